What follows belongs to an exercise in optimizing a design on an open flow for small area, a short achievable clock period and few clock cycles; a production flow would make more cautious choices. RTL that was checked went through simulation tests only; none was proved equivalent to the original. Runs are listed by start time; runs that overlapped did not see each other's results, and the first one shown may already differ from the original design. Some runs may be left out. An edit can pass the tests and still lose a function that they never use. No functional check of the RTL was part of runs 2 to 12, 14 to 16 and 30 to 33. Power is estimated from default activity; no workload was simulated.

## flow/config.mk

```make
export PLATFORM = sky130hd
export DESIGN_NAME = ALU
export DESIGN_NICKNAME = ALU
export VERILOG_FILES = /design/flow/design.v
export SDC_FILE = /design/flow/constraint.sdc
export NUM_CORES = 4
export LEC_CHECK = 0
export CAP_MARGIN = 20
export CORE_MARGIN = 2
export CORE_UTILIZATION = 40
export SLEW_MARGIN = 20
```

## flow/constraint.sdc

```tcl
create_clock -name core_clock -period 7.0 [get_ports {i_clk}]
set_input_delay 1.4000 -clock core_clock [delete_from_list [all_inputs] [get_ports {i_clk}]]
set_output_delay 1.4000 -clock core_clock [all_outputs]
set_load 0.01 [all_outputs]
```

## flow/design.v

```verilog
module ALU #(
    parameter DATA_W = 32
)
(
    input                       i_clk,    
    input                       i_rst_n,  
    input                       i_valid,  
    input [DATA_W - 1 : 0]      i_A,      
    input [DATA_W - 1 : 0]      i_B,      
    input [         2 : 0]      i_inst,   
    output [2*DATA_W - 1 : 0]   o_data,   
    output                      o_done    
);
    parameter S_IDLE           = 2'd0;
    parameter S_ONE_CYCLE_OP   = 2'd1;
    parameter S_MULTI_CYCLE_OP = 2'd2;
    reg  [         1: 0] state, state_nxt;  
    reg  [  DATA_W-1: 0] operand_a, operand_a_nxt;
    reg  [  DATA_W-1: 0] operand_b, operand_b_nxt;
    reg  [         2: 0] inst, inst_nxt;
    wire [  DATA_W-1: 0] add_buf, sub_buf;
    reg  [  2*DATA_W: 0] shift_reg, shift_reg_nxt;
    reg                  done, done_nxt;
    reg  [         4: 0] counter;
    assign add_buf = operand_a + operand_b;
    assign sub_buf = operand_a - operand_b;
    assign o_data = shift_reg[ 2*DATA_W-1: 0];
    assign o_done = done;
    always @(*) begin
        if (i_valid) begin
            operand_a_nxt = i_A;
            operand_b_nxt = i_B;
            inst_nxt      = i_inst;
        end
        else begin
            operand_a_nxt = operand_a;
            operand_b_nxt = operand_b;
            inst_nxt      = inst;
        end
    end
    always @(*) begin
        case(state)
            S_IDLE           :  begin
                if (i_valid) state_nxt = (i_inst >= 6 ) ? S_MULTI_CYCLE_OP : S_ONE_CYCLE_OP;
                else state_nxt = state;
            end
            S_ONE_CYCLE_OP   :  state_nxt = S_IDLE;
            S_MULTI_CYCLE_OP :  state_nxt = (counter == 31) ? S_IDLE : state;           
            default : state_nxt = state;
        endcase
    end
    always @(posedge i_clk) begin 
        counter <= (state == S_MULTI_CYCLE_OP) ? counter + 5'd1 : 5'd0;
    end
    always @(*) begin
        shift_reg_nxt = shift_reg;
        case (state)
            S_IDLE          : begin
                shift_reg_nxt = 65'b0;
                done_nxt = 1'b0;
            end
            S_ONE_CYCLE_OP  : begin
                case (inst)
                    3'd0    : begin
                        if ((operand_a[DATA_W-1] == 1) && (operand_b[DATA_W-1] == 1) && (add_buf[DATA_W-1] == 0))
                            shift_reg_nxt[31:0] = {1'b1, 31'b0};
                        else if ((operand_a[DATA_W-1] == 0) && (operand_b[DATA_W-1] == 0) && (add_buf[DATA_W-1] == 1))
                            shift_reg_nxt[31:0] = {1'b0, {31{1'b1}}};
                        else
                            shift_reg_nxt[31:0] = add_buf;
                    end
                    3'd1    : begin
                        if ((operand_a[DATA_W-1] == 1) && (operand_b[DATA_W-1] == 0) && (sub_buf[DATA_W-1] == 0))
                            shift_reg_nxt[31:0] = {1'b1, 31'b0};
                        else if ((operand_a[DATA_W-1] == 0) && (operand_b[DATA_W-1] == 1) && (sub_buf[DATA_W-1] == 1))
                            shift_reg_nxt[31:0] = {1'b0, {31{1'b1}}};
                        else
                            shift_reg_nxt[31:0] = sub_buf;
                    end
                    3'd2    : shift_reg_nxt[31:0] = operand_a & operand_b;
                    3'd3    : shift_reg_nxt[31:0] = operand_a | operand_b;
                    3'd4    : shift_reg_nxt[31:0] = ($signed(operand_a) < $signed(operand_b)) ? 32'd1 : 32'd0;
                    3'd5    : shift_reg_nxt[31:0] = $signed(operand_a) >>> $signed(operand_b);
                    default : shift_reg_nxt[31:0] = shift_reg[31:0];
                endcase
                shift_reg_nxt[64:32] = 33'b0;
                done_nxt = 1'b1;
            end
            S_MULTI_CYCLE_OP: begin
                case (inst)
                    3'd6    : begin
                        if (counter == 0)
                            shift_reg_nxt[31:0] = operand_a;
                        else
                            shift_reg_nxt[31:0] = shift_reg[31:0];
                        if(shift_reg_nxt[0] == 1)
                            shift_reg_nxt[64:32] = shift_reg[63:32] + operand_b;
                        else
                            shift_reg_nxt[64:32] = shift_reg[63:32];
                        shift_reg_nxt = shift_reg_nxt >> 1;
                        if (counter == 31) 
                            done_nxt = 1'b1;
                        else 
                            done_nxt = 1'b0;
                    end
                    3'd7    :begin
                        if (counter == 0) begin
                            if ((operand_b == 1) && (operand_a[31] == 1)) begin
                                shift_reg_nxt[31:1] = operand_a[30:0];
                                shift_reg_nxt[32] = 0;
                                shift_reg_nxt[0] = 1;
                            end
                            else begin
                                shift_reg_nxt[32:1] = operand_a;
                                shift_reg_nxt[0] = 0;
                            end
                            shift_reg_nxt[63:33] = shift_reg[63:33];
                        end
                        else begin
                            if (shift_reg[63:32] >= operand_b) begin
                                shift_reg_nxt[63:32] = shift_reg[63:32] - operand_b;
                                shift_reg_nxt[0] = 1;
                            end
                            else begin
                                shift_reg_nxt[63:32] = shift_reg[63:32];
                                shift_reg_nxt[0] = 0;
                            end
                            shift_reg_nxt[31:1] = shift_reg[31:1];
                        end
                        if (counter == 31) 
                            done_nxt = 1'b1;
                        else begin
                            shift_reg_nxt = shift_reg_nxt << 1;
                            done_nxt = 1'b0;
                        end
                    end
                    default :begin
                        shift_reg_nxt = shift_reg;
                        done_nxt = done;
                    end
                endcase
            end
            default : begin
                shift_reg_nxt = shift_reg;
                done_nxt = 1'b0;
            end
        endcase
    end
    always @(posedge i_clk or negedge i_rst_n) begin
        if(!i_rst_n) begin 
            done <= 0;
        end
        else begin
            done <= done_nxt;
        end
    end
    always @(posedge i_clk or negedge i_rst_n) begin
        if (!i_rst_n) begin
            state       <= S_IDLE;
            operand_a   <= 0;
            operand_b   <= 0;
            inst        <= 0;
            shift_reg   <= 0;
        end
        else begin
            state       <= state_nxt;
            operand_a   <= operand_a_nxt;
            operand_b   <= operand_b_nxt;
            inst        <= inst_nxt;
            shift_reg   <= shift_reg_nxt;
        end
    end
endmodule
```

## flow/run.sh

```bash
#!/bin/bash
# synth_recipe.tcl (not shown) runs the flow's synth.tcl, then flattens the netlist and writes it again
# the make line also repeats each setting of config.mk as NAME=value (left out here)
make -C /OpenROAD-flow-scripts/flow DESIGN_CONFIG=/design/flow/config.mk WORK_HOME=/design/flow/orfs CLKGATE_MAP_FILE= SYNTH_SCRIPT=/design/flow/synth_recipe.tcl finish
```

==> results.cfg, run 1 <==
[setup_path]
crit-reg2reg-launch = operand_b[2]
crit_path_top_delay_cell = sky130_fd_sc_hd__a21oi_2
timing.critical_path.from = operand_b[2]
slowest_delay_ns = 0.91
cp_max_fo = 46
timing.critical_path.cells = buf_4, inv_2, ha_1, o21ai_0, o21a_1, o311a_1, o2bb2ai_2, a21oi_2, mux2i_1, nor2_4, a21oi_2, a21oi_1, a221o_1
r2r-end = shift_reg[1]
setup.worst_path.class = reg -> reg
worst-endpoint-arrival_ns = 5.49
worst-r2r-cell-count = 13
worst_ep_required_time_ns = 7.38
startpoint_types = flop
endpoint_kind = flop
regToRegSetupSlack_ns = 1.89
critPathMostFrequentCell = sky130_fd_sc_hd__a21oi_2

[floorplanning]
design.die.area_mm2 = 0.04623
rows = 77
top_level_ports = 135
chipHeight_um = 215.0
starting_density_of_the_core_pct = 40.36
die_width_um = 215.0
core-area_mm2 = 0.04412

[power]
peak_supply_drop_mv = 0.1691
power.leakage_nw = 8.336
cellPowerDensity_mw_per_mm2 = 243.1

[yosys]
syn_area_mm2 = 0.01781
seq_area_frac_synth_pct = 19.39
synth_top_cell_area_share_pct = 18.83
proportion_of_register_bits_with_asynchronous_set_or_reset_after_synthesis_pct = 96.40
synth_top_area_cell = sky130_fd_sc_hd__dfrtp_1
yosys_warnings = 1
synthesis.nets = 2670
synth_area_per_cell_um2 = 7.341
yosys_most_used_dff = sky130_fd_sc_hd__dfrtp_1
synthesis.instances = 2426
count_of_flip_flops_with_a_built_in_enable_after_synthesis = 0
synth_cell_types = 93
post_synth_main_area_contributors = sky130_fd_sc_hd__dfrtp_1 19%, sky130_fd_sc_hd__ha_1 12%, sky130_fd_sc_hd__a21oi_1 7.8%
synth.ff_latch_count = 139

[drt]
wl_met2_um = 36920
postRouteWirelength_um = 84490
met3_length_um = 7082
dr.max_layer_used = met4
first_pass_iters = 6
wirelength_met1_um = 36120
post-route-drc-count = 0
drt.antenna.violating_nets = 0
vias = 19670
drt_first_iter_violations = 2412
wire_per_inst_um = 27.79
route.detailed.vias_per_inst = 6.469

[clock_tree]
cts_root_buf = sky130_fd_sc_hd__clkbuf_16
worst_skew_pair.late_latency_ns = 0.51
post_cts_resize_count = 0
clock_sink_count = 139
ctsHoldBuffers = 0
cts-htree-levels = 4
cts_tree = built
bufs_on_longest_clock_path = 2
clkTransAtPathRegs_ns = 0.07
setup_fix_bufs_post_cts = 0
cts-buffers-inserted = 17

[layout]
layout-area-overhead-vs-synth_pct = 12.36
multiInputGateArea_mm2 = 0.01319
final_layout_size_suffix_gt1_share_pct = 5.721
final_common_cell = sky130_fd_sc_hd__nand2_1
final_nets = 2679
finish.utilization_pct = 45.35
final_layout_fill_cell_count = 4636
area.sequential_mm2 = 0.003456
final_cell_mix = 305 x sky130_fd_sc_hd__nand2_1, 277 x sky130_fd_sc_hd__a21oi_1, 206 x sky130_fd_sc_hd__o21ai_0
fin_cells = 3040
largest_register_ff_count = 64

[timing]
fin_setup_tns_ns = 0
worst_tran_pin_value_ns = 1.290
final.setup_skew_ns = 0.01230
fmax_ghz = 0.1959
maxSlewHeadroom_pct = 14.01
finalMaxSlewViolations = 0
hold_violation_total_from_the_final_report = 0
hold_ws_ns = 0.4642
rsz0062_at_grt = no
setup_violations = 0
min_cycle_time_layout_ns = 5.105
final_min_period_over_clock_period_pct = 72.93

[global_route]
antenna_violations_before_repair = 1
overflow = 0
grt_max_degree = 73
grt_pass1_vias = 18490
first_pass_grt_wire_length_um = 124100
grtUsageTotal_pct = 35.84

[hold_path]
hold_path_class = reg -> reg
beginning_of_the_worst_hold_path = counter[0]
worst_hold_path.endpoint = counter[0]
hold-path-cell-count = 1

[placed_design]
place_inst = 3008
port_buffers = 134
routabilityCongestion = 1.020
dpl.hpwl_um = 63840

[run]
max_cap_violations = 0

[outcome]
status = finished clean
## cells by family (layout without fill, tap and decap cells)
kind of cell | Yosys count | in the layout | share of synthesized area, %
and+or+nand+nor | 731 | 731 | 18.32
buffers and inverters | 301 | 322 | 6.801
adders and majority gates | 174 | 174 | 12.39
muxes | 67 | 67 | 5.501
AOI/OAI and AO/OA | 904 | 904 | 32.19
xor gates and xnor gates | 110 | 110 | 5.410
other | 0 | 1 | 0
DFF | 139 | 139 | 19.39
## metrics by stage
stage | setup slack [ns] | power (mW) | instance area [µm²]
after floorplan | 3.216 | 2.779 | 17810
after global placement | 2.200 | 3.809 | 19430
after detailed placement | 2.061 | 3.804 | 19430
after CTS | 2.035 | 4.803 | 20010
after global routing | 1.779 | 5.105 | 20010
final | 1.895 | 4.865 | 20010
## worst max path at each step
stage               slack (ns)  cells after the start       endpoint
floorplan                 3.22                     15  shift_reg[30]
global placement          2.20                     13  shift_reg[30]
detailed placement        2.06                     13   shift_reg[1]
CTS                       2.04                     13   shift_reg[1]
global route              1.78                     13   shift_reg[1]
finish                    1.89                     13   shift_reg[1]
## power breakdown
group / switching [mW] / leakage (nW) / internal (mW)
clock: 0.436 / 0.273 / 0.542
sequential: 0.256 / 1.77 / 0.937
combinational: 1.72 / 6.29 / 0.971
## synthesized netlist by cell type (18+ instances only)
cell / n
sky130_fd_sc_hd__a31oi_1: 30
sky130_fd_sc_hd__o211ai_1: 27
sky130_fd_sc_hd__buf_2: 29
sky130_fd_sc_hd__nor2_1: 186
sky130_fd_sc_hd__o21bai_1: 21
sky130_fd_sc_hd__o21ai_0: 206
sky130_fd_sc_hd__and2_1: 18
sky130_fd_sc_hd__a21oi_1: 278
sky130_fd_sc_hd__buf_1: 20
sky130_fd_sc_hd__mux2i_1: 36
sky130_fd_sc_hd__clkbuf_1: 116
sky130_fd_sc_hd__o31ai_1: 22
sky130_fd_sc_hd__a21o_1: 24
sky130_fd_sc_hd__a221oi_1: 18
sky130_fd_sc_hd__nor3_1: 35
sky130_fd_sc_hd__nand3_1: 67
sky130_fd_sc_hd__ha_1: 170
sky130_fd_sc_hd__a221o_1: 22
sky130_fd_sc_hd__inv_1: 118
sky130_fd_sc_hd__mux4_2: 24
sky130_fd_sc_hd__nor2b_1: 24
sky130_fd_sc_hd__o21ai_1: 47
sky130_fd_sc_hd__a211oi_1: 44
sky130_fd_sc_hd__a311oi_1: 24
sky130_fd_sc_hd__dfrtp_1: 134
sky130_fd_sc_hd__xnor2_1: 94
sky130_fd_sc_hd__nand2_1: 306
## worst max-delay path: cells and delay by family, from the launching register on
| kind | cells | cell delay, ns |
|---|---|---|
| AO/OA/AOI/OAI | 8 | 2.73 |
| adder cells (fa/ha/maj) | 1 | 0.57 |
| buffers and inverters | 2 | 0.83 |
| flip-flops | 1 | 0.33 |
| multiplexers | 1 | 0.44 |
| AND/OR/NAND/NOR | 1 | 0.08 |
## routing by layer
layer | global-route usage (%) | vias to the layer above
li1 | - | 8816
met1 | 48.45 | 9604
met2 | 54.34 | 1064
met3 | 6.808 | 183
met4 | 18.53 | 0
met5 | 0 | -
## area by class of cell
cell class              instances  share of cell area, %
repair buffers                164                  7.822
clock inverters                 9                 0.5690
flip-flops and latches        139                  17.27
clock buffers                  22                  2.320
multi-input cells            1986                  65.92
diodes                          1                0.01251
well taps                     592                  3.702
inverters                     127                  2.382
Testbench counts, summed over its fixed seeds: cycles 30,518.
==> inputs of run 2 (changes only) <==
==> flow/design.v (replaced) <==
module ALU #(
    parameter DATA_W = 32
)
(
    input                       i_clk,    
    input                       i_rst_n,  
    input                       i_valid,  
    input [DATA_W - 1 : 0]      i_A,      
    input [DATA_W - 1 : 0]      i_B,      
    input [         2 : 0]      i_inst,   
    output [2*DATA_W - 1 : 0]   o_data,   
    output                      o_done    
);
    reg         busy;       
    reg         done;
    reg         is_div;     
    reg  [4:0]  cnt;        
    reg  [63:0] acc;        
    reg  [31:0] opb;        
    assign o_data = acc;
    assign o_done = done;
    wire [31:0] H = acc[63:32];
    wire [31:0] L = acc[31:0];
    wire [35:0] p0 = {4'd0, opb & {32{L[0]}}};
    wire [35:0] p1 = {3'd0, opb & {32{L[1]}}, 1'b0};
    wire [35:0] p2 = {2'd0, opb & {32{L[2]}}, 2'b0};
    wire [35:0] p3 = {1'd0, opb & {32{L[3]}}, 3'b0};
    wire [35:0] p4 = {4'd0, H};
    wire [35:0] s1 = p0 ^ p1 ^ p2;
    wire [35:0] c1 = {((p0 & p1) | (p0 & p2) | (p1 & p2)), 1'b0};
    wire [35:0] s2 = p3 ^ p4 ^ s1;
    wire [35:0] c2 = {((p3 & p4) | (p3 & s1) | (p4 & s1)), 1'b0};
    wire [35:0] s3 = c1 ^ s2 ^ c2;
    wire [35:0] c3 = {((c1 & s2) | (c1 & c2) | (s2 & c2)), 1'b0};
    wire        sub  = (i_inst == 3'd1) | (i_inst == 3'd4);
    wire [31:0] bx   = i_B ^ {32{sub}};
    reg  [35:0] ax, ay;
    reg         ac;
    always @(*) begin
        if (busy) begin
            if (is_div) begin
                ax = {4'd0, H};
                ay = {4'hf, ~opb};
                ac = 1'b1;
            end else begin
                ax = s3;
                ay = c3;
                ac = 1'b0;
            end
        end else begin
            ax = {{4{i_A[31]}}, i_A};
            ay = {{4{bx[31]}}, bx};
            ac = sub;
        end
    end
    wire [35:0] sum = ax + ay + {35'd0, ac};
    wire        ovf  = sum[32] ^ sum[31];
    wire [31:0] sat  = ovf ? {sum[32], {31{~sum[32]}}} : sum[31:0];
    wire        lt   = sum[32];
    reg  [4:0]  clz;
    integer k;
    always @(*) begin
        clz = 5'd31;
        for (k = 0; k < 32; k = k + 1)
            if (i_B[k]) clz = 5'd31 - k[4:0];
    end
    wire        bzero = ~|i_B;
    wire        dv    = i_inst[1];    
    reg  [31:0] brev;
    always @(*) for (k = 0; k < 32; k = k + 1) brev[k] = i_B[31-k];
    wire [31:0] shin  = dv ? brev : i_A;
    wire [4:0]  shamt = dv ? clz : i_B[4:0];
    wire        fill  = ~dv & i_A[31];
    wire [63:0] shx   = {{32{fill}}, shin} >> shamt;
    wire [31:0] shr   = shx[31:0];
    reg  [31:0] bnorm;
    always @(*) for (k = 0; k < 32; k = k + 1) bnorm[k] = shr[31-k];
    wire        bbig  = |i_B[31:5];
    wire [31:0] sra   = bbig ? {32{i_A[31]}} : shr;
    reg  [31:0] lo_init;
    always @(*) begin
        case (i_inst)
            3'd0, 3'd1: lo_init = sat;
            3'd2:       lo_init = i_A & i_B;
            3'd3:       lo_init = i_A | i_B;
            3'd4:       lo_init = {31'd0, lt};
            3'd5:       lo_init = sra;
            3'd6:       lo_init = i_A;
            default:    lo_init = bzero ? 32'h7fffffff : 32'd0;
        endcase
    end
    wire [31:0] hi_init = (i_inst == 3'd7) ? i_A : 32'd0;
    wire        q     = ~sum[35];
    wire [31:0] rnext = q ? sum[31:0] : H;
    wire        last  = (cnt == 5'd0);
    wire        muldv = i_inst[2] & i_inst[1];
    always @(posedge i_clk or negedge i_rst_n) begin
        if (!i_rst_n) begin
            busy <= 1'b0;
            done <= 1'b0;
        end else if (busy) begin
            busy <= ~last;
            done <= last;
        end else begin
            busy <= i_valid & muldv & ~(i_inst[0] & bzero);
            done <= i_valid & ~(muldv & ~(i_inst[0] & bzero));
        end
    end
    always @(posedge i_clk) begin
        if (busy) begin
            cnt <= cnt - 5'd1;
            if (is_div) begin
                acc <= {rnext, L[30:0], q};
                opb <= {1'b0, opb[31:1]};
            end else begin
                acc <= {sum, L[31:4]};
            end
        end else begin
            is_div <= i_inst[0];
            cnt    <= i_inst[0] ? clz : 5'd7;
            acc    <= {hi_init, lo_init};
            opb    <= i_inst[0] ? bnorm : i_B;
        end
    end
endmodule
--- a/flow/config.mk
+++ b/flow/config.mk
@@ -5,6 +5,7 @@
 export SDC_FILE = /design/flow/constraint.sdc
 export NUM_CORES = 4
 export LEC_CHECK = 0
+export ABC_AREA = 1
 export CAP_MARGIN = 20
 export CORE_MARGIN = 2
 export CORE_UTILIZATION = 40
==> results.cfg, run 2 <==
[yosys]
seq_area_frac_synth_pct = 17.83
post_synth_main_area_contributors = sky130_fd_sc_hd__nand2_1 17%, sky130_fd_sc_hd__edfxtp_1 13%, sky130_fd_sc_hd__fa_1 12%
synth.ff_latch_count = 104
ys_top_cells_by_count = 679 x sky130_fd_sc_hd__nand2_1, 406 x sky130_fd_sc_hd__inv_1, 296 x sky130_fd_sc_hd__nand3_1
yosysMostFrequentCell = sky130_fd_sc_hd__nand2_1
synth_top_cell_area_share_pct = 16.57
count_of_flip_flops_with_a_built_in_enable_after_synthesis = 65
synth_cell_types = 55
syn_area_mm2 = 0.01538
yosys_most_used_dff = sky130_fd_sc_hd__edfxtp_1
synthesis.instances = 2443
synthesis.nets = 2652
synth_area_per_cell_um2 = 6.295
yosys_warnings = 1
synth_top_area_cell = sky130_fd_sc_hd__nand2_1
proportion_of_register_bits_with_asynchronous_set_or_reset_after_synthesis_pct = 1.923

[drt]
drt_first_iter_violations = 2193
postRouteWirelength_um = 74100
first_pass_iters = 6
vias = 17710
route.detailed.vias_per_inst = 5.804
post-route-drc-count = 0
wire_per_inst_um = 24.28
drt.antenna.violating_nets = 0

[floorplanning]
core-area_mm2 = 0.03776
design.die.area_mm2 = 0.04003
die_width_um = 200.1
chipHeight_um = 200.1
starting_density_of_the_core_pct = 40.74
top_level_ports = 135
rows = 71

[setup_path]
top_cell_family_by_delay_on_the_critical_path = simple AND/OR/NAND/NOR gates
regToRegSetupSlack_ns = 0.37
path_buf_inv = 6
r2r-end = acc[25]
timing.critical_path.from = i_inst[2]
worstSetupPathDepth = 39
setup.worst_path.class = in -> reg
endpoint_kind = flop
critPathMostFrequentCell = sky130_fd_sc_hd__nand2_1
crit_path_top_delay_cell = sky130_fd_sc_hd__clkdlybuf4s50_1
slowest_delay_ns = 0.50
worst-r2r-cell-count = 42
worstSetupEndpoint = acc[25]
crit-reg2reg-launch = opb[2]
worst_ep_required_time_ns = 7.29
startpoint_types = input pin
cp_max_fo = 8
worst-endpoint-arrival_ns = 6.97

[timing]
hold_ws_ns = 0.4411
maxSlewHeadroom_pct = 27.31
setup_violations = 0
final_min_period_over_clock_period_pct = 95.42
min_cycle_time_layout_ns = 6.679
fmax_ghz = 0.1497
final.setup_skew_ns = 0.01651
worst_tran_pin_value_ns = 1.079
hold_violation_total_from_the_final_report = 0
finalMaxSlewViolations = 0

[placed_design]
place_inst = 3030
dpl.hpwl_um = 59120
port_buffers = 134
post_place_instance_area_mm2 = 0.01743
routabilityCongestion = 1.053

[layout]
final_layout_size_suffix_gt1_share_pct = 7.323
final_design_area_no_fill_mm2 = 0.01783
fin_cells = 3052
final_nets = 2744
area.sequential_mm2 = 0.002749
largest_register_ff_count = 64
final_cell_mix = 678 x sky130_fd_sc_hd__nand2_1, 402 x sky130_fd_sc_hd__inv_1, 296 x sky130_fd_sc_hd__nand3_1
layout-area-overhead-vs-synth_pct = 15.92
final_layout_fill_cell_count = 3983
final_common_cell = sky130_fd_sc_hd__nand2_1
multiInputGateArea_mm2 = 0.01052

[clock_tree]
worst_skew_pair.late_latency_ns = 0.39
ctsHoldBuffers = 0
bufs_on_longest_clock_path = 2
clkTransAtPathRegs_ns = 0.08
cts-htree-levels = 3
clock_sink_count = 104
cts_root_buf = sky130_fd_sc_hd__clkbuf_16
cts-buffers-inserted = 9
cts_tree = built

[global_route]
grt_pass1_vias = 16860
antenna_violations_before_repair = 3
grtUsageTotal_pct = 37.40
overflow = 0
first_pass_grt_wire_length_um = 109600
grt_max_degree = 72

[hold_path]
hold_path_class = reg -> reg
beginning_of_the_worst_hold_path = cnt[0]

[outcome]
status = finished clean

[run]
max_cap_violations = 0
[run 2: cell count changes after synthesis, moves of 124 or more]
cell	delta
sky130_fd_sc_hd__nand3_1	+229
sky130_fd_sc_hd__inv_1	+288
sky130_fd_sc_hd__a21oi_1	-200
sky130_fd_sc_hd__dfrtp_1	-132
sky130_fd_sc_hd__ha_1	-124
sky130_fd_sc_hd__nand2_1	+373
[run 2: cell type report]
cell class	count	area share [%]
clock inverters	6	0.2807
clock buffers	10	1.284
flip-flops and latches	104	15.42
multi-input cells	1778	59.02
diodes	1	0.01404
well taps	511	3.586
repair buffers	227	11.64
inverters	415	8.752
[run 2: metrics by stage]
step | TNS, ns | worst slack (ns) | utilization, %
2_1_floorplan | 0 | 0.4833 | -
4_1_cts | 0 | 0.1392 | 46.91
3_5_place_dp | -0.2637 | -0.07538 | 46.17
3_3_place_gp | 0 | 0.08122 | 46.17
6_report | 0 | 0.3206 | 47.22
5_1_grt | -0.02277 | -0.005656 | 47.21
[run 2: per-layer routing]
metal  wire, µm  GRT usage, %  vias up
li1           -             -     8109
met1      31670         52.64     8430
met2      31560         55.65     1021
met3       7347         7.241      150
met4       3485         16.27        4
met5         26             0        -
[run 2: logic make-up after synthesis]
family / share of synthesized area, %
XOR/XNOR: 1.822
adder cells (fa/ha/maj): 15.85
buffers and inverters: 14.25
AND/OR/NAND/NOR: 30.63
flip-flops: 17.83
AO/OA/AOI/OAI: 19.61
[run 2: worst min-delay path by stage]
stage / endpoint / slack (ns) / cells after the start
after floorplan: cnt[0] / 0.41 / 1
after global placement: cnt[0] / 0.42 / 1
after detailed placement: cnt[0] / 0.43 / 1
after CTS: cnt[0] / 0.45 / 1
after global routing: cnt[0] / 0.47 / 1
final: cnt[0] / 0.44 / 1
[run 2: repair_timing]
item	in CTS	in global routing
setup endpoints to repair	0	53
buffers inserted	0	4
gates resized for setup	0	15
[run 2: worst register-to-register path: cells and delay by family (launching register included)]
kind / cells / cell delay [ns]
adder cells (fa/ha/maj): 5 / 2.23
XOR/XNOR: 1 / 0.23
flip-flops: 1 / 0.54
AND/OR/NAND/NOR: 18 / 1.26
AO/OA/AOI/OAI: 11 / 1.67
buffers and inverters: 7 / 0.64
Power of run 2 is left out: the tool's default activity adds up to more than one toggle a clock period on the data nets, which glitch-free logic cannot reach.
==> inputs of run 3 (changes only) <==
--- a/flow/config.mk
+++ b/flow/config.mk
@@ -5,7 +5,6 @@
 export SDC_FILE = /design/flow/constraint.sdc
 export NUM_CORES = 4
 export LEC_CHECK = 0
-export ABC_AREA = 1
 export CAP_MARGIN = 20
 export CORE_MARGIN = 2
 export CORE_UTILIZATION = 40
==> results.cfg, run 3 <==
[global_route]
overflow = 0
first_pass_grt_wire_length_um = 117500
antenna_violations_before_repair = 2
grt_pass1_vias = 16980
grtUsageTotal_pct = 38.56
grt_max_degree = 70

[setup_path]
setup.worst_path.class = reg -> reg
crit_path_top_delay_cell = sky130_fd_sc_hd__fa_1
worst_ep_required_time_ns = 7.24
r2r-end = acc[15]
top_cell_family_by_delay_on_the_critical_path = adder cells
worst-endpoint-arrival_ns = 6.89
regToRegSetupSlack_ns = 0.34
endpoint_kind = flop
startpoint_types = flop
critPathMostFrequentCell = sky130_fd_sc_hd__fa_1
worst-r2r-cell-count = 26
slowest_delay_ns = 0.53
cp_max_fo = 24
path_buf_inv = 4
crit-reg2reg-launch = acc[2]

[timing]
maxSlewHeadroom_pct = 31.77
fin_setup_tns_ns = 0
finalMaxSlewViolations = 0
worst_tran_pin_value_ns = 1.022
final_min_period_over_clock_period_pct = 95.11
hold_violation_total_from_the_final_report = 0
setup_violations = 0
fmax_ghz = 0.1502
rsz0062_at_grt = no
min_cycle_time_layout_ns = 6.658
final.setup_skew_ns = 0.01787

[hold_path]
hold_path_class = reg -> reg
hold-path-cell-count = 1
worst_hold_path.endpoint = cnt[0]
beginning_of_the_worst_hold_path = cnt[0]

[floorplanning]
die_width_um = 204.9
chipHeight_um = 204.9
core-area_mm2 = 0.03982
design.die.area_mm2 = 0.04198
starting_density_of_the_core_pct = 40.54
rows = 73
top_level_ports = 135

[yosys]
seq_area_frac_synth_pct = 16.99
post_synth_main_area_contributors = sky130_fd_sc_hd__edfxtp_1 12%, sky130_fd_sc_hd__fa_1 12%, sky130_fd_sc_hd__mux2i_1 6.9%
ys_top_cells_by_count = 239 x sky130_fd_sc_hd__nand2_1, 208 x sky130_fd_sc_hd__o21ai_0, 169 x sky130_fd_sc_hd__a21oi_1
synthesis.nets = 2312
synth_top_cell_area_share_pct = 12.09
synth_area_per_cell_um2 = 7.676
yosys_warnings = 1
synth_cell_types = 95
proportion_of_register_bits_with_asynchronous_set_or_reset_after_synthesis_pct = 1.923
synthesis.instances = 2103
yosys_most_used_dff = sky130_fd_sc_hd__edfxtp_1
synth_top_area_cell = sky130_fd_sc_hd__edfxtp_1
yosysMostFrequentCell = sky130_fd_sc_hd__nand2_1
syn_area_mm2 = 0.01614
synth.ff_latch_count = 104
count_of_flip_flops_with_a_built_in_enable_after_synthesis = 65

[clock_tree]
clkTransAtPathRegs_ns = 0.09
cts-htree-levels = 3
bufs_on_longest_clock_path = 2
setup_fix_bufs_post_cts = 0
worst_skew_pair.late_latency_ns = 0.38
clock_sink_count = 104
cts_tree = built
cts_root_buf = sky130_fd_sc_hd__clkbuf_16
cts-buffers-inserted = 9

[drt]
post-route-drc-count = 0
first_pass_iters = 6
drt_first_iter_violations = 2089
route.detailed.vias_per_inst = 6.429
wire_per_inst_um = 29.72
vias = 17550
drt.antenna.violating_nets = 0
postRouteWirelength_um = 81140

[layout]
largest_register_ff_count = 64
final_nets = 2408
area.sequential_mm2 = 0.002746
final_common_cell = sky130_fd_sc_hd__nand2_1
final_layout_fill_cell_count = 4039
final_layout_size_suffix_gt1_share_pct = 10.21
finish.utilization_pct = 46.91
final_cell_mix = 239 x sky130_fd_sc_hd__nand2_1, 207 x sky130_fd_sc_hd__o21ai_0, 168 x sky130_fd_sc_hd__a21oi_1
multiInputGateArea_mm2 = 0.01229
layout-area-overhead-vs-synth_pct = 15.72

[placed_design]
port_buffers = 134
dpl.hpwl_um = 63710
routabilityCongestion = 1.041

[outcome]
status = finished clean

[run]
max_cap_violations = 0
## run 3: changes by cell type in the layout (fill, tap and decap cells not counted), sizes merged, moves of 28 or more
| cell | previous run | this run |
|---|---|---|
| nand3 | 304 | 28 |
| nor3 | 5 | 39 |
| and2 | 1 | 102 |
| a21o | 1 | 29 |
| xnor2 | 16 | 50 |
| mux2i | 0 | 113 |
| o21ai | 249 | 219 |
| inv | 416 | 123 |
| a21oi | 80 | 171 |
| o211ai | 12 | 41 |
| mux2 | 0 | 49 |
| nand2 | 696 | 242 |
| a22oi | 66 | 15 |
| nor2 | 100 | 151 |
## run 3: timing repair
action	CTS	global route
hold buffers	0	0
resized for setup	0	4
endpoints found under the setup margin	0	16
## run 3: metrics by stage
step / hold WS [ns] / cell area (µm²) / setup WS (ns) / std cells
2_1_floorplan: 0.4329 / 16170 / 0.02175 / 2103
3_3_place_gp: 0.4558 / 18380 / 0.09934 / 2713
3_5_place_dp: 0.4628 / 18380 / 0.03840 / 2713
4_1_cts: 0.4754 / 18660 / 0.2066 / 2729
5_1_grt: 0.5130 / 18680 / 0.04652 / 2729
6_report: 0.4731 / 18680 / 0.3424 / 2730
## run 3: cell type report
cell class	instances	share of cell area (%)
timing repair buffer	251	12.03
clock inverter	7	0.3014
tap	525	3.516
antenna	1	0.01340
clock buffer	9	1.206
inverter	122	2.451
multi-input combinational	1711	65.78
sequential	104	14.70
## run 3: cells by family after synthesis
group | count (synthesis) | share of synthesized area (%)
AOI/OAI and AO/OA | 693 | 27.47
and+or+nand+nor | 653 | 19.11
buffers and inverters | 288 | 7.138
muxes | 165 | 10.89
adders and majority gates | 139 | 15.10
DFF | 104 | 16.99
xor gates and xnor gates | 61 | 3.310
## run 3: worst max-delay path by stage
stage          slack [ns]       to  cells after the start       from
2_1_floorplan        0.02  acc[30]                     26  i_inst[1]
3_3_place_gp          0.1  acc[19]                     23  i_inst[0]
3_5_place_dp         0.04  acc[19]                     23  i_inst[0]
4_1_cts              0.21  acc[19]                     24     acc[2]
5_1_grt              0.05   acc[3]                     25     acc[2]
6_report             0.34  acc[15]                     26     acc[2]
## run 3: metal layers
| layer | track usage [%] | routed length (µm) |
|---|---|---|
| met5 | 0 | 18 |
| met4 | 21.76 | 5216 |
| met3 | 8.097 | 8954 |
| met2 | 57.96 | 34640 |
| met1 | 51.29 | 32310 |
## run 3: worst reg2reg max path, stage by stage (launching register included)
cell	delay (ns)
sky130_fd_sc_hd__dfxtp_1	0.40
sky130_fd_sc_hd__buf_6	0.21
sky130_fd_sc_hd__and2_1	0.20
sky130_fd_sc_hd__fa_1	0.53
sky130_fd_sc_hd__inv_1	0.05
sky130_fd_sc_hd__fa_1	0.48
sky130_fd_sc_hd__fa_1	0.51
sky130_fd_sc_hd__o21ai_0	0.08
sky130_fd_sc_hd__mux2_2	0.30
sky130_fd_sc_hd__ha_1	0.34
sky130_fd_sc_hd__nor3_1	0.26
sky130_fd_sc_hd__nor3_1	0.12
sky130_fd_sc_hd__a2111oi_1	0.48
sky130_fd_sc_hd__buf_4	0.22
sky130_fd_sc_hd__nor4_2	0.06
sky130_fd_sc_hd__o21a_1	0.25
sky130_fd_sc_hd__o21a_1	0.21
sky130_fd_sc_hd__and2_1	0.16
sky130_fd_sc_hd__o21ai_0	0.18
sky130_fd_sc_hd__a21oi_1	0.15
sky130_fd_sc_hd__ha_1	0.37
sky130_fd_sc_hd__buf_4	0.21
sky130_fd_sc_hd__a21oi_1	0.15
sky130_fd_sc_hd__o211ai_1	0.09
sky130_fd_sc_hd__a211oi_1	0.29
sky130_fd_sc_hd__a22o_1	0.17
sky130_fd_sc_hd__a31oi_1	0.04
Power of run 3 is not shown: the default activity estimate is doubtful for this run.
==> inputs of run 4 (changes only) <==
==> flow/design.v (replaced) <==
module ALU #(
    parameter DATA_W = 32
)
(
    input                       i_clk,    
    input                       i_rst_n,  
    input                       i_valid,  
    input [DATA_W - 1 : 0]      i_A,      
    input [DATA_W - 1 : 0]      i_B,      
    input [         2 : 0]      i_inst,   
    output [2*DATA_W - 1 : 0]   o_data,   
    output                      o_done    
);
    localparam S_IDLE = 3'd0, S_EXEC = 3'd1, S_MUL = 3'd2, S_MULF = 3'd3,
               S_DIV  = 3'd4, S_DIVC = 3'd5;
    reg  [2:0]  st;
    reg         done;
    reg  [2:0]  inst;
    reg  [4:0]  cnt;
    reg  [31:0] hi, lo;     
    reg  [31:0] opb;        
    reg  [31:0] hc;         
    reg         cy;         
    reg         rs;         
    reg         satf, sats; 
    assign o_data = {hi, satf ? {sats, {31{~sats}}} : lo};
    assign o_done = done;
    wire [35:0] p0 = {4'd0, opb & {32{lo[0]}}};
    wire [35:0] p1 = {3'd0, opb & {32{lo[1]}}, 1'b0};
    wire [35:0] p2 = {2'd0, opb & {32{lo[2]}}, 2'b0};
    wire [35:0] p3 = {1'd0, opb & {32{lo[3]}}, 3'b0};
    wire [35:0] p4 = {4'd0, hi};
    wire [35:0] p5 = {4'd0, hc};
    wire [35:0] s1a = p0 ^ p1 ^ p2;
    wire [35:0] c1a = {((p0 & p1) | (p0 & p2) | (p1 & p2)), 1'b0};
    wire [35:0] s1b = p3 ^ p4 ^ p5;
    wire [35:0] c1b = {((p3 & p4) | (p3 & p5) | (p4 & p5)), 1'b0};
    wire [35:0] s2  = s1a ^ c1a ^ s1b;
    wire [35:0] c2  = {((s1a & c1a) | (s1a & s1b) | (c1a & s1b)), 1'b0};
    wire [35:0] s3  = s2 ^ c2 ^ c1b;
    wire [35:0] c3  = {((s2 & c2) | (s2 & c1b) | (c2 & c1b)), 1'b0};
    wire [4:0]  nib = {1'b0, s3[3:0]} + {1'b0, c3[3:0]} + {4'd0, cy};
    wire        t_mul = (st == S_MULF);
    wire        t_div = st[2];
    wire        inv   = t_div & ~rs;            
    wire [35:0] ax    = t_div ? {{4{rs}}, hi} : t_mul ? {4'd0, hi} : {{4{lo[31]}}, lo};
    wire [35:0] yb    = t_mul ? {4'd0, hc} : {{4{opb[31] & ~t_div}}, opb};
    wire [35:0] ay    = yb ^ {36{inv}};
    wire        ac    = t_div ? inv : t_mul ? cy : inst[0] | inst[2];
    wire [35:0] sum;
    pfx_add #(36) u_add (.a(ax), .b(ay), .c(ac), .s(sum));
    integer k;
    wire        dv    = inst[1];
    reg  [31:0] brev;
    always @(*) for (k = 0; k < 32; k = k + 1) brev[k] = opb[31-k];
    wire [31:0] shin  = dv ? brev : lo;
    wire [4:0]  shamt = dv ? cnt : opb[4:0];
    wire        fill  = ~dv & lo[31];
    wire [63:0] shx   = {{32{fill}}, shin} >> shamt;
    reg  [31:0] bnorm;
    always @(*) for (k = 0; k < 32; k = k + 1) bnorm[k] = shx[31-k];
    wire        bbig  = |opb[31:5];
    wire [31:0] sra   = bbig ? {32{lo[31]}} : shx[31:0];
    reg  [4:0]  clz;
    always @(*) begin
        clz = 5'd31;
        for (k = 0; k < 32; k = k + 1)
            if (i_B[k]) clz = 5'd31 - k[4:0];
    end
    wire        bzero = ~|i_B;
    wire        i_sub = (i_inst == 3'd1) | (i_inst == 3'd4);
    reg  [31:0] lo_iss;
    always @(*) begin
        case (i_inst)
            3'd2:    lo_iss = i_A & i_B;
            3'd3:    lo_iss = i_A | i_B;
            3'd7:    lo_iss = bzero ? 32'h7fffffff : 32'd0;
            default: lo_iss = i_A;
        endcase
    end
    reg  [2:0]  st_iss;
    always @(*) begin
        case (i_inst)
            3'd2, 3'd3: st_iss = S_IDLE;
            3'd6:       st_iss = S_MUL;
            3'd7:       st_iss = bzero ? S_IDLE : S_EXEC;
            default:    st_iss = S_EXEC;
        endcase
    end
    wire        dn_iss = (i_inst == 3'd2) | (i_inst == 3'd3) | ((i_inst == 3'd7) & bzero);
    wire        ovf   = sum[32] ^ sum[31];
    reg  [31:0] lo_ex;
    always @(*) begin
        case (inst)
            3'd4:    lo_ex = {31'd0, sum[32]};
            3'd5:    lo_ex = sra;
            default: lo_ex = sum[31:0];
        endcase
    end
    wire        last  = (cnt == 5'd0);
    wire        rneg  = sum[32];
    always @(posedge i_clk or negedge i_rst_n) begin
        if (!i_rst_n) begin
            st   <= S_IDLE;
            done <= 1'b0;
        end else begin
            case (st)
                S_EXEC: begin
                    st   <= inst[2] & inst[1] ? S_DIV : S_IDLE;
                    done <= ~(inst[2] & inst[1]);
                end
                S_MUL: begin
                    st   <= last ? S_MULF : S_MUL;
                    done <= 1'b0;
                end
                S_DIV: begin
                    st   <= last ? (rneg ? S_DIVC : S_IDLE) : S_DIV;
                    done <= last & ~rneg;
                end
                S_MULF, S_DIVC: begin
                    st   <= S_IDLE;
                    done <= 1'b1;
                end
                default: begin
                    st   <= i_valid ? st_iss : S_IDLE;
                    done <= i_valid & dn_iss;
                end
            endcase
        end
    end
    always @(posedge i_clk) begin
        case (st)
            S_EXEC: begin
                opb  <= bnorm;
                lo   <= (inst[2] & inst[1]) ? 32'd0 : lo_ex;
                satf <= ~inst[2] & ~inst[1] & ovf;
                sats <= sum[32];
                rs   <= 1'b0;
            end
            S_MUL: begin
                hi  <= s3[35:4];
                hc  <= c3[35:4];
                lo  <= {nib[3:0], lo[31:4]};
                cy  <= nib[4];
                cnt <= cnt - 5'd1;
            end
            S_MULF: begin
                hi  <= sum[31:0];
            end
            S_DIV: begin
                hi  <= sum[31:0];
                rs  <= sum[32];
                lo  <= {lo[30:0], ~sum[32]};
                if (!last) opb <= {1'b0, opb[31:1]};
                cnt <= cnt - 5'd1;
            end
            S_DIVC: begin
                hi  <= sum[31:0];
            end
            default: begin
                inst <= i_inst;
                opb  <= i_B ^ {32{i_sub}};
                cnt  <= (i_inst[0]) ? clz : 5'd7;
                hi   <= (i_inst == 3'd7) ? i_A : 32'd0;
                lo   <= lo_iss;
                hc   <= 32'd0;
                cy   <= 1'b0;
                satf <= 1'b0;
            end
        endcase
    end
endmodule
module pfx_add #(parameter N = 36) (
    input  [N-1:0] a,
    input  [N-1:0] b,
    input          c,
    output [N-1:0] s
);
    localparam L = $clog2(N + 1);
    wire [N:0] g [0:L];
    wire [N:0] p [0:L];
    assign g[0] = {a & b, c};
    assign p[0] = {a ^ b, 1'b0};
    genvar i, j;
    generate
        for (i = 0; i < L; i = i + 1) begin : lv
            for (j = 0; j <= N; j = j + 1) begin : bt
                if ((j >> i) & 1) begin : m
                    assign g[i+1][j] = g[i][j] | (p[i][j] & g[i][((j >> i) << i) - 1]);
                    assign p[i+1][j] = p[i][j] & p[i][((j >> i) << i) - 1];
                end else begin : t
                    assign g[i+1][j] = g[i][j];
                    assign p[i+1][j] = p[i][j];
                end
            end
        end
    endgenerate
    assign s = p[0][N:1] ^ g[L][N-1:0];
endmodule
--- a/flow/config.mk
+++ b/flow/config.mk
@@ -8,4 +8,5 @@
 export CAP_MARGIN = 20
 export CORE_MARGIN = 2
 export CORE_UTILIZATION = 40
+export SETUP_SLACK_MARGIN = 2.5
 export SLEW_MARGIN = 20
==> results.cfg, run 4 <==
[outcome]
status = finished clean

[yosys]
syn_area_mm2 = 0.01732
synth_xor_xnor_area_share_pct = 4.653
fraction_of_the_mapped_netlist_area_in_adder_cells_pct = 18.09
seq_area_frac_synth_pct = 24.86
ys_top_cells_by_count = 170 x sky130_fd_sc_hd__and2_1, 140 x sky130_fd_sc_hd__edfxtp_1, 129 x sky130_fd_sc_hd__fa_1
synth.ff_latch_count = 144
count_of_flip_flops_with_a_built_in_enable_after_synthesis = 140
synth_cell_types = 77
post_synth_main_area_contributors = sky130_fd_sc_hd__edfxtp_1 24%, sky130_fd_sc_hd__fa_1 15%, sky130_fd_sc_hd__mux2i_1 6.4%
synthesis.nets = 2042
complex_gate_fraction_of_the_synthesized_area_pct = 18.79
fraction_of_synthesized_area_in_multiplexers_pct = 13.76
proportion_of_register_bits_with_asynchronous_set_or_reset_after_synthesis_pct = 2.778
synth_top_family_by_area = compound AO/OA/AOI/OAI gates
synth_simple_gate_area_share_pct = 14.96
yosys_warnings = 2
synth_top_cell_area_share_pct = 24.28
yosysMostFrequentCell = sky130_fd_sc_hd__and2_1
yosys_most_used_dff = sky130_fd_sc_hd__edfxtp_1
synth_area_per_cell_um2 = 9.626
synthesis.instances = 1799
synth_top_area_cell = sky130_fd_sc_hd__edfxtp_1

[layout]
final_layout_fill_cell_count = 4003
final_common_cell = sky130_fd_sc_hd__and2_1
layout-area-overhead-vs-synth_pct = 18.08
multiInputGateArea_mm2 = 0.01258
area.sequential_mm2 = 0.004310
final_nets = 2143
final_layout_size_suffix_gt1_share_pct = 14.11
final_cell_mix = 170 x sky130_fd_sc_hd__and2_1, 140 x sky130_fd_sc_hd__edfxtp_1, 132 x sky130_fd_sc_hd__clkdlybuf4s50_1
final_antenna_diode_count = 0

[setup_path]
setup.worst_path.class = reg -> reg
worst_ep_required_time_ns = 7.21
endpoint_kind = flop
worst-endpoint-arrival_ns = 4.78
cp_max_fo = 8
startpoint_types = flop
slowest_delay_ns = 0.44
timing.critical_path.cells = buf_6, a21oi_4, buf_12, buf_12, mux2_4, ha_4, nand4_1, or3_4, nor3b_4, o21ai_4, a21oi_4, a211o_1, a21oi_2, o21ba_4, fa_2, xnor2_4, o311ai_2, o21ai_1, a21oi_1
crit_path_top_delay_cell = sky130_fd_sc_hd__or3_4

[timing]
fmax_ghz = 0.2187
rsz0062_at_grt = yes
fin_setup_tns_ns = 0
final_min_period_over_clock_period_pct = 65.33
finalMaxSlewViolations = 0
min_cycle_time_layout_ns = 4.573
setup_violations = 0
worst_tran_pin_value_ns = 1.189
maxSlewHeadroom_pct = 20.72
final.setup_skew_ns = 0.01299
hold_violation_total_from_the_final_report = 0

[floorplanning]
chipHeight_um = 212.1
design.die.area_mm2 = 0.04497
core-area_mm2 = 0.04289
top_level_ports = 135
rows = 76
die_width_um = 212.1
starting_density_of_the_core_pct = 40.38

[drt]
drt.antenna.violating_nets = 0
postRouteWirelength_um = 75950
drt_first_iter_violations = 1911
vias = 16100
wire_per_inst_um = 30.40
post-route-drc-count = 0
first_pass_iters = 6
route.detailed.vias_per_inst = 6.446

[clock_tree]
clkTransAtPathRegs_ns = 0.08
cts-htree-levels = 4
cts-buffers-inserted = 17
bufs_on_longest_clock_path = 2
clock_sink_count = 144
ctsHoldBuffers = 0
cts_tree = built
worst_skew_pair.late_latency_ns = 0.47
cts_root_buf = sky130_fd_sc_hd__clkbuf_16

[global_route]
overflow = 0
grt_pass1_vias = 15740
first_pass_grt_wire_length_um = 110100
grt_max_degree = 65
antenna_violations_before_repair = 3
grtUsageTotal_pct = 33.92

[placed_design]
port_buffers = 134
routabilityCongestion = 1.004
dpl.hpwl_um = 55140

[run]
max_cap_violations = 0

[hold_path]
hold_path_class = reg -> reg
## run 4: changes by cell type in the layout (fill, tap and decap cells not counted), moves of 47 or more
cell                       delta
sky130_fd_sc_hd__o21ai_0    -142
sky130_fd_sc_hd__nand2_1    -114
sky130_fd_sc_hd__inv_1       -78
sky130_fd_sc_hd__edfxtp_1    +75
sky130_fd_sc_hd__and2_1      +70
sky130_fd_sc_hd__nor2_1      -64
sky130_fd_sc_hd__o21a_1      +57
sky130_fd_sc_hd__a21oi_1     -47
## run 4: final timing paths
| kind | startpoint | end | slack, ns | cells past startpoint |
|---|---|---|---|---|
| worst max register to register | st[1] | lo[0] | 2.43 | 19 |
| worst min-delay path | opb[3] | opb[2] | 0.79 | 3 |
| min in group asynchronous | i_rst_n | st[0] | 1.22 | 1 |
| max in group asynchronous | i_rst_n | st[0] | 5.47 | 1 |
| worst min register to register | opb[3] | opb[2] | 0.79 | 3 |
| worst max-delay path | st[1] | lo[0] | 2.43 | 19 |
## run 4: cells by family (layout without fill, tap and decap cells)
logic type | count (synthesis) | in the layout
AO/OA/AOI/OAI | 491 | 491
XOR/XNOR | 92 | 92
adder cells (fa/ha/maj) | 173 | 173
buffers and inverters | 188 | 299
flip-flops | 144 | 144
multiplexers | 200 | 200
AND/OR/NAND/NOR | 511 | 514
## run 4: repair_timing
| action | in CTS | in global routing |
|---|---|---|
| setup endpoints to repair | 33 | 8 |
| gates resized for setup | 25 | 27 |
| cloned | 2 | 1 |
| pin swaps | 12 | 29 |
| setup buffers | 17 | 30 |
## run 4: metrics by stage
stage | cells | setup slack (ns) | instance area [µm²] | util (%) | hold slack, ns
final | 2498 | 2.427 | 20450 | 47.68 | 0.7895
after global routing | 2498 | 2.322 | 20450 | 47.68 | 0.8259
after CTS | 2467 | 2.510 | 20000 | 46.63 | 0.7930
after detailed placement | 2416 | 1.233 | 19160 | 44.67 | 0.7771
after global placement | 2414 | 1.510 | 19100 | 44.54 | 0.7721
after floorplan | 1799 | 2.513 | 17390 | - | 0.6060
## run 4: critical path: cells and delay by family, from the launching register on
family	cells	cell delay (ns)
adders and majority gates	2	0.70
and+or+nand+nor	3	0.85
muxes	1	0.32
AOI/OAI and AO/OA	9	1.27
DFF	1	0.43
buffers and inverters	3	0.44
xor gates and xnor gates	1	0.27
## run 4: routing by layer
layer / wire length, µm / GRT usage (%)
met1: 30070 / 44.31
met2: 34320 / 53.14
met3: 7224 / 7.474
met4: 4306 / 16.88
met5: 25 / 0
## run 4: final cells by class
cell class	count	area share [%]
flip-flops and latches	144	21.08
clock buffers	18	2.099
repair buffers	224	10.37
multi-input cells	1470	61.50
well taps	585	3.580
clock inverters	14	0.5752
inverters	43	0.7894
Power of run 4 is not shown: default switching activity piles up to over one toggle a cycle in this logic, so the estimate is an artifact.
==> inputs of run 5 (changes only) <==
--- a/flow/config.mk
+++ b/flow/config.mk
@@ -8,5 +8,5 @@
 export CAP_MARGIN = 20
 export CORE_MARGIN = 2
 export CORE_UTILIZATION = 40
-export SETUP_SLACK_MARGIN = 2.5
+export SETUP_SLACK_MARGIN = 3.5
 export SLEW_MARGIN = 20
==> results.cfg, run 5 <==
[drt]
drt_first_iter_violations = 2247
first_pass_iters = 6
post-route-drc-count = 0
postRouteWirelength_um = 78570
drt.antenna.violating_nets = 0
vias = 16660
route.detailed.vias_per_inst = 6.559
wire_per_inst_um = 30.93

[placed_design]
dpl.hpwl_um = 55620
post_place_instance_area_mm2 = 0.01926
port_buffers = 134
routabilityCongestion = 1.071

[clock_tree]
cts-htree-levels = 4
ctsHoldBuffers = 0
clkTransAtPathRegs_ns = 0.07
worst_skew_pair.late_latency_ns = 0.46
bufs_on_longest_clock_path = 2
clock_sink_count = 144
cts_tree = built
cts_root_buf = sky130_fd_sc_hd__clkbuf_16
cts-buffers-inserted = 17

[timing]
rsz0062_at_grt = yes
setup_violations = 0
final_min_period_over_clock_period_pct = 65.65
worst_tran_pin_value_ns = 1.034
fin_setup_tns_ns = 0
fmax_ghz = 0.2176
hold_violation_total_from_the_final_report = 0
maxSlewHeadroom_pct = 30.88
hold_ws_ns = 0.5654
finalMaxSlewViolations = 0
final.setup_skew_ns = 0.01269
min_cycle_time_layout_ns = 4.596

[layout]
final_layout_fill_cell_count = 3894
final_common_cell = sky130_fd_sc_hd__and2_1
final_design_area_no_fill_mm2 = 0.02164
final_layout_size_suffix_gt1_share_pct = 20.56
finish.utilization_pct = 50.47
final_antenna_diode_count = 0
layout-area-overhead-vs-synth_pct = 24.99
final_nets = 2185
final_cell_mix = 169 x sky130_fd_sc_hd__and2_1, 140 x sky130_fd_sc_hd__edfxtp_1, 124 x sky130_fd_sc_hd__fa_1

[yosys]
synth_cell_types = 77
yosysMostFrequentCell = sky130_fd_sc_hd__and2_1
synth_area_per_cell_um2 = 9.626
synth.ff_latch_count = 144
ys_top_cells_by_count = 170 x sky130_fd_sc_hd__and2_1, 140 x sky130_fd_sc_hd__edfxtp_1, 129 x sky130_fd_sc_hd__fa_1
synthesis.instances = 1799
yosys_most_used_dff = sky130_fd_sc_hd__edfxtp_1
syn_area_mm2 = 0.01732
synthesis.nets = 2042
post_synth_main_area_contributors = sky130_fd_sc_hd__edfxtp_1 24%, sky130_fd_sc_hd__fa_1 15%, sky130_fd_sc_hd__mux2i_1 6.4%
yosys_warnings = 2
synth_top_area_cell = sky130_fd_sc_hd__edfxtp_1
proportion_of_register_bits_with_asynchronous_set_or_reset_after_synthesis_pct = 2.778
count_of_flip_flops_with_a_built_in_enable_after_synthesis = 140
seq_area_frac_synth_pct = 24.86
synth_top_cell_area_share_pct = 24.28

[setup_path]
worst-endpoint-arrival_ns = 4.78
startpoint_types = flop
cp_max_fo = 5
worst_ep_required_time_ns = 7.18
endpoint_kind = flop
setup.worst_path.class = reg -> reg

[floorplanning]
design.die.area_mm2 = 0.04497
die_width_um = 212.1
chipHeight_um = 212.1
top_level_ports = 135
core-area_mm2 = 0.04289
rows = 76
starting_density_of_the_core_pct = 40.38

[hold_path]
hold_path_class = reg -> reg

[run]
max_cap_violations = 0

[global_route]
overflow = 0
grt_max_degree = 62
antenna_violations_before_repair = 1
first_pass_grt_wire_length_um = 112700
grt_pass1_vias = 16280
grtUsageTotal_pct = 34.98

[outcome]
status = finished clean
[run 5: cell counts after synthesis]
No cell type changed its count.
[run 5: logic make-up (layout without fill, tap and decap cells)]
kind of cell | after synthesis | in the layout | synth area share [%]
flops | 144 | 144 | 24.86
simple gates | 511 | 515 | 14.96
compound gates | 491 | 491 | 18.79
xor+xnor | 92 | 92 | 4.653
mux | 200 | 200 | 13.76
buf+inv | 188 | 340 | 4.892
fa+ha+maj | 173 | 173 | 18.09
[run 5: final timing paths]
check | from | to | slack (ns) | cells past startpoint
worst max-delay path | st[2] | satf | 2.40 | 19
worst max register to register | st[2] | satf | 2.40 | 19
max in group asynchronous | i_rst_n | st[2] | 5.56 | 1
worst min-delay path | opb[3] | opb[2] | 0.57 | 2
worst min register to register | opb[3] | opb[2] | 0.57 | 2
min in group asynchronous | i_rst_n | done | 1.18 | 1
[run 5: area by class of cell]
type                            instances  area, µm²  area share (%)
Sequential cell                       144       4313           19.93
Tap cell                              585      732.0           3.382
Multi-Input combinational cell       1471      13270           61.32
Inverter                               43      161.4          0.7457
Clock inverter                          5      75.07          0.3468
Clock buffer                           27      513.0           2.370
Timing Repair Buffer                  265       2579           11.91
[run 5: metal layers]
metal  vias to the layer above  share of wire [%]  wire [µm]  GRT usage [%]
met5                         -              0.013         10              0
met2                      1295                 44      34190          52.46
met1                      8233                 38      29670          46.07
li1                       6853                  -          -              -
met4                         2                6.6       5172          19.55
met3                       278                 12       9518          8.892
[run 5: metrics by stage]
| stage | worst slack, ns | instances |
|---|---|---|
| floorplan | 2.836 | 1799 |
| global placement | 1.712 | 2413 |
| detailed placement | 1.689 | 2413 |
| CTS | 2.518 | 2515 |
| global route | 2.324 | 2540 |
| finish | 2.404 | 2540 |
[run 5: what timing repair did]
item,in CTS,in global routing
cloned,7,1
resized for setup,160,87
setup buffers,63,24
pin swaps,52,46
endpoints found under the setup margin,113,67
[run 5: worst max-delay path: stages, from the launching register on]
cell and delay [ns]:
sky130_fd_sc_hd__dfrtp_4 0.52, sky130_fd_sc_hd__nor2b_4 0.33, sky130_fd_sc_hd__buf_12 0.16, sky130_fd_sc_hd__nand2_8 0.09, sky130_fd_sc_hd__mux2i_4 0.21, sky130_fd_sc_hd__xnor2_2 0.18
sky130_fd_sc_hd__ha_4 0.32, sky130_fd_sc_hd__nand4_1 0.13, sky130_fd_sc_hd__or3_4 0.38, sky130_fd_sc_hd__nor3b_4 0.28, sky130_fd_sc_hd__o21ai_4 0.12, sky130_fd_sc_hd__a21oi_4 0.20
sky130_fd_sc_hd__a211o_1 0.19, sky130_fd_sc_hd__a21oi_2 0.08, sky130_fd_sc_hd__o21ba_4 0.21, sky130_fd_sc_hd__fa_2 0.39, sky130_fd_sc_hd__xnor2_4 0.23, sky130_fd_sc_hd__buf_4 0.14
sky130_fd_sc_hd__xnor2_1 0.11, sky130_fd_sc_hd__nor4_1 0.06
Power of run 5 is left out for the same reason.
==> inputs of run 6 (changes only) <==
==> flow/design.v (replaced) <==
module ALU #(
    parameter DATA_W = 32
)
(
    input                       i_clk,    
    input                       i_rst_n,  
    input                       i_valid,  
    input [DATA_W - 1 : 0]      i_A,      
    input [DATA_W - 1 : 0]      i_B,      
    input [         2 : 0]      i_inst,   
    output [2*DATA_W - 1 : 0]   o_data,   
    output                      o_done    
);
    reg         s_ex, s_mul, s_mulf, s_div, s_divc;
    reg         done;
    reg         x_hi;       
    reg         x_rs;       
    reg         x_lo;       
    reg         y_hc;       
    reg         y_sx;       
    reg         inv;        
    reg         e_sum, e_slt, e_sra, e_div;  
    reg         e_sub;      
    reg  [4:0]  cnt;
    reg  [31:0] hi, lo;     
    reg  [31:0] opb;        
    reg  [31:0] hc;         
    reg         cy;         
    reg         rs;         
    reg         satf, sats; 
    wire        idle = ~(s_ex | s_mul | s_mulf | s_div | s_divc);
    assign o_data = {hi, satf ? {sats, {31{~sats}}} : lo};
    assign o_done = done;
    wire [35:0] p0 = {4'd0, opb & {32{lo[0]}}};
    wire [35:0] p1 = {3'd0, opb & {32{lo[1]}}, 1'b0};
    wire [35:0] p2 = {2'd0, opb & {32{lo[2]}}, 2'b0};
    wire [35:0] p3 = {1'd0, opb & {32{lo[3]}}, 3'b0};
    wire [35:0] p4 = {4'd0, hi};
    wire [35:0] p5 = {4'd0, hc};
    wire [35:0] s1a = p0 ^ p1 ^ p2;
    wire [35:0] c1a = {((p0 & p1) | (p0 & p2) | (p1 & p2)), 1'b0};
    wire [35:0] s1b = p3 ^ p4 ^ p5;
    wire [35:0] c1b = {((p3 & p4) | (p3 & p5) | (p4 & p5)), 1'b0};
    wire [35:0] s2  = s1a ^ c1a ^ s1b;
    wire [35:0] c2  = {((s1a & c1a) | (s1a & s1b) | (c1a & s1b)), 1'b0};
    wire [35:0] s3  = s2 ^ c2 ^ c1b;
    wire [35:0] c3  = {((s2 & c2) | (s2 & c1b) | (c2 & c1b)), 1'b0};
    wire [4:0]  nib = {1'b0, s3[3:0]} + {1'b0, c3[3:0]} + {4'd0, cy};
    wire [31:0] xa    = x_hi ? hi : lo;
    wire        xs    = (x_rs & rs) | (x_lo & lo[31]);
    wire [31:0] ya    = (y_hc ? hc : opb) ^ {32{inv}};
    wire        ys    = (y_sx & opb[31]) ^ inv;
    wire        ac    = inv | e_sub | (y_hc & cy);
    wire [35:0] sum;
    pfx_add #(36) u_add (.a({{4{xs}}, xa}), .b({{4{ys}}, ya}), .c(ac), .s(sum));
    integer k;
    reg  [31:0] brev;
    always @(*) for (k = 0; k < 32; k = k + 1) brev[k] = opb[31-k];
    wire [31:0] shin  = e_div ? brev : lo;
    wire [4:0]  shamt = e_div ? cnt : opb[4:0];
    wire        fill  = ~e_div & lo[31];
    wire [63:0] shx   = {{32{fill}}, shin} >> shamt;
    reg  [31:0] bnorm;
    always @(*) for (k = 0; k < 32; k = k + 1) bnorm[k] = shx[31-k];
    wire        bbig  = |opb[31:5];
    wire [31:0] sra   = bbig ? {32{lo[31]}} : shx[31:0];
    reg  [4:0]  clz;
    always @(*) begin
        clz = 5'd31;
        for (k = 0; k < 32; k = k + 1)
            if (i_B[k]) clz = 5'd31 - k[4:0];
    end
    wire        bzero = ~|i_B;
    wire        op_as  = (i_inst == 3'd0) | (i_inst == 3'd1);
    wire        op_sub = (i_inst == 3'd1) | (i_inst == 3'd4);
    wire        op_lo  = (i_inst == 3'd2) | (i_inst == 3'd3);
    wire        op_mul = (i_inst == 3'd6);
    wire        op_div = (i_inst == 3'd7);
    reg  [31:0] lo_iss;
    always @(*) begin
        case (i_inst)
            3'd2:    lo_iss = i_A & i_B;
            3'd3:    lo_iss = i_A | i_B;
            3'd7:    lo_iss = bzero ? 32'h7fffffff : i_A;
            default: lo_iss = i_A;
        endcase
    end
    wire        last  = (cnt == 5'd0);
    wire        rneg  = sum[32];
    wire        ovf   = sum[32] ^ sum[31];
    wire        go      = idle & i_valid;
    wire        n_ex    = go & ~op_lo & ~op_mul & ~(op_div & bzero);
    wire        n_mul   = (go & op_mul) | (s_mul & ~last);
    wire        n_mulf  = s_mul & last;
    wire        n_div   = (s_ex & e_div) | (s_div & ~last);
    wire        n_divc  = s_div & last & rneg;
    wire        n_done  = (go & (op_lo | (op_div & bzero))) | (s_ex & ~e_div) |
                          s_mulf | s_divc | (s_div & last & ~rneg);
    always @(posedge i_clk or negedge i_rst_n) begin
        if (!i_rst_n) begin
            s_ex   <= 1'b0;
            s_mul  <= 1'b0;
            s_mulf <= 1'b0;
            s_div  <= 1'b0;
            s_divc <= 1'b0;
            done   <= 1'b0;
        end else begin
            s_ex   <= n_ex;
            s_mul  <= n_mul;
            s_mulf <= n_mulf;
            s_div  <= n_div;
            s_divc <= n_divc;
            done   <= n_done;
        end
    end
    always @(posedge i_clk) begin
        x_hi  <= n_mulf | n_div | n_divc;
        x_rs  <= n_div | n_divc;
        x_lo  <= ~(n_mulf | n_div | n_divc);
        y_hc  <= n_mulf;
        y_sx  <= ~(n_mulf | n_div | n_divc);
        inv   <= (s_ex & e_div) | (s_div & ~last & ~rneg);
        cy    <= idle ? 1'b0 : nib[4];
        rs    <= s_ex ? 1'b0 : rneg;
        if (idle) begin
            e_sum <= op_as;
            e_slt <= (i_inst == 3'd4);
            e_sra <= (i_inst == 3'd5);
            e_div <= op_div;
            e_sub <= op_sub;
        end else begin
            e_sub <= 1'b0;
        end
        hc   <= idle ? 32'd0 : c3[35:4];
        cnt  <= idle ? (i_inst[0] ? clz : 5'd7) : s_ex ? cnt : cnt - 5'd1;
        satf <= s_ex & e_sum & ovf;
        sats <= rneg;
        if (idle)        hi <= (op_div & bzero) ? i_A : 32'd0;
        else if (s_ex)   hi <= e_div ? lo : 32'd0;
        else if (s_mul)  hi <= s3[35:4];
        else             hi <= sum[31:0];
        if (idle)        lo <= lo_iss;
        else if (s_ex)   lo <= ({32{e_sum}} & sum[31:0]) | {31'd0, e_slt & rneg} |
                               ({32{e_sra}} & sra);
        else if (s_mul)  lo <= {nib[3:0], lo[31:4]};
        else if (s_div)  lo <= {lo[30:0], ~rneg};
        if (idle)        opb <= i_B ^ {32{op_sub}};
        else if (s_ex)   opb <= bnorm;
        else if (s_div & ~last) opb <= {1'b0, opb[31:1]};
    end
endmodule
module pfx_add #(parameter N = 36) (
    input  [N-1:0] a,
    input  [N-1:0] b,
    input          c,
    output [N-1:0] s
);
    localparam L = $clog2(N + 1);
    wire [N:0] g [0:L];
    wire [N:0] p [0:L];
    assign g[0] = {a & b, c};
    assign p[0] = {a ^ b, 1'b0};
    genvar i, j;
    generate
        for (i = 0; i < L; i = i + 1) begin : lv
            for (j = 0; j <= N; j = j + 1) begin : bt
                if ((j >> i) & 1) begin : m
                    assign g[i+1][j] = g[i][j] | (p[i][j] & g[i][((j >> i) << i) - 1]);
                    assign p[i+1][j] = p[i][j] & p[i][((j >> i) << i) - 1];
                end else begin : t
                    assign g[i+1][j] = g[i][j];
                    assign p[i+1][j] = p[i][j];
                end
            end
        end
    endgenerate
    assign s = p[0][N:1] ^ g[L][N-1:0];
endmodule
--- a/flow/config.mk
+++ b/flow/config.mk
@@ -8,5 +8,5 @@
 export CAP_MARGIN = 20
 export CORE_MARGIN = 2
 export CORE_UTILIZATION = 40
-export SETUP_SLACK_MARGIN = 3.5
+export SETUP_SLACK_MARGIN = 2.5
 export SLEW_MARGIN = 20
==> results.cfg, run 6 <==
[outcome]
status = finished clean

[layout]
final_common_cell = sky130_fd_sc_hd__inv_1
final_layout_fill_cell_count = 4221
final_cell_mix = 171 x sky130_fd_sc_hd__inv_1, 147 x sky130_fd_sc_hd__mux2i_1, 136 x sky130_fd_sc_hd__o21ai_0
final_nets = 2292
layout-area-overhead-vs-synth_pct = 16.61
final_layout_size_suffix_gt1_share_pct = 11.60

[clock_tree]
clock_sink_count = 153
cts_tree = built
cts-htree-levels = 4
clkTransAtPathRegs_ns = 0.07
cts-buffers-inserted = 17
cts_root_buf = sky130_fd_sc_hd__clkbuf_16
bufs_on_longest_clock_path = 2
worst_skew_pair.late_latency_ns = 0.47

[drt]
drt_first_iter_violations = 2225
wire_per_inst_um = 30.27
postRouteWirelength_um = 80120
drt.antenna.violating_nets = 0
vias = 16710
route.detailed.vias_per_inst = 6.314
first_pass_iters = 8
post-route-drc-count = 0

[yosys]
yosys_warnings = 2
seq_area_frac_synth_pct = 21.77
synth_top_cell_area_share_pct = 14.70
synthesis.instances = 1974
yosys_most_used_dff = sky130_fd_sc_hd__dfxtp_1
count_of_flip_flops_with_a_built_in_enable_after_synthesis = 73
syn_area_mm2 = 0.01756
synth_cell_types = 75
proportion_of_register_bits_with_asynchronous_set_or_reset_after_synthesis_pct = 3.922
synth_top_area_cell = sky130_fd_sc_hd__fa_1
synthesis.nets = 2218
yosysMostFrequentCell = sky130_fd_sc_hd__inv_1
post_synth_main_area_contributors = sky130_fd_sc_hd__fa_1 15%, sky130_fd_sc_hd__edfxtp_1 12%, sky130_fd_sc_hd__mux2i_1 8.7%
synth_area_per_cell_um2 = 8.897
ys_top_cells_by_count = 172 x sky130_fd_sc_hd__inv_1, 152 x sky130_fd_sc_hd__mux2i_1, 138 x sky130_fd_sc_hd__o21ai_0
synth.ff_latch_count = 153

[setup_path]
worstSetupPathDepth = 18
timing.critical_path.cells = buf_12, mux2i_2, xnor2_2, ha_1, a211oi_2, o21a_2, o211ai_1, nand4_1, nand2_2, a31oi_4, nor2_2, a211oi_2, fa_2, xor2_4, xnor2_4, o21ai_0, a21oi_1, o211ai_1
top_cell_family_by_delay_on_the_critical_path = compound AO/OA/AOI/OAI gates
regToRegSetupSlack_ns = 2.57
crit_path_top_delay_cell = sky130_fd_sc_hd__o211ai_1
timing.critical_path.from = y_hc
worst_ep_required_time_ns = 7.19
cp_max_fo = 10
slowest_delay_ns = 0.48
setup.worst_path.class = reg -> reg
r2r-end = lo[0]
crit-reg2reg-launch = y_hc
path_buf_inv = 1
worst-r2r-cell-count = 18
worstSetupEndpoint = lo[0]
startpoint_types = flop
endpoint_kind = flop
worst-endpoint-arrival_ns = 4.61

[hold_path]
hold-path-cell-count = 2
hold_path_class = reg -> reg

[timing]
final_min_period_over_clock_period_pct = 63.23
setup_violations = 0
maxSlewHeadroom_pct = 18.05
fmax_ghz = 0.2259
worst_tran_pin_value_ns = 1.225
hold_violation_total_from_the_final_report = 0
final.setup_skew_ns = 0.01522
rsz0062_at_grt = yes
fin_setup_tns_ns = 0
finalMaxSlewViolations = 0
min_cycle_time_layout_ns = 4.426

[floorplanning]
die_width_um = 213.5
design.die.area_mm2 = 0.04560
chipHeight_um = 213.5
rows = 76
core-area_mm2 = 0.04317
top_level_ports = 135
starting_density_of_the_core_pct = 40.68

[global_route]
first_pass_grt_wire_length_um = 114100
overflow = 0
antenna_violations_before_repair = 1
grt_pass1_vias = 16280
grtUsageTotal_pct = 35.03
grt_max_degree = 68

[placed_design]
routabilityCongestion = 0.9778
port_buffers = 134
dpl.hpwl_um = 56620

[run]
max_cap_violations = 0
[run 6: cell count changes after synthesis, sizes merged, moves of 36 or more]
cell / before / now
mux2i: 113 / 154
inv: 43 / 172
edfxtp: 140 / 73
dfxtp: 0 / 74
and2: 170 / 134
o21ai: 86 / 142
[run 6: repair_timing]
action | 4_1_cts | 5_1_grt
hold buffers | 0 | 0
resized for setup | 23 | 14
cloned | 0 | 1
buffers inserted | 24 | 12
pin swaps | 10 | 9
setup endpoints to repair | 55 | 18
[run 6: cell type report]
class	count	area [µm²]	area share, %
diodes	1	2.502	0.01222
clock buffers	19	454.2	2.218
clock inverters	13	123.9	0.6048
inverters	173	649.4	3.171
multi-input cells	1494	12630	61.68
flip-flops and latches	153	3837	18.74
well taps	585	732.0	3.574
repair buffers	209	2048	10.00
[run 6: kinds of logic after synthesis]
| family | count (synthesis) | synth area share [%] |
|---|---|---|
| AO/OA/AOI/OAI | 482 | 18.31 |
| XOR/XNOR | 97 | 4.837 |
| adder cells (fa/ha/maj) | 174 | 17.91 |
| buffers and inverters | 327 | 7.395 |
| flip-flops | 153 | 21.77 |
| multiplexers | 240 | 15.40 |
| AND/OR/NAND/NOR | 501 | 14.38 |
[run 6: worst min-delay path by stage]
stage,from,endpoint,slack (ns)
floorplan,s_mulf,done,0.48
global placement,s_div,done,0.58
detailed placement,s_div,done,0.57
CTS,s_div,done,0.60
global route,s_div,done,0.63
finish,s_div,done,0.61
[run 6: metal layers]
metal / routed length, µm / share of wire (%) / vias to the layer above / global-route usage [%]
li1: - / - / 7079 / -
met1: 33820 / 42 / 8301 / 48.89
met2: 34450 / 43 / 1159 / 52.82
met3: 8041 / 10 / 175 / 7.264
met4: 3806 / 4.8 / 0 / 14.37
met5: 0 / 0 / - / 0
[run 6: stage by stage]
| stage | area [µm²] | setup WS [ns] | utilization [%] | hold WS [ns] | instances |
|---|---|---|---|---|---|
| after global routing | 20480 | 2.455 | 47.44 | 0.6342 | 2646 |
| after CTS | 20260 | 2.503 | 46.92 | 0.6043 | 2632 |
| after floorplan | 17580 | 2.549 | - | 0.4798 | 1974 |
| after global placement | 19330 | 1.513 | 44.77 | 0.5812 | 2576 |
| after detailed placement | 19330 | 1.432 | 44.79 | 0.5729 | 2576 |
| final | 20480 | 2.574 | 47.44 | 0.6143 | 2647 |
[run 6: worst min-delay path, cell delays in order (launching register included)]
cell and delay [ns]:
sky130_fd_sc_hd__dfrtp_1 0.39, sky130_fd_sc_hd__nand3b_1 0.09, sky130_fd_sc_hd__o2111ai_1 0.08
Power of run 6 is left out for the same reason.
==> inputs of run 7 (changes only) <==
==> flow/design.v (replaced) <==
module ALU #(
    parameter DATA_W = 32
)
(
    input                       i_clk,    
    input                       i_rst_n,  
    input                       i_valid,  
    input [DATA_W - 1 : 0]      i_A,      
    input [DATA_W - 1 : 0]      i_B,      
    input [         2 : 0]      i_inst,   
    output [2*DATA_W - 1 : 0]   o_data,   
    output                      o_done    
);
    reg         s_ex, s_mul, s_mulf, s_div, s_divc;
    reg         busy;       
    reg         done;
    reg         y_hc;       
    reg         inv;        
    reg         x_rs;       
    reg  [4:0]  cnt;
    reg  [31:0] hi, lo;     
    reg  [31:0] opb;        
    reg  [31:0] hc;         
    reg         cy;         
    reg         rs;         
    reg         satf, sats; 
    assign o_data = {hi, satf ? {sats, {31{~sats}}} : lo};
    assign o_done = done;
    wire [35:0] p0 = {4'd0, opb & {32{lo[0]}}};
    wire [35:0] p1 = {3'd0, opb & {32{lo[1]}}, 1'b0};
    wire [35:0] p2 = {2'd0, opb & {32{lo[2]}}, 2'b0};
    wire [35:0] p3 = {1'd0, opb & {32{lo[3]}}, 3'b0};
    wire [35:0] p4 = {4'd0, hi};
    wire [35:0] p5 = {4'd0, hc};
    wire [35:0] s1a = p0 ^ p1 ^ p2;
    wire [35:0] c1a = {((p0 & p1) | (p0 & p2) | (p1 & p2)), 1'b0};
    wire [35:0] s1b = p3 ^ p4 ^ p5;
    wire [35:0] c1b = {((p3 & p4) | (p3 & p5) | (p4 & p5)), 1'b0};
    wire [35:0] s2  = s1a ^ c1a ^ s1b;
    wire [35:0] c2  = {((s1a & c1a) | (s1a & s1b) | (c1a & s1b)), 1'b0};
    wire [35:0] s3  = s2 ^ c2 ^ c1b;
    wire [35:0] c3  = {((s2 & c2) | (s2 & c1b) | (c2 & c1b)), 1'b0};
    wire [4:0]  nib = {1'b0, s3[3:0]} + {1'b0, c3[3:0]} + {4'd0, cy};
    wire        op_as  = (i_inst == 3'd0) | (i_inst == 3'd1);
    wire        op_sub = (i_inst == 3'd1) | (i_inst == 3'd4);
    wire        op_lo  = (i_inst == 3'd2) | (i_inst == 3'd3);
    wire        op_mul = (i_inst == 3'd6);
    wire        op_div = (i_inst == 3'd7);
    wire [31:0] xa    = busy ? hi : i_A;
    wire        xs    = busy ? (x_rs & rs) : i_A[31];
    wire [31:0] yb    = busy ? (y_hc ? hc : opb) : i_B;
    wire        ysb   = ~busy & i_B[31];
    wire        yi    = busy ? inv : op_sub;
    wire [31:0] ya    = yb ^ {32{yi}};
    wire        ys    = ysb ^ yi;
    wire        ac    = yi | (y_hc & cy);
    wire [35:0] sum;
    pfx_add #(36) u_add (.a({{4{xs}}, xa}), .b({{4{ys}}, ya}), .c(ac), .s(sum));
    integer k;
    reg  [31:0] brev;
    always @(*) for (k = 0; k < 32; k = k + 1) brev[k] = opb[31-k];
    wire [31:0] shin  = busy ? brev : i_A;
    wire [4:0]  shamt = busy ? cnt : i_B[4:0];
    wire        fill  = ~busy & i_A[31];
    wire [63:0] shx   = {{32{fill}}, shin} >> shamt;
    reg  [31:0] bnorm;
    always @(*) for (k = 0; k < 32; k = k + 1) bnorm[k] = shx[31-k];
    wire        bbig  = |i_B[31:5];
    wire [31:0] sra   = bbig ? {32{i_A[31]}} : shx[31:0];
    reg  [4:0]  clzb, clza;
    always @(*) begin
        clzb = 5'd31;
        clza = 5'd31;
        for (k = 0; k < 32; k = k + 1) begin
            if (i_B[k]) clzb = 5'd31 - k[4:0];
            if (i_A[k]) clza = 5'd31 - k[4:0];
        end
    end
    wire        bzero = ~|i_B;
    wire [5:0]  dlz   = {1'b0, clzb} - {1'b0, clza};
    wire        aless = dlz[5];             
    wire        dp0   = (dlz == 6'd0);      
    wire        dnow  = bzero | aless;      
    wire        ovf   = sum[32] ^ sum[31];
    wire        rneg  = sum[32];
    reg  [31:0] lo_iss;
    always @(*) begin
        case (i_inst)
            3'd0, 3'd1: lo_iss = sum[31:0];
            3'd2:       lo_iss = i_A & i_B;
            3'd3:       lo_iss = i_A | i_B;
            3'd4:       lo_iss = {31'd0, rneg};
            3'd5:       lo_iss = sra;
            3'd6:       lo_iss = i_A;
            default:    lo_iss = bzero ? 32'h7fffffff : (aless | dp0) ? 32'd0 : i_A;
        endcase
    end
    wire        last  = (cnt == 5'd0);
    wire        go      = ~busy & i_valid;
    wire        n_ex    = go & op_div & ~dnow & ~dp0;
    wire        n_mul   = (go & op_mul) | (s_mul & ~last);
    wire        n_mulf  = s_mul & last;
    wire        n_div   = (go & op_div & ~dnow & dp0) | s_ex | (s_div & ~last);
    wire        n_divc  = s_div & last & rneg;
    wire        n_done  = (go & ~op_mul & ~(op_div & ~dnow)) |
                          s_mulf | s_divc | (s_div & last & ~rneg);
    always @(posedge i_clk or negedge i_rst_n) begin
        if (!i_rst_n) begin
            s_ex   <= 1'b0;
            s_mul  <= 1'b0;
            s_mulf <= 1'b0;
            s_div  <= 1'b0;
            s_divc <= 1'b0;
            busy   <= 1'b0;
            done   <= 1'b0;
        end else begin
            s_ex   <= n_ex;
            s_mul  <= n_mul;
            s_mulf <= n_mulf;
            s_div  <= n_div;
            s_divc <= n_divc;
            busy   <= n_ex | n_mul | n_mulf | n_div | n_divc;
            done   <= n_done;
        end
    end
    always @(posedge i_clk) begin
        x_rs  <= n_div | n_divc;
        y_hc  <= n_mulf;
        inv   <= (go & op_div) | s_ex | (s_div & ~last & ~rneg);
        cy    <= busy ? nib[4] : 1'b0;
        rs    <= (s_div | s_divc) ? rneg : 1'b0;
        hc    <= busy ? c3[35:4] : 32'd0;
        cnt   <= busy ? (s_ex ? cnt : cnt - 5'd1) : (i_inst[0] ? dlz[4:0] : 5'd7);
        satf  <= ~busy & op_as & ovf;
        sats  <= rneg;
        if (!busy)       hi <= (op_div & (dnow | dp0)) ? i_A : 32'd0;
        else if (s_ex)   hi <= lo;
        else if (s_mul)  hi <= s3[35:4];
        else             hi <= sum[31:0];
        if (!busy)       lo <= lo_iss;
        else if (s_ex)   lo <= 32'd0;
        else if (s_mul)  lo <= {nib[3:0], lo[31:4]};
        else if (s_div)  lo <= {lo[30:0], ~rneg};
        if (!busy)       opb <= i_B;
        else if (s_ex)   opb <= bnorm;
        else if (s_div & ~last) opb <= {1'b0, opb[31:1]};
    end
endmodule
module pfx_add #(parameter N = 36) (
    input  [N-1:0] a,
    input  [N-1:0] b,
    input          c,
    output [N-1:0] s
);
    localparam L = $clog2(N + 1);
    wire [N:0] g [0:L];
    wire [N:0] p [0:L];
    assign g[0] = {a & b, c};
    assign p[0] = {a ^ b, 1'b0};
    genvar i, j;
    generate
        for (i = 0; i < L; i = i + 1) begin : lv
            for (j = 0; j <= N; j = j + 1) begin : bt
                if ((j >> i) & 1) begin : m
                    assign g[i+1][j] = g[i][j] | (p[i][j] & g[i][((j >> i) << i) - 1]);
                    assign p[i+1][j] = p[i][j] & p[i][((j >> i) << i) - 1];
                end else begin : t
                    assign g[i+1][j] = g[i][j];
                    assign p[i+1][j] = p[i][j];
                end
            end
        end
    endgenerate
    assign s = p[0][N:1] ^ g[L][N-1:0];
endmodule
==> results.cfg, run 7 <==
[outcome]
status = finished clean

[yosys]
yosys_most_used_dff = sky130_fd_sc_hd__dfxtp_1
synth.ff_latch_count = 147
proportion_of_register_bits_with_asynchronous_set_or_reset_after_synthesis_pct = 4.762
synth_top_area_cell = sky130_fd_sc_hd__fa_1
yosys_warnings = 2
yosysMostFrequentCell = sky130_fd_sc_hd__inv_1
synth_area_per_cell_um2 = 8.523
ys_top_cells_by_count = 186 x sky130_fd_sc_hd__inv_1, 169 x sky130_fd_sc_hd__nand2_1, 168 x sky130_fd_sc_hd__a21oi_1
seq_area_frac_synth_pct = 20.63
synthesis.nets = 2336
synth_cell_types = 78
count_of_flip_flops_with_a_built_in_enable_after_synthesis = 69
synthesis.instances = 2086
syn_area_mm2 = 0.01778
post_synth_main_area_contributors = sky130_fd_sc_hd__fa_1 15%, sky130_fd_sc_hd__edfxtp_1 12%, sky130_fd_sc_hd__dfxtp_1 8.0%
synth_top_cell_area_share_pct = 14.64

[drt]
wire_per_inst_um = 30.17
first_pass_iters = 8
drt_first_iter_violations = 2180
post-route-drc-count = 0
route.detailed.vias_per_inst = 6.377
postRouteWirelength_um = 85710
drt.antenna.violating_nets = 0
vias = 18120

[timing]
fmax_ghz = 0.1890
final.setup_skew_ns = 0.01797
worst_tran_pin_value_ns = 1.211
min_cycle_time_layout_ns = 5.291
maxSlewHeadroom_pct = 19.17
setup_violations = 0
hold_violation_total_from_the_final_report = 0
finalMaxSlewViolations = 0
fin_setup_tns_ns = 0
final.setup.worst_slack_ns = 1.709
hold_ws_ns = 0.4870
final_min_period_over_clock_period_pct = 75.58
rsz0062_at_grt = yes

[run]
max_cap_violations = 0

[floorplanning]
starting_density_of_the_core_pct = 40.38
core-area_mm2 = 0.04403
die_width_um = 214.8
rows = 77
design.die.area_mm2 = 0.04615
chipHeight_um = 214.8
top_level_ports = 135

[clock_tree]
clock_sink_count = 147
worst_skew_pair.late_latency_ns = 0.49
ctsHoldBuffers = 0
clkTransAtPathRegs_ns = 0.07
cts-htree-levels = 4
cts_tree = built
cts_root_buf = sky130_fd_sc_hd__clkbuf_16
cts-buffers-inserted = 17
bufs_on_longest_clock_path = 2

[placed_design]
routabilityCongestion = 1.014
dp_worst_setup_slack_ns = 0.4375
place_inst = 2727
dpl.hpwl_um = 61980
port_buffers = 134

[setup_path]
setup.worst_path.class = in -> reg
cp_max_fo = 8
endpoint_kind = flop
crit-reg2reg-launch = busy
worst-r2r-cell-count = 18
worst_ep_required_time_ns = 7.35
r2r-end = busy
regToRegSetupSlack_ns = 1.98
worst-endpoint-arrival_ns = 5.64
startpoint_types = input pin

[layout]
layout-area-overhead-vs-synth_pct = 24.23
final_layout_fill_cell_count = 4209
fin_cells = 2841
final_cell_mix = 182 x sky130_fd_sc_hd__inv_1, 168 x sky130_fd_sc_hd__nand2_1, 163 x sky130_fd_sc_hd__and2_1
final_nets = 2484
final_common_cell = sky130_fd_sc_hd__inv_1
final_layout_size_suffix_gt1_share_pct = 19.27

[global_route]
grtUsageTotal_pct = 36.54
grt_pass1_vias = 18010
first_pass_grt_wire_length_um = 123700
grt_max_degree = 57
antenna_violations_before_repair = 3
overflow = 0

[hold_path]
worst_hold_path.endpoint = done
hold_path_class = reg -> reg
hold-path-cell-count = 2
beginning_of_the_worst_hold_path = s_mulf
## run 7: area by class of cell
type	instances	area, µm²	area share, %
multi-input cells	1598	13640	61.76
flip-flops and latches	147	3680	16.66
repair buffers	284	2776	12.57
well taps	592	740.7	3.354
inverters	186	698.2	3.161
clock buffers	21	471.7	2.136
clock inverters	11	73.82	0.3342
diodes	2	5.005	0.02266
## run 7: routing by layer
metal / vias to the layer above / wire length (µm) / track usage (%)
met3: 273 / 7630 / 7.615
li1: 7663 / - / -
met4: 2 / 4316 / 17.45
met5: - / 13 / 0
met2: 1137 / 39340 / 58.47
met1: 9041 / 34410 / 47.18
## run 7: critical path: stages
cell and delay [ns]:
sky130_fd_sc_hd__buf_6 0.10, sky130_fd_sc_hd__xor2_2 0.17, sky130_fd_sc_hd__a22o_4 0.32, sky130_fd_sc_hd__buf_6 0.17, sky130_fd_sc_hd__xor2_1 0.15, sky130_fd_sc_hd__ha_1 0.33
sky130_fd_sc_hd__o21a_1 0.20, sky130_fd_sc_hd__o21ai_4 0.09, sky130_fd_sc_hd__o31ai_4 0.39, sky130_fd_sc_hd__a31oi_4 0.19, sky130_fd_sc_hd__inv_2 0.12, sky130_fd_sc_hd__a41oi_4 0.16
sky130_fd_sc_hd__o21ai_2 0.23, sky130_fd_sc_hd__a21oi_2 0.09, sky130_fd_sc_hd__fa_2 0.37, sky130_fd_sc_hd__xor2_2 0.20, sky130_fd_sc_hd__xor2_2 0.26, sky130_fd_sc_hd__buf_4 0.16
sky130_fd_sc_hd__o21ai_2 0.06, sky130_fd_sc_hd__or4_1 0.47
## run 7: cell families after synthesis
kind of cell	synth area share (%)
compound gates	21.57
simple gates	15.50
buf+inv	7.502
mux	13.19
fa+ha+maj	18.16
flops	20.63
xor+xnor	3.448
## run 7: metrics by stage
stage          utilization, %  instance area (µm²)
4_1_cts                 48.70                21440
6_report                50.17                22090
2_1_floorplan               -                18100
3_3_place_gp            45.34                19960
3_5_place_dp            45.34                19960
5_1_grt                 50.15                22080
## run 7: how the worst max path moves through the flow
stage	startpoint	to	slack [ns]	cells after the start
2_1_floorplan	i_inst[2]	lo[0]	1.54	22
3_3_place_gp	i_A[3]	hi[13]	0.52	19
3_5_place_dp	i_inst[1]	lo[0]	0.44	20
4_1_cts	i_inst[2]	lo[0]	1.63	20
5_1_grt	i_inst[0]	lo[0]	1.61	21
6_report	i_inst[2]	busy	1.71	20
## run 7: repair_timing
action / in CTS / in global routing
cloned: 6 / 0
pin swaps: 81 / 72
setup buffers: 43 / 31
setup endpoints to repair: 92 / 86
resized for setup: 205 / 118
Power of run 7 is not shown: the default activity estimate is doubtful for this run.
==> inputs of run 8 (changes only) <==
--- a/flow/design.v
+++ b/flow/design.v
@@ -54,8 +54,8 @@
     wire [31:0] ya    = yb ^ {32{yi}};
     wire        ys    = ysb ^ yi;
     wire        ac    = yi | (y_hc & cy);
-    wire [35:0] sum;
-    pfx_add #(36) u_add (.a({{4{xs}}, xa}), .b({{4{ys}}, ya}), .c(ac), .s(sum));
+    wire [32:0] sum;
+    pfx_add #(33) u_add (.a({xs, xa}), .b({ys, ya}), .c(ac), .s(sum));
     integer k;
     reg  [31:0] brev;
     always @(*) for (k = 0; k < 32; k = k + 1) brev[k] = opb[31-k];
==> results.cfg, run 8 <==
[floorplanning]
rows = 77
die_width_um = 215.3
core-area_mm2 = 0.04412
starting_density_of_the_core_pct = 40.47
chipHeight_um = 215.3
top_level_ports = 135
design.die.area_mm2 = 0.04635

[drt]
route.detailed.vias_per_inst = 6.304
first_pass_iters = 5
drt.antenna.violating_nets = 0
drt_first_iter_violations = 2175
vias = 18250
post-route-drc-count = 0
postRouteWirelength_um = 86430
wire_per_inst_um = 29.86

[timing]
hold_violation_total_from_the_final_report = 0
rsz0062_at_grt = yes
worst_tran_pin_value_ns = 0.9884
fmax_ghz = 0.1820
min_cycle_time_layout_ns = 5.494
setup_violations = 0
final.setup.worst_slack_ns = 1.506
fin_setup_tns_ns = 0
final_min_period_over_clock_period_pct = 78.48
maxSlewHeadroom_pct = 33.18
final.setup_skew_ns = 0.02314
finalMaxSlewViolations = 0

[clock_tree]
cts_root_buf = sky130_fd_sc_hd__clkbuf_16
worst_skew_pair.late_latency_ns = 0.49
bufs_on_longest_clock_path = 2
clkTransAtPathRegs_ns = 0.07
cts-buffers-inserted = 17
cts-htree-levels = 4
ctsHoldBuffers = 0
cts_tree = built
clock_sink_count = 147

[placed_design]
post_place_instance_area_mm2 = 0.02006
port_buffers = 134
dp_worst_setup_slack_ns = 0.3216
dpl.hpwl_um = 62800
place_inst = 2769
routabilityCongestion = 0.9758

[layout]
layout-area-overhead-vs-synth_pct = 24.54
final_layout_size_suffix_gt1_share_pct = 17.85
final_common_cell = sky130_fd_sc_hd__inv_1
final_design_area_no_fill_mm2 = 0.02224
final_cell_mix = 180 x sky130_fd_sc_hd__inv_1, 170 x sky130_fd_sc_hd__nand2_1, 164 x sky130_fd_sc_hd__and2_1
fin_cells = 2895
final_nets = 2540
final_antenna_diode_count = 0

[outcome]
status = finished clean

[yosys]
yosys_most_used_dff = sky130_fd_sc_hd__dfxtp_1
yosys_warnings = 2
synth_top_area_cell = sky130_fd_sc_hd__fa_1
ys_top_cells_by_count = 182 x sky130_fd_sc_hd__inv_1, 175 x sky130_fd_sc_hd__a21oi_1, 174 x sky130_fd_sc_hd__nand2_1
seq_area_frac_synth_pct = 20.54
post_synth_main_area_contributors = sky130_fd_sc_hd__fa_1 15%, sky130_fd_sc_hd__edfxtp_1 12%, sky130_fd_sc_hd__dfxtp_1 8.0%
synth_cell_types = 83
synthesis.nets = 2377
yosysMostFrequentCell = sky130_fd_sc_hd__inv_1
synth_top_cell_area_share_pct = 14.57
synth_area_per_cell_um2 = 8.396
count_of_flip_flops_with_a_built_in_enable_after_synthesis = 69
syn_area_mm2 = 0.01786
synth.ff_latch_count = 147
proportion_of_register_bits_with_asynchronous_set_or_reset_after_synthesis_pct = 4.762
synthesis.instances = 2127

[global_route]
grtUsageTotal_pct = 36.42
antenna_violations_before_repair = 0
overflow = 0
grt_pass1_vias = 18090
grt_max_degree = 107
first_pass_grt_wire_length_um = 123700

[setup_path]
worst_ep_required_time_ns = 7.34
worst-endpoint-arrival_ns = 5.83
setup.worst_path.class = in -> reg
startpoint_types = input pin
cp_max_fo = 6
endpoint_kind = flop

[run]
max_cap_violations = 0

[hold_path]
hold_path_class = reg -> reg
## run 8: layer usage
layer / share of wire, % / GRT usage [%] / vias to the layer above
met1: 41 / 48.11 / 9115
met2: 45 / 57.63 / 1124
met5: 0 / 0 / -
li1: - / - / 7770
met3: 9.4 / 7.955 / 241
met4: 5.0 / 15.38 / 0
## run 8: cell type report
class,count,area [µm²]
Tap cell,592,740.7
Inverter,183,686.9
Sequential cell,147,3679
Multi-Input combinational cell,1648,13620
Timing Repair Buffer,293,2889
Fill cell,4275,21880
Clock inverter,7,55.05
Clock buffer,25,570.5
## run 8: cells by family (layout without fill, tap and decap cells)
logic type                 count (synthesis)  after routing  share of synthesized area (%)
buffers and inverters                    333            508                          7.581
muxes                                    188            188                          12.25
xor gates and xnor gates                  65             65                          3.188
and+or+nand+nor                          622            622                          17.29
adders and majority gates                180            180                          18.08
AOI/OAI and AO/OA                        592            593                          21.07
DFF                                      147            147                          20.54
## run 8: worst paths after layout
kind                            startpoint  endpoint  slack [ns]  cells past startpoint
worst max-delay path             i_inst[0]     lo[0]        1.51                     21
worst min-delay path                s_mulf      done        0.50                      2
worst max register to register        busy     lo[0]        1.70                     21
worst min register to register      s_mulf      done        0.50                      2
max in group asynchronous          i_rst_n      busy        5.53                      1
min in group asynchronous          i_rst_n    s_mulf        1.18                      1
## run 8: through the flow
stage	hold slack (ns)	utilization [%]
floorplan	0.4483	-
global placement	0.4693	45.45
detailed placement	0.4915	45.46
CTS	0.5017	48.64
global route	0.5325	50.41
finish	0.5020	50.41
## run 8: what timing repair did
| item | 4_1_cts | 5_1_grt |
|---|---|---|
| setup endpoints to repair | 82 | 79 |
| pin swaps | 72 | 63 |
| gates cloned | 2 | 4 |
| setup buffers | 54 | 33 |
| gates resized for setup | 177 | 79 |
## run 8: worst max-delay path, stage by stage
cell,delay [ns]
sky130_fd_sc_hd__buf_6,0.11
sky130_fd_sc_hd__xor2_4,0.19
sky130_fd_sc_hd__a22o_4,0.32
sky130_fd_sc_hd__buf_12,0.18
sky130_fd_sc_hd__xor2_2,0.17
sky130_fd_sc_hd__ha_1,0.36
sky130_fd_sc_hd__nand4_1,0.16
sky130_fd_sc_hd__nor3_4,0.44
sky130_fd_sc_hd__o2111ai_4,0.20
sky130_fd_sc_hd__a21oi_4,0.20
sky130_fd_sc_hd__nor2_2,0.06
sky130_fd_sc_hd__o21ai_2,0.19
sky130_fd_sc_hd__o21a_1,0.18
sky130_fd_sc_hd__nor2_2,0.04
sky130_fd_sc_hd__fa_2,0.38
sky130_fd_sc_hd__xor2_4,0.21
sky130_fd_sc_hd__xor2_4,0.25
sky130_fd_sc_hd__o31ai_2,0.26
sky130_fd_sc_hd__a21oi_1,0.11
sky130_fd_sc_hd__o32a_1,0.30
sky130_fd_sc_hd__o21ai_1,0.07
Power of run 8 is not shown: the default activity estimate is doubtful for this run.
==> inputs of run 9 (changes only) <==
--- a/flow/design.v
+++ b/flow/design.v
@@ -24,7 +24,8 @@
     reg         cy;         
     reg         rs;         
     reg         satf, sats; 
-    assign o_data = {hi, satf ? {sats, {31{~sats}}} : lo};
+    reg         sltf;       
+    assign o_data = {hi, satf ? {sats, {31{~sats}}} : {lo[31:1], lo[0] | sltf}};
     assign o_done = done;
     wire [35:0] p0 = {4'd0, opb & {32{lo[0]}}};
     wire [35:0] p1 = {3'd0, opb & {32{lo[1]}}, 1'b0};
@@ -89,7 +90,7 @@
             3'd0, 3'd1: lo_iss = sum[31:0];
             3'd2:       lo_iss = i_A & i_B;
             3'd3:       lo_iss = i_A | i_B;
-            3'd4:       lo_iss = {31'd0, rneg};
+            3'd4:       lo_iss = 32'd0;
             3'd5:       lo_iss = sra;
             3'd6:       lo_iss = i_A;
             default:    lo_iss = bzero ? 32'h7fffffff : (aless | dp0) ? 32'd0 : i_A;
@@ -133,6 +134,7 @@
         cnt   <= busy ? (s_ex ? cnt : cnt - 5'd1) : (i_inst[0] ? dlz[4:0] : 5'd7);
         satf  <= ~busy & op_as & ovf;
         sats  <= rneg;
+        sltf  <= ~busy & (i_inst == 3'd4) & rneg;
         if (!busy)       hi <= (op_div & (dnow | dp0)) ? i_A : 32'd0;
         else if (s_ex)   hi <= lo;
         else if (s_mul)  hi <= s3[35:4];
--- a/flow/config.mk
+++ b/flow/config.mk
@@ -8,5 +8,5 @@
 export CAP_MARGIN = 20
 export CORE_MARGIN = 2
 export CORE_UTILIZATION = 40
-export SETUP_SLACK_MARGIN = 2.5
+export SETUP_SLACK_MARGIN = 2.0
 export SLEW_MARGIN = 20
==> results.cfg, run 9 <==
[global_route]
antenna_violations_before_repair = 1
first_pass_grt_wire_length_um = 124000
grtUsageTotal_pct = 36.09
overflow = 0
grt_pass1_vias = 18060
grt_max_degree = 70

[floorplanning]
design.die.area_mm2 = 0.04701
starting_density_of_the_core_pct = 40.79
chipHeight_um = 216.8
top_level_ports = 135
core-area_mm2 = 0.04441
rows = 77
die_width_um = 216.8

[clock_tree]
cts-buffers-inserted = 17
cts_tree = built
cts-htree-levels = 4
clkTransAtPathRegs_ns = 0.07
clock_sink_count = 148
worst_skew_pair.late_latency_ns = 0.49
cts_root_buf = sky130_fd_sc_hd__clkbuf_16
bufs_on_longest_clock_path = 2

[outcome]
status = finished clean

[drt]
wirelength_met1_um = 33330
post-route-drc-count = 0
wl_met2_um = 37130
drt.antenna.violating_nets = 0
vias = 18580
met3_length_um = 9606
drt_first_iter_violations = 2255
route.detailed.vias_per_inst = 6.474
dr.max_layer_used = met4
postRouteWirelength_um = 85910
wire_per_inst_um = 29.93
first_pass_iters = 8

[setup_path]
startpoint_types = input pin
worst-r2r-cell-count = 17
worstSetupEndpoint = busy
r2r-end = busy
regToRegSetupSlack_ns = 1.93
endpoint_kind = flop
timing.critical_path.cells = buf_8, xnor2_4, o31ai_4, buf_12, buf_8, buf_16, buf_4, xor2_1, ha_1, and3_4, nand2_2, a2bb2oi_4, a32oi_2, nand2_2, o21ai_4, a21oi_2, fa_2, xor2_4, xnor2_4, nand3_2, o311ai_4, or4_1
crit_path_top_delay_cell = sky130_fd_sc_hd__or4_1
crit-reg2reg-launch = busy
worst_ep_required_time_ns = 7.34
setup.worst_path.class = in -> reg
cp_max_fo = 6
slowest_delay_ns = 0.41
worst-endpoint-arrival_ns = 5.53
timing.critical_path.from = i_inst[0]

[placed_design]
routabilityCongestion = 1.055
dpl.hpwl_um = 61650
port_buffers = 134

[layout]
final_cell_mix = 185 x sky130_fd_sc_hd__inv_1, 175 x sky130_fd_sc_hd__nand2_1, 164 x sky130_fd_sc_hd__and2_1
layout-area-overhead-vs-synth_pct = 23.50
final_layout_size_suffix_gt1_share_pct = 17.49
final_nets = 2513
final_layout_fill_cell_count = 4256
final_common_cell = sky130_fd_sc_hd__inv_1

[yosys]
synthesis.nets = 2392
synth_area_per_cell_um2 = 8.458
count_of_flip_flops_with_a_built_in_enable_after_synthesis = 69
synth_top_cell_area_share_pct = 14.37
yosys_most_used_dff = sky130_fd_sc_hd__dfxtp_1
syn_area_mm2 = 0.01812
yosys_warnings = 2
synth.ff_latch_count = 148
synthesis.instances = 2142
synth_top_area_cell = sky130_fd_sc_hd__fa_1
yosysMostFrequentCell = sky130_fd_sc_hd__inv_1
post_synth_main_area_contributors = sky130_fd_sc_hd__fa_1 14%, sky130_fd_sc_hd__edfxtp_1 11%, sky130_fd_sc_hd__dfxtp_1 8.0%
ys_top_cells_by_count = 188 x sky130_fd_sc_hd__inv_1, 182 x sky130_fd_sc_hd__nand2_1, 177 x sky130_fd_sc_hd__a21oi_1
synth_cell_types = 89
proportion_of_register_bits_with_asynchronous_set_or_reset_after_synthesis_pct = 4.730
seq_area_frac_synth_pct = 20.36

[timing]
final_min_period_over_clock_period_pct = 74.05
min_cycle_time_layout_ns = 5.184
finalMaxSlewViolations = 0
worst_tran_pin_value_ns = 1.080
fin_setup_tns_ns = 0
hold_violation_total_from_the_final_report = 0
rsz0062_at_grt = yes
maxSlewHeadroom_pct = 28.01
setup_violations = 0
fmax_ghz = 0.1929
final.setup_skew_ns = 0.03038

[hold_path]
hold_path_class = reg -> reg

[run]
max_cap_violations = 0
==> run 9: cell types whose count changed in the layout (fill, tap and decap cells not counted), sizes merged, moves of 12 or more <==
cell / before / now
mux2i: 139 / 112
buf: 171 / 138
o22ai: 15 / 28
dlygate4sd2: 10 / 30
clkdlybuf4s50: 99 / 79
o211ai: 21 / 33
o21ai: 151 / 87
a211oi: 14 / 27
==> run 9: layer usage <==
layer  vias up  GRT usage [%]
met1      9253          47.24
li1       7802              -
met3       297          9.294
met5         -              0
met4         0          20.25
met2      1228          54.25
==> run 9: logic make-up after synthesis <==
| group | after synthesis | share of synthesized area (%) |
|---|---|---|
| AOI/OAI and AO/OA | 593 | 21.82 |
| xor gates and xnor gates | 70 | 3.384 |
| adders and majority gates | 181 | 17.87 |
| muxes | 171 | 11.50 |
| and+or+nand+nor | 627 | 17.25 |
| DFF | 148 | 20.36 |
| buffers and inverters | 352 | 7.818 |
==> run 9: worst max-delay path, delay by kind of cell <==
family / cells / cell delay (ns)
buffers and inverters: 5 / 0.73
AOI/OAI and AO/OA: 6 / 1.09
and+or+nand+nor: 5 / 0.95
xor gates and xnor gates: 4 / 0.59
adders and majority gates: 2 / 0.74
==> run 9: stage by stage <==
stage	area (µm²)	hold WS, ns	setup slack (ns)	util (%)	std cells
2_1_floorplan	18240	0.4381	1.758	-	2142
3_3_place_gp	20150	0.4599	0.6812	45.37	2771
6_report	22370	0.4741	1.816	50.38	2870
4_1_cts	21760	0.4811	1.838	49.00	2848
3_5_place_dp	20160	0.4659	0.5948	45.40	2771
5_1_grt	22370	0.5046	1.729	50.37	2869
==> run 9: repair_timing <==
action	in CTS	in global routing
setup buffers	36	20
hold buffers	0	0
gates resized for setup	192	126
endpoints found under the setup margin	74	67
gates cloned	9	0
pin swaps	78	69
==> run 9: how the worst min path moves through the flow <==
stage                      start    to  slack [ns]  cells after the start
after floorplan           s_mulf  done        0.44                      2
after global placement    s_mulf  done        0.46                      2
after detailed placement  s_mulf  done        0.47                      2
after CTS                 s_mulf  done        0.48                      2
after global routing      s_mulf  done        0.50                      2
final                     s_mulf  done        0.47                      2
==> run 9: final cells by class <==
| class | count | area (µm²) | area share [%] |
|---|---|---|---|
| flip-flops and latches | 148 | 3695 | 16.51 |
| repair buffers | 266 | 2745 | 12.27 |
| well taps | 592 | 740.7 | 3.311 |
| clock inverters | 12 | 128.9 | 0.5760 |
| multi-input cells | 1642 | 13920 | 62.20 |
| diodes | 2 | 5.005 | 0.02237 |
| inverters | 188 | 705.7 | 3.154 |
| clock buffers | 20 | 436.7 | 1.952 |
Power of run 9 is not shown: the default activity estimate is doubtful for this run.
==> inputs of run 10 (changes only) <==
==> flow/design.v (replaced) <==
module ALU #(
    parameter DATA_W = 32
)
(
    input                       i_clk,    
    input                       i_rst_n,  
    input                       i_valid,  
    input [DATA_W - 1 : 0]      i_A,      
    input [DATA_W - 1 : 0]      i_B,      
    input [         2 : 0]      i_inst,   
    output [2*DATA_W - 1 : 0]   o_data,   
    output                      o_done    
);
    reg         s_ex, s_mul, s_mulf, s_div, s_divc;
    reg         done;
    reg         x_hi;       
    reg         x_rs;       
    reg         x_lo;       
    reg         y_hc;       
    reg         y_sx;       
    reg         inv;        
    reg         e_sum, e_slt, e_sra, e_div;  
    reg         e_sub;      
    reg  [4:0]  cnt;
    reg  [31:0] hi, lo;     
    reg  [31:0] opb;        
    reg  [31:0] hc;         
    reg         cy;         
    reg         rs;         
    reg         satf, sats; 
    wire        idle = ~(s_ex | s_mul | s_mulf | s_div | s_divc);
    assign o_data = {hi, satf ? {sats, {31{~sats}}} : lo};
    assign o_done = done;
    wire [35:0] p0 = {4'd0, opb & {32{lo[0]}}};
    wire [35:0] p1 = {3'd0, opb & {32{lo[1]}}, 1'b0};
    wire [35:0] p2 = {2'd0, opb & {32{lo[2]}}, 2'b0};
    wire [35:0] p3 = {1'd0, opb & {32{lo[3]}}, 3'b0};
    wire [35:0] p4 = {4'd0, hi};
    wire [35:0] p5 = {4'd0, hc};
    wire [35:0] s1a = p0 ^ p1 ^ p2;
    wire [35:0] c1a = {((p0 & p1) | (p0 & p2) | (p1 & p2)), 1'b0};
    wire [35:0] s1b = p3 ^ p4 ^ p5;
    wire [35:0] c1b = {((p3 & p4) | (p3 & p5) | (p4 & p5)), 1'b0};
    wire [35:0] s2  = s1a ^ c1a ^ s1b;
    wire [35:0] c2  = {((s1a & c1a) | (s1a & s1b) | (c1a & s1b)), 1'b0};
    wire [35:0] s3  = s2 ^ c2 ^ c1b;
    wire [35:0] c3  = {((s2 & c2) | (s2 & c1b) | (c2 & c1b)), 1'b0};
    wire [4:0]  nib = {1'b0, s3[3:0]} + {1'b0, c3[3:0]} + {4'd0, cy};
    wire [31:0] xa    = x_hi ? hi : lo;
    wire        xs    = (x_rs & rs) | (x_lo & lo[31]);
    wire [31:0] ya    = (y_hc ? hc : opb) ^ {32{inv}};
    wire        ys    = (y_sx & opb[31]) ^ inv;
    wire        ac    = inv | e_sub | (y_hc & cy);
    wire [35:0] sum;
    pfx_add #(36) u_add (.a({{4{xs}}, xa}), .b({{4{ys}}, ya}), .c(ac), .s(sum));
    integer k;
    reg  [31:0] brev;
    always @(*) for (k = 0; k < 32; k = k + 1) brev[k] = opb[31-k];
    wire [31:0] shin  = e_div ? brev : lo;
    wire [4:0]  shamt = e_div ? cnt : opb[4:0];
    wire        fill  = ~e_div & lo[31];
    wire [63:0] shx   = {{32{fill}}, shin} >> shamt;
    reg  [31:0] bnorm;
    always @(*) for (k = 0; k < 32; k = k + 1) bnorm[k] = shx[31-k];
    wire        bbig  = |opb[31:5];
    wire [31:0] sra   = bbig ? {32{lo[31]}} : shx[31:0];
    reg  [4:0]  clzb, clza;
    always @(*) begin
        clzb = 5'd31;
        clza = 5'd31;
        for (k = 0; k < 32; k = k + 1) begin
            if (i_B[k]) clzb = 5'd31 - k[4:0];
            if (i_A[k]) clza = 5'd31 - k[4:0];
        end
    end
    wire        bzero = ~|i_B;
    wire [5:0]  dlz   = {1'b0, clzb} - {1'b0, clza};
    wire        aless = dlz[5];             
    wire        dp0   = (dlz == 6'd0);      
    wire        dnow  = bzero | aless;      
    wire        op_as  = (i_inst == 3'd0) | (i_inst == 3'd1);
    wire        op_sub = (i_inst == 3'd1) | (i_inst == 3'd4);
    wire        op_lo  = (i_inst == 3'd2) | (i_inst == 3'd3);
    wire        op_mul = (i_inst == 3'd6);
    wire        op_div = (i_inst == 3'd7);
    reg  [31:0] lo_iss;
    always @(*) begin
        case (i_inst)
            3'd2:    lo_iss = i_A & i_B;
            3'd3:    lo_iss = i_A | i_B;
            3'd7:    lo_iss = bzero ? 32'h7fffffff : (aless | dp0) ? 32'd0 : i_A;
            default: lo_iss = i_A;
        endcase
    end
    wire        last  = (cnt == 5'd0);
    wire        rneg  = sum[32];
    wire        ovf   = sum[32] ^ sum[31];
    wire        go      = idle & i_valid;
    wire        n_ex    = go & ~op_lo & ~op_mul & ~(op_div & (dnow | dp0));
    wire        n_mul   = (go & op_mul) | (s_mul & ~last);
    wire        n_mulf  = s_mul & last;
    wire        n_div   = (go & op_div & ~dnow & dp0) | (s_ex & e_div) | (s_div & ~last);
    wire        n_divc  = s_div & last & rneg;
    wire        n_done  = (go & (op_lo | (op_div & dnow))) | (s_ex & ~e_div) |
                          s_mulf | s_divc | (s_div & last & ~rneg);
    always @(posedge i_clk or negedge i_rst_n) begin
        if (!i_rst_n) begin
            s_ex   <= 1'b0;
            s_mul  <= 1'b0;
            s_mulf <= 1'b0;
            s_div  <= 1'b0;
            s_divc <= 1'b0;
            done   <= 1'b0;
        end else begin
            s_ex   <= n_ex;
            s_mul  <= n_mul;
            s_mulf <= n_mulf;
            s_div  <= n_div;
            s_divc <= n_divc;
            done   <= n_done;
        end
    end
    always @(posedge i_clk) begin
        x_hi  <= n_mulf | n_div | n_divc;
        x_rs  <= n_div | n_divc;
        x_lo  <= ~(n_mulf | n_div | n_divc);
        y_hc  <= n_mulf;
        y_sx  <= ~(n_mulf | n_div | n_divc);
        inv   <= (go & op_div) | (s_ex & e_div) | (s_div & ~last & ~rneg);
        cy    <= idle ? 1'b0 : nib[4];
        rs    <= (idle | s_ex) ? 1'b0 : rneg;
        if (idle) begin
            e_sum <= op_as;
            e_slt <= (i_inst == 3'd4);
            e_sra <= (i_inst == 3'd5);
            e_div <= op_div;
            e_sub <= op_sub;
        end else begin
            e_sub <= 1'b0;
        end
        hc   <= idle ? 32'd0 : c3[35:4];
        cnt  <= idle ? (i_inst[0] ? dlz[4:0] : 5'd7) : s_ex ? cnt : cnt - 5'd1;
        satf <= s_ex & e_sum & ovf;
        sats <= rneg;
        if (idle)        hi <= (op_div & (dnow | dp0)) ? i_A : 32'd0;
        else if (s_ex)   hi <= e_div ? lo : 32'd0;
        else if (s_mul)  hi <= s3[35:4];
        else             hi <= sum[31:0];
        if (idle)        lo <= lo_iss;
        else if (s_ex)   lo <= ({32{e_sum}} & sum[31:0]) | {31'd0, e_slt & rneg} |
                               ({32{e_sra}} & sra);
        else if (s_mul)  lo <= {nib[3:0], lo[31:4]};
        else if (s_div)  lo <= {lo[30:0], ~rneg};
        if (idle)        opb <= i_B ^ {32{op_sub}};
        else if (s_ex)   opb <= bnorm;
        else if (s_div & ~last) opb <= {1'b0, opb[31:1]};
    end
endmodule
module pfx_add #(parameter N = 36) (
    input  [N-1:0] a,
    input  [N-1:0] b,
    input          c,
    output [N-1:0] s
);
    localparam L = $clog2(N + 1);
    wire [N:0] g [0:L];
    wire [N:0] p [0:L];
    assign g[0] = {a & b, c};
    assign p[0] = {a ^ b, 1'b0};
    genvar i, j;
    generate
        for (i = 0; i < L; i = i + 1) begin : lv
            for (j = 0; j <= N; j = j + 1) begin : bt
                if ((j >> i) & 1) begin : m
                    assign g[i+1][j] = g[i][j] | (p[i][j] & g[i][((j >> i) << i) - 1]);
                    assign p[i+1][j] = p[i][j] & p[i][((j >> i) << i) - 1];
                end else begin : t
                    assign g[i+1][j] = g[i][j];
                    assign p[i+1][j] = p[i][j];
                end
            end
        end
    endgenerate
    assign s = p[0][N:1] ^ g[L][N-1:0];
endmodule
--- a/flow/config.mk
+++ b/flow/config.mk
@@ -8,5 +8,5 @@
 export CAP_MARGIN = 20
 export CORE_MARGIN = 2
 export CORE_UTILIZATION = 40
-export SETUP_SLACK_MARGIN = 2.0
+export SETUP_SLACK_MARGIN = 2.5
 export SLEW_MARGIN = 20
==> results.cfg, run 10 <==
[layout]
final_cell_mix = 178 x sky130_fd_sc_hd__inv_1, 171 x sky130_fd_sc_hd__and2_1, 137 x sky130_fd_sc_hd__nand2_1
final_layout_size_suffix_gt1_share_pct = 18.69
layout-area-overhead-vs-synth_pct = 22.12
final_common_cell = sky130_fd_sc_hd__inv_1
finish.utilization_pct = 49.45
final_antenna_diode_count = 0
final_nets = 2399

[yosys]
synth_top_cell_area_share_pct = 14.54
yosys_most_used_dff = sky130_fd_sc_hd__dfxtp_1
count_of_flip_flops_with_a_built_in_enable_after_synthesis = 73
ys_top_cells_by_count = 179 x sky130_fd_sc_hd__inv_1, 171 x sky130_fd_sc_hd__and2_1, 148 x sky130_fd_sc_hd__nand2_1
synth_cell_types = 82
yosysMostFrequentCell = sky130_fd_sc_hd__inv_1
yosys_warnings = 2
synthesis.instances = 2025
post_synth_main_area_contributors = sky130_fd_sc_hd__fa_1 15%, sky130_fd_sc_hd__edfxtp_1 12%, sky130_fd_sc_hd__dfxtp_1 8.3%
synth.ff_latch_count = 153
seq_area_frac_synth_pct = 21.36
synth_top_area_cell = sky130_fd_sc_hd__fa_1
proportion_of_register_bits_with_asynchronous_set_or_reset_after_synthesis_pct = 3.922
synth_area_per_cell_um2 = 8.842
syn_area_mm2 = 0.01790
synthesis.nets = 2275

[drt]
post-route-drc-count = 0
vias = 17920
postRouteWirelength_um = 84660
drt.antenna.violating_nets = 0
wire_per_inst_um = 30.74
first_pass_iters = 9
drt_first_iter_violations = 3081
route.detailed.vias_per_inst = 6.507

[floorplanning]
die_width_um = 215.6
top_level_ports = 135
core-area_mm2 = 0.04422
starting_density_of_the_core_pct = 40.49
design.die.area_mm2 = 0.04647
rows = 77
chipHeight_um = 215.6

[clock_tree]
clkTransAtPathRegs_ns = 0.07
cts_tree = built
cts-htree-levels = 4
cts_root_buf = sky130_fd_sc_hd__clkbuf_16
bufs_on_longest_clock_path = 2
cts-buffers-inserted = 17
clock_sink_count = 153
worst_skew_pair.late_latency_ns = 0.47

[timing]
rsz0062_at_grt = yes
setup_violations = 0
final.setup_skew_ns = 0.02169
finalMaxSlewViolations = 0
fmax_ghz = 0.1994
hold_violation_total_from_the_final_report = 0
min_cycle_time_layout_ns = 5.016
worst_tran_pin_value_ns = 1.170
maxSlewHeadroom_pct = 21.52
final_min_period_over_clock_period_pct = 71.66
final.setup.worst_slack_ns = 1.984
fin_setup_tns_ns = 0

[placed_design]
dp_worst_setup_slack_ns = 0.9840
dpl.hpwl_um = 61080
routabilityCongestion = 1.045
port_buffers = 134

[outcome]
status = finished clean

[setup_path]
slowest_delay_ns = 0.89
setup.worst_path.class = in -> reg
crit_path_top_delay_cell = sky130_fd_sc_hd__clkdlybuf4s50_1
worst-endpoint-arrival_ns = 5.22
endpoint_kind = flop
worst_ep_required_time_ns = 7.20
critPathMostFrequentCell = sky130_fd_sc_hd__a21oi_2
startpoint_types = input pin
timing.critical_path.cells = clkdlybuf4s50_1, a221oi_1, a21oi_2, ha_2, inv_1, fa_2, a21o_1, a21oi_2, xnor2_2, nor4bb_4, a21oi_4, buf_4, buf_16, nor2b_4, a2111oi_2, o21ai_1
cp_max_fo = 7

[global_route]
grt_pass1_vias = 17260
grt_max_degree = 55
overflow = 0
antenna_violations_before_repair = 2
grtUsageTotal_pct = 35.96
first_pass_grt_wire_length_um = 122200

[run]
max_cap_violations = 0

[hold_path]
hold_path_class = reg -> reg
## run 10: final cells by class
| cell class | count | area (µm²) |
|---|---|---|
| clock inverters | 14 | 148.9 |
| fillers | 4176 | 22360 |
| clock buffers | 18 | 429.2 |
| inverters | 182 | 686.9 |
| flip-flops and latches | 153 | 3834 |
| multi-input cells | 1544 | 13530 |
| well taps | 592 | 740.7 |
| repair buffers | 251 | 2494 |
## run 10: per-layer routing
metal,GRT usage [%],wire length [µm]
met1,48.74,33150
met2,52.89,35730
met5,0,25
met3,8.612,10550
met4,19.47,5209
## run 10: worst max-delay path: cells and delay by family
kind / cells / cell delay [ns]
AOI/OAI and AO/OA: 7 / 1.35
buffers and inverters: 4 / 1.27
adders and majority gates: 2 / 0.55
and+or+nand+nor: 2 / 0.52
xor gates and xnor gates: 1 / 0.12
## run 10: cells by family (layout without fill, tap and decap cells)
kind of cell	Yosys count	in the layout	share of synthesized area, %
flip-flops	153	153	21.36
adder cells (fa/ha/maj)	180	180	18.03
AND/OR/NAND/NOR	568	568	16.13
buffers and inverters	328	465	7.365
XOR/XNOR	96	96	4.696
multiplexers	190	190	12.98
AO/OA/AOI/OAI	510	510	19.45
## run 10: final timing paths
check	depth (start not counted)	start	endpoint	slack (ns)
worst max-delay path	16	i_A[28]	lo[24]	1.98
worst min-delay path	1	s_div	s_divc	0.61
worst max register to register	11	s_ex	hi[24]	2.39
worst min register to register	1	s_div	s_divc	0.61
max in group asynchronous	1	i_rst_n	s_mul	5.50
min in group asynchronous	1	i_rst_n	s_mulf	1.22
## run 10: timing repair
item / in CTS / in global routing
gates cloned: 8 / 0
endpoints found under the setup margin: 77 / 104
pin swaps: 69 / 57
gates resized for setup: 278 / 87
hold buffers: 0 / 0
setup buffers: 35 / 18
## run 10: through the flow
step / cells / hold WS, ns / cell area [µm²]
2_1_floorplan: 2025 / 0.5578 / 18010
3_3_place_gp: 2659 / 0.6228 / 19910
3_5_place_dp: 2661 / 0.6270 / 19960
4_1_cts: 2736 / 0.6064 / 21490
5_1_grt: 2754 / 0.6324 / 21870
6_report: 2754 / 0.6128 / 21870
Power of run 10 is left out: the tool's default activity adds up to more than one toggle a clock period on the data nets, which glitch-free logic cannot reach.
==> inputs of run 11 (changes only) <==
--- a/flow/design.v
+++ b/flow/design.v
@@ -28,8 +28,9 @@
     reg         cy;         
     reg         rs;         
     reg         satf, sats; 
+    reg         sltf;       
     wire        idle = ~(s_ex | s_mul | s_mulf | s_div | s_divc);
-    assign o_data = {hi, satf ? {sats, {31{~sats}}} : lo};
+    assign o_data = {hi, satf ? {sats, {31{~sats}}} : {lo[31:1], lo[0] | sltf}};
     assign o_done = done;
     wire [35:0] p0 = {4'd0, opb & {32{lo[0]}}};
     wire [35:0] p1 = {3'd0, opb & {32{lo[1]}}, 1'b0};
@@ -51,8 +52,8 @@
     wire [31:0] ya    = (y_hc ? hc : opb) ^ {32{inv}};
     wire        ys    = (y_sx & opb[31]) ^ inv;
     wire        ac    = inv | e_sub | (y_hc & cy);
-    wire [35:0] sum;
-    pfx_add #(36) u_add (.a({{4{xs}}, xa}), .b({{4{ys}}, ya}), .c(ac), .s(sum));
+    wire [32:0] sum;
+    pfx_add #(33) u_add (.a({xs, xa}), .b({ys, ya}), .c(ac), .s(sum));
     integer k;
     reg  [31:0] brev;
     always @(*) for (k = 0; k < 32; k = k + 1) brev[k] = opb[31-k];
@@ -88,7 +89,7 @@
         case (i_inst)
             3'd2:    lo_iss = i_A & i_B;
             3'd3:    lo_iss = i_A | i_B;
-            3'd7:    lo_iss = bzero ? 32'h7fffffff : (aless | dp0) ? 32'd0 : i_A;
+            3'd7:    lo_iss = bzero ? 32'h7fffffff : 32'd0;
             default: lo_iss = i_A;
         endcase
     end
@@ -142,13 +143,13 @@
         cnt  <= idle ? (i_inst[0] ? dlz[4:0] : 5'd7) : s_ex ? cnt : cnt - 5'd1;
         satf <= s_ex & e_sum & ovf;
         sats <= rneg;
-        if (idle)        hi <= (op_div & (dnow | dp0)) ? i_A : 32'd0;
-        else if (s_ex)   hi <= e_div ? lo : 32'd0;
+        sltf <= s_ex & e_slt & rneg;
+        if (idle)        hi <= op_div ? i_A : 32'd0;
+        else if (s_ex)   hi <= e_div ? hi : 32'd0;
         else if (s_mul)  hi <= s3[35:4];
         else             hi <= sum[31:0];
         if (idle)        lo <= lo_iss;
-        else if (s_ex)   lo <= ({32{e_sum}} & sum[31:0]) | {31'd0, e_slt & rneg} |
-                               ({32{e_sra}} & sra);
+        else if (s_ex)   lo <= ({32{e_sum}} & sum[31:0]) | ({32{e_sra}} & sra);
         else if (s_mul)  lo <= {nib[3:0], lo[31:4]};
         else if (s_div)  lo <= {lo[30:0], ~rneg};
         if (idle)        opb <= i_B ^ {32{op_sub}};
@@ -171,9 +172,9 @@
     generate
         for (i = 0; i < L; i = i + 1) begin : lv
             for (j = 0; j <= N; j = j + 1) begin : bt
-                if ((j >> i) & 1) begin : m
-                    assign g[i+1][j] = g[i][j] | (p[i][j] & g[i][((j >> i) << i) - 1]);
-                    assign p[i+1][j] = p[i][j] & p[i][((j >> i) << i) - 1];
+                if (j >= (1 << i)) begin : m
+                    assign g[i+1][j] = g[i][j] | (p[i][j] & g[i][j - (1 << i)]);
+                    assign p[i+1][j] = p[i][j] & p[i][j - (1 << i)];
                 end else begin : t
                     assign g[i+1][j] = g[i][j];
                     assign p[i+1][j] = p[i][j];
==> results.cfg, run 11 <==
[setup_path]
worst-r2r-cell-count = 12
worstSetupEndpoint = x_hi
regToRegSetupSlack_ns = 2.62
top_cell_family_by_delay_on_the_critical_path = compound AO/OA/AOI/OAI gates
crit-reg2reg-launch = x_hi
worst_ep_required_time_ns = 7.38
crit_path_top_delay_cell = sky130_fd_sc_hd__a211oi_4
timing.critical_path.from = i_A[4]
worst-endpoint-arrival_ns = 4.78
setup.worst_path.class = in -> reg
timing.critical_path.cells = buf_4, nor2_4, o21ai_2, a211oi_4, o31ai_2, a211oi_2, nor3_2, o31ai_2, a21boi_1, o31ai_2, ha_1, a21o_1, a21o_1, a21o_1, a21oi_2, nor2_1, a41oi_2, o21ai_2, nand2b_1
cp_max_fo = 5
endpoint_kind = flop
path_buf_inv = 1
r2r-end = hi[31]
slowest_delay_ns = 0.33
startpoint_types = input pin
worstSetupPathDepth = 19

[clock_tree]
cts_root_buf = sky130_fd_sc_hd__clkbuf_16
cts-buffers-inserted = 17
cts-htree-levels = 4
ctsHoldBuffers = 0
clkTransAtPathRegs_ns = 0.06
bufs_on_longest_clock_path = 2
clock_sink_count = 154
cts_tree = built
worst_skew_pair.late_latency_ns = 0.49

[placed_design]
routabilityCongestion = 1.010
dpl.hpwl_um = 59030
port_buffers = 134

[yosys]
seq_area_frac_synth_pct = 23.23
ys_top_cells_by_count = 168 x sky130_fd_sc_hd__and2_1, 147 x sky130_fd_sc_hd__nor2_1, 143 x sky130_fd_sc_hd__a21oi_1
proportion_of_register_bits_with_asynchronous_set_or_reset_after_synthesis_pct = 3.896
syn_area_mm2 = 0.01793
synthesis.nets = 2214
synthesis.instances = 1967
yosys_most_used_dff = sky130_fd_sc_hd__edfxtp_1
count_of_flip_flops_with_a_built_in_enable_after_synthesis = 105
synth_top_area_cell = sky130_fd_sc_hd__edfxtp_1
synth_top_cell_area_share_pct = 17.59
synth.ff_latch_count = 154
synth_area_per_cell_um2 = 9.115
yosysMostFrequentCell = sky130_fd_sc_hd__and2_1
synth_cell_types = 79
yosys_warnings = 2
post_synth_main_area_contributors = sky130_fd_sc_hd__edfxtp_1 18%, sky130_fd_sc_hd__fa_1 14%, sky130_fd_sc_hd__mux2i_1 7.0%

[drt]
drt_first_iter_violations = 2255
route.detailed.vias_per_inst = 6.496
first_pass_iters = 7
drt.antenna.violating_nets = 0
post-route-drc-count = 0
wire_per_inst_um = 30.59
postRouteWirelength_um = 80500
vias = 17100

[timing]
worst_tran_pin_value_ns = 1.095
maxSlewHeadroom_pct = 26.99
final_min_period_over_clock_period_pct = 62.80
fmax_ghz = 0.2275
hold_violation_total_from_the_final_report = 0
final.setup_skew_ns = 0.01505
fin_setup_tns_ns = 0
finalMaxSlewViolations = 0
setup_violations = 0
rsz0062_at_grt = yes
min_cycle_time_layout_ns = 4.396

[floorplanning]
design.die.area_mm2 = 0.04653
top_level_ports = 135
starting_density_of_the_core_pct = 40.54
die_width_um = 215.7
rows = 77
core-area_mm2 = 0.04422
chipHeight_um = 215.7

[global_route]
grtUsageTotal_pct = 34.46
grt_max_degree = 67
grt_pass1_vias = 16980
first_pass_grt_wire_length_um = 116900
overflow = 0
antenna_violations_before_repair = 2

[layout]
layout-area-overhead-vs-synth_pct = 15.26
final_common_cell = sky130_fd_sc_hd__and2_1
final_layout_size_suffix_gt1_share_pct = 12.65
final_cell_mix = 168 x sky130_fd_sc_hd__and2_1, 140 x sky130_fd_sc_hd__nor2_1, 139 x sky130_fd_sc_hd__a21oi_1
final_nets = 2274
final_antenna_diode_count = 0

[hold_path]
hold_path_class = reg -> reg

[run]
max_cap_violations = 0

[outcome]
status = finished clean
-- run 11: layer usage --
layer,vias up,GRT usage [%],wire length [µm]
met2,1116,53.80,36040
met1,8486,44.53,32070
met4,2,17.17,4487
met3,263,8.443,7899
met5,-,0,12
li1,7231,-,-
-- run 11: stage by stage --
stage	instances	area (µm²)	setup slack, ns	util [%]	hold slack, ns
3_5_place_dp	2579	19730	1.065	44.61	0.5997
3_3_place_gp	2579	19730	1.019	44.61	0.5700
6_report	2632	20660	2.604	46.73	0.6134
5_1_grt	2632	20660	2.438	46.73	0.6395
2_1_floorplan	1967	17930	2.582	-	0.4509
4_1_cts	2623	20520	2.459	46.39	0.6112
-- run 11: cells by family (layout without fill, tap and decap cells) --
kind of cell	after synthesis	in the layout	share of synthesized area (%)
AOI/OAI and AO/OA	558	558	20.29
buffers and inverters	200	273	4.529
xor gates and xnor gates	100	100	4.885
DFF	154	154	23.23
adders and majority gates	177	177	17.59
and+or+nand+nor	559	559	15.52
muxes	219	219	13.96
-- run 11: worst register-to-register path: stages (launching register included) --
cell	delay [ns]
sky130_fd_sc_hd__dfxtp_4	0.55
sky130_fd_sc_hd__buf_4	0.34
sky130_fd_sc_hd__mux2_2	0.38
sky130_fd_sc_hd__ha_1	0.49
sky130_fd_sc_hd__o21ai_0	0.24
sky130_fd_sc_hd__a2111oi_1	0.62
sky130_fd_sc_hd__o21ai_0	0.17
sky130_fd_sc_hd__a21oi_1	0.17
sky130_fd_sc_hd__o21ai_1	0.16
sky130_fd_sc_hd__a21oi_2	0.23
sky130_fd_sc_hd__nor4_1	0.08
sky130_fd_sc_hd__a311oi_2	0.51
sky130_fd_sc_hd__o21ai_0	0.17
-- run 11: layout make-up --
| cell class | count | area, µm² |
|---|---|---|
| flip-flops and latches | 154 | 4177 |
| clock buffers | 23 | 553.0 |
| inverters | 49 | 183.9 |
| clock inverters | 9 | 71.32 |
| fillers | 4230 | 23560 |
| well taps | 592 | 740.7 |
| multi-input cells | 1613 | 13190 |
| repair buffers | 192 | 1753 |
-- run 11: how the worst min path moves through the flow --
stage          cells past startpoint  startpoint  slack [ns]     end
4_1_cts                            2       s_div        0.61  s_divc
3_3_place_gp                       1       s_div        0.57    done
2_1_floorplan                      1       e_slt        0.45    sltf
3_5_place_dp                       2       s_div        0.60  s_divc
6_report                           2       s_div        0.61  s_divc
5_1_grt                            2       s_div        0.64  s_divc
-- run 11: repair_timing --
action | in CTS | in global routing
setup endpoints to repair | 28 | 28
buffers inserted | 12 | 9
resized for setup | 48 | 65
pin swaps | 11 | 22
Power of run 11 is left out for the same reason.
==> inputs of run 12 (changes only) <==
==> flow/flow/run.sh (new file) <==
#!/bin/bash
# The standard layout (standard.sh: ORFS synthesis to final layout),
# with one ORFS setting changed: the port buffers are buf_2 cells instead of
# the resizer's default pick (a delay cell); every input and output port
# still gets a buffer.
set -euo pipefail
export BUFFER_PORTS_ARGS="-buffer_cell sky130_fd_sc_hd__buf_2"
bash standard.sh > standard.log 2>&1
==> flow/standard.sh (new file) <==
#!/bin/bash
# synth_recipe.tcl (not shown) runs the flow's synth.tcl, then flattens the netlist and writes it again
# the make line also repeats each setting of config.mk as NAME=value (left out here)
make -C /OpenROAD-flow-scripts/flow DESIGN_CONFIG=/design/flow/config.mk WORK_HOME=/design/flow/orfs CLKGATE_MAP_FILE= SYNTH_SCRIPT=/design/flow/synth_recipe.tcl "${@:-finish}"
removed: flow/run.sh
==> results.cfg, run 12 <==
[yosys]
synth_simple_gate_area_share_pct = 15.52
seq_area_frac_synth_pct = 23.23
synth_top_family_by_area = compound AO/OA/AOI/OAI gates
synthesis.nets = 2214
proportion_of_register_bits_with_asynchronous_set_or_reset_after_synthesis_pct = 3.896
synth.ff_latch_count = 154
fraction_of_the_mapped_netlist_area_in_adder_cells_pct = 17.59
synthesis.instances = 1967
ys_top_cells_by_count = 168 x sky130_fd_sc_hd__and2_1, 147 x sky130_fd_sc_hd__nor2_1, 143 x sky130_fd_sc_hd__a21oi_1
synth_top_area_cell = sky130_fd_sc_hd__edfxtp_1
syn_area_mm2 = 0.01793
count_of_flip_flops_with_a_built_in_enable_after_synthesis = 105
synth_cell_types = 79
complex_gate_fraction_of_the_synthesized_area_pct = 20.29
yosys_most_used_dff = sky130_fd_sc_hd__edfxtp_1
yosys_warnings = 2
synth_area_per_cell_um2 = 9.115
post_synth_main_area_contributors = sky130_fd_sc_hd__edfxtp_1 18%, sky130_fd_sc_hd__fa_1 14%, sky130_fd_sc_hd__mux2i_1 7.0%
yosysMostFrequentCell = sky130_fd_sc_hd__and2_1
synth_xor_xnor_area_share_pct = 4.885
fraction_of_synthesized_area_in_multiplexers_pct = 13.96
synth_top_cell_area_share_pct = 17.59

[global_route]
grt_max_degree = 62
overflow = 0
grt_pass1_vias = 16390
grtUsageTotal_pct = 33.17
antenna_violations_before_repair = 2
first_pass_grt_wire_length_um = 112600

[placed_design]
dpl.hpwl_um = 57450
routabilityCongestion = 0.9939
port_buffers = 134

[timing]
hold_ws_ns = 0.6015
final_min_period_over_clock_period_pct = 62.65
fin_setup_tns_ns = 0
maxSlewHeadroom_pct = 25.60
hold_violation_total_from_the_final_report = 0
finalMaxSlewViolations = 0
setup_violations = 0
min_cycle_time_layout_ns = 4.385
fmax_ghz = 0.2280
final.setup_skew_ns = 0.01347
rsz0062_at_grt = yes
worst_tran_pin_value_ns = 1.112

[drt]
post-route-drc-count = 0
drt.antenna.violating_nets = 0
vias = 16880
first_pass_iters = 6
route.detailed.vias_per_inst = 6.454
drt_first_iter_violations = 2156
postRouteWirelength_um = 78090
wire_per_inst_um = 29.86

[layout]
final_common_cell = sky130_fd_sc_hd__and2_1
final_layout_fill_cell_count = 4366
final_cell_mix = 168 x sky130_fd_sc_hd__and2_1, 143 x sky130_fd_sc_hd__nor2_1, 137 x sky130_fd_sc_hd__a21oi_1
final_layout_size_suffix_gt1_share_pct = 17.26
layout-area-overhead-vs-synth_pct = 10.31
final_nets = 2256

[setup_path]
cp_max_fo = 5
worst-endpoint-arrival_ns = 4.75
slowest_delay_ns = 0.34
crit_path_top_delay_cell = sky130_fd_sc_hd__a211oi_2
regToRegSetupSlack_ns = 2.69
setup.worst_path.class = in -> reg
crit-reg2reg-launch = x_hi
worst-r2r-cell-count = 12
critPathMostFrequentCell = sky130_fd_sc_hd__a21o_1
endpoint_kind = flop
worst_ep_required_time_ns = 7.37
r2r-end = hi[25]
startpoint_types = input pin
timing.critical_path.cells = buf_2, nor2_1, o21ai_1, a211oi_2, o31ai_2, a211oi_2, nor3_2, o31ai_1, a21boi_1, o31ai_2, buf_4, ha_1, a21o_1, a21o_1, a21o_1, a21oi_2, nor2_1, a41oi_2, o21ai_2, nand2b_1

[floorplanning]
top_level_ports = 135
rows = 77
die_width_um = 215.7
starting_density_of_the_core_pct = 40.54
core-area_mm2 = 0.04422
design.die.area_mm2 = 0.04653
chipHeight_um = 215.7

[clock_tree]
ctsHoldBuffers = 0
cts_tree = built
cts-buffers-inserted = 17
cts-htree-levels = 4
clock_sink_count = 154
bufs_on_longest_clock_path = 2
cts_root_buf = sky130_fd_sc_hd__clkbuf_16
clkTransAtPathRegs_ns = 0.06
worst_skew_pair.late_latency_ns = 0.48

[hold_path]
worst_hold_path.endpoint = done
hold_path_class = reg -> reg
beginning_of_the_worst_hold_path = s_div
hold-path-cell-count = 1

[outcome]
status = finished clean

[run]
max_cap_violations = 0
-- run 12: changes by cell type in the layout (fill, tap and decap cells not counted), moves of 3 or more --
| cell | delta |
|---|---|
| sky130_fd_sc_hd__clkdlybuf4s50_1 | -106 |
| sky130_fd_sc_hd__buf_4 | -18 |
| sky130_fd_sc_hd__o31ai_2 | -3 |
| sky130_fd_sc_hd__clkinvlp_4 | +3 |
| sky130_fd_sc_hd__nor2_1 | +3 |
| sky130_fd_sc_hd__o31ai_1 | +3 |
| sky130_fd_sc_hd__clkbuf_2 | -13 |
| sky130_fd_sc_hd__buf_2 | +134 |
| sky130_fd_sc_hd__clkbuf_16 | -4 |
| sky130_fd_sc_hd__dlygate4sd2_1 | -3 |
| sky130_fd_sc_hd__dlymetal6s2s_1 | -9 |
-- run 12: repair_timing --
item	4_1_cts	5_1_grt
cloned	0	0
setup endpoints to repair	16	16
gates resized for setup	4	21
pin swaps	1	9
buffers inserted	3	2
-- run 12: cell families after synthesis --
logic type	count (synthesis)
muxes	219
AOI/OAI and AO/OA	558
xor gates and xnor gates	100
and+or+nand+nor	559
buffers and inverters	200
adders and majority gates	177
DFF	154
-- run 12: metal layers --
layer,vias up,global-route usage (%),routed length (µm)
met2,1032,51.03,34970
met5,-,0,31
met3,211,6.455,7441
met4,4,18.21,4588
met1,8409,43.92,31060
li1,7222,-,-
-- run 12: area by class of cell --
type	count	area (µm²)	area share [%]
multi-input combinational	1613	13110	66.27
tap	592	740.7	3.745
sequential	154	4173	21.10
timing repair buffer	174	991.0	5.011
antenna	1	2.502	0.01265
clock buffer	18	429.2	2.170
clock inverter	14	150.1	0.7592
inverter	49	183.9	0.9300
-- run 12: worst max-delay path by stage --
stage | slack [ns] | cells after the start | end | startpoint
2_1_floorplan | 2.58 | 18 | x_hi | i_A[5]
3_3_place_gp | 1.52 | 19 | x_hi | i_A[5]
3_5_place_dp | 1.59 | 19 | x_hi | i_A[5]
4_1_cts | 2.43 | 19 | x_hi | i_A[5]
5_1_grt | 2.46 | 20 | x_hi | i_A[5]
6_report | 2.61 | 20 | x_hi | i_A[5]
-- run 12: per-stage QoR --
stage | area [µm²] | std cells | setup WS [ns] | util, %
6_report | 19780 | 2615 | 2.615 | 44.72
5_1_grt | 19770 | 2614 | 2.462 | 44.72
4_1_cts | 19680 | 2612 | 2.433 | 44.49
3_5_place_dp | 19050 | 2577 | 1.589 | 43.09
3_3_place_gp | 19050 | 2577 | 1.519 | 43.07
2_1_floorplan | 17930 | 1967 | 2.582 | -
-- run 12: critical path: cells and delay by family --
kind,cells,cell delay (ns)
fa+ha+maj,1,0.22
compound gates,13,2.41
buf+inv,2,0.30
simple gates,4,0.43
Power of run 12 is left out for the same reason.
==> inputs of run 13 (changes only) <==
--- a/flow/design.v
+++ b/flow/design.v
@@ -163,7 +163,7 @@
     input          c,
     output [N-1:0] s
 );
-    localparam L = $clog2(N + 1);
+    localparam L = (N < 16) ? 4 : (N < 32) ? 5 : (N < 64) ? 6 : 7;
     wire [N:0] g [0:L];
     wire [N:0] p [0:L];
     assign g[0] = {a & b, c};
==> flow/run.sh (new file) <==
#!/bin/bash
# synth_recipe.tcl (not shown) runs the flow's synth.tcl, then flattens the netlist and writes it again
# the make line also repeats each setting of config.mk as NAME=value (left out here)
make -C /OpenROAD-flow-scripts/flow DESIGN_CONFIG=/design/flow/config.mk WORK_HOME=/design/flow/orfs CLKGATE_MAP_FILE= SYNTH_SCRIPT=/design/flow/synth_recipe.tcl finish
removed: flow/flow/run.sh
removed: flow/standard.sh
==> results.cfg, run 13 <==
[placed_design]
routabilityCongestion = 1.010
dpl.hpwl_um = 59030
port_buffers = 134

[layout]
final_layout_size_suffix_gt1_share_pct = 12.65
final_cell_mix = 168 x sky130_fd_sc_hd__and2_1, 140 x sky130_fd_sc_hd__nor2_1, 139 x sky130_fd_sc_hd__a21oi_1
final_antenna_diode_count = 0
layout-area-overhead-vs-synth_pct = 15.26
final_nets = 2274
final_common_cell = sky130_fd_sc_hd__and2_1

[setup_path]
worst-endpoint-arrival_ns = 4.78
worst_ep_required_time_ns = 7.38
cp_max_fo = 5
setup.worst_path.class = in -> reg
startpoint_types = input pin
endpoint_kind = flop

[clock_tree]
bufs_on_longest_clock_path = 2
clkTransAtPathRegs_ns = 0.06
ctsHoldBuffers = 0
cts_root_buf = sky130_fd_sc_hd__clkbuf_16
cts_tree = built
worst_skew_pair.late_latency_ns = 0.49
cts-htree-levels = 4
clock_sink_count = 154
cts-buffers-inserted = 17

[drt]
post-route-drc-count = 0
first_pass_iters = 7
vias = 17100
route.detailed.vias_per_inst = 6.496
postRouteWirelength_um = 80500
wire_per_inst_um = 30.59
drt_first_iter_violations = 2255
drt.antenna.violating_nets = 0

[floorplanning]
starting_density_of_the_core_pct = 40.54
top_level_ports = 135
rows = 77
core-area_mm2 = 0.04422
chipHeight_um = 215.7
design.die.area_mm2 = 0.04653
die_width_um = 215.7

[timing]
min_cycle_time_layout_ns = 4.396
final_min_period_over_clock_period_pct = 62.80
final.setup_skew_ns = 0.01505
fin_setup_tns_ns = 0
hold_violation_total_from_the_final_report = 0
rsz0062_at_grt = yes
maxSlewHeadroom_pct = 26.99
setup_violations = 0
fmax_ghz = 0.2275
worst_tran_pin_value_ns = 1.095
finalMaxSlewViolations = 0

[global_route]
grt_max_degree = 67
grtUsageTotal_pct = 34.46
first_pass_grt_wire_length_um = 116900
antenna_violations_before_repair = 2
grt_pass1_vias = 16980
overflow = 0

[yosys]
ys_top_cells_by_count = 168 x sky130_fd_sc_hd__and2_1, 147 x sky130_fd_sc_hd__nor2_1, 143 x sky130_fd_sc_hd__a21oi_1
synth_cell_types = 79
synth_top_cell_area_share_pct = 17.59
yosys_warnings = 2
count_of_flip_flops_with_a_built_in_enable_after_synthesis = 105
proportion_of_register_bits_with_asynchronous_set_or_reset_after_synthesis_pct = 3.896
seq_area_frac_synth_pct = 23.23
post_synth_main_area_contributors = sky130_fd_sc_hd__edfxtp_1 18%, sky130_fd_sc_hd__fa_1 14%, sky130_fd_sc_hd__mux2i_1 7.0%
synth_top_area_cell = sky130_fd_sc_hd__edfxtp_1
synthesis.nets = 2214
synthesis.instances = 1967
yosys_most_used_dff = sky130_fd_sc_hd__edfxtp_1
synth.ff_latch_count = 154
yosysMostFrequentCell = sky130_fd_sc_hd__and2_1
syn_area_mm2 = 0.01793
synth_area_per_cell_um2 = 9.115

[outcome]
status = finished clean

[run]
max_cap_violations = 0

[hold_path]
hold_path_class = reg -> reg
-- run 13: area by class of cell --
| class | instances | area, µm² |
|---|---|---|
| clock inverter | 9 | 71.32 |
| fill | 4230 | 23560 |
| clock buffer | 23 | 553.0 |
| multi-input combinational | 1613 | 13190 |
| tap | 592 | 740.7 |
| inverter | 49 | 183.9 |
| timing repair buffer | 192 | 1753 |
| sequential | 154 | 4177 |
-- run 13: path summary, 6_finish.rpt --
check | from | endpoint | slack [ns] | cells after the start
max | i_A[4] | x_hi | 2.60 | 19
min in group asynchronous | i_rst_n | s_mulf | 1.15 | 1
min | s_div | s_divc | 0.61 | 2
min reg2reg | s_div | s_divc | 0.61 | 2
max reg2reg | x_hi | hi[31] | 2.62 | 12
max in group asynchronous | i_rst_n | s_mul | 5.61 | 1
-- run 13: kinds of logic (layout without fill, tap and decap cells) --
| kind of cell | Yosys count | in the layout | share of synthesized area [%] |
|---|---|---|---|
| multiplexers | 219 | 219 | 13.96 |
| flip-flops | 154 | 154 | 23.23 |
| XOR/XNOR | 100 | 100 | 4.885 |
| AO/OA/AOI/OAI | 558 | 558 | 20.29 |
| adder cells (fa/ha/maj) | 177 | 177 | 17.59 |
| buffers and inverters | 200 | 273 | 4.529 |
| AND/OR/NAND/NOR | 559 | 559 | 15.52 |
-- run 13: timing repair --
item / CTS / global route
pin swaps: 11 / 22
resized for setup: 48 / 65
buffers inserted: 12 / 9
endpoints found under the setup margin: 28 / 28
gates cloned: 0 / 0
-- run 13: worst max-delay path, cell delays in order --
cell                       delay, ns
sky130_fd_sc_hd__buf_4          0.14
sky130_fd_sc_hd__nor2_4         0.11
sky130_fd_sc_hd__o21ai_2        0.09
sky130_fd_sc_hd__a211oi_4       0.33
sky130_fd_sc_hd__o31ai_2        0.12
sky130_fd_sc_hd__a211oi_2       0.28
sky130_fd_sc_hd__nor3_2         0.08
sky130_fd_sc_hd__o31ai_2        0.24
sky130_fd_sc_hd__a21boi_1       0.12
sky130_fd_sc_hd__o31ai_2        0.32
sky130_fd_sc_hd__ha_1           0.30
sky130_fd_sc_hd__a21o_1         0.16
sky130_fd_sc_hd__a21o_1         0.16
sky130_fd_sc_hd__a21o_1         0.18
sky130_fd_sc_hd__a21oi_2        0.18
sky130_fd_sc_hd__nor2_1         0.07
sky130_fd_sc_hd__a41oi_2        0.25
sky130_fd_sc_hd__o21ai_2        0.10
sky130_fd_sc_hd__nand2b_1       0.14
-- run 13: per-stage QoR --
step	utilization, %	setup slack [ns]	instance area, µm²	hold WS [ns]	instances
final	46.73	2.604	20660	0.6134	2632
after global routing	46.73	2.438	20660	0.6395	2632
after CTS	46.39	2.459	20520	0.6112	2623
after detailed placement	44.61	1.065	19730	0.5997	2579
after global placement	44.61	1.019	19730	0.5700	2579
after floorplan	-	2.582	17930	0.4509	1967
-- run 13: metal layers --
layer / track usage (%) / share of wire (%)
met2: 53.80 / 45
met3: 8.443 / 9.8
met1: 44.53 / 40
met4: 17.17 / 5.6
met5: 0 / 0.015
Testbench counts for the RTL of run 13, summed over its fixed seeds: cycles 9,974.
Power of run 13 is left out for the same reason.
==> inputs of run 14 (changes only) <==
--- a/flow/design.v
+++ b/flow/design.v
@@ -21,6 +21,7 @@
     reg         inv;        
     reg         e_sum, e_slt, e_sra, e_div;  
     reg         e_sub;      
+    reg         hz;         
     reg  [4:0]  cnt;
     reg  [31:0] hi, lo;     
     reg  [31:0] opb;        
@@ -102,6 +103,7 @@
     wire        n_mulf  = s_mul & last;
     wire        n_div   = (go & op_div & ~dnow & dp0) | (s_ex & e_div) | (s_div & ~last);
     wire        n_divc  = s_div & last & rneg;
+    wire        n_exdiv = go & op_div & ~dnow & ~dp0;    
     wire        n_done  = (go & (op_lo | (op_div & dnow))) | (s_ex & ~e_div) |
                           s_mulf | s_divc | (s_div & last & ~rneg);
     always @(posedge i_clk or negedge i_rst_n) begin
@@ -122,32 +124,28 @@
         end
     end
     always @(posedge i_clk) begin
-        x_hi  <= n_mulf | n_div | n_divc;
+        x_hi  <= n_mulf | n_div | n_divc | n_exdiv;
         x_rs  <= n_div | n_divc;
-        x_lo  <= ~(n_mulf | n_div | n_divc);
-        y_hc  <= n_mulf;
-        y_sx  <= ~(n_mulf | n_div | n_divc);
-        inv   <= (go & op_div) | (s_ex & e_div) | (s_div & ~last & ~rneg);
+        x_lo  <= ~(n_mulf | n_div | n_divc | n_exdiv);
+        y_hc  <= n_mulf | n_exdiv;
+        y_sx  <= ~(n_mulf | n_div | n_divc | n_exdiv);
+        inv   <= (go & op_div & dp0) | (s_ex & e_div) | (s_div & ~last & ~rneg);
+        hz    <= n_ex & ~op_div;
         cy    <= idle ? 1'b0 : nib[4];
         rs    <= (idle | s_ex) ? 1'b0 : rneg;
-        if (idle) begin
-            e_sum <= op_as;
-            e_slt <= (i_inst == 3'd4);
-            e_sra <= (i_inst == 3'd5);
-            e_div <= op_div;
-            e_sub <= op_sub;
-        end else begin
-            e_sub <= 1'b0;
-        end
+        e_sum <= op_as;
+        e_slt <= (i_inst == 3'd4);
+        e_sra <= (i_inst == 3'd5);
+        e_div <= op_div;
+        e_sub <= idle & op_sub;
         hc   <= idle ? 32'd0 : c3[35:4];
         cnt  <= idle ? (i_inst[0] ? dlz[4:0] : 5'd7) : s_ex ? cnt : cnt - 5'd1;
         satf <= s_ex & e_sum & ovf;
         sats <= rneg;
         sltf <= s_ex & e_slt & rneg;
         if (idle)        hi <= op_div ? i_A : 32'd0;
-        else if (s_ex)   hi <= e_div ? hi : 32'd0;
         else if (s_mul)  hi <= s3[35:4];
-        else             hi <= sum[31:0];
+        else             hi <= sum[31:0] & {32{~hz}};   
         if (idle)        lo <= lo_iss;
         else if (s_ex)   lo <= ({32{e_sum}} & sum[31:0]) | ({32{e_sra}} & sra);
         else if (s_mul)  lo <= {nib[3:0], lo[31:4]};
==> flow/flow/run.sh (new file) <==
#!/bin/bash
# The standard layout (standard.sh: ORFS synthesis to final layout),
# with one ORFS setting changed: the port buffers are buf_2 cells instead of
# the resizer's default pick (a delay cell); every input and output port
# still gets a buffer.
set -euo pipefail
export BUFFER_PORTS_ARGS="-buffer_cell sky130_fd_sc_hd__buf_2"
bash standard.sh > standard.log 2>&1
==> flow/standard.sh (new file) <==
#!/bin/bash
# synth_recipe.tcl (not shown) runs the flow's synth.tcl, then flattens the netlist and writes it again
# the make line also repeats each setting of config.mk as NAME=value (left out here)
make -C /OpenROAD-flow-scripts/flow DESIGN_CONFIG=/design/flow/config.mk WORK_HOME=/design/flow/orfs CLKGATE_MAP_FILE= SYNTH_SCRIPT=/design/flow/synth_recipe.tcl "${@:-finish}"
removed: flow/run.sh
==> results.cfg, run 14 <==
[outcome]
status = finished clean

[floorplanning]
die_width_um = 216.5
starting_density_of_the_core_pct = 40.66
chipHeight_um = 216.5
rows = 77
top_level_ports = 135
core-area_mm2 = 0.04441
design.die.area_mm2 = 0.04686

[global_route]
overflow = 0
grt_pass1_vias = 16480
grtUsageTotal_pct = 32.24
antenna_violations_before_repair = 5
grt_max_degree = 53
first_pass_grt_wire_length_um = 110700

[drt]
post-route-drc-count = 0
route.detailed.vias_per_inst = 6.184
first_pass_iters = 6
drt.antenna.violating_nets = 0
drt_first_iter_violations = 2108
postRouteWirelength_um = 75980
vias = 16810
wire_per_inst_um = 27.94

[setup_path]
endpoint_kind = flop
crit-reg2reg-launch = x_hi
worst_ep_required_time_ns = 7.20
setup.worst_path.class = reg -> reg
worst-endpoint-arrival_ns = 4.64
startpoint_types = flop
cp_max_fo = 20
timing.critical_path.from = x_hi

[timing]
maxSlewHeadroom_pct = 24.73
worst_tran_pin_value_ns = 1.129
fmax_ghz = 0.2252
fin_setup_tns_ns = 0
finalMaxSlewViolations = 0
setup_violations = 0
final_min_period_over_clock_period_pct = 63.43
hold_violation_total_from_the_final_report = 0
min_cycle_time_layout_ns = 4.440
final.setup_skew_ns = 0.01626
rsz0062_at_grt = yes

[layout]
final_cell_mix = 183 x sky130_fd_sc_hd__inv_1, 169 x sky130_fd_sc_hd__and2_1, 134 x sky130_fd_sc_hd__nand2_1
layout-area-overhead-vs-synth_pct = 10.44
final_layout_size_suffix_gt1_share_pct = 16.51
final_nets = 2360
final_design_area_no_fill_mm2 = 0.01994
final_common_cell = sky130_fd_sc_hd__inv_1

[yosys]
proportion_of_register_bits_with_asynchronous_set_or_reset_after_synthesis_pct = 3.871
synthesis.nets = 2308
fraction_of_synthesized_area_in_multiplexers_pct = 14.38
synth_cell_types = 82
synth_top_cell_area_share_pct = 13.86
post_synth_main_area_contributors = sky130_fd_sc_hd__fa_1 14%, sky130_fd_sc_hd__edfxtp_1 11%, sky130_fd_sc_hd__dfxtp_1 8.9%
synth_top_family_by_area = compound AO/OA/AOI/OAI gates
complex_gate_fraction_of_the_synthesized_area_pct = 19.33
synthesis.instances = 2061
syn_area_mm2 = 0.01806
synth_simple_gate_area_share_pct = 15.13
synth_top_area_cell = sky130_fd_sc_hd__fa_1
synth_area_per_cell_um2 = 8.762
ys_top_cells_by_count = 184 x sky130_fd_sc_hd__inv_1, 169 x sky130_fd_sc_hd__and2_1, 135 x sky130_fd_sc_hd__nand2_1
seq_area_frac_synth_pct = 21.17
yosys_warnings = 2
yosysMostFrequentCell = sky130_fd_sc_hd__inv_1
count_of_flip_flops_with_a_built_in_enable_after_synthesis = 69
synth_xor_xnor_area_share_pct = 4.995
synth.ff_latch_count = 155
yosys_most_used_dff = sky130_fd_sc_hd__dfxtp_1
fraction_of_the_mapped_netlist_area_in_adder_cells_pct = 17.46

[hold_path]
beginning_of_the_worst_hold_path = e_slt
hold_path_class = reg -> reg

[placed_design]
post_place_instance_area_mm2 = 0.01916
routabilityCongestion = 0.9977
dpl.hpwl_um = 57520
port_buffers = 134

[clock_tree]
bufs_on_longest_clock_path = 2
cts_root_buf = sky130_fd_sc_hd__clkbuf_16
cts-htree-levels = 4
ctsHoldBuffers = 0
clock_sink_count = 155
cts-buffers-inserted = 17
worst_skew_pair.late_latency_ns = 0.46
clkTransAtPathRegs_ns = 0.07
cts_tree = built

[run]
max_cap_violations = 0
run 14: changes by cell type after synthesis, moves of 9 or more:
cell	previous run	this run
sky130_fd_sc_hd__o21ai_0	126	107
sky130_fd_sc_hd__a21oi_1	143	133
sky130_fd_sc_hd__a211oi_1	21	31
sky130_fd_sc_hd__inv_1	45	184
sky130_fd_sc_hd__nor2_1	147	119
sky130_fd_sc_hd__edfxtp_1	105	69
sky130_fd_sc_hd__clkbuf_1	108	99
sky130_fd_sc_hd__nand3_1	9	19
sky130_fd_sc_hd__dfxtp_1	43	80
run 14: stage by stage:
stage               std cells  util [%]  hold slack, ns  worst slack [ns]
floorplan                2061         -          0.4367             2.625
global placement         2682     43.13          0.4725             1.763
detailed placement       2682     43.13          0.4611             1.748
CTS                      2714     44.49          0.4857             2.489
global route             2718     44.90          0.5103             2.341
finish                   2719     44.91          0.4884             2.560
run 14: worst paths after layout:
check,to,slack (ns),cells after the start
setup reg to reg,lo[0],2.56,11
setup / recovery,lo[0],2.56,11
min in group asynchronous,s_mulf,0.76,1
hold reg to reg,sltf,0.49,1
max in group asynchronous,s_mul,6.08,1
hold / removal,sltf,0.49,1
run 14: repair_timing:
item	in CTS	in global routing
setup endpoints to repair	5	10
gates cloned	0	0
setup buffers	0	4
resized for setup	8	46
pin swaps	0	19
run 14: layout make-up:
class	count	area [µm²]
Multi-Input combinational cell	1579	13090
Sequential cell	155	3832
Clock inverter	12	123.9
Antenna cell	1	2.502
Tap cell	592	740.7
Timing Repair Buffer	175	1015
Inverter	185	694.4
Fill cell	4364	24470
Clock buffer	20	446.7
run 14: routing by layer:
| layer | vias up | GRT usage (%) | share of wire, % |
|---|---|---|---|
| met1 | 8291 | 43.28 | 41 |
| met5 | - | 0 | 0.059 |
| met2 | 996 | 49.93 | 44 |
| met3 | 186 | 6.765 | 9.8 |
| met4 | 8 | 14.54 | 4.9 |
| li1 | 7332 | - | - |
run 14: kinds of logic (layout without fill, tap and decap cells):
kind of cell               Yosys count  count (layout)
other                                0               1
buffers and inverters              327             392
AOI/OAI and AO/OA                  535             535
xor gates and xnor gates           103             103
adders and majority gates          177             177
and+or+nand+nor                    542             542
muxes                              222             222
DFF                                155             155
run 14: critical path, stage by stage, from the launching register on:
cell,delay [ns]
sky130_fd_sc_hd__dfxtp_2,0.78
sky130_fd_sc_hd__mux2_2,0.42
sky130_fd_sc_hd__ha_1,0.39
sky130_fd_sc_hd__nand4_1,0.12
sky130_fd_sc_hd__o22ai_1,0.48
sky130_fd_sc_hd__o21ai_1,0.35
sky130_fd_sc_hd__a211oi_2,0.50
sky130_fd_sc_hd__o31ai_2,0.15
sky130_fd_sc_hd__mux2i_1,0.21
sky130_fd_sc_hd__nor2_4,0.28
sky130_fd_sc_hd__nor3_1,0.07
sky130_fd_sc_hd__or4_1,0.41
Power of run 14 is left out for the same reason.
==> inputs of run 15 (changes only) <==
--- a/flow/design.v
+++ b/flow/design.v
@@ -13,15 +13,12 @@
 );
     reg         s_ex, s_mul, s_mulf, s_div, s_divc;
     reg         done;
-    reg         x_hi;       
     reg         x_rs;       
-    reg         x_lo;       
     reg         y_hc;       
     reg         y_sx;       
     reg         inv;        
-    reg         e_sum, e_slt, e_sra, e_div;  
+    reg         e_sum, e_slt, e_div;  
     reg         e_sub;      
-    reg         hz;         
     reg  [4:0]  cnt;
     reg  [31:0] hi, lo;     
     reg  [31:0] opb;        
@@ -48,9 +45,9 @@
     wire [35:0] s3  = s2 ^ c2 ^ c1b;
     wire [35:0] c3  = {((s2 & c2) | (s2 & c1b) | (c2 & c1b)), 1'b0};
     wire [4:0]  nib = {1'b0, s3[3:0]} + {1'b0, c3[3:0]} + {4'd0, cy};
-    wire [31:0] xa    = x_hi ? hi : lo;
-    wire        xs    = (x_rs & rs) | (x_lo & lo[31]);
-    wire [31:0] ya    = (y_hc ? hc : opb) ^ {32{inv}};
+    wire [31:0] xa    = hi;
+    wire        xs    = (x_rs & rs) | (y_sx & hi[31]);
+    wire [31:0] ya    = opb ^ {32{inv}};
     wire        ys    = (y_sx & opb[31]) ^ inv;
     wire        ac    = inv | e_sub | (y_hc & cy);
     wire [32:0] sum;
@@ -58,14 +55,14 @@
     integer k;
     reg  [31:0] brev;
     always @(*) for (k = 0; k < 32; k = k + 1) brev[k] = opb[31-k];
-    wire [31:0] shin  = e_div ? brev : lo;
-    wire [4:0]  shamt = e_div ? cnt : opb[4:0];
-    wire        fill  = ~e_div & lo[31];
+    wire [31:0] shin  = s_ex ? brev : i_A;
+    wire [4:0]  shamt = s_ex ? cnt : i_B[4:0];
+    wire        fill  = ~s_ex & i_A[31];
     wire [63:0] shx   = {{32{fill}}, shin} >> shamt;
     reg  [31:0] bnorm;
     always @(*) for (k = 0; k < 32; k = k + 1) bnorm[k] = shx[31-k];
-    wire        bbig  = |opb[31:5];
-    wire [31:0] sra   = bbig ? {32{lo[31]}} : shx[31:0];
+    wire        bbig  = |i_B[31:5];
+    wire [31:0] sra   = bbig ? {32{i_A[31]}} : shx[31:0];
     reg  [4:0]  clzb, clza;
     always @(*) begin
         clzb = 5'd31;
@@ -76,13 +73,13 @@
         end
     end
     wire        bzero = ~|i_B;
-    wire [5:0]  dlz   = {1'b0, clzb} - {1'b0, clza};
-    wire        aless = dlz[5];             
-    wire        dp0   = (dlz == 6'd0);      
+    wire [4:0]  dlz   = clzb - clza;
+    wire        aless = clza > clzb;        
+    wire        dp0   = clza == clzb;       
     wire        dnow  = bzero | aless;      
     wire        op_as  = (i_inst == 3'd0) | (i_inst == 3'd1);
     wire        op_sub = (i_inst == 3'd1) | (i_inst == 3'd4);
-    wire        op_lo  = (i_inst == 3'd2) | (i_inst == 3'd3);
+    wire        op_lo  = (i_inst == 3'd2) | (i_inst == 3'd3) | (i_inst == 3'd5);  
     wire        op_mul = (i_inst == 3'd6);
     wire        op_div = (i_inst == 3'd7);
     reg  [31:0] lo_iss;
@@ -90,6 +87,7 @@
         case (i_inst)
             3'd2:    lo_iss = i_A & i_B;
             3'd3:    lo_iss = i_A | i_B;
+            3'd5:    lo_iss = sra;
             3'd7:    lo_iss = bzero ? 32'h7fffffff : 32'd0;
             default: lo_iss = i_A;
         endcase
@@ -124,34 +122,32 @@
         end
     end
     always @(posedge i_clk) begin
-        x_hi  <= n_mulf | n_div | n_divc | n_exdiv;
         x_rs  <= n_div | n_divc;
-        x_lo  <= ~(n_mulf | n_div | n_divc | n_exdiv);
-        y_hc  <= n_mulf | n_exdiv;
-        y_sx  <= ~(n_mulf | n_div | n_divc | n_exdiv);
+        y_hc  <= n_mulf;
+        y_sx  <= n_ex & ~op_div;
         inv   <= (go & op_div & dp0) | (s_ex & e_div) | (s_div & ~last & ~rneg);
-        hz    <= n_ex & ~op_div;
         cy    <= idle ? 1'b0 : nib[4];
         rs    <= (idle | s_ex) ? 1'b0 : rneg;
         e_sum <= op_as;
         e_slt <= (i_inst == 3'd4);
-        e_sra <= (i_inst == 3'd5);
         e_div <= op_div;
         e_sub <= idle & op_sub;
         hc   <= idle ? 32'd0 : c3[35:4];
-        cnt  <= idle ? (i_inst[0] ? dlz[4:0] : 5'd7) : s_ex ? cnt : cnt - 5'd1;
+        cnt  <= idle ? (i_inst[0] ? dlz : 5'd7) : s_ex ? cnt : cnt - 5'd1;
         satf <= s_ex & e_sum & ovf;
         sats <= rneg;
         sltf <= s_ex & e_slt & rneg;
-        if (idle)        hi <= op_div ? i_A : 32'd0;
-        else if (s_mul)  hi <= s3[35:4];
-        else             hi <= sum[31:0] & {32{~hz}};   
+        hi <= ({32{idle & (op_as | op_sub | op_div)}} & i_A) |
+              ({32{s_mul}} & s3[35:4]) |
+              ({32{s_ex & e_div}} & hi) |
+              ({32{s_mulf | s_div | s_divc}} & sum[31:0]);
         if (idle)        lo <= lo_iss;
-        else if (s_ex)   lo <= ({32{e_sum}} & sum[31:0]) | ({32{e_sra}} & sra);
+        else if (s_ex)   lo <= {32{e_sum}} & sum[31:0];
         else if (s_mul)  lo <= {nib[3:0], lo[31:4]};
         else if (s_div)  lo <= {lo[30:0], ~rneg};
         if (idle)        opb <= i_B ^ {32{op_sub}};
         else if (s_ex)   opb <= bnorm;
+        else if (s_mul & last) opb <= c3[35:4];      
         else if (s_div & ~last) opb <= {1'b0, opb[31:1]};
     end
 endmodule
--- a/flow/config.mk
+++ b/flow/config.mk
@@ -8,5 +8,5 @@
 export CAP_MARGIN = 20
 export CORE_MARGIN = 2
 export CORE_UTILIZATION = 40
-export SETUP_SLACK_MARGIN = 2.5
+export SETUP_SLACK_MARGIN = 3.0
 export SLEW_MARGIN = 20
==> results.cfg, run 15 <==
[hold_path]
hold-path-cell-count = 1
beginning_of_the_worst_hold_path = e_slt
hold_path_class = reg -> reg
worst_hold_path.endpoint = sltf

[yosys]
proportion_of_register_bits_with_asynchronous_set_or_reset_after_synthesis_pct = 3.947
synth_top_area_cell = sky130_fd_sc_hd__fa_1
synthesis.instances = 1973
syn_area_mm2 = 0.01730
yosysMostFrequentCell = sky130_fd_sc_hd__inv_1
synthesis.nets = 2219
synth_area_per_cell_um2 = 8.770
seq_area_frac_synth_pct = 21.75
synth_top_cell_area_share_pct = 14.46
ys_top_cells_by_count = 151 x sky130_fd_sc_hd__inv_1, 139 x sky130_fd_sc_hd__and2_1, 139 x sky130_fd_sc_hd__nand2_1
yosys_most_used_dff = sky130_fd_sc_hd__dfxtp_1
synth_cell_types = 85
yosys_warnings = 2
post_synth_main_area_contributors = sky130_fd_sc_hd__fa_1 14%, sky130_fd_sc_hd__edfxtp_1 12%, sky130_fd_sc_hd__dfxtp_1 8.9%
count_of_flip_flops_with_a_built_in_enable_after_synthesis = 69
synth.ff_latch_count = 152

[timing]
final.setup_skew_ns = 0.01621
worst_tran_pin_value_ns = 0.9832
final.setup.worst_slack_ns = 2.746
min_cycle_time_layout_ns = 4.254
final_min_period_over_clock_period_pct = 60.77
fin_setup_tns_ns = 0
hold_violation_total_from_the_final_report = 0
maxSlewHeadroom_pct = 33.76
setup_violations = 0
fmax_ghz = 0.2351
finalMaxSlewViolations = 0
rsz0062_at_grt = yes

[setup_path]
regToRegSetupSlack_ns = 3.04
worst-r2r-cell-count = 8
timing.critical_path.cells = buf_12, nor2_4, o21ai_4, a211oi_4, o31ai_2, a211oi_2, nor3_1, o31ai_1, a21boi_1, o31ai_1, ha_1, nor2b_4, o21ai_2, nand2b_1, a21o_1, a21oi_2, a21oi_2, inv_1, o211ai_1, or2_1
slowest_delay_ns = 0.37
crit-reg2reg-launch = s_ex
worst-endpoint-arrival_ns = 4.62
endpoint_kind = flop
setup.worst_path.class = in -> reg
path_buf_inv = 2
r2r-end = opb[28]
top_cell_family_by_delay_on_the_critical_path = compound AO/OA/AOI/OAI gates
startpoint_types = input pin
crit_path_top_delay_cell = sky130_fd_sc_hd__a211oi_4
cp_max_fo = 3
worst_ep_required_time_ns = 7.37

[clock_tree]
cts-buffers-inserted = 17
clkTransAtPathRegs_ns = 0.07
cts_root_buf = sky130_fd_sc_hd__clkbuf_16
clock_sink_count = 152
bufs_on_longest_clock_path = 2
worst_skew_pair.late_latency_ns = 0.47
ctsHoldBuffers = 0
cts_tree = built
cts-htree-levels = 4

[outcome]
status = finished clean

[global_route]
overflow = 0
first_pass_grt_wire_length_um = 114800
grtUsageTotal_pct = 35.87
antenna_violations_before_repair = 2
grt_max_degree = 49
grt_pass1_vias = 16300

[layout]
final_layout_size_suffix_gt1_share_pct = 16.75
final_layout_fill_cell_count = 4193
layout-area-overhead-vs-synth_pct = 12.65
final_cell_mix = 151 x sky130_fd_sc_hd__inv_1, 139 x sky130_fd_sc_hd__and2_1, 138 x sky130_fd_sc_hd__nand2_1
final_design_area_no_fill_mm2 = 0.01949
final_common_cell = sky130_fd_sc_hd__inv_1
fin_cells = 2641
final_nets = 2287

[drt]
route.detailed.vias_per_inst = 6.331
postRouteWirelength_um = 80240
wire_per_inst_um = 30.38
drt.antenna.violating_nets = 0
vias = 16720
first_pass_iters = 6
post-route-drc-count = 0
drt_first_iter_violations = 2058

[placed_design]
dpl.hpwl_um = 60530
place_inst = 2578
dp_worst_setup_slack_ns = 1.831
routabilityCongestion = 1.002
post_place_instance_area_mm2 = 0.01838
port_buffers = 134

[floorplanning]
rows = 76
design.die.area_mm2 = 0.04494
core-area_mm2 = 0.04289
die_width_um = 212.0
starting_density_of_the_core_pct = 40.35
chipHeight_um = 212.0
top_level_ports = 135

[run]
max_cap_violations = 0
## run 15: cell types whose count changed after synthesis, sizes merged, moves of 19 or more
| cell | before | now |
|---|---|---|
| o21ai | 120 | 146 |
| o221ai | 3 | 36 |
| xnor2 | 82 | 45 |
| maj3 | 0 | 31 |
| xor2 | 21 | 53 |
| inv | 184 | 151 |
| mux2 | 78 | 40 |
| and2 | 169 | 139 |
| clkbuf | 100 | 119 |
## run 15: cell families after synthesis
| group | count (synthesis) | synth area share, % |
|---|---|---|
| flip-flops | 152 | 21.75 |
| XOR/XNOR | 98 | 4.961 |
| adder cells (fa/ha/maj) | 207 | 19.94 |
| buffers and inverters | 299 | 6.927 |
| AND/OR/NAND/NOR | 496 | 14.33 |
| AO/OA/AOI/OAI | 561 | 21.75 |
| multiplexers | 160 | 10.33 |
## run 15: layer usage
metal	share of wire, %	vias to the layer above	GRT usage [%]
li1	-	7138	-
met1	40	8338	47.51
met2	44	1045	54.82
met3	11	198	8.523
met4	5.3	0	17.73
met5	0	-	0
## run 15: worst max path at each step
stage	start	end	slack (ns)	cells past startpoint
finish	i_A[4]	x_rs	2.75	20
detailed placement	i_A[5]	x_rs	1.83	20
floorplan	i_B[3]	x_rs	2.74	21
global route	i_B[3]	x_rs	2.59	21
CTS	i_A[4]	x_rs	2.73	20
global placement	i_A[5]	x_rs	1.83	20
## run 15: cell type report
| type | count | area [µm²] | area share, % |
|---|---|---|---|
| well taps | 585 | 732.0 | 3.755 |
| repair buffers | 195 | 1225 | 6.284 |
| multi-input cells | 1523 | 12620 | 64.74 |
| diodes | 2 | 5.005 | 0.02568 |
| flip-flops and latches | 152 | 3774 | 19.36 |
| inverters | 152 | 570.5 | 2.927 |
| clock inverters | 11 | 95.09 | 0.4879 |
| clock buffers | 21 | 471.7 | 2.420 |
## run 15: timing repair
item | in CTS | in global routing
pin swaps | 19 | 18
setup endpoints to repair | 90 | 37
setup buffers | 9 | 18
gates cloned | 1 | 1
resized for setup | 33 | 37
hold endpoints to repair | 0 | 0
## run 15: per-stage QoR
| step | util (%) | hold WS, ns |
|---|---|---|
| after global routing | 45.44 | 0.5319 |
| after detailed placement | 42.87 | 0.5031 |
| final | 45.45 | 0.5316 |
| after CTS | 44.63 | 0.5215 |
| after global placement | 42.87 | 0.5036 |
| after floorplan | - | 0.4367 |
Power of run 15 is not shown: the default activity estimate is doubtful for this run.
==> inputs of run 16 (changes only) <==
--- a/flow/design.v
+++ b/flow/design.v
@@ -20,6 +20,7 @@
     reg         e_sum, e_slt, e_div;  
     reg         e_sub;      
     reg  [4:0]  cnt;
+    reg         dneg;       
     reg  [31:0] hi, lo;     
     reg  [31:0] opb;        
     reg  [31:0] hc;         
@@ -63,20 +64,11 @@
     always @(*) for (k = 0; k < 32; k = k + 1) bnorm[k] = shx[31-k];
     wire        bbig  = |i_B[31:5];
     wire [31:0] sra   = bbig ? {32{i_A[31]}} : shx[31:0];
-    reg  [4:0]  clzb, clza;
-    always @(*) begin
-        clzb = 5'd31;
-        clza = 5'd31;
-        for (k = 0; k < 32; k = k + 1) begin
-            if (i_B[k]) clzb = 5'd31 - k[4:0];
-            if (i_A[k]) clza = 5'd31 - k[4:0];
-        end
-    end
+    wire [4:0]  clzb, clza;
+    clz32 u_clzb (.x(i_B), .n(clzb));
+    clz32 u_clza (.x(i_A), .n(clza));
     wire        bzero = ~|i_B;
-    wire [4:0]  dlz   = clzb - clza;
-    wire        aless = clza > clzb;        
-    wire        dp0   = clza == clzb;       
-    wire        dnow  = bzero | aless;      
+    wire [5:0]  dlz   = {1'b0, clzb} - {1'b0, clza};
     wire        op_as  = (i_inst == 3'd0) | (i_inst == 3'd1);
     wire        op_sub = (i_inst == 3'd1) | (i_inst == 3'd4);
     wire        op_lo  = (i_inst == 3'd2) | (i_inst == 3'd3) | (i_inst == 3'd5);  
@@ -96,13 +88,12 @@
     wire        rneg  = sum[32];
     wire        ovf   = sum[32] ^ sum[31];
     wire        go      = idle & i_valid;
-    wire        n_ex    = go & ~op_lo & ~op_mul & ~(op_div & (dnow | dp0));
+    wire        n_ex    = go & ~op_lo & ~op_mul & ~(op_div & bzero);
     wire        n_mul   = (go & op_mul) | (s_mul & ~last);
     wire        n_mulf  = s_mul & last;
-    wire        n_div   = (go & op_div & ~dnow & dp0) | (s_ex & e_div) | (s_div & ~last);
+    wire        n_div   = (s_ex & e_div & ~dneg) | (s_div & ~last);
     wire        n_divc  = s_div & last & rneg;
-    wire        n_exdiv = go & op_div & ~dnow & ~dp0;    
-    wire        n_done  = (go & (op_lo | (op_div & dnow))) | (s_ex & ~e_div) |
+    wire        n_done  = (go & (op_lo | (op_div & bzero))) | (s_ex & ~(e_div & ~dneg)) |
                           s_mulf | s_divc | (s_div & last & ~rneg);
     always @(posedge i_clk or negedge i_rst_n) begin
         if (!i_rst_n) begin
@@ -125,7 +116,8 @@
         x_rs  <= n_div | n_divc;
         y_hc  <= n_mulf;
         y_sx  <= n_ex & ~op_div;
-        inv   <= (go & op_div & dp0) | (s_ex & e_div) | (s_div & ~last & ~rneg);
+        inv   <= (s_ex & e_div) | (s_div & ~last & ~rneg);
+        dneg  <= dlz[5];
         cy    <= idle ? 1'b0 : nib[4];
         rs    <= (idle | s_ex) ? 1'b0 : rneg;
         e_sum <= op_as;
@@ -133,7 +125,7 @@
         e_div <= op_div;
         e_sub <= idle & op_sub;
         hc   <= idle ? 32'd0 : c3[35:4];
-        cnt  <= idle ? (i_inst[0] ? dlz : 5'd7) : s_ex ? cnt : cnt - 5'd1;
+        cnt  <= idle ? (i_inst[0] ? dlz[4:0] : 5'd7) : s_ex ? cnt : cnt - 5'd1;
         satf <= s_ex & e_sum & ovf;
         sats <= rneg;
         sltf <= s_ex & e_slt & rneg;
@@ -178,3 +170,35 @@
     endgenerate
     assign s = p[0][N:1] ^ g[L][N-1:0];
 endmodule
+module clz32 (
+    input  [31:0] x,
+    output [4:0]  n
+);
+    wire [7:0]  z;           
+    wire [15:0] c;           
+    genvar i;
+    generate
+        for (i = 0; i < 8; i = i + 1) begin : nb
+            wire [3:0] v = x[4*i+3:4*i];
+            assign z[i] = ~|v;
+            assign c[2*i+1:2*i] = v[3] ? 2'd0 : v[2] ? 2'd1 : v[1] ? 2'd2 : 2'd3;
+        end
+    endgenerate
+    wire [3:0]  zb;
+    wire [11:0] cb;
+    generate
+        for (i = 0; i < 4; i = i + 1) begin : by
+            assign zb[i] = z[2*i+1] & z[2*i];
+            assign cb[3*i+2:3*i] = z[2*i+1] ? {1'b1, c[4*i+1:4*i]} : {1'b0, c[4*i+3:4*i+2]};
+        end
+    endgenerate
+    wire [1:0]  zh;
+    wire [7:0]  ch;
+    generate
+        for (i = 0; i < 2; i = i + 1) begin : hw
+            assign zh[i] = zb[2*i+1] & zb[2*i];
+            assign ch[4*i+3:4*i] = zb[2*i+1] ? {1'b1, cb[6*i+2:6*i]} : {1'b0, cb[6*i+5:6*i+3]};
+        end
+    endgenerate
+    assign n = zh[1] ? {1'b1, ch[3:0]} : {1'b0, ch[7:4]};
+endmodule
==> results.cfg, run 16 <==
[layout]
final_layout_size_suffix_gt1_share_pct = 16.57
final_nets = 2370
layout-area-overhead-vs-synth_pct = 12.39
final_common_cell = sky130_fd_sc_hd__nand2_1
multiInputGateArea_mm2 = 0.01288
final_layout_fill_cell_count = 4318
area.sequential_mm2 = 0.003790
final_cell_mix = 187 x sky130_fd_sc_hd__nand2_1, 156 x sky130_fd_sc_hd__inv_1, 154 x sky130_fd_sc_hd__o21ai_0
fin_cells = 2723
final_design_area_no_fill_mm2 = 0.01978

[global_route]
grt_pass1_vias = 17030
overflow = 0
antenna_violations_before_repair = 4
first_pass_grt_wire_length_um = 122800
grtUsageTotal_pct = 38.18
grt_max_degree = 46

[drt]
postRouteWirelength_um = 86860
route.detailed.vias_per_inst = 6.514
wire_per_inst_um = 31.90
drt.antenna.violating_nets = 0
first_pass_iters = 6
vias = 17740
drt_first_iter_violations = 2450
post-route-drc-count = 0

[clock_tree]
cts_tree = built
ctsHoldBuffers = 0
cts_root_buf = sky130_fd_sc_hd__clkbuf_16
clkTransAtPathRegs_ns = 0.09
worst_skew_pair.late_latency_ns = 0.49
clock_sink_count = 153
cts-buffers-inserted = 17
bufs_on_longest_clock_path = 2
cts-htree-levels = 4

[placed_design]
post_place_instance_area_mm2 = 0.01870
place_inst = 2657
port_buffers = 134
routabilityCongestion = 1.061
dpl.hpwl_um = 65650

[yosys]
synthesis.instances = 2056
ys_top_cells_by_count = 189 x sky130_fd_sc_hd__nand2_1, 160 x sky130_fd_sc_hd__o21ai_0, 157 x sky130_fd_sc_hd__inv_1
synth_top_area_cell = sky130_fd_sc_hd__fa_1
synth.ff_latch_count = 153
count_of_flip_flops_with_a_built_in_enable_after_synthesis = 69
post_synth_main_area_contributors = sky130_fd_sc_hd__fa_1 14%, sky130_fd_sc_hd__edfxtp_1 12%, sky130_fd_sc_hd__dfxtp_1 8.9%
synth_top_cell_area_share_pct = 14.22
syn_area_mm2 = 0.01760
proportion_of_register_bits_with_asynchronous_set_or_reset_after_synthesis_pct = 3.922
synth_cell_types = 87
yosys_most_used_dff = sky130_fd_sc_hd__dfxtp_1
yosys_warnings = 2
synth_area_per_cell_um2 = 8.561
seq_area_frac_synth_pct = 21.50
yosysMostFrequentCell = sky130_fd_sc_hd__nand2_1
synthesis.nets = 2302

[floorplanning]
starting_density_of_the_core_pct = 40.68
rows = 76
design.die.area_mm2 = 0.04570
top_level_ports = 135
chipHeight_um = 213.8
die_width_um = 213.8
core-area_mm2 = 0.04327

[setup_path]
startpoint_types = input pin
crit-reg2reg-launch = s_ex
worst-endpoint-arrival_ns = 4.33
r2r-end = lo[6]
worst-r2r-cell-count = 9
cp_max_fo = 12
endpoint_kind = flop
worst_ep_required_time_ns = 7.21
setup.worst_path.class = in -> reg
regToRegSetupSlack_ns = 2.93

[timing]
fmax_ghz = 0.2428
final.setup_skew_ns = 0.02452
final_min_period_over_clock_period_pct = 58.85
finalMaxSlewViolations = 0
min_cycle_time_layout_ns = 4.119
hold_ws_ns = 0.5081
setup_violations = 0
worst_tran_pin_value_ns = 0.9801
rsz0062_at_grt = yes
maxSlewHeadroom_pct = 33.37
hold_violation_total_from_the_final_report = 0
fin_setup_tns_ns = 0

[run]
max_cap_violations = 0

[outcome]
status = finished clean

[hold_path]
hold_path_class = reg -> reg
worst_hold_path.endpoint = inv
hold-path-cell-count = 2
beginning_of_the_worst_hold_path = e_div
-- run 16: changes by cell type after synthesis, moves of 10 or more --
cell,change
sky130_fd_sc_hd__xnor2_1,+10
sky130_fd_sc_hd__nor2_1,+16
sky130_fd_sc_hd__a211oi_1,-15
sky130_fd_sc_hd__o21ai_0,+29
sky130_fd_sc_hd__mux2i_1,-34
sky130_fd_sc_hd__mux4_2,+19
sky130_fd_sc_hd__nand2_1,+50
sky130_fd_sc_hd__mux2_2,-15
sky130_fd_sc_hd__maj3_1,-13
-- run 16: final cells by class --
type                            count  area share [%]
Clock inverter                     15          0.6957
Tap cell                          585           3.700
Antenna cell                        1         0.01265
Inverter                          160           3.042
Timing Repair Buffer              196           6.141
Multi-Input combinational cell   1596           65.10
Sequential cell                   153           19.16
Clock buffer                       17           2.150
-- run 16: critical path, stage by stage --
cell                       delay [ns]
sky130_fd_sc_hd__buf_2           0.35
sky130_fd_sc_hd__mux2i_4         0.13
sky130_fd_sc_hd__buf_12          0.17
sky130_fd_sc_hd__mux4_2          0.35
sky130_fd_sc_hd__mux2_2          0.31
sky130_fd_sc_hd__mux2i_1         0.24
sky130_fd_sc_hd__o21ai_0         0.18
sky130_fd_sc_hd__o22ai_1         0.33
sky130_fd_sc_hd__nand2_1         0.09
sky130_fd_sc_hd__a221oi_1        0.58
sky130_fd_sc_hd__o21ai_0         0.20
-- run 16: layer usage --
layer  GRT usage (%)  wire length (µm)
met5               0                48
met4           20.64              5147
met3           9.783             10230
met2           57.79             37430
met1           49.96             34000
-- run 16: worst max path at each step --
stage	start	endpoint	slack, ns	depth (start not counted)
after floorplan	i_B[27]	cnt[4]	3.00	13
after global placement	i_B[1]	lo[1]	1.82	10
after detailed placement	i_B[1]	lo[1]	1.86	10
after CTS	i_B[1]	lo[1]	2.94	11
after global routing	s_ex	lo[6]	2.92	9
final	i_B[0]	lo[6]	2.88	11
-- run 16: cell families (layout without fill, tap and decap cells) --
logic type | Yosys count | after routing | synth area share, %
simple gates | 590 | 590 | 16.65
compound gates | 581 | 581 | 21.58
buf+inv | 309 | 388 | 6.945
fa+ha+maj | 194 | 194 | 18.87
flops | 153 | 153 | 21.50
mux | 126 | 128 | 9.333
xor+xnor | 103 | 103 | 5.125
other cells | 0 | 1 | 0
-- run 16: per-stage QoR --
| step | utilization (%) | setup WS, ns |
|---|---|---|
| floorplan | - | 3.002 |
| global placement | 43.22 | 1.819 |
| detailed placement | 43.22 | 1.861 |
| CTS | 45.02 | 2.943 |
| global route | 45.72 | 2.924 |
| finish | 45.72 | 2.881 |
-- run 16: timing repair --
| action | CTS | global route |
|---|---|---|
| pin swaps | 7 | 13 |
| setup buffers | 11 | 20 |
| gates cloned | 2 | 0 |
| resized for setup | 20 | 35 |
| setup endpoints to repair | 75 | 29 |
Power of run 16 is not shown: the default activity estimate is doubtful for this run.
==> inputs of run 17 (changes only) <==
--- a/flow/design.v
+++ b/flow/design.v
@@ -17,10 +17,9 @@
     reg         y_hc;       
     reg         y_sx;       
     reg         inv;        
-    reg         e_sum, e_slt, e_div;  
+    reg         e_sum, e_slt, e_sra, e_div;  
     reg         e_sub;      
     reg  [4:0]  cnt;
-    reg         dneg;       
     reg  [31:0] hi, lo;     
     reg  [31:0] opb;        
     reg  [31:0] hc;         
@@ -56,22 +55,31 @@
     integer k;
     reg  [31:0] brev;
     always @(*) for (k = 0; k < 32; k = k + 1) brev[k] = opb[31-k];
-    wire [31:0] shin  = s_ex ? brev : i_A;
-    wire [4:0]  shamt = s_ex ? cnt : i_B[4:0];
-    wire        fill  = ~s_ex & i_A[31];
+    wire [31:0] shin  = e_div ? brev : lo;
+    wire [4:0]  shamt = e_div ? cnt : opb[4:0];
+    wire        fill  = ~e_div & lo[31];
     wire [63:0] shx   = {{32{fill}}, shin} >> shamt;
     reg  [31:0] bnorm;
     always @(*) for (k = 0; k < 32; k = k + 1) bnorm[k] = shx[31-k];
-    wire        bbig  = |i_B[31:5];
-    wire [31:0] sra   = bbig ? {32{i_A[31]}} : shx[31:0];
-    wire [4:0]  clzb, clza;
-    clz32 u_clzb (.x(i_B), .n(clzb));
-    clz32 u_clza (.x(i_A), .n(clza));
+    wire        bbig  = |opb[31:5];
+    wire [31:0] sra   = bbig ? {32{lo[31]}} : shx[31:0];
+    reg  [4:0]  clzb, clza;
+    always @(*) begin
+        clzb = 5'd31;
+        clza = 5'd31;
+        for (k = 0; k < 32; k = k + 1) begin
+            if (i_B[k]) clzb = 5'd31 - k[4:0];
+            if (i_A[k]) clza = 5'd31 - k[4:0];
+        end
+    end
     wire        bzero = ~|i_B;
-    wire [5:0]  dlz   = {1'b0, clzb} - {1'b0, clza};
+    wire [4:0]  dlz   = clzb - clza;
+    wire        aless = clza > clzb;        
+    wire        dp0   = clza == clzb;       
+    wire        dnow  = bzero | aless;      
     wire        op_as  = (i_inst == 3'd0) | (i_inst == 3'd1);
     wire        op_sub = (i_inst == 3'd1) | (i_inst == 3'd4);
-    wire        op_lo  = (i_inst == 3'd2) | (i_inst == 3'd3) | (i_inst == 3'd5);  
+    wire        op_lo  = (i_inst == 3'd2) | (i_inst == 3'd3);
     wire        op_mul = (i_inst == 3'd6);
     wire        op_div = (i_inst == 3'd7);
     reg  [31:0] lo_iss;
@@ -79,7 +87,6 @@
         case (i_inst)
             3'd2:    lo_iss = i_A & i_B;
             3'd3:    lo_iss = i_A | i_B;
-            3'd5:    lo_iss = sra;
             3'd7:    lo_iss = bzero ? 32'h7fffffff : 32'd0;
             default: lo_iss = i_A;
         endcase
@@ -88,12 +95,13 @@
     wire        rneg  = sum[32];
     wire        ovf   = sum[32] ^ sum[31];
     wire        go      = idle & i_valid;
-    wire        n_ex    = go & ~op_lo & ~op_mul & ~(op_div & bzero);
+    wire        n_ex    = go & ~op_lo & ~op_mul & ~(op_div & (dnow | dp0));
     wire        n_mul   = (go & op_mul) | (s_mul & ~last);
     wire        n_mulf  = s_mul & last;
-    wire        n_div   = (s_ex & e_div & ~dneg) | (s_div & ~last);
+    wire        n_div   = (go & op_div & ~dnow & dp0) | (s_ex & e_div) | (s_div & ~last);
     wire        n_divc  = s_div & last & rneg;
-    wire        n_done  = (go & (op_lo | (op_div & bzero))) | (s_ex & ~(e_div & ~dneg)) |
+    wire        n_exdiv = go & op_div & ~dnow & ~dp0;    
+    wire        n_done  = (go & (op_lo | (op_div & dnow))) | (s_ex & ~e_div) |
                           s_mulf | s_divc | (s_div & last & ~rneg);
     always @(posedge i_clk or negedge i_rst_n) begin
         if (!i_rst_n) begin
@@ -116,16 +124,16 @@
         x_rs  <= n_div | n_divc;
         y_hc  <= n_mulf;
         y_sx  <= n_ex & ~op_div;
-        inv   <= (s_ex & e_div) | (s_div & ~last & ~rneg);
-        dneg  <= dlz[5];
+        inv   <= (go & op_div & dp0) | (s_ex & e_div) | (s_div & ~last & ~rneg);
         cy    <= idle ? 1'b0 : nib[4];
         rs    <= (idle | s_ex) ? 1'b0 : rneg;
         e_sum <= op_as;
         e_slt <= (i_inst == 3'd4);
+        e_sra <= (i_inst == 3'd5);
         e_div <= op_div;
         e_sub <= idle & op_sub;
         hc   <= idle ? 32'd0 : c3[35:4];
-        cnt  <= idle ? (i_inst[0] ? dlz[4:0] : 5'd7) : s_ex ? cnt : cnt - 5'd1;
+        cnt  <= idle ? (i_inst[0] ? dlz : 5'd7) : s_ex ? cnt : cnt - 5'd1;
         satf <= s_ex & e_sum & ovf;
         sats <= rneg;
         sltf <= s_ex & e_slt & rneg;
@@ -134,7 +142,7 @@
               ({32{s_ex & e_div}} & hi) |
               ({32{s_mulf | s_div | s_divc}} & sum[31:0]);
         if (idle)        lo <= lo_iss;
-        else if (s_ex)   lo <= {32{e_sum}} & sum[31:0];
+        else if (s_ex)   lo <= ({32{e_sum}} & sum[31:0]) | ({32{e_sra}} & sra);
         else if (s_mul)  lo <= {nib[3:0], lo[31:4]};
         else if (s_div)  lo <= {lo[30:0], ~rneg};
         if (idle)        opb <= i_B ^ {32{op_sub}};
@@ -170,35 +178,3 @@
     endgenerate
     assign s = p[0][N:1] ^ g[L][N-1:0];
 endmodule
-module clz32 (
-    input  [31:0] x,
-    output [4:0]  n
-);
-    wire [7:0]  z;           
-    wire [15:0] c;           
-    genvar i;
-    generate
-        for (i = 0; i < 8; i = i + 1) begin : nb
-            wire [3:0] v = x[4*i+3:4*i];
-            assign z[i] = ~|v;
-            assign c[2*i+1:2*i] = v[3] ? 2'd0 : v[2] ? 2'd1 : v[1] ? 2'd2 : 2'd3;
-        end
-    endgenerate
-    wire [3:0]  zb;
-    wire [11:0] cb;
-    generate
-        for (i = 0; i < 4; i = i + 1) begin : by
-            assign zb[i] = z[2*i+1] & z[2*i];
-            assign cb[3*i+2:3*i] = z[2*i+1] ? {1'b1, c[4*i+1:4*i]} : {1'b0, c[4*i+3:4*i+2]};
-        end
-    endgenerate
-    wire [1:0]  zh;
-    wire [7:0]  ch;
-    generate
-        for (i = 0; i < 2; i = i + 1) begin : hw
-            assign zh[i] = zb[2*i+1] & zb[2*i];
-            assign ch[4*i+3:4*i] = zb[2*i+1] ? {1'b1, cb[6*i+2:6*i]} : {1'b0, cb[6*i+5:6*i+3]};
-        end
-    endgenerate
-    assign n = zh[1] ? {1'b1, ch[3:0]} : {1'b0, ch[7:4]};
-endmodule
==> results.cfg, run 17 <==
[outcome]
status = finished clean

[timing]
final_min_period_over_clock_period_pct = 60.58
rsz0062_at_grt = yes
worst_tran_pin_value_ns = 1.044
hold_ws_ns = 0.4719
finalMaxSlewViolations = 0
setup_violations = 0
final.setup_skew_ns = 0.01504
hold_violation_total_from_the_final_report = 0
fin_setup_tns_ns = 0
min_cycle_time_layout_ns = 4.241
fmax_ghz = 0.2358
maxSlewHeadroom_pct = 30.33

[yosys]
synth_area_per_cell_um2 = 8.257
post_synth_main_area_contributors = sky130_fd_sc_hd__fa_1 14%, sky130_fd_sc_hd__edfxtp_1 12%, sky130_fd_sc_hd__dfxtp_1 8.9%
synth_xor_xnor_area_share_pct = 5.151
synth_top_cell_area_share_pct = 14.29
synth.ff_latch_count = 153
yosysMostFrequentCell = sky130_fd_sc_hd__nand2_1
fraction_of_synthesized_area_in_multiplexers_pct = 8.052
yosys_most_used_dff = sky130_fd_sc_hd__dfxtp_1
proportion_of_register_bits_with_asynchronous_set_or_reset_after_synthesis_pct = 3.922
synth_top_family_by_area = compound AO/OA/AOI/OAI gates
ys_top_cells_by_count = 189 x sky130_fd_sc_hd__nand2_1, 170 x sky130_fd_sc_hd__o21ai_0, 157 x sky130_fd_sc_hd__inv_1
yosys_warnings = 2
seq_area_frac_synth_pct = 21.60
count_of_flip_flops_with_a_built_in_enable_after_synthesis = 69
fraction_of_the_mapped_netlist_area_in_adder_cells_pct = 17.93
synth_simple_gate_area_share_pct = 16.78
synth_cell_types = 77
synth_top_area_cell = sky130_fd_sc_hd__fa_1
complex_gate_fraction_of_the_synthesized_area_pct = 22.93
synthesis.instances = 2121
synthesis.nets = 2367
syn_area_mm2 = 0.01751

[setup_path]
regToRegSetupSlack_ns = 2.99
worstSetupPathDepth = 20
top_cell_family_by_delay_on_the_critical_path = compound AO/OA/AOI/OAI gates
r2r-end = lo[28]
startpoint_types = input pin
worst-endpoint-arrival_ns = 4.62
endpoint_kind = flop
crit-reg2reg-launch = inv
crit_path_top_delay_cell = sky130_fd_sc_hd__a211oi_2
slowest_delay_ns = 0.35
path_buf_inv = 1
worst_ep_required_time_ns = 7.38
critPathMostFrequentCell = sky130_fd_sc_hd__o21ai_1
setup.worst_path.class = in -> reg
timing.critical_path.from = i_B[5]
timing.critical_path.cells = buf_8, nor2_4, o21ai_2, a211oi_4, o31ai_2, a211oi_2, o31ai_1, a211oi_1, nor3_1, o31a_1, ha_1, nor2b_4, o21ai_1, nand2b_1, a21o_1, a21oi_2, o21ai_1, nand2_1, a41oi_2, o21ai_1
cp_max_fo = 2
worst-r2r-cell-count = 11
worstSetupEndpoint = done

[drt]
post-route-drc-count = 0
first_pass_iters = 6
vias = 17230
wire_per_inst_um = 27.86
route.detailed.vias_per_inst = 6.276
drt_first_iter_violations = 2165
postRouteWirelength_um = 76470
drt.antenna.violating_nets = 0

[placed_design]
place_inst = 2698
routabilityCongestion = 1.057
port_buffers = 134
dpl.hpwl_um = 57590

[floorplanning]
core-area_mm2 = 0.04317
rows = 76
design.die.area_mm2 = 0.04547
die_width_um = 213.2
chipHeight_um = 213.2
starting_density_of_the_core_pct = 40.57
top_level_ports = 135

[clock_tree]
cts_tree = built
clock_sink_count = 153
bufs_on_longest_clock_path = 2
clkTransAtPathRegs_ns = 0.07
cts_root_buf = sky130_fd_sc_hd__clkbuf_16
cts-buffers-inserted = 17
cts-htree-levels = 4
worst_skew_pair.late_latency_ns = 0.47

[layout]
final_nets = 2392
layout-area-overhead-vs-synth_pct = 10.95
final_layout_size_suffix_gt1_share_pct = 14.22
fin_cells = 2745
final_layout_fill_cell_count = 4391
final_cell_mix = 188 x sky130_fd_sc_hd__nand2_1, 162 x sky130_fd_sc_hd__o21ai_0, 157 x sky130_fd_sc_hd__inv_1
final_common_cell = sky130_fd_sc_hd__nand2_1

[hold_path]
hold_path_class = reg -> reg

[global_route]
overflow = 0
first_pass_grt_wire_length_um = 111200
grtUsageTotal_pct = 33.78
antenna_violations_before_repair = 5
grt_pass1_vias = 16540
grt_max_degree = 71

[run]
max_cap_violations = 0
run 17: cell types whose count changed in the layout (fill, tap and decap cells not counted), sizes merged, moves of 18 or more:
cell and delta:
a211oi +36, nor4 +25, nor2 +21, mux4 -20, o21ai +20, maj3 -18
run 17: logic make-up after synthesis:
group	count (synthesis)
compound gates	621
xor+xnor	103
fa+ha+maj	176
buf+inv	330
flops	153
mux	126
simple gates	612
run 17: final cells by class:
class | instances | area (µm²) | area share [%]
multi-input combinational | 1638 | 12650 | 65.08
sequential | 153 | 3787 | 19.49
timing repair buffer | 179 | 1070 | 5.506
tap | 585 | 732.0 | 3.767
inverter | 157 | 589.3 | 3.033
clock buffer | 21 | 525.5 | 2.705
clock inverter | 11 | 77.57 | 0.3993
antenna | 1 | 2.502 | 0.01288
run 17: metrics by stage:
step | setup slack (ns) | utilization [%] | area [µm²]
after floorplan | 3.022 | - | 17510
after global placement | 1.883 | 42.78 | 18470
after detailed placement | 1.949 | 42.81 | 18480
after CTS | 2.867 | 44.52 | 19220
after global routing | 2.723 | 45.00 | 19430
final | 2.759 | 45.01 | 19430
run 17: worst min path at each step:
stage | startpoint | to | slack, ns | cells past startpoint
CTS | e_slt | sltf | 0.48 | 1
finish | e_slt | sltf | 0.47 | 1
floorplan | e_slt | sltf | 0.44 | 1
global route | e_slt | sltf | 0.50 | 1
global placement | e_slt | sltf | 0.45 | 1
detailed placement | e_slt | sltf | 0.46 | 1
run 17: layer usage:
metal,part of all wire [%],GRT usage (%),vias up
met4,4.3,14.32,2
met5,0.017,0,-
li1,-,-,7513
met1,40,44.17,8499
met2,45,53.61,1015
met3,10,7.751,198
run 17: what timing repair did:
| item | CTS | global route |
|---|---|---|
| hold buffers | 0 | 0 |
| cloned | 0 | 0 |
| pin swaps | 7 | 22 |
| resized for setup | 25 | 42 |
| setup endpoints to repair | 50 | 58 |
| buffers inserted | 6 | 7 |
Testbench counts for the RTL of run 17, summed over its fixed seeds: cycles 9,974.
Power of run 17 is not shown: default switching activity piles up to over one toggle a cycle in this logic, so the estimate is an artifact.
==> inputs of run 18 (changes only) <==
==> flow/design.v (replaced) <==
module ALU #(
    parameter DATA_W = 32
)
(
    input                       i_clk,    
    input                       i_rst_n,  
    input                       i_valid,  
    input [DATA_W - 1 : 0]      i_A,      
    input [DATA_W - 1 : 0]      i_B,      
    input [         2 : 0]      i_inst,   
    output [2*DATA_W - 1 : 0]   o_data,   
    output                      o_done    
);
    reg         s_ex, s_mul, s_mulf, s_div;
    reg         done;
    reg         y_hc;       
    reg         y_sx;       
    reg         y_dv;       
    reg         e_sum, e_slt, e_div;  
    reg         e_sub;      
    reg  [4:0]  cnt;
    reg  [31:0] hi, lo;     
    reg  [31:0] opb;        
    reg  [31:0] hc;         
    reg         cy;         
    reg         satf, sats; 
    reg         sltf;       
    wire        idle = ~(s_ex | s_mul | s_mulf | s_div);
    assign o_data = {hi, satf ? {sats, {31{~sats}}} : {lo[31:1], lo[0] | sltf}};
    assign o_done = done;
    wire [35:0] p0 = {4'd0, opb & {32{lo[0]}}};
    wire [35:0] p1 = {3'd0, opb & {32{lo[1]}}, 1'b0};
    wire [35:0] p2 = {2'd0, opb & {32{lo[2]}}, 2'b0};
    wire [35:0] p3 = {1'd0, opb & {32{lo[3]}}, 3'b0};
    wire [35:0] p4 = {4'd0, hi};
    wire [35:0] p5 = {4'd0, hc};
    wire [35:0] s1a = p0 ^ p1 ^ p2;
    wire [35:0] c1a = {((p0 & p1) | (p0 & p2) | (p1 & p2)), 1'b0};
    wire [35:0] s1b = p3 ^ p4 ^ p5;
    wire [35:0] c1b = {((p3 & p4) | (p3 & p5) | (p4 & p5)), 1'b0};
    wire [35:0] s2  = s1a ^ c1a ^ s1b;
    wire [35:0] c2  = {((s1a & c1a) | (s1a & s1b) | (c1a & s1b)), 1'b0};
    wire [35:0] s3  = s2 ^ c2 ^ c1b;
    wire [35:0] c3  = {((s2 & c2) | (s2 & c1b) | (c2 & c1b)), 1'b0};
    wire [4:0]  nib = {1'b0, s3[3:0]} + {1'b0, c3[3:0]} + {4'd0, cy};
    wire [31:0] xa    = hi;
    wire        xs    = y_sx & hi[31];
    wire [31:0] ya    = opb;
    wire        ys    = (y_sx & opb[31]) | y_dv;
    wire        ac    = y_dv | e_sub | (y_hc & cy);
    wire [32:0] sum;
    pfx_add #(33) u_add (.a({xs, xa}), .b({ys, ya}), .c(ac), .s(sum));
    integer k;
    reg  [31:0] brev;
    always @(*) for (k = 0; k < 32; k = k + 1) brev[k] = opb[31-k];
    wire [31:0] shin  = s_ex ? brev : i_A;
    wire [4:0]  shamt = s_ex ? cnt : i_B[4:0];
    wire        fill  = s_ex | i_A[31];    
    wire [63:0] shx   = {{32{fill}}, shin} >> shamt;
    reg  [31:0] bnorm;
    always @(*) for (k = 0; k < 32; k = k + 1) bnorm[k] = shx[31-k];
    wire        bbig  = |i_B[31:5];
    wire [31:0] sra   = bbig ? {32{i_A[31]}} : shx[31:0];
    wire [4:0]  clzb, clza;
    clz32 u_clzb (.x(i_B), .n(clzb));
    clz32 u_clza (.x(i_A), .n(clza));
    wire        bzero = ~|i_B;
    wire [4:0]  dlz   = clzb - clza;
    wire        aless = clza > clzb;        
    wire        dp0   = clza == clzb;       
    wire        dnow  = bzero | aless;      
    wire        op_as  = (i_inst == 3'd0) | (i_inst == 3'd1);
    wire        op_sub = (i_inst == 3'd1) | (i_inst == 3'd4);
    wire        op_lo  = (i_inst == 3'd2) | (i_inst == 3'd3) | (i_inst == 3'd5);  
    wire        op_mul = (i_inst == 3'd6);
    wire        op_div = (i_inst == 3'd7);
    reg  [31:0] lo_iss;
    always @(*) begin
        case (i_inst)
            3'd2:    lo_iss = i_A & i_B;
            3'd3:    lo_iss = i_A | i_B;
            3'd5:    lo_iss = sra;
            3'd7:    lo_iss = bzero ? 32'h7fffffff : 32'd0;
            default: lo_iss = i_A;
        endcase
    end
    wire        last  = (cnt == 5'd0);
    wire        rneg  = sum[32];
    wire        q     = ~sum[32];           
    wire        ovf   = sum[32] ^ sum[31];
    wire        go      = idle & i_valid;
    wire        n_ex    = go & ~op_lo & ~op_mul & ~(op_div & (dnow | dp0));
    wire        n_mul   = (go & op_mul) | (s_mul & ~last);
    wire        n_mulf  = s_mul & last;
    wire        n_div   = (go & op_div & ~dnow & dp0) | (s_ex & e_div) | (s_div & ~last);
    wire        n_exdiv = go & op_div & ~dnow & ~dp0;    
    wire        n_done  = (go & (op_lo | (op_div & dnow))) | (s_ex & ~e_div) |
                          s_mulf | (s_div & last);
    always @(posedge i_clk or negedge i_rst_n) begin
        if (!i_rst_n) begin
            s_ex   <= 1'b0;
            s_mul  <= 1'b0;
            s_mulf <= 1'b0;
            s_div  <= 1'b0;
            done   <= 1'b0;
        end else begin
            s_ex   <= n_ex;
            s_mul  <= n_mul;
            s_mulf <= n_mulf;
            s_div  <= n_div;
            done   <= n_done;
        end
    end
    always @(posedge i_clk) begin
        y_hc  <= n_mulf;
        y_sx  <= n_ex & ~op_div;
        y_dv  <= n_div;
        cy    <= idle ? 1'b0 : nib[4];
        e_sum <= op_as;
        e_slt <= (i_inst == 3'd4);
        e_div <= op_div;
        e_sub <= idle & op_sub;
        hc   <= idle ? 32'd0 : c3[35:4];
        cnt  <= idle ? (i_inst[0] ? dlz : 5'd7) : s_ex ? cnt : cnt - 5'd1;
        satf <= s_ex & e_sum & ovf;
        sats <= rneg;
        sltf <= s_ex & e_slt & rneg;
        hi <= ({32{idle & (op_as | op_sub | op_div)}} & i_A) |
              ({32{s_mul}} & s3[35:4]) |
              ({32{s_ex & e_div}} & hi) |
              ({32{s_mulf | (s_div & q)}} & sum[31:0]) |
              ({32{s_div & ~q}} & hi);
        if (idle)        lo <= lo_iss;
        else if (s_ex)   lo <= {32{e_sum}} & sum[31:0];
        else if (s_mul)  lo <= {nib[3:0], lo[31:4]};
        else if (s_div)  lo <= {lo[30:0], q};
        if (idle)        opb <= i_B ^ {32{op_sub | op_div}};
        else if (s_ex)   opb <= bnorm;
        else if (s_mul & last) opb <= c3[35:4];      
        else if (s_div)  opb <= {1'b1, opb[31:1]};
    end
endmodule
module pfx_add #(parameter N = 36) (
    input  [N-1:0] a,
    input  [N-1:0] b,
    input          c,
    output [N-1:0] s
);
    localparam L = (N < 16) ? 4 : (N < 32) ? 5 : (N < 64) ? 6 : 7;
    wire [N:0] g [0:L];
    wire [N:0] p [0:L];
    assign g[0] = {a & b, c};
    assign p[0] = {a ^ b, 1'b0};
    genvar i, j;
    generate
        for (i = 0; i < L; i = i + 1) begin : lv
            for (j = 0; j <= N; j = j + 1) begin : bt
                if (j >= (1 << i)) begin : m
                    assign g[i+1][j] = g[i][j] | (p[i][j] & g[i][j - (1 << i)]);
                    assign p[i+1][j] = p[i][j] & p[i][j - (1 << i)];
                end else begin : t
                    assign g[i+1][j] = g[i][j];
                    assign p[i+1][j] = p[i][j];
                end
            end
        end
    endgenerate
    assign s = p[0][N:1] ^ g[L][N-1:0];
endmodule
module clz32 (
    input  [31:0] x,
    output [4:0]  n
);
    wire [7:0]  z;           
    wire [15:0] c;           
    genvar i;
    generate
        for (i = 0; i < 8; i = i + 1) begin : nb
            wire [3:0] v = x[4*i+3:4*i];
            assign z[i] = ~|v;
            assign c[2*i+1:2*i] = v[3] ? 2'd0 : v[2] ? 2'd1 : v[1] ? 2'd2 : 2'd3;
        end
    endgenerate
    wire [3:0]  zb;
    wire [11:0] cb;
    generate
        for (i = 0; i < 4; i = i + 1) begin : by
            assign zb[i] = z[2*i+1] & z[2*i];
            assign cb[3*i+2:3*i] = z[2*i+1] ? {1'b1, c[4*i+1:4*i]} : {1'b0, c[4*i+3:4*i+2]};
        end
    endgenerate
    wire [1:0]  zh;
    wire [7:0]  ch;
    generate
        for (i = 0; i < 2; i = i + 1) begin : hw
            assign zh[i] = zb[2*i+1] & zb[2*i];
            assign ch[4*i+3:4*i] = zb[2*i+1] ? {1'b1, cb[6*i+2:6*i]} : {1'b0, cb[6*i+5:6*i+3]};
        end
    endgenerate
    assign n = zh[1] ? {1'b1, ch[3:0]} : {1'b0, ch[7:4]};
endmodule
==> results.cfg, run 18 <==
[outcome]
status = finished clean

[setup_path]
worst_ep_required_time_ns = 7.18
endpoint_kind = flop
startpoint_types = input pin
cp_max_fo = 6
regToRegSetupSlack_ns = 3.07
crit-reg2reg-launch = s_ex
worst-endpoint-arrival_ns = 4.13
r2r-end = lo[31]
setup.worst_path.class = in -> reg
worst-r2r-cell-count = 8

[clock_tree]
worst_skew_pair.late_latency_ns = 0.46
cts_root_buf = sky130_fd_sc_hd__clkbuf_16
cts_tree = built
bufs_on_longest_clock_path = 2
cts-buffers-inserted = 17
clkTransAtPathRegs_ns = 0.08
clock_sink_count = 149
cts-htree-levels = 4

[placed_design]
port_buffers = 134
dpl.hpwl_um = 61550
routabilityCongestion = 1.070

[layout]
final_layout_size_suffix_gt1_share_pct = 14.43
final_antenna_diode_count = 0
multiInputGateArea_mm2 = 0.01272
final_cell_mix = 164 x sky130_fd_sc_hd__a21oi_1, 164 x sky130_fd_sc_hd__inv_1, 162 x sky130_fd_sc_hd__nand2_1
area.sequential_mm2 = 0.003704
layout-area-overhead-vs-synth_pct = 11.46
final_nets = 2354
final_layout_fill_cell_count = 4340

[yosys]
fraction_of_synthesized_area_in_multiplexers_pct = 10.21
yosysMostFrequentCell = sky130_fd_sc_hd__a21oi_1
post_synth_main_area_contributors = sky130_fd_sc_hd__fa_1 14%, sky130_fd_sc_hd__edfxtp_1 12%, sky130_fd_sc_hd__dfxtp_1 8.6%
syn_area_mm2 = 0.01740
synth_cell_types = 85
synthesis.nets = 2313
yosys_warnings = 2
ys_top_cells_by_count = 173 x sky130_fd_sc_hd__a21oi_1, 166 x sky130_fd_sc_hd__nand2_1, 165 x sky130_fd_sc_hd__inv_1
synth_top_area_cell = sky130_fd_sc_hd__fa_1
synth_area_per_cell_um2 = 8.416
seq_area_frac_synth_pct = 21.26
synth_top_cell_area_share_pct = 14.39
synth_xor_xnor_area_share_pct = 3.568
synth_top_family_by_area = compound AO/OA/AOI/OAI gates
synthesis.instances = 2067
synth.ff_latch_count = 149
complex_gate_fraction_of_the_synthesized_area_pct = 22.97
proportion_of_register_bits_with_asynchronous_set_or_reset_after_synthesis_pct = 3.356
count_of_flip_flops_with_a_built_in_enable_after_synthesis = 69
yosys_most_used_dff = sky130_fd_sc_hd__dfxtp_1
synth_simple_gate_area_share_pct = 15.09
fraction_of_the_mapped_netlist_area_in_adder_cells_pct = 19.55

[timing]
min_cycle_time_layout_ns = 3.946
final.setup_skew_ns = 0.02280
setup_violations = 0
worst_tran_pin_value_ns = 1.050
maxSlewHeadroom_pct = 29.99
final_min_period_over_clock_period_pct = 56.38
rsz0062_at_grt = yes
hold_violation_total_from_the_final_report = 0
finalMaxSlewViolations = 0
fin_setup_tns_ns = 0
fmax_ghz = 0.2534

[hold_path]
hold-path-cell-count = 3
worst_hold_path.endpoint = done
beginning_of_the_worst_hold_path = e_div
hold_path_class = reg -> reg

[floorplanning]
chipHeight_um = 212.5
core-area_mm2 = 0.04298
die_width_um = 212.5
starting_density_of_the_core_pct = 40.47
top_level_ports = 135
design.die.area_mm2 = 0.04517
rows = 76

[global_route]
grt_max_degree = 64
overflow = 0
first_pass_grt_wire_length_um = 114700
grt_pass1_vias = 16520
grtUsageTotal_pct = 35.27
antenna_violations_before_repair = 3

[drt]
first_pass_iters = 5
drt_first_iter_violations = 2066
postRouteWirelength_um = 79480
route.detailed.vias_per_inst = 6.348
drt.antenna.violating_nets = 0
vias = 17180
post-route-drc-count = 0
wire_per_inst_um = 29.37

[run]
max_cap_violations = 0
## run 18: cells by family (layout without fill, tap and decap cells)
logic type	after synthesis	in the layout
compound gates	622	622
xor+xnor	70	70
fa+ha+maj	202	202
buf+inv	317	370
flops	149	149
mux	161	162
simple gates	546	546
## run 18: how the worst max path moves through the flow
stage / endpoint / startpoint
floorplan: s_ex / i_A[25]
global placement: lo[22] / i_B[0]
detailed placement: lo[22] / i_B[0]
CTS: lo[31] / s_ex
global route: lo[0] / i_B[0]
finish: cnt[4] / i_A[1]
## run 18: critical path, stage by stage
cell,delay [ns]
sky130_fd_sc_hd__buf_2,0.20
sky130_fd_sc_hd__a21oi_1,0.18
sky130_fd_sc_hd__o21bai_1,0.07
sky130_fd_sc_hd__a21oi_1,0.19
sky130_fd_sc_hd__o21bai_1,0.08
sky130_fd_sc_hd__a21oi_1,0.17
sky130_fd_sc_hd__o21bai_1,0.12
sky130_fd_sc_hd__a21oi_2,0.22
sky130_fd_sc_hd__o221a_2,0.22
sky130_fd_sc_hd__ha_2,0.16
sky130_fd_sc_hd__inv_1,0.07
sky130_fd_sc_hd__fa_2,0.37
sky130_fd_sc_hd__a21o_1,0.21
sky130_fd_sc_hd__a21oi_2,0.17
sky130_fd_sc_hd__xnor2_1,0.09
sky130_fd_sc_hd__a21oi_1,0.14
sky130_fd_sc_hd__a31oi_1,0.06
## run 18: area by class of cell
cell class                      instances  share of cell area (%)
Multi-Input combinational cell       1602                   65.60
Sequential cell                       149                   19.10
Timing Repair Buffer                  171                   5.259
Tap cell                              585                   3.775
Inverter                              167                   3.246
Clock buffer                           17                   2.194
Clock inverter                         15                  0.8196
## run 18: per-stage QoR
step,area [µm²],hold WS [ns],cells,util (%),setup WS [ns]
after global placement,18460,0.5182,2666,42.94,1.789
after global routing,19390,0.5635,2706,45.11,2.866
after floorplan,17420,0.4367,2067,-,3.001
after CTS,19200,0.5458,2702,44.68,3.005
after detailed placement,18460,0.5244,2666,42.94,1.659
final,19390,0.5473,2706,45.11,3.054
## run 18: metal layers
metal	share of wire [%]	track usage [%]	vias to the layer above	routed length, µm
met1	41	48.33	8550	32960
met5	0.025	0	-	20
met2	45	54.85	1046	35530
li1	-	-	7405	-
met4	4.2	14.03	4	3350
met3	9.6	6.677	172	7617
## run 18: what timing repair did
item,CTS,global route
cloned,1,0
endpoints found under the hold margin,0,0
buffers inserted,3,4
pin swaps,1,13
setup endpoints to repair,67,30
gates resized for setup,26,31
hold buffers,0,0
Testbench counts for the RTL of run 18, summed over its fixed seeds: cycles 9,458.
Power of run 18 is not shown: the default activity estimate is doubtful for this run.
==> inputs of run 19 (changes only) <==
--- a/flow/config.mk
+++ b/flow/config.mk
@@ -8,5 +8,5 @@
 export CAP_MARGIN = 20
 export CORE_MARGIN = 2
 export CORE_UTILIZATION = 40
-export SETUP_SLACK_MARGIN = 3.0
+export SETUP_SLACK_MARGIN = 2.7
 export SLEW_MARGIN = 20
==> results.cfg, run 19 <==
[outcome]
status = finished clean

[hold_path]
beginning_of_the_worst_hold_path = e_slt
worst_hold_path.endpoint = sltf
hold_path_class = reg -> reg
hold-path-cell-count = 1

[yosys]
synthesis.instances = 2067
synth_cell_types = 85
seq_area_frac_synth_pct = 21.26
synth_top_cell_area_share_pct = 14.39
yosys_warnings = 2
post_synth_main_area_contributors = sky130_fd_sc_hd__fa_1 14%, sky130_fd_sc_hd__edfxtp_1 12%, sky130_fd_sc_hd__dfxtp_1 8.6%
yosys_most_used_dff = sky130_fd_sc_hd__dfxtp_1
ys_top_cells_by_count = 173 x sky130_fd_sc_hd__a21oi_1, 166 x sky130_fd_sc_hd__nand2_1, 165 x sky130_fd_sc_hd__inv_1
synth.ff_latch_count = 149
proportion_of_register_bits_with_asynchronous_set_or_reset_after_synthesis_pct = 3.356
synthesis.nets = 2313
syn_area_mm2 = 0.01740
synth_area_per_cell_um2 = 8.416
yosysMostFrequentCell = sky130_fd_sc_hd__a21oi_1
count_of_flip_flops_with_a_built_in_enable_after_synthesis = 69
synth_top_area_cell = sky130_fd_sc_hd__fa_1

[layout]
layout-area-overhead-vs-synth_pct = 9.940
final_common_cell = sky130_fd_sc_hd__a21oi_1
final_cell_mix = 169 x sky130_fd_sc_hd__a21oi_1, 165 x sky130_fd_sc_hd__inv_1, 164 x sky130_fd_sc_hd__nand2_1
final_layout_size_suffix_gt1_share_pct = 13.19
final_layout_fill_cell_count = 4384
multiInputGateArea_mm2 = 0.01258
fin_cells = 2701
final_nets = 2349
area.sequential_mm2 = 0.003704
final_antenna_diode_count = 0

[drt]
post-route-drc-count = 0
wire_per_inst_um = 29.50
drt_first_iter_violations = 2204
first_pass_iters = 7
drt.antenna.violating_nets = 0
postRouteWirelength_um = 79680
route.detailed.vias_per_inst = 6.446
vias = 17410

[setup_path]
worst-r2r-cell-count = 9
crit-reg2reg-launch = s_ex
regToRegSetupSlack_ns = 2.85
r2r-end = lo[3]
startpoint_types = input pin
worst-endpoint-arrival_ns = 4.61
cp_max_fo = 6
setup.worst_path.class = in -> reg
endpoint_kind = flop
worst_ep_required_time_ns = 7.34

[timing]
final_min_period_over_clock_period_pct = 61.01
final.setup.worst_slack_ns = 2.729
min_cycle_time_layout_ns = 4.271
rsz0062_at_grt = yes
hold_violation_total_from_the_final_report = 0
worst_tran_pin_value_ns = 1.063
fmax_ghz = 0.2342
setup_violations = 0
finalMaxSlewViolations = 0
maxSlewHeadroom_pct = 28.93
final.setup_skew_ns = 0.01431
fin_setup_tns_ns = 0

[floorplanning]
top_level_ports = 135
core-area_mm2 = 0.04298
die_width_um = 212.5
starting_density_of_the_core_pct = 40.47
design.die.area_mm2 = 0.04517
chipHeight_um = 212.5
rows = 76

[clock_tree]
worst_skew_pair.late_latency_ns = 0.46
cts_root_buf = sky130_fd_sc_hd__clkbuf_16
clkTransAtPathRegs_ns = 0.07
cts-htree-levels = 4
cts-buffers-inserted = 17
ctsHoldBuffers = 0
cts_tree = built
bufs_on_longest_clock_path = 2
clock_sink_count = 149

[placed_design]
port_buffers = 134
dp_worst_setup_slack_ns = 1.635
dpl.hpwl_um = 60700
place_inst = 2668
routabilityCongestion = 1.049

[global_route]
grt_max_degree = 70
first_pass_grt_wire_length_um = 115300
grtUsageTotal_pct = 35.45
grt_pass1_vias = 16970
overflow = 0
antenna_violations_before_repair = 2

[run]
max_cap_violations = 0
-- run 19: cell families after synthesis --
kind of cell	count (synthesis)	synth area share (%)
AOI/OAI and AO/OA	622	22.97
and+or+nand+nor	546	15.09
buffers and inverters	317	7.351
adders and majority gates	202	19.55
muxes	161	10.21
DFF	149	21.26
xor gates and xnor gates	70	3.568
-- run 19: area by class of cell --
cell class | count | share of cell area (%)
well taps | 585 | 3.827
clock buffers | 18 | 2.244
repair buffers | 167 | 4.900
multi-input cells | 1601 | 65.76
inverters | 167 | 3.278
clock inverters | 14 | 0.6215
flip-flops and latches | 149 | 19.37
-- run 19: critical path: stages --
cell	delay, ns
sky130_fd_sc_hd__buf_2	0.19
sky130_fd_sc_hd__inv_1	0.09
sky130_fd_sc_hd__a21oi_1	0.33
sky130_fd_sc_hd__o21bai_1	0.10
sky130_fd_sc_hd__a21oi_1	0.22
sky130_fd_sc_hd__o21bai_1	0.09
sky130_fd_sc_hd__a21oi_1	0.19
sky130_fd_sc_hd__o21bai_1	0.11
sky130_fd_sc_hd__a21oi_2	0.30
sky130_fd_sc_hd__o221ai_1	0.16
sky130_fd_sc_hd__ha_1	0.20
sky130_fd_sc_hd__inv_1	0.09
sky130_fd_sc_hd__a21o_1	0.12
sky130_fd_sc_hd__a21o_1	0.14
sky130_fd_sc_hd__a21o_1	0.12
sky130_fd_sc_hd__nand2_1	0.06
sky130_fd_sc_hd__a21oi_1	0.26
sky130_fd_sc_hd__nand2_1	0.11
sky130_fd_sc_hd__a21boi_0	0.22
sky130_fd_sc_hd__o31ai_1	0.10
-- run 19: how the worst max path moves through the flow --
stage          startpoint  slack (ns)      end  cells after the start
6_report           i_B[2]        2.73     done                     20
5_1_grt           i_B[25]        2.65     done                     15
4_1_cts            i_B[2]        2.71     done                     20
3_5_place_dp       i_B[0]        1.63  opb[27]                     10
3_3_place_gp       i_B[0]        1.48   lo[22]                      8
2_1_floorplan     i_A[26]        2.90     s_ex                     15
-- run 19: layer usage --
metal | global-route usage, % | part of all wire [%] | vias to the layer above
met4 | 18.30 | 5.7 | 6
met3 | 8.493 | 12 | 261
met5 | 0 | 0.053 | -
met1 | 48.19 | 40 | 8555
met2 | 52.22 | 42 | 1199
li1 | - | - | 7389
-- run 19: per-stage QoR --
step / hold WS [ns] / utilization (%) / instance area (µm²)
after floorplan: 0.4367 / - / 17400
after global placement: 0.4458 / 42.92 / 18450
after detailed placement: 0.4538 / 42.92 / 18450
after CTS: 0.4700 / 44.35 / 19060
after global routing: 0.4792 / 44.50 / 19120
final: 0.4663 / 44.50 / 19120
-- run 19: timing repair --
item / CTS / global route
endpoints found under the setup margin: 26 / 43
buffers inserted: 1 / 0
resized for setup: 9 / 13
Power of run 19 is not shown: the default activity estimate is doubtful for this run.
==> inputs of run 20 (changes only) <==
--- a/flow/config.mk
+++ b/flow/config.mk
@@ -7,6 +7,6 @@
 export LEC_CHECK = 0
 export CAP_MARGIN = 20
 export CORE_MARGIN = 2
-export CORE_UTILIZATION = 40
-export SETUP_SLACK_MARGIN = 2.7
+export CORE_UTILIZATION = 55
+export SETUP_SLACK_MARGIN = 3.0
 export SLEW_MARGIN = 20
==> results.cfg, run 20 <==
[drt]
wire_per_inst_um = 29.99
route.detailed.vias_per_inst = 6.960
drt.antenna.violating_nets = 0
drt_first_iter_violations = 2642
postRouteWirelength_um = 75780
vias = 17590
first_pass_iters = 6
post-route-drc-count = 0

[global_route]
grtUsageTotal_pct = 45.78
grt_max_degree = 80
overflow = 0
antenna_violations_before_repair = 1
grt_pass1_vias = 16610
first_pass_grt_wire_length_um = 110200

[floorplanning]
die_width_um = 181.8
chipHeight_um = 181.8
core-area_mm2 = 0.03131
rows = 65
design.die.area_mm2 = 0.03307
starting_density_of_the_core_pct = 55.56
top_level_ports = 135

[timing]
setup_violations = 0
finalMaxSlewViolations = 0
min_cycle_time_layout_ns = 3.994
worst_tran_pin_value_ns = 1.095
hold_violation_total_from_the_final_report = 0
maxSlewHeadroom_pct = 26.38
fmax_ghz = 0.2504
final_min_period_over_clock_period_pct = 57.06
fin_setup_tns_ns = 0
final.setup_skew_ns = 0.02079
rsz0062_at_grt = yes

[yosys]
synth_top_area_cell = sky130_fd_sc_hd__fa_1
synth_top_cell_area_share_pct = 14.39
seq_area_frac_synth_pct = 21.26
synth.ff_latch_count = 149
syn_area_mm2 = 0.01740
ys_top_cells_by_count = 173 x sky130_fd_sc_hd__a21oi_1, 166 x sky130_fd_sc_hd__nand2_1, 165 x sky130_fd_sc_hd__inv_1
post_synth_main_area_contributors = sky130_fd_sc_hd__fa_1 14%, sky130_fd_sc_hd__edfxtp_1 12%, sky130_fd_sc_hd__dfxtp_1 8.6%
yosysMostFrequentCell = sky130_fd_sc_hd__a21oi_1
synth_cell_types = 85
synthesis.instances = 2067
proportion_of_register_bits_with_asynchronous_set_or_reset_after_synthesis_pct = 3.356
yosys_most_used_dff = sky130_fd_sc_hd__dfxtp_1
count_of_flip_flops_with_a_built_in_enable_after_synthesis = 69
yosys_warnings = 2
synthesis.nets = 2313
synth_area_per_cell_um2 = 8.416

[clock_tree]
cts-htree-levels = 4
clkTransAtPathRegs_ns = 0.08
cts_root_buf = sky130_fd_sc_hd__clkbuf_16
worst_skew_pair.late_latency_ns = 0.47
cts-buffers-inserted = 17
bufs_on_longest_clock_path = 2
cts_tree = built
clock_sink_count = 149

[setup_path]
critPathMostFrequentCell = sky130_fd_sc_hd__buf_4
crit_path_top_delay_cell = sky130_fd_sc_hd__a21boi_1
worst-r2r-cell-count = 9
timing.critical_path.from = i_B[11]
top_cell_family_by_delay_on_the_critical_path = compound AO/OA/AOI/OAI gates
crit-reg2reg-launch = opb[22]
worstSetupEndpoint = lo[9]
endpoint_kind = flop
slowest_delay_ns = 0.66
regToRegSetupSlack_ns = 3.18
setup.worst_path.class = in -> reg
worst_ep_required_time_ns = 7.33
timing.critical_path.cells = buf_2, nor4_4, nand4b_1, buf_4, or2_0, buf_4, a21boi_1, o31ai_1, o21ai_1, o21ai_0, a21oi_1
worstSetupPathDepth = 11
startpoint_types = input pin
cp_max_fo = 13
path_buf_inv = 3
r2r-end = hi[0]
worst-endpoint-arrival_ns = 4.32

[outcome]
status = finished clean

[placed_design]
place_inst = 2487
port_buffers = 134
routabilityCongestion = 1.105
dpl.hpwl_um = 57280

[layout]
final_nets = 2358
final_cell_mix = 168 x sky130_fd_sc_hd__a21oi_1, 164 x sky130_fd_sc_hd__inv_1, 162 x sky130_fd_sc_hd__nand2_1
final_layout_size_suffix_gt1_share_pct = 14.26
layout-area-overhead-vs-synth_pct = 10.07
final_antenna_diode_count = 0
final_common_cell = sky130_fd_sc_hd__a21oi_1
fin_cells = 2527

[hold_path]
hold_path_class = reg -> reg

[run]
max_cap_violations = 0
## run 20: cell counts after synthesis
No cell type changed its count.
## run 20: stage by stage
stage / util, % / instance area [µm²] / hold slack, ns / setup WS [ns]
5_1_grt: 61.15 / 19150 / 0.5037 / 2.949
6_report: 61.15 / 19150 / 0.4750 / 3.006
3_3_place_gp: 58.34 / 18270 / 0.4482 / 1.713
3_5_place_dp: 58.34 / 18270 / 0.4609 / 1.715
2_1_floorplan: - / 17420 / 0.4367 / 3.001
4_1_cts: 60.43 / 18920 / 0.4753 / 3.003
## run 20: final cells by class
type	count	area, µm²
multi-input combinational	1601	12700
fill	2843	12160
sequential	149	3704
timing repair buffer	176	1054
inverter	167	626.9
tap	402	503.0
clock buffer	17	425.4
clock inverter	15	130.1
## run 20: cell families after synthesis
kind of cell	Yosys count	synth area share, %
AO/OA/AOI/OAI	622	22.97
multiplexers	161	10.21
AND/OR/NAND/NOR	546	15.09
adder cells (fa/ha/maj)	202	19.55
buffers and inverters	317	7.351
XOR/XNOR	70	3.568
flip-flops	149	21.26
## run 20: timing repair
| item | in CTS | in global routing |
|---|---|---|
| setup endpoints to repair | 51 | 45 |
| pin swaps | 0 | 14 |
| resized for setup | 13 | 43 |
| hold buffers | 0 | 0 |
| setup buffers | 3 | 5 |
## run 20: how the worst min path moves through the flow
stage	from	slack [ns]	to	cells after the start
after floorplan	e_slt	0.44	sltf	1
after global placement	e_slt	0.45	sltf	1
after detailed placement	e_slt	0.46	sltf	1
after CTS	e_slt	0.48	sltf	1
after global routing	e_slt	0.50	sltf	1
final	e_slt	0.48	sltf	1
## run 20: metal layers
metal | part of all wire (%) | track usage [%] | vias to the layer above
met2 | 42 | 66.62 | 1461
li1 | - | - | 7415
met5 | 0.013 | 0 | -
met3 | 14 | 11.69 | 276
met1 | 38 | 62.33 | 8434
met4 | 6.1 | 25.07 | 2
## run 20: worst reg2reg max path, cell delays in order (launching register included)
cell and delay, ns:
sky130_fd_sc_hd__edfxtp_1 0.59, sky130_fd_sc_hd__ha_1 0.55, sky130_fd_sc_hd__nand2_1 0.16, sky130_fd_sc_hd__or4_1 0.59
sky130_fd_sc_hd__nor4_1 0.54, sky130_fd_sc_hd__a2111oi_4 0.14, sky130_fd_sc_hd__xnor2_2 0.31, sky130_fd_sc_hd__o21ai_2 0.08
sky130_fd_sc_hd__buf_4 0.26, sky130_fd_sc_hd__a221o_2 0.48
Power of run 20 is not shown: the default activity estimate is doubtful for this run.
==> inputs of run 21 (changes only) <==
--- a/flow/config.mk
+++ b/flow/config.mk
@@ -7,6 +7,6 @@
 export LEC_CHECK = 0
 export CAP_MARGIN = 20
 export CORE_MARGIN = 2
-export CORE_UTILIZATION = 55
-export SETUP_SLACK_MARGIN = 3.0
+export CORE_UTILIZATION = 40
+export SETUP_SLACK_MARGIN = 3.6
 export SLEW_MARGIN = 20
==> results.cfg, run 21 <==
[timing]
rsz0062_at_grt = yes
final.setup.worst_slack_ns = 3.232
setup_violations = 0
fin_setup_tns_ns = 0
fmax_ghz = 0.2654
maxSlewHeadroom_pct = 26.10
final.setup_skew_ns = 0.01655
min_cycle_time_layout_ns = 3.768
worst_tran_pin_value_ns = 1.108
final_min_period_over_clock_period_pct = 53.83
hold_violation_total_from_the_final_report = 0
finalMaxSlewViolations = 0

[yosys]
count_of_flip_flops_with_a_built_in_enable_after_synthesis = 69
yosysMostFrequentCell = sky130_fd_sc_hd__a21oi_1
synthesis.nets = 2313
synth_cell_types = 85
proportion_of_register_bits_with_asynchronous_set_or_reset_after_synthesis_pct = 3.356
synth.ff_latch_count = 149
synth_top_area_cell = sky130_fd_sc_hd__fa_1
syn_area_mm2 = 0.01740
yosys_warnings = 2
yosys_most_used_dff = sky130_fd_sc_hd__dfxtp_1
post_synth_main_area_contributors = sky130_fd_sc_hd__fa_1 14%, sky130_fd_sc_hd__edfxtp_1 12%, sky130_fd_sc_hd__dfxtp_1 8.6%
seq_area_frac_synth_pct = 21.26
synth_area_per_cell_um2 = 8.416
synthesis.instances = 2067
ys_top_cells_by_count = 173 x sky130_fd_sc_hd__a21oi_1, 166 x sky130_fd_sc_hd__nand2_1, 165 x sky130_fd_sc_hd__inv_1
synth_top_cell_area_share_pct = 14.39

[global_route]
first_pass_grt_wire_length_um = 120500
overflow = 0
grt_max_degree = 66
antenna_violations_before_repair = 5
grtUsageTotal_pct = 37.54
grt_pass1_vias = 17190

[setup_path]
endpoint_kind = flop
worst_ep_required_time_ns = 7.37
setup.worst_path.class = in -> reg
cp_max_fo = 5
startpoint_types = input pin
worst-endpoint-arrival_ns = 4.13

[outcome]
status = finished clean

[clock_tree]
clkTransAtPathRegs_ns = 0.07
clock_sink_count = 149
worst_skew_pair.late_latency_ns = 0.47
cts-buffers-inserted = 17
cts-htree-levels = 4
cts_tree = built
cts_root_buf = sky130_fd_sc_hd__clkbuf_16
bufs_on_longest_clock_path = 2

[drt]
drt.antenna.violating_nets = 0
post-route-drc-count = 0
wire_per_inst_um = 30.14
vias = 18220
first_pass_iters = 6
drt_first_iter_violations = 2309
route.detailed.vias_per_inst = 6.381
postRouteWirelength_um = 86070

[layout]
final_common_cell = sky130_fd_sc_hd__inv_1
layout-area-overhead-vs-synth_pct = 25.59
final_cell_mix = 162 x sky130_fd_sc_hd__inv_1, 159 x sky130_fd_sc_hd__nand2_1, 158 x sky130_fd_sc_hd__buf_4
final_layout_size_suffix_gt1_share_pct = 25.30
final_layout_fill_cell_count = 4145
final_nets = 2502

[floorplanning]
rows = 76
core-area_mm2 = 0.04298
chipHeight_um = 212.5
starting_density_of_the_core_pct = 40.47
top_level_ports = 135
design.die.area_mm2 = 0.04517
die_width_um = 212.5

[hold_path]
hold_path_class = reg -> reg

[placed_design]
dpl.hpwl_um = 62290
dp_worst_setup_slack_ns = 1.973
routabilityCongestion = 1.065
port_buffers = 134

[run]
max_cap_violations = 0
## run 21: cell types whose count changed in the layout (fill, tap and decap cells not counted), moves of 8 or more
cell	before	now
sky130_fd_sc_hd__a21oi_2	5	30
sky130_fd_sc_hd__mux2i_1	119	110
sky130_fd_sc_hd__buf_6	0	23
sky130_fd_sc_hd__o21ai_0	152	134
sky130_fd_sc_hd__o21ai_1	6	18
sky130_fd_sc_hd__a21oi_4	1	10
sky130_fd_sc_hd__a21oi_1	168	134
sky130_fd_sc_hd__ha_1	50	38
sky130_fd_sc_hd__buf_4	43	158
sky130_fd_sc_hd__nor2_1	140	132
sky130_fd_sc_hd__buf_2	125	104
sky130_fd_sc_hd__buf_12	3	17
## run 21: per-layer routing
metal	wire, µm	global-route usage, %
met1	33830	50.60
met2	36930	56.31
met3	9945	7.903
met4	5326	20.16
met5	37	0
## run 21: what timing repair did
item,4_1_cts,5_1_grt
setup buffers,81,67
pin swaps,56,97
setup endpoints to repair,150,86
resized for setup,168,153
hold buffers,0,0
cloned,5,2
## run 21: cell type report
| class | count | area, µm² | area share [%] |
|---|---|---|---|
| repair buffers | 317 | 2564 | 11.73 |
| diodes | 2 | 5.005 | 0.02291 |
| clock buffers | 19 | 432.9 | 1.982 |
| well taps | 585 | 732.0 | 3.350 |
| flip-flops and latches | 149 | 3705 | 16.96 |
| inverters | 167 | 636.9 | 2.915 |
| clock inverters | 13 | 160.2 | 0.7331 |
| multi-input cells | 1604 | 13610 | 62.30 |
## run 21: cell families after synthesis
kind of cell / Yosys count / synth area share (%)
simple gates: 546 / 15.09
fa+ha+maj: 202 / 19.55
mux: 161 / 10.21
compound gates: 622 / 22.97
buf+inv: 317 / 7.351
xor+xnor: 70 / 3.568
flops: 149 / 21.26
## run 21: worst paths after layout
check                             start       to  slack [ns]  cells past startpoint
worst max-delay path            i_B[12]     done        3.23                     15
worst min-delay path              e_div     done        0.57                      3
worst max register to register    s_mul  opb[30]        3.41                      8
worst min register to register    e_div     done        0.57                      3
max in group asynchronous       i_rst_n     s_ex        6.07                      1
min in group asynchronous       i_rst_n   s_mulf        0.76                      1
## run 21: worst max-delay path, stage by stage
cell,delay [ns]
sky130_fd_sc_hd__buf_2,0.19
sky130_fd_sc_hd__nor4_4,0.39
sky130_fd_sc_hd__nand4b_1,0.18
sky130_fd_sc_hd__nor2_1,0.18
sky130_fd_sc_hd__buf_4,0.13
sky130_fd_sc_hd__o21ai_0,0.11
sky130_fd_sc_hd__a21boi_1,0.24
sky130_fd_sc_hd__ha_2,0.35
sky130_fd_sc_hd__a21o_1,0.21
sky130_fd_sc_hd__a21o_1,0.18
sky130_fd_sc_hd__nand2_1,0.09
sky130_fd_sc_hd__a21oi_2,0.07
sky130_fd_sc_hd__nand2_1,0.09
sky130_fd_sc_hd__a21boi_1,0.08
sky130_fd_sc_hd__o31ai_1,0.24
## run 21: metrics by stage
step / util (%) / hold WS (ns) / instances / instance area (µm²)
2_1_floorplan: - / 0.4367 / 2067 / 17570
3_3_place_gp: 43.23 / 0.5322 / 2667 / 18580
3_5_place_dp: 43.23 / 0.5398 / 2667 / 18580
4_1_cts: 48.08 / 0.5626 / 2785 / 20660
5_1_grt: 50.82 / 0.5758 / 2854 / 21840
6_report: 50.83 / 0.5717 / 2856 / 21850
Power of run 21 is not shown: the default activity estimate is doubtful for this run.
==> inputs of run 22 (changes only) <==
==> flow/flow/run.sh (replaced) <==
#!/bin/bash
# The standard layout (standard.sh: ORFS synthesis to final layout),
# with one ORFS setting changed: the port buffers are buf_1 cells instead of
# the resizer's default pick (a delay cell); every input and output port
# still gets a buffer.
set -euo pipefail
export BUFFER_PORTS_ARGS="-buffer_cell sky130_fd_sc_hd__buf_1"
bash standard.sh > standard.log 2>&1
--- a/flow/config.mk
+++ b/flow/config.mk
@@ -8,5 +8,5 @@
 export CAP_MARGIN = 20
 export CORE_MARGIN = 2
 export CORE_UTILIZATION = 40
-export SETUP_SLACK_MARGIN = 3.6
+export SETUP_SLACK_MARGIN = 3.3
 export SLEW_MARGIN = 20
==> results.cfg, run 22 <==
[timing]
hold_violation_total_from_the_final_report = 0
maxSlewHeadroom_pct = 28.69
final.setup.worst_slack_ns = 3.259
setup_violations = 0
fmax_ghz = 0.2673
finalMaxSlewViolations = 0
rsz0062_at_grt = yes
fin_setup_tns_ns = 0
final.setup_skew_ns = 0.01239
min_cycle_time_layout_ns = 3.741
worst_tran_pin_value_ns = 1.070
final_min_period_over_clock_period_pct = 53.45

[layout]
final_layout_size_suffix_gt1_share_pct = 15.17
finish.utilization_pct = 47.26
final_cell_mix = 162 x sky130_fd_sc_hd__nand2_1, 162 x sky130_fd_sc_hd__inv_1, 159 x sky130_fd_sc_hd__a21oi_1
layout-area-overhead-vs-synth_pct = 16.77
final_nets = 2442

[drt]
wl_met2_um = 36810
first_pass_iters = 5
drt.antenna.violating_nets = 0
post-route-drc-count = 0
wirelength_met1_um = 35620
route.detailed.vias_per_inst = 6.337
drt_first_iter_violations = 2132
postRouteWirelength_um = 84890
dr.max_layer_used = met5
met3_length_um = 7986
vias = 17710
wire_per_inst_um = 30.37

[global_route]
grtUsageTotal_pct = 37.41
grt_pass1_vias = 16860
overflow = 0
grt_max_degree = 68
first_pass_grt_wire_length_um = 120100
antenna_violations_before_repair = 2

[yosys]
synthesis.nets = 2313
seq_area_frac_synth_pct = 21.26
post_synth_main_area_contributors = sky130_fd_sc_hd__fa_1 14%, sky130_fd_sc_hd__edfxtp_1 12%, sky130_fd_sc_hd__dfxtp_1 8.6%
yosys_warnings = 2
synthesis.instances = 2067
yosysMostFrequentCell = sky130_fd_sc_hd__a21oi_1
synth_top_cell_area_share_pct = 14.39
synth_cell_types = 85
ys_top_cells_by_count = 173 x sky130_fd_sc_hd__a21oi_1, 166 x sky130_fd_sc_hd__nand2_1, 165 x sky130_fd_sc_hd__inv_1
yosys_most_used_dff = sky130_fd_sc_hd__dfxtp_1
count_of_flip_flops_with_a_built_in_enable_after_synthesis = 69
synth.ff_latch_count = 149
synth_top_area_cell = sky130_fd_sc_hd__fa_1
syn_area_mm2 = 0.01740
proportion_of_register_bits_with_asynchronous_set_or_reset_after_synthesis_pct = 3.356
synth_area_per_cell_um2 = 8.416

[setup_path]
worst-endpoint-arrival_ns = 3.94
startpoint_types = input pin
endpoint_kind = flop
cp_max_fo = 8
setup.worst_path.class = in -> reg
worst_ep_required_time_ns = 7.20

[placed_design]
port_buffers = 134
dpl.hpwl_um = 64360
dp_worst_setup_slack_ns = 1.411
routabilityCongestion = 1.089

[clock_tree]
cts_root_buf = sky130_fd_sc_hd__clkbuf_16
cts-buffers-inserted = 17
clock_sink_count = 149
bufs_on_longest_clock_path = 2
ctsHoldBuffers = 0
clkTransAtPathRegs_ns = 0.07
worst_skew_pair.late_latency_ns = 0.46
cts-htree-levels = 4
cts_tree = built

[floorplanning]
chipHeight_um = 212.5
die_width_um = 212.5
top_level_ports = 135
rows = 76
design.die.area_mm2 = 0.04517
starting_density_of_the_core_pct = 40.47
core-area_mm2 = 0.04298

[run]
max_cap_violations = 0

[hold_path]
hold_path_class = reg -> reg

[outcome]
status = finished clean
[run 22: changes by cell type in the layout (fill, tap and decap cells not counted), moves of 19 or more]
cell,change
sky130_fd_sc_hd__buf_2,-84
sky130_fd_sc_hd__buf_1,+91
sky130_fd_sc_hd__a21oi_2,-19
sky130_fd_sc_hd__a21oi_1,+25
sky130_fd_sc_hd__buf_4,-43
[run 22: final timing paths]
check / startpoint / slack (ns) / end / depth (start not counted)
max: i_A[27] / 3.26 / cnt[4] / 13
min: e_div / 0.54 / done / 3
max reg2reg: opb[18] / 3.37 / hi[1] / 9
min reg2reg: e_div / 0.54 / done / 3
max in group asynchronous: i_rst_n / 5.91 / s_ex / 1
min in group asynchronous: i_rst_n / 0.81 / s_ex / 1
[run 22: repair_timing]
item                       in CTS  in global routing
buffers inserted               31                 46
resized for setup             101                 98
cloned                          1                  0
setup endpoints to repair     135                 83
pin swaps                      19                 31
[run 22: layer usage]
metal	GRT usage [%]	vias to the layer above
li1	-	7591
met1	52.15	8898
met2	56.27	1025
met3	6.337	195
met4	17.80	2
met5	0	-
[run 22: worst max-delay path: stages]
cell	delay, ns
sky130_fd_sc_hd__buf_4	0.19
sky130_fd_sc_hd__or4_4	0.56
sky130_fd_sc_hd__nor2_4	0.14
sky130_fd_sc_hd__nand2_4	0.09
sky130_fd_sc_hd__nor4_4	0.31
sky130_fd_sc_hd__a31oi_2	0.09
sky130_fd_sc_hd__buf_4	0.17
sky130_fd_sc_hd__fa_2	0.40
sky130_fd_sc_hd__a21o_1	0.18
sky130_fd_sc_hd__a21oi_2	0.15
sky130_fd_sc_hd__xnor2_1	0.08
sky130_fd_sc_hd__a21oi_1	0.12
sky130_fd_sc_hd__a31oi_1	0.06
[run 22: stage by stage]
stage / instances / hold slack (ns) / instance area [µm²]
3_3_place_gp: 2684 / 0.5239 / 18480
3_5_place_dp: 2684 / 0.5227 / 18480
4_1_cts: 2748 / 0.5381 / 19630
6_report: 2795 / 0.5424 / 20310
5_1_grt: 2794 / 0.5562 / 20310
2_1_floorplan: 2067 / 0.4367 / 17460
[run 22: layout make-up]
cell class	count	area, µm²
Inverter	167	626.9
Antenna cell	1	2.502
Timing Repair Buffer	259	1675
Multi-Input combinational cell	1602	13000
Clock inverter	12	132.6
Clock buffer	20	436.7
Sequential cell	149	3704
Fill cell	4335	22670
Tap cell	585	732.0
[run 22: cell families after synthesis]
group	Yosys count	share of synthesized area, %
adder cells (fa/ha/maj)	202	19.55
multiplexers	161	10.21
XOR/XNOR	70	3.568
buffers and inverters	317	7.351
flip-flops	149	21.26
AO/OA/AOI/OAI	622	22.97
AND/OR/NAND/NOR	546	15.09
Power of run 22 is not shown: the default activity estimate is doubtful for this run.
==> inputs of run 23 (changes only) <==
==> flow/flow/run.sh (replaced) <==
#!/bin/bash
# The standard layout (standard.sh: ORFS synthesis to final layout),
# with one ORFS setting changed: the port buffers are buf_2 cells instead of
# the resizer's default pick (a delay cell); every input and output port
# still gets a buffer.
set -euo pipefail
export BUFFER_PORTS_ARGS="-buffer_cell sky130_fd_sc_hd__buf_2"
bash standard.sh > standard.log 2>&1
--- a/flow/config.mk
+++ b/flow/config.mk
@@ -8,5 +8,6 @@
 export CAP_MARGIN = 20
 export CORE_MARGIN = 2
 export CORE_UTILIZATION = 40
+export CTS_BUF_LIST = sky130_fd_sc_hd__clkbuf_4 sky130_fd_sc_hd__clkbuf_8
 export SETUP_SLACK_MARGIN = 3.3
 export SLEW_MARGIN = 20
==> results.cfg, run 23 <==
[yosys]
synth_top_area_cell = sky130_fd_sc_hd__fa_1
synth_area_per_cell_um2 = 8.416
synthesis.nets = 2313
synth_top_cell_area_share_pct = 14.39
syn_area_mm2 = 0.01740
synth_cell_types = 85
proportion_of_register_bits_with_asynchronous_set_or_reset_after_synthesis_pct = 3.356
count_of_flip_flops_with_a_built_in_enable_after_synthesis = 69
ys_top_cells_by_count = 173 x sky130_fd_sc_hd__a21oi_1, 166 x sky130_fd_sc_hd__nand2_1, 165 x sky130_fd_sc_hd__inv_1
yosys_most_used_dff = sky130_fd_sc_hd__dfxtp_1
post_synth_main_area_contributors = sky130_fd_sc_hd__fa_1 14%, sky130_fd_sc_hd__edfxtp_1 12%, sky130_fd_sc_hd__dfxtp_1 8.6%
yosysMostFrequentCell = sky130_fd_sc_hd__a21oi_1
synth.ff_latch_count = 149
yosys_warnings = 2
seq_area_frac_synth_pct = 21.26
synthesis.instances = 2067

[layout]
final_cell_mix = 162 x sky130_fd_sc_hd__inv_1, 161 x sky130_fd_sc_hd__nand2_1, 156 x sky130_fd_sc_hd__a21oi_1
final_nets = 2406
final_design_area_no_fill_mm2 = 0.02008
final_common_cell = sky130_fd_sc_hd__inv_1
layout-area-overhead-vs-synth_pct = 15.42
final_layout_size_suffix_gt1_share_pct = 18.27

[clock_tree]
bufs_on_longest_clock_path = 2
cts-buffers-inserted = 17
ctsHoldBuffers = 0
cts-htree-levels = 4
cts_tree = built
clkTransAtPathRegs_ns = 0.10
clock_sink_count = 149
worst_skew_pair.late_latency_ns = 0.51
cts_root_buf = sky130_fd_sc_hd__clkbuf_8

[setup_path]
cp_max_fo = 21
worst_ep_required_time_ns = 7.39
worst-endpoint-arrival_ns = 4.23
endpoint_kind = flop
setup.worst_path.class = reg -> reg
startpoint_types = flop
worst-r2r-cell-count = 9

[floorplanning]
die_width_um = 212.5
rows = 76
core-area_mm2 = 0.04298
top_level_ports = 135
starting_density_of_the_core_pct = 40.47
design.die.area_mm2 = 0.04517
chipHeight_um = 212.5

[global_route]
overflow = 0
grt_pass1_vias = 16790
grt_most_used_layer = met2
antenna_violations_before_repair = 4
grtUsageTotal_pct = 36.69
met3_demand_to_capacity_share_in_global_routing_pct = 7.105
grt_max_degree = 64
groute.layer.met1.usage_pct = 51.39
first_pass_grt_wire_length_um = 118400
grt_met2_use_pct = 54.96

[timing]
hold_violation_total_from_the_final_report = 0
fmax_ghz = 0.2604
setup_violations = 0
finalMaxSlewViolations = 0
worst_tran_pin_value_ns = 0.9453
rsz0062_at_grt = yes
final.setup_skew_ns = 0.02397
final_min_period_over_clock_period_pct = 54.86
min_cycle_time_layout_ns = 3.840
maxSlewHeadroom_pct = 36.83
fin_setup_tns_ns = 0

[drt]
route.detailed.vias_per_inst = 6.390
drt_first_iter_violations = 2350
wire_per_inst_um = 30.06
vias = 17630
drt.antenna.violating_nets = 0
post-route-drc-count = 0
postRouteWirelength_um = 82920
first_pass_iters = 7

[hold_path]
hold-path-cell-count = 1
hold_path_class = reg -> reg

[placed_design]
routabilityCongestion = 1.019
post_place_instance_area_mm2 = 0.01850
port_buffers = 134
dpl.hpwl_um = 62280

[outcome]
status = finished clean

[run]
max_cap_violations = 0
## run 23: logic make-up after synthesis
| group | Yosys count | share of synthesized area (%) |
|---|---|---|
| xor+xnor | 70 | 3.568 |
| mux | 161 | 10.21 |
| flops | 149 | 21.26 |
| simple gates | 546 | 15.09 |
| buf+inv | 317 | 7.351 |
| fa+ha+maj | 202 | 19.55 |
| compound gates | 622 | 22.97 |
## run 23: final timing paths
| check | from | endpoint | slack, ns |
|---|---|---|---|
| max | s_ex | lo[18] | 3.16 |
| min | e_slt | sltf | 0.57 |
| max reg2reg | s_ex | lo[18] | 3.16 |
| min reg2reg | e_slt | sltf | 0.57 |
| max in group asynchronous | i_rst_n | s_ex | 6.12 |
| min in group asynchronous | i_rst_n | s_mul | 0.70 |
## run 23: repair_timing
action | CTS | global route
resized for setup | 81 | 83
pin swaps | 22 | 48
setup endpoints to repair | 165 | 77
setup buffers | 23 | 33
gates cloned | 1 | 1
## run 23: per-stage QoR
| stage | hold slack (ns) | std cells | setup slack, ns | util, % |
|---|---|---|---|---|
| after floorplan | 0.4367 | 2067 | 3.081 | - |
| after global placement | 0.5349 | 2667 | 1.564 | 43.04 |
| after detailed placement | 0.5340 | 2667 | 1.807 | 43.05 |
| after CTS | 0.5545 | 2723 | 3.202 | 45.26 |
| after global routing | 0.5831 | 2758 | 3.126 | 46.71 |
| final | 0.5703 | 2759 | 3.160 | 46.71 |
## run 23: area by class of cell
class,instances,area (µm²)
clock inverters,12,152.6
flip-flops and latches,149,3704
clock buffers,20,262.8
repair buffers,223,1593
inverters,167,633.1
fillers,4316,22900
diodes,1,2.502
well taps,585,732.0
multi-input cells,1602,13000
## run 23: metal layers
metal	wire [µm]	vias up
li1	-	7513
met2	36140	1161
met1	34230	8759
met3	8830	190
met4	3683	6
met5	36	-
## run 23: worst max-delay path: stages, from the launching register on
cell and delay, ns:
sky130_fd_sc_hd__dfrtp_4 0.69, sky130_fd_sc_hd__inv_4 0.37, sky130_fd_sc_hd__buf_4 0.39, sky130_fd_sc_hd__mux4_2 0.60, sky130_fd_sc_hd__mux2i_2 0.34, sky130_fd_sc_hd__nor2_1 0.07, sky130_fd_sc_hd__a21oi_1 0.42, sky130_fd_sc_hd__a21boi_0 0.23
sky130_fd_sc_hd__o21ai_0 0.35, sky130_fd_sc_hd__o211a_1 0.20
Power of run 23 is not shown: the default activity estimate is doubtful for this run.
==> inputs of run 24 (changes only) <==
--- a/flow/config.mk
+++ b/flow/config.mk
@@ -8,6 +8,5 @@
 export CAP_MARGIN = 20
 export CORE_MARGIN = 2
 export CORE_UTILIZATION = 40
-export CTS_BUF_LIST = sky130_fd_sc_hd__clkbuf_4 sky130_fd_sc_hd__clkbuf_8
 export SETUP_SLACK_MARGIN = 3.3
 export SLEW_MARGIN = 20
==> results.cfg, run 24 <==
[yosys]
fraction_of_synthesized_area_in_multiplexers_pct = 10.21
synth_area_per_cell_um2 = 8.416
post_synth_main_area_contributors = sky130_fd_sc_hd__fa_1 14%, sky130_fd_sc_hd__edfxtp_1 12%, sky130_fd_sc_hd__dfxtp_1 8.6%
synthesis.instances = 2067
synth_cell_types = 85
seq_area_frac_synth_pct = 21.26
yosysMostFrequentCell = sky130_fd_sc_hd__a21oi_1
synth_top_area_cell = sky130_fd_sc_hd__fa_1
synthesis.nets = 2313
synth_simple_gate_area_share_pct = 15.09
count_of_flip_flops_with_a_built_in_enable_after_synthesis = 69
synth_top_cell_area_share_pct = 14.39
yosys_most_used_dff = sky130_fd_sc_hd__dfxtp_1
synth.ff_latch_count = 149
complex_gate_fraction_of_the_synthesized_area_pct = 22.97
fraction_of_the_mapped_netlist_area_in_adder_cells_pct = 19.55
syn_area_mm2 = 0.01740
proportion_of_register_bits_with_asynchronous_set_or_reset_after_synthesis_pct = 3.356
ys_top_cells_by_count = 173 x sky130_fd_sc_hd__a21oi_1, 166 x sky130_fd_sc_hd__nand2_1, 165 x sky130_fd_sc_hd__inv_1
synth_xor_xnor_area_share_pct = 3.568
yosys_warnings = 2
synth_top_family_by_area = compound AO/OA/AOI/OAI gates

[clock_tree]
clkTransAtPathRegs_ns = 0.06
cts-buffers-inserted = 17
cts_tree = built
bufs_on_longest_clock_path = 2
clock_sink_count = 149
cts_root_buf = sky130_fd_sc_hd__clkbuf_16
cts-htree-levels = 4
worst_skew_pair.late_latency_ns = 0.46

[timing]
final.setup_skew_ns = 0.01838
hold_violation_total_from_the_final_report = 0
fmax_ghz = 0.2660
fin_setup_tns_ns = 0
worst_tran_pin_value_ns = 0.9384
final_min_period_over_clock_period_pct = 53.71
maxSlewHeadroom_pct = 36.21
setup_violations = 0
min_cycle_time_layout_ns = 3.759
rsz0062_at_grt = yes
finalMaxSlewViolations = 0

[layout]
final_cell_mix = 162 x sky130_fd_sc_hd__inv_1, 160 x sky130_fd_sc_hd__nand2_1, 156 x sky130_fd_sc_hd__a21oi_1
final_layout_size_suffix_gt1_share_pct = 18.11
layout-area-overhead-vs-synth_pct = 16.08
final_nets = 2397
final_common_cell = sky130_fd_sc_hd__inv_1
final_layout_fill_cell_count = 4282
finish.utilization_pct = 46.98

[setup_path]
worst-r2r-cell-count = 10
r2r-end = lo[20]
top_cell_family_by_delay_on_the_critical_path = multiplexers
crit-reg2reg-launch = opb[3]
worst-endpoint-arrival_ns = 3.92
worst_ep_required_time_ns = 7.16
cp_max_fo = 30
setup.worst_path.class = in -> reg
endpoint_kind = flop
worstSetupPathDepth = 8
startpoint_types = input pin
timing.critical_path.cells = buf_8, mux2i_4, mux2_2, mux4_2, mux2i_1, a21oi_1, a2111oi_2, a21oi_1
slowest_delay_ns = 0.62
path_buf_inv = 1
regToRegSetupSlack_ns = 3.30
crit_path_top_delay_cell = sky130_fd_sc_hd__a2111oi_2
critPathMostFrequentCell = sky130_fd_sc_hd__a21oi_1

[global_route]
first_pass_grt_wire_length_um = 118300
antenna_violations_before_repair = 1
grt_pass1_vias = 16840
grtUsageTotal_pct = 36.65
overflow = 0
grt_max_degree = 64

[floorplanning]
chipHeight_um = 212.5
top_level_ports = 135
core-area_mm2 = 0.04298
rows = 76
design.die.area_mm2 = 0.04517
starting_density_of_the_core_pct = 40.47
die_width_um = 212.5

[drt]
post-route-drc-count = 0
met3_length_um = 8932
wl_met2_um = 35540
first_pass_iters = 5
postRouteWirelength_um = 82750
dr.max_layer_used = met5
wire_per_inst_um = 30.08
wirelength_met1_um = 34020
route.detailed.vias_per_inst = 6.375
drt_first_iter_violations = 2162
drt.antenna.violating_nets = 0
vias = 17540

[run]
max_cap_violations = 0

[placed_design]
routabilityCongestion = 1.019
dpl.hpwl_um = 62280
port_buffers = 134

[hold_path]
hold_path_class = reg -> reg
worst_hold_path.endpoint = sltf
beginning_of_the_worst_hold_path = e_slt
hold-path-cell-count = 1

[outcome]
status = finished clean
## run 24: cell counts after synthesis
Identical to the previous run, type by type.
## run 24: layout make-up
class | instances | area, µm² | share of cell area (%)
Antenna cell | 2 | 5.005 | 0.02478
Tap cell | 585 | 732.0 | 3.625
Timing Repair Buffer | 213 | 1481 | 7.336
Sequential cell | 149 | 3704 | 18.34
Clock buffer | 20 | 446.7 | 2.212
Clock inverter | 12 | 152.6 | 0.7559
Multi-Input combinational cell | 1603 | 13040 | 64.56
Inverter | 167 | 635.6 | 3.148
## run 24: layer usage
| layer | global-route usage (%) | vias to the layer above |
|---|---|---|
| met5 | 0 | - |
| met4 | 18.18 | 2 |
| met3 | 6.617 | 199 |
| met2 | 54.38 | 1114 |
| met1 | 51.20 | 8721 |
| li1 | - | 7501 |
## run 24: worst max path at each step
| stage | to | startpoint | slack (ns) |
|---|---|---|---|
| after global routing | s_ex | i_B[12] | 3.10 |
| final | lo[22] | i_B[0] | 3.24 |
| after detailed placement | lo[22] | i_B[0] | 1.81 |
| after floorplan | s_ex | i_A[25] | 3.08 |
| after CTS | done | i_A[21] | 3.28 |
| after global placement | lo[22] | i_B[0] | 1.56 |
## run 24: cell families (layout without fill, tap and decap cells)
group           count (synthesis)  count (layout)
compound gates                622             623
xor+xnor                       70              70
fa+ha+maj                     202             202
buf+inv                       317             412
flops                         149             149
mux                           161             162
other cells                     0               2
simple gates                  546             546
## run 24: timing repair
item	in CTS	in global routing
buffers inserted	17	31
hold buffers	0	0
endpoints found under the hold margin	0	0
gates resized for setup	86	84
cloned	1	1
pin swaps	19	37
setup endpoints to repair	166	75
## run 24: through the flow
step | worst slack [ns] | hold slack (ns) | instance area, µm² | instances
after floorplan | 3.081 | 0.4367 | 17460 | 2067
after global placement | 1.564 | 0.5349 | 18500 | 2667
after detailed placement | 1.807 | 0.5340 | 18500 | 2667
after CTS | 3.280 | 0.5488 | 19630 | 2717
after global routing | 3.096 | 0.5708 | 20190 | 2749
final | 3.241 | 0.5615 | 20190 | 2751
Power of run 24 is not shown: the default activity estimate is doubtful for this run.
==> inputs of run 25 (changes only) <==
--- a/flow/config.mk
+++ b/flow/config.mk
@@ -5,6 +5,7 @@
 export SDC_FILE = /design/flow/constraint.sdc
 export NUM_CORES = 4
 export LEC_CHECK = 0
+export ABC_AREA = 1
 export CAP_MARGIN = 20
 export CORE_MARGIN = 2
 export CORE_UTILIZATION = 40
==> results.cfg, run 25 <==
[timing]
fmax_ghz = 0.2710
min_cycle_time_layout_ns = 3.690
finalMaxSlewViolations = 0
setup_violations = 0
rsz0062_at_grt = yes
fin_setup_tns_ns = 0
maxSlewHeadroom_pct = 26.25
worst_tran_pin_value_ns = 1.100
final.setup_skew_ns = 0.01875
final_min_period_over_clock_period_pct = 52.71
hold_violation_total_from_the_final_report = 0

[setup_path]
setup.worst_path.class = reg -> reg
startpoint_types = flop
endpoint_kind = flop
cp_max_fo = 16
worst-endpoint-arrival_ns = 4.11
timing.critical_path.cells = ha_1, inv_1, o21ai_0, o21bai_1, a21oi_1, nand3_2, nand2_1, nand3b_1, nand2_2, nor2_2, nand2_1, nand3b_1
crit_path_top_delay_cell = sky130_fd_sc_hd__nor2_2
worst_ep_required_time_ns = 7.43
slowest_delay_ns = 0.86

[clock_tree]
clock_sink_count = 149
clkTransAtPathRegs_ns = 0.08
ctsHoldBuffers = 0
cts_root_buf = sky130_fd_sc_hd__clkbuf_16
cts-htree-levels = 4
worst_skew_pair.late_latency_ns = 0.49
cts_tree = built
cts-buffers-inserted = 17
bufs_on_longest_clock_path = 2

[yosys]
synth_xor_xnor_area_share_pct = 1.376
synth_cell_types = 55
yosys_most_used_dff = sky130_fd_sc_hd__dfxtp_1
synth_area_per_cell_um2 = 6.311
proportion_of_register_bits_with_asynchronous_set_or_reset_after_synthesis_pct = 3.356
count_of_flip_flops_with_a_built_in_enable_after_synthesis = 69
yosysMostFrequentCell = sky130_fd_sc_hd__nand2_1
complex_gate_fraction_of_the_synthesized_area_pct = 17.51
fraction_of_the_mapped_netlist_area_in_adder_cells_pct = 17.02
synth.ff_latch_count = 149
synth_top_cell_area_share_pct = 18.55
ys_top_cells_by_count = 912 x sky130_fd_sc_hd__nand2_1, 467 x sky130_fd_sc_hd__inv_1, 246 x sky130_fd_sc_hd__nand3_1
fraction_of_synthesized_area_in_multiplexers_pct = 0
synth_simple_gate_area_share_pct = 30.45
synthesis.nets = 3170
syn_area_mm2 = 0.01845
synth_top_family_by_area = simple AND/OR/NAND/NOR gates
synthesis.instances = 2924
synth_top_area_cell = sky130_fd_sc_hd__nand2_1
yosys_warnings = 2
seq_area_frac_synth_pct = 20.04
post_synth_main_area_contributors = sky130_fd_sc_hd__nand2_1 19%, sky130_fd_sc_hd__fa_1 14%, sky130_fd_sc_hd__edfxtp_1 11%

[drt]
route.detailed.vias_per_inst = 5.880
wire_per_inst_um = 27.07
vias = 21260
postRouteWirelength_um = 97840
first_pass_iters = 8
post-route-drc-count = 0
drt.antenna.violating_nets = 0
drt_first_iter_violations = 2928

[global_route]
overflow = 0
groute.layer.met1.usage_pct = 54.96
antenna_violations_before_repair = 7
first_pass_grt_wire_length_um = 137400
grtUsageTotal_pct = 40.17
met3_demand_to_capacity_share_in_global_routing_pct = 7.096
grt_most_used_layer = met2
grt_max_degree = 91
grt_pass1_vias = 19750
grt_met2_use_pct = 60.75

[layout]
final_cell_mix = 911 x sky130_fd_sc_hd__nand2_1, 445 x sky130_fd_sc_hd__inv_1, 243 x sky130_fd_sc_hd__nand3_1
final_nets = 3246
final_layout_fill_cell_count = 4945
final_common_cell = sky130_fd_sc_hd__nand2_1
final_layout_size_suffix_gt1_share_pct = 10.16
layout-area-overhead-vs-synth_pct = 11.35
fin_cells = 3615

[outcome]
status = finished clean

[floorplanning]
rows = 78
top_level_ports = 135
die_width_um = 218.8
design.die.area_mm2 = 0.04787
starting_density_of_the_core_pct = 40.57
chipHeight_um = 218.8
core-area_mm2 = 0.04548

[placed_design]
dpl.hpwl_um = 74150
port_buffers = 134
routabilityCongestion = 1.020
place_inst = 3542

[hold_path]
hold_path_class = reg -> reg

[run]
max_cap_violations = 0
[run 25: cell types whose count changed after synthesis, sizes merged, moves of 40 or more]
cell | previous run | this run
and2 | 130 | 10
clkbuf | 111 | 71
inv | 166 | 475
mux2i | 122 | 0
nand2 | 166 | 917
nand3 | 11 | 248
o21ai | 160 | 253
[run 25: kinds of logic (layout without fill, tap and decap cells)]
logic type	Yosys count	after routing
simple gates	1369	1371
buf+inv	622	708
compound gates	579	580
fa+ha+maj	176	176
flops	149	149
xor+xnor	29	29
other cells	0	2
[run 25: critical path, delay by kind of cell, from the launching register on]
kind	cells	cell delay (ns)
AO/OA/AOI/OAI	3	0.64
adder cells (fa/ha/maj)	1	0.50
buffers and inverters	1	0.05
flip-flops	1	0.67
AND/OR/NAND/NOR	7	1.75
[run 25: per-stage QoR]
stage | utilization, % | setup WS [ns] | hold slack, ns | area, µm²
2_1_floorplan | - | 3.466 | 0.4101 | 18450
3_3_place_gp | 42.66 | 2.566 | 0.4808 | 19400
3_5_place_dp | 42.66 | 2.615 | 0.4886 | 19400
4_1_cts | 44.34 | 3.286 | 0.5075 | 20170
5_1_grt | 45.17 | 3.227 | 0.5489 | 20540
6_report | 45.18 | 3.310 | 0.5237 | 20550
[run 25: area by class of cell]
type,instances,area (µm²),area share (%)
inverter,477,1841,8.958
timing repair buffer,198,1265,6.156
timing repair inverter,1,7.507,0.03654
antenna,2,5.005,0.02436
sequential,149,3706,18.04
tap,600,750.7,3.654
clock inverter,15,187.7,0.9134
clock buffer,17,425.4,2.070
multi-input combinational,2156,12360,60.15
[run 25: per-layer routing]
metal,vias to the layer above,part of all wire [%]
li1,9502,-
met5,-,0.040
met4,6,5.8
met2,1372,43
met3,247,10
met1,10130,41
[run 25: timing repair]
action | in CTS | in global routing
gates cloned | 2 | 4
resized for setup | 25 | 45
pin swaps | 3 | 9
buffers inserted | 8 | 25
endpoints found under the setup margin | 84 | 96
[run 25: worst paths after layout]
path	from	endpoint	slack (ns)	cells past startpoint
worst min register to register	e_div	done	0.52	1
worst min-delay path	e_div	done	0.52	1
worst max-delay path	opb[15]	hi[27]	3.31	12
max in group asynchronous	i_rst_n	s_ex	6.10	1
min in group asynchronous	i_rst_n	s_div	0.72	1
worst max register to register	opb[15]	hi[27]	3.31	12
Power of run 25 is not shown: the default activity estimate is doubtful for this run.
==> inputs of run 26 (changes only) <==
--- a/flow/config.mk
+++ b/flow/config.mk
@@ -5,9 +5,9 @@
 export SDC_FILE = /design/flow/constraint.sdc
 export NUM_CORES = 4
 export LEC_CHECK = 0
-export ABC_AREA = 1
 export CAP_MARGIN = 20
 export CORE_MARGIN = 2
 export CORE_UTILIZATION = 40
 export SETUP_SLACK_MARGIN = 3.3
 export SLEW_MARGIN = 20
+export TNS_END_PERCENT = 10
==> results.cfg, run 26 <==
[outcome]
status = finished clean

[setup_path]
r2r-end = opb[30]
worst_ep_required_time_ns = 7.22
crit-reg2reg-launch = s_ex
startpoint_types = flop
worst-endpoint-arrival_ns = 4.16
cp_max_fo = 37
worst-r2r-cell-count = 8
setup.worst_path.class = reg -> reg
endpoint_kind = flop
regToRegSetupSlack_ns = 3.06

[clock_tree]
cts-htree-levels = 4
bufs_on_longest_clock_path = 2
worst_skew_pair.late_latency_ns = 0.46
clock_sink_count = 149
cts-buffers-inserted = 17
cts_tree = built
ctsHoldBuffers = 0
cts_root_buf = sky130_fd_sc_hd__clkbuf_16
clkTransAtPathRegs_ns = 0.08

[placed_design]
port_buffers = 134
dpl.hpwl_um = 63090
post_place_instance_area_mm2 = 0.01847
routabilityCongestion = 1.066
dp_worst_setup_slack_ns = 1.686
place_inst = 2668

[yosys]
synth_top_area_cell = sky130_fd_sc_hd__fa_1
yosysMostFrequentCell = sky130_fd_sc_hd__a21oi_1
yosys_most_used_dff = sky130_fd_sc_hd__dfxtp_1
ys_top_cells_by_count = 173 x sky130_fd_sc_hd__a21oi_1, 166 x sky130_fd_sc_hd__nand2_1, 165 x sky130_fd_sc_hd__inv_1
syn_area_mm2 = 0.01740
synth_area_per_cell_um2 = 8.416
post_synth_main_area_contributors = sky130_fd_sc_hd__fa_1 14%, sky130_fd_sc_hd__edfxtp_1 12%, sky130_fd_sc_hd__dfxtp_1 8.6%
synth_cell_types = 85
proportion_of_register_bits_with_asynchronous_set_or_reset_after_synthesis_pct = 3.356
seq_area_frac_synth_pct = 21.26
count_of_flip_flops_with_a_built_in_enable_after_synthesis = 69
synthesis.nets = 2313
synth_top_cell_area_share_pct = 14.39
synth.ff_latch_count = 149
yosys_warnings = 2
synthesis.instances = 2067

[timing]
final_min_period_over_clock_period_pct = 56.28
hold_violation_total_from_the_final_report = 0
min_cycle_time_layout_ns = 3.940
final.setup_skew_ns = 0.01890
fmax_ghz = 0.2538
finalMaxSlewViolations = 0
worst_tran_pin_value_ns = 1.058
rsz0062_at_grt = yes
final.setup.worst_slack_ns = 3.060
maxSlewHeadroom_pct = 29.46
fin_setup_tns_ns = 0
setup_violations = 0

[hold_path]
worst_hold_path.endpoint = done
beginning_of_the_worst_hold_path = e_div
hold_path_class = reg -> reg
hold-path-cell-count = 3

[drt]
post-route-drc-count = 0
route.detailed.vias_per_inst = 6.436
drt_first_iter_violations = 2060
vias = 17480
drt.antenna.violating_nets = 0
postRouteWirelength_um = 82050
first_pass_iters = 5
wire_per_inst_um = 30.22

[floorplanning]
rows = 76
design.die.area_mm2 = 0.04517
die_width_um = 212.5
chipHeight_um = 212.5
top_level_ports = 135
core-area_mm2 = 0.04298
starting_density_of_the_core_pct = 40.47

[layout]
final_cell_mix = 163 x sky130_fd_sc_hd__inv_1, 160 x sky130_fd_sc_hd__nand2_1, 158 x sky130_fd_sc_hd__a21oi_1
final_design_area_no_fill_mm2 = 0.01966
layout-area-overhead-vs-synth_pct = 13.02
final_nets = 2362
fin_cells = 2715
final_layout_size_suffix_gt1_share_pct = 15.78
final_layout_fill_cell_count = 4365
final_common_cell = sky130_fd_sc_hd__inv_1

[global_route]
grt_pass1_vias = 16660
antenna_violations_before_repair = 5
grt_max_degree = 62
overflow = 0
first_pass_grt_wire_length_um = 117400
grtUsageTotal_pct = 36.38

[run]
max_cap_violations = 0
==> run 26: kinds of logic (layout without fill, tap and decap cells) <==
group           count (synthesis)  in the layout  share of synthesized area [%]
xor+xnor                       70             70                          3.568
compound gates                622            622                          22.97
simple gates                  546            546                          15.09
fa+ha+maj                     202            202                          19.55
buf+inv                       317            379                          7.351
mux                           161            161                          10.21
flops                         149            149                          21.26
other cells                     0              1                              0
==> run 26: how the worst max path moves through the flow <==
| stage | slack, ns | cells past startpoint | startpoint | to |
|---|---|---|---|---|
| after CTS | 2.95 | 18 | i_A[2] | cnt[4] |
| final | 3.06 | 8 | s_ex | opb[30] |
| after global placement | 1.74 | 8 | i_B[0] | lo[22] |
| after global routing | 3.01 | 20 | i_A[20] | s_ex |
| after detailed placement | 1.69 | 10 | i_B[0] | lo[4] |
| after floorplan | 3.08 | 15 | i_A[25] | s_ex |
==> run 26: layout make-up <==
type | instances | area, µm² | share of cell area, %
Tap cell | 585 | 732.0 | 3.723
Clock inverter | 13 | 126.4 | 0.6428
Sequential cell | 149 | 3704 | 18.84
Antenna cell | 1 | 2.502 | 0.01273
Multi-Input combinational cell | 1601 | 12860 | 65.39
Timing Repair Buffer | 180 | 1165 | 5.925
Clock buffer | 19 | 442.9 | 2.253
Inverter | 167 | 631.9 | 3.214
==> run 26: repair_timing <==
| action | 4_1_cts | 5_1_grt |
|---|---|---|
| buffers inserted | 6 | 8 |
| pin swaps | 0 | 37 |
| gates resized for setup | 30 | 99 |
| setup endpoints to repair | 115 | 85 |
==> run 26: critical path: stages (launching register included) <==
cell and delay [ns]:
sky130_fd_sc_hd__dfrtp_4 0.69, sky130_fd_sc_hd__buf_8 0.37, sky130_fd_sc_hd__mux2i_4 0.53, sky130_fd_sc_hd__buf_4 0.44
sky130_fd_sc_hd__mux2i_1 0.17, sky130_fd_sc_hd__a211oi_1 0.72, sky130_fd_sc_hd__a211oi_1 0.10, sky130_fd_sc_hd__o21bai_1 0.23
sky130_fd_sc_hd__a21oi_1 0.41
==> run 26: per-layer routing <==
| metal | vias up | track usage, % | share of wire, % |
|---|---|---|---|
| met3 | 160 | 5.702 | 9.9 |
| li1 | 7428 | - | - |
| met2 | 1076 | 55.41 | 44 |
| met4 | 2 | 15.12 | 4.3 |
| met5 | - | 0 | 0.016 |
| met1 | 8809 | 51.28 | 42 |
==> run 26: per-stage QoR <==
step / util [%] / hold WS [ns]
floorplan: - / 0.4367
global placement: 42.98 / 0.5270
detailed placement: 42.98 / 0.5129
CTS: 44.71 / 0.5415
global route: 45.74 / 0.5785
finish: 45.74 / 0.5456
Power of run 26 is not shown: the default activity estimate is doubtful for this run.
==> inputs of run 27 (changes only) <==
--- a/flow/config.mk
+++ b/flow/config.mk
@@ -10,4 +10,4 @@
 export CORE_UTILIZATION = 40
 export SETUP_SLACK_MARGIN = 3.3
 export SLEW_MARGIN = 20
-export TNS_END_PERCENT = 10
+export SYNTH_HIERARCHICAL = 1
==> results.cfg, run 27 <==
[yosys]
synthesis.instances = 2065
post_synth_main_area_contributors = sky130_fd_sc_hd__fa_1 14%, sky130_fd_sc_hd__edfxtp_1 12%, sky130_fd_sc_hd__dfxtp_1 8.6%
yosys_most_used_dff = sky130_fd_sc_hd__dfxtp_1
synth_top_cell_area_share_pct = 14.33
synthesis.nets = 2311
seq_area_frac_synth_pct = 21.18
ys_top_cells_by_count = 287 x sky130_fd_sc_hd__nand2_1, 176 x sky130_fd_sc_hd__nor2_1, 157 x sky130_fd_sc_hd__a21oi_1
count_of_flip_flops_with_a_built_in_enable_after_synthesis = 69
yosysMostFrequentCell = sky130_fd_sc_hd__nand2_1
proportion_of_register_bits_with_asynchronous_set_or_reset_after_synthesis_pct = 3.356
synth_top_area_cell = sky130_fd_sc_hd__fa_1
syn_area_mm2 = 0.01746
synth_area_per_cell_um2 = 8.457
synth.ff_latch_count = 149
synth_cell_types = 98
yosys_warnings = 8

[setup_path]
crit_path_top_delay_cell = sky130_fd_sc_hd__dfrtp_4
cp_max_fo = 31
r2r-end = lo[29]
startpoint_types = flop
worst-r2r-cell-count = 7
setup.worst_path.class = reg -> reg
worst-endpoint-arrival_ns = 4.02
crit-reg2reg-launch = s_ex
timing.critical_path.cells = buf_6, mux2_2, nor3_2, a21oi_1, mux2_2, a221oi_1, nor2_1
worst_ep_required_time_ns = 7.21
slowest_delay_ns = 0.70
regToRegSetupSlack_ns = 3.19
top_cell_family_by_delay_on_the_critical_path = multiplexers
critPathMostFrequentCell = sky130_fd_sc_hd__mux2_2
endpoint_kind = flop
path_buf_inv = 1

[global_route]
antenna_violations_before_repair = 2
grtUsageTotal_pct = 39.47
first_pass_grt_wire_length_um = 126400
grt_pass1_vias = 17330
grt_max_degree = 100
overflow = 0

[layout]
final_design_area_no_fill_mm2 = 0.02013
fin_cells = 2763
final_layout_size_suffix_gt1_share_pct = 19.33
final_common_cell = sky130_fd_sc_hd__nand2_1
layout-area-overhead-vs-synth_pct = 15.29
final_nets = 2406
final_cell_mix = 283 x sky130_fd_sc_hd__nand2_1, 171 x sky130_fd_sc_hd__nor2_1, 150 x sky130_fd_sc_hd__a21oi_1

[placed_design]
port_buffers = 134
post_place_instance_area_mm2 = 0.01846
place_inst = 2671
routabilityCongestion = 1.057
dpl.hpwl_um = 67320

[clock_tree]
cts_root_buf = sky130_fd_sc_hd__clkbuf_16
cts-buffers-inserted = 17
clock_sink_count = 149
cts_tree = built
clkTransAtPathRegs_ns = 0.08
cts-htree-levels = 4
worst_skew_pair.late_latency_ns = 0.49
bufs_on_longest_clock_path = 2

[timing]
hold_violation_total_from_the_final_report = 0
hold_ws_ns = 0.4804
fin_setup_tns_ns = 0
min_cycle_time_layout_ns = 3.812
final.setup_skew_ns = 0.01849
final_min_period_over_clock_period_pct = 54.46
rsz0062_at_grt = yes
fmax_ghz = 0.2623
maxSlewHeadroom_pct = 28.85
worst_tran_pin_value_ns = 1.067
setup_violations = 0
finalMaxSlewViolations = 0

[drt]
post-route-drc-count = 0
wire_per_inst_um = 32.63
route.detailed.vias_per_inst = 6.549
vias = 18100
postRouteWirelength_um = 90150
drt.antenna.violating_nets = 0
drt_first_iter_violations = 2540
first_pass_iters = 8

[hold_path]
hold_path_class = reg -> reg
beginning_of_the_worst_hold_path = e_slt
hold-path-cell-count = 1
worst_hold_path.endpoint = sltf

[floorplanning]
rows = 76
die_width_um = 213.0
design.die.area_mm2 = 0.04535
top_level_ports = 135
core-area_mm2 = 0.04308
chipHeight_um = 213.0
starting_density_of_the_core_pct = 40.54

[run]
max_cap_violations = 0

[outcome]
status = finished clean
[run 27: changes by cell type after synthesis, sizes merged, moves of 25 or more]
cell    change
a222oi     +34
and2       -86
buf        +25
clkbuf     -30
inv        -40
nand2     +122
nor2       +33
o21ai      -26
[run 27: kinds of logic after synthesis]
logic type	count (synthesis)	share of synthesized area [%]
buffers and inverters	270	6.727
xor gates and xnor gates	73	3.661
AOI/OAI and AO/OA	585	22.48
DFF	149	21.18
and+or+nand+nor	640	16.32
muxes	152	10.50
adders and majority gates	196	19.13
[run 27: worst max path at each step]
stage	from	to	slack, ns	cells past startpoint
after global placement	i_inst[0]	opb[25]	2.24	7
after detailed placement	i_inst[0]	opb[31]	2.22	7
after CTS	i_B[0]	lo[3]	3.20	8
after floorplan	i_A[9]	s_ex	3.27	13
final	s_ex	lo[29]	3.19	7
after global routing	opb[2]	hi[19]	3.26	14
[run 27: area by class of cell]
class                           count  area [µm²]
Clock inverter                     14       146.4
Clock buffer                       18       429.2
Inverter                          126       475.5
Fill cell                        4203       22940
Tap cell                          585       732.0
Timing Repair Buffer              219        1511
Antenna cell                        5       12.51
Multi-Input combinational cell   1647       13120
Sequential cell                   149        3705
[run 27: metal layers]
metal  wire [µm]  GRT usage, %  up-vias
li1            -             -     7618
met1       35940         53.20     8963
met2       38160         57.49     1250
met3       10370         9.134      263
met4        5666         23.51        2
met5          10             0        -
[run 27: metrics by stage]
step                      worst slack (ns)  utilization (%)
final                                3.188            46.74
after global routing                 3.261            46.71
after CTS                            3.196            45.34
after detailed placement             2.222            42.86
after global placement               2.242            42.86
after floorplan                      3.268                -
[run 27: timing repair]
action | 4_1_cts | 5_1_grt
setup endpoints to repair | 101 | 106
hold buffers | 0 | 0
buffers inserted | 21 | 32
gates resized for setup | 70 | 58
cloned | 1 | 1
pin swaps | 19 | 23
[run 27: worst reg2reg max path, stage by stage (launching register included)]
cell and delay [ns]:
sky130_fd_sc_hd__dfrtp_4 0.70, sky130_fd_sc_hd__buf_6 0.39, sky130_fd_sc_hd__mux2_2 0.69, sky130_fd_sc_hd__nor3_2 0.50
sky130_fd_sc_hd__a21oi_1 0.29, sky130_fd_sc_hd__mux2_2 0.33, sky130_fd_sc_hd__a221oi_1 0.52, sky130_fd_sc_hd__nor2_1 0.11
[run 27: modules after synthesis (local to each module, per instance), excerpt]
module | cell area [µm²] | flip-flops and latches | times used | cells
ALU | 15150 | 149 | 1 | 1722
clz32 | 327.8 | 0 | 2 | 53
Power of run 27 is not shown: the default activity estimate is doubtful for this run.
==> inputs of run 28 (changes only) <==
--- a/flow/config.mk
+++ b/flow/config.mk
@@ -8,6 +8,6 @@
 export CAP_MARGIN = 20
 export CORE_MARGIN = 2
 export CORE_UTILIZATION = 40
+export GPL_TIMING_DRIVEN = 0
 export SETUP_SLACK_MARGIN = 3.3
 export SLEW_MARGIN = 20
-export SYNTH_HIERARCHICAL = 1
==> results.cfg, run 28 <==
[yosys]
synth_cell_types = 85
seq_area_frac_synth_pct = 21.26
yosysMostFrequentCell = sky130_fd_sc_hd__a21oi_1
synthesis.instances = 2067
count_of_flip_flops_with_a_built_in_enable_after_synthesis = 69
proportion_of_register_bits_with_asynchronous_set_or_reset_after_synthesis_pct = 3.356
yosys_warnings = 2
synthesis.nets = 2313
post_synth_main_area_contributors = sky130_fd_sc_hd__fa_1 14%, sky130_fd_sc_hd__edfxtp_1 12%, sky130_fd_sc_hd__dfxtp_1 8.6%
yosys_most_used_dff = sky130_fd_sc_hd__dfxtp_1
synth_top_cell_area_share_pct = 14.39
ys_top_cells_by_count = 173 x sky130_fd_sc_hd__a21oi_1, 166 x sky130_fd_sc_hd__nand2_1, 165 x sky130_fd_sc_hd__inv_1
synth_top_area_cell = sky130_fd_sc_hd__fa_1
syn_area_mm2 = 0.01740
synth_area_per_cell_um2 = 8.416
synth.ff_latch_count = 149

[setup_path]
crit_path_top_delay_cell = sky130_fd_sc_hd__fa_2
cp_max_fo = 3
worst-endpoint-arrival_ns = 4.19
timing.critical_path.cells = buf_12, buf_6, a21oi_2, o21bai_1, a21oi_1, o21bai_1, a21oi_2, o21bai_1, a21oi_2, o221a_2, ha_4, inv_4, fa_2, a21o_1, a21oi_2, xnor2_1, a21oi_1, a31oi_1
worst_ep_required_time_ns = 7.31
endpoint_kind = flop
top_cell_family_by_delay_on_the_critical_path = compound AO/OA/AOI/OAI gates
startpoint_types = input pin
critPathMostFrequentCell = sky130_fd_sc_hd__a21oi_2
path_buf_inv = 3
setup.worst_path.class = in -> reg
worst-r2r-cell-count = 12
worstSetupPathDepth = 18
slowest_delay_ns = 0.35

[layout]
final_layout_size_suffix_gt1_share_pct = 21.02
final_nets = 2526
final_design_area_no_fill_mm2 = 0.02104
final_layout_fill_cell_count = 4263
final_common_cell = sky130_fd_sc_hd__inv_1
final_cell_mix = 162 x sky130_fd_sc_hd__inv_1, 160 x sky130_fd_sc_hd__nand2_1, 152 x sky130_fd_sc_hd__a21oi_1
layout-area-overhead-vs-synth_pct = 20.96

[clock_tree]
cts_tree = built
worst_skew_pair.late_latency_ns = 0.48
bufs_on_longest_clock_path = 2
clock_sink_count = 149
cts_root_buf = sky130_fd_sc_hd__clkbuf_16
cts-htree-levels = 4
ctsHoldBuffers = 0
cts-buffers-inserted = 17
clkTransAtPathRegs_ns = 0.07

[hold_path]
hold_path_class = reg -> reg
hold-path-cell-count = 2

[timing]
final.setup_skew_ns = 0.01770
final_min_period_over_clock_period_pct = 55.37
finalMaxSlewViolations = 0
fmax_ghz = 0.2580
hold_violation_total_from_the_final_report = 0
setup_violations = 0
fin_setup_tns_ns = 0
maxSlewHeadroom_pct = 14.72
worst_tran_pin_value_ns = 1.279
min_cycle_time_layout_ns = 3.876
rsz0062_at_grt = yes

[global_route]
grtUsageTotal_pct = 43.85
overflow = 0
grt_max_degree = 24
grt_pass1_vias = 17910
first_pass_grt_wire_length_um = 136200
antenna_violations_before_repair = 5

[drt]
route.detailed.vias_per_inst = 6.468
first_pass_iters = 6
post-route-drc-count = 0
drt.antenna.violating_nets = 0
wire_per_inst_um = 34.45
postRouteWirelength_um = 99250
vias = 18630
drt_first_iter_violations = 2453

[outcome]
status = finished clean

[placed_design]
dpl.hpwl_um = 79360
port_buffers = 120
routabilityCongestion = 1.085
post_place_instance_area_mm2 = 0.01887

[floorplanning]
core-area_mm2 = 0.04298
starting_density_of_the_core_pct = 40.47
top_level_ports = 135
rows = 76
chipHeight_um = 212.5
design.die.area_mm2 = 0.04517
die_width_um = 212.5

[run]
max_cap_violations = 0
[run 28: changes by cell type after synthesis, sizes merged, moves of 26 or more]
cell	before	now
nand2	288	166
o21ai	134	160
clkbuf	81	111
inv	126	166
and2	44	130
a222oi	34	0
nor2	177	144
[run 28: cell type report]
| cell class | count | area, µm² | share of cell area, % |
|---|---|---|---|
| multi-input combinational | 1601 | 13250 | 62.99 |
| clock buffer | 24 | 526.8 | 2.503 |
| buffer | 150 | 835.8 | 3.972 |
| tap | 585 | 732.0 | 3.479 |
| antenna | 3 | 7.507 | 0.03568 |
| timing repair buffer | 194 | 1277 | 6.071 |
| inverter | 167 | 629.4 | 2.991 |
| sequential | 149 | 3699 | 17.58 |
| clock inverter | 8 | 80.08 | 0.3806 |
[run 28: kinds of logic (layout without fill, tap and decap cells)]
kind of cell | count (synthesis) | in the layout | share of synthesized area (%)
AND/OR/NAND/NOR | 546 | 546 | 15.09
XOR/XNOR | 70 | 70 | 3.568
multiplexers | 161 | 161 | 10.21
adder cells (fa/ha/maj) | 202 | 202 | 19.55
other | 0 | 3 | 0
AO/OA/AOI/OAI | 622 | 622 | 22.97
buffers and inverters | 317 | 543 | 7.351
flip-flops | 149 | 149 | 21.26
[run 28: what timing repair did]
| action | in CTS | in global routing |
|---|---|---|
| endpoints found under the setup margin | 169 | 116 |
| gates resized for setup | 187 | 100 |
| pin swaps | 40 | 33 |
| endpoints found under the hold margin | 0 | 0 |
| buffers inserted | 26 | 45 |
[run 28: tightest hold or removal path, delay by kind of cell, from the launching register on]
kind / cells / cell delay [ns]
and+or+nand+nor: 1 / 0.07
AOI/OAI and AO/OA: 1 / 0.07
DFF: 1 / 0.36
[run 28: final timing paths]
path | startpoint | endpoint | slack [ns]
max | i_A[3] | cnt[4] | 3.12
min reg2reg | hi[10] | hi[10] | 0.56
min in group asynchronous | i_rst_n | s_mulf | 0.72
max reg2reg | cnt[0] | lo[9] | 3.18
max in group asynchronous | i_rst_n | s_ex | 6.14
min | hi[10] | hi[10] | 0.56
[run 28: routing by layer]
| metal | track usage (%) | part of all wire (%) |
|---|---|---|
| met1 | 56.78 | 38 |
| met3 | 7.622 | 11 |
| met2 | 67.65 | 43 |
| met4 | 28.07 | 7.8 |
| met5 | 0 | 0.0081 |
[run 28: stage by stage]
stage	utilization [%]	cells	hold slack, ns	worst slack, ns
2_1_floorplan	-	2067	0.4367	3.081
3_3_place_gp	43.72	2772	0.5466	0.9984
3_5_place_dp	43.90	2775	0.5534	1.877
4_1_cts	47.42	2833	0.5637	3.098
5_1_grt	48.94	2878	0.6086	3.034
6_report	48.95	2881	0.5614	3.124
Power of run 28 is not shown: the default activity estimate is doubtful for this run.
==> inputs of run 29 (changes only) <==
--- a/flow/config.mk
+++ b/flow/config.mk
@@ -8,6 +8,6 @@
 export CAP_MARGIN = 20
 export CORE_MARGIN = 2
 export CORE_UTILIZATION = 40
-export GPL_TIMING_DRIVEN = 0
+export PLACE_DENSITY = 0.7
 export SETUP_SLACK_MARGIN = 3.3
 export SLEW_MARGIN = 20
==> results.cfg, run 29 <==
[timing]
rsz0062_at_grt = yes
setup_violations = 0
maxSlewHeadroom_pct = 30.70
fmax_ghz = 0.2652
final_min_period_over_clock_period_pct = 53.87
fin_setup_tns_ns = 0
worst_tran_pin_value_ns = 1.039
hold_violation_total_from_the_final_report = 0
finalMaxSlewViolations = 0
final.setup_skew_ns = 0.009821
min_cycle_time_layout_ns = 3.771

[global_route]
grtUsageTotal_pct = 35.58
first_pass_grt_wire_length_um = 116200
antenna_violations_before_repair = 3
grt_pass1_vias = 17200
grt_max_degree = 78
overflow = 0

[yosys]
synth.ff_latch_count = 149
synthesis.instances = 2067
synth_top_area_cell = sky130_fd_sc_hd__fa_1
post_synth_main_area_contributors = sky130_fd_sc_hd__fa_1 14%, sky130_fd_sc_hd__edfxtp_1 12%, sky130_fd_sc_hd__dfxtp_1 8.6%
proportion_of_register_bits_with_asynchronous_set_or_reset_after_synthesis_pct = 3.356
synthesis.nets = 2313
ys_top_cells_by_count = 173 x sky130_fd_sc_hd__a21oi_1, 166 x sky130_fd_sc_hd__nand2_1, 165 x sky130_fd_sc_hd__inv_1
yosys_warnings = 2
synth_cell_types = 85
count_of_flip_flops_with_a_built_in_enable_after_synthesis = 69
yosysMostFrequentCell = sky130_fd_sc_hd__a21oi_1
yosys_most_used_dff = sky130_fd_sc_hd__dfxtp_1
syn_area_mm2 = 0.01740
synth_top_cell_area_share_pct = 14.39
synth_area_per_cell_um2 = 8.416
seq_area_frac_synth_pct = 21.26

[layout]
layout-area-overhead-vs-synth_pct = 16.33
final_common_cell = sky130_fd_sc_hd__inv_1
final_cell_mix = 162 x sky130_fd_sc_hd__inv_1, 160 x sky130_fd_sc_hd__a21oi_1, 160 x sky130_fd_sc_hd__nand2_1
final_layout_size_suffix_gt1_share_pct = 18.61
final_nets = 2409

[floorplanning]
die_width_um = 212.5
core-area_mm2 = 0.04298
chipHeight_um = 212.5
design.die.area_mm2 = 0.04517
rows = 76
top_level_ports = 135
starting_density_of_the_core_pct = 40.47

[setup_path]
setup.worst_path.class = in -> reg
worst_ep_required_time_ns = 7.16
slowest_delay_ns = 0.38
cp_max_fo = 7
endpoint_kind = flop
startpoint_types = input pin
worst-endpoint-arrival_ns = 3.93
crit_path_top_delay_cell = sky130_fd_sc_hd__fa_2
timing.critical_path.cells = buf_12, inv_2, a21oi_2, o21bai_1, a21oi_1, o21bai_1, a21oi_1, o21bai_1, a21oi_2, o221a_4, ha_4, inv_4, fa_2, a21o_1, a21oi_2, xnor2_1, a21oi_1, a31oi_1

[drt]
route.detailed.vias_per_inst = 6.446
vias = 17820
drt_first_iter_violations = 2302
drt.antenna.violating_nets = 0
wire_per_inst_um = 29.23
first_pass_iters = 6
post-route-drc-count = 0
postRouteWirelength_um = 80790

[clock_tree]
cts_tree = built
bufs_on_longest_clock_path = 2
worst_skew_pair.late_latency_ns = 0.44
cts_root_buf = sky130_fd_sc_hd__clkbuf_16
cts-buffers-inserted = 17
clkTransAtPathRegs_ns = 0.07
cts-htree-levels = 4
clock_sink_count = 149

[outcome]
status = finished clean

[hold_path]
hold_path_class = reg -> reg

[placed_design]
routabilityCongestion = 1.107
dpl.hpwl_um = 60520
port_buffers = 134

[run]
max_cap_violations = 0
-- run 29: cell counts after synthesis --
No cell type changed its count.
-- run 29: timing repair --
action,in CTS,in global routing
resized for setup,86,84
buffers inserted,30,32
pin swaps,23,40
hold endpoints to repair,0,0
hold buffers,0,0
endpoints found under the setup margin,132,66
-- run 29: through the flow --
stage,instance area (µm²),instances,setup slack (ns),utilization [%],hold WS [ns]
after floorplan,17460,2067,3.081,-,0.4367
after global placement,18500,2667,1.426,43.04,0.5111
after detailed placement,18500,2667,1.674,43.05,0.5298
after CTS,19660,2729,3.240,45.74,0.5343
after global routing,20230,2762,3.142,47.07,0.5354
final,20240,2764,3.229,47.08,0.5387
-- run 29: final timing paths --
check | slack [ns] | cells after the start | endpoint | from
setup / recovery | 3.23 | 18 | cnt[4] | i_A[2]
hold / removal | 0.54 | 1 | sltf | e_slt
setup reg to reg | 3.34 | 10 | lo[0] | opb[18]
hold reg to reg | 0.54 | 1 | sltf | e_slt
max in group asynchronous | 6.07 | 1 | s_ex | i_rst_n
min in group asynchronous | 0.76 | 1 | s_mul | i_rst_n
-- run 29: routing by layer --
metal  part of all wire [%]  track usage (%)
met5                  0.017                0
met4                    5.3            16.93
met3                     12            8.966
met2                     43            53.89
met1                     39            47.44
-- run 29: worst max-delay path: cells and delay by family --
family | cells | cell delay, ns
buf+inv | 3 | 0.19
fa+ha+maj | 2 | 0.52
compound gates | 12 | 1.74
xor+xnor | 1 | 0.09
-- run 29: final cells by class --
cell class / count / area [µm²]
timing repair buffer: 227 / 1550
inverter: 167 / 629.4
sequential: 149 / 3705
clock buffer: 19 / 432.9
clock inverter: 13 / 125.1
multi-input combinational: 1601 / 13050
tap: 585 / 732.0
antenna: 3 / 7.507
fill: 4240 / 22750
-- run 29: logic make-up after synthesis --
logic type                 Yosys count  share of synthesized area (%)
AOI/OAI and AO/OA                  622                          22.97
and+or+nand+nor                    546                          15.09
buffers and inverters              317                          7.351
adders and majority gates          202                          19.55
muxes                              161                          10.21
DFF                                149                          21.26
xor gates and xnor gates            70                          3.568
Power of run 29 is not shown: the default activity estimate is doubtful for this run.
==> inputs of run 30 (changes only) <==
--- a/flow/design.v
+++ b/flow/design.v
@@ -65,6 +65,7 @@
     clz32 u_clzb (.x(i_B), .n(clzb));
     clz32 u_clza (.x(i_A), .n(clza));
     wire        bzero = ~|i_B;
+    wire        mzero = bzero | ~|i_A;      
     wire [4:0]  dlz   = clzb - clza;
     wire        aless = clza > clzb;        
     wire        dp0   = clza == clzb;       
@@ -80,6 +81,7 @@
             3'd2:    lo_iss = i_A & i_B;
             3'd3:    lo_iss = i_A | i_B;
             3'd5:    lo_iss = sra;
+            3'd6:    lo_iss = bzero ? 32'd0 : i_A;
             3'd7:    lo_iss = bzero ? 32'h7fffffff : 32'd0;
             default: lo_iss = i_A;
         endcase
@@ -90,11 +92,11 @@
     wire        ovf   = sum[32] ^ sum[31];
     wire        go      = idle & i_valid;
     wire        n_ex    = go & ~op_lo & ~op_mul & ~(op_div & (dnow | dp0));
-    wire        n_mul   = (go & op_mul) | (s_mul & ~last);
+    wire        n_mul   = (go & op_mul & ~mzero) | (s_mul & ~last);
     wire        n_mulf  = s_mul & last;
     wire        n_div   = (go & op_div & ~dnow & dp0) | (s_ex & e_div) | (s_div & ~last);
     wire        n_exdiv = go & op_div & ~dnow & ~dp0;    
-    wire        n_done  = (go & (op_lo | (op_div & dnow))) | (s_ex & ~e_div) |
+    wire        n_done  = (go & (op_lo | (op_div & dnow) | (op_mul & mzero))) | (s_ex & ~e_div) |
                           s_mulf | (s_div & last);
     always @(posedge i_clk or negedge i_rst_n) begin
         if (!i_rst_n) begin
--- a/flow/config.mk
+++ b/flow/config.mk
@@ -8,6 +8,5 @@
 export CAP_MARGIN = 20
 export CORE_MARGIN = 2
 export CORE_UTILIZATION = 40
-export PLACE_DENSITY = 0.7
 export SETUP_SLACK_MARGIN = 3.3
 export SLEW_MARGIN = 20
==> results.cfg, run 30 <==
[setup_path]
path_buf_inv = 1
setup.worst_path.class = in -> reg
worst-endpoint-arrival_ns = 4.17
critPathMostFrequentCell = sky130_fd_sc_hd__a21oi_1
crit_path_top_delay_cell = sky130_fd_sc_hd__or4_4
slowest_delay_ns = 0.59
top_cell_family_by_delay_on_the_critical_path = compound AO/OA/AOI/OAI gates
endpoint_kind = flop
cp_max_fo = 8
startpoint_types = input pin
worst_ep_required_time_ns = 7.40
timing.critical_path.cells = buf_2, or4_4, o21ai_2, a21oi_1, or2_2, ha_1, a21o_1, a21o_1, a21oi_2, nor2_4, a21oi_1, a21oi_1, o21ai_1

[timing]
finalMaxSlewViolations = 0
fin_setup_tns_ns = 0
final.setup_skew_ns = 0.01227
worst_tran_pin_value_ns = 0.9909
min_cycle_time_layout_ns = 3.769
final_min_period_over_clock_period_pct = 53.84
fmax_ghz = 0.2654
maxSlewHeadroom_pct = 33.70
setup_violations = 0
hold_violation_total_from_the_final_report = 0
rsz0062_at_grt = yes

[yosys]
synth_area_per_cell_um2 = 8.417
synth.ff_latch_count = 149
ys_top_cells_by_count = 167 x sky130_fd_sc_hd__inv_1, 166 x sky130_fd_sc_hd__nand2_1, 163 x sky130_fd_sc_hd__a21oi_1
synthesis.instances = 2070
yosys_warnings = 2
yosysMostFrequentCell = sky130_fd_sc_hd__inv_1
synth_top_area_cell = sky130_fd_sc_hd__fa_1
synth_cell_types = 76
proportion_of_register_bits_with_asynchronous_set_or_reset_after_synthesis_pct = 3.356
synth_top_cell_area_share_pct = 14.36
post_synth_main_area_contributors = sky130_fd_sc_hd__fa_1 14%, sky130_fd_sc_hd__edfxtp_1 12%, sky130_fd_sc_hd__dfxtp_1 8.6%
synthesis.nets = 2316
count_of_flip_flops_with_a_built_in_enable_after_synthesis = 69
syn_area_mm2 = 0.01742
seq_area_frac_synth_pct = 21.23
yosys_most_used_dff = sky130_fd_sc_hd__dfxtp_1

[layout]
area.sequential_mm2 = 0.003709
layout-area-overhead-vs-synth_pct = 18.63
final_common_cell = sky130_fd_sc_hd__inv_1
final_antenna_diode_count = 0
multiInputGateArea_mm2 = 0.01330
final_cell_mix = 164 x sky130_fd_sc_hd__inv_1, 163 x sky130_fd_sc_hd__nand2_1, 151 x sky130_fd_sc_hd__nor2_1
final_layout_fill_cell_count = 4265
final_layout_size_suffix_gt1_share_pct = 20.43
final_nets = 2445

[clock_tree]
clkTransAtPathRegs_ns = 0.07
ctsHoldBuffers = 0
worst_skew_pair.late_latency_ns = 0.48
cts_root_buf = sky130_fd_sc_hd__clkbuf_16
cts-htree-levels = 4
bufs_on_longest_clock_path = 2
clock_sink_count = 149
cts_tree = built
cts-buffers-inserted = 17

[global_route]
overflow = 0
grt_pass1_vias = 17600
antenna_violations_before_repair = 3
first_pass_grt_wire_length_um = 128500
grtUsageTotal_pct = 40.49
grt_max_degree = 48

[drt]
wire_per_inst_um = 32.77
post-route-drc-count = 0
postRouteWirelength_um = 91650
first_pass_iters = 6
vias = 18350
route.detailed.vias_per_inst = 6.562
drt.antenna.violating_nets = 0
drt_first_iter_violations = 2574

[floorplanning]
rows = 76
design.die.area_mm2 = 0.04525
top_level_ports = 135
starting_density_of_the_core_pct = 40.45
chipHeight_um = 212.7
die_width_um = 212.7
core-area_mm2 = 0.04308

[placed_design]
routabilityCongestion = 1.026
port_buffers = 134
dpl.hpwl_um = 66550

[hold_path]
hold_path_class = reg -> reg

[outcome]
status = finished clean

[run]
max_cap_violations = 0
run 30: cell types whose count changed after synthesis, moves of 12 or more:
cell                       change
sky130_fd_sc_hd__a21o_1       +16
sky130_fd_sc_hd__nor2_1       +16
sky130_fd_sc_hd__a221oi_1     +12
sky130_fd_sc_hd__o21ai_0      -29
sky130_fd_sc_hd__maj3_1       -26
sky130_fd_sc_hd__mux2_2       +13
sky130_fd_sc_hd__nand3_1      +13
run 30: routing by layer:
| layer | wire length (µm) | part of all wire [%] | track usage, % | vias up |
|---|---|---|---|---|
| met1 | 37150 | 41 | 54.84 | 9153 |
| met4 | 5960 | 6.5 | 23.95 | 2 |
| met2 | 38550 | 42 | 59.25 | 1287 |
| met3 | 9977 | 11 | 8.751 | 262 |
| met5 | 13 | 0.014 | 0 | - |
| li1 | - | - | - | 7650 |
run 30: repair_timing:
action / in CTS / in global routing
resized for setup: 102 / 80
buffers inserted: 51 / 21
pin swaps: 27 / 34
setup endpoints to repair: 128 / 84
cloned: 2 / 1
run 30: final timing paths:
path,start,endpoint,slack (ns),depth (start not counted)
setup / recovery,i_A[14],done,3.23,13
hold / removal,e_slt,sltf,0.54,1
setup reg to reg,opb[12],hi[29],3.29,13
hold reg to reg,e_slt,sltf,0.54,1
max in group asynchronous,i_rst_n,s_ex,6.13,1
min in group asynchronous,i_rst_n,s_mul,0.72,1
run 30: stage by stage:
step	setup slack [ns]	hold slack [ns]	util, %	cells	instance area, µm²
3_3_place_gp	1.944	0.5303	43.36	2690	18680
2_1_floorplan	3.024	0.4367	-	2070	17480
6_report	3.231	0.5426	47.99	2797	20670
4_1_cts	3.131	0.5406	46.78	2775	20150
3_5_place_dp	1.882	0.5284	43.36	2690	18680
5_1_grt	3.037	0.5513	47.99	2797	20670
run 30: final cells by class:
type	count	area share [%]
inverters	168	3.087
clock buffers	19	2.246
repair buffers	243	8.401
multi-input cells	1620	64.33
well taps	585	3.541
flip-flops and latches	149	17.94
clock inverters	13	0.4540
run 30: kinds of logic (layout without fill, tap and decap cells):
| group | count (synthesis) | in the layout | share of synthesized area (%) |
|---|---|---|---|
| compound gates | 620 | 621 | 23.84 |
| simple gates | 577 | 577 | 15.84 |
| buf+inv | 303 | 443 | 6.800 |
| fa+ha+maj | 176 | 176 | 18.02 |
| flops | 149 | 149 | 21.23 |
| mux | 178 | 179 | 10.86 |
| xor+xnor | 67 | 67 | 3.411 |
Power of run 30 is not shown: the default activity estimate is doubtful for this run.
==> inputs of run 31 (changes only) <==
--- a/flow/config.mk
+++ b/flow/config.mk
@@ -8,5 +8,5 @@
 export CAP_MARGIN = 20
 export CORE_MARGIN = 2
 export CORE_UTILIZATION = 40
-export SETUP_SLACK_MARGIN = 3.3
+export SETUP_SLACK_MARGIN = 3.0
 export SLEW_MARGIN = 20
==> results.cfg, run 31 <==
[drt]
vias = 17750
drt_first_iter_violations = 2447
drt.antenna.violating_nets = 0
wire_per_inst_um = 31.85
post-route-drc-count = 0
route.detailed.vias_per_inst = 6.441
first_pass_iters = 6
postRouteWirelength_um = 87780

[timing]
hold_ws_ns = 0.5271
hold_violation_total_from_the_final_report = 0
finalMaxSlewViolations = 0
fin_setup_tns_ns = 0
maxSlewHeadroom_pct = 32.49
worst_tran_pin_value_ns = 1.004
rsz0062_at_grt = yes
final.setup_skew_ns = 0.01912
final_min_period_over_clock_period_pct = 58.19
min_cycle_time_layout_ns = 4.074
fmax_ghz = 0.2455
setup_violations = 0

[layout]
final_common_cell = sky130_fd_sc_hd__inv_1
multiInputGateArea_mm2 = 0.01302
final_nets = 2404
final_cell_mix = 165 x sky130_fd_sc_hd__inv_1, 164 x sky130_fd_sc_hd__nand2_1, 155 x sky130_fd_sc_hd__a21oi_1
area.sequential_mm2 = 0.003704
final_antenna_diode_count = 0
final_layout_fill_cell_count = 4318
final_layout_size_suffix_gt1_share_pct = 16.77
layout-area-overhead-vs-synth_pct = 14.46

[clock_tree]
worst_skew_pair.late_latency_ns = 0.48
cts_tree = built
ctsHoldBuffers = 0
cts_root_buf = sky130_fd_sc_hd__clkbuf_16
clkTransAtPathRegs_ns = 0.07
cts-htree-levels = 4
clock_sink_count = 149
bufs_on_longest_clock_path = 2
cts-buffers-inserted = 17

[global_route]
antenna_violations_before_repair = 4
overflow = 0
grt_max_degree = 84
grtUsageTotal_pct = 38.56
grt_pass1_vias = 17020
first_pass_grt_wire_length_um = 122600

[outcome]
status = finished clean

[yosys]
count_of_flip_flops_with_a_built_in_enable_after_synthesis = 69
synth_top_cell_area_share_pct = 14.36
yosys_most_used_dff = sky130_fd_sc_hd__dfxtp_1
yosys_warnings = 2
synthesis.nets = 2316
proportion_of_register_bits_with_asynchronous_set_or_reset_after_synthesis_pct = 3.356
post_synth_main_area_contributors = sky130_fd_sc_hd__fa_1 14%, sky130_fd_sc_hd__edfxtp_1 12%, sky130_fd_sc_hd__dfxtp_1 8.6%
synth.ff_latch_count = 149
ys_top_cells_by_count = 167 x sky130_fd_sc_hd__inv_1, 166 x sky130_fd_sc_hd__nand2_1, 163 x sky130_fd_sc_hd__a21oi_1
seq_area_frac_synth_pct = 21.23
yosysMostFrequentCell = sky130_fd_sc_hd__inv_1
synth_area_per_cell_um2 = 8.417
synth_top_area_cell = sky130_fd_sc_hd__fa_1
syn_area_mm2 = 0.01742
synth_cell_types = 76
synthesis.instances = 2070

[floorplanning]
core-area_mm2 = 0.04308
die_width_um = 212.7
rows = 76
chipHeight_um = 212.7
starting_density_of_the_core_pct = 40.45
design.die.area_mm2 = 0.04525
top_level_ports = 135

[hold_path]
worst_hold_path.endpoint = sltf
hold-path-cell-count = 1
beginning_of_the_worst_hold_path = e_slt
hold_path_class = reg -> reg

[setup_path]
endpoint_kind = flop
setup.worst_path.class = in -> reg
worst_ep_required_time_ns = 7.22
cp_max_fo = 10
worst-endpoint-arrival_ns = 4.29
r2r-end = hi[2]
worst-r2r-cell-count = 11
crit-reg2reg-launch = opb[11]
regToRegSetupSlack_ns = 3.01
startpoint_types = input pin

[placed_design]
routabilityCongestion = 1.010
port_buffers = 134
dpl.hpwl_um = 65220

[run]
max_cap_violations = 0
==> run 31: cell count changes in the layout (fill, tap and decap cells not counted), moves of 5 or more <==
cell / delta
sky130_fd_sc_hd__ha_2: -6
sky130_fd_sc_hd__buf_2: +9
sky130_fd_sc_hd__a21oi_2: -5
sky130_fd_sc_hd__a21oi_1: +5
sky130_fd_sc_hd__buf_4: -44
sky130_fd_sc_hd__o21ai_0: +8
sky130_fd_sc_hd__ha_1: +7
==> run 31: final cells by class <==
cell class              instances  share of cell area, %
flip-flops and latches        149                  18.57
multi-input cells            1621                  65.29
inverters                     168                  3.162
repair buffers                201                  6.587
clock inverters                13                 0.5458
clock buffers                  19                  2.171
well taps                     585                  3.670
==> run 31: critical path: stages <==
cell                       delay [ns]
sky130_fd_sc_hd__buf_2           0.26
sky130_fd_sc_hd__nor4_4          0.06
sky130_fd_sc_hd__buf_4           0.15
sky130_fd_sc_hd__nand4_1         0.08
sky130_fd_sc_hd__buf_4           0.14
sky130_fd_sc_hd__inv_2           0.08
sky130_fd_sc_hd__and3_2          0.31
sky130_fd_sc_hd__o21ai_1         0.77
sky130_fd_sc_hd__nor2_1          0.34
sky130_fd_sc_hd__o311a_1         0.28
sky130_fd_sc_hd__a2111o_1        0.40
==> run 31: kinds of logic (layout without fill, tap and decap cells) <==
group / after synthesis / in the layout / synth area share [%]
flops: 149 / 149 / 21.23
buf+inv: 303 / 401 / 6.800
mux: 178 / 179 / 10.86
xor+xnor: 67 / 67 / 3.411
compound gates: 620 / 621 / 23.84
simple gates: 577 / 578 / 15.84
fa+ha+maj: 176 / 176 / 18.02
==> run 31: worst max path at each step <==
stage,slack [ns],cells after the start,to,startpoint
finish,2.93,11,lo[11],i_B[20]
global route,2.95,19,done,i_A[21]
CTS,2.99,11,lo[31],lo[2]
detailed placement,1.73,11,lo[25],i_B[24]
global placement,1.30,8,lo[19],i_B[24]
floorplan,3.01,15,done,i_A[30]
==> run 31: timing repair <==
| action | CTS | global route |
|---|---|---|
| resized for setup | 34 | 45 |
| buffers inserted | 12 | 19 |
| pin swaps | 8 | 20 |
| cloned | 1 | 2 |
| setup endpoints to repair | 73 | 67 |
==> run 31: metal layers <==
| metal | wire length, µm | track usage (%) |
|---|---|---|
| met5 | 27 | 0 |
| met4 | 5170 | 19.48 |
| met3 | 8878 | 8.634 |
| met2 | 37350 | 57.37 |
| met1 | 36350 | 52.55 |
==> run 31: through the flow <==
step / setup WS [ns] / utilization (%) / cells / area, µm²
2_1_floorplan: 3.009 / - / 2070 / 17460
3_3_place_gp: 1.302 / 43.35 / 2688 / 18670
3_5_place_dp: 1.728 / 43.38 / 2689 / 18690
4_1_cts: 2.985 / 45.46 / 2734 / 19580
5_1_grt: 2.952 / 46.30 / 2756 / 19940
6_report: 2.926 / 46.30 / 2756 / 19940
Power of run 31 is not shown: the default activity estimate is doubtful for this run.
==> inputs of run 32 (changes only) <==
--- a/flow/config.mk
+++ b/flow/config.mk
@@ -8,5 +8,6 @@
 export CAP_MARGIN = 20
 export CORE_MARGIN = 2
 export CORE_UTILIZATION = 40
-export SETUP_SLACK_MARGIN = 3.0
+export SETUP_SLACK_MARGIN = 3.3
 export SLEW_MARGIN = 20
+export TNS_END_PERCENT = 10
==> results.cfg, run 32 <==
[outcome]
status = finished clean

[yosys]
syn_area_mm2 = 0.01742
synth.ff_latch_count = 149
seq_area_frac_synth_pct = 21.23
synth_cell_types = 76
synth_area_per_cell_um2 = 8.417
synth_top_cell_area_share_pct = 14.36
synthesis.instances = 2070
yosys_most_used_dff = sky130_fd_sc_hd__dfxtp_1
post_synth_main_area_contributors = sky130_fd_sc_hd__fa_1 14%, sky130_fd_sc_hd__edfxtp_1 12%, sky130_fd_sc_hd__dfxtp_1 8.6%
proportion_of_register_bits_with_asynchronous_set_or_reset_after_synthesis_pct = 3.356
yosys_warnings = 2
ys_top_cells_by_count = 167 x sky130_fd_sc_hd__inv_1, 166 x sky130_fd_sc_hd__nand2_1, 163 x sky130_fd_sc_hd__a21oi_1
synthesis.nets = 2316
count_of_flip_flops_with_a_built_in_enable_after_synthesis = 69
synth_top_area_cell = sky130_fd_sc_hd__fa_1
yosysMostFrequentCell = sky130_fd_sc_hd__inv_1

[layout]
finish.utilization_pct = 47.18
final_common_cell = sky130_fd_sc_hd__inv_1
final_cell_mix = 166 x sky130_fd_sc_hd__inv_1, 161 x sky130_fd_sc_hd__nand2_1, 155 x sky130_fd_sc_hd__a21oi_1
final_layout_size_suffix_gt1_share_pct = 18.20
layout-area-overhead-vs-synth_pct = 16.65
fin_cells = 2780
final_nets = 2425

[floorplanning]
top_level_ports = 135
die_width_um = 212.7
chipHeight_um = 212.7
design.die.area_mm2 = 0.04525
core-area_mm2 = 0.04308
rows = 76
starting_density_of_the_core_pct = 40.45

[timing]
rsz0062_at_grt = yes
hold_violation_total_from_the_final_report = 0
finalMaxSlewViolations = 0
fmax_ghz = 0.2569
maxSlewHeadroom_pct = 25.68
setup_violations = 0
final.setup_skew_ns = 0.009946
min_cycle_time_layout_ns = 3.893
final_min_period_over_clock_period_pct = 55.61
fin_setup_tns_ns = 0
worst_tran_pin_value_ns = 1.114

[setup_path]
timing.critical_path.cells = ha_1, nand2_2, nor3_4, nand4_1, buf_4, a211oi_4, nor3_4, o31ai_4, xor2_4, buf_12, buf_12, o22ai_4, a221o_1
crit_path_top_delay_cell = sky130_fd_sc_hd__o22ai_4
worst_ep_required_time_ns = 7.42
cp_max_fo = 11
endpoint_kind = flop
slowest_delay_ns = 0.62
worst-endpoint-arrival_ns = 4.31
startpoint_types = flop
setup.worst_path.class = reg -> reg

[placed_design]
routabilityCongestion = 1.029
port_buffers = 134
place_inst = 2688
dpl.hpwl_um = 67160

[clock_tree]
clock_sink_count = 149
ctsHoldBuffers = 0
worst_skew_pair.late_latency_ns = 0.47
clkTransAtPathRegs_ns = 0.07
cts-buffers-inserted = 17
cts-htree-levels = 4
bufs_on_longest_clock_path = 2
cts_root_buf = sky130_fd_sc_hd__clkbuf_16
cts_tree = built

[drt]
drt.antenna.violating_nets = 0
route.detailed.vias_per_inst = 6.543
post-route-drc-count = 0
vias = 18190
postRouteWirelength_um = 92180
wire_per_inst_um = 33.16
first_pass_iters = 5
drt_first_iter_violations = 2377

[global_route]
grt_pass1_vias = 17700
grtUsageTotal_pct = 41.08
overflow = 0
antenna_violations_before_repair = 5
first_pass_grt_wire_length_um = 130100
grt_max_degree = 59

[run]
max_cap_violations = 0

[hold_path]
hold_path_class = reg -> reg
[run 32: cell counts after synthesis]
Identical to the previous run, type by type.
[run 32: routing by layer]
metal | vias up | GRT usage (%) | wire [µm]
met3 | 256 | 9.663 | 9687
met1 | 9145 | 54.67 | 37100
li1 | 7611 | - | -
met5 | - | 0 | 23
met4 | 4 | 21.82 | 5127
met2 | 1174 | 61.82 | 40240
[run 32: layout make-up]
cell class,instances,area (µm²)
Antenna cell,3,7.507
Clock buffer,19,464.2
Clock inverter,13,145.1
Fill cell,4257,22750
Inverter,168,630.6
Multi-Input combinational cell,1621,13130
Sequential cell,149,3704
Tap cell,585,732.0
Timing Repair Buffer,222,1515
[run 32: cells by family after synthesis]
kind of cell | share of synthesized area, %
AOI/OAI and AO/OA | 23.84
DFF | 21.23
adders and majority gates | 18.02
xor gates and xnor gates | 3.411
muxes | 10.86
and+or+nand+nor | 15.84
buffers and inverters | 6.800
[run 32: worst paths after layout]
path                            startpoint     end  slack [ns]  depth (start not counted)
worst max-delay path               opb[12]  hi[28]        3.11                         13
worst min-delay path                 e_slt    sltf        0.54                          1
worst max register to register     opb[12]  hi[28]        3.11                         13
worst min register to register       e_slt    sltf        0.54                          1
max in group asynchronous          i_rst_n    s_ex        6.13                          1
min in group asynchronous          i_rst_n    s_ex        0.72                          1
[run 32: metrics by stage]
step | instance area [µm²] | setup slack [ns] | hold WS (ns)
floorplan | 17470 | 3.017 | 0.4367
finish | 20320 | 3.107 | 0.5375
global route | 20320 | 3.057 | 0.5348
detailed placement | 18680 | 1.949 | 0.5062
global placement | 18680 | 1.978 | 0.5030
CTS | 20000 | 3.096 | 0.5253
[run 32: timing repair]
item                                    4_1_cts  5_1_grt
pin swaps                                    21       31
hold endpoints to repair                      0        0
gates cloned                                  3        0
setup buffers                                39       15
resized for setup                            73       52
endpoints found under the setup margin      134       87
[run 32: worst max-delay path, delay by kind of cell, from the launching register on]
family / cells / cell delay (ns)
AND/OR/NAND/NOR: 4 / 0.83
adder cells (fa/ha/maj): 1 / 0.42
flip-flops: 1 / 0.43
buffers and inverters: 3 / 0.49
XOR/XNOR: 1 / 0.12
AO/OA/AOI/OAI: 4 / 1.54
Power of run 32 is not shown: the default activity estimate is doubtful for this run.
==> inputs of run 33 (changes only) <==
--- a/flow/config.mk
+++ b/flow/config.mk
@@ -8,6 +8,5 @@
 export CAP_MARGIN = 20
 export CORE_MARGIN = 2
 export CORE_UTILIZATION = 40
-export SETUP_SLACK_MARGIN = 3.3
+export SETUP_SLACK_MARGIN = 3.1
 export SLEW_MARGIN = 20
-export TNS_END_PERCENT = 10
==> results.cfg, run 33 <==
[outcome]
status = finished clean

[floorplanning]
starting_density_of_the_core_pct = 40.45
core-area_mm2 = 0.04308
die_width_um = 212.7
top_level_ports = 135
rows = 76
chipHeight_um = 212.7
design.die.area_mm2 = 0.04525

[setup_path]
worst-r2r-cell-count = 13
timing.critical_path.cells = buf_2, mux2i_4, buf_4, mux4_2, mux2i_1, a211oi_1, a21oi_1, nand2_1, a31oi_1
endpoint_kind = flop
setup.worst_path.class = in -> reg
crit_path_top_delay_cell = sky130_fd_sc_hd__buf_4
worst-endpoint-arrival_ns = 4.19
crit-reg2reg-launch = y_dv
slowest_delay_ns = 0.47
cp_max_fo = 36
regToRegSetupSlack_ns = 3.17
worst_ep_required_time_ns = 7.33
r2r-end = lo[31]
startpoint_types = input pin

[timing]
worst_tran_pin_value_ns = 1.081
final_min_period_over_clock_period_pct = 55.14
final.setup_skew_ns = 0.01226
hold_violation_total_from_the_final_report = 0
fmax_ghz = 0.2591
min_cycle_time_layout_ns = 3.860
finalMaxSlewViolations = 0
setup_violations = 0
rsz0062_at_grt = yes
maxSlewHeadroom_pct = 27.68
hold_ws_ns = 0.4748
fin_setup_tns_ns = 0

[global_route]
first_pass_grt_wire_length_um = 127400
grtUsageTotal_pct = 39.97
antenna_violations_before_repair = 6
grt_max_degree = 54
overflow = 0
grt_pass1_vias = 17350

[hold_path]
worst_hold_path.endpoint = sltf
hold-path-cell-count = 1
hold_path_class = reg -> reg
beginning_of_the_worst_hold_path = e_slt

[layout]
layout-area-overhead-vs-synth_pct = 15.73
fin_cells = 2771
final_nets = 2417
final_layout_size_suffix_gt1_share_pct = 17.58
multiInputGateArea_mm2 = 0.01306
area.sequential_mm2 = 0.003704
final_cell_mix = 167 x sky130_fd_sc_hd__inv_1, 163 x sky130_fd_sc_hd__nand2_1, 154 x sky130_fd_sc_hd__nor2_1, 154 x sky130_fd_sc_hd__a21oi_1, 130 x sky130_fd_sc_hd__and2_1
final_layout_fill_cell_count = 4261
final_common_cell = sky130_fd_sc_hd__inv_1

[placed_design]
dpl.hpwl_um = 67460
port_buffers = 134
routabilityCongestion = 1.049
place_inst = 2691

[clock_tree]
cts-buffers-inserted = 17
cts-htree-levels = 4
worst_skew_pair.late_latency_ns = 0.48
bufs_on_longest_clock_path = 2
clock_sink_count = 149
cts_tree = built
cts_root_buf = sky130_fd_sc_hd__clkbuf_16
clkTransAtPathRegs_ns = 0.07

[yosys]
synthesis.instances = 2070
syn_area_mm2 = 0.01742
seq_area_frac_synth_pct = 21.23
ys_top_cells_by_count = 167 x sky130_fd_sc_hd__inv_1, 166 x sky130_fd_sc_hd__nand2_1, 163 x sky130_fd_sc_hd__a21oi_1
post_synth_main_area_contributors = sky130_fd_sc_hd__fa_1 14%, sky130_fd_sc_hd__edfxtp_1 12%, sky130_fd_sc_hd__dfxtp_1 8.6%
synth_top_cell_area_share_pct = 14.36
count_of_flip_flops_with_a_built_in_enable_after_synthesis = 69
synth_top_area_cell = sky130_fd_sc_hd__fa_1
yosysMostFrequentCell = sky130_fd_sc_hd__inv_1
synth_cell_types = 76
yosys_warnings = 2
proportion_of_register_bits_with_asynchronous_set_or_reset_after_synthesis_pct = 3.356
synth_area_per_cell_um2 = 8.417
synth.ff_latch_count = 149
synthesis.nets = 2316
yosys_most_used_dff = sky130_fd_sc_hd__dfxtp_1

[drt]
wl_met2_um = 39170
post-route-drc-count = 0
route.detailed.vias_per_inst = 6.495
first_pass_iters = 6
wirelength_met1_um = 36170
met3_length_um = 10070
dr.max_layer_used = met5
drt_first_iter_violations = 2117
vias = 18000
wire_per_inst_um = 32.67
postRouteWirelength_um = 90530
drt.antenna.violating_nets = 0

[run]
max_cap_violations = 0
[run 33: critical path: cells and delay by family]
| family | cells | cell delay [ns] |
|---|---|---|
| AND/OR/NAND/NOR | 1 | 0.24 |
| multiplexers | 3 | 1.05 |
| AO/OA/AOI/OAI | 3 | 0.78 |
| buffers and inverters | 2 | 0.66 |
[run 33: cell families after synthesis]
family	Yosys count	synth area share (%)
compound gates	620	23.84
flops	149	21.23
mux	178	10.86
buf+inv	303	6.800
simple gates	577	15.84
fa+ha+maj	176	18.02
xor+xnor	67	3.411
[run 33: how the worst max path moves through the flow]
stage	start	endpoint	slack, ns	cells after the start
after floorplan	i_A[30]	done	3.02	15
after global placement	i_B[30]	lo[20]	1.83	10
after detailed placement	i_B[30]	lo[29]	1.77	9
after CTS	i_A[22]	done	3.06	19
after global routing	i_B[4]	cnt[4]	3.09	18
final	i_B[2]	lo[5]	3.14	9
[run 33: layout make-up]
class                      count  share of cell area [%]
inverter                     168                   3.127
multi-input combinational   1621                   64.78
timing repair buffer         214                   7.117
clock buffer                  17                   2.110
sequential                   149                   18.37
tap                          585                   3.630
antenna                        2                 0.02482
clock inverter                15                  0.8439
[run 33: layer usage]
layer | GRT usage (%) | vias to the layer above
met5 | 0 | -
met4 | 21.36 | 6
met3 | 8.325 | 231
met2 | 59.86 | 1223
met1 | 54.09 | 8944
li1 | - | 7593
[run 33: stage by stage]
stage,util (%),worst slack [ns],cell area (µm²)
floorplan,-,3.017,17470
global placement,43.37,1.834,18680
detailed placement,43.44,1.771,18710
CTS,45.70,3.060,19690
global route,46.80,3.087,20160
finish,46.81,3.140,20160
[run 33: timing repair]
action,in CTS,in global routing
endpoints found under the setup margin,78,64
pin swaps,10,22
gates cloned,1,2
hold buffers,0,0
hold endpoints to repair,0,0
setup buffers,11,32
resized for setup,51,46
Power of run 33 is not shown: the default activity estimate is doubtful for this run.
==> inputs of run 34 (changes only) <==
--- a/flow/design.v
+++ b/flow/design.v
@@ -72,6 +72,8 @@
     wire        dnow  = bzero | aless;      
     wire        op_as  = (i_inst == 3'd0) | (i_inst == 3'd1);
     wire        op_sub = (i_inst == 3'd1) | (i_inst == 3'd4);
+    wire        op_slt = (i_inst == 3'd4);
+    wire        sgnd   = i_A[31] ^ i_B[31];   
     wire        op_lo  = (i_inst == 3'd2) | (i_inst == 3'd3) | (i_inst == 3'd5);  
     wire        op_mul = (i_inst == 3'd6);
     wire        op_div = (i_inst == 3'd7);
@@ -83,6 +85,7 @@
             3'd5:    lo_iss = sra;
             3'd6:    lo_iss = bzero ? 32'd0 : i_A;
             3'd7:    lo_iss = bzero ? 32'h7fffffff : 32'd0;
+            3'd4:    lo_iss = 32'd0;
             default: lo_iss = i_A;
         endcase
     end
@@ -91,12 +94,13 @@
     wire        q     = ~sum[32];           
     wire        ovf   = sum[32] ^ sum[31];
     wire        go      = idle & i_valid;
-    wire        n_ex    = go & ~op_lo & ~op_mul & ~(op_div & (dnow | dp0));
+    wire        n_ex    = go & ~op_lo & ~op_mul & ~(op_div & (dnow | dp0)) & ~(op_slt & sgnd);
     wire        n_mul   = (go & op_mul & ~mzero) | (s_mul & ~last);
     wire        n_mulf  = s_mul & last;
     wire        n_div   = (go & op_div & ~dnow & dp0) | (s_ex & e_div) | (s_div & ~last);
     wire        n_exdiv = go & op_div & ~dnow & ~dp0;    
-    wire        n_done  = (go & (op_lo | (op_div & dnow) | (op_mul & mzero))) | (s_ex & ~e_div) |
+    wire        n_done  = (go & (op_lo | (op_div & dnow) | (op_mul & mzero) | (op_slt & sgnd))) |
+                          (s_ex & ~e_div) |
                           s_mulf | (s_div & last);
     always @(posedge i_clk or negedge i_rst_n) begin
         if (!i_rst_n) begin
@@ -126,8 +130,8 @@
         cnt  <= idle ? (i_inst[0] ? dlz : 5'd7) : s_ex ? cnt : cnt - 5'd1;
         satf <= s_ex & e_sum & ovf;
         sats <= rneg;
-        sltf <= s_ex & e_slt & rneg;
-        hi <= ({32{idle & (op_as | op_sub | op_div)}} & i_A) |
+        sltf <= (s_ex & e_slt & rneg) | (go & op_slt & sgnd & i_A[31]);
+        hi <= ({32{idle & (op_as | op_sub | op_div) & ~(op_slt & sgnd)}} & i_A) |
               ({32{s_mul}} & s3[35:4]) |
               ({32{s_ex & e_div}} & hi) |
               ({32{s_mulf | (s_div & q)}} & sum[31:0]) |
--- a/flow/config.mk
+++ b/flow/config.mk
@@ -8,5 +8,5 @@
 export CAP_MARGIN = 20
 export CORE_MARGIN = 2
 export CORE_UTILIZATION = 40
-export SETUP_SLACK_MARGIN = 3.1
+export SETUP_SLACK_MARGIN = 3.0
 export SLEW_MARGIN = 20
==> results.cfg, run 34 <==
[yosys]
complex_gate_fraction_of_the_synthesized_area_pct = 23.15
post_synth_main_area_contributors = sky130_fd_sc_hd__fa_1 14%, sky130_fd_sc_hd__edfxtp_1 12%, sky130_fd_sc_hd__dfxtp_1 8.7%
yosys_warnings = 2
fraction_of_the_mapped_netlist_area_in_adder_cells_pct = 19.36
ys_top_cells_by_count = 168 x sky130_fd_sc_hd__inv_1, 164 x sky130_fd_sc_hd__nor2_1, 146 x sky130_fd_sc_hd__a21oi_1
yosys_most_used_dff = sky130_fd_sc_hd__dfxtp_1
synthesis.instances = 2062
synth_top_family_by_area = compound AO/OA/AOI/OAI gates
synth.ff_latch_count = 149
fraction_of_synthesized_area_in_multiplexers_pct = 9.160
synth_area_per_cell_um2 = 8.406
count_of_flip_flops_with_a_built_in_enable_after_synthesis = 69
synth_cell_types = 76
proportion_of_register_bits_with_asynchronous_set_or_reset_after_synthesis_pct = 3.356
synthesis.nets = 2310
synth_simple_gate_area_share_pct = 15.79
synth_top_cell_area_share_pct = 14.44
yosysMostFrequentCell = sky130_fd_sc_hd__inv_1
synth_top_area_cell = sky130_fd_sc_hd__fa_1
syn_area_mm2 = 0.01733
seq_area_frac_synth_pct = 21.34
synth_xor_xnor_area_share_pct = 3.732

[placed_design]
dp_worst_setup_slack_ns = 1.748
routabilityCongestion = 1.034
place_inst = 2656
port_buffers = 134
dpl.hpwl_um = 65640
post_place_instance_area_mm2 = 0.01848

[floorplanning]
chipHeight_um = 212.2
starting_density_of_the_core_pct = 40.42
design.die.area_mm2 = 0.04502
core-area_mm2 = 0.04289
die_width_um = 212.2
rows = 76
top_level_ports = 135

[drt]
drt.antenna.violating_nets = 0
route.detailed.vias_per_inst = 6.461
first_pass_iters = 6
wire_per_inst_um = 32.48
post-route-drc-count = 0
vias = 17610
postRouteWirelength_um = 88550
drt_first_iter_violations = 2202

[global_route]
first_pass_grt_wire_length_um = 124300
antenna_violations_before_repair = 4
grt_max_degree = 57
grtUsageTotal_pct = 39.51
grt_pass1_vias = 16730
overflow = 0

[timing]
fin_setup_tns_ns = 0
hold_violation_total_from_the_final_report = 0
rsz0062_at_grt = yes
setup_violations = 0
maxSlewHeadroom_pct = 26.96
min_cycle_time_layout_ns = 4.034
final_min_period_over_clock_period_pct = 57.63
fmax_ghz = 0.2479
final.setup.worst_slack_ns = 2.966
finalMaxSlewViolations = 0
worst_tran_pin_value_ns = 1.084
final.setup_skew_ns = 0.02125

[setup_path]
endpoint_kind = flop
cp_max_fo = 26
startpoint_types = input pin
timing.critical_path.from = i_inst[2]
setup.worst_path.class = in -> reg
worst-endpoint-arrival_ns = 4.25
crit-reg2reg-launch = opb[0]
worst_ep_required_time_ns = 7.22

[layout]
layout-area-overhead-vs-synth_pct = 13.54
final_cell_mix = 167 x sky130_fd_sc_hd__inv_1, 159 x sky130_fd_sc_hd__nor2_1, 143 x sky130_fd_sc_hd__a21oi_1
final_design_area_no_fill_mm2 = 0.01968
final_layout_fill_cell_count = 4291
fin_cells = 2726
final_nets = 2374
final_layout_size_suffix_gt1_share_pct = 15.24
final_common_cell = sky130_fd_sc_hd__inv_1

[clock_tree]
cts-buffers-inserted = 17
cts_root_buf = sky130_fd_sc_hd__clkbuf_16
clock_sink_count = 149
cts_tree = built
bufs_on_longest_clock_path = 2
worst_skew_pair.late_latency_ns = 0.52
cts-htree-levels = 4
clkTransAtPathRegs_ns = 0.07

[run]
max_cap_violations = 0

[outcome]
status = finished clean

[hold_path]
beginning_of_the_worst_hold_path = hi[17]
hold_path_class = reg -> reg
==> run 34: final cells by class <==
type                    count  area (µm²)  area share (%)
inverters                 169       638.1           3.242
clock inverters            10       70.07          0.3560
clock buffers              22       506.7           2.575
flip-flops and latches    149        3704           18.82
diodes                      2       5.005         0.02543
well taps                 585       732.0           3.719
multi-input cells        1586       12710           64.60
repair buffers            203        1311           6.662
==> run 34: what timing repair did <==
action,CTS,global route
setup endpoints to repair,53,49
pin swaps,2,12
cloned,2,1
hold buffers,0,0
setup buffers,12,21
resized for setup,20,56
==> run 34: layer usage <==
layer  vias to the layer above  GRT usage [%]  part of all wire, %
met5                         -              0                    0
met4                         0          19.72                  5.6
met3                       214          9.645                   11
met2                      1182          58.91                   43
met1                      8751          53.27                   41
li1                       7466              -                    -
==> run 34: critical path, cell delays in order <==
cell	delay, ns
sky130_fd_sc_hd__buf_2	0.42
sky130_fd_sc_hd__or2_4	0.50
sky130_fd_sc_hd__inv_1	0.14
sky130_fd_sc_hd__a21oi_1	0.37
sky130_fd_sc_hd__nand2_1	0.26
sky130_fd_sc_hd__a221oi_1	0.42
sky130_fd_sc_hd__nor2_1	0.11
sky130_fd_sc_hd__a311oi_2	0.41
sky130_fd_sc_hd__o311ai_0	0.21
==> run 34: kinds of logic (layout without fill, tap and decap cells) <==
group / Yosys count / in the layout
AOI/OAI and AO/OA: 597 / 600
and+or+nand+nor: 564 / 564
buffers and inverters: 330 / 404
adders and majority gates: 197 / 197
muxes: 152 / 152
DFF: 149 / 149
xor gates and xnor gates: 73 / 73
other: 0 / 2
==> run 34: final timing paths <==
path                       depth (start not counted)      to  slack [ns]
min in group asynchronous                          1  s_mulf        0.71
setup / recovery                                   9   lo[0]        2.97
hold / removal                                     2  hi[17]        0.60
hold reg to reg                                    2  hi[17]        0.60
setup reg to reg                                  11  lo[31]        3.03
max in group asynchronous                          1    s_ex        6.13
==> run 34: metrics by stage <==
step	util (%)	hold slack, ns
final	45.89	0.5951
after global routing	45.89	0.6370
after CTS	44.98	0.6033
after detailed placement	43.09	0.5940
after global placement	43.06	0.5881
after floorplan	-	0.4308
Testbench counts for the RTL of run 34, summed over its fixed seeds: cycles 9,006.
Power of run 34 is not shown: the default activity estimate is doubtful for this run.
==> inputs of run 35 (changes only) <==
--- a/flow/config.mk
+++ b/flow/config.mk
@@ -8,5 +8,5 @@
 export CAP_MARGIN = 20
 export CORE_MARGIN = 2
 export CORE_UTILIZATION = 40
-export SETUP_SLACK_MARGIN = 3.0
+export SETUP_SLACK_MARGIN = 3.3
 export SLEW_MARGIN = 20
==> results.cfg, run 35 <==
[clock_tree]
clock_sink_count = 149
cts-buffers-inserted = 17
bufs_on_longest_clock_path = 2
ctsHoldBuffers = 0
cts_root_buf = sky130_fd_sc_hd__clkbuf_16
cts_tree = built
cts-htree-levels = 4
clkTransAtPathRegs_ns = 0.06
worst_skew_pair.late_latency_ns = 0.51

[placed_design]
routabilityCongestion = 1.056
place_inst = 2651
port_buffers = 134
dpl.hpwl_um = 65300

[drt]
wl_met2_um = 37160
met3_length_um = 10670
vias = 17800
route.detailed.vias_per_inst = 6.455
wirelength_met1_um = 36420
postRouteWirelength_um = 89710
post-route-drc-count = 0
first_pass_iters = 8
wire_per_inst_um = 32.54
drt_first_iter_violations = 2058
dr.max_layer_used = met5
drt.antenna.violating_nets = 0

[floorplanning]
rows = 76
top_level_ports = 135
core-area_mm2 = 0.04289
starting_density_of_the_core_pct = 40.42
design.die.area_mm2 = 0.04502
die_width_um = 212.2
chipHeight_um = 212.2

[setup_path]
endpoint_kind = flop
timing.critical_path.cells = buf_8, nor4_2, nand2_1, a21oi_1, or4_4, a2111oi_4, ha_1, a21o_1, a21o_1, a21o_1, a21oi_2, nor2_2, mux2i_1, nor2_1, o31ai_2
cp_max_fo = 5
worstSetupPathDepth = 15
setup.worst_path.class = in -> reg
top_cell_family_by_delay_on_the_critical_path = compound AO/OA/AOI/OAI gates
critPathMostFrequentCell = sky130_fd_sc_hd__a21o_1
r2r-end = lo[31]
worst_ep_required_time_ns = 7.39
regToRegSetupSlack_ns = 3.27
slowest_delay_ns = 0.52
crit-reg2reg-launch = lo[2]
worst-endpoint-arrival_ns = 4.26
startpoint_types = input pin
path_buf_inv = 1
worst-r2r-cell-count = 11
crit_path_top_delay_cell = sky130_fd_sc_hd__or4_4

[yosys]
seq_area_frac_synth_pct = 21.34
syn_area_mm2 = 0.01733
synth_top_cell_area_share_pct = 14.44
yosys_warnings = 2
yosys_most_used_dff = sky130_fd_sc_hd__dfxtp_1
synthesis.instances = 2062
post_synth_main_area_contributors = sky130_fd_sc_hd__fa_1 14%, sky130_fd_sc_hd__edfxtp_1 12%, sky130_fd_sc_hd__dfxtp_1 8.7%
ys_top_cells_by_count = 168 x sky130_fd_sc_hd__inv_1, 164 x sky130_fd_sc_hd__nor2_1, 146 x sky130_fd_sc_hd__a21oi_1
yosysMostFrequentCell = sky130_fd_sc_hd__inv_1
synth.ff_latch_count = 149
count_of_flip_flops_with_a_built_in_enable_after_synthesis = 69
synth_top_area_cell = sky130_fd_sc_hd__fa_1
synthesis.nets = 2310
proportion_of_register_bits_with_asynchronous_set_or_reset_after_synthesis_pct = 3.356
synth_area_per_cell_um2 = 8.406
synth_cell_types = 76

[timing]
hold_violation_total_from_the_final_report = 0
rsz0062_at_grt = yes
min_cycle_time_layout_ns = 3.872
maxSlewHeadroom_pct = 25.13
worst_tran_pin_value_ns = 1.119
fmax_ghz = 0.2583
final.setup_skew_ns = 0.02256
fin_setup_tns_ns = 0
setup_violations = 0
finalMaxSlewViolations = 0
final_min_period_over_clock_period_pct = 55.32

[global_route]
grtUsageTotal_pct = 40.23
antenna_violations_before_repair = 1
overflow = 0
grt_max_degree = 53
grt_pass1_vias = 16970
first_pass_grt_wire_length_um = 126500

[layout]
area.sequential_mm2 = 0.003705
final_nets = 2407
final_common_cell = sky130_fd_sc_hd__inv_1
layout-area-overhead-vs-synth_pct = 17.52
final_antenna_diode_count = 0
multiInputGateArea_mm2 = 0.01304
final_cell_mix = 166 x sky130_fd_sc_hd__inv_1, 159 x sky130_fd_sc_hd__nor2_1, 142 x sky130_fd_sc_hd__a21oi_1
fin_cells = 2757
final_layout_fill_cell_count = 4194
final_layout_size_suffix_gt1_share_pct = 18.28

[hold_path]
beginning_of_the_worst_hold_path = hi[1]
hold-path-cell-count = 2
hold_path_class = reg -> reg
worst_hold_path.endpoint = hi[1]

[run]
max_cap_violations = 0

[outcome]
status = finished clean
run 35: cell types whose count changed in the layout (fill, tap and decap cells not counted), sizes merged:
| cell | delta |
|---|---|
| diode | -2 |
| bufinv | +4 |
| inv | -1 |
| clkbuf | -4 |
| bufbuf | +2 |
| a22o | +1 |
| mux2i | +1 |
| buf | +31 |
| clkinvlp | -5 |
| clkinv | +4 |
run 35: worst min-delay path, stage by stage (launching register included):
cell and delay (ns):
sky130_fd_sc_hd__dfxtp_1 0.34, sky130_fd_sc_hd__inv_1 0.06, sky130_fd_sc_hd__o221ai_1 0.11
run 35: logic make-up after synthesis:
group	share of synthesized area, %
AO/OA/AOI/OAI	23.15
XOR/XNOR	3.732
adder cells (fa/ha/maj)	19.36
buffers and inverters	7.471
flip-flops	21.34
multiplexers	9.160
AND/OR/NAND/NOR	15.79
run 35: layer usage:
layer / track usage, % / up-vias
li1: - / 7538
met1: 53.94 / 8791
met2: 58.28 / 1211
met3: 11.62 / 252
met4: 21.44 / 4
met5: 0.7786 / -
run 35: cell type report:
cell class              count  share of cell area [%]
multi-input cells        1588                   63.99
flip-flops and latches    149                   18.19
repair buffers            234                   8.151
well taps                 585                   3.593
inverters                 169                   3.151
clock buffers              20                   2.144
clock inverters            12                  0.7862
run 35: how the worst max path moves through the flow:
stage | startpoint | to
2_1_floorplan | i_B[2] | done
3_3_place_gp | i_B[1] | lo[1]
3_5_place_dp | i_B[1] | lo[1]
4_1_cts | i_B[2] | done
5_1_grt | i_B[7] | done
6_report | i_B[10] | done
run 35: through the flow:
step | utilization (%) | hold WS (ns) | instance area [µm²] | setup slack (ns)
4_1_cts | 46.48 | 0.5878 | 19940 | 3.115
3_3_place_gp | 43.12 | 0.5641 | 18490 | 1.909
5_1_grt | 47.50 | 0.6252 | 20370 | 3.019
3_5_place_dp | 43.13 | 0.5790 | 18500 | 1.963
6_report | 47.50 | 0.5852 | 20370 | 3.128
2_1_floorplan | - | 0.4308 | 17460 | 3.039
run 35: what timing repair did:
action,4_1_cts,5_1_grt
buffers inserted,40,27
gates resized for setup,84,60
endpoints found under the hold margin,0,0
setup endpoints to repair,123,60
gates cloned,7,0
pin swaps,21,28
Power of run 35 is not shown: the default activity estimate is doubtful for this run.
==> inputs of run 36 (changes only) <==
--- a/flow/config.mk
+++ b/flow/config.mk
@@ -8,5 +8,5 @@
 export CAP_MARGIN = 20
 export CORE_MARGIN = 2
 export CORE_UTILIZATION = 40
-export SETUP_SLACK_MARGIN = 3.3
+export SETUP_SLACK_MARGIN = 3.4
 export SLEW_MARGIN = 20
==> results.cfg, run 36 <==
[drt]
route.detailed.vias_per_inst = 6.499
vias = 18060
postRouteWirelength_um = 90280
first_pass_iters = 6
post-route-drc-count = 0
wire_per_inst_um = 32.49
drt_first_iter_violations = 2403
drt.antenna.violating_nets = 0

[global_route]
first_pass_grt_wire_length_um = 126800
antenna_violations_before_repair = 2
overflow = 0
grt_max_degree = 64
grtUsageTotal_pct = 39.95
grt_pass1_vias = 17280

[timing]
final.setup_skew_ns = 0.01539
final_min_period_over_clock_period_pct = 55.96
hold_violation_total_from_the_final_report = 0
min_cycle_time_layout_ns = 3.917
fmax_ghz = 0.2553
finalMaxSlewViolations = 0
fin_setup_tns_ns = 0
setup_violations = 0
maxSlewHeadroom_pct = 15.40
rsz0062_at_grt = yes
worst_tran_pin_value_ns = 1.256

[placed_design]
dpl.hpwl_um = 64850
post_place_instance_area_mm2 = 0.01854
routabilityCongestion = 1.075
port_buffers = 134
place_inst = 2653

[layout]
final_nets = 2428
fin_cells = 2779
layout-area-overhead-vs-synth_pct = 20.77
final_layout_size_suffix_gt1_share_pct = 20.61
final_layout_fill_cell_count = 4157
final_cell_mix = 167 x sky130_fd_sc_hd__inv_1, 156 x sky130_fd_sc_hd__nor2_1, 135 x sky130_fd_sc_hd__a21oi_1
final_common_cell = sky130_fd_sc_hd__inv_1
final_design_area_no_fill_mm2 = 0.02094

[setup_path]
worst-endpoint-arrival_ns = 4.27
startpoint_types = input pin
crit-reg2reg-launch = s_ex
cp_max_fo = 6
setup.worst_path.class = in -> reg
top_cell_family_by_delay_on_the_critical_path = compound AO/OA/AOI/OAI gates
worst-r2r-cell-count = 10
worst_ep_required_time_ns = 7.35
critPathMostFrequentCell = sky130_fd_sc_hd__a21o_1
r2r-end = lo[26]
regToRegSetupSlack_ns = 3.28
timing.critical_path.cells = buf_8, nor4_4, nand2_1, a21oi_1, or4_4, a2111oi_4, ha_1, a21o_1, a21o_1, a21o_1, a21oi_2, nor2_2, mux2i_1, nor2_1, o31ai_2
crit_path_top_delay_cell = sky130_fd_sc_hd__or4_4
endpoint_kind = flop
path_buf_inv = 1
slowest_delay_ns = 0.53

[yosys]
yosysMostFrequentCell = sky130_fd_sc_hd__inv_1
synthesis.nets = 2310
fraction_of_synthesized_area_in_multiplexers_pct = 9.160
proportion_of_register_bits_with_asynchronous_set_or_reset_after_synthesis_pct = 3.356
syn_area_mm2 = 0.01733
synth_top_family_by_area = compound AO/OA/AOI/OAI gates
synth_area_per_cell_um2 = 8.406
complex_gate_fraction_of_the_synthesized_area_pct = 23.15
synth.ff_latch_count = 149
yosys_most_used_dff = sky130_fd_sc_hd__dfxtp_1
yosys_warnings = 2
count_of_flip_flops_with_a_built_in_enable_after_synthesis = 69
synth_cell_types = 76
synth_xor_xnor_area_share_pct = 3.732
synthesis.instances = 2062
seq_area_frac_synth_pct = 21.34
fraction_of_the_mapped_netlist_area_in_adder_cells_pct = 19.36
post_synth_main_area_contributors = sky130_fd_sc_hd__fa_1 14%, sky130_fd_sc_hd__edfxtp_1 12%, sky130_fd_sc_hd__dfxtp_1 8.7%
synth_top_area_cell = sky130_fd_sc_hd__fa_1
ys_top_cells_by_count = 168 x sky130_fd_sc_hd__inv_1, 164 x sky130_fd_sc_hd__nor2_1, 146 x sky130_fd_sc_hd__a21oi_1
synth_simple_gate_area_share_pct = 15.79
synth_top_cell_area_share_pct = 14.44

[clock_tree]
ctsHoldBuffers = 0
cts_root_buf = sky130_fd_sc_hd__clkbuf_16
clkTransAtPathRegs_ns = 0.06
worst_skew_pair.late_latency_ns = 0.48
clock_sink_count = 149
cts-buffers-inserted = 17
bufs_on_longest_clock_path = 2
cts-htree-levels = 4
cts_tree = built

[floorplanning]
die_width_um = 212.2
top_level_ports = 135
core-area_mm2 = 0.04289
starting_density_of_the_core_pct = 40.42
chipHeight_um = 212.2
rows = 76
design.die.area_mm2 = 0.04502

[hold_path]
worst_hold_path.endpoint = hi[1]
beginning_of_the_worst_hold_path = hi[1]
hold-path-cell-count = 2
hold_path_class = reg -> reg

[run]
max_cap_violations = 0

[outcome]
status = finished clean
## run 36: cell counts after synthesis
Identical to the previous run, type by type.
## run 36: what timing repair did
item | CTS | global route
gates cloned | 5 | 1
hold endpoints to repair | 0 | 0
setup buffers | 59 | 28
setup endpoints to repair | 134 | 87
gates resized for setup | 149 | 90
pin swaps | 36 | 34
## run 36: kinds of logic (layout without fill, tap and decap cells)
kind of cell	after synthesis	in the layout
multiplexers	152	153
flip-flops	149	149
other	0	1
adder cells (fa/ha/maj)	197	197
AO/OA/AOI/OAI	597	599
XOR/XNOR	73	73
buffers and inverters	330	457
AND/OR/NAND/NOR	564	565
## run 36: metrics by stage
stage | util, % | hold slack, ns | worst slack [ns]
after floorplan | - | 0.4308 | 3.039
after global placement | 43.20 | 0.5549 | 1.768
after detailed placement | 43.23 | 0.5633 | 1.816
after CTS | 47.40 | 0.5935 | 3.153
after global routing | 48.81 | 0.6072 | 3.059
final | 48.82 | 0.5889 | 3.083
## run 36: tightest hold or removal path: stages (launching register included)
cell and delay [ns]:
sky130_fd_sc_hd__dfxtp_1 0.35, sky130_fd_sc_hd__inv_1 0.06, sky130_fd_sc_hd__o221ai_1 0.11
## run 36: layout make-up
cell class                      instances  area [µm²]  share of cell area (%)
Multi-Input combinational cell       1587       13260                   63.36
Sequential cell                       149        3704                   17.69
Timing Repair Buffer                  256        1997                   9.539
Tap cell                              585       732.0                   3.496
Inverter                              169       636.9                   3.042
Clock buffer                           23       510.5                   2.438
Clock inverter                          9       88.84                  0.4243
Antenna cell                            1       2.502                 0.01195
## run 36: metal layers
layer  share of wire (%)  vias to the layer above  global-route usage, %
met5               0.021                        -                      0
met4                 6.5                        4                  22.83
met1                  40                     8887                  53.70
li1                    -                     7579                      -
met3                  12                      301                  10.12
met2                  42                     1291                  58.16
## run 36: worst max-delay path by stage
| stage | start | end | depth (start not counted) |
|---|---|---|---|
| CTS | i_B[8] | done | 15 |
| detailed placement | i_B[1] | lo[18] | 10 |
| global placement | i_B[1] | lo[18] | 10 |
| global route | i_B[3] | done | 14 |
| floorplan | i_B[2] | done | 14 |
| finish | i_B[15] | done | 15 |
Power of run 36 is not shown: the default activity estimate is doubtful for this run.
==> inputs of run 37 (changes only) <==
--- a/flow/config.mk
+++ b/flow/config.mk
@@ -8,5 +8,5 @@
 export CAP_MARGIN = 20
 export CORE_MARGIN = 2
 export CORE_UTILIZATION = 40
-export SETUP_SLACK_MARGIN = 3.4
+export SETUP_SLACK_MARGIN = 3.2
 export SLEW_MARGIN = 20
==> results.cfg, run 37 <==
[global_route]
grt_pass1_vias = 17190
grt_max_degree = 58
first_pass_grt_wire_length_um = 127900
antenna_violations_before_repair = 2
overflow = 0
grtUsageTotal_pct = 40.68

[timing]
min_cycle_time_layout_ns = 3.848
worst_tran_pin_value_ns = 1.121
finalMaxSlewViolations = 0
rsz0062_at_grt = yes
maxSlewHeadroom_pct = 25.01
final_min_period_over_clock_period_pct = 54.96
fin_setup_tns_ns = 0
hold_violation_total_from_the_final_report = 0
final.setup_skew_ns = 0.01719
fmax_ghz = 0.2599
setup_violations = 0

[yosys]
synth_cell_types = 76
count_of_flip_flops_with_a_built_in_enable_after_synthesis = 69
synth_area_per_cell_um2 = 8.406
synth_top_area_cell = sky130_fd_sc_hd__fa_1
synthesis.nets = 2310
syn_area_mm2 = 0.01733
seq_area_frac_synth_pct = 21.34
yosysMostFrequentCell = sky130_fd_sc_hd__inv_1
synth.ff_latch_count = 149
synth_top_cell_area_share_pct = 14.44
yosys_warnings = 2
yosys_most_used_dff = sky130_fd_sc_hd__dfxtp_1
ys_top_cells_by_count = 168 x sky130_fd_sc_hd__inv_1, 164 x sky130_fd_sc_hd__nor2_1, 146 x sky130_fd_sc_hd__a21oi_1
proportion_of_register_bits_with_asynchronous_set_or_reset_after_synthesis_pct = 3.356
post_synth_main_area_contributors = sky130_fd_sc_hd__fa_1 14%, sky130_fd_sc_hd__edfxtp_1 12%, sky130_fd_sc_hd__dfxtp_1 8.7%
synthesis.instances = 2062

[setup_path]
worst-r2r-cell-count = 10
endpoint_kind = flop
regToRegSetupSlack_ns = 3.23
crit-reg2reg-launch = lo[2]
worst-endpoint-arrival_ns = 4.16
timing.critical_path.from = i_B[2]
worstSetupEndpoint = lo[3]
setup.worst_path.class = in -> reg
startpoint_types = input pin
r2r-end = lo[30]
cp_max_fo = 16
worst_ep_required_time_ns = 7.32

[floorplanning]
chipHeight_um = 212.2
starting_density_of_the_core_pct = 40.42
core-area_mm2 = 0.04289
rows = 76
die_width_um = 212.2
design.die.area_mm2 = 0.04502
top_level_ports = 135

[clock_tree]
cts-htree-levels = 4
cts_tree = built
cts-buffers-inserted = 17
clkTransAtPathRegs_ns = 0.07
worst_skew_pair.late_latency_ns = 0.49
clock_sink_count = 149
cts_root_buf = sky130_fd_sc_hd__clkbuf_16
bufs_on_longest_clock_path = 2
ctsHoldBuffers = 0

[placed_design]
routabilityCongestion = 1.052
port_buffers = 134
dpl.hpwl_um = 67290

[layout]
layout-area-overhead-vs-synth_pct = 15.79
final_nets = 2377
final_common_cell = sky130_fd_sc_hd__inv_1
finish.utilization_pct = 46.80
final_layout_size_suffix_gt1_share_pct = 16.81
final_cell_mix = 166 x sky130_fd_sc_hd__inv_1, 159 x sky130_fd_sc_hd__nor2_1, 138 x sky130_fd_sc_hd__a21oi_1

[drt]
postRouteWirelength_um = 90970
vias = 17710
drt.antenna.violating_nets = 0
post-route-drc-count = 0
wire_per_inst_um = 33.35
drt_first_iter_violations = 1992
route.detailed.vias_per_inst = 6.491
first_pass_iters = 5

[hold_path]
hold_path_class = reg -> reg

[run]
max_cap_violations = 0

[outcome]
status = finished clean
[run 37: cell counts after synthesis]
Identical to the previous run, type by type.
[run 37: worst max-delay path, cell delays in order]
cell                      delay [ns]
sky130_fd_sc_hd__buf_6          0.13
sky130_fd_sc_hd__mux2i_4        0.60
sky130_fd_sc_hd__buf_4          0.37
sky130_fd_sc_hd__mux2_2         0.21
sky130_fd_sc_hd__nor2_1         0.06
sky130_fd_sc_hd__a21oi_1        0.41
sky130_fd_sc_hd__a21oi_1        0.16
sky130_fd_sc_hd__mux2i_2        0.43
sky130_fd_sc_hd__a21oi_2        0.19
sky130_fd_sc_hd__nor3_1         0.18
[run 37: layer usage]
metal | part of all wire, % | global-route usage, % | vias to the layer above
met1 | 41 | 54.63 | 8860
met3 | 11 | 10.49 | 242
met5 | 0.014 | 0 | -
li1 | - | - | 7468
met4 | 5.8 | 21.88 | 2
met2 | 42 | 59.77 | 1136
[run 37: kinds of logic (layout without fill, tap and decap cells)]
logic type / count (synthesis) / after routing / synth area share [%]
DFF: 149 / 149 / 21.34
xor gates and xnor gates: 73 / 73 / 3.732
adders and majority gates: 197 / 197 / 19.36
AOI/OAI and AO/OA: 597 / 599 / 23.15
other: 0 / 1 / 0
muxes: 152 / 153 / 9.160
buffers and inverters: 330 / 407 / 7.471
and+or+nand+nor: 564 / 564 / 15.79
[run 37: worst min path at each step]
| stage | cells past startpoint | slack [ns] | to | from |
|---|---|---|---|---|
| CTS | 2 | 0.61 | hi[17] | hi[17] |
| floorplan | 2 | 0.43 | sltf | e_slt |
| detailed placement | 2 | 0.58 | s_div | e_div |
| global placement | 2 | 0.56 | s_div | e_div |
| global route | 2 | 0.64 | hi[18] | hi[18] |
| finish | 2 | 0.60 | hi[18] | hi[18] |
[run 37: layout make-up]
type                            instances  area (µm²)
Fill cell                            4234       22820
Multi-Input combinational cell       1586       12920
Sequential cell                       149        3704
Timing Repair Buffer                  206        1484
Tap cell                              585       732.0
Inverter                              169       645.6
Clock buffer                           17       425.4
Clock inverter                         15       152.6
Antenna cell                            1       2.502
[run 37: timing repair]
| item | in CTS | in global routing |
|---|---|---|
| cloned | 3 | 1 |
| buffers inserted | 29 | 8 |
| endpoints found under the setup margin | 103 | 64 |
| gates resized for setup | 93 | 58 |
| hold endpoints to repair | 0 | 0 |
| pin swaps | 24 | 22 |
[run 37: per-stage QoR]
| step | cell area, µm² | hold WS, ns | setup slack [ns] | cells |
|---|---|---|---|---|
| floorplan | 17450 | 0.4308 | 3.038 | 2062 |
| global placement | 18510 | 0.5625 | 1.932 | 2654 |
| detailed placement | 18510 | 0.5834 | 1.992 | 2654 |
| CTS | 19740 | 0.6101 | 3.169 | 2718 |
| global route | 20070 | 0.6372 | 3.034 | 2727 |
| finish | 20070 | 0.6037 | 3.153 | 2728 |
Power of run 37 is not shown: the default activity estimate is doubtful for this run.
==> inputs of run 38 (changes only) <==
--- a/flow/config.mk
+++ b/flow/config.mk
@@ -7,6 +7,6 @@
 export LEC_CHECK = 0
 export CAP_MARGIN = 20
 export CORE_MARGIN = 2
-export CORE_UTILIZATION = 40
+export CORE_UTILIZATION = 45
 export SETUP_SLACK_MARGIN = 3.2
 export SLEW_MARGIN = 20
==> results.cfg, run 38 <==
[drt]
postRouteWirelength_um = 86820
vias = 17760
route.detailed.vias_per_inst = 6.655
first_pass_iters = 6
post-route-drc-count = 0
drt.antenna.violating_nets = 0
drt_first_iter_violations = 2728
wire_per_inst_um = 32.53

[timing]
fmax_ghz = 0.2621
maxSlewHeadroom_pct = 27.85
final.setup_skew_ns = 0.01175
final.setup.worst_slack_ns = 3.185
setup_violations = 0
final_min_period_over_clock_period_pct = 54.51
fin_setup_tns_ns = 0
hold_ws_ns = 0.5217
worst_tran_pin_value_ns = 1.077
min_cycle_time_layout_ns = 3.815
hold_violation_total_from_the_final_report = 0
rsz0062_at_grt = yes
finalMaxSlewViolations = 0

[floorplanning]
starting_density_of_the_core_pct = 45.80
rows = 71
design.die.area_mm2 = 0.04011
chipHeight_um = 200.3
die_width_um = 200.3
top_level_ports = 135
core-area_mm2 = 0.03784

[layout]
final_common_cell = sky130_fd_sc_hd__inv_1
layout-area-overhead-vs-synth_pct = 16.09
final_nets = 2393
final_cell_mix = 166 x sky130_fd_sc_hd__inv_1, 158 x sky130_fd_sc_hd__nor2_1, 139 x sky130_fd_sc_hd__a21oi_1
final_layout_size_suffix_gt1_share_pct = 17.24
final_antenna_diode_count = 0

[setup_path]
worst-r2r-cell-count = 10
setup.worst_path.class = in -> reg
regToRegSetupSlack_ns = 3.21
crit-reg2reg-launch = opb[3]
r2r-end = lo[30]
timing.critical_path.from = i_B[11]
worstSetupEndpoint = done
startpoint_types = input pin
worst-endpoint-arrival_ns = 4.18
endpoint_kind = flop
cp_max_fo = 5
worst_ep_required_time_ns = 7.36

[global_route]
overflow = 0
first_pass_grt_wire_length_um = 123900
grt_met2_use_pct = 60.08
antenna_violations_before_repair = 0
grt_max_degree = 62
grt_pass1_vias = 17170
grt_most_used_layer = met2
groute.layer.met1.usage_pct = 57.86
grtUsageTotal_pct = 42.75
met3_demand_to_capacity_share_in_global_routing_pct = 10.48

[clock_tree]
clock_sink_count = 149
ctsHoldBuffers = 0
cts_tree = built
cts-htree-levels = 4
worst_skew_pair.late_latency_ns = 0.47
cts_root_buf = sky130_fd_sc_hd__clkbuf_16
clkTransAtPathRegs_ns = 0.07
cts-buffers-inserted = 17
bufs_on_longest_clock_path = 2

[yosys]
proportion_of_register_bits_with_asynchronous_set_or_reset_after_synthesis_pct = 3.356
synth_top_area_cell = sky130_fd_sc_hd__fa_1
seq_area_frac_synth_pct = 21.34
synth_area_per_cell_um2 = 8.406
yosys_most_used_dff = sky130_fd_sc_hd__dfxtp_1
yosysMostFrequentCell = sky130_fd_sc_hd__inv_1
synth_cell_types = 76
synth_top_cell_area_share_pct = 14.44
synthesis.nets = 2310
count_of_flip_flops_with_a_built_in_enable_after_synthesis = 69
post_synth_main_area_contributors = sky130_fd_sc_hd__fa_1 14%, sky130_fd_sc_hd__edfxtp_1 12%, sky130_fd_sc_hd__dfxtp_1 8.7%
yosys_warnings = 2
ys_top_cells_by_count = 168 x sky130_fd_sc_hd__inv_1, 164 x sky130_fd_sc_hd__nor2_1, 146 x sky130_fd_sc_hd__a21oi_1
synthesis.instances = 2062
syn_area_mm2 = 0.01733
synth.ff_latch_count = 149

[placed_design]
dp_worst_setup_slack_ns = 2.228
dpl.hpwl_um = 63220
routabilityCongestion = 1.056
port_buffers = 134

[hold_path]
hold_path_class = reg -> reg

[run]
max_cap_violations = 0

[outcome]
status = finished clean
run 38: cell counts after synthesis:
No cell type changed its count.
run 38: layout make-up:
cell class / count / area (µm²)
flip-flops and latches: 149 / 3704
repair buffers: 223 / 1717
clock buffers: 19 / 452.9
fillers: 3652 / 17720
well taps: 511 / 639.4
inverters: 169 / 639.4
multi-input cells: 1585 / 12850
clock inverters: 13 / 121.4
run 38: worst max-delay path: stages:
cell and delay, ns:
sky130_fd_sc_hd__buf_8 0.09, sky130_fd_sc_hd__nor4_4 0.05, sky130_fd_sc_hd__nand2_1 0.10, sky130_fd_sc_hd__a21oi_1 0.05, sky130_fd_sc_hd__or4_4 0.56, sky130_fd_sc_hd__a2111oi_4 0.44, sky130_fd_sc_hd__ha_1 0.31, sky130_fd_sc_hd__a21o_1 0.16
sky130_fd_sc_hd__a21o_1 0.16, sky130_fd_sc_hd__a21o_1 0.17, sky130_fd_sc_hd__a21oi_2 0.13, sky130_fd_sc_hd__nor2_2 0.06, sky130_fd_sc_hd__mux2i_1 0.12, sky130_fd_sc_hd__nor2_1 0.07, sky130_fd_sc_hd__o31ai_2 0.28
run 38: logic make-up after synthesis:
| family | count (synthesis) | synth area share (%) |
|---|---|---|
| AO/OA/AOI/OAI | 597 | 23.15 |
| XOR/XNOR | 73 | 3.732 |
| adder cells (fa/ha/maj) | 197 | 19.36 |
| buffers and inverters | 330 | 7.471 |
| flip-flops | 149 | 21.34 |
| multiplexers | 152 | 9.160 |
| AND/OR/NAND/NOR | 564 | 15.79 |
run 38: routing by layer:
metal,part of all wire (%),vias to the layer above
li1,-,7516
met1,40,8694
met2,41,1265
met3,11,288
met4,7.8,0
met5,0,-
run 38: worst min-delay path by stage:
| stage | from | to | slack [ns] | depth (start not counted) |
|---|---|---|---|---|
| after floorplan | e_slt | sltf | 0.43 | 2 |
| after global placement | s_mul | s_mul | 0.51 | 1 |
| after detailed placement | s_mul | s_mul | 0.50 | 1 |
| after CTS | s_mul | s_mul | 0.52 | 1 |
| after global routing | s_mul | s_mul | 0.53 | 1 |
| final | s_mul | s_mul | 0.52 | 1 |
run 38: stage by stage:
stage	cell area (µm²)	utilization, %	cells
final	20120	53.17	2669
after global routing	20120	53.17	2669
after CTS	19700	52.06	2647
after detailed placement	18390	48.60	2578
after global placement	18390	48.60	2578
after floorplan	17450	-	2062
run 38: timing repair:
action	in CTS	in global routing
gates resized for setup	95	70
setup buffers	35	20
pin swaps	19	29
setup endpoints to repair	88	75
cloned	2	0
Power of run 38 is not shown: the default activity estimate is doubtful for this run.

## what the ideal ports hide
How much do the figures lean on ideal ports? The routed layouts below were timed once more, with nothing changed but the port constraints.
Step 1 assumes that a clkbuf_16 drives the clock port and a buf_2 every other input.
Step 2, shift: input delay + t, output delay - t, t = (earliest + latest rising clock arrival at the registers) / 2. This alone moves slack from input paths to output paths.
Three values: no drivers, after step 1, after step 2; two values: the first two.
run | t (ns) | setup slack, ns | worst setup path at the end
run 1 | 0.556 | 1.895 / 1.895 / 1.895 | register to register
run 2 | 0.438 | 0.321 / 0.353 / -0.085 | input to register
run 3 | 0.431 | 0.342 / 0.342 / 0.014 | input to register
run 4 | 0.522 | 2.427 / 2.427 / 2.295 | input to register
run 5 | 0.510 | 2.404 / 2.404 / 2.404 | register to register
run 6 | 0.518 | 2.574 / 2.574 / 2.097 | input to register
run 7 | 0.544 | 1.709 / 1.738 / 1.194 | input to register
run 8 | 0.536 | 1.506 / 1.533 / 0.997 | input to register
run 9 | 0.532 | 1.816 / 1.824 / 1.292 | input to register
run 10 | 0.516 | 1.984 / 2.014 / 1.498 | input to register
run 11 | 0.540 | 2.604 / 2.620 / 2.093 | input to register
run 12 | 0.540 | 2.615 / 2.656 / 2.116 | input to register
run 13 | 0.540 | 2.604 / 2.620 / 2.093 | input to register
run 14 | 0.506 | 2.560 / 2.560 / 2.083 | input to register
run 15 | 0.526 | 2.746 / 2.752 / 2.226 | input to register
run 16 | 0.530 | 2.881 / 2.913 / 2.383 | input to register
run 17 | 0.514 | 2.759 / 2.772 / 2.258 | input to register
run 18 | 0.501 | 3.054 / 3.066 / 2.583 | input to register
run 19 | 0.514 | 2.729 / 2.766 / 2.252 | input to register
run 20 | 0.516 | 3.006 / 3.043 / 2.527 | input to register
run 21 | 0.513 | 3.232 / 3.266 / 2.753 | input to register
run 22 | 0.510 | 3.259 / 3.291 / 2.780 | input to register
run 23 | 0.546 | 3.160 / 3.160 / 2.677 | input to register
run 24 | 0.505 | 3.241 / 3.257 / 2.752 | input to register
run 25 | 0.542 | 3.310 / 3.310 / 2.832 | input to register
run 26 | 0.506 | 3.060 / 3.060 / 2.672 | input to register
run 27 | 0.538 | 3.188 / 3.188 / 2.756 | input to register
run 28 | 0.523 | 3.124 / 3.124 / 2.601 | input to register
run 29 | 0.493 | 3.229 / 3.220 / 2.727 | input to register
run 30 | 0.538 | 3.231 / 3.263 / 2.725 | input to register
run 31 | 0.532 | 2.926 / 2.966 / 2.433 | input to register
run 32 | 0.528 | 3.107 / 3.107 / 2.625 | input to register
run 33 | 0.532 | 3.140 / 3.171 / 2.650 | input to register
run 34 | 0.560 | 2.966 / 2.999 / 2.439 | input to register
run 35 | 0.559 | 3.128 / 3.094 / 2.535 | input to register
run 36 | 0.532 | 3.083 / 3.043 / 2.511 | input to register
run 37 | 0.538 | 3.153 / 3.147 / 2.609 | input to register
run 38 | 0.521 | 3.185 / 3.172 / 2.651 | input to register
With both steps, setup timing fails in run 2, where it was met with ideal ports. For run 35, which loses most, drivers alone change the setup slack by -0.034 ns; drivers and shift together by -0.593 ns.
